From an optimization exercise on the open Yosys and OpenROAD flow, aimed at small area; shortcuts taken in it are not production practice.
At most, simulation tests tie the RTL to the original design; equivalence was not proved.
The runs stand in the order in which they began. Some may have run side by side, so a run need not build on the results above it, and the first need not be the original design.
The series may have gaps, and a smaller design here may also do less where the tests do not look.
Only the layout flow was run in run 22; the RTL was not checked for function there.

==> flow/design.v <==
`timescale 1ns / 1ps
module complex_mult
#(
    parameter AWIDTH = 16,
    parameter BWIDTH = 16,
    parameter OUTWIDTH = 33   
) (
    input  wire clk,
    input  wire [  AWIDTH-1:0] a_real,
    input  wire [  AWIDTH-1:0] a_imag,
    input  wire [  BWIDTH-1:0] b_real,
    input  wire [  BWIDTH-1:0] b_imag,
    input  wire                 valid,
    output wire [OUTWIDTH-1:0] z_real,
    output wire [OUTWIDTH-1:0] z_imag
);
    reg  signed [AWIDTH-1:0]
    dsp1_trig1_1, dsp1_trig1_2,dsp1_trig1_3,dsp1_trig2_1,
    dsp2_trig1_1, dsp2_trig1_2,dsp2_trig1_3,dsp2_trig2_1,
    dsp3_trig1_1, dsp3_trig1_2,dsp3_trig1_3,dsp3_trig2_1;
    reg  signed [AWIDTH:0]
        dsp1_adder_1,dsp2_adder_1,dsp3_adder_1;
    reg  signed [OUTWIDTH-1:0]
        dsp1_mult,dsp2_mult,dsp3_mult,
        dsp1_mult_del,dsp2_mult_del,dsp3_mult_del;
    reg  signed [OUTWIDTH-1:0]
        dsp1_adder_2,dsp3_adder_2,
        dsp1_adder_2_del,dsp3_adder_2_del;
    reg signed [OUTWIDTH-1:0] z_real_int;
    reg signed [OUTWIDTH-1:0] z_imag_int;
always @(posedge clk) begin
    if (valid) begin
        dsp1_trig1_1 <= b_imag;
        dsp1_trig1_2 <= a_real;
        dsp1_trig1_3 <= a_imag;
        dsp2_trig1_1 <= a_real;
        dsp2_trig1_2 <= b_real;
        dsp2_trig1_3 <= b_imag;
        dsp3_trig1_1 <= b_real;
        dsp3_trig1_2 <= a_real;
        dsp3_trig1_3 <= a_imag;
    end
end
always @(posedge clk) begin
        dsp1_trig2_1    <=      dsp1_trig1_1;
        dsp1_adder_1    <=      dsp1_trig1_2 + dsp1_trig1_3;
        dsp2_trig2_1    <=      dsp2_trig1_1;
        dsp2_adder_1    <=      dsp2_trig1_2 + dsp2_trig1_3;
        dsp3_trig2_1    <=      dsp3_trig1_1;
        dsp3_adder_1    <=      dsp3_trig1_3 - dsp3_trig1_2;
end
always @(posedge clk)
    begin
        dsp1_mult       <=      dsp1_trig2_1 * dsp1_adder_1;
        dsp2_mult       <=      dsp2_trig2_1 * dsp2_adder_1;
        dsp3_mult       <=      dsp3_trig2_1 * dsp3_adder_1;
    end
always @(posedge clk)
   begin
        dsp1_mult_del   <=      dsp1_mult;
        dsp2_mult_del   <=      dsp2_mult;
        dsp3_mult_del   <=      dsp3_mult;
    end
always @(posedge clk)
    begin
        dsp1_adder_2    <=      dsp2_mult_del-dsp1_mult_del;
        dsp3_adder_2    <=      dsp2_mult_del+dsp3_mult_del;
    end
always @(posedge clk)
      begin
        dsp1_adder_2_del <=     dsp1_adder_2;
        dsp3_adder_2_del <=     dsp3_adder_2;
      end
always @(posedge clk)
    begin
        z_real_int       <=     dsp1_adder_2_del;
        z_imag_int       <=     dsp3_adder_2_del;
    end
    assign z_real = z_real_int;
    assign z_imag = z_imag_int;
endmodule
==> flow/run.sh <==
#!/bin/bash
# synth_recipe.tcl (not shown) runs the flow's synth.tcl, then flattens the netlist and writes it again
# the make line also repeats each setting of config.mk as NAME=value (left out here)
make -C /OpenROAD-flow-scripts/flow DESIGN_CONFIG=/design/flow/config.mk WORK_HOME=/design/flow/orfs CLKGATE_MAP_FILE= SYNTH_SCRIPT=/design/flow/synth_recipe.tcl finish
==> flow/config.mk <==
export PLATFORM = sky130hd
export DESIGN_NAME = complex_mult
export DESIGN_NICKNAME = complex_mult
export VERILOG_FILES = /design/flow/design.v
export SDC_FILE = /design/flow/constraint.sdc
export NUM_CORES = 4
export LEC_CHECK = 0
export CAP_MARGIN = 20
export CORE_MARGIN = 2
export CORE_UTILIZATION = 40
export SLEW_MARGIN = 20
==> flow/constraint.sdc <==
create_clock -name core_clock -period 7.0 [get_ports {clk}]
set_input_delay 1.4000 -clock core_clock [delete_from_list [all_inputs] [get_ports {clk}]]
set_output_delay 1.4000 -clock core_clock [all_outputs]
set_load 0.01 [all_outputs]
==> metrics.md, run 1 <==
| Metric | Value |
|---|---|
| Run status | `no timing/DRC/antenna violations` |
| Worst Tran Pin Value | `0.931 ns` |
| Crit-path max cell delay | `0.87 ns` |
| Post-DR vias/cell | `4.85` |
| Setup-failing EPs final | `0` |
| Worst Setup Path Type | `reg -> reg` |
| Die footprint | `0.122 mm2` |
| Wire length per cell | `17.5 um` |
| Most frequent cell after synthesis | `inv_1` |
| Startpoint types | `flip-flop` |
| Sequential area share after synthesis | `0.247` |
| Register-to-register setup slack | `0.36 ns` |
| Share of layout cells above drive strength 1 | `0.0435` |
| Delay-heaviest family, CP | `adder cells` |
| Critical Path RT | `7.56 ns` |
| Post-Syn Instances | `4,684` |
| Antenna Violating Nets Remaining | `0` |
| Crit Path Max Fanout | `17` |
| CP bufs+invs | `3` |
| Critical path cell sequence | `nand2_1 > fa_1 > inv_1 > fa_1 > fa_1 > fa_1 > fa_1 > inv_1 > fa_1 > inv_1 > ha_1 > o21ai_0 > o21ai_0 > a21oi_1 > o211a_1 > o21bai_2 > o31a_4 > a21o_1 > or4_1 > nand3_1` |
| Min-delay worst type | `reg -> reg` |
| DPL Wire Length | `94,800 um` |
| Fin crit period | `6.64 ns` |
| Die Wd | `350 um` |
| Via count | `31,200` |
| Most common flop cell mapped by yosys | `dfxtp_1` |
| DRC | `0` |
| I/O pin count | `132` |
| Max-cap violations | `0` |
| Vias in the first global route | `33,800` |
| CTS tree | `yes` |
| Unrepaired setup endpoints after global routing | `no` |
| Synth top area share | `0.349` |
| Max clock buf depth | `3` |
| First-pass GRT wire length | `185,000 um` |
| PortBufs | `131` |
| Hold-fix buffers, CTS | `0` |
| Final Hold Viols | `0` |
| Layout Utilization | `0.452` |
| Initial core utilization | `0.404` |
| Die Y | `350 um` |
| Post-CTS Setup Bufs | `0` |
| Maximum clock frequency | `151 MHz` |
| CTS clk-pin slew, worst paths | `0.06 ns` |
| # rows | `126` |
| Post-Syn Area per Cell | `10.2 um2` |
| Root buffer cell | `clkbuf_16` |
| Setup_tns | `0 ns` |
| Syn Std Cell Area | `0.0478 mm2` |
| CTS Sinks | `558` |
| Area occupied by multi-input gates | `0.0318 mm2` |
| Pre-CTS setup slack | `0.238 ns` |
| Top cells by area, synth | `fa_1 (35%), dfxtp_1 (21%), ha_1 (9.5%)` |
| Total GRT Usage | `0.195` |
| Placer Congestion | `0.889` |
| DR iter-0 viols | `1,722` |
| Fin nets | `6,102` |
| Post-synth EDFFs | `64` |
| Tcrit/Tclk final | `0.949` |
| TritonRoute pass-1 iters | `5` |
| Flops & latches, synth | `558` |
| DRT Wirelength | `113,000 um` |
| H-tree Lvls | `3` |
| Yosys Warn Count | `1` |
| Worst-skew pair later-pin latency | `0.65 ns` |
| Final Cell Area | `0.0535 mm2` |
| Crit end category | `flip-flop` |
| Synth top cells by count | `inv_1 (988), fa_1 (833), dfxtp_1 (494)` |
| Core region area | `0.118 mm2` |
| Slew Viols, Final | `0` |
| Most used cell, CP | `fa_1` |
| Largest net degree at the start of global routing | `65` |
| Placed cell areas | `0.0511 mm2` |
| Clk_skew | `0.0412 ns` |
| Slowest cell on the critical path | `dfxtp_1` |
| Net count after synthesis | `5,947` |
| Fillers | `11,200` |
| CTS Buf Count | `66` |
| Netlist cell types | `71` |
| PnR worst setup slack | `0.357 ns` |
| Relative slew slack | `0.380` |
| FF/Latch Area | `0.0118 mm2` |
| Total grt overflow | `0` |
| Ys async rst share | `0` |
| PostCTS Resize Cnt | `0` |
| Leading area contributor after synthesis | `fa_1` |
| Worst Path Arrival | `7.20 ns` |
| Initial antenna violation count | `8` |
| Area delta synth->final | `11.9%` |
[kinds of logic (layout without fill, tap and decap cells)]
group / Yosys count / count (layout) / synth area share
XOR/XNOR: 196 / 196 / 0.0359
AND/OR/NAND/NOR: 1135 / 1135 / 0.118
other: 0 / 1 / 0
adder cells (fa/ha/maj): 1197 / 1197 / 0.444
multiplexers: 1 / 1 / 0.000210
buffers and inverters: 1106 / 1314 / 0.0869
AO/OA/AOI/OAI: 491 / 491 / 0.0674
flip-flops: 558 / 558 / 0.247
[final timing paths]
kind,cells past startpoint,to,startpoint
max reg2reg,20,dsp2_mult[32]$_DFF_P_,dsp2_trig2_1[8]$_DFF_P_
max,20,dsp2_mult[32]$_DFF_P_,dsp2_trig2_1[8]$_DFF_P_
min reg2reg,0,dsp2_mult_del[22]$_DFF_P_,dsp2_mult[22]$_DFF_P_
min,0,dsp2_mult_del[22]$_DFF_P_,dsp2_mult[22]$_DFF_P_
[metal layers]
layer | track usage | part of all wire | vias to the layer above
met5 | 0 | 0.00030 | -
met4 | 0.0746 | 0.040 | 6
met3 | 0.0227 | 0.043 | 162
met2 | 0.332 | 0.48 | 696
met1 | 0.255 | 0.44 | 15700
li1 | - | - | 14600
[worst reg2reg max path, cell delays in order (launching register included)]
cell and delay (ns):
dfxtp_1 0.87, nand2_1 0.22, fa_1 0.57, inv_1 0.06, fa_1 0.48, fa_1 0.60
fa_1 0.45, fa_1 0.50, inv_1 0.05, fa_1 0.47, inv_1 0.04, ha_1 0.35
o21ai_0 0.22, o21ai_0 0.12, a21oi_1 0.19, o211a_1 0.20, o21bai_2 0.10, o31a_4 0.31
a21o_1 0.19, or4_1 0.50, nand3_1 0.10
[metrics by stage]
| stage | cells | hold slack (ns) |
|---|---|---|
| 6_report | 6429 | 0.308 |
| 5_1_grt | 6428 | 0.309 |
| 4_1_cts | 6428 | 0.300 |
| 3_5_place_dp | 6307 | 0.312 |
| 3_3_place_gp | 6307 | 0.310 |
| 2_1_floorplan | 4684 | 0.310 |
[layout make-up]
type                            count  area share
Antenna cell                        1   0.0000468
Multi-Input combinational cell   3020       0.595
Inverter                          988      0.0694
Sequential cell                   558       0.221
Clock buffer                       84      0.0339
Tap cell                         1536      0.0360
Clock inverter                     37     0.00927
Timing Repair Buffer              205      0.0351
[cells in the final DEF, fill, tap and decap left out, types with 9 or more instances in the layout]
master and instances:
nor2_1 139, nor3_1 30, buf_4 74, nor2b_1 18, xnor2_1 150, a21o_1 75, nand2b_1 29, nand3_1 17
o211ai_1 11, clkbuf_16 67, xor2_1 46, clkdlybuf4s50_1 130, fa_1 833, nand4_1 14, or3_1 11, clkbuf_1 10
o21ai_0 78, dfxtp_1 491, edfxtp_1 64, clkinv_2 10, a211oi_1 27, ha_1 364, and2_1 386, and3_1 19
a31oi_1 9, inv_1 988, nand2_1 441, o21bai_1 29, a21oi_1 142, o21a_1 38
Power of run 1 is not shown: default switching activity piles up to over one toggle a cycle in this logic, so the estimate is an artifact.
--- run 2: outline of the changes from run 1 ---
flow/design.v: 81 -> 2059 lines; modules unchanged: 0
  complex_mult: edited, 80 -> 2058 lines, shown in part
==> module complex_mult, changes in run 2, first 53 of 2118 lines <==
@@ -2,7 +2,7 @@
 #(
     parameter AWIDTH = 16,
     parameter BWIDTH = 16,
-    parameter OUTWIDTH = 33   
+    parameter OUTWIDTH = 33
 ) (
     input  wire clk,
     input  wire [  AWIDTH-1:0] a_real,
@@ -13,68 +13,2046 @@
     output wire [OUTWIDTH-1:0] z_real,
     output wire [OUTWIDTH-1:0] z_imag
 );
-    reg  signed [AWIDTH-1:0]
-    dsp1_trig1_1, dsp1_trig1_2,dsp1_trig1_3,dsp1_trig2_1,
-    dsp2_trig1_1, dsp2_trig1_2,dsp2_trig1_3,dsp2_trig2_1,
-    dsp3_trig1_1, dsp3_trig1_2,dsp3_trig1_3,dsp3_trig2_1;
-    reg  signed [AWIDTH:0]
-        dsp1_adder_1,dsp2_adder_1,dsp3_adder_1;
-    reg  signed [OUTWIDTH-1:0]
-        dsp1_mult,dsp2_mult,dsp3_mult,
-        dsp1_mult_del,dsp2_mult_del,dsp3_mult_del;
-    reg  signed [OUTWIDTH-1:0]
-        dsp1_adder_2,dsp3_adder_2,
-        dsp1_adder_2_del,dsp3_adder_2_del;
-    reg signed [OUTWIDTH-1:0] z_real_int;
-    reg signed [OUTWIDTH-1:0] z_imag_int;
-always @(posedge clk) begin
+  reg [15:0] ar1, ai1, br1, bi1;
+  reg [15:0] ar2, ai2, br2, bi2;
+  reg [15:0] ar3, ai3, br3, bi3;
+  reg [15:0] ar4, ai4, br4, bi4;
+  reg [15:0] ar5, ai5, br5, bi5;
+  reg [15:0] ar6, ai6, br6;
+  reg [16:0] ps1, ps2, ps3;
+  reg [32:0] zr7, zi7;
+  always @(posedge clk) begin
     if (valid) begin
-        dsp1_trig1_1 <= b_imag;
-        dsp1_trig1_2 <= a_real;
-        dsp1_trig1_3 <= a_imag;
-        dsp2_trig1_1 <= a_real;
-        dsp2_trig1_2 <= b_real;
-        dsp2_trig1_3 <= b_imag;
-        dsp3_trig1_1 <= b_real;
-        dsp3_trig1_2 <= a_real;
-        dsp3_trig1_3 <= a_imag;
+      ar1 <= a_real; ai1 <= a_imag; br1 <= b_real; bi1 <= b_imag;
     end
-end
-always @(posedge clk) begin
-        dsp1_trig2_1    <=      dsp1_trig1_1;
-        dsp1_adder_1    <=      dsp1_trig1_2 + dsp1_trig1_3;
--- a/flow/config.mk
+++ b/flow/config.mk
@@ -5,6 +5,7 @@
 export SDC_FILE = /design/flow/constraint.sdc
 export NUM_CORES = 4
 export LEC_CHECK = 0
+export ABC_AREA = 1
 export CAP_MARGIN = 20
 export CORE_MARGIN = 2
 export CORE_UTILIZATION = 40
==> run 2 against run 1 <==
Effect of this change:
- first-iteration DRC count fell by 9.4%
- sequential cell count down 74
- clock skew is 0.0066 ns lower
- cell area shrank 28%
- clock-buffer cell count down 16
- global-route usage rose by 1.4 points
- non-clock buffer count is 71 higher
- hold slack about the same
- via count shrank 29%
- critical path depth fell by 2
==> metrics.md, run 2 <==
| Metric | Value |
|---|---|
| Die footprint | `0.0864 mm2 (-29%)` |
| Wire length per cell | `19.6 um (+12%)` |
| Top cells by area, synth | `fa_1 (28%), dfxtp_1 (25%), xor2_1 (11%)` |
| Crit Path Max Fanout | `2 (-15)` |
| Root buffer cell | `clkbuf_16` |
| Unrepaired setup endpoints after global routing | `no` |
| Setup-failing EPs final | `0 (unchanged)` |
| Via count | `22,200 (-29%)` |
| Die Wd | `294 um (-16%)` |
| Most frequent cells in the layout | `inv_1 (721), fa_1 (471), dfxtp_1 (420)` |
| Post-Syn Area per Cell | `10.5 um2 (+2.5%)` |
| Die Y | `294 um (-16%)` |
| Fin nets | `4,084 (-33%)` |
| Leading area contributor after synthesis | `fa_1` |
| DRC | `0 (unchanged)` |
| Synth top area share | `0.280 (-0.0687)` |
| Crit end category | `flip-flop` |
| First-pass GRT wire length | `135,000 um (-27%)` |
| Min-delay worst type | `reg -> reg` |
| CTS tree | `yes` |
| Clk_skew | `0.0347 ns (-0.00656 ns)` |
| Top flop regs | `zi7 x33, zr7 x33` |
| Largest net degree at the start of global routing | `65 (unchanged)` |
| Register-to-register setup slack | `0.23 ns (-0.12 ns)` |
| Post-DR vias/cell | `4.92 (+1.3%)` |
| Post-Syn Instances | `3,217 (-31%)` |
| Ys async rst share | `0 (unchanged)` |
| Initial core utilization | `0.403 (-0.000936)` |
| WHS | `0.308 ns (-0.000145 ns)` |
| Total grt overflow | `0 (unchanged)` |
| Net count after synthesis | `3,909 (-34%)` |
| CTS Sinks | `484 (-13%)` |
| Antenna Violating Nets Remaining | `0 (unchanged)` |
| Total GRT Usage | `0.209 (+0.0138)` |
| Relative slew slack | `0.401 (+0.0216)` |
| Run status | `no timing/DRC/antenna violations` |
| Worst Path Arrival | `7.28 ns (+0.08 ns)` |
| Most common flop cell mapped by yosys | `dfxtp_1` |
| Area occupied by multi-input gates | `0.0196 mm2 (-38%)` |
| I/O pin count | `132 (unchanged)` |
| Post-CTS Setup Bufs | `0 (unchanged)` |
| Setup_tns | `0 ns (unchanged)` |
| Most common cell after layout, fill and taps aside | `inv_1` |
| Worst-skew pair later-pin latency | `0.63 ns (-0.02 ns)` |
| Syn Std Cell Area | `0.0336 mm2 (-30%)` |
| Max clock buf depth | `3 (unchanged)` |
| Yosys Warn Count | `1 (unchanged)` |
| N_diodes | `0 (-1)` |
| Synth top cells by count | `inv_1 (721), fa_1 (471), dfxtp_1 (420)` |
| Share of layout cells above drive strength 1 | `0.0981 (+0.0546)` |
| Startpoint types | `flip-flop` |
| PortBufs | `131 (unchanged)` |
| DRT Wirelength | `88,600 um (-21%)` |
| Critical Path RT | `7.51 ns (-0.05 ns)` |
| Flops & latches, synth | `484 (-13%)` |
| Reg2Reg Depth | `18 (-10%)` |
| Sequential area share after synthesis | `0.307 (+0.0599)` |
| WHS Path Cells | `0 (unchanged)` |
| Fin crit period | `6.77 ns (+0.123 ns)` |
| CTS Buf Count | `51 (-23%)` |
| R2r startpoint | `bi5[0]$_DFF_P_` |
| Final Hold Viols | `0 (unchanged)` |
| Vias in the first global route | `22,500 (-33%)` |
| FF/Latch Area | `0.0103 mm2 (-13%)` |
| CTS clk-pin slew, worst paths | `0.06 ns (about the same)` |
| DR iter-0 viols | `1,560 (-9.4%)` |
| Slew Viols, Final | `0 (unchanged)` |
| # rows | `106 (-16%)` |
| Placer Congestion | `0.939 (+5.7%)` |
| DPL Wire Length | `72,800 um (-23%)` |
| Most frequent cell after synthesis | `inv_1` |
| Maximum clock frequency | `148 MHz (-1.8%)` |
| TritonRoute pass-1 iters | `6 (+1)` |
| Core region area | `0.0834 mm2 (-29%)` |
| Min-Delay Endpoint | `br4[14]$_DFF_P_` |
| Area delta synth->final | `13.7%` |
| Initial antenna violation count | `0 (-8)` |
| Reg2reg end | `ps2[15]$_DFF_P_` |
| Worst Tran Pin Value | `0.889 ns (-0.0417 ns)` |
| Post-synth EDFFs | `64 (unchanged)` |
| H-tree Lvls | `2 (-1)` |
| Fillers | `7,908 (-29%)` |
| Hold_sp | `br3[14]$_DFF_P_` |
| Max-cap violations | `0 (unchanged)` |
| Tcrit/Tclk final | `0.967 (+0.0176)` |
| Worst Setup Path Type | `reg -> reg` |
| Netlist cell types | `40 (-44%)` |
run 2: cell types whose count changed after synthesis, moves of 65 or more:
cell	delta
and2_1	-386
fa_1	-362
xor2_1	+369
inv_1	-267
a21o_1	-65
nor2_1	-92
nand2_1	-266
a21oi_1	-109
dfxtp_1	-74
o22ai_1	+319
ha_1	-209
clkbuf_1	-81
xnor2_1	-148
run 2: stage by stage:
step	setup slack, ns	cell area, um2	instances	util
6_report	0.234	38200	4515	0.458
5_1_grt	0.0156	38200	4515	0.458
4_1_cts	0.234	38200	4515	0.458
3_5_place_dp	0.320	36500	4419	0.437
3_3_place_gp	0.385	36500	4419	0.437
2_1_floorplan	0.558	33600	3217	-
run 2: cells by family after synthesis:
logic type	share of synthesized area
flip-flops	0.307
buffers and inverters	0.110
adder cells (fa/ha/maj)	0.338
XOR/XNOR	0.109
AND/OR/NAND/NOR	0.0366
AO/OA/AOI/OAI	0.0998
run 2: area by class of cell:
| cell class | instances | share of cell area |
|---|---|---|
| timing repair buffer | 276 | 0.0626 |
| tap | 1080 | 0.0353 |
| clock buffer | 68 | 0.0380 |
| multi-input combinational | 1837 | 0.513 |
| clock inverter | 28 | 0.00759 |
| sequential | 484 | 0.270 |
| inverter | 742 | 0.0731 |
run 2: critical path, stage by stage, from the launching register on:
cell	delay [ns]
dfxtp_1	0.34
inv_1	0.05
ha_1	0.20
fa_1	0.41
fa_1	0.39
fa_1	0.39
fa_1	0.40
fa_1	0.39
fa_1	0.40
fa_1	0.39
fa_1	0.39
fa_1	0.39
fa_1	0.40
fa_1	0.40
fa_1	0.40
fa_1	0.39
fa_1	0.39
fa_1	0.49
inv_1	0.04
run 2: how the worst max path moves through the flow:
| stage | from | to | slack (ns) | cells after the start |
|---|---|---|---|---|
| 5_1_grt | br6[3]$_DFF_P_ | zi7[31]$_DFF_P_ | 0.02 | 31 |
| 3_5_place_dp | bi5[0]$_DFF_P_ | ps2[15]$_DFF_P_ | 0.32 | 18 |
| 2_1_floorplan | bi5[0]$_DFF_P_ | ps2[15]$_DFF_P_ | 0.56 | 18 |
| 3_3_place_gp | bi5[0]$_DFF_P_ | ps2[15]$_DFF_P_ | 0.38 | 18 |
| 4_1_cts | bi5[0]$_DFF_P_ | ps2[15]$_DFF_P_ | 0.23 | 18 |
| 6_report | bi5[0]$_DFF_P_ | ps2[15]$_DFF_P_ | 0.23 | 18 |
run 2: metal layers:
layer,track usage,routed length (um)
met3,0.0293,5860
met4,0.101,4940
met5,0,0
met1,0.283,37500
met2,0.330,40300
run 2: repair_timing:
item	in CTS	in global routing
setup endpoints to repair	0	2
resized for setup	0	2
hold buffers	0	0
hold endpoints to repair	0	0
Power of run 2 is left out for the same reason.
==> run 3, diff against run 2 <==
--- a/flow/config.mk
+++ b/flow/config.mk
@@ -8,5 +8,5 @@
 export ABC_AREA = 1
 export CAP_MARGIN = 20
 export CORE_MARGIN = 2
-export CORE_UTILIZATION = 40
+export CORE_UTILIZATION = 65
 export SLEW_MARGIN = 20
==> run 3 against run 2 <==
Effect of this change:
- still clean on timing, DRC and antenna
- register-to-register slack worse by 0.08 ns
- sequential cell count stayed put
- via count rose by 4.4%
- worst setup slack worse by 0.085 ns
- first-iteration DRC count rose by 36%
- cell area down 2.0%
- global-route usage rose by 15 points
- synthesized area stayed put
==> metrics.md, run 3 <==
| Metric | Value |
|---|---|
| PortBufs | `131 (unchanged)` |
| DRT Wirelength | `94,500 um (+6.7%)` |
| Slew Viols, Final | `0 (unchanged)` |
| Via count | `23,200 (+4.4%)` |
| Worst-skew pair later-pin latency | `0.63 ns (about the same)` |
| Netlist cell types | `40 (unchanged)` |
| Placer Congestion | `1.03 (+9.8%)` |
| Worst Setup Path Type | `reg -> reg` |
| CTS clk-pin slew, worst paths | `0.06 ns (about the same)` |
| Final Hold Viols | `0 (unchanged)` |
| Final Cell Area | `0.0375 mm2 (-2.0%)` |
| Vias in the first global route | `23,900 (+6.0%)` |
| Worst Tran Pin Value | `1.13 ns (+0.243 ns)` |
| WHS | `0.309 ns (+0.00125 ns)` |
| Area delta synth->final | `11.4%` |
| CTS Buf Count | `46 (-9.8%)` |
| Clk_skew | `0.0517 ns (+0.0170 ns)` |
| Total GRT Usage | `0.359 (+0.150)` |
| Antenna Violating Nets Remaining | `0 (unchanged)` |
| Die Y | `231 um (-21%)` |
| Most frequent cell after synthesis | `inv_1` |
| N_diodes | `0 (unchanged)` |
| Initial core utilization | `0.657 (+0.254)` |
| Syn Std Cell Area | `0.0336 mm2 (unchanged)` |
| Top flop regs | `zi7 x33, zr7 x33` |
| Leading area contributor after synthesis | `fa_1` |
| First-pass GRT wire length | `142,000 um (+5.0%)` |
| Hold-fix buffers, CTS | `0 (unchanged)` |
| Maximum clock frequency | `146 MHz (-1.2%)` |
| H-tree Lvls | `2 (unchanged)` |
| I/O pin count | `132 (unchanged)` |
| Post-Syn Instances | `3,217 (unchanged)` |
| Post-synth EDFFs | `64 (unchanged)` |
| Placed Cells | `3,986 (-9.8%)` |
| Startpoint types | `flip-flop` |
| DR iter-0 viols | `2,127 (+36%)` |
| Max clock buf depth | `3 (unchanged)` |
| Run status | `no timing/DRC/antenna violations` |
| Fin crit period | `6.85 ns (+0.0845 ns)` |
| Relative slew slack | `0.238 (-0.163)` |
| CTS Sinks | `484 (unchanged)` |
| DRC | `0 (unchanged)` |
| Share of layout cells above drive strength 1 | `0.0959 (-0.00217)` |
| TritonRoute pass-1 iters | `7 (+1)` |
| Flops & latches, synth | `484 (unchanged)` |
| Non-Filler Instances | `4,078 (-9.7%)` |
| Initial antenna violation count | `1 (+1)` |
| Total grt overflow | `0 (unchanged)` |
| Post-DR vias/cell | `5.69 (+16%)` |
| Post-Syn Area per Cell | `10.5 um2 (unchanged)` |
| Root buffer cell | `clkbuf_16` |
| Layout Utilization | `0.732 (+0.273)` |
| Min-delay worst type | `reg -> reg` |
| Most frequent cells in the layout | `inv_1 (716), fa_1 (464), xor2_1 (415), dfxtp_1 (415), o22ai_1 (326)` |
| Critical Path RT | `7.47 ns (-0.04 ns)` |
| Die Wd | `231 um (-21%)` |
| Top cells by area, synth | `fa_1 (28%), dfxtp_1 (25%), xor2_1 (11%)` |
| Most common flop cell mapped by yosys | `dfxtp_1` |
| Die footprint | `0.0536 mm2 (-38%)` |
| Wire length per cell | `23.2 um (+18%)` |
| Tcrit/Tclk final | `0.979 (+0.0121)` |
| Fin nets | `4,052 (-0.78%)` |
| Crit end category | `flip-flop` |
| Net count after synthesis | `3,909 (unchanged)` |
| Largest net degree at the start of global routing | `65 (unchanged)` |
| CTS tree | `yes` |
| Setup-failing EPs final | `0 (unchanged)` |
| Synth top cells by count | `inv_1 (721), fa_1 (471), dfxtp_1 (420)` |
| Worst Path Arrival | `7.32 ns (+0.04 ns)` |
| Core region area | `0.0512 mm2 (-39%)` |
| Max-cap violations | `0 (unchanged)` |
| Ys async rst share | `0 (unchanged)` |
| Crit Path Max Fanout | `3 (+1)` |
| Placed cell areas | `0.0357 mm2 (-2.1%)` |
| Most common cell after layout, fill and taps aside | `inv_1` |
| Sequential area share after synthesis | `0.307 (unchanged)` |
| DPL Wire Length | `74,900 um (+2.9%)` |
| # rows | `83 (-22%)` |
| Synth top area share | `0.280 (unchanged)` |
| Yosys Warn Count | `1 (unchanged)` |
==> run 3: cell counts after synthesis <==
No cell type changed its count.
==> run 3: area by class of cell <==
| cell class | instances | area, um2 |
|---|---|---|
| inverter | 742 | 2800 |
| clock buffer | 65 | 1330 |
| multi-input combinational | 1837 | 19700 |
| fill | 3529 | 13700 |
| tap | 680 | 851 |
| sequential | 484 | 10300 |
| timing repair buffer | 249 | 2210 |
| clock inverter | 21 | 216 |
==> run 3: per-layer routing <==
layer  GRT usage  vias up  routed length, um
met5           0        -                  0
met4       0.174        0               5470
met3      0.0728      285               8780
met2       0.574     1217              43500
met1       0.470    11400              36700
li1            -    10300                  -
==> run 3: path summary, 6_finish.rpt <==
check	cells after the start	startpoint	end	slack, ns
setup reg to reg	16	br5[0]$_DFF_P_	ps3[15]$_DFF_P_	0.15
hold / removal	0	br4[4]$_DFF_P_	br5[4]$_DFF_P_	0.31
hold reg to reg	0	br4[4]$_DFF_P_	br5[4]$_DFF_P_	0.31
setup / recovery	16	br5[0]$_DFF_P_	ps3[15]$_DFF_P_	0.15
==> run 3: repair_timing <==
action / 4_1_cts / 5_1_grt
pin swaps: 0 / 3
resized for setup: 2 / 36
endpoints found under the setup margin: 2 / 24
hold endpoints to repair: 0 / 0
setup buffers: 0 / 6
==> run 3: per-stage QoR <==
step	worst slack [ns]	TNS [ns]
after floorplan	0.558	0
after global placement	0.234	0
after detailed placement	0.158	0
after CTS	0.0537	0
after global routing	-0.0289	-0.0379
final	0.149	0
==> run 3: critical path, stage by stage, from the launching register on <==
cell	delay [ns]
dfxtp_1	0.33
ha_1	0.22
fa_1	0.39
fa_1	0.40
fa_1	0.40
fa_1	0.40
fa_1	0.43
fa_1	0.42
fa_2	0.39
fa_1	0.42
fa_1	0.39
fa_1	0.40
fa_1	0.42
fa_1	0.44
fa_1	0.43
fa_2	0.39
fa_1	0.44
==> run 3: logic make-up after synthesis <==
family	after synthesis	share of synthesized area
xor+xnor	417	0.109
compound gates	505	0.0998
simple gates	289	0.0366
buf+inv	896	0.110
flops	484	0.307
fa+ha+maj	626	0.338
Power of run 3 is left out for the same reason.
==> run 4, diff against run 3 <==
--- a/flow/config.mk
+++ b/flow/config.mk
@@ -9,4 +9,5 @@
 export CAP_MARGIN = 20
 export CORE_MARGIN = 2
 export CORE_UTILIZATION = 65
+export CTS_BUF_LIST = sky130_fd_sc_hd__clkbuf_4
 export SLEW_MARGIN = 20
==> run 4 against run 3 <==
Effect of this change:
- final cell count grew 2.8%
- via count up 1.1%
- hold slack got worse by 0.049 ns
- cell area shrank 0.45%
- utilization down 0.33 points
- clock-buffer cell count increased by 98
- maximum frequency is 0.73% lower
- worst setup slack got worse by 0.050 ns
- critical endpoint is now ps1[15]$_DFF_P_
- critical path depth unchanged
- synthesized cell count is the same
- highest routed layer is now met5
- sequential share of layout area rose by 0.11 points
==> metrics.md, run 4 <==
| Metric | Value |
|---|---|
| Root buffer cell | `clkbuf_4` |
| DRC | `0 (unchanged)` |
| Non-Filler Instances | `4,193 (+2.8%)` |
| Post-Syn Area per Cell | `10.5 um2 (unchanged)` |
| Clk_skew | `0.160 ns (+0.109 ns)` |
| Post-Syn Instances | `3,217 (unchanged)` |
| Relative slew slack | `0.319 (+0.0811)` |
| Vias in the first global route | `24,300 (+1.8%)` |
| Crit Path Max Fanout | `2 (-1)` |
| WHS | `0.260 ns (-0.0492 ns)` |
| Flops & latches, synth | `484 (unchanged)` |
| Post-synth EDFFs | `64 (unchanged)` |
| Synth top cells by count | `inv_1 (721), fa_1 (471), dfxtp_1 (420)` |
| PortBufs | `131 (unchanged)` |
| Reg2Reg Depth | `16 (unchanged)` |
| Netlist cell types | `40 (unchanged)` |
| Yosys Warn Count | `1 (unchanged)` |
| Critical Path RT | `7.70 ns (+0.23 ns)` |
| Worst Path Arrival | `7.60 ns (+0.28 ns)` |
| CTS Sinks | `484 (unchanged)` |
| Crit end category | `flip-flop` |
| Total grt overflow | `0 (unchanged)` |
| TritonRoute pass-1 iters | `6 (-1)` |
| Initial core utilization | `0.657 (unchanged)` |
| Final Hold Viols | `0 (unchanged)` |
| Core region area | `0.0512 mm2 (unchanged)` |
| H-tree Lvls | `3 (+1)` |
| Setup-failing EPs final | `0 (unchanged)` |
| Worst-skew pair later-pin latency | `0.97 ns (+0.34 ns)` |
| Max-cap violations | `0 (unchanged)` |
| Net count after synthesis | `3,909 (unchanged)` |
| Antenna Violating Nets Remaining | `0 (unchanged)` |
| # rows | `83 (unchanged)` |
| Max clock buf depth | `3 (unchanged)` |
| Post-DR vias/cell | `5.59 (-1.7%)` |
| Area delta synth->final | `10.9%` |
| Fin nets | `4,111 (+1.5%)` |
| Syn Std Cell Area | `0.0336 mm2 (unchanged)` |
| Die Wd | `231 um (unchanged)` |
| First-pass GRT wire length | `141,000 um (-0.76%)` |
| DPL Wire Length | `74,900 um (unchanged)` |
| CTS clk-pin slew, worst paths | `0.07 ns (about the same)` |
| DR iter-0 viols | `2,088 (-1.8%)` |
| Run status | `no timing/DRC/antenna violations` |
| PnR worst setup slack | `0.0988 ns (-0.0505 ns)` |
| Initial antenna violation count | `2 (+1)` |
| Slew Viols, Final | `0 (unchanged)` |
| Largest net degree at the start of global routing | `65 (unchanged)` |
| Top cells by area, synth | `fa_1 (28%), dfxtp_1 (25%), xor2_1 (11%)` |
| Min-delay worst type | `reg -> reg` |
| Placed Cells | `3,986 (unchanged)` |
| Synth top area share | `0.280 (unchanged)` |
| Post-CTS Setup Bufs | `0 (unchanged)` |
| WHS Path Cells | `0 (unchanged)` |
| Via count | `23,400 (+1.1%)` |
| Fin crit period | `6.90 ns (+0.0505 ns)` |
| Pre-CTS setup slack | `0.158 ns (unchanged)` |
| CTS tree | `yes` |
| Worst Setup Path Type | `reg -> reg` |
| Startpoint types | `flip-flop` |
| Most frequent cell after synthesis | `inv_1` |
| Most common flop cell mapped by yosys | `dfxtp_1` |
| Wire length per cell | `22.2 um (-4.2%)` |
| Die Y | `231 um (unchanged)` |
| Fillers | `3,571 (+1.2%)` |
| Sequential area share after synthesis | `0.307 (unchanged)` |
| I/O pin count | `132 (unchanged)` |
| Leading area contributor after synthesis | `fa_1` |
| CTS Buf Count | `111 (+140%)` |
| Placer Congestion | `1.03 (unchanged)` |
| DRT Wirelength | `93,100 um (-1.5%)` |
| Most common cell after layout, fill and taps aside | `inv_1` |
| Worst Tran Pin Value | `1.01 ns (-0.120 ns)` |
| Die footprint | `0.0536 mm2 (unchanged)` |
| Maximum clock frequency | `145 MHz (-0.73%)` |
| Ys async rst share | `0 (unchanged)` |
| Share of layout cells above drive strength 1 | `0.116 (+0.0206)` |
| Most frequent cells in the layout | `inv_1 (721), fa_1 (466), dfxtp_1 (418)` |
| Total GRT Usage | `0.356 (-0.00279)` |
| Tcrit/Tclk final | `0.986 (+0.00721)` |
| Top flop regs | `zi7 x33, zr7 x33` |
run 4: area by class of cell:
cell class              instances  area [um2]  share of cell area
clock buffers                 163        1220              0.0328
clock inverters                42         283             0.00758
diodes                          2        5.00            0.000134
inverters                     742        2800              0.0750
multi-input cells            1837       19700               0.527
flip-flops and latches        484       10300               0.277
repair buffers                243        2150              0.0577
well taps                     680         851              0.0228
run 4: layer usage:
| metal | wire, um | up-vias | global-route usage |
|---|---|---|---|
| met2 | 43600 | 1149 | 0.575 |
| met4 | 4540 | 2 | 0.162 |
| li1 | - | 10500 | - |
| met1 | 36400 | 11500 | 0.457 |
| met3 | 8520 | 247 | 0.0865 |
| met5 | 11 | - | 0 |
run 4: stage by stage:
stage | setup TNS [ns] | utilization | area (um2)
2_1_floorplan | 0 | - | 33600
3_3_place_gp | 0 | 0.698 | 35700
3_5_place_dp | 0 | 0.698 | 35700
4_1_cts | 0 | 0.727 | 37200
5_1_grt | -0.0317 | 0.728 | 37300
6_report | 0 | 0.728 | 37300
run 4: final timing paths:
path | startpoint | endpoint | slack (ns)
min reg2reg | ar4[0]$_DFF_P_ | ar5[0]$_DFF_P_ | 0.26
max reg2reg | ar5[0]$_DFF_P_ | ps1[15]$_DFF_P_ | 0.1
min | ar4[0]$_DFF_P_ | ar5[0]$_DFF_P_ | 0.26
max | ar5[0]$_DFF_P_ | ps1[15]$_DFF_P_ | 0.1
run 4: cells by family (layout without fill, tap and decap cells):
family,after synthesis,after routing,share of synthesized area
AND/OR/NAND/NOR,289,289,0.0366
XOR/XNOR,417,417,0.109
flip-flops,484,484,0.307
AO/OA/AOI/OAI,505,505,0.0998
adder cells (fa/ha/maj),626,626,0.338
buffers and inverters,896,1190,0.110
other,0,2,0
run 4: what timing repair did:
item | 4_1_cts | 5_1_grt
resized for setup | 0 | 15
endpoints found under the setup margin | 0 | 17
hold buffers | 0 | 0
run 4: critical path, stage by stage, from the launching register on:
cell     delay, ns
dfxtp_1       0.32
ha_1          0.20
fa_1          0.38
fa_1          0.39
fa_1          0.44
fa_1          0.41
fa_1          0.41
fa_1          0.40
fa_1          0.40
fa_1          0.41
fa_1          0.39
fa_1          0.43
fa_1          0.39
fa_1          0.40
fa_1          0.41
fa_1          0.43
fa_1          0.45
Power of run 4 is left out for the same reason.
==> run 5, diff against run 4 <==
--- a/flow/config.mk
+++ b/flow/config.mk
@@ -9,5 +9,5 @@
 export CAP_MARGIN = 20
 export CORE_MARGIN = 2
 export CORE_UTILIZATION = 65
-export CTS_BUF_LIST = sky130_fd_sc_hd__clkbuf_4
+export CTS_BUF_LIST = sky130_fd_sc_hd__clkbuf_8
 export SLEW_MARGIN = 20
==> run 5 against run 4 <==
Effect of this change:
- cell area grew 0.14%
- clock skew fell by 0.095 ns
- non-clock buffer count is the same
- register-to-register slack gained 0.03 ns
- hold slack gained 0.058 ns
- first-iteration DRC count up 4.6%
==> metrics.md, run 5 <==
| Metric | Value |
|---|---|
| Run status | `no timing/DRC/antenna violations` |
| Initial antenna violation count | `0 (-2)` |
| N_diodes | `0 (-2)` |
| Worst Path Arrival | `7.41 ns (-0.19 ns)` |
| Tcrit/Tclk final | `0.982 (-0.00365)` |
| Total GRT Usage | `0.360 (+0.00439)` |
| Net count after synthesis | `3,909 (unchanged)` |
| Placed cell areas | `0.0357 mm2 (unchanged)` |
| Most frequent cells in the layout | `inv_1 (744), fa_1 (465), dfxtp_1 (418)` |
| Synth top area share | `0.280 (unchanged)` |
| Flops & latches, synth | `484 (unchanged)` |
| Clk_skew | `0.0654 ns (-0.0949 ns)` |
| DR iter-0 viols | `2,185 (+4.6%)` |
| Most common cell after layout, fill and taps aside | `inv_1` |
| DRC | `0 (unchanged)` |
| Fin nets | `4,073 (-0.92%)` |
| CTS tree | `yes` |
| Netlist cell types | `40 (unchanged)` |
| Relative slew slack | `0.237 (-0.0821)` |
| Worst Tran Pin Value | `1.13 ns (+0.122 ns)` |
| Setup_tns | `0 ns (unchanged)` |
| Total grt overflow | `0 (unchanged)` |
| # rows | `83 (unchanged)` |
| Top cells by area, synth | `fa_1 (28%), dfxtp_1 (25%), xor2_1 (11%)` |
| Post-DR vias/cell | `5.62 (+0.59%)` |
| Largest net degree at the start of global routing | `65 (unchanged)` |
| Core region area | `0.0512 mm2 (unchanged)` |
| Most common flop cell mapped by yosys | `dfxtp_1` |
| Vias in the first global route | `24,200 (-0.53%)` |
| Worst-skew pair later-pin latency | `0.72 ns (-0.25 ns)` |
| Unrepaired setup endpoints after global routing | `no` |
| Root buffer cell | `clkbuf_8` |
| Sequential area share after synthesis | `0.307 (unchanged)` |
| Share of layout cells above drive strength 1 | `0.0991 (-0.0174)` |
| Fin crit period | `6.88 ns (-0.0255 ns)` |
| Die Wd | `231 um (unchanged)` |
| H-tree Lvls | `3 (unchanged)` |
| Leading area contributor after synthesis | `fa_1` |
| Wire length per cell | `22.9 um (+3.0%)` |
| Slew Viols, Final | `0 (unchanged)` |
| Post-CTS Setup Bufs | `0 (unchanged)` |
| Worst Setup Path Type | `reg -> reg` |
| Top flop regs | `zi7 x33, zr7 x33` |
| Max clock buf depth | `3 (unchanged)` |
| Min-delay worst type | `reg -> reg` |
| DPL Wire Length | `74,900 um (unchanged)` |
| Placer Congestion | `1.03 (unchanged)` |
| I/O pin count | `132 (unchanged)` |
| Post-Syn Area per Cell | `10.5 um2 (unchanged)` |
| Maximum clock frequency | `145 MHz (+0.37%)` |
| PortBufs | `131 (unchanged)` |
| Synth top cells by count | `inv_1 (721), fa_1 (471), dfxtp_1 (420)` |
| Via count | `23,200 (-1.2%)` |
| First-pass GRT wire length | `143,000 um (+1.0%)` |
| Fillers | `3,548 (-0.64%)` |
| Startpoint types | `flip-flop` |
| Setup-failing EPs final | `0 (unchanged)` |
| Critical Path RT | `7.54 ns (-0.16 ns)` |
| CTS clk-pin slew, worst paths | `0.07 ns (about the same)` |
| Die footprint | `0.0536 mm2 (unchanged)` |
| TritonRoute pass-1 iters | `6 (unchanged)` |
| Syn Std Cell Area | `0.0336 mm2 (unchanged)` |
| Final Cell Area | `0.0373 mm2 (+0.14%)` |
| Max-cap violations | `0 (unchanged)` |
| Crit Path Max Fanout | `3 (+1)` |
| Initial core utilization | `0.657 (unchanged)` |
| DRT Wirelength | `94,200 um (+1.2%)` |
| Ys async rst share | `0 (unchanged)` |
| Final Hold Viols | `0 (unchanged)` |
| Most frequent cell after synthesis | `inv_1` |
| Die Y | `231 um (unchanged)` |
| CTS Buf Count | `73 (-34%)` |
| Yosys Warn Count | `1 (unchanged)` |
| Post-Syn Instances | `3,217 (unchanged)` |
| Area delta synth->final | `11.1%` |
| Antenna Violating Nets Remaining | `0 (unchanged)` |
| Crit end category | `flip-flop` |
| CTS Sinks | `484 (unchanged)` |
| Post-synth EDFFs | `64 (unchanged)` |
==> run 5: cell counts after synthesis <==
Identical to the previous run, type by type.
==> run 5: final cells by class <==
class	instances	area, um2	share of cell area
Tap cell	680	851	0.0228
Timing Repair Buffer	243	2150	0.0576
Multi-Input combinational cell	1837	19700	0.527
Sequential cell	484	10300	0.277
Clock inverter	40	250	0.00670
Clock buffer	94	1290	0.0346
Inverter	742	2790	0.0748
==> run 5: stage by stage <==
| step | utilization | cells | hold WS (ns) | setup WS (ns) |
|---|---|---|---|---|
| 2_1_floorplan | - | 3217 | 0.310 | 0.558 |
| 3_3_place_gp | 0.698 | 3986 | 0.310 | 0.234 |
| 3_5_place_dp | 0.698 | 3986 | 0.312 | 0.158 |
| 4_1_cts | 0.728 | 4120 | 0.322 | 0.0350 |
| 5_1_grt | 0.729 | 4120 | 0.320 | 0.00649 |
| 6_report | 0.729 | 4120 | 0.318 | 0.124 |
==> run 5: critical path, cell delays in order (launching register included) <==
cell	delay, ns
dfxtp_1	0.34
ha_1	0.22
fa_1	0.40
fa_1	0.41
fa_1	0.43
fa_1	0.43
fa_1	0.46
fa_1	0.44
fa_2	0.41
fa_1	0.40
fa_1	0.40
fa_1	0.40
fa_1	0.39
fa_1	0.38
fa_1	0.40
fa_2	0.39
fa_1	0.44
==> run 5: what timing repair did <==
item,in CTS,in global routing
pin swaps,0,1
gates resized for setup,1,19
endpoints found under the setup margin,1,19
hold buffers,0,0
==> run 5: cells by family after synthesis <==
kind of cell	after synthesis	share of synthesized area
buffers and inverters	896	0.110
AND/OR/NAND/NOR	289	0.0366
XOR/XNOR	417	0.109
flip-flops	484	0.307
adder cells (fa/ha/maj)	626	0.338
AO/OA/AOI/OAI	505	0.0998
==> run 5: worst paths after layout <==
| kind | to | slack, ns | start | depth (start not counted) |
|---|---|---|---|---|
| max | ps3[15]$_DFF_P_ | 0.12 | br5[0]$_DFF_P_ | 16 |
| min | bi4[10]$_DFF_P_ | 0.32 | bi3[10]$_DFF_P_ | 0 |
| max reg2reg | ps3[15]$_DFF_P_ | 0.12 | br5[0]$_DFF_P_ | 16 |
| min reg2reg | bi4[10]$_DFF_P_ | 0.32 | bi3[10]$_DFF_P_ | 0 |
==> run 5: routing by layer <==
metal,vias to the layer above,wire [um],GRT usage,share of wire
li1,10400,-,-,-
met1,11400,36800,0.464,0.39
met2,1145,43600,0.577,0.46
met3,253,8470,0.0796,0.090
met4,0,5330,0.181,0.057
met5,-,0,0,0
Power of run 5 is left out for the same reason.
==> run 6, diff against run 5 <==
==> flow/flow/run.sh (new file) <==
#!/bin/bash
# Standard synthesis, then an inverter clean-up around full adders and XOR gates
# (flow/invopt.py), then the standard layout with 1x port buffers.
set -euo pipefail
R=orfs/results/${FLOW_PLATFORM}/complex_mult/base
bash standard.sh synth > synth.log 2>&1
cp $R/1_2_yosys.v $R/1_2_yosys_std.v
python3 flow/invopt.py $R/1_2_yosys_std.v $R/1_2_yosys.v > invopt.log 2>&1
touch $R/1_2_yosys.v
bash standard.sh BUFFER_PORTS_ARGS="-buffer_cell sky130_fd_sc_hd__buf_1" finish > layout.log 2>&1
==> flow/flow/invopt.py (new file) <==
#!/usr/bin/env python3
"""Remove inverters around full adders and XOR gates in a flat sky130 Yosys netlist.

A full adder is self-dual: FA(~a,~b,~c) = (~sum, ~cout), so each fa cell may be
flipped (all its pins complemented) without changing the logic.  An XOR gate can
absorb an inversion on any input or on its output by swapping xor2 <-> xnor2.
A greedy search picks flips that minimise the inverters needed; the netlist is
then rewritten with at most one inverter per signal whose complement is used.
Registers and every other cell are kept as they are.
usage: invopt2.py in.v out.v
"""
import re, sys, random
from collections import defaultdict

P = 'sky130_fd_sc_hd__'
INV = {P + 'inv_1', P + 'inv_2', P + 'clkinv_1'}
FA = {P + 'fa_1', P + 'fa_2', P + 'fa_4'}
XOR = {P + 'xor2_1': (P + 'xor2_1', P + 'xnor2_1', 0), P + 'xnor2_1': (P + 'xor2_1', P + 'xnor2_1', 1),
       P + 'xor2_2': (P + 'xor2_2', P + 'xnor2_2', 0), P + 'xnor2_2': (P + 'xor2_2', P + 'xnor2_2', 1),
       P + 'xor3_1': (P + 'xor3_1', P + 'xnor3_1', 0), P + 'xnor3_1': (P + 'xor3_1', P + 'xnor3_1', 1)}
OUTPINS = {'X', 'Y', 'Q', 'Q_N', 'SUM', 'COUT', 'HI', 'LO'}

src = open(sys.argv[1]).read()
mod = re.search(r'^(module\s+\w+\s*\(.*?\);)(.*)^(endmodule)', src, re.S | re.M)
pre, head, body, tail = src[:mod.start()], mod.group(1), mod.group(2), src[mod.start(3):]

cell_re = re.compile(r'^\s*(sky130_fd_sc_hd__\w+)\s+(\\\S+|\S+)\s*\((.*?)\);\n?', re.S | re.M)
pin_re = re.compile(r'\.(\w+)\(\s*(\\\S+\s|[^()\s]+)\s*\)')
cells = []
for mm in cell_re.finditer(body):
    typ, name, pins = mm.groups()
    pm = {p: n.strip() for p, n in pin_re.findall(pins)}
    cells.append([typ, name, pm])
rest = cell_re.sub('', body)

def q(n):
    return n + ' ' if n.startswith('\\') else n

protected = set()   # nets named in assigns or ports: their polarity is fixed
for a in re.findall(r'assign\s+(.*?);', rest, re.S):
    for tok in re.findall(r'\\\S+|[A-Za-z_][\w$]*(?:\[\d+\])?', a):
        protected.add(tok)
ports = set()
for d in re.findall(r'^\s*(?:input|output)\b([^;]*);', rest, re.M):
    for tok in re.findall(r'[A-Za-z_]\w*', d.split(']')[-1]):
        ports.add(tok)
def is_port_net(n):
    return n.split('[')[0] in ports or n in protected

drv = {}
for i, (typ, name, pm) in enumerate(cells):
    for p, n in pm.items():
        if p in OUTPINS:
            drv[n] = i
isinv = [c[0] in INV for c in cells]
isfa = [c[0] in FA for c in cells]
isxor = [c[0] in XOR for c in cells]

def resolve(n):
    i = drv.get(n)
    if i is not None and isinv[i] and not is_port_net(n):
        return cells[i][2]['A'], 1
    return n, 0

# loads of each base signal: (cell, pin, w0); w0 = 1 if it currently reads the complement
loads = defaultdict(list)
for i, (typ, name, pm) in enumerate(cells):
    if isinv[i] and not is_port_net(pm['Y']):
        continue
    for p, n in pm.items():
        if p in OUTPINS:
            continue
        b, w = resolve(n)
        loads[b].append((i, p, w))

flip = [0] * len(cells)       # FA: all pins complemented; XOR: output complemented
pinned = set()
for i, (typ, name, pm) in enumerate(cells):
    if isfa[i] or isxor[i]:
        for p, n in pm.items():
            if p in OUTPINS and is_port_net(n):
                pinned.add(i)

def dpol(b):
    i = drv.get(b)
    return flip[i] if i is not None and (isfa[i] or isxor[i]) else 0

def need(b):
    d = dpol(b)
    for (i, p, w) in loads[b]:
        if isxor[i]:
            continue
        wf = w ^ (flip[i] if isfa[i] else 0)
        if wf != d:
            return 1
    return 0

touch = defaultdict(set)
for b, ls in loads.items():
    for (i, p, w) in ls:
        touch[i].add(b)
for b in loads:
    i = drv.get(b)
    if i is not None:
        touch[i].add(b)

before = sum(need(b) for b in loads)
cand = [i for i in range(len(cells)) if (isfa[i] or isxor[i]) and i not in pinned]
best_flip, best = list(flip), before
random.seed(1)
for restart in range(int(sys.argv[3]) if len(sys.argv) > 3 else 8):
    if restart:
        flip = list(best_flip)
        for i in random.sample(cand, len(cand) // 10):
            flip[i] ^= 1
    changed = True
    while changed:
        changed = False
        order = cand[:]
        random.shuffle(order)
        for i in order:
            bs = touch[i]
            c0 = sum(need(b) for b in bs)
            flip[i] ^= 1
            c1 = sum(need(b) for b in bs)
            if c1 < c0 or (c1 == c0 and random.random() < 0.3):
                changed = changed or c1 < c0
            else:
                flip[i] ^= 1
    tot = sum(need(b) for b in loads)
    if tot < best:
        best, best_flip = tot, list(flip)
flip = best_flip
print(f'inverters: {sum(isinv)} in netlist, {before} signals needing a complement -> {best}', file=sys.stderr)

# rewrite
compl = {}
newcells = []
def comp_net(b):
    if b not in compl:
        nm = f'_invopt_{len(compl)}_'
        compl[b] = nm
        newcells.append((P + 'inv_1', nm + 'i', {'A': b, 'Y': nm}))
    return compl[b]

out = []
for i, (typ, name, pm) in enumerate(cells):
    if isinv[i] and not is_port_net(pm['Y']):
        continue
    npm = {}
    par = 0
    for p, n in pm.items():
        if p in OUTPINS:
            npm[p] = n
            continue
        b, w = resolve(n)
        d = dpol(b)
        if isxor[i]:
            npm[p] = b
            par ^= w ^ d          # reads b^d physically, wanted b^w
        else:
            wf = w ^ (flip[i] if isfa[i] else 0)
            npm[p] = b if wf == d else comp_net(b)
    if isxor[i]:
        xt, xnt, inv0 = XOR[typ]
        # wanted out = xor(inputs wanted) ^ inv0; physical output = wanted ^ flip
        typ = xnt if (inv0 ^ par ^ flip[i]) else xt
        opin = 'Y' if 'xnor2' in typ else 'X'
        onet = npm.pop('X', None) or npm.pop('Y')
        npm[opin] = onet
    out.append((typ, name, npm))

lines = [f'  wire {n};' for n in compl.values()]
for typ, name, pm in newcells + out:
    pins = ', '.join(f'.{p}({q(n)})' for p, n in pm.items())
    lines.append(f'  {typ} {q(name)} ({pins});')
open(sys.argv[2], 'w').write(pre + head + rest + '\n'.join(lines) + '\n' + tail)
==> flow/standard.sh (new file) <==
#!/bin/bash
# synth_recipe.tcl (not shown) runs the flow's synth.tcl, then flattens the netlist and writes it again
# the make line also repeats each setting of config.mk as NAME=value (left out here)
make -C /OpenROAD-flow-scripts/flow DESIGN_CONFIG=/design/flow/config.mk WORK_HOME=/design/flow/orfs CLKGATE_MAP_FILE= SYNTH_SCRIPT=/design/flow/synth_recipe.tcl "${@:-finish}"
--- a/flow/config.mk
+++ b/flow/config.mk
@@ -9,5 +9,5 @@
 export CAP_MARGIN = 20
 export CORE_MARGIN = 2
 export CORE_UTILIZATION = 65
-export CTS_BUF_LIST = sky130_fd_sc_hd__clkbuf_8
+export CTS_BUF_LIST = sky130_fd_sc_hd__clkbuf_4
 export SLEW_MARGIN = 20
removed: flow/run.sh
==> run 6 against run 5 <==
Effect of this change:
- die area decreased by 5.0%
- largest cell class unchanged
- highest routed layer unchanged
- first-iteration DRC count fell by 18%
- global-route usage shrank 2.6 points
- clock-buffer cell count is 65 higher
==> metrics.md, run 6 <==
| Metric | Value |
|---|---|
| Run status | `no timing/DRC/antenna violations` |
| Unrepaired setup endpoints after global routing | `no` |
| DR iter-0 viols | `1,785 (-18%)` |
| Layout Utilization | `0.711 (-0.0182)` |
| Largest net degree at the start of global routing | `65 (unchanged)` |
| Tcrit/Tclk final | `0.954 (-0.0287)` |
| Core region area | `0.0487 mm2 (-4.8%)` |
| Placed Cells | `3,516 (-12%)` |
| Setup-failing EPs final | `0 (unchanged)` |
| Final Hold Viols | `0 (unchanged)` |
| WHS | `0.261 ns (-0.0572 ns)` |
| DRC | `0 (unchanged)` |
| Most frequent cells in the layout | `fa_1 (471), dfxtp_1 (420), o22ai_1 (327)` |
| Top flop regs | `zi7 x33, zr7 x33` |
| Relative slew slack | `0.418 (+0.181)` |
| Fin nets | `3,658 (-10%)` |
| Initial antenna violation count | `1 (+1)` |
| CTS tree | `yes` |
| Setup_tns | `0 ns (unchanged)` |
| Syn Std Cell Area | `0.0319 mm2 (-5.0%)` |
| Crit end category | `flip-flop` |
| Fin crit period | `6.67 ns (-0.201 ns)` |
| Max-cap violations | `0 (unchanged)` |
| Slew Viols, Final | `0 (unchanged)` |
| Die Y | `226 um (-2.5%)` |
| Min-delay worst type | `reg -> reg` |
| Post-Syn Area per Cell | `11.5 um2 (+10%)` |
| TritonRoute pass-1 iters | `6 (unchanged)` |
| Total grt overflow | `0 (unchanged)` |
| Net count after synthesis | `3,457 (-12%)` |
| PortBufs | `131 (unchanged)` |
| CTS Buf Count | `112 (+53%)` |
| Die Wd | `226 um (-2.5%)` |
| Post-DR vias/cell | `5.75 (+2.3%)` |
| Initial core utilization | `0.655 (-0.00180)` |
| First-pass GRT wire length | `126,000 um (-12%)` |
| Crit Path Max Fanout | `3 (unchanged)` |
| Clk_skew | `0.0657 ns (+0.000299 ns)` |
| DPL Wire Length | `67,000 um (-10%)` |
| Worst Path Arrival | `7.38 ns (-0.03 ns)` |
| # rows | `81 (-2.4%)` |
| Antenna Violating Nets Remaining | `0 (unchanged)` |
| Worst-skew pair later-pin latency | `0.89 ns (+0.17 ns)` |
| Worst Tran Pin Value | `0.864 ns (-0.269 ns)` |
| CTS Sinks | `484 (unchanged)` |
| Total GRT Usage | `0.335 (-0.0255)` |
| PostCTS Resize Cnt | `0 (-1)` |
| Max clock buf depth | `3 (unchanged)` |
| Yosys Warn Count | `1 (unchanged)` |
| Wire length per cell | `21.9 um (-4.0%)` |
| Critical Path RT | `7.71 ns (+0.17 ns)` |
| Worst Setup Path Type | `reg -> reg` |
| CTS clk-pin slew, worst paths | `0.07 ns (about the same)` |
| Maximum clock frequency | `150 MHz (+3.0%)` |
| Hold-fix buffers, CTS | `0 (unchanged)` |
| Vias in the first global route | `22,400 (-7.4%)` |
| I/O pin count | `132 (unchanged)` |
| Post-Syn Instances | `2,765 (-14%)` |
| Fillers | `3,616 (+1.9%)` |
| Root buffer cell | `clkbuf_4` |
| Most common cell after layout, fill and taps aside | `fa_1` |
| Post-CTS Setup Bufs | `0 (unchanged)` |
| Startpoint types | `flip-flop` |
| Area delta synth->final | `8.57%` |
| Via count | `21,400 (-7.7%)` |
| H-tree Lvls | `3 (unchanged)` |
| Placer Congestion | `0.977 (-5.2%)` |
| Non-Filler Instances | `3,717 (-9.8%)` |
| DRT Wirelength | `81,500 um (-13%)` |
| Die footprint | `0.0509 mm2 (-5.0%)` |
| Share of layout cells above drive strength 1 | `0.122 (+0.0226)` |
## run 6: routing by layer
metal | share of wire | track usage | wire [um]
met1 | 0.40 | 0.436 | 32400
met2 | 0.46 | 0.524 | 37700
met3 | 0.074 | 0.0640 | 6000
met4 | 0.066 | 0.203 | 5390
met5 | 0 | 0 | 0
## run 6: layout make-up
class                           instances  area, um2  area share
Multi-Input combinational cell       1837      19600       0.566
Sequential cell                       484      10300       0.298
Timing Repair Buffer                  241       1320      0.0380
Clock buffer                          159       1190      0.0344
Inverter                              290       1100      0.0316
Tap cell                              664        831      0.0240
Clock inverter                         38        280     0.00808
Antenna cell                            4       10.0    0.000289
## run 6: final timing paths
kind / from / endpoint / slack, ns / depth (start not counted)
worst min-delay path: br4[13]$_DFF_P_ / br5[13]$_DFF_P_ / 0.26 / 0
worst min register to register: br4[13]$_DFF_P_ / br5[13]$_DFF_P_ / 0.26 / 0
worst max register to register: br5[0]$_DFF_P_ / ps2[15]$_DFF_P_ / 0.33 / 17
worst max-delay path: br5[0]$_DFF_P_ / ps2[15]$_DFF_P_ / 0.33 / 17
## run 6: per-stage QoR
stage / instance area, um2 / setup slack [ns]
after floorplan: 31900 / 0.628
after global placement: 33200 / 0.457
after detailed placement: 33200 / 0.365
after CTS: 34700 / 0.314
after global routing: 34700 / 0.00325
final: 34700 / 0.325
## run 6: critical path, cell delays in order (launching register included)
cell and delay (ns):
dfxtp_1 0.37, ha_1 0.16, inv_1 0.05, fa_1 0.38, fa_1 0.39, fa_1 0.40, fa_1 0.39, fa_1 0.40
fa_1 0.40, fa_1 0.39, fa_1 0.39, fa_1 0.40, fa_1 0.39, fa_1 0.39, fa_1 0.39, fa_1 0.39
fa_1 0.39, fa_1 0.42
Power of run 6 is left out for the same reason.
==> run 7, diff against run 6 <==
--- a/flow/flow/run.sh
+++ b/flow/flow/run.sh
@@ -5,6 +5,6 @@
 R=orfs/results/${FLOW_PLATFORM}/complex_mult/base
 bash standard.sh synth > synth.log 2>&1
 cp $R/1_2_yosys.v $R/1_2_yosys_std.v
-python3 flow/invopt.py $R/1_2_yosys_std.v $R/1_2_yosys.v > invopt.log 2>&1
+python3 flow/invopt.py $R/1_2_yosys_std.v $R/1_2_yosys.v downsize > invopt.log 2>&1
 touch $R/1_2_yosys.v
 bash standard.sh BUFFER_PORTS_ARGS="-buffer_cell sky130_fd_sc_hd__buf_1" finish > layout.log 2>&1
--- a/flow/flow/invopt.py
+++ b/flow/flow/invopt.py
@@ -7,7 +7,9 @@
 A greedy search picks flips that minimise the inverters needed; the netlist is
 then rewritten with at most one inverter per signal whose complement is used.
 Registers and every other cell are kept as they are.
-usage: invopt2.py in.v out.v
+With a third argument 'downsize', every multi-size combinational cell is set
+to its smallest size, for the layout's timing repair to size up where needed.
+usage: invopt.py in.v out.v [downsize]
 """
 import re, sys, random
 from collections import defaultdict
@@ -108,7 +110,7 @@
 cand = [i for i in range(len(cells)) if (isfa[i] or isxor[i]) and i not in pinned]
 best_flip, best = list(flip), before
 random.seed(1)
-for restart in range(int(sys.argv[3]) if len(sys.argv) > 3 else 8):
+for restart in range(8):
     if restart:
         flip = list(best_flip)
         for i in random.sample(cand, len(cand) // 10):
@@ -170,6 +172,16 @@
         npm[opin] = onet
     out.append((typ, name, npm))
 
+SMALLEST = {'a2111o': 1, 'a2111oi': 0, 'a211o': 1, 'a211oi': 1, 'a21bo': 2, 'a21boi': 1, 'a21o': 1, 'a21oi': 1, 'a221o': 1, 'a221oi': 1, 'a22o': 1, 'a22oi': 1, 'a2bb2o': 1, 'a2bb2oi': 1, 'a311o': 1, 'a311oi': 1, 'a31o': 2, 'a31oi': 1, 'a32o': 1, 'a32oi': 1, 'a41o': 1, 'a41oi': 1, 'and2': 1, 'and2b': 1, 'and3': 1, 'and3b': 1, 'and4': 1, 'and4b': 1, 'and4bb': 2, 'buf': 1, 'bufbuf': 8, 'bufinv': 8, 'ebufn': 1, 'einvn': 0, 'einvp': 1, 'fa': 1, 'ha': 1, 'inv': 2, 'maj3': 1, 'mux2': 2, 'mux2i': 1, 'mux4': 2, 'nand2': 1, 'nand2b': 1, 'nand3': 1, 'nand3b': 1, 'nand4': 1, 'nand4b': 1, 'nand4bb': 1, 'nor2': 1, 'nor2b': 1, 'nor3': 1, 'nor3b': 1, 'nor4': 1, 'nor4b': 1, 'nor4bb': 1, 'o2111a': 1, 'o2111ai': 1, 'o211a': 2, 'o211ai': 1, 'o21a': 1, 'o21ai': 1, 'o21ba': 2, 'o21bai': 1, 'o221a': 2, 'o221ai': 1, 'o22a': 1, 'o22ai': 1, 'o2bb2a': 1, 'o2bb2ai': 1, 'o311a': 1, 'o311ai': 1, 'o31a': 1, 'o31ai': 1, 'o32a': 1, 'o32ai': 1, 'o41a': 1, 'o41ai': 1, 'or2': 2, 'or2b': 1, 'or3': 1, 'or3b': 2, 'or4': 1, 'or4b': 2, 'or4bb': 1, 'sdlclkp': 1, 'sedfxbp': 1, 'sedfxtp': 1, 'xnor2': 1, 'xnor3': 1, 'xor2': 1, 'xor3': 1}
+if len(sys.argv) > 3 and sys.argv[3] == 'downsize':
+    nd = 0
+    for k, (typ, name, pm) in enumerate(out):
+        base, _, sz = typ[len(P):].rpartition('_')
+        if base in SMALLEST and int(sz) != SMALLEST[base]:
+            out[k] = (f'{P}{base}_{SMALLEST[base]}', name, pm)
+            nd += 1
+    print(f'downsized {nd} cells', file=sys.stderr)
+
 lines = [f'  wire {n};' for n in compl.values()]
 for typ, name, pm in newcells + out:
     pins = ', '.join(f'.{p}({q(n)})' for p, n in pm.items())
==> run 7 against run 6 <==
Effect of this change:
- critical endpoint unchanged
- die area down 2.0%
- largest cell class unchanged
- highest routed layer unchanged
- clock-buffer cell count up 4
- synthesized area down 2.0%
==> metrics.md, run 7 <==
| Metric | Value |
|---|---|
| Syn Std Cell Area | `0.0313 mm2 (-2.0%)` |
| Clk_skew | `0.0684 ns (+0.00273 ns)` |
| # rows | `80 (-1.2%)` |
| Die Wd | `223 um (-0.99%)` |
| Share of layout cells above drive strength 1 | `0.111 (-0.0110)` |
| Run status | `no timing/DRC/antenna violations` |
| Core region area | `0.0476 mm2 (-2.3%)` |
| Worst-skew pair later-pin latency | `0.87 ns (-0.02 ns)` |
| DRC | `0 (unchanged)` |
| DPL Wire Length | `67,600 um (+0.84%)` |
| Crit-path max cell delay | `0.45 ns (+0.03 ns)` |
| Post-Syn Area per Cell | `11.3 um2 (-2.0%)` |
| Startpoint types | `flip-flop` |
| Most used cell, CP | `fa_1` |
| Area delta synth->final | `10.8%` |
| Worst Path Arrival | `7.44 ns (+0.06 ns)` |
| Wl on met1 | `32,100 um (-1.0%)` |
| Setup-failing EPs final | `0 (unchanged)` |
| Via count | `21,700 (+1.4%)` |
| Slowest cell on the critical path | `fa_1` |
| First-pass GRT wire length | `127,000 um (+0.84%)` |
| Placer Congestion | `1.02 (+4.7%)` |
| Max clock buf depth | `3 (unchanged)` |
| Wire length per cell | `22.3 um (+1.5%)` |
| I/O pin count | `132 (unchanged)` |
| Hold-fix buffers, CTS | `0 (unchanged)` |
| Setup_tns | `0 ns (unchanged)` |
| Fin crit period | `6.75 ns (+0.0709 ns)` |
| Initial antenna violation count | `2 (+1)` |
| Final Hold Viols | `0 (unchanged)` |
| Critical Path RT | `7.69 ns (-0.02 ns)` |
| Register-to-register setup slack | `0.25 ns (-0.07 ns)` |
| Crit end category | `flip-flop` |
| Top Metal Used | `met4` |
| Met2 wire length | `37,600 um (-0.35%)` |
| Non-Filler Instances | `3,700 (-0.46%)` |
| Placed Cells | `3,492 (-0.68%)` |
| Relative slew slack | `0.413 (-0.00553)` |
| Total grt overflow | `0 (unchanged)` |
| Min-delay worst type | `reg -> reg` |
| Critical path cell sequence | `inv_1 > fa_1 > fa_1 > fa_1 > fa_1 > fa_1 > fa_1 > fa_1 > fa_1 > fa_1 > fa_1 > fa_1 > fa_1 > fa_1 > fa_1 > fa_1` |
| Fin nets | `3,687 (+0.79%)` |
| CTS Sinks | `484 (unchanged)` |
| Most frequent cells in the layout | `fa_1 (471), dfxtp_1 (419), o22ai_1 (351)` |
| Total GRT Usage | `0.343 (+0.00823)` |
| CTS tree | `yes` |
| Slew Viols, Final | `0 (unchanged)` |
| CTS Buf Count | `114 (+1.8%)` |
| Crit Path Max Fanout | `3 (unchanged)` |
| Post-Syn Instances | `2,765 (unchanged)` |
| Max-cap violations | `0 (unchanged)` |
| PortBufs | `131 (unchanged)` |
| CTS clk-pin slew, worst paths | `0.07 ns (about the same)` |
| Die footprint | `0.0499 mm2 (-2.0%)` |
| DR iter-0 viols | `2,182 (+22%)` |
| Largest net degree at the start of global routing | `55 (-15%)` |
| Worst Tran Pin Value | `0.875 ns (+0.0115 ns)` |
| Met3 wire len | `6820 um (+14%)` |
| Root buffer cell | `clkbuf_4` |
| WHS | `0.268 ns (+0.00675 ns)` |
| Antenna Violating Nets Remaining | `0 (unchanged)` |
| Die Y | `223 um (-0.99%)` |
| Post-DR vias/cell | `5.86 (+1.9%)` |
| DRT Wirelength | `82,400 um (+1.1%)` |
| Maximum clock frequency | `148 MHz (-1.1%)` |
| Most common cell after layout, fill and taps aside | `fa_1` |
| Unrepaired setup endpoints after global routing | `no` |
| Initial core utilization | `0.657 (+0.00179)` |
| Net count after synthesis | `3,457 (unchanged)` |
| TritonRoute pass-1 iters | `6 (unchanged)` |
| Yosys Warn Count | `1 (unchanged)` |
| Tcrit/Tclk final | `0.964 (+0.0101)` |
| Top flop regs | `zi7 x33, zr7 x33` |
| Worst Setup Path Type | `reg -> reg` |
| Vias in the first global route | `22,500 (+0.20%)` |
| H-tree Lvls | `3 (unchanged)` |
-- run 7: area by class of cell --
type	instances	area [um2]
multi-input combinational	1837	19300
fill	3452	13000
sequential	484	10300
timing repair buffer	268	1550
clock buffer	163	1220
inverter	290	1090
tap	615	769
clock inverter	40	374
antenna	3	7.51
-- run 7: metal layers --
metal  vias up  global-route usage
met4         0               0.220
li1       9668                   -
met1     10600               0.455
met3       240              0.0554
met2      1181               0.531
met5         -                   0
-- run 7: critical path: cells and delay by family (launching register included) --
family	cells	cell delay, ns
fa+ha+maj	15	6.05
flops	1	0.43
buf+inv	1	0.10
-- run 7: repair_timing --
item	4_1_cts	5_1_grt
buffers inserted	0	2
setup endpoints to repair	0	8
gates resized for setup	0	9
hold endpoints to repair	0	0
-- run 7: stage by stage --
stage               setup WS (ns)  instance area [um2]  utilization
floorplan                   0.370                31300            -
global placement            0.325                33000        0.693
detailed placement          0.136                33000        0.693
CTS                         0.148                34600        0.726
global route              0.00432                34700        0.727
finish                      0.255                34700        0.728
-- run 7: worst paths after layout --
| check | start | to | depth (start not counted) |
|---|---|---|---|
| max | br5[1]$_DFF_P_ | ps2[15]$_DFF_P_ | 16 |
| min | bi3[14]$_DFF_P_ | bi4[14]$_DFF_P_ | 0 |
| max reg2reg | br5[1]$_DFF_P_ | ps2[15]$_DFF_P_ | 16 |
| min reg2reg | bi3[14]$_DFF_P_ | bi4[14]$_DFF_P_ | 0 |
Power of run 7 is left out for the same reason.
==> run 8, diff against run 7 <==
--- a/flow/config.mk
+++ b/flow/config.mk
@@ -6,8 +6,8 @@
 export NUM_CORES = 4
 export LEC_CHECK = 0
 export ABC_AREA = 1
-export CAP_MARGIN = 20
+export CAP_MARGIN = 0
 export CORE_MARGIN = 2
 export CORE_UTILIZATION = 65
 export CTS_BUF_LIST = sky130_fd_sc_hd__clkbuf_4
-export SLEW_MARGIN = 20
+export SLEW_MARGIN = 0
==> run 8 against run 7 <==
Effect of this change:
- highest routed layer unchanged
- critical path depth did not move
- clock skew did not move
- critical endpoint unchanged
- global-route usage did not move
==> metrics.md, run 8 <==
| Metric | Value |
|---|---|
| Run status | `no timing/DRC/antenna violations` |
| Antenna Violating Nets Remaining | `0 (unchanged)` |
| CTS Buf Count | `114 (unchanged)` |
| Unrepaired setup endpoints after global routing | `no` |
| Largest net degree at the start of global routing | `55 (unchanged)` |
| Critical path cell sequence | `inv_1 > fa_1 > fa_1 > fa_1 > fa_1 > fa_1 > fa_1 > fa_1 > fa_1 > fa_1 > fa_1 > fa_1 > fa_1 > fa_1 > fa_1 > fa_1` |
| Setup-failing EPs final | `0 (unchanged)` |
| TritonRoute pass-1 iters | `6 (unchanged)` |
| Post-Syn Area per Cell | `11.3 um2 (unchanged)` |
| Die footprint | `0.0499 mm2 (unchanged)` |
| Yosys Warn Count | `1 (unchanged)` |
| Max-cap violations | `0 (unchanged)` |
| Share of layout cells above drive strength 1 | `0.111 (unchanged)` |
| CTS tree | `yes` |
| Die Y | `223 um (unchanged)` |
| Total grt overflow | `0 (unchanged)` |
| Most common cell after layout, fill and taps aside | `fa_1` |
| Slew Viols, Final | `0 (unchanged)` |
| Crit path capture | `ps2[15]$_DFF_P_` |
| Wire length per cell | `22.3 um (unchanged)` |
| CP bufs+invs | `1 (unchanged)` |
| Vias in the first global route | `22,500 (unchanged)` |
| Final Hold Viols | `0 (unchanged)` |
| Crit end category | `flip-flop` |
| Initial antenna violation count | `2 (unchanged)` |
| Net count after synthesis | `3,457 (unchanged)` |
| CTS Sinks | `484 (unchanged)` |
| Reg2Reg Depth | `16 (unchanged)` |
| Top flop regs | `zi7 x33, zr7 x33` |
| Placer Congestion | `1.02 (unchanged)` |
| DPL Wire Length | `67,600 um (unchanged)` |
| Crit-path max cell delay | `0.45 ns (about the same)` |
| Post-DR vias/cell | `5.86 (unchanged)` |
| Area occupied by multi-input gates | `0.0193 mm2 (unchanged)` |
| Met1 GRT Util | `0.455 (unchanged)` |
| GRT met2 Usage | `0.531 (unchanged)` |
| Worst Tran Pin Value | `0.875 ns (unchanged)` |
| DRC | `0 (unchanged)` |
| DR iter-0 viols | `2,182 (unchanged)` |
| Grt peak-use layer | `met2` |
| R2r startpoint | `br5[1]$_DFF_P_` |
| First-pass GRT wire length | `127,000 um (unchanged)` |
| Start point of the critical path | `br5[1]$_DFF_P_` |
| DRT Wirelength | `82,400 um (unchanged)` |
| PortBufs | `131 (unchanged)` |
| Slowest cell on the critical path | `fa_1` |
| Crit. path cell count | `16 (unchanged)` |
| Worst Setup Path Type | `reg -> reg` |
| Delay-heaviest family, CP | `adder cells` |
| # rows | `80 (unchanged)` |
| Worst-skew pair later-pin latency | `0.87 ns (about the same)` |
| Relative slew slack | `0.413 (unchanged)` |
| Fin crit period | `6.75 ns (unchanged)` |
| Reg2reg end | `ps2[15]$_DFF_P_` |
| Setup_tns | `0 ns (unchanged)` |
| GRT met3 Usage | `0.0554 (unchanged)` |
| FF/Latch Area | `0.0103 mm2 (unchanged)` |
| Via count | `21,700 (unchanged)` |
| Register-to-register setup slack | `0.25 ns (about the same)` |
| H-tree Lvls | `3 (unchanged)` |
| Min-delay worst type | `reg -> reg` |
| Worst Path Arrival | `7.44 ns (about the same)` |
| Most frequent cells in the layout | `fa_1 (471), dfxtp_1 (419), o22ai_1 (351)` |
| Maximum clock frequency | `148 MHz (unchanged)` |
| Crit Path Max Fanout | `3 (unchanged)` |
| CTS clk-pin slew, worst paths | `0.07 ns (about the same)` |
| Max clock buf depth | `3 (unchanged)` |
| Core region area | `0.0476 mm2 (unchanged)` |
| I/O pin count | `132 (unchanged)` |
| Hold-fix buffers, CTS | `0 (unchanged)` |
| Post-Syn Instances | `2,765 (unchanged)` |
| Die Wd | `223 um (unchanged)` |
| Tcrit/Tclk final | `0.964 (unchanged)` |
| Clk_skew | `0.0684 ns (unchanged)` |
| Fin nets | `3,687 (unchanged)` |
| Root buffer cell | `clkbuf_4` |
| Initial core utilization | `0.657 (unchanged)` |
| Fillers | `3,452 (unchanged)` |
| Most used cell, CP | `fa_1` |
| Total GRT Usage | `0.343 (unchanged)` |
| Startpoint types | `flip-flop` |
| Critical Path RT | `7.69 ns (about the same)` |
| Syn Std Cell Area | `0.0313 mm2 (unchanged)` |
| Area delta synth->final | `10.8% (unchanged)` |
run 8: metrics by stage:
| step | setup WS [ns] | instances | util | hold WS, ns | area [um2] |
|---|---|---|---|---|---|
| finish | 0.255 | 3700 | 0.728 | 0.268 | 34700 |
| global route | 0.00432 | 3699 | 0.727 | 0.284 | 34700 |
| CTS | 0.148 | 3695 | 0.726 | 0.271 | 34600 |
| detailed placement | 0.136 | 3492 | 0.693 | 0.312 | 33000 |
| global placement | 0.325 | 3492 | 0.693 | 0.310 | 33000 |
| floorplan | 0.370 | 2765 | - | 0.310 | 31300 |
run 8: worst min-delay path by stage:
stage	start	endpoint	slack, ns	cells past startpoint
floorplan	ai2[0]$_DFF_P_	ai3[0]$_DFF_P_	0.31	0
global placement	ar2[14]$_DFF_P_	ar3[14]$_DFF_P_	0.31	0
detailed placement	ai3[9]$_DFF_P_	ai4[9]$_DFF_P_	0.31	0
CTS	bi3[14]$_DFF_P_	bi4[14]$_DFF_P_	0.27	0
global route	br2[14]$_DFF_P_	br3[14]$_DFF_P_	0.28	0
finish	bi3[14]$_DFF_P_	bi4[14]$_DFF_P_	0.27	0
run 8: layer usage:
layer,vias to the layer above,routed length [um]
met2,1181,37600
met4,0,5890
met1,10600,32100
met3,240,6820
li1,9668,-
met5,-,0
run 8: repair_timing:
item / in CTS / in global routing
hold endpoints to repair: 0 / 0
endpoints found under the setup margin: 0 / 8
gates resized for setup: 0 / 9
buffers inserted: 0 / 2
run 8: area by class of cell:
class | instances | share of cell area
clock buffers | 163 | 0.0353
inverters | 290 | 0.0315
repair buffers | 268 | 0.0448
flip-flops and latches | 484 | 0.298
multi-input cells | 1837 | 0.557
diodes | 3 | 0.000217
well taps | 615 | 0.0222
clock inverters | 40 | 0.0108
Power of run 8 is left out for the same reason.
==> run 9, diff against run 8 <==
==> flow/flow/run.sh (replaced) <==
#!/bin/bash
# Standard synthesis, then an inverter clean-up around full adders and XOR gates
# (flow/invopt.py), then the standard layout with 1x port buffers.
set -euo pipefail
R=orfs/results/${FLOW_PLATFORM}/complex_mult/base
bash standard.sh synth > synth.log 2>&1
cp $R/1_2_yosys.v $R/1_2_yosys_std.v
python3 flow/invopt.py $R/1_2_yosys_std.v $R/1_2_yosys.v > invopt.log 2>&1
touch $R/1_2_yosys.v
bash standard.sh BUFFER_PORTS_ARGS="-buffer_cell sky130_fd_sc_hd__buf_1" "CTS_ARGS=-sink_clustering_enable -repair_clock_nets -dont_use_dummy_load -buf_list sky130_fd_sc_hd__clkbuf_8 -sink_clustering_size 14 -sink_clustering_max_diameter 60" finish > layout.log 2>&1
==> flow/flow/invopt.py: back to that of run 6 <==
--- a/flow/config.mk
+++ b/flow/config.mk
@@ -6,8 +6,8 @@
 export NUM_CORES = 4
 export LEC_CHECK = 0
 export ABC_AREA = 1
-export CAP_MARGIN = 0
+export CAP_MARGIN = 20
 export CORE_MARGIN = 2
 export CORE_UTILIZATION = 65
 export CTS_BUF_LIST = sky130_fd_sc_hd__clkbuf_4
-export SLEW_MARGIN = 0
+export SLEW_MARGIN = 20
==> run 9 against run 8 <==
Effect of this change:
- synthesized cell count is the same
- critical path depth increased by 1
- wire length down 2.0%
- largest cell class unchanged
- clock-buffer cell count decreased by 116
- critical endpoint unchanged
- critical path type unchanged
==> metrics.md, run 9 <==
| Metric | Value |
|---|---|
| Max-cap violations | `0 (unchanged)` |
| Post-DR vias/cell | `5.85 (-0.22%)` |
| DPL Wire Length | `67,000 um (-0.83%)` |
| Crit path capture | `ps2[15]$_DFF_P_` |
| Clk_skew | `0.0543 ns (-0.0140 ns)` |
| Syn Std Cell Area | `0.0319 mm2 (+2.0%)` |
| Pre-CTS setup slack | `0.365 ns (+0.229 ns)` |
| Total GRT Usage | `0.330 (-0.0129)` |
| Yosys Warn Count | `1 (unchanged)` |
| Initial antenna violation count | `0 (-2)` |
| H-tree Lvls | `2 (-1)` |
| # rows | `81 (+1.3%)` |
| Setup-failing EPs final | `0 (unchanged)` |
| Slew Viols, Final | `0 (unchanged)` |
| Root buffer cell | `clkbuf_8` |
| R2r startpoint | `br5[0]$_DFF_P_` |
| Tcrit/Tclk final | `0.955 (-0.00853)` |
| Met2 wire length | `37,400 um (-0.56%)` |
| Vias in the first global route | `21,800 (-2.9%)` |
| N_diodes | `0 (-3)` |
| Reg2reg end | `ps2[15]$_DFF_P_` |
| Critical Path RT | `7.47 ns (-0.22 ns)` |
| Maximum clock frequency | `150 MHz (+0.89%)` |
| CTS clk-pin slew, worst paths | `0.09 ns (+0.02 ns)` |
| Start point of the critical path | `br5[0]$_DFF_P_` |
| PnR worst setup slack | `0.314 ns (+0.0597 ns)` |
| Total grt overflow | `0 (unchanged)` |
| Setup_tns | `0 ns (unchanged)` |
| Placer Congestion | `0.977 (-4.5%)` |
| Top flop regs | `zi7 x33, zr7 x33` |
| Crit Path Max Fanout | `3 (unchanged)` |
| Top Metal Used | `met4` |
| Register-to-register setup slack | `0.31 ns (+0.06 ns)` |
| Initial core utilization | `0.655 (-0.00179)` |
| Largest net degree at the start of global routing | `65 (+18%)` |
| Startpoint types | `flip-flop` |
| WHS Path Cells | `0 (unchanged)` |
| CTS Sinks | `484 (unchanged)` |
| Wl on met1 | `32,000 um (about the same)` |
| Die Y | `226 um (+1.0%)` |
| Final Cell Area | `0.0339 mm2 (-2.3%)` |
| Die Wd | `226 um (+1.0%)` |
| DRC | `0 (unchanged)` |
| Antenna Violating Nets Remaining | `0 (unchanged)` |
| I/O pin count | `132 (unchanged)` |
| Post-Syn Instances | `2,765 (unchanged)` |
| Placed cell areas | `0.0332 mm2 (+0.52%)` |
| Max clock buf depth | `3 (unchanged)` |
| Final Hold Viols | `0 (unchanged)` |
| Net count after synthesis | `3,457 (unchanged)` |
| Fin crit period | `6.69 ns (-0.0597 ns)` |
| Fillers | `3,675 (+6.5%)` |
| Hold-fix buffers, CTS | `0 (unchanged)` |
| CTS tree | `yes` |
| Worst Setup Path Type | `reg -> reg` |
| Fin nets | `3,593 (-2.5%)` |
| Reg2Reg Depth | `17 (+1)` |
| Wire length per cell | `22.7 um (+1.8%)` |
| Core region area | `0.0487 mm2 (+2.3%)` |
| Run status | `no timing/DRC/antenna violations` |
| TritonRoute pass-1 iters | `6 (unchanged)` |
| Post-Syn Area per Cell | `11.5 um2 (+2.0%)` |
| Worst Tran Pin Value | `0.877 ns (+0.00127 ns)` |
| Unrepaired setup endpoints after global routing | `no` |
| Met3 wire len | `6000 um (-12%)` |
| DRT Wirelength | `80,800 um (-2.0%)` |
| Worst-skew pair later-pin latency | `0.63 ns (-0.24 ns)` |
| Post-CTS Setup Bufs | `0 (unchanged)` |
| DR iter-0 viols | `1,826 (-16%)` |
| Layout Utilization | `0.694 (-0.0331)` |
| CTS Buf Count | `47 (-59%)` |
| Min-delay worst type | `reg -> reg` |
| Relative slew slack | `0.409 (-0.00311)` |
| Worst Path Arrival | `7.16 ns (-0.28 ns)` |
| Crit end category | `flip-flop` |
| Most frequent cells in the layout | `fa_1 (471), dfxtp_1 (420), o22ai_1 (327)` |
| Most common cell after layout, fill and taps aside | `fa_1` |
| Die footprint | `0.0509 mm2 (+2.0%)` |
| Area delta synth->final | `6.01%` |
| Share of layout cells above drive strength 1 | `0.0845 (-0.0261)` |
| PortBufs | `131 (unchanged)` |
| Via count | `20,800 (-3.9%)` |
| First-pass GRT wire length | `124,000 um (-2.1%)` |
-- run 9: how the worst min path moves through the flow --
stage,slack (ns),endpoint,start
global placement,0.31,ar4[14]$_DFF_P_,ar3[14]$_DFF_P_
CTS,0.31,bi5[13]$_DFF_P_,bi4[13]$_DFF_P_
finish,0.32,bi5[13]$_DFF_P_,bi4[13]$_DFF_P_
global route,0.33,br3[11]$_DFF_P_,br2[11]$_DFF_P_
floorplan,0.31,ai3[0]$_DFF_P_,ai2[0]$_DFF_P_
detailed placement,0.31,ar3[12]$_DFF_P_,ar2[12]$_DFF_P_
-- run 9: per-layer routing --
layer  up-vias  global-route usage
li1       9337                   -
met3       189              0.0520
met2       891               0.521
met5         -                   0
met1     10400               0.439
met4         0               0.189
-- run 9: stage by stage --
stage          hold slack, ns  std cells
2_1_floorplan           0.310       2765
3_3_place_gp            0.310       3516
3_5_place_dp            0.312       3516
4_1_cts                 0.311       3563
5_1_grt                 0.332       3563
6_report                0.320       3563
-- run 9: layout make-up --
class                   count  area [um2]  share of cell area
clock buffers              47         647              0.0191
inverters                 290        1100              0.0324
multi-input cells        1837       19600               0.580
flip-flops and latches    484       10300               0.305
well taps                 664         831              0.0245
repair buffers            241        1320              0.0391
-- run 9: worst max-delay path: stages, from the launching register on --
cell and delay, ns:
dfxtp_1 0.38, ha_1 0.16, inv_1 0.05, fa_1 0.38
fa_1 0.39, fa_1 0.40, fa_1 0.39, fa_1 0.39
fa_1 0.41, fa_1 0.40, fa_1 0.39, fa_1 0.40
fa_1 0.39, fa_1 0.39, fa_1 0.39, fa_1 0.39
fa_1 0.39, fa_1 0.42
-- run 9: repair_timing --
action | CTS | global route
endpoints found under the setup margin | 0 | 2
gates resized for setup | 0 | 3
endpoints found under the hold margin | 0 | 0
Power of run 9 is left out for the same reason.
==> run 10, diff against run 9 <==
==> flow/flow/run.sh (replaced) <==
#!/bin/bash
# Standard synthesis, then an inverter clean-up around full adders and XOR gates
# (flow/invopt.py), then the standard layout with 1x port buffers.
set -euo pipefail
R=orfs/results/${FLOW_PLATFORM}/complex_mult/base
bash standard.sh synth > synth.log 2>&1
cp $R/1_2_yosys.v $R/1_2_yosys_std.v
python3 flow/invopt.py $R/1_2_yosys_std.v $R/1_2_yosys.v > invopt.log 2>&1
touch $R/1_2_yosys.v
bash standard.sh BUFFER_PORTS_ARGS="-buffer_cell sky130_fd_sc_hd__buf_1" "CTS_ARGS=-sink_clustering_enable -repair_clock_nets -dont_use_dummy_load -buf_list sky130_fd_sc_hd__clkbuf_4 -sink_clustering_size 10 -sink_clustering_max_diameter 50" finish > layout.log 2>&1
==> run 10 against run 9 <==
Effect of this change:
- worst setup slack got worse by 0.029 ns
- cell area fell by 0.57%
- hold slack got worse by 0.043 ns
- die area did not move
- final cell count rose by 0.42%
- critical path depth did not move
- first-iteration DRC count fell by 4.7%
- synthesized cell count did not move
- critical path type unchanged
==> metrics.md, run 10 <==
| Metric | Value |
|---|---|
| Area delta synth->final | `5.40%` |
| Post-Syn Area per Cell | `11.5 um2 (unchanged)` |
| Final Cell Area | `0.0337 mm2 (-0.57%)` |
| Largest net degree at the start of global routing | `65 (unchanged)` |
| DRT Wirelength | `80,600 um (-0.20%)` |
| FF/Latch Area | `0.0103 mm2 (unchanged)` |
| Fin nets | `3,607 (+0.39%)` |
| # rows | `81 (unchanged)` |
| PostCTS Resize Cnt | `0 (unchanged)` |
| TritonRoute pass-1 iters | `6 (unchanged)` |
| Slew Viols, Final | `0 (unchanged)` |
| Worst Setup Path Type | `reg -> reg` |
| DR iter-0 viols | `1,741 (-4.7%)` |
| Via count | `21,000 (+0.81%)` |
| Net count after synthesis | `3,457 (unchanged)` |
| Hold-fix buffers, CTS | `0 (unchanged)` |
| Crit Path Max Fanout | `3 (unchanged)` |
| Fillers | `3,715 (+1.1%)` |
| Worst-skew pair later-pin latency | `0.83 ns (+0.20 ns)` |
| I/O pin count | `132 (unchanged)` |
| Die Wd | `226 um (unchanged)` |
| Syn Std Cell Area | `0.0319 mm2 (unchanged)` |
| Tcrit/Tclk final | `0.959 (+0.00413)` |
| Run status | `no timing/DRC/antenna violations` |
| Max clock buf depth | `3 (unchanged)` |
| PortBufs | `131 (unchanged)` |
| Area occupied by multi-input gates | `0.0196 mm2 (about the same)` |
| Min-delay worst type | `reg -> reg` |
| DPL Wire Length | `67,000 um (unchanged)` |
| Root buffer cell | `clkbuf_4` |
| Worst Tran Pin Value | `0.829 ns (-0.0471 ns)` |
| Unrepaired setup endpoints after global routing | `no` |
| Final Hold Viols | `0 (unchanged)` |
| Total GRT Usage | `0.330 (-0.000452)` |
| DRC | `0 (unchanged)` |
| CTS tree | `yes` |
| H-tree Lvls | `2 (unchanged)` |
| Post-DR vias/cell | `5.87 (+0.39%)` |
| Initial antenna violation count | `1 (+1)` |
| Top flop regs | `zi7 x33, zr7 x33` |
| Setup_tns | `0 ns (unchanged)` |
| Post-CTS Setup Bufs | `0 (unchanged)` |
| Placed cell areas | `0.0332 mm2 (unchanged)` |
| Maximum clock frequency | `149 MHz (-0.43%)` |
| Relative slew slack | `0.441 (+0.0317)` |
| Placer Congestion | `0.977 (unchanged)` |
| Wire length per cell | `22.5 um (-0.62%)` |
| WHS | `0.277 ns (-0.0432 ns)` |
| CTS clk-pin slew, worst paths | `0.10 ns (about the same)` |
| Max-cap violations | `0 (unchanged)` |
| Worst Path Arrival | `7.37 ns (+0.21 ns)` |
| Fin crit period | `6.71 ns (+0.0289 ns)` |
| Core region area | `0.0487 mm2 (unchanged)` |
| Most common cell after layout, fill and taps aside | `fa_1` |
| Critical Path RT | `7.65 ns (+0.18 ns)` |
| Vias in the first global route | `21,900 (+0.26%)` |
| Die Y | `226 um (unchanged)` |
| Die footprint | `0.0509 mm2 (unchanged)` |
| CTS Buf Count | `61 (+30%)` |
| Share of layout cells above drive strength 1 | `0.0889 (+0.00440)` |
| Crit end category | `flip-flop` |
| Setup-failing EPs final | `0 (unchanged)` |
| Clk_skew | `0.101 ns (+0.0466 ns)` |
| Antenna Violating Nets Remaining | `0 (unchanged)` |
| Initial core utilization | `0.655 (unchanged)` |
| Total grt overflow | `0 (unchanged)` |
| Post-Syn Instances | `2,765 (unchanged)` |
| Yosys Warn Count | `1 (unchanged)` |
| Startpoint types | `flip-flop` |
| Most frequent cells in the layout | `fa_1 (471), dfxtp_1 (420), o22ai_1 (327)` |
| CTS Sinks | `484 (unchanged)` |
| First-pass GRT wire length | `124,000 um (about the same)` |
[run 10: per-layer routing]
| metal | vias up | routed length, um | track usage |
|---|---|---|---|
| li1 | 9394 | - | - |
| met1 | 10400 | 32000 | 0.438 |
| met5 | - | 0 | 0 |
| met3 | 217 | 5950 | 0.0524 |
| met2 | 941 | 36900 | 0.516 |
| met4 | 0 | 5750 | 0.198 |
[run 10: area by class of cell]
| type | instances | area share |
|---|---|---|
| antenna | 1 | 0.0000744 |
| clock buffer | 61 | 0.0136 |
| inverter | 290 | 0.0326 |
| multi-input combinational | 1837 | 0.583 |
| sequential | 484 | 0.307 |
| tap | 664 | 0.0247 |
| timing repair buffer | 241 | 0.0393 |
[run 10: per-stage QoR]
stage,setup WS [ns],std cells,utilization
global route,0.0380,3578,0.690
CTS,0.306,3577,0.690
global placement,0.457,3516,0.681
floorplan,0.628,2765,-
finish,0.285,3578,0.690
detailed placement,0.365,3516,0.681
[run 10: critical path, cell delays in order (launching register included)]
cell	delay [ns]
dfxtp_1	0.39
ha_1	0.16
inv_1	0.05
fa_1	0.38
fa_1	0.39
fa_1	0.40
fa_1	0.39
fa_1	0.39
fa_1	0.40
fa_1	0.41
fa_1	0.40
fa_1	0.40
fa_1	0.39
fa_1	0.39
fa_1	0.39
fa_1	0.39
fa_1	0.39
fa_1	0.42
[run 10: path summary, 6_finish.rpt]
check	cells past startpoint	slack (ns)	startpoint	end
worst max-delay path	17	0.29	br5[0]$_DFF_P_	ps2[15]$_DFF_P_
worst min-delay path	0	0.28	br4[13]$_DFF_P_	br5[13]$_DFF_P_
worst max register to register	17	0.29	br5[0]$_DFF_P_	ps2[15]$_DFF_P_
worst min register to register	0	0.28	br4[13]$_DFF_P_	br5[13]$_DFF_P_
Power of run 10 is left out for the same reason.
--- run 11: outline of the changes from run 10 ---
flow/design.v: 2059 -> 1939 lines; modules unchanged: 0
  complex_mult: edited, 2058 -> 1938 lines, shown in part
==> module complex_mult as of run 11, first 48 of 1938 lines <==
module complex_mult
#(
    parameter AWIDTH = 16,
    parameter BWIDTH = 16,
    parameter OUTWIDTH = 33
) (
    input  wire clk,
    input  wire [  AWIDTH-1:0] a_real,
    input  wire [  AWIDTH-1:0] a_imag,
    input  wire [  BWIDTH-1:0] b_real,
    input  wire [  BWIDTH-1:0] b_imag,
    input  wire                 valid,
    output wire [OUTWIDTH-1:0] z_real,
    output wire [OUTWIDTH-1:0] z_imag
);
  reg [15:0] ar1, ai1, br1, bi1;
  reg [15:0] ar2, ai2, br2, bi2;
  reg [15:0] ar3, ai3, br3, bi3;
  reg [15:0] ar4, ai4, br4, bi4;
  reg [15:0] ar5, ai5, br5, bi5;
  reg [15:0] ar6, ai6, br6;
  reg [16:0] ps1, ps2, ps3;
  reg [32:0] zr7, zi7;
  always @(posedge clk) begin
    if (valid) begin
      ar1 <= a_real; ai1 <= a_imag; br1 <= b_real; bi1 <= b_imag;
    end
  end
  always @(posedge clk) begin
    ar2 <= ar1; ai2 <= ai1; br2 <= br1; bi2 <= bi1;
    ar3 <= ar2; ai3 <= ai2; br3 <= br2; bi3 <= bi2;
    ar4 <= ar3; ai4 <= ai3; br4 <= br3; bi4 <= bi3;
    ar5 <= ar4; ai5 <= ai4; br5 <= br4; bi5 <= bi4;
  end
  wire pas1 = ar5[0] ^ ai5[0] ^ 1'b0;
  wire pac2 = (ar5[0] & ai5[0]) | (ar5[0] & 1'b0) | (ai5[0] & 1'b0);
  wire pas3 = ar5[1] ^ ai5[1] ^ pac2;
  wire pac4 = (ar5[1] & ai5[1]) | (ar5[1] & pac2) | (ai5[1] & pac2);
  wire pas5 = ar5[2] ^ ai5[2] ^ pac4;
  wire pac6 = (ar5[2] & ai5[2]) | (ar5[2] & pac4) | (ai5[2] & pac4);
  wire pas7 = ar5[3] ^ ai5[3] ^ pac6;
  wire pac8 = (ar5[3] & ai5[3]) | (ar5[3] & pac6) | (ai5[3] & pac6);
  wire pas9 = ar5[4] ^ ai5[4] ^ pac8;
  wire pac10 = (ar5[4] & ai5[4]) | (ar5[4] & pac8) | (ai5[4] & pac8);
  wire pas11 = ar5[5] ^ ai5[5] ^ pac10;
  wire pac12 = (ar5[5] & ai5[5]) | (ar5[5] & pac10) | (ai5[5] & pac10);
  wire pas13 = ar5[6] ^ ai5[6] ^ pac12;
  wire pac14 = (ar5[6] & ai5[6]) | (ar5[6] & pac12) | (ai5[6] & pac12);
==> flow/flow/run.sh (replaced) <==
#!/bin/bash
# Standard synthesis, then an inverter clean-up around full adders and XOR gates
# (flow/invopt.py), then the standard layout with 1x port buffers.
set -euo pipefail
R=orfs/results/${FLOW_PLATFORM}/complex_mult/base
bash standard.sh synth > synth.log 2>&1
cp $R/1_2_yosys.v $R/1_2_yosys_std.v
python3 flow/invopt.py $R/1_2_yosys_std.v $R/1_2_yosys.v > invopt.log 2>&1
touch $R/1_2_yosys.v
bash standard.sh BUFFER_PORTS_ARGS="-buffer_cell sky130_fd_sc_hd__buf_1" finish > layout.log 2>&1
==> run 11 against run 10 <==
Effect of this change:
- wire length grew 12%
- hold slack lost 0.0021 ns
- sequential share of layout area shrank 0.093 points
- still clean
- worst setup slack lost 0.12 ns
- utilization grew 3.5 points
- critical path type unchanged
==> metrics.md, run 11 <==
| Metric | Value |
|---|---|
| Run status | `no timing/DRC/antenna violations` |
| Total GRT Usage | `0.380 (+0.0504)` |
| Register-to-register setup slack | `0.16 ns (-0.12 ns)` |
| Worst Path Arrival | `7.54 ns (+0.17 ns)` |
| Reg2Reg Depth | `16 (-1)` |
| CTS Sinks | `484 (unchanged)` |
| DR iter-0 viols | `2,176 (+25%)` |
| Min-Delay Endpoint | `br4[10]$_DFF_P_` |
| Area delta synth->final | `10.3%` |
| Via count | `21,700 (+3.1%)` |
| Yosys Warn Count | `1 (unchanged)` |
| PnR worst setup slack | `0.162 ns (-0.123 ns)` |
| Total grt overflow | `0 (unchanged)` |
| CTS tree | `yes` |
| First-pass GRT wire length | `138,000 um (+11%)` |
| WHS | `0.275 ns (-0.00205 ns)` |
| Worst Tran Pin Value | `1.04 ns (+0.212 ns)` |
| Clk_skew | `0.146 ns (+0.0449 ns)` |
| TritonRoute pass-1 iters | `6 (unchanged)` |
| Fillers | `3,213 (-14%)` |
| R2r startpoint | `ai5[0]$_DFF_P_` |
| Worst-skew pair later-pin latency | `0.95 ns (+0.12 ns)` |
| Hold_sp | `br3[10]$_DFF_P_` |
| Setup-failing EPs final | `0 (unchanged)` |
| Share of layout cells above drive strength 1 | `0.123 (+0.0343)` |
| Syn Std Cell Area | `0.0306 mm2 (-4.1%)` |
| Core region area | `0.0466 mm2 (-4.5%)` |
| Root buffer cell | `clkbuf_4` |
| # rows | `79 (-2.5%)` |
| WHS Path Cells | `0 (unchanged)` |
| Post-DR vias/cell | `5.99 (+2.1%)` |
| Tcrit/Tclk final | `0.977 (+0.0176)` |
| Crit Path Max Fanout | `2 (-1)` |
| Die footprint | `0.0489 mm2 (-4.0%)` |
| Pre-CTS setup slack | `-0.00547 ns (-0.371 ns)` |
| Slew Viols, Final | `0 (unchanged)` |
| Max clock buf depth | `3 (unchanged)` |
| I/O pin count | `132 (unchanged)` |
| Initial antenna violation count | `4 (+3)` |
| Net count after synthesis | `3,309 (-4.3%)` |
| Reg2reg end | `ps1[15]$_DFF_P_` |
| Largest net degree at the start of global routing | `65 (unchanged)` |
| Startpoint types | `flip-flop` |
| DPL Wire Length | `70,700 um (+5.5%)` |
| CTS clk-pin slew, worst paths | `0.07 ns (-0.03 ns)` |
| Fin crit period | `6.84 ns (+0.123 ns)` |
| Antenna Violating Nets Remaining | `0 (unchanged)` |
| Placed cell areas | `0.0322 mm2 (-3.0%)` |
| Post-Syn Instances | `2,686 (-2.9%)` |
| Relative slew slack | `0.298 (-0.143)` |
| Worst Setup Path Type | `reg -> reg` |
| CTS Buf Count | `111 (+82%)` |
| Most frequent cells in the layout | `fa_1 (455), dfxtp_1 (418), o22ai_1 (351)` |
| Min-delay worst type | `reg -> reg` |
| Wire length per cell | `25.1 um (+11%)` |
| Final Hold Viols | `0 (unchanged)` |
| Initial core utilization | `0.658 (+0.00276)` |
| Die Y | `221 um (-2.0%)` |
| Fin nets | `3,538 (-1.9%)` |
| DRT Wirelength | `90,500 um (+12%)` |
| Post-Syn Area per Cell | `11.4 um2 (-1.3%)` |
| PortBufs | `131 (unchanged)` |
| Crit end category | `flip-flop` |
| Placer Congestion | `1.04 (+6.1%)` |
| Unrepaired setup endpoints after global routing | `no` |
| Critical Path RT | `7.70 ns (+0.05 ns)` |
| H-tree Lvls | `3 (+1)` |
| Most common cell after layout, fill and taps aside | `fa_1` |
| Top flop regs | `zi7 x33, zr7 x33` |
| Maximum clock frequency | `146 MHz (-1.8%)` |
| DRC | `0 (unchanged)` |
| Final Cell Area | `0.0338 mm2 (+0.33%)` |
| Die Wd | `221 um (-2.0%)` |
| Vias in the first global route | `23,500 (+7.4%)` |
| Max-cap violations | `0 (unchanged)` |
==> run 11: cell count changes in the layout (fill, tap and decap cells not counted), moves of 18 or more <==
cell,previous run,this run
o22ai_1,327,351
xnor2_1,92,155
ha_1,155,96
clkinv_1,0,18
xor2_1,325,265
clkbuf_4,61,169
buf_4,109,132
o22ai_2,24,0
==> run 11: worst max path at each step <==
stage	start	to	slack, ns	cells after the start
finish	ai5[0]$_DFF_P_	ps1[15]$_DFF_P_	0.16	16
global route	br6[1]$_DFF_P_	zr7[31]$_DFF_P_	0.009	26
CTS	br5[0]$_DFF_P_	ps2[15]$_DFF_P_	0.03	17
detailed placement	br5[0]$_DFF_P_	ps2[15]$_DFF_P_	-0.005	17
global placement	br5[0]$_DFF_P_	ps2[15]$_DFF_P_	0.15	17
floorplan	br5[0]$_DFF_P_	ps3[15]$_DFF_P_	0.63	16
==> run 11: critical path, stage by stage, from the launching register on <==
cell and delay, ns:
dfxtp_1 0.32, ha_1 0.20, fa_1 0.42, fa_1 0.40, fa_1 0.39, fa_1 0.40
fa_1 0.42, fa_1 0.39, fa_1 0.43, fa_1 0.41, fa_1 0.39, fa_1 0.39
fa_1 0.40, fa_1 0.39, fa_1 0.41, fa_2 0.37, fa_1 0.44
==> run 11: metal layers <==
metal  track usage  up-vias  wire, um
li1              -     9348         -
met1         0.474    10800     33200
met2         0.609     1203     42700
met3         0.106      284      9410
met4         0.199        4      5180
met5             0        -        26
==> run 11: repair_timing <==
action                     in CTS  in global routing
pin swaps                       0                  1
gates resized for setup         2                 10
hold buffers                    0                  0
setup endpoints to repair       1                 12
setup buffers                   0                  0
==> run 11: final cells by class <==
| cell class | count | area, um2 | area share |
|---|---|---|---|
| Clock inverter | 33 | 283 | 0.00837 |
| Clock buffer | 169 | 1270 | 0.0376 |
| Inverter | 277 | 1040 | 0.0308 |
| Antenna cell | 2 | 5.00 | 0.000148 |
| Tap cell | 607 | 759 | 0.0225 |
| Timing Repair Buffer | 267 | 1560 | 0.0461 |
| Multi-Input combinational cell | 1774 | 18500 | 0.549 |
| Sequential cell | 484 | 10300 | 0.306 |
==> run 11: per-stage QoR <==
stage               cells   util  setup TNS, ns
floorplan            2686      -              0
global placement     3409  0.691              0
detailed placement   3409  0.691       -0.00547
CTS                  3611  0.725              0
global route         3613  0.725              0
finish               3613  0.725              0
Power of run 11 is left out for the same reason.
==> run 12, diff against run 11 <==
--- a/flow/flow/run.sh
+++ b/flow/flow/run.sh
@@ -7,4 +7,4 @@
 cp $R/1_2_yosys.v $R/1_2_yosys_std.v
 python3 flow/invopt.py $R/1_2_yosys_std.v $R/1_2_yosys.v > invopt.log 2>&1
 touch $R/1_2_yosys.v
-bash standard.sh BUFFER_PORTS_ARGS="-buffer_cell sky130_fd_sc_hd__buf_1" finish > layout.log 2>&1
+bash standard.sh BUFFER_PORTS_ARGS="-buffer_cell sky130_fd_sc_hd__buf_1" "CTS_ARGS=-sink_clustering_enable -repair_clock_nets -dont_use_dummy_load -buf_list sky130_fd_sc_hd__clkbuf_4 -sink_clustering_size 10 -sink_clustering_max_diameter 50" finish > layout.log 2>&1
==> run 12 against run 11 <==
Effect of this change:
- die area is the same
- sequential cell count stayed put
- clock-buffer cell count shrank 111
- cell area shrank 3.4%
- still clean on timing, DRC and antenna
- via count is 2.5% lower
- maximum frequency is 0.57% lower
- final cell count decreased by 4.0%
- hold slack worse by 0.014 ns
- global-route usage shrank 1.4 points
- register-to-register slack lost 0.04 ns
- worst setup slack lost 0.039 ns
==> metrics.md, run 12 <==
| Metric | Value |
|---|---|
| DRC | `0 (unchanged)` |
| Run status | `no timing/DRC/antenna violations` |
| I/O pin count | `132 (unchanged)` |
| Worst Path Arrival | `7.54 ns (about the same)` |
| Fin crit period | `6.88 ns (+0.0393 ns)` |
| Die footprint | `0.0489 mm2 (unchanged)` |
| Hold_sp | `ai2[3]$_DFF_P_` |
| Die Wd | `221 um (unchanged)` |
| Net count after synthesis | `3,309 (unchanged)` |
| Root buffer cell | `clkbuf_4` |
| Area delta synth->final | `6.55%` |
| # rows | `79 (unchanged)` |
| Syn Std Cell Area | `0.0306 mm2 (unchanged)` |
| Initial antenna violation count | `3 (-1)` |
| CTS tree | `yes` |
| Tcrit/Tclk final | `0.982 (+0.00562)` |
| H-tree Lvls | `2 (-1)` |
| Post-Syn Instances | `2,686 (unchanged)` |
| Crit Path Max Fanout | `3 (+1)` |
| Max-cap violations | `0 (unchanged)` |
| Final Cell Area | `0.0326 mm2 (-3.4%)` |
| Total GRT Usage | `0.366 (-0.0144)` |
| Max clock buf depth | `3 (unchanged)` |
| CTS Sinks | `484 (unchanged)` |
| CP bufs+invs | `1 (+1)` |
| Placed Cells | `3,409 (unchanged)` |
| Setup-failing EPs final | `0 (unchanged)` |
| Total grt overflow | `0 (unchanged)` |
| Reg2Reg Depth | `17 (+1)` |
| Critical path cell sequence | `ha_1 > inv_1 > fa_1 > fa_1 > fa_1 > fa_1 > fa_1 > fa_1 > fa_1 > fa_1 > fa_1 > fa_1 > fa_1 > fa_1 > fa_1 > fa_1 > fa_1` |
| Setup_tns | `0 ns (unchanged)` |
| Initial core utilization | `0.658 (unchanged)` |
| Die Y | `221 um (unchanged)` |
| Most used cell, CP | `fa_1` |
| Slowest cell on the critical path | `fa_1` |
| Min-delay worst type | `reg -> reg` |
| PortBufs | `131 (unchanged)` |
| Register-to-register setup slack | `0.12 ns (-0.04 ns)` |
| DRT Wirelength | `87,100 um (-3.8%)` |
| Placed cell areas | `0.0322 mm2 (unchanged)` |
| Crit-path max cell delay | `0.51 ns (+0.07 ns)` |
| Layout Utilization | `0.701 (-0.0244)` |
| Critical Path RT | `7.66 ns (-0.04 ns)` |
| Min-Delay Endpoint | `ai3[3]$_DFF_P_` |
| Hold-fix buffers, CTS | `0 (unchanged)` |
| Crit end category | `flip-flop` |
| Fillers | `3,388 (+5.4%)` |
| DPL Wire Length | `70,700 um (unchanged)` |
| CTS clk-pin slew, worst paths | `0.10 ns (+0.03 ns)` |
| Fin nets | `3,485 (-1.5%)` |
| Delay-heaviest family, CP | `adder cells` |
| Slew Viols, Final | `0 (unchanged)` |
| Worst Tran Pin Value | `1.11 ns (+0.0689 ns)` |
| Via count | `21,100 (-2.5%)` |
| DR iter-0 viols | `2,064 (-5.1%)` |
| Clk_skew | `0.144 ns (-0.00231 ns)` |
| Final Hold Viols | `0 (unchanged)` |
| TritonRoute pass-1 iters | `8 (+2)` |
| Wire length per cell | `25.1 um (+0.24%)` |
| Antenna Violating Nets Remaining | `0 (unchanged)` |
| Worst-skew pair later-pin latency | `0.87 ns (-0.08 ns)` |
| Share of layout cells above drive strength 1 | `0.0836 (-0.0396)` |
| Worst Setup Path Type | `reg -> reg` |
| Non-Filler Instances | `3,469 (-4.0%)` |
| CTS Buf Count | `58 (-48%)` |
| Placer Congestion | `1.04 (unchanged)` |
| Post-DR vias/cell | `6.09 (+1.6%)` |
| First-pass GRT wire length | `133,000 um (-3.5%)` |
| Reg2reg end | `ps2[15]$_DFF_P_` |
| Core region area | `0.0466 mm2 (unchanged)` |
| Post-Syn Area per Cell | `11.4 um2 (unchanged)` |
| Maximum clock frequency | `145 MHz (-0.57%)` |
| Startpoint types | `flip-flop` |
| Most frequent cells in the layout | `fa_1 (461), dfxtp_1 (418), o22ai_1 (351)` |
| Most common cell after layout, fill and taps aside | `fa_1` |
| R2r startpoint | `br5[0]$_DFF_P_` |
| Yosys Warn Count | `1 (unchanged)` |
| WHS Path Cells | `0 (unchanged)` |
| Largest net degree at the start of global routing | `65 (unchanged)` |
| Top flop regs | `zi7 x33, zr7 x33` |
| Unrepaired setup endpoints after global routing | `yes` |
| Vias in the first global route | `22,500 (-4.0%)` |
| Relative slew slack | `0.252 (-0.0464)` |
## run 12: repair_timing
action | CTS | global route
endpoints found under the setup margin | 1 | 6
resized for setup | 1 | 5
setup buffers | 0 | 0
## run 12: per-layer routing
layer	global-route usage	wire (um)
met1	0.471	32100
met2	0.586	41100
met3	0.0915	9290
met4	0.171	4610
met5	0	13
## run 12: cell type report
| type | count | area (um2) | share of cell area |
|---|---|---|---|
| multi-input cells | 1774 | 18500 | 0.567 |
| well taps | 607 | 759 | 0.0233 |
| clock buffers | 58 | 435 | 0.0133 |
| repair buffers | 267 | 1550 | 0.0475 |
| flip-flops and latches | 484 | 10300 | 0.317 |
| inverters | 277 | 1040 | 0.0319 |
| diodes | 2 | 5.00 | 0.000153 |
## run 12: metrics by stage
step                      setup slack [ns]  hold slack [ns]
after detailed placement          -0.00547            0.312
after global placement               0.152            0.310
after floorplan                      0.628            0.310
after global routing               -0.0654            0.262
after CTS                           0.0315            0.246
final                                0.123            0.260
## run 12: worst max path at each step
| stage | from | end | slack (ns) | cells after the start |
|---|---|---|---|---|
| 6_report | br5[0]$_DFF_P_ | ps2[15]$_DFF_P_ | 0.12 | 17 |
| 4_1_cts | br5[0]$_DFF_P_ | ps2[15]$_DFF_P_ | 0.03 | 17 |
| 2_1_floorplan | br5[0]$_DFF_P_ | ps3[15]$_DFF_P_ | 0.63 | 16 |
| 3_5_place_dp | br5[0]$_DFF_P_ | ps2[15]$_DFF_P_ | -0.005 | 17 |
| 3_3_place_gp | br5[0]$_DFF_P_ | ps2[15]$_DFF_P_ | 0.15 | 17 |
| 5_1_grt | br5[0]$_DFF_P_ | ps2[15]$_DFF_P_ | -0.07 | 17 |
Power of run 12 is left out for the same reason.
==> run 13, diff against run 12 <==
==> flow/flow/run.sh (replaced) <==
#!/bin/bash
# Standard synthesis, then an inverter clean-up around full adders and XOR gates
# (flow/invopt.py), then the standard layout with 1x port buffers.
set -euo pipefail
R=orfs/results/${FLOW_PLATFORM}/complex_mult/base
bash standard.sh synth > synth.log 2>&1
cp $R/1_2_yosys.v $R/1_2_yosys_std.v
python3 flow/invopt.py $R/1_2_yosys_std.v $R/1_2_yosys.v > invopt.log 2>&1
touch $R/1_2_yosys.v
bash standard.sh BUFFER_PORTS_ARGS="-buffer_cell sky130_fd_sc_hd__buf_1" "CTS_ARGS=-sink_clustering_enable -repair_clock_nets -dont_use_dummy_load -buf_list sky130_fd_sc_hd__clkbuf_4 -sink_clustering_size 10 -sink_clustering_max_diameter 50" GPL_KEEP_OVERFLOW=0 finish > layout.log 2>&1
==> run 13 against run 12 <==
Effect of this change:
- wire length down 1.2%
- still clean
- worst setup slack better by 0.14 ns
- utilization up 1.5 points
- clock skew down 0.053 ns
- synthesized cell count unchanged
- sequential cell count unchanged
- critical path depth up 7
- cell area up 2.1%
- non-clock buffer count up 4
==> metrics.md, run 13 <==
| Metric | Value |
|---|---|
| Run status | `no timing/DRC/antenna violations` |
| Total grt overflow | `0 (unchanged)` |
| Crit end category | `flip-flop` |
| Maximum clock frequency | `148 MHz (+2.1%)` |
| Core region area | `0.0466 mm2 (unchanged)` |
| Post-Syn Area per Cell | `11.4 um2 (unchanged)` |
| CTS tree | `yes` |
| TritonRoute pass-1 iters | `6 (-2)` |
| Initial antenna violation count | `2 (-1)` |
| Clk_skew | `0.0908 ns (-0.0527 ns)` |
| Max-cap violations | `0 (unchanged)` |
| Placer Congestion | `0.976 (-5.8%)` |
| Slew Viols, Final | `0 (unchanged)` |
| WHS | `0.268 ns (+0.00731 ns)` |
| Top flop regs | `zi7 x33, zr7 x33` |
| DRC | `0 (unchanged)` |
| DR iter-0 viols | `2,080 (+0.78%)` |
| Die footprint | `0.0489 mm2 (unchanged)` |
| Syn Std Cell Area | `0.0306 mm2 (unchanged)` |
| Critical path cell sequence | `inv_1 > o22ai_1 > xor2_1 > fa_1 > fa_1 > fa_1 > inv_1 > fa_1 > fa_1 > fa_1 > ha_1 > nand2_1 > nor2_1 > inv_1 > nor2_1 > nand2_1 > nand2_4 > nand2_1 > nand2_1 > nand2_1 > nand2_1 > nand2_1 > nand2_1 > fa_1` |
| CTS clk-pin slew, worst paths | `0.09 ns (about the same)` |
| Worst Tran Pin Value | `1.06 ns (-0.0492 ns)` |
| Antenna Violating Nets Remaining | `0 (unchanged)` |
| Post-Syn Instances | `2,686 (unchanged)` |
| Die Y | `221 um (unchanged)` |
| Startpoint types | `flip-flop` |
| Setup-failing EPs final | `0 (unchanged)` |
| Tcrit/Tclk final | `0.962 (-0.0204)` |
| Slowest cell on the critical path | `fa_1` |
| Most frequent cells in the layout | `fa_1 (456), dfxtp_1 (392), o22ai_1 (351)` |
| Setup_tns | `0 ns (unchanged)` |
| Die Wd | `221 um (unchanged)` |
| PortBufs | `131 (unchanged)` |
| DRT Wirelength | `86,100 um (-1.2%)` |
| I/O pin count | `132 (unchanged)` |
| Vias in the first global route | `21,500 (-4.7%)` |
| CTS Buf Count | `59 (+1.7%)` |
| Layout Utilization | `0.716 (+0.0149)` |
| Yosys Warn Count | `1 (unchanged)` |
| Net count after synthesis | `3,309 (unchanged)` |
| Total GRT Usage | `0.353 (-0.0132)` |
| H-tree Lvls | `2 (unchanged)` |
| Most common cell after layout, fill and taps aside | `fa_1` |
| PnR worst setup slack | `0.265 ns (+0.143 ns)` |
| Largest net degree at the start of global routing | `37 (-43%)` |
| Wire length per cell | `24.8 um (-1.4%)` |
| Delay-heaviest family, CP | `adder cells` |
| Most used cell, CP | `nand2_1` |
| Critical Path RT | `7.65 ns (about the same)` |
| Max clock buf depth | `3 (unchanged)` |
| # rows | `79 (unchanged)` |
| Fin crit period | `6.73 ns (-0.143 ns)` |
| Via count | `21,300 (+0.83%)` |
| Post-DR vias/cell | `6.13 (+0.63%)` |
| Crit-path max cell delay | `0.61 ns (+0.10 ns)` |
| DPL Wire Length | `65,200 um (-7.9%)` |
| Crit Path Max Fanout | `16 (+13)` |
| Pre-CTS setup slack | `-1.17 ns (-1.17 ns)` |
| First-pass GRT wire length | `129,000 um (-3.0%)` |
| CP bufs+invs | `3 (+2)` |
| Worst Path Arrival | `7.38 ns (-0.16 ns)` |
| Fillers | `3,301 (-2.6%)` |
| Area delta synth->final | `8.82%` |
| Root buffer cell | `clkbuf_4` |
| Fin nets | `3,490 (+0.14%)` |
| Initial core utilization | `0.658 (unchanged)` |
| Min-delay worst type | `reg -> reg` |
| Final Hold Viols | `0 (unchanged)` |
| Relative slew slack | `0.285 (+0.0331)` |
| CTS Sinks | `484 (unchanged)` |
| Share of layout cells above drive strength 1 | `0.113 (+0.0295)` |
| Worst-skew pair later-pin latency | `0.83 ns (-0.04 ns)` |
| Worst Setup Path Type | `reg -> reg` |
==> run 13: cell type report <==
type                            count  area [um2]  area share
Multi-Input combinational cell   1774       18800       0.566
Timing Repair Buffer              271        1740      0.0523
Inverter                          277        1110      0.0335
Sequential cell                   484       10400       0.312
Clock buffer                       59         443      0.0133
Tap cell                          607         759      0.0228
Antenna cell                        4        10.0    0.000300
==> run 13: metal layers <==
layer / track usage / up-vias / routed length [um]
met5: 0 / - / 0
met4: 0.162 / 0 / 4780
met3: 0.0744 / 298 / 9600
met2: 0.549 / 1327 / 39400
met1: 0.479 / 10500 / 32300
li1: - / 9160 / -
==> run 13: what timing repair did <==
action / CTS / global route
setup buffers: 48 / 89
hold buffers: 0 / 0
endpoints found under the setup margin: 37 / 23
resized for setup: 72 / 58
pin swaps: 9 / 15
==> run 13: final timing paths <==
check,from,end,slack (ns),depth (start not counted)
setup reg to reg,ps3[4]$_DFF_P_,zr7[30]$_DFF_P_,0.27,24
hold reg to reg,br3[14]$_DFF_P_,br4[14]$_DFF_P_,0.27,0
setup / recovery,ps3[4]$_DFF_P_,zr7[30]$_DFF_P_,0.27,24
hold / removal,br3[14]$_DFF_P_,br4[14]$_DFF_P_,0.27,0
==> run 13: metrics by stage <==
| stage | area, um2 | std cells |
|---|---|---|
| after floorplan | 30600 | 2686 |
| after global placement | 31100 | 3273 |
| after detailed placement | 31200 | 3276 |
| after CTS | 32300 | 3383 |
| after global routing | 33300 | 3476 |
| final | 33300 | 3476 |
Power of run 13 is left out for the same reason.
==> run 14, diff against run 13 <==
--- a/flow/design.v
+++ b/flow/design.v
@@ -21,7 +21,8 @@
   reg [15:0] ar5, ai5, br5, bi5;
   reg [15:0] ar6, ai6, br6;
   reg [16:0] ps1, ps2, ps3;
-  reg [32:0] zr7, zi7;
+  reg [31:0] zr7;
+  reg [32:0] zi7;
   always @(posedge clk) begin
     if (valid) begin
       ar1 <= a_real; ai1 <= a_imag; br1 <= b_real; bi1 <= b_imag;
@@ -139,7 +140,8 @@
     ar6 <= ar5; ai6 <= ai5; br6 <= br5;
     ps1 <= s1_d; ps2 <= s2_d; ps3 <= s3_d;
   end
-  wire [32:0] zr_d, zi_d;
+  wire [31:0] zr_d;
+  wire [32:0] zi_d;
   wire k1two100 = br6[1] & ~br6[0];
   wire k1neg101 = br6[1];
   wire k1pp102 = (br6[0] & ps1[0]) ^ k1neg101;
@@ -1561,379 +1563,374 @@
   wire g1518 = c1132 & s1135;
   wire p1519 = s1139 ^ c1136;
   wire g1520 = s1139 & c1136;
-  wire p1521 = c1138 ^ c1140;
-  wire g1522 = c1138 & c1140;
-  wire g1523 = g1458 | (p1457 & 1'b0);
-  wire G1524 = g1460 | (p1459 & g1523);
-  wire P1525 = p1459 & p1457;
-  wire G1526 = g1464 | (p1463 & g1462);
-  wire P1527 = p1463 & p1461;
-  wire G1528 = g1468 | (p1467 & g1466);
-  wire P1529 = p1467 & p1465;
-  wire G1530 = g1472 | (p1471 & g1470);
-  wire P1531 = p1471 & p1469;
-  wire G1532 = g1476 | (p1475 & g1474);
-  wire P1533 = p1475 & p1473;
-  wire G1534 = g1480 | (p1479 & g1478);
-  wire P1535 = p1479 & p1477;
-  wire G1536 = g1484 | (p1483 & g1482);
-  wire P1537 = p1483 & p1481;
-  wire G1538 = g1488 | (p1487 & g1486);
-  wire P1539 = p1487 & p1485;
-  wire G1540 = g1492 | (p1491 & g1490);
-  wire P1541 = p1491 & p1489;
-  wire G1542 = g1496 | (p1495 & g1494);
-  wire P1543 = p1495 & p1493;
-  wire G1544 = g1500 | (p1499 & g1498);
-  wire P1545 = p1499 & p1497;
-  wire G1546 = g1504 | (p1503 & g1502);
-  wire P1547 = p1503 & p1501;
-  wire G1548 = g1508 | (p1507 & g1506);
-  wire P1549 = p1507 & p1505;
-  wire G1550 = g1512 | (p1511 & g1510);
-  wire P1551 = p1511 & p1509;
-  wire G1552 = g1516 | (p1515 & g1514);
-  wire P1553 = p1515 & p1513;
-  wire G1554 = g1520 | (p1519 & g1518);
-  wire P1555 = p1519 & p1517;
-  wire G1556 = G1526 | (P1527 & G1524);
-  wire P1557 = P1527 & P1525;
-  wire G1558 = G1530 | (P1531 & G1528);
-  wire P1559 = P1531 & P1529;
-  wire G1560 = G1534 | (P1535 & G1532);
-  wire P1561 = P1535 & P1533;
-  wire G1562 = G1538 | (P1539 & G1536);
-  wire P1563 = P1539 & P1537;
-  wire G1564 = G1542 | (P1543 & G1540);
-  wire P1565 = P1543 & P1541;
-  wire G1566 = G1546 | (P1547 & G1544);
-  wire P1567 = P1547 & P1545;
-  wire G1568 = G1550 | (P1551 & G1548);
-  wire P1569 = P1551 & P1549;
-  wire G1570 = G1554 | (P1555 & G1552);
-  wire P1571 = P1555 & P1553;
-  wire G1572 = G1558 | (P1559 & G1556);
-  wire P1573 = P1559 & P1557;
-  wire G1574 = G1562 | (P1563 & G1560);
-  wire P1575 = P1563 & P1561;
-  wire G1576 = G1566 | (P1567 & G1564);
-  wire P1577 = P1567 & P1565;
-  wire G1578 = G1570 | (P1571 & G1568);
-  wire P1579 = P1571 & P1569;
-  wire G1580 = G1574 | (P1575 & G1572);
-  wire P1581 = P1575 & P1573;
-  wire G1582 = G1578 | (P1579 & G1576);
-  wire P1583 = P1579 & P1577;
-  wire G1584 = G1582 | (P1583 & G1580);
-  wire P1585 = P1583 & P1581;
-  wire G1586 = G1576 | (P1577 & G1580);
-  wire P1587 = P1577 & P1581;
-  wire G1588 = G1560 | (P1561 & G1572);
-  wire P1589 = P1561 & P1573;
-  wire G1590 = G1564 | (P1565 & G1580);
-  wire P1591 = P1565 & P1581;
-  wire G1592 = G1568 | (P1569 & G1586);
-  wire P1593 = P1569 & P1587;
-  wire G1594 = G1528 | (P1529 & G1556);
-  wire P1595 = P1529 & P1557;
-  wire G1596 = G1532 | (P1533 & G1572);
-  wire P1597 = P1533 & P1573;
-  wire G1598 = G1536 | (P1537 & G1588);
-  wire P1599 = P1537 & P1589;
-  wire G1600 = G1540 | (P1541 & G1580);
-  wire P1601 = P1541 & P1581;
-  wire G1602 = G1544 | (P1545 & G1590);
-  wire P1603 = P1545 & P1591;
-  wire G1604 = G1548 | (P1549 & G1586);
-  wire P1605 = P1549 & P1587;
-  wire G1606 = G1552 | (P1553 & G1592);
-  wire P1607 = P1553 & P1593;
-  wire G1608 = g1462 | (p1461 & G1524);
-  wire P1609 = p1461 & P1525;
-  wire G1610 = g1466 | (p1465 & G1556);
-  wire P1611 = p1465 & P1557;
-  wire G1612 = g1470 | (p1469 & G1594);
-  wire P1613 = p1469 & P1595;
-  wire G1614 = g1474 | (p1473 & G1572);
-  wire P1615 = p1473 & P1573;
-  wire G1616 = g1478 | (p1477 & G1596);
-  wire P1617 = p1477 & P1597;
-  wire G1618 = g1482 | (p1481 & G1588);
-  wire P1619 = p1481 & P1589;
-  wire G1620 = g1486 | (p1485 & G1598);
-  wire P1621 = p1485 & P1599;
-  wire G1622 = g1490 | (p1489 & G1580);
-  wire P1623 = p1489 & P1581;
-  wire G1624 = g1494 | (p1493 & G1600);
-  wire P1625 = p1493 & P1601;
-  wire G1626 = g1498 | (p1497 & G1590);
-  wire P1627 = p1497 & P1591;
-  wire G1628 = g1502 | (p1501 & G1602);
-  wire P1629 = p1501 & P1603;
-  wire G1630 = g1506 | (p1505 & G1586);
-  wire P1631 = p1505 & P1587;
-  wire G1632 = g1510 | (p1509 & G1604);
-  wire P1633 = p1509 & P1605;
-  wire G1634 = g1514 | (p1513 & G1592);
-  wire P1635 = p1513 & P1593;
-  wire G1636 = g1518 | (p1517 & G1606);
-  wire P1637 = p1517 & P1607;
-  wire G1638 = g1522 | (p1521 & G1584);
-  wire P1639 = p1521 & P1585;
-  wire sum1640 = p1457 ^ 1'b0;
-  wire sum1641 = p1459 ^ g1523;
-  wire sum1642 = p1461 ^ G1524;
-  wire sum1643 = p1463 ^ G1608;
-  wire sum1644 = p1465 ^ G1556;
-  wire sum1645 = p1467 ^ G1610;
-  wire sum1646 = p1469 ^ G1594;
-  wire sum1647 = p1471 ^ G1612;
-  wire sum1648 = p1473 ^ G1572;
-  wire sum1649 = p1475 ^ G1614;
-  wire sum1650 = p1477 ^ G1596;
-  wire sum1651 = p1479 ^ G1616;
-  wire sum1652 = p1481 ^ G1588;
-  wire sum1653 = p1483 ^ G1618;
-  wire sum1654 = p1485 ^ G1598;
-  wire sum1655 = p1487 ^ G1620;
-  wire sum1656 = p1489 ^ G1580;
-  wire sum1657 = p1491 ^ G1622;
-  wire sum1658 = p1493 ^ G1600;
-  wire sum1659 = p1495 ^ G1624;
-  wire sum1660 = p1497 ^ G1590;
-  wire sum1661 = p1499 ^ G1626;
-  wire sum1662 = p1501 ^ G1602;
-  wire sum1663 = p1503 ^ G1628;
-  wire sum1664 = p1505 ^ G1586;
-  wire sum1665 = p1507 ^ G1630;
-  wire sum1666 = p1509 ^ G1604;
-  wire sum1667 = p1511 ^ G1632;
-  wire sum1668 = p1513 ^ G1592;
-  wire sum1669 = p1515 ^ G1634;
-  wire sum1670 = p1517 ^ G1606;
-  wire sum1671 = p1519 ^ G1636;
-  wire sum1672 = p1521 ^ G1584;
-  assign zr_d = {sum1672, sum1671, sum1670, sum1669, sum1668, sum1667, sum1666, sum1665, sum1664, sum1663, sum1662, sum1661, sum1660, sum1659, sum1658, sum1657, sum1656, sum1655, sum1654, sum1653, sum1652, sum1651, sum1650, sum1649, sum1648, sum1647, sum1646, sum1645, sum1644, sum1643, sum1642, sum1641, sum1640};
-  wire p1673 = k2pp269 ^ s1141;
-  wire g1674 = k2pp269 & s1141;
-  wire p1675 = s1143 ^ c1142;
-  wire g1676 = s1143 & c1142;
-  wire p1677 = s1147 ^ 1'b0;
-  wire g1678 = s1147 & 1'b0;
-  wire p1679 = c1148 ^ s1151;
-  wire g1680 = c1148 & s1151;
-  wire p1681 = c1152 ^ s1157;
-  wire g1682 = c1152 & s1157;
-  wire p1683 = s1163 ^ 1'b0;
-  wire g1684 = s1163 & 1'b0;
-  wire p1685 = s1171 ^ 1'b0;
-  wire g1686 = s1171 & 1'b0;
-  wire p1687 = c1172 ^ s1179;
-  wire g1688 = c1172 & s1179;
-  wire p1689 = c1180 ^ s1189;
-  wire g1690 = c1180 & s1189;
-  wire p1691 = s1199 ^ 1'b0;
-  wire g1692 = s1199 & 1'b0;
-  wire p1693 = c1200 ^ s1211;
-  wire g1694 = c1200 & s1211;
-  wire p1695 = c1212 ^ s1223;
-  wire g1696 = c1212 & s1223;
-  wire p1697 = c1224 ^ s1237;
-  wire g1698 = c1224 & s1237;
-  wire p1699 = s1251 ^ 1'b0;
-  wire g1700 = s1251 & 1'b0;
-  wire p1701 = c1252 ^ s1267;
-  wire g1702 = c1252 & s1267;
-  wire p1703 = c1268 ^ s1283;
-  wire g1704 = c1268 & s1283;
-  wire p1705 = c1284 ^ s1299;
-  wire g1706 = c1284 & s1299;
-  wire p1707 = c1300 ^ s1315;
-  wire g1708 = c1300 & s1315;
-  wire p1709 = c1316 ^ s1331;
-  wire g1710 = c1316 & s1331;
-  wire p1711 = c1332 ^ s1347;
-  wire g1712 = c1332 & s1347;
-  wire p1713 = c1348 ^ s1361;
-  wire g1714 = c1348 & s1361;
-  wire p1715 = c1362 ^ s1375;
-  wire g1716 = c1362 & s1375;
-  wire p1717 = s1387 ^ c1376;
-  wire g1718 = s1387 & c1376;
-  wire p1719 = c1388 ^ s1399;
-  wire g1720 = c1388 & s1399;
-  wire p1721 = c1400 ^ s1409;
-  wire g1722 = c1400 & s1409;
-  wire p1723 = c1410 ^ s1419;
-  wire g1724 = c1410 & s1419;
-  wire p1725 = s1427 ^ c1420;
-  wire g1726 = s1427 & c1420;
-  wire p1727 = c1428 ^ s1435;
-  wire g1728 = c1428 & s1435;
-  wire p1729 = c1436 ^ s1441;
-  wire g1730 = c1436 & s1441;
-  wire p1731 = s1447 ^ c1442;
-  wire g1732 = s1447 & c1442;
-  wire p1733 = c1448 ^ s1451;
-  wire g1734 = c1448 & s1451;
-  wire p1735 = s1455 ^ c1452;
-  wire g1736 = s1455 & c1452;
-  wire p1737 = c1454 ^ c1456;
-  wire g1738 = c1454 & c1456;
-  wire g1739 = g1674 | (p1673 & 1'b0);
-  wire G1740 = g1676 | (p1675 & g1739);
-  wire P1741 = p1675 & p1673;
-  wire G1742 = g1680 | (p1679 & g1678);
-  wire P1743 = p1679 & p1677;
-  wire G1744 = g1684 | (p1683 & g1682);
-  wire P1745 = p1683 & p1681;
-  wire G1746 = g1688 | (p1687 & g1686);
-  wire P1747 = p1687 & p1685;
-  wire G1748 = g1692 | (p1691 & g1690);
-  wire P1749 = p1691 & p1689;
-  wire G1750 = g1696 | (p1695 & g1694);
-  wire P1751 = p1695 & p1693;
-  wire G1752 = g1700 | (p1699 & g1698);
-  wire P1753 = p1699 & p1697;
-  wire G1754 = g1704 | (p1703 & g1702);
-  wire P1755 = p1703 & p1701;
-  wire G1756 = g1708 | (p1707 & g1706);
-  wire P1757 = p1707 & p1705;
-  wire G1758 = g1712 | (p1711 & g1710);
-  wire P1759 = p1711 & p1709;
-  wire G1760 = g1716 | (p1715 & g1714);
-  wire P1761 = p1715 & p1713;
-  wire G1762 = g1720 | (p1719 & g1718);
-  wire P1763 = p1719 & p1717;
-  wire G1764 = g1724 | (p1723 & g1722);
-  wire P1765 = p1723 & p1721;
-  wire G1766 = g1728 | (p1727 & g1726);
-  wire P1767 = p1727 & p1725;
-  wire G1768 = g1732 | (p1731 & g1730);
-  wire P1769 = p1731 & p1729;
-  wire G1770 = g1736 | (p1735 & g1734);
-  wire P1771 = p1735 & p1733;
-  wire G1772 = G1742 | (P1743 & G1740);
-  wire P1773 = P1743 & P1741;
-  wire G1774 = G1746 | (P1747 & G1744);
-  wire P1775 = P1747 & P1745;
-  wire G1776 = G1750 | (P1751 & G1748);
-  wire P1777 = P1751 & P1749;
-  wire G1778 = G1754 | (P1755 & G1752);
-  wire P1779 = P1755 & P1753;
-  wire G1780 = G1758 | (P1759 & G1756);
-  wire P1781 = P1759 & P1757;
-  wire G1782 = G1762 | (P1763 & G1760);
-  wire P1783 = P1763 & P1761;
-  wire G1784 = G1766 | (P1767 & G1764);
-  wire P1785 = P1767 & P1765;
-  wire G1786 = G1770 | (P1771 & G1768);
-  wire P1787 = P1771 & P1769;
-  wire G1788 = G1774 | (P1775 & G1772);
-  wire P1789 = P1775 & P1773;
-  wire G1790 = G1778 | (P1779 & G1776);
-  wire P1791 = P1779 & P1777;
-  wire G1792 = G1782 | (P1783 & G1780);
-  wire P1793 = P1783 & P1781;
-  wire G1794 = G1786 | (P1787 & G1784);
-  wire P1795 = P1787 & P1785;
-  wire G1796 = G1790 | (P1791 & G1788);
-  wire P1797 = P1791 & P1789;
-  wire G1798 = G1794 | (P1795 & G1792);
-  wire P1799 = P1795 & P1793;
-  wire G1800 = G1798 | (P1799 & G1796);
-  wire P1801 = P1799 & P1797;
-  wire G1802 = G1792 | (P1793 & G1796);
-  wire P1803 = P1793 & P1797;
-  wire G1804 = G1776 | (P1777 & G1788);
-  wire P1805 = P1777 & P1789;
-  wire G1806 = G1780 | (P1781 & G1796);
-  wire P1807 = P1781 & P1797;
-  wire G1808 = G1784 | (P1785 & G1802);
-  wire P1809 = P1785 & P1803;
-  wire G1810 = G1744 | (P1745 & G1772);
-  wire P1811 = P1745 & P1773;
-  wire G1812 = G1748 | (P1749 & G1788);
-  wire P1813 = P1749 & P1789;
-  wire G1814 = G1752 | (P1753 & G1804);
-  wire P1815 = P1753 & P1805;
-  wire G1816 = G1756 | (P1757 & G1796);
-  wire P1817 = P1757 & P1797;
-  wire G1818 = G1760 | (P1761 & G1806);
-  wire P1819 = P1761 & P1807;
-  wire G1820 = G1764 | (P1765 & G1802);
-  wire P1821 = P1765 & P1803;
-  wire G1822 = G1768 | (P1769 & G1808);
-  wire P1823 = P1769 & P1809;
-  wire G1824 = g1678 | (p1677 & G1740);
-  wire P1825 = p1677 & P1741;
-  wire G1826 = g1682 | (p1681 & G1772);
-  wire P1827 = p1681 & P1773;
-  wire G1828 = g1686 | (p1685 & G1810);
-  wire P1829 = p1685 & P1811;
-  wire G1830 = g1690 | (p1689 & G1788);
-  wire P1831 = p1689 & P1789;
-  wire G1832 = g1694 | (p1693 & G1812);
-  wire P1833 = p1693 & P1813;
-  wire G1834 = g1698 | (p1697 & G1804);
-  wire P1835 = p1697 & P1805;
-  wire G1836 = g1702 | (p1701 & G1814);
-  wire P1837 = p1701 & P1815;
-  wire G1838 = g1706 | (p1705 & G1796);
-  wire P1839 = p1705 & P1797;
-  wire G1840 = g1710 | (p1709 & G1816);
-  wire P1841 = p1709 & P1817;
-  wire G1842 = g1714 | (p1713 & G1806);
-  wire P1843 = p1713 & P1807;
-  wire G1844 = g1718 | (p1717 & G1818);
-  wire P1845 = p1717 & P1819;
-  wire G1846 = g1722 | (p1721 & G1802);
-  wire P1847 = p1721 & P1803;
-  wire G1848 = g1726 | (p1725 & G1820);
-  wire P1849 = p1725 & P1821;
-  wire G1850 = g1730 | (p1729 & G1808);
-  wire P1851 = p1729 & P1809;
-  wire G1852 = g1734 | (p1733 & G1822);
-  wire P1853 = p1733 & P1823;
-  wire G1854 = g1738 | (p1737 & G1800);
-  wire P1855 = p1737 & P1801;
-  wire sum1856 = p1673 ^ 1'b0;
-  wire sum1857 = p1675 ^ g1739;
-  wire sum1858 = p1677 ^ G1740;
-  wire sum1859 = p1679 ^ G1824;
-  wire sum1860 = p1681 ^ G1772;
-  wire sum1861 = p1683 ^ G1826;
-  wire sum1862 = p1685 ^ G1810;
-  wire sum1863 = p1687 ^ G1828;
-  wire sum1864 = p1689 ^ G1788;
-  wire sum1865 = p1691 ^ G1830;
-  wire sum1866 = p1693 ^ G1812;
-  wire sum1867 = p1695 ^ G1832;
-  wire sum1868 = p1697 ^ G1804;
-  wire sum1869 = p1699 ^ G1834;
-  wire sum1870 = p1701 ^ G1814;
-  wire sum1871 = p1703 ^ G1836;
-  wire sum1872 = p1705 ^ G1796;
-  wire sum1873 = p1707 ^ G1838;
-  wire sum1874 = p1709 ^ G1816;
-  wire sum1875 = p1711 ^ G1840;
-  wire sum1876 = p1713 ^ G1806;
-  wire sum1877 = p1715 ^ G1842;
-  wire sum1878 = p1717 ^ G1818;
-  wire sum1879 = p1719 ^ G1844;
-  wire sum1880 = p1721 ^ G1802;
-  wire sum1881 = p1723 ^ G1846;
-  wire sum1882 = p1725 ^ G1820;
-  wire sum1883 = p1727 ^ G1848;
-  wire sum1884 = p1729 ^ G1808;
-  wire sum1885 = p1731 ^ G1850;
-  wire sum1886 = p1733 ^ G1822;
-  wire sum1887 = p1735 ^ G1852;
-  wire sum1888 = p1737 ^ G1800;
-  assign zi_d = {sum1888, sum1887, sum1886, sum1885, sum1884, sum1883, sum1882, sum1881, sum1880, sum1879, sum1878, sum1877, sum1876, sum1875, sum1874, sum1873, sum1872, sum1871, sum1870, sum1869, sum1868, sum1867, sum1866, sum1865, sum1864, sum1863, sum1862, sum1861, sum1860, sum1859, sum1858, sum1857, sum1856};
+  wire g1521 = g1458 | (p1457 & 1'b0);
+  wire G1522 = g1460 | (p1459 & g1521);
+  wire P1523 = p1459 & p1457;
+  wire G1524 = g1464 | (p1463 & g1462);
+  wire P1525 = p1463 & p1461;
+  wire G1526 = g1468 | (p1467 & g1466);
+  wire P1527 = p1467 & p1465;
+  wire G1528 = g1472 | (p1471 & g1470);
+  wire P1529 = p1471 & p1469;
+  wire G1530 = g1476 | (p1475 & g1474);
+  wire P1531 = p1475 & p1473;
+  wire G1532 = g1480 | (p1479 & g1478);
+  wire P1533 = p1479 & p1477;
+  wire G1534 = g1484 | (p1483 & g1482);
+  wire P1535 = p1483 & p1481;
+  wire G1536 = g1488 | (p1487 & g1486);
+  wire P1537 = p1487 & p1485;
+  wire G1538 = g1492 | (p1491 & g1490);
+  wire P1539 = p1491 & p1489;
+  wire G1540 = g1496 | (p1495 & g1494);
+  wire P1541 = p1495 & p1493;
+  wire G1542 = g1500 | (p1499 & g1498);
+  wire P1543 = p1499 & p1497;
+  wire G1544 = g1504 | (p1503 & g1502);
+  wire P1545 = p1503 & p1501;
+  wire G1546 = g1508 | (p1507 & g1506);
+  wire P1547 = p1507 & p1505;
+  wire G1548 = g1512 | (p1511 & g1510);
+  wire P1549 = p1511 & p1509;
+  wire G1550 = g1516 | (p1515 & g1514);
+  wire P1551 = p1515 & p1513;
+  wire G1552 = g1520 | (p1519 & g1518);
+  wire P1553 = p1519 & p1517;
+  wire G1554 = G1524 | (P1525 & G1522);
+  wire P1555 = P1525 & P1523;
+  wire G1556 = G1528 | (P1529 & G1526);
+  wire P1557 = P1529 & P1527;
+  wire G1558 = G1532 | (P1533 & G1530);
+  wire P1559 = P1533 & P1531;
+  wire G1560 = G1536 | (P1537 & G1534);
+  wire P1561 = P1537 & P1535;
+  wire G1562 = G1540 | (P1541 & G1538);
+  wire P1563 = P1541 & P1539;
+  wire G1564 = G1544 | (P1545 & G1542);
+  wire P1565 = P1545 & P1543;
+  wire G1566 = G1548 | (P1549 & G1546);
+  wire P1567 = P1549 & P1547;
+  wire G1568 = G1552 | (P1553 & G1550);
+  wire P1569 = P1553 & P1551;
+  wire G1570 = G1556 | (P1557 & G1554);
+  wire P1571 = P1557 & P1555;
+  wire G1572 = G1560 | (P1561 & G1558);
+  wire P1573 = P1561 & P1559;
+  wire G1574 = G1564 | (P1565 & G1562);
+  wire P1575 = P1565 & P1563;
+  wire G1576 = G1568 | (P1569 & G1566);
+  wire P1577 = P1569 & P1567;
+  wire G1578 = G1572 | (P1573 & G1570);
+  wire P1579 = P1573 & P1571;
+  wire G1580 = G1576 | (P1577 & G1574);
+  wire P1581 = P1577 & P1575;
+  wire G1582 = G1580 | (P1581 & G1578);
+  wire P1583 = P1581 & P1579;
+  wire G1584 = G1574 | (P1575 & G1578);
+  wire P1585 = P1575 & P1579;
+  wire G1586 = G1558 | (P1559 & G1570);
+  wire P1587 = P1559 & P1571;
+  wire G1588 = G1562 | (P1563 & G1578);
+  wire P1589 = P1563 & P1579;
+  wire G1590 = G1566 | (P1567 & G1584);
+  wire P1591 = P1567 & P1585;
+  wire G1592 = G1526 | (P1527 & G1554);
+  wire P1593 = P1527 & P1555;
+  wire G1594 = G1530 | (P1531 & G1570);
+  wire P1595 = P1531 & P1571;
+  wire G1596 = G1534 | (P1535 & G1586);
+  wire P1597 = P1535 & P1587;
+  wire G1598 = G1538 | (P1539 & G1578);
+  wire P1599 = P1539 & P1579;
+  wire G1600 = G1542 | (P1543 & G1588);
+  wire P1601 = P1543 & P1589;
+  wire G1602 = G1546 | (P1547 & G1584);
+  wire P1603 = P1547 & P1585;
+  wire G1604 = G1550 | (P1551 & G1590);
+  wire P1605 = P1551 & P1591;
+  wire G1606 = g1462 | (p1461 & G1522);
+  wire P1607 = p1461 & P1523;
+  wire G1608 = g1466 | (p1465 & G1554);
+  wire P1609 = p1465 & P1555;
+  wire G1610 = g1470 | (p1469 & G1592);
+  wire P1611 = p1469 & P1593;
+  wire G1612 = g1474 | (p1473 & G1570);
+  wire P1613 = p1473 & P1571;
+  wire G1614 = g1478 | (p1477 & G1594);
+  wire P1615 = p1477 & P1595;
+  wire G1616 = g1482 | (p1481 & G1586);
+  wire P1617 = p1481 & P1587;
+  wire G1618 = g1486 | (p1485 & G1596);
+  wire P1619 = p1485 & P1597;
+  wire G1620 = g1490 | (p1489 & G1578);
+  wire P1621 = p1489 & P1579;
+  wire G1622 = g1494 | (p1493 & G1598);
+  wire P1623 = p1493 & P1599;
+  wire G1624 = g1498 | (p1497 & G1588);
+  wire P1625 = p1497 & P1589;
+  wire G1626 = g1502 | (p1501 & G1600);
+  wire P1627 = p1501 & P1601;
+  wire G1628 = g1506 | (p1505 & G1584);
+  wire P1629 = p1505 & P1585;
+  wire G1630 = g1510 | (p1509 & G1602);
+  wire P1631 = p1509 & P1603;
+  wire G1632 = g1514 | (p1513 & G1590);
+  wire P1633 = p1513 & P1591;
+  wire G1634 = g1518 | (p1517 & G1604);
+  wire P1635 = p1517 & P1605;
+  wire sum1636 = p1457 ^ 1'b0;
+  wire sum1637 = p1459 ^ g1521;
+  wire sum1638 = p1461 ^ G1522;
+  wire sum1639 = p1463 ^ G1606;
+  wire sum1640 = p1465 ^ G1554;
+  wire sum1641 = p1467 ^ G1608;
+  wire sum1642 = p1469 ^ G1592;
+  wire sum1643 = p1471 ^ G1610;
+  wire sum1644 = p1473 ^ G1570;
+  wire sum1645 = p1475 ^ G1612;
+  wire sum1646 = p1477 ^ G1594;
+  wire sum1647 = p1479 ^ G1614;
+  wire sum1648 = p1481 ^ G1586;
+  wire sum1649 = p1483 ^ G1616;
+  wire sum1650 = p1485 ^ G1596;
+  wire sum1651 = p1487 ^ G1618;
+  wire sum1652 = p1489 ^ G1578;
+  wire sum1653 = p1491 ^ G1620;
+  wire sum1654 = p1493 ^ G1598;
+  wire sum1655 = p1495 ^ G1622;
+  wire sum1656 = p1497 ^ G1588;
+  wire sum1657 = p1499 ^ G1624;
+  wire sum1658 = p1501 ^ G1600;
+  wire sum1659 = p1503 ^ G1626;
+  wire sum1660 = p1505 ^ G1584;
+  wire sum1661 = p1507 ^ G1628;
+  wire sum1662 = p1509 ^ G1602;
+  wire sum1663 = p1511 ^ G1630;
+  wire sum1664 = p1513 ^ G1590;
+  wire sum1665 = p1515 ^ G1632;
+  wire sum1666 = p1517 ^ G1604;
+  wire sum1667 = p1519 ^ G1634;
+  assign zr_d = {sum1667, sum1666, sum1665, sum1664, sum1663, sum1662, sum1661, sum1660, sum1659, sum1658, sum1657, sum1656, sum1655, sum1654, sum1653, sum1652, sum1651, sum1650, sum1649, sum1648, sum1647, sum1646, sum1645, sum1644, sum1643, sum1642, sum1641, sum1640, sum1639, sum1638, sum1637, sum1636};
+  wire p1668 = k2pp269 ^ s1141;
+  wire g1669 = k2pp269 & s1141;
+  wire p1670 = s1143 ^ c1142;
+  wire g1671 = s1143 & c1142;
+  wire p1672 = s1147 ^ 1'b0;
+  wire g1673 = s1147 & 1'b0;
+  wire p1674 = c1148 ^ s1151;
+  wire g1675 = c1148 & s1151;
+  wire p1676 = c1152 ^ s1157;
+  wire g1677 = c1152 & s1157;
+  wire p1678 = s1163 ^ 1'b0;
+  wire g1679 = s1163 & 1'b0;
+  wire p1680 = s1171 ^ 1'b0;
+  wire g1681 = s1171 & 1'b0;
+  wire p1682 = c1172 ^ s1179;
+  wire g1683 = c1172 & s1179;
+  wire p1684 = c1180 ^ s1189;
+  wire g1685 = c1180 & s1189;
+  wire p1686 = s1199 ^ 1'b0;
+  wire g1687 = s1199 & 1'b0;
+  wire p1688 = c1200 ^ s1211;
+  wire g1689 = c1200 & s1211;
+  wire p1690 = c1212 ^ s1223;
+  wire g1691 = c1212 & s1223;
+  wire p1692 = c1224 ^ s1237;
+  wire g1693 = c1224 & s1237;
+  wire p1694 = s1251 ^ 1'b0;
+  wire g1695 = s1251 & 1'b0;
+  wire p1696 = c1252 ^ s1267;
+  wire g1697 = c1252 & s1267;
+  wire p1698 = c1268 ^ s1283;
+  wire g1699 = c1268 & s1283;
+  wire p1700 = c1284 ^ s1299;
+  wire g1701 = c1284 & s1299;
+  wire p1702 = c1300 ^ s1315;
+  wire g1703 = c1300 & s1315;
+  wire p1704 = c1316 ^ s1331;
+  wire g1705 = c1316 & s1331;
+  wire p1706 = c1332 ^ s1347;
+  wire g1707 = c1332 & s1347;
+  wire p1708 = c1348 ^ s1361;
+  wire g1709 = c1348 & s1361;
+  wire p1710 = c1362 ^ s1375;
+  wire g1711 = c1362 & s1375;
+  wire p1712 = s1387 ^ c1376;
+  wire g1713 = s1387 & c1376;
+  wire p1714 = c1388 ^ s1399;
+  wire g1715 = c1388 & s1399;
+  wire p1716 = c1400 ^ s1409;
+  wire g1717 = c1400 & s1409;
+  wire p1718 = c1410 ^ s1419;
+  wire g1719 = c1410 & s1419;
+  wire p1720 = s1427 ^ c1420;
+  wire g1721 = s1427 & c1420;
+  wire p1722 = c1428 ^ s1435;
+  wire g1723 = c1428 & s1435;
+  wire p1724 = c1436 ^ s1441;
+  wire g1725 = c1436 & s1441;
+  wire p1726 = s1447 ^ c1442;
+  wire g1727 = s1447 & c1442;
+  wire p1728 = c1448 ^ s1451;
+  wire g1729 = c1448 & s1451;
+  wire p1730 = s1455 ^ c1452;
+  wire g1731 = s1455 & c1452;
+  wire p1732 = c1454 ^ c1456;
+  wire g1733 = c1454 & c1456;
+  wire g1734 = g1669 | (p1668 & 1'b0);
+  wire G1735 = g1671 | (p1670 & g1734);
+  wire P1736 = p1670 & p1668;
+  wire G1737 = g1675 | (p1674 & g1673);
+  wire P1738 = p1674 & p1672;
+  wire G1739 = g1679 | (p1678 & g1677);
+  wire P1740 = p1678 & p1676;
+  wire G1741 = g1683 | (p1682 & g1681);
+  wire P1742 = p1682 & p1680;
+  wire G1743 = g1687 | (p1686 & g1685);
+  wire P1744 = p1686 & p1684;
+  wire G1745 = g1691 | (p1690 & g1689);
+  wire P1746 = p1690 & p1688;
+  wire G1747 = g1695 | (p1694 & g1693);
+  wire P1748 = p1694 & p1692;
+  wire G1749 = g1699 | (p1698 & g1697);
+  wire P1750 = p1698 & p1696;
+  wire G1751 = g1703 | (p1702 & g1701);
+  wire P1752 = p1702 & p1700;
+  wire G1753 = g1707 | (p1706 & g1705);
+  wire P1754 = p1706 & p1704;
+  wire G1755 = g1711 | (p1710 & g1709);
+  wire P1756 = p1710 & p1708;
+  wire G1757 = g1715 | (p1714 & g1713);
+  wire P1758 = p1714 & p1712;
+  wire G1759 = g1719 | (p1718 & g1717);
+  wire P1760 = p1718 & p1716;
+  wire G1761 = g1723 | (p1722 & g1721);
+  wire P1762 = p1722 & p1720;
+  wire G1763 = g1727 | (p1726 & g1725);
+  wire P1764 = p1726 & p1724;
+  wire G1765 = g1731 | (p1730 & g1729);
+  wire P1766 = p1730 & p1728;
+  wire G1767 = G1737 | (P1738 & G1735);
+  wire P1768 = P1738 & P1736;
+  wire G1769 = G1741 | (P1742 & G1739);
+  wire P1770 = P1742 & P1740;
+  wire G1771 = G1745 | (P1746 & G1743);
+  wire P1772 = P1746 & P1744;
+  wire G1773 = G1749 | (P1750 & G1747);
+  wire P1774 = P1750 & P1748;
+  wire G1775 = G1753 | (P1754 & G1751);
+  wire P1776 = P1754 & P1752;
+  wire G1777 = G1757 | (P1758 & G1755);
+  wire P1778 = P1758 & P1756;
+  wire G1779 = G1761 | (P1762 & G1759);
+  wire P1780 = P1762 & P1760;
+  wire G1781 = G1765 | (P1766 & G1763);
+  wire P1782 = P1766 & P1764;
+  wire G1783 = G1769 | (P1770 & G1767);
+  wire P1784 = P1770 & P1768;
+  wire G1785 = G1773 | (P1774 & G1771);
+  wire P1786 = P1774 & P1772;
+  wire G1787 = G1777 | (P1778 & G1775);
+  wire P1788 = P1778 & P1776;
+  wire G1789 = G1781 | (P1782 & G1779);
+  wire P1790 = P1782 & P1780;
+  wire G1791 = G1785 | (P1786 & G1783);
+  wire P1792 = P1786 & P1784;
+  wire G1793 = G1789 | (P1790 & G1787);
+  wire P1794 = P1790 & P1788;
+  wire G1795 = G1793 | (P1794 & G1791);
+  wire P1796 = P1794 & P1792;
+  wire G1797 = G1787 | (P1788 & G1791);
+  wire P1798 = P1788 & P1792;
+  wire G1799 = G1771 | (P1772 & G1783);
+  wire P1800 = P1772 & P1784;
+  wire G1801 = G1775 | (P1776 & G1791);
+  wire P1802 = P1776 & P1792;
+  wire G1803 = G1779 | (P1780 & G1797);
+  wire P1804 = P1780 & P1798;
+  wire G1805 = G1739 | (P1740 & G1767);
+  wire P1806 = P1740 & P1768;
+  wire G1807 = G1743 | (P1744 & G1783);
+  wire P1808 = P1744 & P1784;
+  wire G1809 = G1747 | (P1748 & G1799);
+  wire P1810 = P1748 & P1800;
+  wire G1811 = G1751 | (P1752 & G1791);
+  wire P1812 = P1752 & P1792;
+  wire G1813 = G1755 | (P1756 & G1801);
+  wire P1814 = P1756 & P1802;
+  wire G1815 = G1759 | (P1760 & G1797);
+  wire P1816 = P1760 & P1798;
+  wire G1817 = G1763 | (P1764 & G1803);
+  wire P1818 = P1764 & P1804;
+  wire G1819 = g1673 | (p1672 & G1735);
+  wire P1820 = p1672 & P1736;
+  wire G1821 = g1677 | (p1676 & G1767);
+  wire P1822 = p1676 & P1768;
+  wire G1823 = g1681 | (p1680 & G1805);
+  wire P1824 = p1680 & P1806;
+  wire G1825 = g1685 | (p1684 & G1783);
+  wire P1826 = p1684 & P1784;
+  wire G1827 = g1689 | (p1688 & G1807);
+  wire P1828 = p1688 & P1808;
+  wire G1829 = g1693 | (p1692 & G1799);
+  wire P1830 = p1692 & P1800;
+  wire G1831 = g1697 | (p1696 & G1809);
+  wire P1832 = p1696 & P1810;
+  wire G1833 = g1701 | (p1700 & G1791);
+  wire P1834 = p1700 & P1792;
+  wire G1835 = g1705 | (p1704 & G1811);
+  wire P1836 = p1704 & P1812;
+  wire G1837 = g1709 | (p1708 & G1801);
+  wire P1838 = p1708 & P1802;
+  wire G1839 = g1713 | (p1712 & G1813);
+  wire P1840 = p1712 & P1814;
+  wire G1841 = g1717 | (p1716 & G1797);
+  wire P1842 = p1716 & P1798;
+  wire G1843 = g1721 | (p1720 & G1815);
+  wire P1844 = p1720 & P1816;
+  wire G1845 = g1725 | (p1724 & G1803);
+  wire P1846 = p1724 & P1804;
+  wire G1847 = g1729 | (p1728 & G1817);
+  wire P1848 = p1728 & P1818;
+  wire G1849 = g1733 | (p1732 & G1795);
+  wire P1850 = p1732 & P1796;
+  wire sum1851 = p1668 ^ 1'b0;
+  wire sum1852 = p1670 ^ g1734;
+  wire sum1853 = p1672 ^ G1735;
+  wire sum1854 = p1674 ^ G1819;
+  wire sum1855 = p1676 ^ G1767;
+  wire sum1856 = p1678 ^ G1821;
+  wire sum1857 = p1680 ^ G1805;
+  wire sum1858 = p1682 ^ G1823;
+  wire sum1859 = p1684 ^ G1783;
+  wire sum1860 = p1686 ^ G1825;
+  wire sum1861 = p1688 ^ G1807;
+  wire sum1862 = p1690 ^ G1827;
+  wire sum1863 = p1692 ^ G1799;
+  wire sum1864 = p1694 ^ G1829;
+  wire sum1865 = p1696 ^ G1809;
+  wire sum1866 = p1698 ^ G1831;
+  wire sum1867 = p1700 ^ G1791;
+  wire sum1868 = p1702 ^ G1833;
+  wire sum1869 = p1704 ^ G1811;
+  wire sum1870 = p1706 ^ G1835;
+  wire sum1871 = p1708 ^ G1801;
+  wire sum1872 = p1710 ^ G1837;
+  wire sum1873 = p1712 ^ G1813;
+  wire sum1874 = p1714 ^ G1839;
+  wire sum1875 = p1716 ^ G1797;
+  wire sum1876 = p1718 ^ G1841;
+  wire sum1877 = p1720 ^ G1815;
+  wire sum1878 = p1722 ^ G1843;
+  wire sum1879 = p1724 ^ G1803;
+  wire sum1880 = p1726 ^ G1845;
+  wire sum1881 = p1728 ^ G1817;
+  wire sum1882 = p1730 ^ G1847;
+  wire sum1883 = p1732 ^ G1795;
+  assign zi_d = {sum1883, sum1882, sum1881, sum1880, sum1879, sum1878, sum1877, sum1876, sum1875, sum1874, sum1873, sum1872, sum1871, sum1870, sum1869, sum1868, sum1867, sum1866, sum1865, sum1864, sum1863, sum1862, sum1861, sum1860, sum1859, sum1858, sum1857, sum1856, sum1855, sum1854, sum1853, sum1852, sum1851};
   always @(posedge clk) begin
     zr7 <= zr_d; zi7 <= zi_d;
   end
-  assign z_real = zr7;
+  assign z_real = {zr7[31], zr7};
   assign z_imag = zi7;
 endmodule
==> flow/flow/run.sh (replaced) <==
#!/bin/bash
# Standard synthesis, then an inverter clean-up around full adders and XOR gates
# (flow/invopt.py), then the standard layout with 1x port buffers.
set -euo pipefail
R=orfs/results/${FLOW_PLATFORM}/complex_mult/base
bash standard.sh synth > synth.log 2>&1
cp $R/1_2_yosys.v $R/1_2_yosys_std.v
python3 flow/invopt.py $R/1_2_yosys_std.v $R/1_2_yosys.v > invopt.log 2>&1
touch $R/1_2_yosys.v
bash standard.sh BUFFER_PORTS_ARGS="-buffer_cell sky130_fd_sc_hd__buf_1" "CTS_ARGS=-sink_clustering_enable -repair_clock_nets -dont_use_dummy_load -buf_list sky130_fd_sc_hd__clkbuf_4 -sink_clustering_size 10 -sink_clustering_max_diameter 50" finish > layout.log 2>&1
==> run 14 against run 13 <==
Effect of this change:
- sequential cell count shrank 1
- die area is 0.28% lower
- sequential share of layout area up 0.39 points
- hold slack lost 0.017 ns
- utilization decreased by 1.4 points
- via count fell by 3.9%
==> metrics.md, run 14 <==
| Metric | Value |
|---|---|
| DRC | `0 (unchanged)` |
| CTS Sinks | `483 (-0.21%)` |
| H-tree Lvls | `2 (unchanged)` |
| DR iter-0 viols | `1,717 (-17%)` |
| Unrepaired setup endpoints after global routing | `no` |
| Die Wd | `221 um (-0.14%)` |
| First-pass GRT wire length | `123,000 um (-4.7%)` |
| Max clock buf depth | `3 (unchanged)` |
| Most common cell after layout, fill and taps aside | `fa_1` |
| DPL Wire Length | `66,400 um (+1.9%)` |
| Most used cell, CP | `fa_1` |
| Yosys Warn Count | `1 (unchanged)` |
| CTS tree | `yes` |
| Start point of the critical path | `br5[0]$_DFF_P_` |
| Die Y | `221 um (-0.14%)` |
| Crit-path max cell delay | `0.46 ns (-0.15 ns)` |
| Critical path cell sequence | `ha_1 > inv_1 > fa_1 > fa_1 > fa_1 > fa_1 > fa_1 > fa_1 > fa_1 > fa_1 > fa_1 > fa_1 > fa_1 > fa_1 > fa_1 > fa_1 > fa_1` |
| Reg2reg end | `ps2[15]$_DFF_P_` |
| Post-CTS Setup Bufs | `0 (-100%)` |
| Startpoint types | `flip-flop` |
| Top flop regs | `zi7 x33, zr7 x32` |
| Core region area | `0.0465 mm2 (-0.21%)` |
| Root buffer cell | `clkbuf_4` |
| Max FFs per register | `33` |
| Share of layout cells above drive strength 1 | `0.0912 (-0.0219)` |
| Slowest cell on the critical path | `fa_1` |
| Max-cap violations | `0 (unchanged)` |
| Worst-skew pair later-pin latency | `0.87 ns (+0.04 ns)` |
| Wire length per cell | `23.4 um (-5.3%)` |
| Worst Tran Pin Value | `0.813 ns (-0.249 ns)` |
| Post-Syn Area per Cell | `11.4 um2 (about the same)` |
| Initial core utilization | `0.657 (about the same)` |
| WHS | `0.251 ns (-0.0169 ns)` |
| CTS clk-pin slew, worst paths | `0.10 ns (about the same)` |
| Syn Std Cell Area | `0.0305 mm2 (-0.29%)` |
| PortBufs | `131 (unchanged)` |
| Hold-fix buffers, CTS | `0 (unchanged)` |
| Setup_tns | `0 ns (unchanged)` |
| CTS Buf Count | `61 (+3.4%)` |
| Reg2Reg Depth | `17 (-29%)` |
| Antenna Violating Nets Remaining | `0 (unchanged)` |
| Area delta synth->final | `6.83%` |
| Setup-failing EPs final | `0 (unchanged)` |
| I/O pin count | `132 (unchanged)` |
| Vias in the first global route | `21,300 (-0.98%)` |
| Largest net degree at the start of global routing | `65 (+76%)` |
| PostCTS Resize Cnt | `0 (-100%)` |
| Fin crit period | `6.81 ns (+0.0756 ns)` |
| # rows | `79 (unchanged)` |
| Crit Path Max Fanout | `3 (-13)` |
| DRT Wirelength | `81,400 um (-5.5%)` |
| Crit end category | `flip-flop` |
| Min-delay worst type | `reg -> reg` |
| Critical Path RT | `7.65 ns (about the same)` |
| Die footprint | `0.0487 mm2 (-0.28%)` |
| Worst Setup Path Type | `reg -> reg` |
| Post-Syn Instances | `2,680 (-0.22%)` |
| Final Hold Viols | `0 (unchanged)` |
| R2r startpoint | `br5[0]$_DFF_P_` |
| Maximum clock frequency | `147 MHz (-1.1%)` |
| Net count after synthesis | `3,299 (-0.30%)` |
| Biggest register | `zi7` |
| Via count | `20,500 (-3.9%)` |
| Fillers | `3,371 (+2.1%)` |
| Register-to-register setup slack | `0.19 ns (-0.08 ns)` |
| Fin nets | `3,484 (-0.17%)` |
| Relative slew slack | `0.454 (+0.169)` |
| Total grt overflow | `0 (unchanged)` |
| Post-DR vias/cell | `5.89 (-3.8%)` |
| Clk_skew | `0.117 ns (+0.0266 ns)` |
| Placer Congestion | `0.998 (+2.3%)` |
| Worst Path Arrival | `7.46 ns (+0.08 ns)` |
| Tcrit/Tclk final | `0.973 (+0.0108)` |
| Slew Viols, Final | `0 (unchanged)` |
| Initial antenna violation count | `3 (+1)` |
| TritonRoute pass-1 iters | `6 (unchanged)` |
| Total GRT Usage | `0.345 (-0.00787)` |
| Crit path capture | `ps2[15]$_DFF_P_` |
| Run status | `no timing/DRC/antenna violations` |
| Most frequent cells in the layout | `fa_1 (461), dfxtp_1 (415), o22ai_1 (351)` |
-- run 14: worst min-delay path by stage --
stage / start / endpoint / depth (start not counted)
final: br4[11]$_DFF_P_ / br5[11]$_DFF_P_ / 0
after global routing: br4[11]$_DFF_P_ / br5[11]$_DFF_P_ / 0
after CTS: ai4[4]$_DFF_P_ / ai5[4]$_DFF_P_ / 0
after detailed placement: ai2[12]$_DFF_P_ / ai3[12]$_DFF_P_ / 0
after global placement: ai2[7]$_DFF_P_ / ai3[7]$_DFF_P_ / 0
after floorplan: ai2[0]$_DFF_P_ / ai3[0]$_DFF_P_ / 0
-- run 14: layout make-up --
cell class / count / area [um2] / share of cell area
Antenna cell: 2 / 5.00 / 0.000153
Clock buffer: 61 / 458 / 0.0140
Inverter: 285 / 1070 / 0.0328
Multi-Input combinational cell: 1761 / 18400 / 0.565
Sequential cell: 483 / 10300 / 0.316
Tap cell: 607 / 759 / 0.0233
Timing Repair Buffer: 273 / 1570 / 0.0481
-- run 14: metal layers --
metal  track usage  routed length (um)  share of wire
met5             0                  11        0.00014
met4         0.235                6480          0.080
met3        0.0667                6900          0.085
met2         0.511               35500           0.44
met1         0.462               32500           0.40
-- run 14: worst max-delay path, delay by kind of cell (launching register included) --
kind / cells / cell delay, ns
adders and majority gates: 16 / 6.23
buffers and inverters: 1 / 0.05
DFF: 1 / 0.38
-- run 14: stage by stage --
step	cell area (um2)	setup WS, ns	util	cells
2_1_floorplan	30500	0.613	-	2680
3_3_place_gp	32100	0.198	0.691	3409
3_5_place_dp	32100	0.161	0.691	3409
4_1_cts	32500	0.146	0.700	3470
5_1_grt	32600	0.0158	0.702	3472
6_report	32600	0.190	0.702	3472
Power of run 14 is left out for the same reason.
==> run 15, diff against run 14 <==
==> flow/flow/run.sh (replaced) <==
#!/bin/bash
# Standard synthesis, then an inverter clean-up around full adders and XOR gates
# (flow/invopt.py), then the standard layout with 1x port buffers.
set -euo pipefail
R=orfs/results/${FLOW_PLATFORM}/complex_mult/base
bash standard.sh synth > synth.log 2>&1
cp $R/1_2_yosys.v $R/1_2_yosys_std.v
python3 flow/invopt.py $R/1_2_yosys_std.v $R/1_2_yosys.v > invopt.log 2>&1
touch $R/1_2_yosys.v
bash standard.sh BUFFER_PORTS_ARGS="-buffer_cell sky130_fd_sc_hd__buf_1" "CTS_ARGS=-sink_clustering_enable -repair_clock_nets -dont_use_dummy_load -buf_list sky130_fd_sc_hd__clkbuf_4 -sink_clustering_size 12 -sink_clustering_max_diameter 45" finish > layout.log 2>&1
==> run 15 against run 14 <==
Effect of this change:
- register-to-register slack about the same
- via count about the same
- utilization hardly changed
- critical path depth unchanged
- wire length is essentially flat
- global-route usage up 0.070 points
- sequential share of layout area barely moved
- synthesized cell count did not move
- cell area hardly changed
- hold slack improved by 0.011 ns
- worst setup slack got worse by 0.0046 ns
- maximum frequency is essentially flat
- largest cell class unchanged
==> metrics.md, run 15 <==
| Metric | Value |
|---|---|
| Share of layout cells above drive strength 1 | `0.0906 (-0.000604)` |
| Post-DR vias/cell | `5.89 (about the same)` |
| Crit Path Max Fanout | `3 (unchanged)` |
| Slowest cell on the critical path | `fa_1` |
| Worst-skew pair later-pin latency | `0.87 ns (about the same)` |
| H-tree Lvls | `2 (unchanged)` |
| Wire length per cell | `23.5 um (+0.16%)` |
| Die footprint | `0.0487 mm2 (unchanged)` |
| Maximum clock frequency | `147 MHz (about the same)` |
| First-pass GRT wire length | `123,000 um (about the same)` |
| Most common cell after layout, fill and taps aside | `fa_1` |
| DR iter-0 viols | `1,594 (-7.2%)` |
| Die Y | `221 um (unchanged)` |
| Total grt overflow | `0 (unchanged)` |
| Reg2reg end | `ps2[15]$_DFF_P_` |
| Critical path cell sequence | `ha_1 > inv_1 > fa_1 > fa_1 > fa_1 > fa_1 > fa_1 > fa_1 > fa_1 > fa_1 > fa_1 > fa_1 > fa_1 > fa_1 > fa_1 > fa_1 > fa_1` |
| Vias in the first global route | `21,200 (-0.53%)` |
| Core region area | `0.0465 mm2 (unchanged)` |
| TritonRoute pass-1 iters | `5 (-1)` |
| PortBufs | `131 (unchanged)` |
| Placer Congestion | `0.998 (unchanged)` |
| R2r startpoint | `br5[0]$_DFF_P_` |
| Yosys Warn Count | `1 (unchanged)` |
| Startpoint types | `flip-flop` |
| CTS clk-pin slew, worst paths | `0.11 ns (about the same)` |
| Total GRT Usage | `0.345 (+0.000704)` |
| Max FFs per register | `33 (unchanged)` |
| Slew Viols, Final | `0 (unchanged)` |
| # rows | `79 (unchanged)` |
| Met2 wire length | `34,800 um (-1.9%)` |
| Antenna Violating Nets Remaining | `0 (unchanged)` |
| Area delta synth->final | `6.80% (about the same)` |
| Critical Path RT | `7.68 ns (+0.03 ns)` |
| Worst Setup Path Type | `reg -> reg` |
| Run status | `no timing/DRC/antenna violations` |
| Worst Path Arrival | `7.50 ns (+0.04 ns)` |
| Fin crit period | `6.81 ns (+0.00463 ns)` |
| Setup-failing EPs final | `0 (unchanged)` |
| Via count | `20,400 (-0.039%)` |
| Top Metal Used | `met5` |
| Crit-path max cell delay | `0.47 ns (about the same)` |
| FF/Latch Area | `0.0103 mm2 (about the same)` |
| Delay-heaviest family, CP | `adder cells` |
| Most used cell, CP | `fa_1` |
| Area occupied by multi-input gates | `0.0185 mm2 (about the same)` |
| DRC | `0 (unchanged)` |
| Clk_skew | `0.114 ns (-0.00312 ns)` |
| Initial core utilization | `0.657 (unchanged)` |
| Top flop regs | `zi7 x33, zr7 x32` |
| Fillers | `3,379 (+0.24%)` |
| Crit end category | `flip-flop` |
| Largest net degree at the start of global routing | `65 (unchanged)` |
| Met3 wire len | `6850 um (-0.80%)` |
| Reg2Reg Depth | `17 (unchanged)` |
| Initial antenna violation count | `3 (unchanged)` |
| Relative slew slack | `0.448 (-0.00627)` |
| Die Wd | `221 um (unchanged)` |
| Final Hold Viols | `0 (unchanged)` |
| CTS Sinks | `483 (unchanged)` |
| Max-cap violations | `0 (unchanged)` |
| Tcrit/Tclk final | `0.974 (about the same)` |
| Biggest register | `zi7` |
| Fin nets | `3,481 (-0.086%)` |
| Hold-fix buffers, CTS | `0 (unchanged)` |
| Start point of the critical path | `br5[0]$_DFF_P_` |
| Unrepaired setup endpoints after global routing | `yes` |
| Post-Syn Instances | `2,680 (unchanged)` |
| Most frequent cells in the layout | `fa_1 (461), dfxtp_1 (414), o22ai_1 (351)` |
| Max clock buf depth | `3 (unchanged)` |
| I/O pin count | `132 (unchanged)` |
| Net count after synthesis | `3,299 (unchanged)` |
| CP bufs+invs | `1 (unchanged)` |
| Crit. path cell count | `17 (unchanged)` |
| DPL Wire Length | `66,400 um (unchanged)` |
| DRT Wirelength | `81,400 um (about the same)` |
| Crit path capture | `ps2[15]$_DFF_P_` |
| Min-delay worst type | `reg -> reg` |
| Post-Syn Area per Cell | `11.4 um2 (unchanged)` |
| Root buffer cell | `clkbuf_4` |
| Register-to-register setup slack | `0.19 ns (about the same)` |
| CTS Buf Count | `57 (-6.6%)` |
| Syn Std Cell Area | `0.0305 mm2 (unchanged)` |
| WHS | `0.262 ns (+0.0109 ns)` |
| CTS tree | `yes` |
| Worst Tran Pin Value | `0.822 ns (+0.00934 ns)` |
| Wl on met1 | `32,700 um (+0.61%)` |
-- run 15: layer usage --
layer | up-vias | track usage
met1 | 10000 | 0.466
met2 | 1057 | 0.505
met5 | - | 0
met3 | 236 | 0.0603
li1 | 9117 | -
met4 | 4 | 0.256
-- run 15: timing repair --
action / in CTS / in global routing
endpoints found under the setup margin: 0 / 16
buffers inserted: 0 / 1
resized for setup: 0 / 29
-- run 15: worst min path at each step --
stage / start / end / slack [ns] / cells past startpoint
detailed placement: ai2[12]$_DFF_P_ / ai3[12]$_DFF_P_ / 0.31 / 0
floorplan: ai2[0]$_DFF_P_ / ai3[0]$_DFF_P_ / 0.31 / 0
CTS: ar1[10]$_DFFE_PP_ / ar2[10]$_DFF_P_ / 0.26 / 0
finish: ar2[11]$_DFF_P_ / ar3[11]$_DFF_P_ / 0.26 / 0
global route: ar2[11]$_DFF_P_ / ar3[11]$_DFF_P_ / 0.26 / 0
global placement: ai2[7]$_DFF_P_ / ai3[7]$_DFF_P_ / 0.31 / 0
-- run 15: worst register-to-register path, stage by stage (launching register included) --
cell and delay, ns:
dfxtp_1 0.42, ha_1 0.17, inv_1 0.05, fa_1 0.38, fa_1 0.40, fa_1 0.40, fa_1 0.39, fa_1 0.43
fa_1 0.40, fa_1 0.39, fa_1 0.38, fa_1 0.39, fa_1 0.40, fa_1 0.40, fa_1 0.41, fa_1 0.41
fa_1 0.41, fa_1 0.47
-- run 15: final cells by class --
cell class                      count  share of cell area
Sequential cell                   483               0.316
Clock buffer                       57              0.0131
Antenna cell                        1           0.0000767
Timing Repair Buffer              274              0.0484
Multi-Input combinational cell   1761               0.566
Inverter                          285              0.0329
Tap cell                          607              0.0233
-- run 15: per-stage QoR --
stage / util / instance area, um2 / TNS (ns) / instances / setup slack (ns)
final: 0.702 / 32600 / 0 / 3468 / 0.185
after global routing: 0.702 / 32600 / -0.0445 / 3468 / -0.0445
after CTS: 0.700 / 32500 / 0 / 3466 / 0.101
after detailed placement: 0.691 / 32100 / 0 / 3409 / 0.161
after global placement: 0.691 / 32100 / 0 / 3409 / 0.198
after floorplan: - / 30500 / 0 / 2680 / 0.613
Power of run 15 is left out for the same reason.
==> run 16, diff against run 15 <==
==> flow/flow/run.sh (replaced) <==
#!/bin/bash
# Standard synthesis, then an inverter clean-up around full adders and XOR gates
# (flow/invopt.py), then the standard layout with 1x port buffers.
set -euo pipefail
R=orfs/results/${FLOW_PLATFORM}/complex_mult/base
bash standard.sh synth > synth.log 2>&1
cp $R/1_2_yosys.v $R/1_2_yosys_std.v
python3 flow/invopt.py $R/1_2_yosys_std.v $R/1_2_yosys.v > invopt.log 2>&1
touch $R/1_2_yosys.v
bash standard.sh BUFFER_PORTS_ARGS="-buffer_cell sky130_fd_sc_hd__buf_1" "CTS_ARGS=-sink_clustering_enable -repair_clock_nets -dont_use_dummy_load -buf_list sky130_fd_sc_hd__clkbuf_4 -sink_clustering_size 10 -sink_clustering_max_diameter 50" "GLOBAL_PLACEMENT_ARGS=-timing_driven_nets_percentage 3" finish > layout.log 2>&1
==> run 16 against run 15 <==
Effect of this change:
- clock skew up 0.027 ns
- die area unchanged
- clock-buffer cell count up 3
- final cell count up 0.49%
- wire length down 0.69%
- maximum frequency down 0.59%
- worst setup slack worse by 0.041 ns
- register-to-register slack worse by 0.04 ns
- still clean
- non-clock buffer count up 12
- hold slack better by 0.0073 ns
- sequential share of layout area down 0.12 points
==> metrics.md, run 16 <==
| Metric | Value |
|---|---|
| CTS Sinks | `483 (unchanged)` |
| Biggest register | `zi7` |
| Min-delay worst type | `reg -> reg` |
| Unrepaired setup endpoints after global routing | `yes` |
| Worst-skew pair later-pin latency | `0.86 ns (about the same)` |
| First-pass GRT wire length | `121,000 um (-1.4%)` |
| Root buffer cell | `clkbuf_4` |
| Critical Path RT | `7.72 ns (+0.04 ns)` |
| Wire length per cell | `23.2 um (-1.2%)` |
| Initial core utilization | `0.657 (unchanged)` |
| Via count | `20,700 (+1.2%)` |
| Max FFs per register | `33 (unchanged)` |
| Slew Viols, Final | `0 (unchanged)` |
| DR iter-0 viols | `2,255 (+41%)` |
| Die Wd | `221 um (unchanged)` |
| Yosys Warn Count | `1 (unchanged)` |
| Most common cell after layout, fill and taps aside | `fa_1` |
| Post-Syn Instances | `2,680 (unchanged)` |
| Syn Std Cell Area | `0.0305 mm2 (unchanged)` |
| Post-Syn Area per Cell | `11.4 um2 (unchanged)` |
| Crit Path Max Fanout | `3 (unchanged)` |
| Max-cap violations | `0 (unchanged)` |
| Relative slew slack | `0.471 (+0.0231)` |
| CTS Buf Count | `60 (+5.3%)` |
| # rows | `79 (unchanged)` |
| Share of layout cells above drive strength 1 | `0.0946 (+0.00405)` |
| H-tree Lvls | `2 (unchanged)` |
| Final Hold Viols | `0 (unchanged)` |
| CTS tree | `yes` |
| Run status | `no timing/DRC/antenna violations` |
| PortBufs | `131 (unchanged)` |
| Core region area | `0.0465 mm2 (unchanged)` |
| Maximum clock frequency | `146 MHz (-0.59%)` |
| DRT Wirelength | `80,800 um (-0.69%)` |
| Largest net degree at the start of global routing | `65 (unchanged)` |
| Worst Path Arrival | `7.58 ns (+0.08 ns)` |
| Total grt overflow | `0 (unchanged)` |
| Fin nets | `3,496 (+0.43%)` |
| Startpoint types | `flip-flop` |
| Tcrit/Tclk final | `0.979 (+0.00580)` |
| Setup-failing EPs final | `0 (unchanged)` |
| Clk_skew | `0.141 ns (+0.0267 ns)` |
| CTS clk-pin slew, worst paths | `0.10 ns (about the same)` |
| Post-DR vias/cell | `5.94 (+0.73%)` |
| Worst Setup Path Type | `reg -> reg` |
| I/O pin count | `132 (unchanged)` |
| DPL Wire Length | `66,300 um (-0.25%)` |
| Die footprint | `0.0487 mm2 (unchanged)` |
| Placer Congestion | `0.976 (-2.3%)` |
| Max clock buf depth | `3 (unchanged)` |
| Crit end category | `flip-flop` |
| Worst Tran Pin Value | `0.792 ns (-0.0298 ns)` |
| Initial antenna violation count | `3 (unchanged)` |
| Most frequent cells in the layout | `fa_1 (461), dfxtp_1 (415), o22ai_1 (351)` |
| Total GRT Usage | `0.341 (-0.00470)` |
| TritonRoute pass-1 iters | `8 (+3)` |
| Die Y | `221 um (unchanged)` |
| Antenna Violating Nets Remaining | `0 (unchanged)` |
| Fin crit period | `6.86 ns (+0.0406 ns)` |
| Net count after synthesis | `3,299 (unchanged)` |
| Top flop regs | `zi7 x33, zr7 x32` |
| Layout Utilization | `0.705 (+0.00269)` |
| Vias in the first global route | `20,700 (-2.4%)` |
| DRC | `0 (unchanged)` |
| Area delta synth->final | `7.21%` |
-- run 16: final cells by class --
cell class | count | area, um2
multi-input cells | 1761 | 18500
fillers | 3350 | 13700
flip-flops and latches | 483 | 10300
repair buffers | 286 | 1670
inverters | 285 | 1070
well taps | 607 | 759
clock buffers | 60 | 450
diodes | 3 | 7.51
-- run 16: metrics by stage --
| step | setup TNS [ns] | hold slack, ns | worst slack (ns) | std cells | cell area, um2 |
|---|---|---|---|---|---|
| 6_report | 0 | 0.269 | 0.145 | 3485 | 32700 |
| 2_1_floorplan | 0 | 0.310 | 0.613 | 2680 | 30500 |
| 5_1_grt | -0.0794 | 0.288 | -0.0782 | 3485 | 32700 |
| 4_1_cts | 0 | 0.268 | 0.0980 | 3478 | 32600 |
| 3_3_place_gp | 0 | 0.310 | 0.192 | 3418 | 32200 |
| 3_5_place_dp | 0 | 0.312 | 0.121 | 3418 | 32200 |
-- run 16: critical path, stage by stage (launching register included) --
cell     delay [ns]
dfxtp_1        0.49
inv_1          0.11
fa_1           0.44
fa_1           0.42
fa_1           0.40
fa_1           0.39
fa_1           0.43
fa_1           0.41
fa_1           0.40
fa_1           0.39
fa_1           0.39
fa_1           0.41
fa_1           0.41
fa_1           0.40
fa_1           0.40
fa_1           0.39
fa_1           0.51
-- run 16: timing repair --
item / CTS / global route
endpoints found under the setup margin: 0 / 15
resized for setup: 0 / 26
buffers inserted: 0 / 4
hold buffers: 0 / 0
-- run 16: layer usage --
metal | share of wire | global-route usage | up-vias
met1 | 0.39 | 0.465 | 10100
met4 | 0.081 | 0.237 | 0
met2 | 0.44 | 0.500 | 1224
met5 | 0 | 0 | -
met3 | 0.095 | 0.0597 | 227
li1 | - | - | 9143
-- run 16: final timing paths --
kind              startpoint               to  slack, ns  depth (start not counted)
min          bi4[10]$_DFF_P_  bi5[10]$_DFF_P_       0.27                          0
max           br5[1]$_DFF_P_  ps2[15]$_DFF_P_       0.14                         16
min reg2reg  bi4[10]$_DFF_P_  bi5[10]$_DFF_P_       0.27                          0
max reg2reg   br5[1]$_DFF_P_  ps2[15]$_DFF_P_       0.14                         16
Power of run 16 is left out for the same reason.
==> run 17, diff against run 16 <==
==> flow/flow/run.sh (replaced) <==
#!/bin/bash
# Standard synthesis, then an inverter clean-up around full adders and XOR gates
# (flow/invopt.py), then the standard layout with 1x port buffers.
set -euo pipefail
R=orfs/results/${FLOW_PLATFORM}/complex_mult/base
bash standard.sh synth > synth.log 2>&1
cp $R/1_2_yosys.v $R/1_2_yosys_std.v
python3 flow/invopt.py $R/1_2_yosys_std.v $R/1_2_yosys.v > invopt.log 2>&1
touch $R/1_2_yosys.v
bash standard.sh BUFFER_PORTS_ARGS="-buffer_cell sky130_fd_sc_hd__buf_1" "CTS_ARGS=-sink_clustering_enable -repair_clock_nets -dont_use_dummy_load -buf_list sky130_fd_sc_hd__clkbuf_4 -sink_clustering_size 10 -sink_clustering_max_diameter 50" "GLOBAL_PLACEMENT_ARGS=-timing_driven_repair_tns_end_percent 0" finish > layout.log 2>&1
==> run 17 against run 16 <==
Effect of this change:
- sequential share of layout area grew 0.11 points
- die area is the same
- clock skew shrank 0.024 ns
- worst setup slack gained 0.045 ns
- register-to-register slack gained 0.05 ns
- critical path type unchanged
==> metrics.md, run 17 <==
| Metric | Value |
|---|---|
| Post-DR vias/cell | `5.89 (-0.80%)` |
| Placer Congestion | `0.998 (+2.3%)` |
| Post-Syn Area per Cell | `11.4 um2 (unchanged)` |
| Largest net degree at the start of global routing | `65 (unchanged)` |
| CTS tree | `yes` |
| Setup-failing EPs final | `0 (unchanged)` |
| Hold_sp | `br4[11]$_DFF_P_` |
| Most frequent cells in the layout | `fa_1 (461), dfxtp_1 (415), o22ai_1 (351)` |
| # rows | `79 (unchanged)` |
| Critical Path RT | `7.65 ns (-0.07 ns)` |
| Min-delay worst type | `reg -> reg` |
| Worst-skew pair later-pin latency | `0.87 ns (about the same)` |
| Register-to-register setup slack | `0.19 ns (+0.05 ns)` |
| Initial core utilization | `0.657 (unchanged)` |
| Min-Delay Endpoint | `br5[11]$_DFF_P_` |
| Critical path cell sequence | `ha_1 > inv_1 > fa_1 > fa_1 > fa_1 > fa_1 > fa_1 > fa_1 > fa_1 > fa_1 > fa_1 > fa_1 > fa_1 > fa_1 > fa_1 > fa_1 > fa_1` |
| Unrepaired setup endpoints after global routing | `no` |
| Net count after synthesis | `3,299 (unchanged)` |
| Worst Tran Pin Value | `0.813 ns (+0.0204 ns)` |
| Slowest cell on the critical path | `fa_1` |
| DRT Wirelength | `81,400 um (+0.64%)` |
| DPL Wire Length | `66,400 um (+0.25%)` |
| Share of layout cells above drive strength 1 | `0.0912 (-0.00345)` |
| Area delta synth->final | `6.83%` |
| TritonRoute pass-1 iters | `6 (-2)` |
| Most common cell after layout, fill and taps aside | `fa_1` |
| Worst Path Arrival | `7.46 ns (-0.12 ns)` |
| Hold-fix buffers, CTS | `0 (unchanged)` |
| Worst Setup Path Type | `reg -> reg` |
| Crit-path max cell delay | `0.46 ns (-0.05 ns)` |
| Top flop regs | `zi7 x33, zr7 x32` |
| CTS Buf Count | `61 (+1.7%)` |
| CTS Sinks | `483 (unchanged)` |
| Total GRT Usage | `0.345 (+0.00400)` |
| Vias in the first global route | `21,300 (+3.0%)` |
| Core region area | `0.0465 mm2 (unchanged)` |
| Run status | `no timing/DRC/antenna violations` |
| I/O pin count | `132 (unchanged)` |
| WHS Path Cells | `0 (unchanged)` |
| Die footprint | `0.0487 mm2 (unchanged)` |
| CTS clk-pin slew, worst paths | `0.10 ns (about the same)` |
| Final Hold Viols | `0 (unchanged)` |
| Reg2reg end | `ps2[15]$_DFF_P_` |
| Die Wd | `221 um (unchanged)` |
| Via count | `20,500 (-1.2%)` |
| R2r startpoint | `br5[0]$_DFF_P_` |
| Max FFs per register | `33 (unchanged)` |
| Setup_tns | `0 ns (unchanged)` |
| Fin nets | `3,484 (-0.34%)` |
| Startpoint types | `flip-flop` |
| First-pass GRT wire length | `123,000 um (+1.5%)` |
| Tcrit/Tclk final | `0.973 (-0.00646)` |
| Post-Syn Instances | `2,680 (unchanged)` |
| Die Y | `221 um (unchanged)` |
| Reg2Reg Depth | `17 (+1)` |
| Root buffer cell | `clkbuf_4` |
| Maximum clock frequency | `147 MHz (+0.66%)` |
| Crit Path Max Fanout | `3 (unchanged)` |
| Relative slew slack | `0.454 (-0.0168)` |
| Slew Viols, Final | `0 (unchanged)` |
| Initial antenna violation count | `3 (unchanged)` |
| Total grt overflow | `0 (unchanged)` |
| PortBufs | `131 (unchanged)` |
| Yosys Warn Count | `1 (unchanged)` |
| Biggest register | `zi7` |
| Max clock buf depth | `3 (unchanged)` |
| Clk_skew | `0.117 ns (-0.0236 ns)` |
| Max-cap violations | `0 (unchanged)` |
| Antenna Violating Nets Remaining | `0 (unchanged)` |
| H-tree Lvls | `2 (unchanged)` |
| Most used cell, CP | `fa_1` |
| Syn Std Cell Area | `0.0305 mm2 (unchanged)` |
| Crit end category | `flip-flop` |
| Start point of the critical path | `br5[0]$_DFF_P_` |
| DR iter-0 viols | `1,717 (-24%)` |
| Wire length per cell | `23.4 um (+1.0%)` |
| DRC | `0 (unchanged)` |
| Fin crit period | `6.81 ns (-0.0452 ns)` |
[run 17: per-stage QoR]
stage	instance area (um2)	setup WS, ns	utilization	std cells	hold slack (ns)
after floorplan	30500	0.613	-	2680	0.310
after global placement	32100	0.198	0.691	3409	0.310
after detailed placement	32100	0.161	0.691	3409	0.312
after CTS	32500	0.146	0.700	3470	0.262
after global routing	32600	0.0158	0.702	3472	0.293
final	32600	0.190	0.702	3472	0.251
[run 17: worst max-delay path by stage]
stage,end,depth (start not counted),slack (ns)
3_5_place_dp,zr7[31]$_DFF_P_,26,0.16
3_3_place_gp,zr7[31]$_DFF_P_,27,0.20
6_report,ps2[15]$_DFF_P_,17,0.19
4_1_cts,zr7[31]$_DFF_P_,26,0.15
5_1_grt,zr7[31]$_DFF_P_,26,0.02
2_1_floorplan,zr7[31]$_DFF_P_,27,0.61
[run 17: cell type report]
class | count | area (um2)
Antenna cell | 2 | 5.00
Clock buffer | 61 | 458
Fill cell | 3371 | 13800
Inverter | 285 | 1070
Multi-Input combinational cell | 1761 | 18400
Sequential cell | 483 | 10300
Tap cell | 607 | 759
Timing Repair Buffer | 273 | 1570
[run 17: critical path, delay by kind of cell, from the launching register on]
| family | cells | cell delay (ns) |
|---|---|---|
| flip-flops | 1 | 0.38 |
| adder cells (fa/ha/maj) | 16 | 6.23 |
| buffers and inverters | 1 | 0.05 |
[run 17: timing repair]
action                     in CTS  in global routing
setup endpoints to repair       0                 11
buffers inserted                0                  0
resized for setup               0                 26
[run 17: layer usage]
| layer | GRT usage | vias to the layer above | share of wire |
|---|---|---|---|
| li1 | - | 9128 | - |
| met2 | 0.511 | 1074 | 0.44 |
| met1 | 0.462 | 10000 | 0.40 |
| met5 | 0 | - | 0.00014 |
| met4 | 0.235 | 2 | 0.080 |
| met3 | 0.0667 | 225 | 0.085 |
Power of run 17 is left out for the same reason.
==> run 18, diff against run 17 <==
==> flow/flow/run.sh (replaced) <==
#!/bin/bash
# Standard synthesis, then an inverter clean-up around full adders and XOR gates
# (flow/invopt.py), then the standard layout with 1x port buffers.
set -euo pipefail
R=orfs/results/${FLOW_PLATFORM}/complex_mult/base
bash standard.sh synth > synth.log 2>&1
cp $R/1_2_yosys.v $R/1_2_yosys_std.v
python3 flow/invopt.py $R/1_2_yosys_std.v $R/1_2_yosys.v > invopt.log 2>&1
touch $R/1_2_yosys.v
bash standard.sh BUFFER_PORTS_ARGS="-buffer_cell sky130_fd_sc_hd__buf_1" "CTS_ARGS=-sink_clustering_enable -repair_clock_nets -dont_use_dummy_load -buf_list sky130_fd_sc_hd__clkbuf_4 -sink_clustering_size 10 -sink_clustering_max_diameter 50" finish > layout.log 2>&1
--- a/flow/config.mk
+++ b/flow/config.mk
@@ -8,6 +8,7 @@
 export ABC_AREA = 1
 export CAP_MARGIN = 20
 export CORE_MARGIN = 2
-export CORE_UTILIZATION = 65
+export CORE_UTILIZATION = 58
 export CTS_BUF_LIST = sky130_fd_sc_hd__clkbuf_4
+export PLACE_DENSITY = 0.6
 export SLEW_MARGIN = 20
==> run 18 against run 17 <==
Effect of this change:
- still clean on timing, DRC and antenna
- highest routed layer unchanged
- hold slack gained 0.011 ns
- wire length grew 7.3%
- worst setup slack lost 0.047 ns
- first-iteration DRC count grew 18%
- critical endpoint is now ps3[15]$_DFF_P_
- register-to-register slack lost 0.05 ns
==> metrics.md, run 18 <==
| Metric | Value |
|---|---|
| Syn Std Cell Area | `0.0305 mm2 (unchanged)` |
| Net count after synthesis | `3,299 (unchanged)` |
| Largest net degree at the start of global routing | `65 (unchanged)` |
| Wire length per cell | `24.5 um (+4.6%)` |
| Most frequent cells in the layout | `fa_1 (458), dfxtp_1 (410), o22ai_1 (351)` |
| Hold-fix buffers, CTS | `0 (unchanged)` |
| CP bufs+invs | `0 (-1)` |
| Top flop regs | `zi7 x33, zr7 x32` |
| Most used cell, CP | `fa_1` |
| H-tree Lvls | `2 (unchanged)` |
| Run status | `no timing/DRC/antenna violations` |
| Die Y | `233 um (+5.8%)` |
| Fin nets | `3,491 (+0.20%)` |
| Initial core utilization | `0.583 (-0.0739)` |
| PnR worst setup slack | `0.142 ns (-0.0473 ns)` |
| TritonRoute pass-1 iters | `9 (+3)` |
| Max clock buf depth | `3 (unchanged)` |
| Worst-skew pair later-pin latency | `0.88 ns (about the same)` |
| Worst Path Arrival | `7.59 ns (+0.13 ns)` |
| Pre-CTS setup slack | `-0.000163 ns (-0.161 ns)` |
| Placed Cells | `3,501 (+2.7%)` |
| Worst Setup Path Type | `reg -> reg` |
| Delay-heaviest family, CP | `adder cells` |
| Share of layout cells above drive strength 1 | `0.0969 (+0.00570)` |
| Biggest register | `zi7` |
| First-pass GRT wire length | `129,000 um (+5.1%)` |
| CTS Buf Count | `57 (-6.6%)` |
| Post-Syn Area per Cell | `11.4 um2 (unchanged)` |
| DPL Wire Length | `72,300 um (+8.9%)` |
| Initial antenna violation count | `5 (+2)` |
| Placer Congestion | `1.01 (+1.0%)` |
| Post-Syn Instances | `2,680 (unchanged)` |
| Tcrit/Tclk final | `0.980 (+0.00676)` |
| Fin crit period | `6.86 ns (+0.0473 ns)` |
| CTS Sinks | `483 (unchanged)` |
| Root buffer cell | `clkbuf_4` |
| Worst Tran Pin Value | `0.813 ns (-0.0000776 ns)` |
| Relative slew slack | `0.452 (-0.00178)` |
| CTS clk-pin slew, worst paths | `0.11 ns (about the same)` |
| Max-cap violations | `0 (unchanged)` |
| Final Cell Area | `0.0329 mm2 (+0.73%)` |
| Crit end category | `flip-flop` |
| I/O pin count | `132 (unchanged)` |
| Max FFs per register | `33 (unchanged)` |
| Setup-failing EPs final | `0 (unchanged)` |
| Startpoint types | `flip-flop` |
| Crit Path Max Fanout | `2 (-1)` |
| Placed cell areas | `0.0323 mm2 (+0.61%)` |
| DRT Wirelength | `87,300 um (+7.3%)` |
| Min-delay worst type | `reg -> reg` |
| Post-DR vias/cell | `5.83 (-1.0%)` |
| Vias in the first global route | `21,100 (-0.69%)` |
| DR iter-0 viols | `2,023 (+18%)` |
| CTS tree | `yes` |
| FF/Latch Area | `0.0103 mm2 (about the same)` |
| Via count | `20,800 (+1.5%)` |
| Crit-path max cell delay | `0.45 ns (about the same)` |
| Non-Filler Instances | `3,561 (+2.6%)` |
| Total grt overflow | `0 (unchanged)` |
| Slowest cell on the critical path | `fa_1` |
| Fillers | `4,281 (+27%)` |
| Antenna Violating Nets Remaining | `0 (unchanged)` |
| Maximum clock frequency | `146 MHz (-0.69%)` |
| Area occupied by multi-input gates | `0.0185 mm2 (+0.35%)` |
| Register-to-register setup slack | `0.14 ns (-0.05 ns)` |
| Post-CTS Setup Bufs | `0 (unchanged)` |
| Die Wd | `233 um (+5.8%)` |
| PortBufs | `131 (unchanged)` |
| Most common cell after layout, fill and taps aside | `fa_1` |
| Final Hold Viols | `0 (unchanged)` |
| Total GRT Usage | `0.328 (-0.0164)` |
| Die footprint | `0.0545 mm2 (+12%)` |
| Slew Viols, Final | `0 (unchanged)` |
| Clk_skew | `0.149 ns (+0.0313 ns)` |
| Area delta synth->final | `7.62%` |
| Core region area | `0.0523 mm2 (+13%)` |
| Yosys Warn Count | `1 (unchanged)` |
| Critical Path RT | `7.73 ns (+0.08 ns)` |
| Critical path cell sequence | `ha_1 > fa_1 > fa_1 > fa_1 > fa_1 > fa_1 > fa_1 > fa_1 > fa_1 > fa_1 > fa_1 > fa_1 > fa_1 > fa_1 > fa_1 > fa_1` |
| # rows | `84 (+6.3%)` |
| DRC | `0 (unchanged)` |
[run 18: worst paths after layout]
path	startpoint	to	cells past startpoint
max	bi5[0]$_DFF_P_	ps3[15]$_DFF_P_	16
max reg2reg	bi5[0]$_DFF_P_	ps3[15]$_DFF_P_	16
min	bi3[6]$_DFF_P_	bi4[6]$_DFF_P_	0
min reg2reg	bi3[6]$_DFF_P_	bi4[6]$_DFF_P_	0
[run 18: cell type report]
type | count | share of cell area
antenna | 3 | 0.000228
clock buffer | 57 | 0.0130
inverter | 285 | 0.0326
multi-input combinational | 1761 | 0.563
sequential | 483 | 0.314
tap | 688 | 0.0262
timing repair buffer | 284 | 0.0507
[run 18: worst reg2reg max path: cells and delay by family, from the launching register on]
kind       cells  cell delay (ns)
fa+ha+maj     16             6.37
flops          1             0.34
[run 18: per-layer routing]
metal	global-route usage	vias to the layer above	share of wire	wire length (um)
met3	0.0671	208	0.093	8120
met2	0.518	1089	0.46	39900
li1	-	9130	-	-
met1	0.444	10300	0.40	34900
met5	0	-	0.00049	43
met4	0.138	6	0.049	4240
[run 18: metrics by stage]
step	TNS, ns	hold WS [ns]	utilization
2_1_floorplan	0	0.310	-
5_1_grt	-0.000300	0.278	0.628
4_1_cts	0	0.254	0.625
3_5_place_dp	-0.000163	0.312	0.617
3_3_place_gp	0	0.310	0.617
6_report	0	0.262	0.628
[run 18: timing repair]
item                                    CTS  global route
endpoints found under the setup margin    1            11
pin swaps                                 0             7
resized for setup                         1            43
Power of run 18 is left out for the same reason.
==> run 19, diff against run 18 <==
--- a/flow/config.mk
+++ b/flow/config.mk
@@ -8,7 +8,7 @@
 export ABC_AREA = 1
 export CAP_MARGIN = 20
 export CORE_MARGIN = 2
-export CORE_UTILIZATION = 58
+export CORE_UTILIZATION = 65
 export CTS_BUF_LIST = sky130_fd_sc_hd__clkbuf_4
-export PLACE_DENSITY = 0.6
+export PLACE_DENSITY = 0.72
 export SLEW_MARGIN = 20
==> run 19 against run 18 <==
Effect of this change:
- still clean on timing, DRC and antenna
- sequential share of layout area grew 0.28 points
- first-iteration DRC count shrank 6.0%
- non-clock buffer count down 19
- synthesized cell count did not move
- register-to-register slack gained 0.06 ns
- clock skew fell by 0.081 ns
- hold slack improved by 0.015 ns
- synthesized area unchanged
- critical path depth rose by 1
- clock-buffer cell count is 4 higher
- utilization rose by 7.3 points
==> metrics.md, run 19 <==
| Metric | Value |
|---|---|
| Biggest register | `zi7` |
| Worst Path Arrival | `7.55 ns (-0.04 ns)` |
| WHS | `0.277 ns (+0.0151 ns)` |
| WHS Path Cells | `0 (unchanged)` |
| Hold-fix buffers, CTS | `0 (unchanged)` |
| TritonRoute pass-1 iters | `6 (-3)` |
| Via count | `20,400 (-1.8%)` |
| Die Wd | `221 um (-5.4%)` |
| Net count after synthesis | `3,299 (unchanged)` |
| Pre-CTS setup slack | `0.101 ns (+0.101 ns)` |
| CTS tree | `yes` |
| Max FFs per register | `33 (unchanged)` |
| Setup-failing EPs final | `0 (unchanged)` |
| Wire length per cell | `22.8 um (-6.9%)` |
| CTS Sinks | `483 (unchanged)` |
| Post-Syn Area per Cell | `11.4 um2 (unchanged)` |
| Most common cell after layout, fill and taps aside | `fa_1` |
| Max-cap violations | `0 (unchanged)` |
| PortBufs | `131 (unchanged)` |
| H-tree Lvls | `2 (unchanged)` |
| Register-to-register setup slack | `0.20 ns (+0.06 ns)` |
| Crit Path Max Fanout | `3 (+1)` |
| Relative slew slack | `0.508 (+0.0559)` |
| Fin nets | `3,476 (-0.43%)` |
| Largest net degree at the start of global routing | `65 (unchanged)` |
| Top flop regs | `zi7 x33, zr7 x32` |
| Startpoint types | `flip-flop` |
| Non-Filler Instances | `3,465 (-2.7%)` |
| Area delta synth->final | `6.59%` |
| Min-delay worst type | `reg -> reg` |
| Placer Congestion | `0.997 (-1.1%)` |
| Area occupied by multi-input gates | `0.0184 mm2 (-0.39%)` |
| Reg2reg end | `ps2[15]$_DFF_P_` |
| Layout Utilization | `0.701 (+0.0727)` |
| Min-Delay Endpoint | `ai4[6]$_DFF_P_` |
| DRT Wirelength | `79,100 um (-9.4%)` |
| Initial core utilization | `0.657 (+0.0739)` |
| Worst Tran Pin Value | `0.737 ns (-0.0753 ns)` |
| Antenna Violating Nets Remaining | `0 (unchanged)` |
| Slew Viols, Final | `0 (unchanged)` |
| Worst Setup Path Type | `reg -> reg` |
| DPL Wire Length | `65,600 um (-9.3%)` |
| Final Hold Viols | `0 (unchanged)` |
| Post-Syn Instances | `2,680 (unchanged)` |
| CTS Buf Count | `61 (+7.0%)` |
| PnR worst setup slack | `0.205 ns (+0.0621 ns)` |
| Reg2Reg Depth | `17 (+1)` |
| Run status | `no timing/DRC/antenna violations` |
| Worst-skew pair later-pin latency | `0.85 ns (-0.03 ns)` |
| FF/Latch Area | `0.0103 mm2 (about the same)` |
| Root buffer cell | `clkbuf_4` |
| Start point of the critical path | `br5[0]$_DFF_P_` |
| Tcrit/Tclk final | `0.971 (-0.00886)` |
| Fin crit period | `6.80 ns (-0.0621 ns)` |
| Vias in the first global route | `21,000 (-0.67%)` |
| DR iter-0 viols | `1,902 (-6.0%)` |
| I/O pin count | `132 (unchanged)` |
| Initial antenna violation count | `2 (-3)` |
| Total grt overflow | `0 (unchanged)` |
| Unrepaired setup endpoints after global routing | `yes` |
| Hold_sp | `ai3[6]$_DFF_P_` |
| Clk_skew | `0.0677 ns (-0.0811 ns)` |
| Fillers | `3,502 (-18%)` |
| Crit end category | `flip-flop` |
| R2r startpoint | `br5[0]$_DFF_P_` |
| Die Y | `221 um (-5.4%)` |
| Placed Cells | `3,401 (-2.9%)` |
| Total GRT Usage | `0.339 (+0.0103)` |
| Critical Path RT | `7.75 ns (+0.02 ns)` |
| Max clock buf depth | `3 (unchanged)` |
| Share of layout cells above drive strength 1 | `0.0862 (-0.0107)` |
| Most frequent cells in the layout | `fa_1 (460), dfxtp_1 (417), o22ai_1 (351)` |
| # rows | `79 (-6.0%)` |
| Maximum clock frequency | `147 MHz (+0.91%)` |
| Die footprint | `0.0487 mm2 (-11%)` |
| CTS clk-pin slew, worst paths | `0.11 ns (about the same)` |
| DRC | `0 (unchanged)` |
| Syn Std Cell Area | `0.0305 mm2 (unchanged)` |
| First-pass GRT wire length | `121,000 um (-6.4%)` |
| Core region area | `0.0465 mm2 (-11%)` |
| Post-DR vias/cell | `5.89 (+0.93%)` |
| Yosys Warn Count | `1 (unchanged)` |
[run 19: changes by cell type in the layout (fill, tap and decap cells not counted), sizes merged]
cell	delta
clkbuf	+4
inv	-1
clkinvlp	+1
buf	-19
[run 19: critical path, cell delays in order, from the launching register on]
cell and delay (ns):
dfxtp_2 0.41, ha_1 0.17, inv_1 0.05, fa_1 0.37
fa_1 0.39, fa_1 0.39, fa_1 0.39, fa_1 0.39
fa_1 0.41, fa_1 0.41, fa_1 0.39, fa_1 0.39
fa_1 0.39, fa_1 0.40, fa_1 0.40, fa_1 0.40
fa_1 0.40, fa_2 0.59
[run 19: per-layer routing]
metal	part of all wire	vias up	wire, um	global-route usage
li1	-	9115	-	-
met1	0.39	9988	31100	0.456
met2	0.46	1083	36200	0.528
met3	0.091	207	7210	0.0676
met4	0.058	0	4600	0.168
met5	0	-	0	0
[run 19: final cells by class]
class                      count  share of cell area
inverter                     285              0.0330
antenna                        3            0.000231
clock buffer                  61              0.0141
timing repair buffer         265              0.0461
tap                          607              0.0233
multi-input combinational   1761               0.566
sequential                   483               0.317
[run 19: worst max path at each step]
| stage | end | cells past startpoint |
|---|---|---|
| 2_1_floorplan | zr7[31]$_DFF_P_ | 27 |
| 6_report | ps2[15]$_DFF_P_ | 17 |
| 3_3_place_gp | ps2[15]$_DFF_P_ | 17 |
| 4_1_cts | ps2[15]$_DFF_P_ | 17 |
| 5_1_grt | zr7[31]$_DFF_P_ | 26 |
| 3_5_place_dp | ps2[15]$_DFF_P_ | 17 |
[run 19: stage by stage]
stage               cell area (um2)  setup TNS, ns
floorplan                     30500              0
global placement              32000              0
detailed placement            32000              0
CTS                           32500              0
global route                  32500        -0.0273
finish                        32500              0
[run 19: what timing repair did]
action | in CTS | in global routing
setup buffers | 0 | 0
gates resized for setup | 0 | 17
setup endpoints to repair | 0 | 7
Power of run 19 is left out for the same reason.
==> run 20, diff against run 19 <==
--- a/flow/flow/invopt.py
+++ b/flow/flow/invopt.py
@@ -7,7 +7,7 @@
 A greedy search picks flips that minimise the inverters needed; the netlist is
 then rewritten with at most one inverter per signal whose complement is used.
 Registers and every other cell are kept as they are.
-usage: invopt2.py in.v out.v
+usage: invopt.py in.v out.v [unused] [annealing steps]
 """
 import re, sys, random
 from collections import defaultdict
@@ -108,28 +108,41 @@
 cand = [i for i in range(len(cells)) if (isfa[i] or isxor[i]) and i not in pinned]
 best_flip, best = list(flip), before
 random.seed(1)
-for restart in range(int(sys.argv[3]) if len(sys.argv) > 3 else 8):
-    if restart:
-        flip = list(best_flip)
-        for i in random.sample(cand, len(cand) // 10):
+import math
+cur = before
+# simulated annealing over flips with the exact inverter count
+T = 2.0
+steps = int(sys.argv[4]) if len(sys.argv) > 4 else 2000000
+for k in range(steps):
+    i = random.choice(cand)
+    bs = touch[i]
+    c0 = sum(need(b) for b in bs)
+    flip[i] ^= 1
+    c1 = sum(need(b) for b in bs)
+    d = c1 - c0
+    if d <= 0 or random.random() < math.exp(-d / T):
+        cur += d
+        if cur < best:
+            best, best_flip = cur, list(flip)
+    else:
+        flip[i] ^= 1
+    T = max(0.05, 2.0 * (1 - k / steps))
+# final greedy polish
+flip = list(best_flip)
+changed = True
+while changed:
+    changed = False
+    for i in cand:
+        bs = touch[i]
+        c0 = sum(need(b) for b in bs)
+        flip[i] ^= 1
+        c1 = sum(need(b) for b in bs)
+        if c1 < c0:
+            changed = True
+        else:
             flip[i] ^= 1
-    changed = True
-    while changed:
-        changed = False
-        order = cand[:]
-        random.shuffle(order)
-        for i in order:
-            bs = touch[i]
-            c0 = sum(need(b) for b in bs)
-            flip[i] ^= 1
-            c1 = sum(need(b) for b in bs)
-            if c1 < c0 or (c1 == c0 and random.random() < 0.3):
-                changed = changed or c1 < c0
-            else:
-                flip[i] ^= 1
-    tot = sum(need(b) for b in loads)
-    if tot < best:
-        best, best_flip = tot, list(flip)
+best_flip = list(flip)
+best = sum(need(b) for b in loads)
 flip = best_flip
 print(f'inverters: {sum(isinv)} in netlist, {before} signals needing a complement -> {best}', file=sys.stderr)
 
==> run 20 against run 19 <==
Effect of this change:
- first-iteration DRC count up 22%
- clock skew up 0.096 ns
- worst setup slack worse by 0.031 ns
- wire length up 4.4%
- sequential cell count unchanged
- non-clock buffer count up 10
- final cell count down 2.8%
- utilization up 0.82 points
- maximum frequency down 0.46%
- cell area down 0.75%
- sequential share of layout area up 0.26 points
==> metrics.md, run 20 <==
| Metric | Value |
|---|---|
| TritonRoute pass-1 iters | `8 (+2)` |
| Run status | `no timing/DRC/antenna violations` |
| DR iter-0 viols | `2,312 (+22%)` |
| Initial core utilization | `0.662 (+0.00455)` |
| Initial antenna violation count | `3 (+1)` |
| CTS clk-pin slew, worst paths | `0.11 ns (about the same)` |
| Unrepaired setup endpoints after global routing | `yes` |
| Root buffer cell | `clkbuf_4` |
| Net count after synthesis | `3,200 (-3.0%)` |
| CTS Sinks | `483 (unchanged)` |
| Placer Congestion | `1.01 (+0.77%)` |
| Post-Syn Instances | `2,581 (-3.7%)` |
| Post-Syn Area per Cell | `11.7 um2 (+2.6%)` |
| Largest net degree at the start of global routing | `54 (-17%)` |
| Reg2reg end | `ps1[15]$_DFF_P_` |
| Fin nets | `3,387 (-2.6%)` |
| Yosys Warn Count | `1 (unchanged)` |
| Syn Std Cell Area | `0.0302 mm2 (-1.2%)` |
| Layout Utilization | `0.709 (+0.00821)` |
| Max FFs per register | `33 (unchanged)` |
| Slew Viols, Final | `0 (unchanged)` |
| Antenna Violating Nets Remaining | `0 (unchanged)` |
| Share of layout cells above drive strength 1 | `0.0962 (+0.0100)` |
| I/O pin count | `132 (unchanged)` |
| Placed cell areas | `0.0317 mm2 (-1.1%)` |
| DRC | `0 (unchanged)` |
| Crit-path max cell delay | `0.45 ns (-0.14 ns)` |
| Die Wd | `219 um (-0.60%)` |
| Clk_skew | `0.164 ns (+0.0963 ns)` |
| Hold_sp | `ar3[11]$_DFF_P_` |
| Min-Delay Endpoint | `ar4[11]$_DFF_P_` |
| Relative slew slack | `0.485 (-0.0235)` |
| Crit Path Max Fanout | `2 (-1)` |
| Hold-fix buffers, CTS | `0 (unchanged)` |
| Reg2Reg Depth | `16 (-1)` |
| Slowest cell on the critical path | `fa_1` |
| Fin crit period | `6.83 ns (+0.0315 ns)` |
| Worst Tran Pin Value | `0.772 ns (+0.0343 ns)` |
| CTS Buf Count | `61 (unchanged)` |
| Worst-skew pair later-pin latency | `0.88 ns (+0.03 ns)` |
| H-tree Lvls | `2 (unchanged)` |
| CTS tree | `yes` |
| Top flop regs | `zi7 x33, zr7 x32` |
| Die footprint | `0.0481 mm2 (-1.2%)` |
| Placed Cells | `3,298 (-3.0%)` |
| Most common cell after layout, fill and taps aside | `fa_1` |
| Total GRT Usage | `0.355 (+0.0158)` |
| Core region area | `0.0456 mm2 (-1.9%)` |
| PnR worst setup slack | `0.173 ns (-0.0315 ns)` |
| Max clock buf depth | `3 (unchanged)` |
| Final Hold Viols | `0 (unchanged)` |
| # rows | `78 (-1.3%)` |
| Crit end category | `flip-flop` |
| Vias in the first global route | `21,200 (+0.80%)` |
| PortBufs | `131 (unchanged)` |
| Most frequent cells in the layout | `fa_1 (459), dfxtp_1 (413), o22ai_1 (351)` |
| Total grt overflow | `0 (unchanged)` |
| Tcrit/Tclk final | `0.975 (+0.00449)` |
| WHS Path Cells | `0 (unchanged)` |
| Non-Filler Instances | `3,368 (-2.8%)` |
| Biggest register | `zi7` |
| Min-delay worst type | `reg -> reg` |
| Maximum clock frequency | `146 MHz (-0.46%)` |
| Critical path cell sequence | `ha_1 > fa_1 > fa_1 > fa_1 > fa_1 > fa_1 > fa_1 > fa_1 > fa_1 > fa_1 > fa_1 > fa_1 > fa_1 > fa_1 > fa_1 > fa_1` |
| Pre-CTS setup slack | `0.0741 ns (-0.0267 ns)` |
| First-pass GRT wire length | `125,000 um (+2.9%)` |
| Worst Setup Path Type | `reg -> reg` |
| Max-cap violations | `0 (unchanged)` |
| Post-DR vias/cell | `6.13 (+4.1%)` |
| Register-to-register setup slack | `0.17 ns (-0.03 ns)` |
| Critical Path RT | `7.61 ns (-0.14 ns)` |
| Worst Path Arrival | `7.43 ns (-0.12 ns)` |
| Most used cell, CP | `fa_1` |
| DPL Wire Length | `67,000 um (+2.2%)` |
| R2r startpoint | `ar5[0]$_DFF_P_` |
| Area delta synth->final | `7.10%` |
| Final Cell Area | `0.0323 mm2 (-0.75%)` |
| Die Y | `219 um (-0.60%)` |
| Via count | `20,600 (+1.2%)` |
| Setup-failing EPs final | `0 (unchanged)` |
| Startpoint types | `flip-flop` |
| Start point of the critical path | `ar5[0]$_DFF_P_` |
| Wire length per cell | `24.5 um (+7.4%)` |
| DRT Wirelength | `82,500 um (+4.4%)` |
==> run 20: changes by cell type in the layout (fill, tap and decap cells not counted), moves of 3 or more <==
cell	change
buf_4	+8
dfxtp_1	-4
dfxtp_2	+3
inv_1	-99
xnor2_1	+104
xor2_1	-104
==> run 20: critical path, delay by kind of cell (launching register included) <==
kind | cells | cell delay, ns
adders and majority gates | 16 | 6.20
DFF | 1 | 0.36
==> run 20: worst max path at each step <==
| stage | end | cells after the start | slack, ns |
|---|---|---|---|
| after global placement | ps2[15]$_DFF_P_ | 17 | 0.13 |
| final | ps1[15]$_DFF_P_ | 16 | 0.17 |
| after CTS | zr7[31]$_DFF_P_ | 24 | 0.02 |
| after detailed placement | ps2[15]$_DFF_P_ | 17 | 0.07 |
| after floorplan | zr7[31]$_DFF_P_ | 27 | 0.53 |
| after global routing | zr7[31]$_DFF_P_ | 26 | -0.07 |
==> run 20: repair_timing <==
item	4_1_cts	5_1_grt
resized for setup	1	32
buffers inserted	0	7
pin swaps	0	1
setup endpoints to repair	1	10
==> run 20: layout make-up <==
cell class                      count  area, um2
Antenna cell                        2       5.00
Clock buffer                       61        458
Fill cell                        3252      13300
Inverter                          186        706
Multi-Input combinational cell   1761      18500
Sequential cell                   483      10300
Tap cell                          600        751
Timing Repair Buffer              275       1590
==> run 20: per-layer routing <==
layer  vias up  share of wire  wire length (um)  track usage
met2      1275           0.45             37000        0.542
met5         -        0.00022                18            0
met4         2          0.068              5640        0.207
met1     10200           0.38             31500        0.476
li1       8942              -                 -            -
met3       251           0.10              8390       0.0669
==> run 20: per-stage QoR <==
step	setup TNS (ns)	hold slack [ns]
final	0	0.194
after global routing	-0.0667	0.227
after CTS	0	0.207
after detailed placement	0	0.312
after global placement	0	0.310
after floorplan	0	0.310
Power of run 20 is left out for the same reason.
==> run 21, diff against run 20 <==
--- a/flow/flow/invopt.py
+++ b/flow/flow/invopt.py
@@ -4,7 +4,7 @@
 A full adder is self-dual: FA(~a,~b,~c) = (~sum, ~cout), so each fa cell may be
 flipped (all its pins complemented) without changing the logic.  An XOR gate can
 absorb an inversion on any input or on its output by swapping xor2 <-> xnor2.
-A greedy search picks flips that minimise the inverters needed; the netlist is
+Simulated annealing picks flips that minimise the inverters needed; the netlist is
 then rewritten with at most one inverter per signal whose complement is used.
 Registers and every other cell are kept as they are.
 usage: invopt.py in.v out.v [unused] [annealing steps]
==> run 21 against run 20 <==
Effect of this change:
- critical path depth did not move
- cell area stayed put
- wire length unchanged
- die area unchanged
- global-route usage unchanged
- still clean on timing, DRC and antenna
- sequential cell count unchanged
- clock skew did not move
- critical path type unchanged
- sequential share of layout area did not move
- utilization stayed put
- non-clock buffer count unchanged
- maximum frequency unchanged
- hold slack stayed put
==> metrics.md, run 21 <==
| Metric | Value |
|---|---|
| Final Hold Viols | `0 (unchanged)` |
| Setup-failing EPs final | `0 (unchanged)` |
| Max FFs per register | `33 (unchanged)` |
| Root buffer cell | `clkbuf_4` |
| Slew Viols, Final | `0 (unchanged)` |
| Relative slew slack | `0.485 (unchanged)` |
| Placer Congestion | `1.01 (unchanged)` |
| Most frequent cells in the layout | `fa_1 (459), dfxtp_1 (413), o22ai_1 (351)` |
| Initial antenna violation count | `3 (unchanged)` |
| Die footprint | `0.0481 mm2 (unchanged)` |
| Startpoint types | `flip-flop` |
| Max-cap violations | `0 (unchanged)` |
| Unrepaired setup endpoints after global routing | `yes` |
| Biggest register | `zi7` |
| Fin nets | `3,387 (unchanged)` |
| Net count after synthesis | `3,200 (unchanged)` |
| Reg2reg end | `ps1[15]$_DFF_P_` |
| Total grt overflow | `0 (unchanged)` |
| CTS Buf Count | `61 (unchanged)` |
| Share of layout cells above drive strength 1 | `0.0962 (unchanged)` |
| Crit Path Max Fanout | `2 (unchanged)` |
| Reg2Reg Depth | `16 (unchanged)` |
| Worst Setup Path Type | `reg -> reg` |
| Register-to-register setup slack | `0.17 ns (about the same)` |
| DPL Wire Length | `67,000 um (unchanged)` |
| Initial core utilization | `0.662 (unchanged)` |
| Min-Delay Endpoint | `ar4[11]$_DFF_P_` |
| Run status | `no timing/DRC/antenna violations` |
| Post-Syn Instances | `2,581 (unchanged)` |
| WHS Path Cells | `0 (unchanged)` |
| Syn Std Cell Area | `0.0302 mm2 (unchanged)` |
| Maximum clock frequency | `146 MHz (unchanged)` |
| Crit end category | `flip-flop` |
| Die Y | `219 um (unchanged)` |
| Vias in the first global route | `21,200 (unchanged)` |
| Post-DR vias/cell | `6.13 (unchanged)` |
| Fin crit period | `6.83 ns (unchanged)` |
| I/O pin count | `132 (unchanged)` |
| CTS Sinks | `483 (unchanged)` |
| Wire length per cell | `24.5 um (unchanged)` |
| Worst Path Arrival | `7.43 ns (about the same)` |
| Final Cell Area | `0.0323 mm2 (unchanged)` |
| CTS clk-pin slew, worst paths | `0.11 ns (about the same)` |
| Most common cell after layout, fill and taps aside | `fa_1` |
| PortBufs | `131 (unchanged)` |
| Total GRT Usage | `0.355 (unchanged)` |
| Via count | `20,600 (unchanged)` |
| # rows | `78 (unchanged)` |
| Placed cell areas | `0.0317 mm2 (unchanged)` |
| H-tree Lvls | `2 (unchanged)` |
| TritonRoute pass-1 iters | `8 (unchanged)` |
| Post-Syn Area per Cell | `11.7 um2 (unchanged)` |
| Worst-skew pair later-pin latency | `0.88 ns (about the same)` |
| DRT Wirelength | `82,500 um (unchanged)` |
| Min-delay worst type | `reg -> reg` |
| Start point of the critical path | `ar5[0]$_DFF_P_` |
| Area delta synth->final | `7.10% (unchanged)` |
| Clk_skew | `0.164 ns (unchanged)` |
| DR iter-0 viols | `2,312 (unchanged)` |
| Antenna Violating Nets Remaining | `0 (unchanged)` |
| DRC | `0 (unchanged)` |
| First-pass GRT wire length | `125,000 um (unchanged)` |
| Die Wd | `219 um (unchanged)` |
| Fillers | `3,252 (unchanged)` |
| Critical Path RT | `7.61 ns (about the same)` |
| Core region area | `0.0456 mm2 (unchanged)` |
| Worst Tran Pin Value | `0.772 ns (unchanged)` |
| Tcrit/Tclk final | `0.975 (unchanged)` |
| R2r startpoint | `ar5[0]$_DFF_P_` |
| Largest net degree at the start of global routing | `54 (unchanged)` |
| Hold_sp | `ar3[11]$_DFF_P_` |
| CTS tree | `yes` |
| Yosys Warn Count | `1 (unchanged)` |
| Top flop regs | `zi7 x33, zr7 x32` |
| Max clock buf depth | `3 (unchanged)` |
-- run 21: layer usage --
| metal | up-vias | wire length [um] | track usage |
|---|---|---|---|
| met1 | 10200 | 31500 | 0.476 |
| met5 | - | 18 | 0 |
| met2 | 1275 | 37000 | 0.542 |
| met3 | 251 | 8390 | 0.0669 |
| li1 | 8942 | - | - |
| met4 | 2 | 5640 | 0.207 |
-- run 21: repair_timing --
| item | in CTS | in global routing |
|---|---|---|
| setup buffers | 0 | 7 |
| gates resized for setup | 1 | 32 |
| hold endpoints to repair | 0 | 0 |
| pin swaps | 0 | 1 |
| hold buffers | 0 | 0 |
| endpoints found under the setup margin | 1 | 10 |
-- run 21: worst max path at each step --
stage,end,slack [ns],cells after the start
floorplan,zr7[31]$_DFF_P_,0.53,27
global placement,ps2[15]$_DFF_P_,0.13,17
detailed placement,ps2[15]$_DFF_P_,0.07,17
CTS,zr7[31]$_DFF_P_,0.02,24
global route,zr7[31]$_DFF_P_,-0.07,26
finish,ps1[15]$_DFF_P_,0.17,16
-- run 21: critical path, cell delays in order, from the launching register on --
cell,delay (ns)
dfxtp_1,0.36
ha_1,0.22
fa_1,0.38
fa_1,0.40
fa_1,0.40
fa_1,0.39
fa_1,0.39
fa_1,0.38
fa_1,0.40
fa_1,0.39
fa_1,0.39
fa_1,0.40
fa_1,0.39
fa_1,0.40
fa_1,0.40
fa_1,0.42
fa_1,0.45
-- run 21: metrics by stage --
stage,TNS [ns],worst slack (ns),instances,utilization,hold WS (ns)
CTS,0,0.0249,3359,0.705,0.207
global route,-0.0667,-0.0667,3368,0.709,0.227
finish,0,0.173,3368,0.709,0.194
detailed placement,0,0.0741,3298,0.695,0.312
global placement,0,0.132,3298,0.695,0.310
floorplan,0,0.530,2581,-,0.310
-- run 21: cell type report --
cell class / instances / area, um2 / area share
multi-input combinational: 1761 / 18500 / 0.572
sequential: 483 / 10300 / 0.319
timing repair buffer: 275 / 1590 / 0.0492
tap: 600 / 751 / 0.0232
inverter: 186 / 706 / 0.0218
clock buffer: 61 / 458 / 0.0142
antenna: 2 / 5.00 / 0.000155
Power of run 21 is left out for the same reason.
==> run 22, diff against run 21 <==
--- a/flow/design.v
+++ b/flow/design.v
@@ -1596,338 +1596,430 @@
   wire P1551 = p1515 & p1513;
   wire G1552 = g1520 | (p1519 & g1518);
   wire P1553 = p1519 & p1517;
-  wire G1554 = G1524 | (P1525 & G1522);
-  wire P1555 = P1525 & P1523;
-  wire G1556 = G1528 | (P1529 & G1526);
-  wire P1557 = P1529 & P1527;
-  wire G1558 = G1532 | (P1533 & G1530);
-  wire P1559 = P1533 & P1531;
-  wire G1560 = G1536 | (P1537 & G1534);
-  wire P1561 = P1537 & P1535;
-  wire G1562 = G1540 | (P1541 & G1538);
-  wire P1563 = P1541 & P1539;
-  wire G1564 = G1544 | (P1545 & G1542);
-  wire P1565 = P1545 & P1543;
-  wire G1566 = G1548 | (P1549 & G1546);
-  wire P1567 = P1549 & P1547;
-  wire G1568 = G1552 | (P1553 & G1550);
-  wire P1569 = P1553 & P1551;
-  wire G1570 = G1556 | (P1557 & G1554);
-  wire P1571 = P1557 & P1555;
-  wire G1572 = G1560 | (P1561 & G1558);
-  wire P1573 = P1561 & P1559;
-  wire G1574 = G1564 | (P1565 & G1562);
-  wire P1575 = P1565 & P1563;
-  wire G1576 = G1568 | (P1569 & G1566);
-  wire P1577 = P1569 & P1567;
-  wire G1578 = G1572 | (P1573 & G1570);
-  wire P1579 = P1573 & P1571;
-  wire G1580 = G1576 | (P1577 & G1574);
-  wire P1581 = P1577 & P1575;
-  wire G1582 = G1580 | (P1581 & G1578);
-  wire P1583 = P1581 & P1579;
-  wire G1584 = G1574 | (P1575 & G1578);
-  wire P1585 = P1575 & P1579;
-  wire G1586 = G1558 | (P1559 & G1570);
-  wire P1587 = P1559 & P1571;
-  wire G1588 = G1562 | (P1563 & G1578);
-  wire P1589 = P1563 & P1579;
-  wire G1590 = G1566 | (P1567 & G1584);
-  wire P1591 = P1567 & P1585;
-  wire G1592 = G1526 | (P1527 & G1554);
-  wire P1593 = P1527 & P1555;
-  wire G1594 = G1530 | (P1531 & G1570);
-  wire P1595 = P1531 & P1571;
-  wire G1596 = G1534 | (P1535 & G1586);
-  wire P1597 = P1535 & P1587;
-  wire G1598 = G1538 | (P1539 & G1578);
-  wire P1599 = P1539 & P1579;
-  wire G1600 = G1542 | (P1543 & G1588);
-  wire P1601 = P1543 & P1589;
-  wire G1602 = G1546 | (P1547 & G1584);
-  wire P1603 = P1547 & P1585;
-  wire G1604 = G1550 | (P1551 & G1590);
-  wire P1605 = P1551 & P1591;
-  wire G1606 = g1462 | (p1461 & G1522);
-  wire P1607 = p1461 & P1523;
-  wire G1608 = g1466 | (p1465 & G1554);
-  wire P1609 = p1465 & P1555;
-  wire G1610 = g1470 | (p1469 & G1592);
-  wire P1611 = p1469 & P1593;
-  wire G1612 = g1474 | (p1473 & G1570);
-  wire P1613 = p1473 & P1571;
-  wire G1614 = g1478 | (p1477 & G1594);
-  wire P1615 = p1477 & P1595;
-  wire G1616 = g1482 | (p1481 & G1586);
-  wire P1617 = p1481 & P1587;
-  wire G1618 = g1486 | (p1485 & G1596);
-  wire P1619 = p1485 & P1597;
-  wire G1620 = g1490 | (p1489 & G1578);
-  wire P1621 = p1489 & P1579;
-  wire G1622 = g1494 | (p1493 & G1598);
-  wire P1623 = p1493 & P1599;
-  wire G1624 = g1498 | (p1497 & G1588);
-  wire P1625 = p1497 & P1589;
-  wire G1626 = g1502 | (p1501 & G1600);
-  wire P1627 = p1501 & P1601;
-  wire G1628 = g1506 | (p1505 & G1584);
-  wire P1629 = p1505 & P1585;
-  wire G1630 = g1510 | (p1509 & G1602);
-  wire P1631 = p1509 & P1603;
-  wire G1632 = g1514 | (p1513 & G1590);
-  wire P1633 = p1513 & P1591;
-  wire G1634 = g1518 | (p1517 & G1604);
-  wire P1635 = p1517 & P1605;
-  wire sum1636 = p1457 ^ 1'b0;
-  wire sum1637 = p1459 ^ g1521;
-  wire sum1638 = p1461 ^ G1522;
-  wire sum1639 = p1463 ^ G1606;
-  wire sum1640 = p1465 ^ G1554;
-  wire sum1641 = p1467 ^ G1608;
-  wire sum1642 = p1469 ^ G1592;
-  wire sum1643 = p1471 ^ G1610;
-  wire sum1644 = p1473 ^ G1570;
-  wire sum1645 = p1475 ^ G1612;
-  wire sum1646 = p1477 ^ G1594;
-  wire sum1647 = p1479 ^ G1614;
-  wire sum1648 = p1481 ^ G1586;
-  wire sum1649 = p1483 ^ G1616;
-  wire sum1650 = p1485 ^ G1596;
-  wire sum1651 = p1487 ^ G1618;
-  wire sum1652 = p1489 ^ G1578;
-  wire sum1653 = p1491 ^ G1620;
-  wire sum1654 = p1493 ^ G1598;
-  wire sum1655 = p1495 ^ G1622;
-  wire sum1656 = p1497 ^ G1588;
-  wire sum1657 = p1499 ^ G1624;
-  wire sum1658 = p1501 ^ G1600;
-  wire sum1659 = p1503 ^ G1626;
-  wire sum1660 = p1505 ^ G1584;
-  wire sum1661 = p1507 ^ G1628;
-  wire sum1662 = p1509 ^ G1602;
-  wire sum1663 = p1511 ^ G1630;
-  wire sum1664 = p1513 ^ G1590;
-  wire sum1665 = p1515 ^ G1632;
-  wire sum1666 = p1517 ^ G1604;
-  wire sum1667 = p1519 ^ G1634;
-  assign zr_d = {sum1667, sum1666, sum1665, sum1664, sum1663, sum1662, sum1661, sum1660, sum1659, sum1658, sum1657, sum1656, sum1655, sum1654, sum1653, sum1652, sum1651, sum1650, sum1649, sum1648, sum1647, sum1646, sum1645, sum1644, sum1643, sum1642, sum1641, sum1640, sum1639, sum1638, sum1637, sum1636};
-  wire p1668 = k2pp269 ^ s1141;
-  wire g1669 = k2pp269 & s1141;
-  wire p1670 = s1143 ^ c1142;
-  wire g1671 = s1143 & c1142;
-  wire p1672 = s1147 ^ 1'b0;
-  wire g1673 = s1147 & 1'b0;
-  wire p1674 = c1148 ^ s1151;
-  wire g1675 = c1148 & s1151;
-  wire p1676 = c1152 ^ s1157;
-  wire g1677 = c1152 & s1157;
-  wire p1678 = s1163 ^ 1'b0;
-  wire g1679 = s1163 & 1'b0;
-  wire p1680 = s1171 ^ 1'b0;
-  wire g1681 = s1171 & 1'b0;
-  wire p1682 = c1172 ^ s1179;
-  wire g1683 = c1172 & s1179;
-  wire p1684 = c1180 ^ s1189;
-  wire g1685 = c1180 & s1189;
-  wire p1686 = s1199 ^ 1'b0;
-  wire g1687 = s1199 & 1'b0;
-  wire p1688 = c1200 ^ s1211;
-  wire g1689 = c1200 & s1211;
-  wire p1690 = c1212 ^ s1223;
-  wire g1691 = c1212 & s1223;
-  wire p1692 = c1224 ^ s1237;
-  wire g1693 = c1224 & s1237;
-  wire p1694 = s1251 ^ 1'b0;
-  wire g1695 = s1251 & 1'b0;
-  wire p1696 = c1252 ^ s1267;
-  wire g1697 = c1252 & s1267;
-  wire p1698 = c1268 ^ s1283;
-  wire g1699 = c1268 & s1283;
-  wire p1700 = c1284 ^ s1299;
-  wire g1701 = c1284 & s1299;
-  wire p1702 = c1300 ^ s1315;
-  wire g1703 = c1300 & s1315;
-  wire p1704 = c1316 ^ s1331;
-  wire g1705 = c1316 & s1331;
-  wire p1706 = c1332 ^ s1347;
-  wire g1707 = c1332 & s1347;
-  wire p1708 = c1348 ^ s1361;
-  wire g1709 = c1348 & s1361;
-  wire p1710 = c1362 ^ s1375;
-  wire g1711 = c1362 & s1375;
-  wire p1712 = s1387 ^ c1376;
-  wire g1713 = s1387 & c1376;
-  wire p1714 = c1388 ^ s1399;
-  wire g1715 = c1388 & s1399;
-  wire p1716 = c1400 ^ s1409;
-  wire g1717 = c1400 & s1409;
-  wire p1718 = c1410 ^ s1419;
-  wire g1719 = c1410 & s1419;
-  wire p1720 = s1427 ^ c1420;
-  wire g1721 = s1427 & c1420;
-  wire p1722 = c1428 ^ s1435;
-  wire g1723 = c1428 & s1435;
-  wire p1724 = c1436 ^ s1441;
-  wire g1725 = c1436 & s1441;
-  wire p1726 = s1447 ^ c1442;
-  wire g1727 = s1447 & c1442;
-  wire p1728 = c1448 ^ s1451;
-  wire g1729 = c1448 & s1451;
-  wire p1730 = s1455 ^ c1452;
-  wire g1731 = s1455 & c1452;
-  wire p1732 = c1454 ^ c1456;
-  wire g1733 = c1454 & c1456;
-  wire g1734 = g1669 | (p1668 & 1'b0);
-  wire G1735 = g1671 | (p1670 & g1734);
-  wire P1736 = p1670 & p1668;
-  wire G1737 = g1675 | (p1674 & g1673);
-  wire P1738 = p1674 & p1672;
-  wire G1739 = g1679 | (p1678 & g1677);
-  wire P1740 = p1678 & p1676;
-  wire G1741 = g1683 | (p1682 & g1681);
-  wire P1742 = p1682 & p1680;
-  wire G1743 = g1687 | (p1686 & g1685);
-  wire P1744 = p1686 & p1684;
-  wire G1745 = g1691 | (p1690 & g1689);
-  wire P1746 = p1690 & p1688;
-  wire G1747 = g1695 | (p1694 & g1693);
-  wire P1748 = p1694 & p1692;
-  wire G1749 = g1699 | (p1698 & g1697);
-  wire P1750 = p1698 & p1696;
-  wire G1751 = g1703 | (p1702 & g1701);
-  wire P1752 = p1702 & p1700;
-  wire G1753 = g1707 | (p1706 & g1705);
-  wire P1754 = p1706 & p1704;
-  wire G1755 = g1711 | (p1710 & g1709);
-  wire P1756 = p1710 & p1708;
-  wire G1757 = g1715 | (p1714 & g1713);
-  wire P1758 = p1714 & p1712;
-  wire G1759 = g1719 | (p1718 & g1717);
-  wire P1760 = p1718 & p1716;
-  wire G1761 = g1723 | (p1722 & g1721);
-  wire P1762 = p1722 & p1720;
-  wire G1763 = g1727 | (p1726 & g1725);
-  wire P1764 = p1726 & p1724;
-  wire G1765 = g1731 | (p1730 & g1729);
-  wire P1766 = p1730 & p1728;
-  wire G1767 = G1737 | (P1738 & G1735);
-  wire P1768 = P1738 & P1736;
-  wire G1769 = G1741 | (P1742 & G1739);
-  wire P1770 = P1742 & P1740;
-  wire G1771 = G1745 | (P1746 & G1743);
-  wire P1772 = P1746 & P1744;
-  wire G1773 = G1749 | (P1750 & G1747);
-  wire P1774 = P1750 & P1748;
-  wire G1775 = G1753 | (P1754 & G1751);
-  wire P1776 = P1754 & P1752;
-  wire G1777 = G1757 | (P1758 & G1755);
-  wire P1778 = P1758 & P1756;
-  wire G1779 = G1761 | (P1762 & G1759);
-  wire P1780 = P1762 & P1760;
-  wire G1781 = G1765 | (P1766 & G1763);
-  wire P1782 = P1766 & P1764;
-  wire G1783 = G1769 | (P1770 & G1767);
-  wire P1784 = P1770 & P1768;
-  wire G1785 = G1773 | (P1774 & G1771);
-  wire P1786 = P1774 & P1772;
-  wire G1787 = G1777 | (P1778 & G1775);
-  wire P1788 = P1778 & P1776;
-  wire G1789 = G1781 | (P1782 & G1779);
-  wire P1790 = P1782 & P1780;
-  wire G1791 = G1785 | (P1786 & G1783);
-  wire P1792 = P1786 & P1784;
-  wire G1793 = G1789 | (P1790 & G1787);
-  wire P1794 = P1790 & P1788;
-  wire G1795 = G1793 | (P1794 & G1791);
-  wire P1796 = P1794 & P1792;
-  wire G1797 = G1787 | (P1788 & G1791);
-  wire P1798 = P1788 & P1792;
-  wire G1799 = G1771 | (P1772 & G1783);
-  wire P1800 = P1772 & P1784;
-  wire G1801 = G1775 | (P1776 & G1791);
-  wire P1802 = P1776 & P1792;
-  wire G1803 = G1779 | (P1780 & G1797);
-  wire P1804 = P1780 & P1798;
-  wire G1805 = G1739 | (P1740 & G1767);
-  wire P1806 = P1740 & P1768;
-  wire G1807 = G1743 | (P1744 & G1783);
-  wire P1808 = P1744 & P1784;
-  wire G1809 = G1747 | (P1748 & G1799);
-  wire P1810 = P1748 & P1800;
-  wire G1811 = G1751 | (P1752 & G1791);
-  wire P1812 = P1752 & P1792;
-  wire G1813 = G1755 | (P1756 & G1801);
-  wire P1814 = P1756 & P1802;
-  wire G1815 = G1759 | (P1760 & G1797);
-  wire P1816 = P1760 & P1798;
-  wire G1817 = G1763 | (P1764 & G1803);
-  wire P1818 = P1764 & P1804;
-  wire G1819 = g1673 | (p1672 & G1735);
-  wire P1820 = p1672 & P1736;
-  wire G1821 = g1677 | (p1676 & G1767);
-  wire P1822 = p1676 & P1768;
-  wire G1823 = g1681 | (p1680 & G1805);
-  wire P1824 = p1680 & P1806;
-  wire G1825 = g1685 | (p1684 & G1783);
-  wire P1826 = p1684 & P1784;
-  wire G1827 = g1689 | (p1688 & G1807);
-  wire P1828 = p1688 & P1808;
-  wire G1829 = g1693 | (p1692 & G1799);
-  wire P1830 = p1692 & P1800;
-  wire G1831 = g1697 | (p1696 & G1809);
-  wire P1832 = p1696 & P1810;
-  wire G1833 = g1701 | (p1700 & G1791);
-  wire P1834 = p1700 & P1792;
-  wire G1835 = g1705 | (p1704 & G1811);
-  wire P1836 = p1704 & P1812;
-  wire G1837 = g1709 | (p1708 & G1801);
-  wire P1838 = p1708 & P1802;
-  wire G1839 = g1713 | (p1712 & G1813);
-  wire P1840 = p1712 & P1814;
-  wire G1841 = g1717 | (p1716 & G1797);
-  wire P1842 = p1716 & P1798;
-  wire G1843 = g1721 | (p1720 & G1815);
-  wire P1844 = p1720 & P1816;
-  wire G1845 = g1725 | (p1724 & G1803);
-  wire P1846 = p1724 & P1804;
-  wire G1847 = g1729 | (p1728 & G1817);
-  wire P1848 = p1728 & P1818;
-  wire G1849 = g1733 | (p1732 & G1795);
-  wire P1850 = p1732 & P1796;
-  wire sum1851 = p1668 ^ 1'b0;
-  wire sum1852 = p1670 ^ g1734;
-  wire sum1853 = p1672 ^ G1735;
-  wire sum1854 = p1674 ^ G1819;
-  wire sum1855 = p1676 ^ G1767;
-  wire sum1856 = p1678 ^ G1821;
-  wire sum1857 = p1680 ^ G1805;
-  wire sum1858 = p1682 ^ G1823;
-  wire sum1859 = p1684 ^ G1783;
-  wire sum1860 = p1686 ^ G1825;
-  wire sum1861 = p1688 ^ G1807;
-  wire sum1862 = p1690 ^ G1827;
-  wire sum1863 = p1692 ^ G1799;
-  wire sum1864 = p1694 ^ G1829;
-  wire sum1865 = p1696 ^ G1809;
-  wire sum1866 = p1698 ^ G1831;
-  wire sum1867 = p1700 ^ G1791;
-  wire sum1868 = p1702 ^ G1833;
-  wire sum1869 = p1704 ^ G1811;
-  wire sum1870 = p1706 ^ G1835;
-  wire sum1871 = p1708 ^ G1801;
-  wire sum1872 = p1710 ^ G1837;
-  wire sum1873 = p1712 ^ G1813;
-  wire sum1874 = p1714 ^ G1839;
-  wire sum1875 = p1716 ^ G1797;
-  wire sum1876 = p1718 ^ G1841;
-  wire sum1877 = p1720 ^ G1815;
-  wire sum1878 = p1722 ^ G1843;
-  wire sum1879 = p1724 ^ G1803;
-  wire sum1880 = p1726 ^ G1845;
-  wire sum1881 = p1728 ^ G1817;
-  wire sum1882 = p1730 ^ G1847;
-  wire sum1883 = p1732 ^ G1795;
-  assign zi_d = {sum1883, sum1882, sum1881, sum1880, sum1879, sum1878, sum1877, sum1876, sum1875, sum1874, sum1873, sum1872, sum1871, sum1870, sum1869, sum1868, sum1867, sum1866, sum1865, sum1864, sum1863, sum1862, sum1861, sum1860, sum1859, sum1858, sum1857, sum1856, sum1855, sum1854, sum1853, sum1852, sum1851};
+  wire G1554 = g1462 | (p1461 & G1522);
+  wire P1555 = p1461 & P1523;
+  wire G1556 = G1524 | (P1525 & G1522);
+  wire P1557 = P1525 & P1523;
+  wire G1558 = g1470 | (p1469 & G1526);
+  wire P1559 = p1469 & P1527;
+  wire G1560 = G1528 | (P1529 & G1526);
+  wire P1561 = P1529 & P1527;
+  wire G1562 = g1478 | (p1477 & G1530);
+  wire P1563 = p1477 & P1531;
+  wire G1564 = G1532 | (P1533 & G1530);
+  wire P1565 = P1533 & P1531;
+  wire G1566 = g1486 | (p1485 & G1534);
+  wire P1567 = p1485 & P1535;
+  wire G1568 = G1536 | (P1537 & G1534);
+  wire P1569 = P1537 & P1535;
+  wire G1570 = g1494 | (p1493 & G1538);
+  wire P1571 = p1493 & P1539;
+  wire G1572 = G1540 | (P1541 & G1538);
+  wire P1573 = P1541 & P1539;
+  wire G1574 = g1502 | (p1501 & G1542);
+  wire P1575 = p1501 & P1543;
+  wire G1576 = G1544 | (P1545 & G1542);
+  wire P1577 = P1545 & P1543;
+  wire G1578 = g1510 | (p1509 & G1546);
+  wire P1579 = p1509 & P1547;
+  wire G1580 = G1548 | (P1549 & G1546);
+  wire P1581 = P1549 & P1547;
+  wire G1582 = g1518 | (p1517 & G1550);
+  wire P1583 = p1517 & P1551;
+  wire G1584 = G1552 | (P1553 & G1550);
+  wire P1585 = P1553 & P1551;
+  wire G1586 = g1466 | (p1465 & G1556);
+  wire P1587 = p1465 & P1557;
+  wire G1588 = G1526 | (P1527 & G1556);
+  wire P1589 = P1527 & P1557;
+  wire G1590 = G1558 | (P1559 & G1556);
+  wire P1591 = P1559 & P1557;
+  wire G1592 = G1560 | (P1561 & G1556);
+  wire P1593 = P1561 & P1557;
+  wire G1594 = g1482 | (p1481 & G1564);
+  wire P1595 = p1481 & P1565;
+  wire G1596 = G1534 | (P1535 & G1564);
+  wire P1597 = P1535 & P1565;
+  wire G1598 = G1566 | (P1567 & G1564);
+  wire P1599 = P1567 & P1565;
+  wire G1600 = G1568 | (P1569 & G1564);
+  wire P1601 = P1569 & P1565;
+  wire G1602 = g1498 | (p1497 & G1572);
+  wire P1603 = p1497 & P1573;
+  wire G1604 = G1542 | (P1543 & G1572);
+  wire P1605 = P1543 & P1573;
+  wire G1606 = G1574 | (P1575 & G1572);
+  wire P1607 = P1575 & P1573;
+  wire G1608 = G1576 | (P1577 & G1572);
+  wire P1609 = P1577 & P1573;
+  wire G1610 = g1514 | (p1513 & G1580);
+  wire P1611 = p1513 & P1581;
+  wire G1612 = G1550 | (P1551 & G1580);
+  wire P1613 = P1551 & P1581;
+  wire G1614 = G1582 | (P1583 & G1580);
+  wire P1615 = P1583 & P1581;
+  wire G1616 = G1584 | (P1585 & G1580);
+  wire P1617 = P1585 & P1581;
+  wire G1618 = g1474 | (p1473 & G1592);
+  wire P1619 = p1473 & P1593;
+  wire G1620 = G1530 | (P1531 & G1592);
+  wire P1621 = P1531 & P1593;
+  wire G1622 = G1562 | (P1563 & G1592);
+  wire P1623 = P1563 & P1593;
+  wire G1624 = G1564 | (P1565 & G1592);
+  wire P1625 = P1565 & P1593;
+  wire G1626 = G1594 | (P1595 & G1592);
+  wire P1627 = P1595 & P1593;
+  wire G1628 = G1596 | (P1597 & G1592);
+  wire P1629 = P1597 & P1593;
+  wire G1630 = G1598 | (P1599 & G1592);
+  wire P1631 = P1599 & P1593;
+  wire G1632 = G1600 | (P1601 & G1592);
+  wire P1633 = P1601 & P1593;
+  wire G1634 = g1506 | (p1505 & G1608);
+  wire P1635 = p1505 & P1609;
+  wire G1636 = G1546 | (P1547 & G1608);
+  wire P1637 = P1547 & P1609;
+  wire G1638 = G1578 | (P1579 & G1608);
+  wire P1639 = P1579 & P1609;
+  wire G1640 = G1580 | (P1581 & G1608);
+  wire P1641 = P1581 & P1609;
+  wire G1642 = G1610 | (P1611 & G1608);
+  wire P1643 = P1611 & P1609;
+  wire G1644 = G1612 | (P1613 & G1608);
+  wire P1645 = P1613 & P1609;
+  wire G1646 = G1614 | (P1615 & G1608);
+  wire P1647 = P1615 & P1609;
+  wire G1648 = G1616 | (P1617 & G1608);
+  wire P1649 = P1617 & P1609;
+  wire G1650 = g1490 | (p1489 & G1632);
+  wire P1651 = p1489 & P1633;
+  wire G1652 = G1538 | (P1539 & G1632);
+  wire P1653 = P1539 & P1633;
+  wire G1654 = G1570 | (P1571 & G1632);
+  wire P1655 = P1571 & P1633;
+  wire G1656 = G1572 | (P1573 & G1632);
+  wire P1657 = P1573 & P1633;
+  wire G1658 = G1602 | (P1603 & G1632);
+  wire P1659 = P1603 & P1633;
+  wire G1660 = G1604 | (P1605 & G1632);
+  wire P1661 = P1605 & P1633;
+  wire G1662 = G1606 | (P1607 & G1632);
+  wire P1663 = P1607 & P1633;
+  wire G1664 = G1608 | (P1609 & G1632);
+  wire P1665 = P1609 & P1633;
+  wire G1666 = G1634 | (P1635 & G1632);
+  wire P1667 = P1635 & P1633;
+  wire G1668 = G1636 | (P1637 & G1632);
+  wire P1669 = P1637 & P1633;
+  wire G1670 = G1638 | (P1639 & G1632);
+  wire P1671 = P1639 & P1633;
+  wire G1672 = G1640 | (P1641 & G1632);
+  wire P1673 = P1641 & P1633;
+  wire G1674 = G1642 | (P1643 & G1632);
+  wire P1675 = P1643 & P1633;
+  wire G1676 = G1644 | (P1645 & G1632);
+  wire P1677 = P1645 & P1633;
+  wire G1678 = G1646 | (P1647 & G1632);
+  wire P1679 = P1647 & P1633;
+  wire G1680 = G1648 | (P1649 & G1632);
+  wire P1681 = P1649 & P1633;
+  wire sum1682 = p1457 ^ 1'b0;
+  wire sum1683 = p1459 ^ g1521;
+  wire sum1684 = p1461 ^ G1522;
+  wire sum1685 = p1463 ^ G1554;
+  wire sum1686 = p1465 ^ G1556;
+  wire sum1687 = p1467 ^ G1586;
+  wire sum1688 = p1469 ^ G1588;
+  wire sum1689 = p1471 ^ G1590;
+  wire sum1690 = p1473 ^ G1592;
+  wire sum1691 = p1475 ^ G1618;
+  wire sum1692 = p1477 ^ G1620;
+  wire sum1693 = p1479 ^ G1622;
+  wire sum1694 = p1481 ^ G1624;
+  wire sum1695 = p1483 ^ G1626;
+  wire sum1696 = p1485 ^ G1628;
+  wire sum1697 = p1487 ^ G1630;
+  wire sum1698 = p1489 ^ G1632;
+  wire sum1699 = p1491 ^ G1650;
+  wire sum1700 = p1493 ^ G1652;
+  wire sum1701 = p1495 ^ G1654;
+  wire sum1702 = p1497 ^ G1656;
+  wire sum1703 = p1499 ^ G1658;
+  wire sum1704 = p1501 ^ G1660;
+  wire sum1705 = p1503 ^ G1662;
+  wire sum1706 = p1505 ^ G1664;
+  wire sum1707 = p1507 ^ G1666;
+  wire sum1708 = p1509 ^ G1668;
+  wire sum1709 = p1511 ^ G1670;
+  wire sum1710 = p1513 ^ G1672;
+  wire sum1711 = p1515 ^ G1674;
+  wire sum1712 = p1517 ^ G1676;
+  wire sum1713 = p1519 ^ G1678;
+  assign zr_d = {sum1713, sum1712, sum1711, sum1710, sum1709, sum1708, sum1707, sum1706, sum1705, sum1704, sum1703, sum1702, sum1701, sum1700, sum1699, sum1698, sum1697, sum1696, sum1695, sum1694, sum1693, sum1692, sum1691, sum1690, sum1689, sum1688, sum1687, sum1686, sum1685, sum1684, sum1683, sum1682};
+  wire p1714 = k2pp269 ^ s1141;
+  wire g1715 = k2pp269 & s1141;
+  wire p1716 = s1143 ^ c1142;
+  wire g1717 = s1143 & c1142;
+  wire p1718 = s1147 ^ 1'b0;
+  wire g1719 = s1147 & 1'b0;
+  wire p1720 = c1148 ^ s1151;
+  wire g1721 = c1148 & s1151;
+  wire p1722 = c1152 ^ s1157;
+  wire g1723 = c1152 & s1157;
+  wire p1724 = s1163 ^ 1'b0;
+  wire g1725 = s1163 & 1'b0;
+  wire p1726 = s1171 ^ 1'b0;
+  wire g1727 = s1171 & 1'b0;
+  wire p1728 = c1172 ^ s1179;
+  wire g1729 = c1172 & s1179;
+  wire p1730 = c1180 ^ s1189;
+  wire g1731 = c1180 & s1189;
+  wire p1732 = s1199 ^ 1'b0;
+  wire g1733 = s1199 & 1'b0;
+  wire p1734 = c1200 ^ s1211;
+  wire g1735 = c1200 & s1211;
+  wire p1736 = c1212 ^ s1223;
+  wire g1737 = c1212 & s1223;
+  wire p1738 = c1224 ^ s1237;
+  wire g1739 = c1224 & s1237;
+  wire p1740 = s1251 ^ 1'b0;
+  wire g1741 = s1251 & 1'b0;
+  wire p1742 = c1252 ^ s1267;
+  wire g1743 = c1252 & s1267;
+  wire p1744 = c1268 ^ s1283;
+  wire g1745 = c1268 & s1283;
+  wire p1746 = c1284 ^ s1299;
+  wire g1747 = c1284 & s1299;
+  wire p1748 = c1300 ^ s1315;
+  wire g1749 = c1300 & s1315;
+  wire p1750 = c1316 ^ s1331;
+  wire g1751 = c1316 & s1331;
+  wire p1752 = c1332 ^ s1347;
+  wire g1753 = c1332 & s1347;
+  wire p1754 = c1348 ^ s1361;
+  wire g1755 = c1348 & s1361;
+  wire p1756 = c1362 ^ s1375;
+  wire g1757 = c1362 & s1375;
+  wire p1758 = s1387 ^ c1376;
+  wire g1759 = s1387 & c1376;
+  wire p1760 = c1388 ^ s1399;
+  wire g1761 = c1388 & s1399;
+  wire p1762 = c1400 ^ s1409;
+  wire g1763 = c1400 & s1409;
+  wire p1764 = c1410 ^ s1419;
+  wire g1765 = c1410 & s1419;
+  wire p1766 = s1427 ^ c1420;
+  wire g1767 = s1427 & c1420;
+  wire p1768 = c1428 ^ s1435;
+  wire g1769 = c1428 & s1435;
+  wire p1770 = c1436 ^ s1441;
+  wire g1771 = c1436 & s1441;
+  wire p1772 = s1447 ^ c1442;
+  wire g1773 = s1447 & c1442;
+  wire p1774 = c1448 ^ s1451;
+  wire g1775 = c1448 & s1451;
+  wire p1776 = s1455 ^ c1452;
+  wire g1777 = s1455 & c1452;
+  wire p1778 = c1454 ^ c1456;
+  wire g1779 = c1454 & c1456;
+  wire g1780 = g1715 | (p1714 & 1'b0);
+  wire G1781 = g1717 | (p1716 & g1780);
+  wire P1782 = p1716 & p1714;
+  wire G1783 = g1721 | (p1720 & g1719);
+  wire P1784 = p1720 & p1718;
+  wire G1785 = g1725 | (p1724 & g1723);
+  wire P1786 = p1724 & p1722;
+  wire G1787 = g1729 | (p1728 & g1727);
+  wire P1788 = p1728 & p1726;
+  wire G1789 = g1733 | (p1732 & g1731);
+  wire P1790 = p1732 & p1730;
+  wire G1791 = g1737 | (p1736 & g1735);
+  wire P1792 = p1736 & p1734;
+  wire G1793 = g1741 | (p1740 & g1739);
+  wire P1794 = p1740 & p1738;
+  wire G1795 = g1745 | (p1744 & g1743);
+  wire P1796 = p1744 & p1742;
+  wire G1797 = g1749 | (p1748 & g1747);
+  wire P1798 = p1748 & p1746;
+  wire G1799 = g1753 | (p1752 & g1751);
+  wire P1800 = p1752 & p1750;
+  wire G1801 = g1757 | (p1756 & g1755);
+  wire P1802 = p1756 & p1754;
+  wire G1803 = g1761 | (p1760 & g1759);
+  wire P1804 = p1760 & p1758;
+  wire G1805 = g1765 | (p1764 & g1763);
+  wire P1806 = p1764 & p1762;
+  wire G1807 = g1769 | (p1768 & g1767);
+  wire P1808 = p1768 & p1766;
+  wire G1809 = g1773 | (p1772 & g1771);
+  wire P1810 = p1772 & p1770;
+  wire G1811 = g1777 | (p1776 & g1775);
+  wire P1812 = p1776 & p1774;
+  wire G1813 = g1719 | (p1718 & G1781);
+  wire P1814 = p1718 & P1782;
+  wire G1815 = G1783 | (P1784 & G1781);
+  wire P1816 = P1784 & P1782;
+  wire G1817 = g1727 | (p1726 & G1785);
+  wire P1818 = p1726 & P1786;
+  wire G1819 = G1787 | (P1788 & G1785);
+  wire P1820 = P1788 & P1786;
+  wire G1821 = g1735 | (p1734 & G1789);
+  wire P1822 = p1734 & P1790;
+  wire G1823 = G1791 | (P1792 & G1789);
+  wire P1824 = P1792 & P1790;
+  wire G1825 = g1743 | (p1742 & G1793);
+  wire P1826 = p1742 & P1794;
+  wire G1827 = G1795 | (P1796 & G1793);
+  wire P1828 = P1796 & P1794;
+  wire G1829 = g1751 | (p1750 & G1797);
+  wire P1830 = p1750 & P1798;
+  wire G1831 = G1799 | (P1800 & G1797);
+  wire P1832 = P1800 & P1798;
+  wire G1833 = g1759 | (p1758 & G1801);
+  wire P1834 = p1758 & P1802;
+  wire G1835 = G1803 | (P1804 & G1801);
+  wire P1836 = P1804 & P1802;
+  wire G1837 = g1767 | (p1766 & G1805);
+  wire P1838 = p1766 & P1806;
+  wire G1839 = G1807 | (P1808 & G1805);
+  wire P1840 = P1808 & P1806;
+  wire G1841 = g1775 | (p1774 & G1809);
+  wire P1842 = p1774 & P1810;
+  wire G1843 = G1811 | (P1812 & G1809);
+  wire P1844 = P1812 & P1810;
+  wire G1845 = g1723 | (p1722 & G1815);
+  wire P1846 = p1722 & P1816;
+  wire G1847 = G1785 | (P1786 & G1815);
+  wire P1848 = P1786 & P1816;
+  wire G1849 = G1817 | (P1818 & G1815);
+  wire P1850 = P1818 & P1816;
+  wire G1851 = G1819 | (P1820 & G1815);
+  wire P1852 = P1820 & P1816;
+  wire G1853 = g1739 | (p1738 & G1823);
+  wire P1854 = p1738 & P1824;
+  wire G1855 = G1793 | (P1794 & G1823);
+  wire P1856 = P1794 & P1824;
+  wire G1857 = G1825 | (P1826 & G1823);
+  wire P1858 = P1826 & P1824;
+  wire G1859 = G1827 | (P1828 & G1823);
+  wire P1860 = P1828 & P1824;
+  wire G1861 = g1755 | (p1754 & G1831);
+  wire P1862 = p1754 & P1832;
+  wire G1863 = G1801 | (P1802 & G1831);
+  wire P1864 = P1802 & P1832;
+  wire G1865 = G1833 | (P1834 & G1831);
+  wire P1866 = P1834 & P1832;
+  wire G1867 = G1835 | (P1836 & G1831);
+  wire P1868 = P1836 & P1832;
+  wire G1869 = g1771 | (p1770 & G1839);
+  wire P1870 = p1770 & P1840;
+  wire G1871 = G1809 | (P1810 & G1839);
+  wire P1872 = P1810 & P1840;
+  wire G1873 = G1841 | (P1842 & G1839);
+  wire P1874 = P1842 & P1840;
+  wire G1875 = G1843 | (P1844 & G1839);
+  wire P1876 = P1844 & P1840;
+  wire G1877 = g1731 | (p1730 & G1851);
+  wire P1878 = p1730 & P1852;
+  wire G1879 = G1789 | (P1790 & G1851);
+  wire P1880 = P1790 & P1852;
+  wire G1881 = G1821 | (P1822 & G1851);
+  wire P1882 = P1822 & P1852;
+  wire G1883 = G1823 | (P1824 & G1851);
+  wire P1884 = P1824 & P1852;
+  wire G1885 = G1853 | (P1854 & G1851);
+  wire P1886 = P1854 & P1852;
+  wire G1887 = G1855 | (P1856 & G1851);
+  wire P1888 = P1856 & P1852;
+  wire G1889 = G1857 | (P1858 & G1851);
+  wire P1890 = P1858 & P1852;
+  wire G1891 = G1859 | (P1860 & G1851);
+  wire P1892 = P1860 & P1852;
+  wire G1893 = g1763 | (p1762 & G1867);
+  wire P1894 = p1762 & P1868;
+  wire G1895 = G1805 | (P1806 & G1867);
+  wire P1896 = P1806 & P1868;
+  wire G1897 = G1837 | (P1838 & G1867);
+  wire P1898 = P1838 & P1868;
+  wire G1899 = G1839 | (P1840 & G1867);
+  wire P1900 = P1840 & P1868;
+  wire G1901 = G1869 | (P1870 & G1867);
+  wire P1902 = P1870 & P1868;
+  wire G1903 = G1871 | (P1872 & G1867);
+  wire P1904 = P1872 & P1868;
+  wire G1905 = G1873 | (P1874 & G1867);
+  wire P1906 = P1874 & P1868;
+  wire G1907 = G1875 | (P1876 & G1867);
+  wire P1908 = P1876 & P1868;
+  wire G1909 = g1747 | (p1746 & G1891);
+  wire P1910 = p1746 & P1892;
+  wire G1911 = G1797 | (P1798 & G1891);
+  wire P1912 = P1798 & P1892;
+  wire G1913 = G1829 | (P1830 & G1891);
+  wire P1914 = P1830 & P1892;
+  wire G1915 = G1831 | (P1832 & G1891);
+  wire P1916 = P1832 & P1892;
+  wire G1917 = G1861 | (P1862 & G1891);
+  wire P1918 = P1862 & P1892;
+  wire G1919 = G1863 | (P1864 & G1891);
+  wire P1920 = P1864 & P1892;
+  wire G1921 = G1865 | (P1866 & G1891);
+  wire P1922 = P1866 & P1892;
+  wire G1923 = G1867 | (P1868 & G1891);
+  wire P1924 = P1868 & P1892;
+  wire G1925 = G1893 | (P1894 & G1891);
+  wire P1926 = P1894 & P1892;
+  wire G1927 = G1895 | (P1896 & G1891);
+  wire P1928 = P1896 & P1892;
+  wire G1929 = G1897 | (P1898 & G1891);
+  wire P1930 = P1898 & P1892;
+  wire G1931 = G1899 | (P1900 & G1891);
+  wire P1932 = P1900 & P1892;
+  wire G1933 = G1901 | (P1902 & G1891);
+  wire P1934 = P1902 & P1892;
+  wire G1935 = G1903 | (P1904 & G1891);
+  wire P1936 = P1904 & P1892;
+  wire G1937 = G1905 | (P1906 & G1891);
+  wire P1938 = P1906 & P1892;
+  wire G1939 = G1907 | (P1908 & G1891);
+  wire P1940 = P1908 & P1892;
+  wire G1941 = g1779 | (p1778 & G1939);
+  wire P1942 = p1778 & P1940;
+  wire sum1943 = p1714 ^ 1'b0;
+  wire sum1944 = p1716 ^ g1780;
+  wire sum1945 = p1718 ^ G1781;
+  wire sum1946 = p1720 ^ G1813;
+  wire sum1947 = p1722 ^ G1815;
+  wire sum1948 = p1724 ^ G1845;
+  wire sum1949 = p1726 ^ G1847;
+  wire sum1950 = p1728 ^ G1849;
+  wire sum1951 = p1730 ^ G1851;
+  wire sum1952 = p1732 ^ G1877;
+  wire sum1953 = p1734 ^ G1879;
+  wire sum1954 = p1736 ^ G1881;
+  wire sum1955 = p1738 ^ G1883;
+  wire sum1956 = p1740 ^ G1885;
+  wire sum1957 = p1742 ^ G1887;
+  wire sum1958 = p1744 ^ G1889;
+  wire sum1959 = p1746 ^ G1891;
+  wire sum1960 = p1748 ^ G1909;
+  wire sum1961 = p1750 ^ G1911;
+  wire sum1962 = p1752 ^ G1913;
+  wire sum1963 = p1754 ^ G1915;
+  wire sum1964 = p1756 ^ G1917;
+  wire sum1965 = p1758 ^ G1919;
+  wire sum1966 = p1760 ^ G1921;
+  wire sum1967 = p1762 ^ G1923;
+  wire sum1968 = p1764 ^ G1925;
+  wire sum1969 = p1766 ^ G1927;
+  wire sum1970 = p1768 ^ G1929;
+  wire sum1971 = p1770 ^ G1931;
+  wire sum1972 = p1772 ^ G1933;
+  wire sum1973 = p1774 ^ G1935;
+  wire sum1974 = p1776 ^ G1937;
+  wire sum1975 = p1778 ^ G1939;
+  assign zi_d = {sum1975, sum1974, sum1973, sum1972, sum1971, sum1970, sum1969, sum1968, sum1967, sum1966, sum1965, sum1964, sum1963, sum1962, sum1961, sum1960, sum1959, sum1958, sum1957, sum1956, sum1955, sum1954, sum1953, sum1952, sum1951, sum1950, sum1949, sum1948, sum1947, sum1946, sum1945, sum1944, sum1943};
   always @(posedge clk) begin
     zr7 <= zr_d; zi7 <= zi_d;
   end
==> run 22 against run 21 <==
Effect of this change:
- critical path type unchanged
- non-clock buffer count is 55 lower
- critical endpoint unchanged
- critical path depth stayed put
- clock-buffer cell count is 2 lower
- still clean on timing, DRC and antenna
- utilization is 2.4 points lower
- via count is 4.4% higher
==> metrics.md, run 22 <==
| Metric | Value |
|---|---|
| Fin nets | `3,580 (+5.7%)` |
| Total GRT Usage | `0.320 (-0.0349)` |
| Maximum clock frequency | `148 MHz (+0.89%)` |
| Crit end category | `flip-flop` |
| H-tree Lvls | `2 (unchanged)` |
| DRC | `0 (unchanged)` |
| Syn Std Cell Area | `0.0319 mm2 (+5.8%)` |
| DPL Wire Length | `64,100 um (-4.4%)` |
| Most frequent cells in the layout | `fa_1 (440), dfxtp_1 (419), nand2_1 (337)` |
| Post-Syn Area per Cell | `11.2 um2 (-4.2%)` |
| Hold_sp | `ar4[5]$_DFF_P_` |
| Worst Setup Path Type | `reg -> reg` |
| Wire length per cell | `21.6 um (-12%)` |
| Min-delay worst type | `reg -> reg` |
| Total grt overflow | `0 (unchanged)` |
| Startpoint types | `flip-flop` |
| Share of layout cells above drive strength 1 | `0.113 (+0.0169)` |
| # rows | `81 (+3.8%)` |
| Critical Path RT | `7.67 ns (+0.06 ns)` |
| Root buffer cell | `clkbuf_4` |
| Via count | `21,500 (+4.4%)` |
| Fin crit period | `6.77 ns (-0.0600 ns)` |
| Initial antenna violation count | `4 (+1)` |
| Final Hold Viols | `0 (unchanged)` |
| Max-cap violations | `0 (unchanged)` |
| Area delta synth->final | `4.67%` |
| DRT Wirelength | `79,000 um (-4.3%)` |
| Vias in the first global route | `21,600 (+2.2%)` |
| Crit Path Max Fanout | `2 (unchanged)` |
| Setup_tns | `0 ns (unchanged)` |
| Pre-CTS setup slack | `0.214 ns (+0.140 ns)` |
| Start point of the critical path | `ar5[0]$_DFF_P_` |
| Non-Filler Instances | `3,649 (+8.3%)` |
| PnR worst setup slack | `0.233 ns (+0.0600 ns)` |
| Relative slew slack | `0.369 (-0.116)` |
| Net count after synthesis | `3,448 (+7.8%)` |
| Max FFs per register | `33 (unchanged)` |
| R2r startpoint | `ar5[0]$_DFF_P_` |
| DR iter-0 viols | `1,762 (-24%)` |
| PortBufs | `131 (unchanged)` |
| Most common cell after layout, fill and taps aside | `fa_1` |
| Post-CTS Setup Bufs | `0 (unchanged)` |
| Die footprint | `0.0509 mm2 (+5.7%)` |
| Worst-skew pair later-pin latency | `0.87 ns (about the same)` |
| I/O pin count | `132 (unchanged)` |
| Biggest register | `zi7` |
| Tcrit/Tclk final | `0.967 (-0.00857)` |
| WHS | `0.271 ns (+0.0767 ns)` |
| Placed Cells | `3,585 (+8.7%)` |
| Clk_skew | `0.149 ns (-0.0153 ns)` |
| Initial core utilization | `0.655 (-0.00726)` |
| Post-DR vias/cell | `5.90 (-3.7%)` |
| Die Y | `226 um (+2.8%)` |
| Post-Syn Instances | `2,850 (+10%)` |
| CTS tree | `yes` |
| Largest net degree at the start of global routing | `65 (+20%)` |
| Core region area | `0.0487 mm2 (+7.0%)` |
| Fillers | `3,683 (+13%)` |
| Yosys Warn Count | `1 (unchanged)` |
| Setup-failing EPs final | `0 (unchanged)` |
| CTS clk-pin slew, worst paths | `0.10 ns (about the same)` |
| Placer Congestion | `0.980 (-2.5%)` |
| TritonRoute pass-1 iters | `6 (-2)` |
| Hold-fix buffers, CTS | `0 (unchanged)` |
| Slew Viols, Final | `0 (unchanged)` |
| Unrepaired setup endpoints after global routing | `no` |
| CTS Buf Count | `59 (-3.3%)` |
| First-pass GRT wire length | `122,000 um (-2.2%)` |
| Antenna Violating Nets Remaining | `0 (unchanged)` |
| CTS Sinks | `483 (unchanged)` |
| Worst Tran Pin Value | `0.946 ns (+0.174 ns)` |
| Die Wd | `226 um (+2.8%)` |
| PostCTS Resize Cnt | `0 (-1)` |
| Worst Path Arrival | `7.43 ns (about the same)` |
| Run status | `no timing/DRC/antenna violations` |
| Max clock buf depth | `3 (unchanged)` |
| Top flop regs | `zi7 x33, zr7 x32` |
run 22: path summary, 6_finish.rpt:
| kind | end | slack (ns) | depth (start not counted) |
|---|---|---|---|
| worst max-delay path | ps1[15]$_DFF_P_ | 0.23 | 16 |
| worst min-delay path | ar5[5]$_DFF_P_ | 0.27 | 0 |
| worst max register to register | ps1[15]$_DFF_P_ | 0.23 | 16 |
| worst min register to register | ar5[5]$_DFF_P_ | 0.27 | 0 |
run 22: per-layer routing:
metal  global-route usage  vias to the layer above  wire length (um)
li1                     -                     9579                 -
met1                0.425                    10700             31600
met2                0.516                     1033             36800
met3               0.0581                      237              6620
met4                0.140                        0              3890
met5                    0                        -                 0
run 22: layout make-up:
cell class                 instances  area (um2)  area share
timing repair buffer             220        1160      0.0348
inverter                         242         922      0.0276
antenna                            5        12.5    0.000375
clock buffer                      59         443      0.0133
sequential                       483       10300       0.309
multi-input combinational       1976       19700       0.590
tap                              664         831      0.0249
run 22: stage by stage:
step / utilization / cell area, um2
3_5_place_dp: 0.676 / 32900
6_report: 0.685 / 33400
4_1_cts: 0.685 / 33400
2_1_floorplan: - / 31900
3_3_place_gp: 0.676 / 32900
5_1_grt: 0.685 / 33400
run 22: critical path, stage by stage (launching register included):
cell     delay, ns
dfxtp_1       0.33
ha_1          0.22
fa_1          0.38
fa_1          0.39
fa_1          0.40
fa_1          0.39
fa_1          0.40
fa_1          0.39
fa_1          0.39
fa_1          0.39
fa_1          0.42
fa_1          0.41
fa_1          0.41
fa_2          0.39
fa_1          0.41
fa_1          0.42
fa_1          0.43
Power of run 22 is left out for the same reason.
==> run 23, diff against run 22 <==
==> flow/design.v: back to that of run 14 <==
==> flow/flow/run.sh (replaced) <==
#!/bin/bash
# Standard synthesis, then an inverter clean-up around full adders and XOR gates
# (flow/invopt.py), then the standard layout with 1x port buffers.
set -euo pipefail
R=orfs/results/${FLOW_PLATFORM}/complex_mult/base
bash standard.sh synth > synth.log 2>&1
cp $R/1_2_yosys.v $R/1_2_yosys_std.v
python3 flow/invopt.py $R/1_2_yosys_std.v $R/1_2_yosys.v > invopt.log 2>&1
touch $R/1_2_yosys.v
bash standard.sh BUFFER_PORTS_ARGS="-buffer_cell sky130_fd_sc_hd__buf_1" "CTS_ARGS=-sink_clustering_enable -repair_clock_nets -dont_use_dummy_load -buf_list sky130_fd_sc_hd__clkbuf_4 -sink_clustering_size 10 -sink_clustering_max_diameter 50" RECOVER_POWER=100 finish > layout.log 2>&1
==> run 23 against run 22 <==
Effect of this change:
- non-clock buffer count increased by 55
- sequential share of layout area increased by 1.1 points
- via count decreased by 4.2%
- synthesized area decreased by 5.5%
- final cell count decreased by 7.7%
- cell area decreased by 3.3%
- maximum frequency decreased by 0.90%
- worst setup slack got worse by 0.061 ns
- critical path type unchanged
- critical endpoint unchanged
- largest cell class unchanged
- highest routed layer is now met5
==> metrics.md, run 23 <==
| Metric | Value |
|---|---|
| Run status | `no timing/DRC/antenna violations` |
| Biggest register | `zi7` |
| Met2 wire length | `36,900 um (+0.28%)` |
| Startpoint types | `flip-flop` |
| Max-cap violations | `0 (unchanged)` |
| Antenna Violating Nets Remaining | `0 (unchanged)` |
| Wire length per cell | `24.5 um (+13%)` |
| Most frequent cells in the layout | `fa_1 (459), dfxtp_1 (414), o22ai_1 (351)` |
| Slew Viols, Final | `0 (unchanged)` |
| Most common cell after layout, fill and taps aside | `fa_1` |
| Relative slew slack | `0.487 (+0.118)` |
| DRC | `0 (unchanged)` |
| Largest net degree at the start of global routing | `54 (-17%)` |
| Met3 wire len | `8510 um (+29%)` |
| Max FFs per register | `33 (unchanged)` |
| Syn Std Cell Area | `0.0302 mm2 (-5.5%)` |
| I/O pin count | `132 (unchanged)` |
| Die Wd | `219 um (-2.7%)` |
| CTS clk-pin slew, worst paths | `0.11 ns (about the same)` |
| DR iter-0 viols | `2,314 (+31%)` |
| DPL Wire Length | `67,000 um (+4.6%)` |
| Worst-skew pair later-pin latency | `0.88 ns (about the same)` |
| Area delta synth->final | `7.09%` |
| Critical Path RT | `7.61 ns (-0.06 ns)` |
| WHS Path Cells | `0 (unchanged)` |
| Clk_skew | `0.164 ns (+0.0150 ns)` |
| Setup-failing EPs final | `0 (unchanged)` |
| Fin nets | `3,387 (-5.4%)` |
| Worst Tran Pin Value | `0.769 ns (-0.177 ns)` |
| Tcrit/Tclk final | `0.975 (+0.00875)` |
| Initial core utilization | `0.662 (+0.00726)` |
| Top Metal Used | `met5` |
| Min-delay worst type | `reg -> reg` |
| Yosys Warn Count | `1 (unchanged)` |
| DRT Wirelength | `82,600 um (+4.6%)` |
| Post-Syn Area per Cell | `11.7 um2 (+4.4%)` |
| Fin crit period | `6.83 ns (+0.0613 ns)` |
| Post-Syn Instances | `2,581 (-9.4%)` |
| CTS tree | `yes` |
| Vias in the first global route | `21,200 (-2.2%)` |
| Wl on met1 | `31,500 um (-0.59%)` |
| Reg2Reg Depth | `16 (unchanged)` |
| Via count | `20,600 (-4.2%)` |
| Post-DR vias/cell | `6.13 (+3.8%)` |
| # rows | `78 (-3.7%)` |
| Core region area | `0.0456 mm2 (-6.5%)` |
| Initial antenna violation count | `3 (-1)` |
| Placer Congestion | `1.01 (+2.6%)` |
| Die Y | `219 um (-2.7%)` |
| Fillers | `3,252 (-12%)` |
| First-pass GRT wire length | `125,000 um (+2.2%)` |
| Maximum clock frequency | `146 MHz (-0.90%)` |
| Total grt overflow | `0 (unchanged)` |
| Worst Path Arrival | `7.44 ns (about the same)` |
| Share of layout cells above drive strength 1 | `0.0954 (-0.0176)` |
| PortBufs | `131 (unchanged)` |
| Crit Path Max Fanout | `2 (unchanged)` |
| Layout Utilization | `0.709 (+0.0236)` |
| Worst Setup Path Type | `reg -> reg` |
| CTS Buf Count | `61 (+3.4%)` |
| Net count after synthesis | `3,200 (-7.2%)` |
| Final Hold Viols | `0 (unchanged)` |
| Top flop regs | `zi7 x33, zr7 x32` |
| TritonRoute pass-1 iters | `7 (+1)` |
| Root buffer cell | `clkbuf_4` |
| Die footprint | `0.0481 mm2 (-5.4%)` |
| H-tree Lvls | `2 (unchanged)` |
| CTS Sinks | `483 (unchanged)` |
| Max clock buf depth | `3 (unchanged)` |
| Total GRT Usage | `0.355 (+0.0349)` |
| Unrepaired setup endpoints after global routing | `yes` |
| Crit end category | `flip-flop` |
## run 23: timing repair
action	CTS	global route
gates resized for setup	1	32
endpoints found under the setup margin	1	10
hold buffers	0	0
setup buffers	0	7
pin swaps	0	1
## run 23: worst max-delay path, stage by stage, from the launching register on
cell,delay (ns)
dfxtp_1,0.36
ha_1,0.22
fa_1,0.38
fa_1,0.40
fa_1,0.40
fa_1,0.39
fa_1,0.39
fa_1,0.38
fa_1,0.40
fa_1,0.39
fa_1,0.39
fa_1,0.40
fa_1,0.39
fa_1,0.40
fa_1,0.40
fa_1,0.42
fa_1,0.45
## run 23: final timing paths
| kind | start | endpoint | slack (ns) |
|---|---|---|---|
| hold / removal | ar3[11]$_DFF_P_ | ar4[11]$_DFF_P_ | 0.19 |
| hold reg to reg | ar3[11]$_DFF_P_ | ar4[11]$_DFF_P_ | 0.19 |
| setup / recovery | ar5[0]$_DFF_P_ | ps1[15]$_DFF_P_ | 0.17 |
| setup reg to reg | ar5[0]$_DFF_P_ | ps1[15]$_DFF_P_ | 0.17 |
## run 23: per-layer routing
| metal | global-route usage | vias up |
|---|---|---|
| met5 | 0 | - |
| met4 | 0.207 | 2 |
| met3 | 0.0669 | 258 |
| met2 | 0.542 | 1289 |
| met1 | 0.476 | 10200 |
| li1 | - | 8939 |
## run 23: through the flow
stage | setup WS (ns) | instance area, um2 | std cells | setup TNS, ns | hold WS (ns)
after floorplan | 0.530 | 30200 | 2581 | 0 | 0.310
after global placement | 0.132 | 31700 | 3298 | 0 | 0.310
after detailed placement | 0.0741 | 31700 | 3298 | 0 | 0.312
after CTS | 0.0249 | 32100 | 3359 | 0 | 0.207
after global routing | -0.0667 | 32300 | 3368 | -0.0667 | 0.227
final | 0.172 | 32300 | 3368 | 0 | 0.194
## run 23: final cells by class
class	instances	area, um2	share of cell area
Multi-Input combinational cell	1761	18500	0.572
Antenna cell	2	5.00	0.000155
Timing Repair Buffer	275	1590	0.0492
Tap cell	600	751	0.0232
Clock buffer	61	458	0.0142
Inverter	186	706	0.0218
Sequential cell	483	10300	0.319
Power of run 23 is left out for the same reason.
==> run 24, diff against run 23 <==
==> flow/flow/run.sh (replaced) <==
#!/bin/bash
# Standard synthesis, then an inverter clean-up around full adders and XOR gates
# (flow/invopt.py), then the standard layout with 1x port buffers.
set -euo pipefail
R=orfs/results/${FLOW_PLATFORM}/complex_mult/base
bash standard.sh synth > synth.log 2>&1
cp $R/1_2_yosys.v $R/1_2_yosys_std.v
python3 flow/invopt.py $R/1_2_yosys_std.v $R/1_2_yosys.v > invopt.log 2>&1
touch $R/1_2_yosys.v
bash standard.sh BUFFER_PORTS_ARGS="-buffer_cell sky130_fd_sc_hd__buf_1" "CTS_ARGS=-sink_clustering_enable -repair_clock_nets -dont_use_dummy_load -buf_list sky130_fd_sc_hd__clkbuf_4 -sink_clustering_size 10 -sink_clustering_max_diameter 50" finish > layout.log 2>&1
--- a/flow/config.mk
+++ b/flow/config.mk
@@ -10,5 +10,5 @@
 export CORE_MARGIN = 2
 export CORE_UTILIZATION = 65
 export CTS_BUF_LIST = sky130_fd_sc_hd__clkbuf_4
-export PLACE_DENSITY = 0.72
+export PLACE_DENSITY = 0.8
 export SLEW_MARGIN = 20
==> run 24 against run 23 <==
Effect of this change:
- via count is 0.39% higher
- highest routed layer is now met4
- first-iteration DRC count down 3.8%
- maximum frequency increased by 0.35%
- critical path type unchanged
- clock-buffer cell count unchanged
- still clean
==> metrics.md, run 24 <==
| Metric | Value |
|---|---|
| Initial antenna violation count | `2 (-1)` |
| Delay-heaviest family, CP | `adder cells` |
| Worst Setup Path Type | `reg -> reg` |
| First-pass GRT wire length | `125,000 um (+0.54%)` |
| Wire length per cell | `24.4 um (-0.60%)` |
| TritonRoute pass-1 iters | `6 (-1)` |
| Top flop regs | `zi7 x33, zr7 x32` |
| Hold-fix buffers, CTS | `0 (unchanged)` |
| Final Hold Viols | `0 (unchanged)` |
| CP bufs+invs | `2 (+2)` |
| Crit-path max cell delay | `0.55 ns (+0.10 ns)` |
| Post-DR vias/cell | `6.16 (+0.45%)` |
| Startpoint types | `flip-flop` |
| Fin crit period | `6.80 ns (-0.0236 ns)` |
| Maximum clock frequency | `147 MHz (+0.35%)` |
| Pre-CTS setup slack | `0.183 ns (+0.109 ns)` |
| CTS clk-pin slew, worst paths | `0.10 ns (about the same)` |
| DPL Wire Length | `66,900 um (-0.27%)` |
| PortBufs | `131 (unchanged)` |
| Die Wd | `219 um (unchanged)` |
| Layout Utilization | `0.708 (about the same)` |
| Root buffer cell | `clkbuf_4` |
| I/O pin count | `132 (unchanged)` |
| Max FFs per register | `33 (unchanged)` |
| Max clock buf depth | `3 (unchanged)` |
| Total grt overflow | `0 (unchanged)` |
| Setup-failing EPs final | `0 (unchanged)` |
| Fin nets | `3,384 (-0.089%)` |
| Placed cell areas | `0.0317 mm2 (+0.13%)` |
| Final Cell Area | `0.0323 mm2 (about the same)` |
| Core region area | `0.0456 mm2 (unchanged)` |
| Area delta synth->final | `7.03% (about the same)` |
| Die Y | `219 um (unchanged)` |
| DR iter-0 viols | `2,226 (-3.8%)` |
| Most common cell after layout, fill and taps aside | `fa_1` |
| Largest net degree at the start of global routing | `65 (+20%)` |
| Worst Path Arrival | `7.51 ns (+0.07 ns)` |
| Critical path cell sequence | `inv_1 > buf_4 > o22ai_1 > xor2_1 > fa_1 > fa_1 > fa_1 > fa_1 > ha_2 > fa_1 > fa_1 > ha_1 > a21oi_1 > o21ai_0 > a21oi_1 > nand2_2 > nand2_1 > nand2_1 > nand2_1 > nand2_1 > fa_1 > xor2_1 > xnor2_1` |
| Total GRT Usage | `0.354 (about the same)` |
| Share of layout cells above drive strength 1 | `0.0937 (-0.00171)` |
| Max-cap violations | `0 (unchanged)` |
| Run status | `no timing/DRC/antenna violations` |
| Slew Viols, Final | `0 (unchanged)` |
| Min-delay worst type | `reg -> reg` |
| Clk_skew | `0.119 ns (-0.0446 ns)` |
| Vias in the first global route | `21,500 (+1.8%)` |
| Biggest register | `zi7` |
| Crit end category | `flip-flop` |
| CTS tree | `yes` |
| Antenna Violating Nets Remaining | `0 (unchanged)` |
| Syn Std Cell Area | `0.0302 mm2 (unchanged)` |
| H-tree Lvls | `2 (unchanged)` |
| Most used cell, CP | `fa_1` |
| Initial core utilization | `0.662 (unchanged)` |
| PostCTS Resize Cnt | `0 (-1)` |
| Worst-skew pair later-pin latency | `0.85 ns (-0.03 ns)` |
| DRT Wirelength | `82,000 um (-0.66%)` |
| Post-CTS Setup Bufs | `0 (unchanged)` |
| Relative slew slack | `0.403 (-0.0836)` |
| Post-Syn Instances | `2,581 (unchanged)` |
| Critical Path RT | `7.71 ns (+0.10 ns)` |
| Most frequent cells in the layout | `fa_1 (460), dfxtp_1 (416), o22ai_1 (351)` |
| Net count after synthesis | `3,200 (unchanged)` |
| Placer Congestion | `0.994 (-1.1%)` |
| # rows | `78 (unchanged)` |
| PnR worst setup slack | `0.195 ns (+0.0236 ns)` |
| DRC | `0 (unchanged)` |
| Worst Tran Pin Value | `0.894 ns (+0.125 ns)` |
| CTS Sinks | `483 (unchanged)` |
| CTS Buf Count | `61 (unchanged)` |
| Post-Syn Area per Cell | `11.7 um2 (unchanged)` |
| Via count | `20,700 (+0.39%)` |
| Crit Path Max Fanout | `9 (+7)` |
| Yosys Warn Count | `1 (unchanged)` |
| Tcrit/Tclk final | `0.972 (-0.00337)` |
| Slowest cell on the critical path | `fa_1` |
| Die footprint | `0.0481 mm2 (unchanged)` |
==> run 24: changes by cell type in the layout (fill, tap and decap cells not counted), moves of 2 or more <==
cell / before / now
clkinvlp_4: 2 / 0
dfxtp_1: 414 / 416
buf_4: 142 / 138
ha_2: 1 / 3
o21ai_4: 5 / 7
o21ai_2: 19 / 17
==> run 24: final timing paths <==
path | from | end | slack [ns] | cells after the start
min | ai4[9]$_DFF_P_ | ai5[9]$_DFF_P_ | 0.27 | 0
max | ps1[8]$_DFF_P_ | zr7[31]$_DFF_P_ | 0.20 | 23
max reg2reg | ps1[8]$_DFF_P_ | zr7[31]$_DFF_P_ | 0.20 | 23
min reg2reg | ai4[9]$_DFF_P_ | ai5[9]$_DFF_P_ | 0.27 | 0
==> run 24: metrics by stage <==
| stage | hold slack, ns | TNS [ns] | std cells |
|---|---|---|---|
| after floorplan | 0.310 | 0 | 2581 |
| after global placement | 0.310 | 0 | 3302 |
| after detailed placement | 0.312 | 0 | 3302 |
| after CTS | 0.288 | 0 | 3363 |
| after global routing | 0.303 | -0.0468 | 3366 |
| final | 0.269 | 0 | 3366 |
==> run 24: area by class of cell <==
class	count	area (um2)
well taps	600	751
inverters	186	698
fillers	3245	13300
clock buffers	61	458
repair buffers	272	1570
diodes	3	7.51
flip-flops and latches	483	10300
multi-input cells	1761	18500
==> run 24: layer usage <==
layer	share of wire	global-route usage
met5	0	0
met4	0.075	0.226
met3	0.095	0.0682
met2	0.45	0.542
met1	0.38	0.467
Power of run 24 is left out for the same reason.
==> run 25, diff against run 24 <==
--- a/flow/flow/invopt.py
+++ b/flow/flow/invopt.py
@@ -6,6 +6,7 @@
 absorb an inversion on any input or on its output by swapping xor2 <-> xnor2.
 Simulated annealing picks flips that minimise the inverters needed; the netlist is
 then rewritten with at most one inverter per signal whose complement is used.
+A half adder whose output is used only complemented is split into two gates.
 Registers and every other cell are kept as they are.
 usage: invopt.py in.v out.v [unused] [annealing steps]
 """
@@ -183,6 +184,42 @@
         npm[opin] = onet
     out.append((typ, name, npm))
 
+# A half adder whose sum or carry is used only complemented is split into an
+# XOR/XNOR gate and an AND/NAND gate, which drops the inverter at no extra area.
+direct = defaultdict(int)
+for typ, name, pm in out:
+    for p, n in pm.items():
+        if p not in OUTPINS:
+            direct[n] += 1
+inv_of = {b: c for b, c in compl.items()}
+dropped = set()
+split = []
+nsplit = 0
+for k, (typ, name, pm) in enumerate(out):
+    if typ != P + 'ha_1':
+        continue
+    sn, cn = pm['SUM'], pm['COUT']
+    s_only = sn in inv_of and direct[sn] == 0 and not is_port_net(sn)
+    c_only = cn in inv_of and direct[cn] == 0 and not is_port_net(cn)
+    if not (s_only or c_only):
+        continue
+    nsplit += 1
+    a, b = pm['A'], pm['B']
+    if s_only:
+        split.append((P + 'xnor2_1', f'_haopt_{nsplit}_s', {'A': a, 'B': b, 'Y': inv_of[sn]}))
+        dropped.add(sn)
+    else:
+        split.append((P + 'xor2_1', f'_haopt_{nsplit}_s', {'A': a, 'B': b, 'X': sn}))
+    if c_only:
+        split.append((P + 'nand2_1', f'_haopt_{nsplit}_c', {'A': a, 'B': b, 'Y': inv_of[cn]}))
+        dropped.add(cn)
+    else:
+        split.append((P + 'and2_1', f'_haopt_{nsplit}_c', {'A': a, 'B': b, 'X': cn}))
+    out[k] = None
+out = [c for c in out if c is not None] + split
+newcells = [c for c in newcells if c[2]['A'] not in dropped]
+print(f'split {nsplit} half adders, dropped {len(dropped)} inverters', file=sys.stderr)
+
 lines = [f'  wire {n};' for n in compl.values()]
 for typ, name, pm in newcells + out:
     pins = ', '.join(f'.{p}({q(n)})' for p, n in pm.items())
--- a/flow/config.mk
+++ b/flow/config.mk
@@ -10,5 +10,5 @@
 export CORE_MARGIN = 2
 export CORE_UTILIZATION = 65
 export CTS_BUF_LIST = sky130_fd_sc_hd__clkbuf_4
-export PLACE_DENSITY = 0.8
+export PLACE_DENSITY = 0.72
 export SLEW_MARGIN = 20
==> run 25 against run 24 <==
Effect of this change:
- sequential cell count stayed put
- non-clock buffer count is 4 higher
- utilization is 0.10 points lower
- hold slack better by 0.0099 ns
- worst setup slack worse by 0.065 ns
- highest routed layer unchanged
==> metrics.md, run 25 <==
| Metric | Value |
|---|---|
| Top flop regs | `zi7 x33, zr7 x32` |
| Syn Std Cell Area | `0.0300 mm2 (-0.40%)` |
| DR iter-0 viols | `2,102 (-5.6%)` |
| Via count | `20,600 (-0.35%)` |
| # rows | `78 (unchanged)` |
| Post-Syn Instances | `2,566 (-0.58%)` |
| I/O pin count | `132 (unchanged)` |
| R2r startpoint | `br5[0]$_DFF_P_` |
| Placer Congestion | `1.01 (+1.5%)` |
| Worst Tran Pin Value | `1.03 ns (+0.141 ns)` |
| DRT Wirelength | `86,500 um (+5.4%)` |
| Worst Setup Path Type | `reg -> reg` |
| Total GRT Usage | `0.374 (+0.0193)` |
| DRC | `0 (unchanged)` |
| Critical Path RT | `7.67 ns (-0.04 ns)` |
| Slew Viols, Final | `0 (unchanged)` |
| Run status | `no timing/DRC/antenna violations` |
| Share of layout cells above drive strength 1 | `0.0960 (+0.00226)` |
| Startpoint types | `flip-flop` |
| H-tree Lvls | `2 (unchanged)` |
| Crit-path max cell delay | `0.45 ns (-0.10 ns)` |
| Fillers | `3,168 (-2.4%)` |
| Tcrit/Tclk final | `0.981 (+0.00932)` |
| Fin crit period | `6.87 ns (+0.0653 ns)` |
| Vias in the first global route | `21,600 (+0.21%)` |
| Die Y | `219 um (-0.20%)` |
| Fin nets | `3,353 (-0.92%)` |
| Hold_sp | `ai2[4]$_DFF_P_` |
| Worst-skew pair later-pin latency | `0.89 ns (+0.04 ns)` |
| Root buffer cell | `clkbuf_4` |
| Wire length per cell | `25.8 um (+5.8%)` |
| TritonRoute pass-1 iters | `6 (unchanged)` |
| Net count after synthesis | `3,167 (-1.0%)` |
| CTS Buf Count | `59 (-3.3%)` |
| Max FFs per register | `33 (unchanged)` |
| Yosys Warn Count | `1 (unchanged)` |
| Clk_skew | `0.215 ns (+0.0961 ns)` |
| DPL Wire Length | `69,800 um (+4.5%)` |
| Min-delay worst type | `reg -> reg` |
| Setup-failing EPs final | `0 (unchanged)` |
| Maximum clock frequency | `146 MHz (-0.95%)` |
| CTS tree | `yes` |
| Core region area | `0.0455 mm2 (-0.21%)` |
| Crit end category | `flip-flop` |
| Die Wd | `219 um (-0.20%)` |
| Antenna Violating Nets Remaining | `0 (unchanged)` |
| Slowest cell on the critical path | `fa_1` |
| Worst Path Arrival | `7.54 ns (+0.03 ns)` |
| Die footprint | `0.0480 mm2 (-0.40%)` |
| Most used cell, CP | `fa_1` |
| PortBufs | `131 (unchanged)` |
| Delay-heaviest family, CP | `adder cells` |
| Largest net degree at the start of global routing | `56 (-14%)` |
| Biggest register | `zi7` |
| Total grt overflow | `0 (unchanged)` |
| Unrepaired setup endpoints after global routing | `yes` |
| CTS clk-pin slew, worst paths | `0.10 ns (about the same)` |
| Final Hold Viols | `0 (unchanged)` |
| Area delta synth->final | `7.08% (about the same)` |
| Start point of the critical path | `br5[0]$_DFF_P_` |
| Relative slew slack | `0.303 (-0.100)` |
| Hold-fix buffers, CTS | `0 (unchanged)` |
| Initial antenna violation count | `2 (unchanged)` |
| Critical path cell sequence | `ha_1 > fa_1 > fa_1 > fa_1 > fa_1 > fa_1 > fa_1 > fa_1 > fa_1 > fa_2 > fa_2 > fa_1 > fa_1 > fa_1 > fa_1 > fa_1` |
| Most frequent cells in the layout | `fa_1 (459), dfxtp_1 (412), o22ai_1 (351)` |
| CTS Sinks | `483 (unchanged)` |
| First-pass GRT wire length | `130,000 um (+3.5%)` |
| Max clock buf depth | `3 (unchanged)` |
| Max-cap violations | `0 (unchanged)` |
| Post-Syn Area per Cell | `11.7 um2 (+0.18%)` |
| Initial core utilization | `0.661 (-0.00125)` |
| Setup_tns | `0 ns (unchanged)` |
| Most common cell after layout, fill and taps aside | `fa_1` |
| Post-DR vias/cell | `6.16 (about the same)` |
| Crit Path Max Fanout | `4 (-5)` |
| CP bufs+invs | `0 (-2)` |
[run 25: final timing paths]
| kind | to | slack (ns) | cells past startpoint |
|---|---|---|---|
| worst min-delay path | ai3[4]$_DFF_P_ | 0.28 | 0 |
| worst max-delay path | ps3[15]$_DFF_P_ | 0.13 | 16 |
| worst min register to register | ai3[4]$_DFF_P_ | 0.28 | 0 |
| worst max register to register | ps3[15]$_DFF_P_ | 0.13 | 16 |
[run 25: repair_timing]
| action | CTS | global route |
|---|---|---|
| pin swaps | 0 | 2 |
| buffers inserted | 0 | 2 |
| hold endpoints to repair | 0 | 0 |
| endpoints found under the setup margin | 3 | 18 |
| resized for setup | 2 | 29 |
| gates cloned | 0 | 0 |
[run 25: per-layer routing]
metal,part of all wire,global-route usage,up-vias
li1,-,-,8912
met5,0,0,-
met2,0.45,0.572,1193
met3,0.10,0.0887,279
met4,0.066,0.207,0
met1,0.38,0.495,10300
[run 25: cell type report]
class | instances | area [um2] | area share
Timing Repair Buffer | 276 | 1620 | 0.0504
Inverter | 153 | 574 | 0.0179
Sequential cell | 483 | 10300 | 0.321
Antenna cell | 2 | 5.00 | 0.000156
Tap cell | 600 | 751 | 0.0233
Multi-Input combinational cell | 1779 | 18500 | 0.574
Clock buffer | 59 | 443 | 0.0138
[run 25: through the flow]
step | cell area (um2) | hold WS (ns) | cells | utilization | setup slack [ns]
after floorplan | 30000 | 0.310 | 2566 | - | 0.530
after detailed placement | 31600 | 0.312 | 3289 | 0.695 | -0.0489
after global placement | 31600 | 0.310 | 3289 | 0.695 | 0.145
after global routing | 32200 | 0.283 | 3352 | 0.707 | -0.0379
after CTS | 32100 | 0.282 | 3348 | 0.705 | 0.0475
final | 32200 | 0.279 | 3352 | 0.707 | 0.130
Power of run 25 is left out for the same reason.
==> run 26, diff against run 25 <==
--- a/flow/flow/invopt.py
+++ b/flow/flow/invopt.py
@@ -6,7 +6,8 @@
 absorb an inversion on any input or on its output by swapping xor2 <-> xnor2.
 Simulated annealing picks flips that minimise the inverters needed; the netlist is
 then rewritten with at most one inverter per signal whose complement is used.
-A half adder whose output is used only complemented is split into two gates.
+A half adder whose output is used only complemented is split into two gates,
+and a complement with many loads gets one inverter per few loads.
 Registers and every other cell are kept as they are.
 usage: invopt.py in.v out.v [unused] [annealing steps]
 """
@@ -48,6 +49,25 @@
 def is_port_net(n):
     return n.split('[')[0] in ports or n in protected
 
+drv = {}
+for i, (typ, name, pm) in enumerate(cells):
+    for p, n in pm.items():
+        if p in OUTPINS:
+            drv[n] = i
+# Buffers from synthesis (the layout removes them anyway) are dropped here so
+# that fanouts are seen as they are.
+isbuf = [re.match(P + r'(clk)?buf_\d+$', c[0]) is not None and not is_port_net(c[2].get('X', '')) for c in cells]
+thru = {cells[i][2]['X']: cells[i][2]['A'] for i in range(len(cells)) if isbuf[i]}
+def unbuf(n):
+    while n in thru:
+        n = thru[n]
+    return n
+for i, c in enumerate(cells):
+    if not isbuf[i]:
+        for p in list(c[2]):
+            if p not in OUTPINS:
+                c[2][p] = unbuf(c[2][p])
+cells = [c for i, c in enumerate(cells) if not isbuf[i]]
 drv = {}
 for i, (typ, name, pm) in enumerate(cells):
     for p, n in pm.items():
@@ -184,6 +204,7 @@
         npm[opin] = onet
     out.append((typ, name, npm))
 
+rev_compl = {}
 # A half adder whose sum or carry is used only complemented is split into an
 # XOR/XNOR gate and an AND/NAND gate, which drops the inverter at no extra area.
 direct = defaultdict(int)
@@ -218,9 +239,31 @@
     out[k] = None
 out = [c for c in out if c is not None] + split
 newcells = [c for c in newcells if c[2]['A'] not in dropped]
+rev_compl = {c: b for b, c in compl.items() if b not in dropped}
 print(f'split {nsplit} half adders, dropped {len(dropped)} inverters', file=sys.stderr)
 
-lines = [f'  wire {n};' for n in compl.values()]
+# A complement used by many pins gets one inverter per SPLIT pins instead of a
+# single inverter that the layout would have to buffer.
+SPLIT = 6
+users = defaultdict(list)
+for k, (typ, name, pm) in enumerate(out):
+    for p, n in pm.items():
+        if p not in OUTPINS and n in rev_compl:
+            users[n].append((k, p))
+extra = []
+for cn, us in users.items():
+    if len(us) <= SPLIT:
+        continue
+    b = rev_compl[cn]
+    for g in range(1, (len(us) + SPLIT - 1) // SPLIT):
+        nn = f'{cn}s{g}_'
+        extra.append(nn)
+        newcells.append((P + 'inv_1', nn + 'i', {'A': b, 'Y': nn}))
+        for (k, p) in us[g * SPLIT:(g + 1) * SPLIT]:
+            out[k][2][p] = nn
+print(f'added {len(extra)} inverters to split high-fanout complements', file=sys.stderr)
+
+lines = [f'  wire {n};' for n in list(compl.values()) + extra]
 for typ, name, pm in newcells + out:
     pins = ', '.join(f'.{p}({q(n)})' for p, n in pm.items())
     lines.append(f'  {typ} {q(name)} ({pins});')
==> run 26 against run 25 <==
Effect of this change:
- clock skew decreased by 0.13 ns
- first-iteration DRC count increased by 30%
- non-clock buffer count down 48
- register-to-register slack is essentially flat
- largest cell class unchanged
- critical path type unchanged
- maximum frequency barely moved
- synthesized cell count fell by 1.6%
- synthesized area decreased by 1.2%
- still clean on timing, DRC and antenna
- final cell count increased by 2.1%
- sequential cell count unchanged
- wire length up 14%
- highest routed layer is now met5
==> metrics.md, run 26 <==
| Metric | Value |
|---|---|
| First-pass GRT wire length | `146,000 um (+13%)` |
| Worst Tran Pin Value | `0.833 ns (-0.202 ns)` |
| Crit path capture | `ps3[15]$_DFF_P_` |
| Critical Path RT | `7.76 ns (+0.09 ns)` |
| R2r startpoint | `bi5[0]$_DFF_P_` |
| Met2 wire length | `42,900 um (+11%)` |
| Net count after synthesis | `3,127 (-1.3%)` |
| CTS Buf Count | `66 (+12%)` |
| Initial core utilization | `0.657 (-0.00347)` |
| Critical path cell sequence | `ha_1 > fa_1 > fa_1 > fa_1 > fa_1 > fa_1 > fa_1 > fa_1 > fa_1 > fa_1 > fa_1 > fa_1 > fa_1 > fa_1 > fa_1 > fa_1` |
| CTS tree | `yes` |
| WHS Path Cells | `0 (unchanged)` |
| Register-to-register setup slack | `0.13 ns (about the same)` |
| Syn Std Cell Area | `0.0297 mm2 (-1.2%)` |
| Antenna Violating Nets Remaining | `0 (unchanged)` |
| WHS | `0.288 ns (+0.00877 ns)` |
| Die footprint | `0.0474 mm2 (-1.1%)` |
| H-tree Lvls | `3 (+1)` |
| Crit-path max cell delay | `0.46 ns (about the same)` |
| Met3 wire len | `11,700 um (+33%)` |
| CP bufs+invs | `0 (unchanged)` |
| Crit end category | `flip-flop` |
| Fillers | `3,037 (-4.1%)` |
| Crit. path cell count | `16 (unchanged)` |
| Worst-skew pair later-pin latency | `0.88 ns (about the same)` |
| Relative slew slack | `0.445 (+0.142)` |
| DRC | `0 (unchanged)` |
| Max FFs per register | `33 (unchanged)` |
| Clk_skew | `0.0816 ns (-0.134 ns)` |
| Min-delay worst type | `reg -> reg` |
| Slowest cell on the critical path | `fa_1` |
| Non-Filler Instances | `3,422 (+2.1%)` |
| CTS Sinks | `483 (unchanged)` |
| Max clock buf depth | `3 (unchanged)` |
| Worst Setup Path Type | `reg -> reg` |
| Vias in the first global route | `23,700 (+10%)` |
| DR iter-0 viols | `2,725 (+30%)` |
| Most frequent cells in the layout | `fa_1 (461), dfxtp_1 (412), o22ai_1 (349)` |
| FF/Latch Area | `0.0103 mm2 (unchanged)` |
| Via count | `22,000 (+6.4%)` |
| DPL Wire Length | `77,400 um (+11%)` |
| Post-Syn Instances | `2,526 (-1.6%)` |
| Run status | `no timing/DRC/antenna violations` |
| Delay-heaviest family, CP | `adder cells` |
| Startpoint types | `flip-flop` |
| Maximum clock frequency | `146 MHz (about the same)` |
| Placed Cells | `3,351 (+1.9%)` |
| Core region area | `0.0452 mm2 (-0.64%)` |
| # rows | `78 (unchanged)` |
| Top Metal Used | `met5` |
| Placer Congestion | `1.05 (+4.3%)` |
| Max-cap violations | `0 (unchanged)` |
| Most used cell, CP | `fa_1` |
| Share of layout cells above drive strength 1 | `0.0816 (-0.0144)` |
| Total grt overflow | `0 (unchanged)` |
| Wire length per cell | `28.8 um (+12%)` |
| Root buffer cell | `clkbuf_4` |
| TritonRoute pass-1 iters | `9 (+3)` |
| Post-DR vias/cell | `6.42 (+4.3%)` |
| Largest net degree at the start of global routing | `61 (+8.9%)` |
| Final Hold Viols | `0 (unchanged)` |
| Slew Viols, Final | `0 (unchanged)` |
| Fin nets | `3,422 (+2.1%)` |
| Setup-failing EPs final | `0 (unchanged)` |
| Initial antenna violation count | `4 (+2)` |
| Die Wd | `218 um (-0.57%)` |
| Worst Path Arrival | `7.63 ns (+0.09 ns)` |
| Area occupied by multi-input gates | `0.0185 mm2 (+0.26%)` |
| Wl on met1 | `35,000 um (+5.1%)` |
| Yosys Warn Count | `1 (unchanged)` |
| Biggest register | `zi7` |
| Most common cell after layout, fill and taps aside | `fa_1` |
| Top flop regs | `zi7 x33, zr7 x32` |
| Fin crit period | `6.87 ns (-0.00203 ns)` |
| DRT Wirelength | `98,400 um (+14%)` |
| Area delta synth->final | `8.77%` |
| Crit Path Max Fanout | `2 (-2)` |
| PortBufs | `131 (unchanged)` |
| Total GRT Usage | `0.430 (+0.0559)` |
| CTS clk-pin slew, worst paths | `0.11 ns (about the same)` |
| Reg2Reg Depth | `16 (unchanged)` |
| Die Y | `218 um (-0.57%)` |
| I/O pin count | `132 (unchanged)` |
| Start point of the critical path | `bi5[0]$_DFF_P_` |
| Tcrit/Tclk final | `0.981 (about the same)` |
| Post-Syn Area per Cell | `11.8 um2 (+0.40%)` |
| Reg2reg end | `ps3[15]$_DFF_P_` |
run 26: worst min path at each step:
stage,start,endpoint,slack [ns]
finish,ar1[10]$_DFFE_PP_,ar2[10]$_DFF_P_,0.29
global route,ar1[10]$_DFFE_PP_,ar2[10]$_DFF_P_,0.28
CTS,ar1[10]$_DFFE_PP_,ar2[10]$_DFF_P_,0.29
detailed placement,ar2[2]$_DFF_P_,ar3[2]$_DFF_P_,0.31
global placement,bi3[6]$_DFF_P_,bi4[6]$_DFF_P_,0.31
floorplan,ai2[0]$_DFF_P_,ai3[0]$_DFF_P_,0.31
run 26: per-stage QoR:
step / TNS, ns / utilization / setup slack, ns / area [um2]
global route: -0.0204 / 0.715 / -0.0204 / 32300
global placement: 0 / 0.700 / 0.308 / 31600
detailed placement: 0 / 0.700 / 0.123 / 31600
floorplan: 0 / - / 0.0172 / 29700
finish: 0 / 0.715 / 0.132 / 32300
CTS: 0 / 0.711 / 0.0718 / 32100
run 26: per-layer routing:
| metal | global-route usage | vias to the layer above |
|---|---|---|
| met1 | 0.535 | 10700 |
| li1 | - | 9031 |
| met2 | 0.644 | 1721 |
| met4 | 0.304 | 2 |
| met5 | 0 | - |
| met3 | 0.129 | 527 |
run 26: final cells by class:
cell class                      count  share of cell area
Multi-Input combinational cell   1779               0.573
Sequential cell                   483               0.319
Timing Repair Buffer              228              0.0379
Inverter                          263              0.0308
Tap cell                          600              0.0232
Clock buffer                       66              0.0153
Antenna cell                        3            0.000232
run 26: what timing repair did:
| item | in CTS | in global routing |
|---|---|---|
| setup endpoints to repair | 0 | 5 |
| hold buffers | 0 | 0 |
| gates resized for setup | 0 | 38 |
| buffers inserted | 0 | 2 |
Power of run 26 is left out for the same reason.

-- re-timing with driven ports --
Ports are ideal in the flow. The routed layouts listed here were re-timed in OpenROAD.
Step 1 sets driving cells, clkbuf_16 on the clock port and buf_2 on the other inputs (assumed; they add their load-dependent delay and slew).
Step 2 moves the port delays by t, midway between the first and last clock arrival at a register: inputs arrive t later, outputs are due t later. That takes back most of the time a late clock gives input paths.
Three values: ideal, step 1, step 2; two values: the first two.
run	shift t [ns]	setup slack, ns	worst hold slack (ns)
run 1	0.706	0.357 / 0.357 / 0.357	0.308 / 0.308 / 0.308
run 2	0.681	0.234 / 0.234 / 0.234	0.308 / 0.308 / 0.308
run 3	0.669	0.149 / 0.149 / 0.149	0.309 / 0.309 / 0.309
run 4	0.942	0.099 / 0.099 / 0.099	0.260 / 0.260 / 0.260
run 5	0.744	0.124 / 0.124 / 0.124	0.318 / 0.318 / 0.318
run 6	0.904	0.325 / 0.325 / 0.325	0.261 / 0.261 / 0.261
run 7	0.895	0.255 / 0.255 / 0.255	0.268 / 0.268 / 0.268
run 8	0.895	0.255 / 0.255 / 0.255	0.268 / 0.268 / 0.268
run 9	0.653	0.314 / 0.314 / 0.314	0.320 / 0.320 / 0.320
run 10	0.839	0.285 / 0.285 / 0.285	0.277 / 0.277 / 0.277
run 11	0.938	0.162 / 0.162 / 0.162	0.275 / 0.275 / 0.275
run 12	0.854	0.123 / 0.123 / 0.123	0.260 / 0.260 / 0.260
run 13	0.844	0.265 / 0.265 / 0.265	0.268 / 0.268 / 0.268
run 14	0.865	0.190 / 0.190 / 0.190	0.251 / 0.251 / 0.251
run 15	0.864	0.185 / 0.185 / 0.185	0.262 / 0.262 / 0.262
run 16	0.849	0.145 / 0.145 / 0.145	0.269 / 0.269 / 0.269
run 17	0.865	0.190 / 0.190 / 0.190	0.251 / 0.251 / 0.251
run 18	0.860	0.142 / 0.142 / 0.142	0.262 / 0.262 / 0.262
run 19	0.859	0.205 / 0.205 / 0.205	0.277 / 0.277 / 0.277
run 20	0.855	0.173 / 0.173 / 0.173	0.194 / 0.194 / 0.194
run 21	0.855	0.173 / 0.173 / 0.173	0.194 / 0.194 / 0.194
run 22	0.855	0.233 / 0.233 / 0.233	0.271 / 0.271 / 0.271
run 23	0.857	0.172 / 0.172 / 0.172	0.194 / 0.194 / 0.194
run 24	0.846	0.195 / 0.195 / 0.195	0.269 / 0.269 / 0.269
run 25	0.841	0.130 / 0.130 / 0.130	0.279 / 0.279 / 0.279
run 26	0.888	0.132 / 0.132 / 0.132	0.288 / 0.288 / 0.288
After both steps setup and hold are still met in every run listed.
